This is an optimization exercise on Yosys and OpenROAD, whose aim is small area, not a production implementation.
RTL that was checked went through simulation tests only; none was proved equivalent to the original.
The runs stand in the order in which they began. Some may have run side by side, so a run need not build on the results above it, and the first need not be the original design.
Not every run is shown, and edits may drop behaviour that the tests do not exercise.
The RTL of runs 4, 5 and 29 was laid out without a check of its function.
No driver is modelled on the clock port, so clocking that relies on it looks cheaper here than on a real chip.
Power and IR drop assume default switching activity.

--- flow/run.sh ---
#!/bin/bash
# synth_recipe.tcl (not shown) runs the flow's synth.tcl, then flattens the netlist and writes it again
# the make line also repeats each setting of config.mk as NAME=value (left out here)
make -C /OpenROAD-flow-scripts/flow DESIGN_CONFIG=/design/flow/config.mk WORK_HOME=/design/flow/orfs CLKGATE_MAP_FILE= SYNTH_SCRIPT=/design/flow/synth_recipe.tcl finish
--- flow/config.mk ---
export PLATFORM = sky130hd
export DESIGN_NAME = SDRAM_arbit
export DESIGN_NICKNAME = SDRAM_arbit
export VERILOG_FILES = /design/flow/design.v
export SDC_FILE = /design/flow/constraint.sdc
export NUM_CORES = 4
export LEC_CHECK = 0
export CAP_MARGIN = 20
export CORE_MARGIN = 2
export CORE_UTILIZATION = 40
export SLEW_MARGIN = 20
--- flow/constraint.sdc ---
create_clock -name core_clock -period 10.0 [get_ports {sysclk_100M}]
set_input_delay 2.0000 -clock core_clock [delete_from_list [all_inputs] [get_ports {sysclk_100M}]]
set_output_delay 2.0000 -clock core_clock [all_outputs]
set_load 0.01 [all_outputs]
--- flow/design.v ---
module SDRAM_init(
    input                   sysclk_100M     ,        
    input                   rst_n           ,
    output  reg     [ 3:0]  cmd_reg         ,
    output          [1:0]   sdram_ba        ,
    output  reg     [12:0]  sdram_addr      ,
    output                  init_end_flag
);
localparam              POWERUP_200us    =   20000  ;
localparam              CMD_CNT          =   11     ;
localparam              NOP         =   4'b0111 ;
localparam              PRECHARGE   =   4'b0010 ;
localparam              REFRESH     =   4'b0001 ;
localparam              MODEREG_SET =   4'b0000 ;
reg     [14:0]      powerup_cnt     ;
reg     [ 3:0]       cmd_cnt         ;
wire                powerup_done    ;
always @(posedge sysclk_100M or negedge rst_n) begin
    if (rst_n == 1'b0)
        powerup_cnt     <=  11'd0   ;
    else if (powerup_cnt == POWERUP_200us)
        powerup_cnt     <=  POWERUP_200us   ;
    else
        powerup_cnt     <= powerup_cnt + 15'd1;
end
assign  powerup_done = (powerup_cnt == POWERUP_200us) ? 1'b1 : 1'b0;
always @(posedge sysclk_100M or negedge rst_n) begin
    if (rst_n == 1'b0)
        cmd_cnt     <= 4'd0     ;
    else if (cmd_cnt == CMD_CNT)
        cmd_cnt     <= CMD_CNT  ;
    else if (powerup_done == 1'b1)
        cmd_cnt     <=  cmd_cnt + 4'd1;
    else
        cmd_cnt     <=  4'd0    ;
end
always @(posedge sysclk_100M or negedge rst_n) begin
    if (rst_n == 1'b0)
        cmd_reg    <=   NOP ;
    else
        case (cmd_cnt)
            0:  begin
                cmd_reg     <=  NOP                     ;
                sdram_addr  <=  13'b0_0100_0000_0000    ;
                end
            1:  begin
                cmd_reg     <=  PRECHARGE               ;
                sdram_addr  <=  13'b0_0100_0000_0000    ;
                end
            3:  begin
                cmd_reg     <=  REFRESH                 ;
                sdram_addr  <=  13'b0_0100_0000_0000    ;
                end
           10:  begin
                cmd_reg     <=  MODEREG_SET             ;
                sdram_addr  <=  13'b0_0000_0011_0011    ;
                end
            default:    begin
                        cmd_reg     <=  NOP                     ;
                        sdram_addr  <=  13'b0_0100_0000_0000    ;
                        end
        endcase
end
assign sdram_ba = 2'b00;
assign init_end_flag = (cmd_cnt == CMD_CNT) ? 1'b1 : 1'b0;
endmodule
module SDRAM_refresh (
    input                       sysclk_100M         ,         
    input                       rst_n               ,
    output          [ 3:0]      cmd_reg             ,
    input                       arbit_refresh_ack   ,
    output                      arbit_refresh_req   ,
    output                      refresh_end      
);
localparam          CNT_7800ns  =   780         ;
localparam          CNT_70ns    =   7           ;
localparam              NOP         =   4'b0111 ;
localparam              REFRESH     =   4'b0001 ;
reg     [12:0]      cnt_refresh                 ;
reg     [ 3:0]      cnt_cmd                     ;
wire                time2refresh                ;
always @(posedge sysclk_100M or negedge rst_n) begin
    if (rst_n == 1'b0)
        cnt_refresh <= 13'd0;
    else if (arbit_refresh_ack == 1'b1)
        cnt_refresh <= 13'd0;
    else if (cnt_refresh == CNT_7800ns)
        cnt_refresh <= cnt_refresh;
    else
        cnt_refresh <= cnt_refresh + 13'd1;
end
assign time2refresh         = (cnt_refresh == CNT_7800ns) ? 1'b1 : 1'b0;
assign arbit_refresh_req    = time2refresh & (~arbit_refresh_ack);
always @(posedge sysclk_100M or negedge rst_n) begin
    if (rst_n == 1'b0)
        cnt_cmd <= 4'd0;
    else if (arbit_refresh_req == 1'b1)
        cnt_cmd <= 4'd0;
    else if (cnt_cmd == CNT_70ns)
        cnt_cmd <= cnt_cmd;
    else
        cnt_cmd <= cnt_cmd + 4'd1;
end
assign cmd_reg = (cnt_cmd == 4'd1) ? REFRESH : NOP;
assign refresh_end = (cnt_cmd == 4'd7) ? 1'b1 : 1'b0;
endmodule
module SDRAM_write(
    input                       sysclk_100M     ,
    input                       rst_n           ,
    output  reg                 arbit_write_req ,
    input                       arbit_write_ack ,
    output  reg                 arbit_prech_end ,
    output  reg                 write_end       ,
    input                       refresh_req     ,
    output  reg     [ 3:0]      cmd_reg         ,
    output  reg     [12:0]      sdram_addr      ,
    output  reg     [ 1:0]      sdram_bank_addr ,
    input                       write_trig      ,
    output  reg                 data_vld        
);
localparam          S_IDLE      =   5'b0_0001   ;
localparam          S_REQ       =   5'b0_0010   ;
localparam          S_ACT       =   5'b0_0100   ;
localparam          S_WRITE     =   5'b0_1000   ;
localparam          S_PRECHG    =   5'b1_0000   ;
localparam          ACTIVE_CMD  =   4'b0011     ;
localparam          WRITE_CMD   =   4'b0100     ;
localparam          NOP         =   4'b0111     ;
localparam          PRECHARGE   =   4'b0010     ;
localparam          ACT_END     =   1           ;
localparam          BURST_END   =   7           ;
localparam          PRECH_END   =   1           ;
localparam          WRITE_TIMEs =   32          ;
reg     [ 4:0]      state       ;
reg                 act_cnt     ;
reg     [ 2:0]      burst_cnt   ;
reg     [19:0]      write_cnt   ;
reg                 prech_cnt   ;
wire                row_end     ;
reg     [12:0]      row_addr    ;
reg     [ 5:0]      col_addr_p  ;
always @(posedge sysclk_100M or negedge rst_n) begin
    if (rst_n == 1'b0)
        state   <=  S_IDLE  ;
    else case (state)
        S_IDLE:
                if (write_trig == 1'b1)
                    state   <=  S_REQ   ;
                else
                    state   <=  S_IDLE  ;
        S_REQ:
                if (arbit_write_ack == 1'b1)
                    state   <=  S_ACT   ;
                else
                    state   <=  S_REQ   ;
        S_ACT:
                if (act_cnt == ACT_END)
                    state   <=  S_WRITE ;
                else
                    state   <=  S_ACT   ;
        S_WRITE:
                if (burst_cnt == BURST_END && (refresh_req == 1'b1 || write_end == 1'b1 || row_end == 1'b1)     )
                    state   <=  S_PRECHG;
                else
                    state   <=  S_WRITE ;
        S_PRECHG:
                if (prech_cnt == PRECH_END && write_end == 1'b1)
                    state   <=  S_IDLE  ;
                else if (prech_cnt == PRECH_END && refresh_req == 1'b1)
                    state   <=  S_REQ   ;
                else if (prech_cnt == PRECH_END)
                    state   <=  S_ACT   ;
        default:    state   <=  S_IDLE  ;
    endcase
end
assign row_end = ({col_addr_p, burst_cnt} == 9'b1_1111_1111) ? 1'b1 : 1'b0;
always @(posedge sysclk_100M or negedge rst_n) begin
    if (rst_n == 1'b0)
        arbit_write_req <= 1'b0 ;
    else if (state == S_REQ)
        arbit_write_req <= 1'b1 ;
    else
        arbit_write_req <= 1'b0 ;
end
always @(posedge sysclk_100M or negedge rst_n) begin
    if (rst_n == 1'b0)
        write_cnt   <=  8'd0    ;
    else if (burst_cnt == BURST_END && write_cnt == WRITE_TIMEs-1)
        write_cnt   <=  8'd0    ;
    else if (burst_cnt == BURST_END)
        write_cnt   <= write_cnt + 8'd1 ;
end
always @(posedge sysclk_100M or negedge rst_n) begin
    if (rst_n == 1'b0)
        write_end   <=  1'b0    ;
    else if (burst_cnt == BURST_END-1 && write_cnt == WRITE_TIMEs-1)
        write_end   <=  1'b1    ;
    else if (state == S_ACT)
        write_end   <=  1'b0    ;
end
always @(posedge sysclk_100M or negedge rst_n) begin
    if (rst_n == 1'b0)
        act_cnt <=  1'd0;
    else if (state == S_ACT)
        act_cnt <=  1'b1;
    else
        act_cnt <=  1'b0;
end
always @(posedge sysclk_100M or negedge rst_n) begin
    if (rst_n == 1'b0)
        prech_cnt <=    1'b0;
    else if (state == S_PRECHG)
        prech_cnt <=    1'b1;
    else
        prech_cnt <=    1'b0;
end
always @(posedge sysclk_100M or negedge rst_n) begin
    if (rst_n == 1'b0)
        arbit_prech_end <=  1'b0 ;
    else if (prech_cnt == PRECH_END)
        arbit_prech_end <=  1'b1 ;
    else
        arbit_prech_end <=  1'b0 ;
end
always @(posedge sysclk_100M or negedge rst_n) begin
    if (rst_n == 1'b0)
        data_vld    <=  1'b0    ;
    else if (state == S_WRITE)
        data_vld    <=  1'b1    ;
    else
        data_vld    <=  1'b0    ;
end
always @(posedge sysclk_100M or negedge rst_n) begin
    if (rst_n == 1'b0)
        burst_cnt   <=  'd0    ;
    else if (state == S_WRITE && burst_cnt == BURST_END)
        burst_cnt   <=  'd0    ;
    else if (state == S_WRITE)
        burst_cnt   <=  burst_cnt + 1'd1    ;
    else
        burst_cnt   <=  'd0    ;
end
always @(posedge sysclk_100M) begin
    case (state)
        S_ACT: 
                if (act_cnt == 1'd0) begin
                    cmd_reg         <=     ACTIVE_CMD        ;
                    sdram_addr      <=     row_addr          ;
                    end
                else begin
                    cmd_reg         <=     NOP               ;
                    sdram_addr      <=     row_addr          ;
                    end
        S_WRITE:
                if (burst_cnt == 2'd0) begin
                    cmd_reg         <=     WRITE_CMD         ;
                    sdram_addr      <=     {4'b0000,col_addr_p, burst_cnt}    ;
                    end
                else begin
                    cmd_reg         <=     NOP               ;
                    sdram_addr      <=     {4'b0000,col_addr_p, burst_cnt}    ;
                    end
        S_PRECHG:
                if (prech_cnt == 1'd0) begin
                    cmd_reg         <=     PRECHARGE         ;
                    sdram_addr      <=     {4'b0010,col_addr_p, burst_cnt}    ;
                    end
                else begin
                    cmd_reg         <=     NOP               ;
                    sdram_addr      <=     {4'b0000,col_addr_p, burst_cnt}    ;
                    end
        default: 
                    begin
                    cmd_reg         <=     NOP               ;
                    sdram_addr      <=     {4'b0000,col_addr_p, burst_cnt}    ;
                    end
    endcase
end
always @(posedge sysclk_100M or negedge rst_n) begin
    if (rst_n == 1'b0)
        col_addr_p <= 'd0;
    else if (row_addr == (1440-1) && {col_addr_p, burst_cnt} == 512-1)
        col_addr_p <= 'd0;
    else if (state == S_WRITE && burst_cnt == BURST_END) 
        col_addr_p <= col_addr_p + 1'd1;
    else
        col_addr_p  <=  col_addr_p  ;
end
always @(posedge sysclk_100M or negedge rst_n) begin
    if (rst_n == 1'b0)
        row_addr    <=  13'd0;
    else if (row_addr == (1440-1) && {col_addr_p, burst_cnt} == 512-1)
        row_addr    <=  13'd0   ;
    else if (state == S_WRITE && {col_addr_p, burst_cnt} == 9'b1_1111_1111)
        row_addr    <=  row_addr + 13'd1;
    else
        row_addr    <=  row_addr    ;
end
always @(posedge sysclk_100M or negedge rst_n) begin
    if (rst_n == 1'b0)
        sdram_bank_addr   <=  2'd0    ;
    else if (row_addr == (1440-1) && {col_addr_p, burst_cnt} == 512-1)
            sdram_bank_addr   <=  sdram_bank_addr + 2'b10   ;
    else
        sdram_bank_addr   <=  sdram_bank_addr   ;
end
endmodule
module SDRAM_read(
    input                       sysclk_100M     ,
    input                       rst_n           ,
    output  reg     [ 3:0]      cmd_reg         ,
    output  reg     [12:0]      sdram_addr      ,
    output  reg     [ 1:0]      sdram_bank_addr ,
    input                       refresh_req     ,
    output  reg                 arbit_read_req  ,
    input                       arbit_read_ack  ,
    output  reg                 arbit_read_end  ,
    output  reg                 arbit_prech_end ,
        input       [ 1:0]      write_bank_addr ,
    input                       read_trig       ,
    output  reg                 data_vld        
);
localparam                      BURST_TIMES =   32  ;   
localparam                      ACT_END     =   1   ;
localparam                      READ_END    =   11   ;   
localparam                      PRECH_END   =   1   ;
localparam                      READ_CMD    =   4'b0101 ;
localparam                      ACTIVE_CMD  =   4'b0011     ;
localparam                      NOP         =   4'b0111     ;
localparam                      PRECH_CMD   =   4'b0010     ;
localparam                      S_IDLE      =   5'b0_0001   ;
localparam                      S_REQ       =   5'b0_0010   ;
localparam                      S_ACT       =   5'b0_0100   ;
localparam                      S_READ      =   5'b0_1000   ;
localparam                      S_PRECH     =   5'b1_0000   ;
reg                             act_cnt     ;
reg                             prech_cnt   ;
reg                 [ 3:0]      read_cnt    ;
reg                 [19:0]      burst_cnt   ;
reg                 [ 4:0]      state       ;
reg                             row_end     ;
reg                 [12:0]      row_addr    ;
reg                 [ 8:0]      col_addr    ;
always @(posedge sysclk_100M or negedge rst_n) begin
    if (rst_n == 1'b0)
        state   <= S_IDLE   ;
    else 
    case (state)
        S_IDLE: begin
                if (read_trig == 1'b1)
                    state   <=  S_REQ   ;
                else 
                    state   <=  S_IDLE  ;
                end
        S_REQ:  begin
                if (arbit_read_ack == 1'b1)
                    state   <=  S_ACT   ;
                else
                    state   <=  S_REQ   ;
                end
        S_ACT:  begin
                if (act_cnt == ACT_END)
                    state   <=  S_READ  ;
                else 
                    state   <=  S_ACT   ;
                end
        S_READ: begin
                if (read_cnt == READ_END && (arbit_read_end == 1'b1 || refresh_req == 1'b1 || row_end == 1'b1) )
                    state   <=  S_PRECH ;
                else
                    state   <=  S_READ  ;
                end
        S_PRECH:begin
                if (prech_cnt == PRECH_END && arbit_read_end == 1'b1)
                    state   <=  S_IDLE  ;
                else if (prech_cnt == PRECH_END && refresh_req == 1'b1)
                    state   <=  S_REQ   ;
                else if (prech_cnt == PRECH_END)
                    state   <=  S_ACT   ;
                else 
                    state   <=  S_PRECH ;
                end
        default:    state   <=  S_IDLE  ;
    endcase
end
always @(posedge sysclk_100M) begin
    case (state)
        S_ACT:  begin
                if (act_cnt == 1'b0)
                    cmd_reg <=  ACTIVE_CMD  ;
                else
                    cmd_reg <=  NOP         ;
                end
        S_READ: begin
                if (read_cnt == 3'd0)
                    cmd_reg <=  READ_CMD    ;
                else
                    cmd_reg <=  NOP         ;
                end
        S_PRECH:begin
                if (prech_cnt == 1'b0)
                    cmd_reg <=  PRECH_CMD   ;
                else
                    cmd_reg <=  NOP         ;
                end
        default: cmd_reg    <=  NOP         ;
    endcase
end
always @(posedge sysclk_100M) begin
    case (state)
        S_REQ:      arbit_read_req  <=  1'b1    ;
        default:    arbit_read_req  <=  1'b0    ;
    endcase
end
always @(posedge sysclk_100M) begin
    case (state)
        S_ACT:      sdram_addr   <=  row_addr   ;
        S_READ:     sdram_addr   <=  {4'b0000, col_addr}    ;
        default:    sdram_addr   <=  13'b0_0100_0000_0000   ;
    endcase
end
always @(posedge sysclk_100M or negedge rst_n) begin
    if (rst_n == 1'b0)
        col_addr    <=  9'd0    ;
    else if (row_addr == (1440-1) && col_addr == (512-1-3'b111) && read_cnt == READ_END)
        col_addr    <=  9'd0    ;
    else if (read_cnt == 4'd11)
        col_addr    <=  col_addr + 9'd8 ;
end
always @(posedge sysclk_100M or negedge rst_n) begin
    if (rst_n == 1'b0)
        sdram_bank_addr <=  2'd0    ;
    else if (row_addr == (1440-1) && col_addr == (512-1-3'b111) && read_cnt == READ_END) begin
            sdram_bank_addr <=  write_bank_addr + 2'b10     ;
    end
end
always @(posedge sysclk_100M or negedge rst_n) begin
    if (rst_n == 1'b0)
        row_addr <=  13'd0   ;
    else if (row_addr == (1440-1) && col_addr == (512-1-3'b111) && read_cnt == READ_END)
        row_addr <=  13'd0   ;
    else if (state == S_READ && col_addr == 9'b1_1111_1000 && read_cnt == READ_END)
        row_addr <= row_addr + 13'd1;
end
always @(posedge sysclk_100M or negedge rst_n) begin
    if (rst_n == 1'b0)
        row_end     <=  1'b0   ;
    else if (col_addr == 9'b1_1111_1001)
        row_end     <=  1'b1   ;
    else if (state == S_ACT)
        row_end     <=  1'b0   ;
end
always @(posedge sysclk_100M or negedge rst_n) begin
    if (rst_n == 1'b0)
        act_cnt     <=  1'b0;
    else if (state == S_ACT && act_cnt == ACT_END)
        act_cnt     <=  act_cnt ;
    else if (state == S_ACT)
        act_cnt     <=  act_cnt + 1'b1;
    else
        act_cnt     <=  1'b0;
end
always @(posedge sysclk_100M or negedge rst_n) begin
    if (rst_n == 1'b0)
        read_cnt    <=  3'd0    ;
    else if (state == S_READ && read_cnt == READ_END)
        read_cnt    <=  3'd0;
    else if (state == S_READ)
        read_cnt    <=  read_cnt + 3'd1 ;
    else
        read_cnt    <=  3'd0    ;
end
always @(posedge sysclk_100M or negedge rst_n) begin
    if (rst_n == 1'b0)
        prech_cnt     <=  1'b0;
    else if (state == S_PRECH && prech_cnt == PRECH_END)
        prech_cnt     <=  prech_cnt ;
    else if (state == S_PRECH)
        prech_cnt     <=  prech_cnt + 1'b1;
    else
        prech_cnt     <=  1'b0;
end
always @(posedge sysclk_100M or negedge rst_n) begin
    if (rst_n == 1'b0)
        arbit_prech_end <=  1'b0 ;
    else if (prech_cnt == PRECH_END)
        arbit_prech_end <=  1'b1 ;
    else
        arbit_prech_end <=  1'b0 ;
end
always @(posedge sysclk_100M) begin
    if (read_cnt >= 4'd4 && read_cnt <= 4'd11)
        data_vld    <=  1'b1    ;
    else
        data_vld    <=  1'b0    ;
end
always @(posedge sysclk_100M or negedge rst_n) begin
    if (rst_n == 1'b0)
        burst_cnt   <=  4'd0    ;
    else if (burst_cnt == BURST_TIMES-1 && read_cnt == 4'd9)
        burst_cnt   <=  4'd0    ;
    else if (state == S_READ && read_cnt == 4'd9)
        burst_cnt   <=  burst_cnt + 4'd1    ;
end
always @(posedge sysclk_100M or negedge rst_n) begin
    if (rst_n == 1'b0)
        arbit_read_end    <=  1'b1    ;
    else if (read_cnt == 4'd9 && burst_cnt == BURST_TIMES-1)
        arbit_read_end    <=  1'b1    ;
    else if (state == S_ACT)
        arbit_read_end    <=  1'b0    ;
end
endmodule
module SDRAM_arbit(
    input                   sysclk_100M         ,
    input                   rst_n               ,
    output                  CKE                 ,
    output  reg             cs_n                ,
    output  reg             ras_n               ,
    output  reg             cas_n               ,
    output  reg             we_n                ,
    output  reg     [12:0]  addr                ,
    output  reg     [ 1:0]  ba                  ,
    output          [ 1:0]  dqm                 ,
    output          [15:0]  dq_o                ,
    output                  dq_oe               ,
    input           [15:0]  dq_i                ,
    input                   write_trig          ,   
    output                  write_data_vld      ,   
    input           [15:0]  w_dq                ,
    input                   read_trig           ,
    output                  read_data_vld       ,   
    output          [15:0]  r_dq                ,
    output                  write_end           
);
localparam              NOP     =   4'b0111     ;
localparam              S_INIT  =   5'b0_0001   ;
localparam              S_ARBIT =   5'b0_0010   ;
localparam              S_REF   =   5'b0_0100   ;
localparam              S_WRITE =   5'b0_1000   ;
localparam              S_READ  =   5'b1_0000   ;
reg         [ 4:0]      state                   ;
wire                    init_end_flag           ;
wire        [ 3:0]      cmd_init                ;
wire        [12:0]      sdram_addr_init         ;
wire        [ 1:0]      bank_addr_init          ;
wire                    arbit_refresh_req       ;
wire                    arbit_refresh_end       ;
reg                     arbit_refresh_ack       ;
wire        [ 3:0]      cmd_refresh             ;
wire        [12:0]      sdram_addr_refresh      ;
wire        [ 1:0]      bank_addr_refresh       ;
wire                    arbit_write_req         ;
wire                    write_prech_end         ;
reg                     arbit_write_ack         ;
wire        [ 3:0]      cmd_write               ;
wire        [12:0]      sdram_addr_write        ;
wire        [ 1:0]      bank_addr_write         ;
wire                    arbit_read_req          ;
wire                    read_prech_end          ;
reg                     arbit_read_ack          ;
wire                    read_end                ;
wire        [ 3:0]      cmd_read                ;
wire        [12:0]      sdram_addr_read         ;
wire        [ 1:0]      bank_addr_read          ;
reg                     write_read_flag         ;
assign dqm  = 2'b00         ;
assign CKE  = 1'b1          ;
assign dq_o  = w_dq                          ;
assign dq_oe = (state == S_WRITE) ? 1'b1 : 1'b0 ;
assign r_dq  = dq_i                          ;
always @(posedge sysclk_100M or negedge rst_n) begin
    if (rst_n == 1'b0)
        state <=    S_INIT  ;
    else
    case (state)
        S_INIT: 
                begin
                    if (init_end_flag == 1'b1)
                        state   <=  S_ARBIT ;
                    else
                        state   <=  S_INIT  ;
                end
        S_ARBIT:
                begin
                    if (arbit_refresh_req == 1'b1)
                        state   <=  S_REF    ;
						  else if (arbit_write_req == 1'b1 && arbit_read_req == 1'b1 && 
                            write_end == 1'b1 && read_end == 1'b1 && write_read_flag == 1'b1)
                        state   <=  S_READ  ;
                    else if (arbit_write_req == 1'b1 && arbit_read_req == 1'b1 && 
                            write_end == 1'b1 && read_end == 1'b1 && write_read_flag == 1'b0)
                        state   <=  S_WRITE ;
                    else if (arbit_write_req == 1'b1 && read_end == 1'b1)
                        state   <= S_WRITE  ;
                    else if (arbit_read_req == 1'b1 && write_end == 1'b1)
                        state   <=  S_READ  ;
                    else 
                        state   <=  S_ARBIT  ;
                end
        S_REF:
                begin
                    if (arbit_refresh_end == 1'b1)
                        state   <=  S_ARBIT ;
                    else
                        state   <=  S_REF   ;
                end
        S_WRITE:
                begin
                    if (write_prech_end == 1'b1 && (arbit_refresh_req == 1'b1 || write_end == 1'b1)) 
                        state   <=  S_ARBIT ;
                    else
                        state   <=  S_WRITE ;
                end
        S_READ:
                begin
                    if (read_prech_end == 1'b1 && (arbit_refresh_req == 1'b1 || read_end == 1'b1))
                        state   <=  S_ARBIT ;
                    else
                        state   <=  S_READ  ;
                end
        default:        state   <=  S_INIT  ;
    endcase
end
always @(posedge sysclk_100M) begin
    case (state)
        S_INIT: 
                begin
                    {cs_n, ras_n, cas_n, we_n}  <=  cmd_init            ;
                    addr                        <=  sdram_addr_init     ;
                    ba                          <=  bank_addr_init      ;
                    write_read_flag             <=  1'b0                ;
                    arbit_refresh_ack           <=  1'b0                ;
                    arbit_write_ack             <=  1'b0                ;
                    arbit_read_ack              <=  1'b0                ;
                end
        S_ARBIT: 
                begin
                    {cs_n, ras_n, cas_n, we_n}  <=  NOP                 ;
                    addr                        <=  addr                ;
                    ba                          <=  ba                  ;
                    write_read_flag             <=  write_read_flag     ;
                    if (arbit_refresh_req == 1'b1) begin
                        arbit_refresh_ack           <=  1'b1                ;
                        arbit_write_ack             <=  1'b0                ;
                        arbit_read_ack              <=  1'b0                ;
                    end
                    else if (arbit_write_req == 1'b1 && arbit_read_req == 1'b1 && 
                            write_end == 1'b1 && read_end == 1'b1 && write_read_flag == 1'b0) begin 
                        arbit_refresh_ack           <=  1'b0                ;
                        arbit_write_ack             <=  1'b1                ;
                        arbit_read_ack              <=  1'b0                ;
                    end
                    else if (arbit_write_req == 1'b1 && arbit_read_req == 1'b1 && 
                            write_end == 1'b1 && read_end == 1'b1 && write_read_flag == 1'b1) begin 
                        arbit_refresh_ack           <=  1'b0                ;
                        arbit_write_ack             <=  1'b0                ;
                        arbit_read_ack              <=  1'b1                ;
                    end
                    else if (arbit_write_req == 1'b1 && read_end == 1'b1) begin 
                        arbit_refresh_ack           <=  1'b0                ;
                        arbit_write_ack             <=  1'b1                ;
                        arbit_read_ack              <=  1'b0                ;
                    end
                    else if (arbit_read_req == 1'b1 && write_end == 1'b1) begin 
                        arbit_refresh_ack           <=  1'b0                ;
                        arbit_write_ack             <=  1'b0                ;
                        arbit_read_ack              <=  1'b1                ;
                    end
                    else begin
                        arbit_refresh_ack           <=  1'b0                ;
                        arbit_write_ack             <=  1'b0                ;
                        arbit_read_ack              <=  1'b0                ;
                    end
                end
        S_REF: 
                begin
                    {cs_n, ras_n, cas_n, we_n}  <=  cmd_refresh         ;
                    addr                        <=  sdram_addr_refresh  ;
                    ba                          <=  bank_addr_refresh   ;
                    write_read_flag             <=  write_read_flag     ;
                    arbit_refresh_ack           <=  1'b0                ;
                    arbit_write_ack             <=  1'b0                ;
                    arbit_read_ack              <=  1'b0                ;
                end
        S_WRITE: 
                begin
                    {cs_n, ras_n, cas_n, we_n}  <=  cmd_write           ;
                    addr                        <=  sdram_addr_write    ;
                    ba                          <=  bank_addr_write     ;
                    write_read_flag             <=  1'b1                ;
                    arbit_refresh_ack           <=  1'b0                ;
                    arbit_write_ack             <=  1'b0                ;
                    arbit_read_ack              <=  1'b0                ;
                end
        S_READ: 
                begin
                    {cs_n, ras_n, cas_n, we_n}  <=  cmd_read            ;
                    addr                        <=  sdram_addr_read     ;
                    ba                          <=  bank_addr_read      ;
                    write_read_flag             <=  1'b0                ;
                    arbit_refresh_ack           <=  1'b0                ;
                    arbit_write_ack             <=  1'b0                ;
                    arbit_read_ack              <=  1'b0                ;
                end
        default: 
                begin
                    {cs_n, ras_n, cas_n, we_n}  <=  NOP                 ;
                    addr                        <=  addr                ;
                    ba                          <=  ba                  ;
                    write_read_flag             <=  write_read_flag     ;
                    arbit_refresh_ack           <=  1'b0                ;
                    arbit_write_ack             <=  1'b0                ;
                    arbit_read_ack              <=  1'b0                ;
                end
    endcase
end
SDRAM_init SDRAM_init_inst(
    .sysclk_100M                (   sysclk_100M                 )   ,        
    .rst_n                      (   rst_n                       )   ,
    .cmd_reg                    (   cmd_init                    )   ,
    .sdram_ba                   (   bank_addr_init              )   ,
    .sdram_addr                 (   sdram_addr_init             )   ,
    .init_end_flag              (   init_end_flag               )
);
SDRAM_refresh SDRAM_refresh_inst(
    .sysclk_100M                (   sysclk_100M                 )   ,         
    .rst_n                      (   rst_n                       )   ,
    .cmd_reg                    (   cmd_refresh                 )   ,
    .arbit_refresh_ack          (   arbit_refresh_ack           )   ,
    .arbit_refresh_req          (   arbit_refresh_req           )   ,
    .refresh_end                (   arbit_refresh_end           )
);
assign  sdram_addr_refresh = 13'd0  ;
assign  bank_addr_refresh  = 2'd0   ;
SDRAM_write SDRAM_write_inst(
    .sysclk_100M                (   sysclk_100M                 )   ,
    .rst_n                      (   rst_n                       )   ,
    .arbit_write_req            (   arbit_write_req             )   ,
    .arbit_write_ack            (   arbit_write_ack             )   ,
    .arbit_prech_end            (   write_prech_end             )   ,
    .write_end                  (   write_end                   )   ,
    .refresh_req                (   arbit_refresh_req           )   ,
    .cmd_reg                    (   cmd_write                   )   ,
    .sdram_addr                 (   sdram_addr_write            )   ,
    .sdram_bank_addr            (   bank_addr_write             )   ,
    .write_trig                 (   write_trig                  )   ,
    .data_vld                   (   write_data_vld              )   
);
SDRAM_read SDRAM_read_inst(
    .sysclk_100M                (   sysclk_100M                 )   ,
    .rst_n                      (   rst_n                       )   ,
    .cmd_reg                    (   cmd_read                    )   ,
    .sdram_addr                 (   sdram_addr_read             )   ,
    .sdram_bank_addr            (   bank_addr_read              )   ,
    .refresh_req                (   arbit_refresh_req           )   ,
    .arbit_read_req             (   arbit_read_req              )   ,
    .arbit_read_ack             (   arbit_read_ack              )   ,
    .arbit_read_end             (   read_end                    )   ,
    .arbit_prech_end            (   read_prech_end              )   ,
        .write_bank_addr        (   bank_addr_write             )   ,
    .read_trig                  (   read_trig                   )   ,
    .data_vld                   (   read_data_vld               )   
);
endmodule
==> out/metrics.cfg, run 1 <==
[routing]
avgRoutedWirePerCell_um=15.14
ant_nets=0
drcViolationCount=0
dr.pass1.iters=5
viasPerCell=5.116
wirelength_um=19140
drtIter0Drc=483
vias=6467

[clock_tree]
clock_latency_ns=0.52
root_buffer=clkbuf_16
cts_buffer_depth=3
numCtsBuffers=24
post_cts_buffers=0
path_clk_slew_ns=0.05
cts.sinks=208
cts_tree=built
htreeDepth=1
cts_resized=0
ctsHoldBuffers=0

[sta]
finalSetupViolations=0
fin_crit_ns=4.633
post-route-period-util_pct=46.33
hold_viol_final=0
tightest_slew_ns=0.9366
finalMaxSlewViolations=0
setup_tns_ns=0
slew_headroom_pct=37.22
skew_ns=0.01692
worst_slack_ns=5.367
timing.fmax_mhz=215.8
rsz0062_at_grt=no

[place]
place_area_um2=9852
place.gp.congestion=0.8198
io_buffer_count=24
dpl.cell_count=1220
pre_cts_ws_ns=5.906
hpwl_um=13070

[setup_path]
critPathMaxFanout=21
endpoint_kind=primary output
crit_type=reg -> out
path_cells=nor3b_1 -> nand2_1 -> inv_1 -> clkdlybuf4s50_1
critPathTopFamily=buffers and inverters
worstSetupStartpointType=register
path_buf_inv=2
crit_cells=4
cp.required_ns=8.00
worstRegToRegCells=5
max_stage_delay_ns=0.67
arrival_ns=2.63
critPathSlowestCell=clkdlybuf4s50_1

[synth]
synth_ff_type=dfrtp_1
synth_most_common_cell=dfrtp_1
yosysTopAreaCellShare_pct=37.86
synth_top_area_cell=dfrtp_1
synth_cell_types=71
yosys_warnings=5
netlist_instances=924
seq_area_frac_synth_pct=53.57
postSynth.asyncResetShare_pct=72.60
yosys-top-cells-area=dfrtp_1, dfxtp_1, edfxtp_1
netlist_area_um2=9518
netlist_top_cells_count=dfrtp_1, nand2_1, nor2_1
synth_edf_count=17
syn_avg_cell_area_um2=10.30
synth-seq-cells=208

[finish]
layout-drive-gt1-share_pct=7.725
final_area_um2=10660
top_regs=SDRAM_read_inst.burst_cnt (20), SDRAM_write_inst.write_cnt (20), SDRAM_init_inst.powerup_cnt (15)
synthToLayoutAreaGrowth_pct=11.99
final_cell_count_no_fill=1264
antenna_cells=0
post-route-util_pct=45.55
nets=988

[run_status]
outcome=timing/DRC/antenna clean

[floorplan]
die_x_um=158.3
coreArea_um2=23400
row_count=56
start_util_pct=40.67
die_y_um=158.3
ios=94
die-area_um2=25040

[grt]
antenna_found_initial=0
grt_overflow=0
grt_usage_pct=15.78
first_global_vias=6203
grt_max_degree=95
grt_pass1_wl_um=31910

[pwr]
ir_drop_mv=0.1322
power.leakage_uw=0.004598
p_per_area_nw_per_um2=165.8

[job]
cap_violations=0

[hold_path]
hold_path_depth=0
hold_class=reg -> reg

routing by layer:
metal / routed length [um] / up-vias / part of all wire [%] / track usage [%]
li1: - / 3216 / - / -
met1: 9564 / 3101 / 50 / 23.59
met4: 393 / 0 / 2.1 / 5.019
met5: 0 / - / 0 / 0
met2: 8293 / 114 / 43 / 23.52
met3: 892 / 36 / 4.7 / 2.422
cell families (layout without fill, tap and decap cells):
family / count (synthesis) / after routing / share of synthesized area, %
compound gates: 125 / 125 / 9.137
buf+inv: 92 / 110 / 5.206
xor+xnor: 84 / 84 / 7.730
simple gates: 385 / 385 / 20.67
flops: 208 / 208 / 53.57
fa+ha+maj: 25 / 25 / 3.286
mux: 3 / 3 / 0.3286
other cells: 2 / 5 / 0.07890
path summary, 6_finish.rpt:
| check | from | to | slack (ns) |
|---|---|---|---|
| hold / removal | SDRAM_read_inst.prech_cnt | SDRAM_read_inst.arbit_prech_end | 0.44 |
| setup / recovery | state[2] | dq_oe | 5.37 |
| min in group asynchronous | rst_n | SDRAM_read_inst.burst_cnt[6] | 1.57 |
| max in group asynchronous | rst_n | SDRAM_read_inst.burst_cnt[4] | 7.15 |
| setup reg to reg | SDRAM_read_inst.row_addr[5] | SDRAM_read_inst.row_addr[8] | 7.39 |
| hold reg to reg | SDRAM_read_inst.prech_cnt | SDRAM_read_inst.arbit_prech_end | 0.44 |
final cells by class:
type	instances	area, um^2
multi-input cells	627	3940
well taps	319	399.1
clock buffers	37	742.0
fillers	2222	12740
inverters	38	142.6
clock inverters	7	65.06
flip-flops and latches	208	5099
repair buffers	28	271.5
report_power, final:
part | leakage (uW) | internal [uW] | switching (uW)
Combinational | 0.00165 | 9.13 | 21.6
Clock | 0.000394 | 535 | 340
Sequential | 0.00255 | 855 | 5.86
cell usage in the layout, fill, tap and decap left out, types with 19 or more instances in the layout:
cell type	instances
dfrtp_1	144
nand2_1	87
nor2_1	83
xnor2_1	54
nand3_1	48
dfxtp_1	40
inv_1	37
o21ai_0	31
xor2_1	30
nand4_1	27
clkbuf_16	26
nor3_1	25
ha_1	25
clkdlybuf4s50_1	23
and2_1	19
a21oi_1	19
through the flow:
stage | hold WS, ns | total power (uW)
after floorplan | 0.3807 | 904.2
after global placement | 0.4107 | 908.5
after detailed placement | 0.4216 | 908.8
after CTS | 0.4516 | 1788
after global routing | 0.4745 | 1829
final | 0.4438 | 1767
==> run 2: changes to the inputs <==
==> flow/design.v (replaced) <==
module SDRAM_arbit(
    input                   sysclk_100M         ,
    input                   rst_n               ,
    output                  CKE                 ,
    output                  cs_n                ,
    output  reg             ras_n               ,
    output  reg             cas_n               ,
    output  reg             we_n                ,
    output          [12:0]  addr                ,
    output          [ 1:0]  ba                  ,
    output          [ 1:0]  dqm                 ,
    output          [15:0]  dq_o                ,
    output                  dq_oe               ,
    input           [15:0]  dq_i                ,
    input                   write_trig          ,
    output                  write_data_vld      ,
    input           [15:0]  w_dq                ,
    input                   read_trig           ,
    output                  read_data_vld       ,
    output          [15:0]  r_dq                ,
    output                  write_end
);
localparam  A_INIT  = 3'b000,
            A_ARB   = 3'b001,
            A_REF0  = 3'b010,    
            A_REF   = 3'b011,
            A_WR0   = 3'b100,    
            A_WR    = 3'b101,
            A_RD0   = 3'b110,    
            A_RD    = 3'b111;
localparam  E_IDLE  = 3'b000,
            E_REQ   = 3'b001,
            E_ACT0  = 3'b010,
            E_ACT1  = 3'b011,
            E_XFER  = 3'b100,
            E_PRE0  = 3'b110,
            E_PRE1  = 3'b111;
localparam  ROW_LAST = 1440 - 1;
reg  [2:0]  sa;
reg         flag;            
reg         ack_d;           
reg  [14:0] dcnt;            
reg         rr_d;            
reg  [10:0] addr_q;
reg         ba_q;
reg  [2:0]  ws;
reg  [8:0]  wcb;             
reg  [10:0] wrow;
reg         wbank;
reg         wend_q;
reg         wpe;             
reg         wtrig_d;
reg  [2:0]  rs;
reg  [3:0]  rc;
reg  [5:0]  rcol;
reg  [10:0] rrow;
reg         rbank;
reg         rend_q;
reg         rpe;
reg         rtrig_d;
assign CKE   = 1'b1;
assign cs_n  = 1'b0;
assign dqm   = 2'b00;
assign addr  = {2'b00, addr_q};
assign ba    = {ba_q, 1'b0};
assign dq_o  = w_dq;
assign r_dq  = dq_i;
assign dq_oe = sa[2] & ~sa[1];
wire d_hi0   = (dcnt[14:1] == 14'd0);
wire d_zero  = d_hi0 & ~dcnt[0];
wire ref0    = (sa == A_REF0);
wire ref_req = d_zero & ~ref0;
wire w_idle  = (ws == E_IDLE);
wire w_req   = (ws == E_REQ);
wire w_act   = ~ws[2] & ws[1];
wire w_act0  = (ws == E_ACT0);
wire w_act1  = (ws == E_ACT1);
wire w_xfer  = ws[2] & ~ws[1];
wire w_pre   = ws[2] & ws[1];
wire w_pre0  = w_pre & ~ws[0];
wire w_pre1  = w_pre & ws[0];
wire w_b7    = (wcb[2:0] == 3'd7);
wire w_rowend = (wcb == 9'h1ff);
wire w_lastrow = (wrow == ROW_LAST);
wire w_frame = w_rowend & w_lastrow;
wire w_end_set = (wcb[7:0] == 8'b1111_1110);
assign write_end      = w_end_set | (~w_act & wend_q);
assign write_data_vld = w_xfer;
wire w_bank_now = wbank ^ w_frame;
wire r_idle  = (rs == E_IDLE);
wire r_req   = (rs == E_REQ);
wire r_act   = ~rs[2] & rs[1];
wire r_act0  = (rs == E_ACT0);
wire r_act1  = (rs == E_ACT1);
wire r_xfer  = rs[2] & ~rs[1];
wire r_pre   = rs[2] & rs[1];
wire r_pre0  = r_pre & ~rs[0];
wire r_pre1  = r_pre & rs[0];
wire rc11    = rc[3] & rc[1] & rc[0];
wire rc9     = rc[3] & ~rc[1] & rc[0];
wire rc0     = (rc == 4'd0);
wire r_rowend = rc11 & (rcol == 6'd63);
wire r_lastrow = (rrow == ROW_LAST);
wire r_frame = r_rowend & r_lastrow;
wire r_end_set = rc9 & (rcol[4:0] == 5'd31);
wire read_end = r_end_set | (~r_act & rend_q);
assign read_data_vld = rc[3] | rc[2];
wire r_bank_now = r_frame ? ~wbank : rbank;
wire both    = w_req & r_req & write_end & read_end;
wire g_ref   = ref_req;
wire g_rd    = both ? flag : (~(w_req & read_end) & r_req & write_end);
wire g_wr    = both ? ~flag : (w_req & read_end);
reg [2:0] sa_nx;
always @(*) begin
    case (sa)
        A_INIT: sa_nx = d_hi0 ? A_ARB : A_INIT;
        A_ARB:  sa_nx = g_ref ? A_REF0 : g_rd ? A_RD0 : g_wr ? A_WR0 : A_ARB;
        A_REF0: sa_nx = A_REF;
        A_REF:  sa_nx = (dcnt[2:0] == 3'b110) ? A_ARB : A_REF;
        A_WR0:  sa_nx = A_WR;
        A_WR:   sa_nx = (wpe & (d_zero | write_end)) ? A_ARB : A_WR;
        A_RD0:  sa_nx = A_RD;
        default: sa_nx = (rpe & (d_zero | read_end)) ? A_ARB : A_RD;
    endcase
end
always @(posedge sysclk_100M or negedge rst_n) begin
    if (!rst_n) begin
        sa    <= A_INIT;
        flag  <= 1'b0;
        ack_d <= 1'b0;
        rr_d  <= 1'b0;
        dcnt  <= 15'd20012;
    end else begin
        sa    <= sa_nx;
        if (sa[2])
            flag <= ~sa[1];
        ack_d <= sa[2] & ~sa[0];
        rr_d  <= ref_req;
        if (ref0)
            dcnt <= 15'd780;
        else if (!d_zero)
            dcnt <= dcnt - 15'd1;
    end
end
reg  [2:0]  cmd_w, cmd_r;
reg  [10:0] adr_w, adr_r;
always @(*) begin
    cmd_w = w_act0 ? 3'b011 : (w_xfer & (wcb[2:0] == 3'd0)) ? 3'b100 : w_pre0 ? 3'b010 : 3'b111;
    adr_w = w_act ? wrow : {w_pre0, 1'b0, wcb};
    cmd_r = r_act0 ? 3'b011 : (r_xfer & rc0) ? 3'b101 : r_pre0 ? 3'b010 : 3'b111;
    adr_r = r_act ? rrow : r_xfer ? {2'b00, rcol, 3'b000} : 11'h400;
end
always @(posedge sysclk_100M) begin
    case (sa)
        A_INIT: begin
            {ras_n, cas_n, we_n} <= (dcnt == 15'd10) ? 3'b010 :
                                    (dcnt == 15'd8)  ? 3'b001 :
                                    (dcnt == 15'd1)  ? 3'b000 : 3'b111;
            addr_q <= (dcnt == 15'd1) ? 11'h033 : 11'h400;
            ba_q   <= 1'b0;
        end
        A_ARB: begin
            {ras_n, cas_n, we_n} <= 3'b111;
        end
        A_REF0, A_REF: begin
            {ras_n, cas_n, we_n} <= (dcnt[2:0] == 3'b100) ? 3'b001 : 3'b111;
            addr_q <= 11'd0;
            ba_q   <= 1'b0;
        end
        A_WR0, A_WR: begin
            {ras_n, cas_n, we_n} <= cmd_w;
            addr_q <= adr_w;
            ba_q   <= w_bank_now;
        end
        default: begin
            {ras_n, cas_n, we_n} <= cmd_r;
            addr_q <= adr_r;
            ba_q   <= r_bank_now;
        end
    endcase
end
wire ack_w_d = ack_d & ~sa[1];
wire ack_r_d = ack_d & sa[1];
reg [2:0] ws_nx;
always @(*) begin
    case (ws)
        E_IDLE: ws_nx = wtrig_d ? E_REQ : E_IDLE;
        E_REQ:  ws_nx = ack_w_d ? E_ACT0 : E_REQ;
        E_ACT0: ws_nx = E_ACT1;
        E_ACT1: ws_nx = E_XFER;
        E_PRE0: ws_nx = E_PRE1;
        E_PRE1: ws_nx = wend_q ? E_IDLE : rr_d ? E_REQ : E_ACT0;
        default: ws_nx = (w_b7 & (rr_d | wend_q | w_rowend)) ? E_PRE0 : E_XFER;
    endcase
end
always @(posedge sysclk_100M or negedge rst_n) begin
    if (!rst_n) begin
        ws      <= E_IDLE;
        wcb     <= 9'd0;
        wrow    <= 11'd0;
        wbank   <= 1'b0;
        wend_q  <= 1'b0;
        wpe     <= 1'b0;
        wtrig_d <= 1'b0;
    end else begin
        ws      <= ws_nx;
        wtrig_d <= write_trig;
        wpe     <= w_pre;
        wend_q  <= write_end;
        if (w_xfer)
            wcb <= wcb + 9'd1;
        if (w_rowend)
            wrow <= w_lastrow ? 11'd0 : wrow + 11'd1;
        wbank <= w_bank_now;
    end
end
reg [2:0] rs_nx;
always @(*) begin
    case (rs)
        E_IDLE: rs_nx = rtrig_d ? E_REQ : E_IDLE;
        E_REQ:  rs_nx = ack_r_d ? E_ACT0 : E_REQ;
        E_ACT0: rs_nx = E_ACT1;
        E_ACT1: rs_nx = E_XFER;
        E_PRE0: rs_nx = E_PRE1;
        E_PRE1: rs_nx = rend_q ? E_IDLE : rr_d ? E_REQ : E_ACT0;
        default: rs_nx = (rc11 & (rend_q | rr_d)) ? E_PRE0 : E_XFER;
    endcase
end
always @(posedge sysclk_100M or negedge rst_n) begin
    if (!rst_n) begin
        rs      <= E_IDLE;
        rc      <= 4'd0;
        rcol    <= 6'd0;
        rrow    <= 11'd0;
        rbank   <= 1'b0;
        rend_q  <= 1'b1;
        rpe     <= 1'b0;
        rtrig_d <= 1'b0;
    end else begin
        rs      <= rs_nx;
        rtrig_d <= read_trig;
        rpe     <= r_pre;
        rend_q  <= read_end;
        if (rc11)
            rc <= 4'd0;
        else if (r_xfer)
            rc <= rc + 4'd1;
        if (rc11)
            rcol <= rcol + 6'd1;
        if (r_rowend)
            rrow <= r_lastrow ? 11'd0 : rrow + 11'd1;
        rbank <= r_bank_now;
    end
end
endmodule
==> out/metrics.cfg, run 2 <==
[finish]
regMostFlops=dcnt
n_fill_cell=1197  ; was 2,222
post-route-util_pct=44.94  ; was 45.55%
final_area_um2=5443  ; was 10,660 um^2
antenna_cells=0  ; unchanged
synthToLayoutAreaGrowth_pct=8.804  ; was 11.99%
nets=555  ; was 988
final_cell_mix=nand2_1, dfrtp_1, nor2_1  ; was dfrtp_1, nand2_1, nor2_1
final_common_cell=nand2_1  ; was dfrtp_1
largest_reg_flops=15
layout-drive-gt1-share_pct=7.466  ; was 7.725%

[clock_tree]
ctsHoldBuffers=0  ; unchanged
htreeDepth=3  ; was 1
clock_latency_ns=0.35  ; was 0.52 ns
path_clk_slew_ns=0.07  ; was 0.05 ns
numCtsBuffers=9  ; was 24
cts.sinks=91  ; was 208
cts_resized=0  ; unchanged
root_buffer=clkbuf_16  ; unchanged
cts_buffer_depth=2  ; was 3
cts_tree=built  ; unchanged
post_cts_buffers=0  ; unchanged

[synth]
synth_ff_type=dfrtp_1  ; unchanged
netlist_instances=529  ; was 924
yosys-top-cells-area=dfrtp_1, edfxtp_1, buf_4  ; was dfrtp_1, dfxtp_1, edfxtp_1
synth_cell_types=67  ; was 71
syn_avg_cell_area_um2=9.456  ; was 10.30 um^2
postSynth.asyncResetShare_pct=83.52  ; was 72.60%
synth_top_area_cell=dfrtp_1  ; unchanged
seq_area_frac_synth_pct=46.62  ; was 53.57%
synthXorXnorAreaFrac_pct=6.303  ; was 7.730%
yosys.area_share.simple_pct=20.06  ; was 20.67%
yosys_warnings=1  ; was 5
synth_top_family_by_area=simple AND/OR/NAND/NOR gates  ; unchanged
synth-seq-cells=91  ; was 208
netlist_area_um2=5002  ; was 9518 um^2
synth_most_common_cell=nand2_1  ; was dfrtp_1
netlist_top_cells_count=nand2_1, dfrtp_1, buf_4  ; was dfrtp_1, nand2_1, nor2_1
yosysTopAreaCellShare_pct=34.02  ; was 37.86%
synth_compound_area_share_pct=11.38  ; was 9.136%
synth_adder_area_share_pct=3.752  ; was 3.286%
synth_edf_count=12  ; was 17
synth.area.mux_share_pct=2.251  ; was 0.3286%

[sta]
skew_ns=0.01297  ; was 0.01692 ns
tightest_slew_ns=0.8307  ; was 0.9366 ns
setup_tns_ns=0  ; unchanged
slew_headroom_pct=43.86  ; was 37.22%
finalSetupViolations=0  ; unchanged
timing.fmax_mhz=235.0  ; was 215.8 MHz
post-route-period-util_pct=42.55  ; was 46.33%
rsz0062_at_grt=no  ; unchanged
finalMaxSlewViolations=0  ; unchanged
hold_viol_final=0  ; unchanged
fin_crit_ns=4.255  ; was 4.633 ns

[place]
place.gp.congestion=0.8916  ; was 0.8198
io_buffer_count=22  ; was 24
place_area_um2=5054  ; was 9852 um^2
hpwl_um=7508  ; was 13,070 um

[routing]
drcViolationCount=0  ; unchanged
drtIter0Drc=253  ; was 483
vias=3575  ; was 6,467
ant_nets=0  ; unchanged
viasPerCell=5.281  ; was 5.116
avgRoutedWirePerCell_um=15.57  ; was 15.14 um
wirelength_um=10540  ; was 19,140 um
dr.pass1.iters=5  ; unchanged

[setup_path]
crit_type=reg -> out  ; unchanged
critPathMaxFanout=18  ; was 21
cp.required_ns=8.00  ; about the same
endpoint_kind=primary output  ; unchanged
worstSetupStartpointType=register  ; unchanged
arrival_ns=2.25  ; was 2.63 ns

[grt]
use_met3_pct=5.178  ; was 2.422%
grt_overflow=0  ; unchanged
met1_usage_pct=23.02  ; was 23.59%
first_global_vias=3532  ; was 6,203
grt_util_met2_pct=27.91  ; was 23.52%
top_usage_layer=met2  ; was met1
grt_pass1_wl_um=18000  ; was 31,910 um
grt_max_degree=77  ; was 95
antenna_found_initial=0  ; unchanged
grt_usage_pct=17.15  ; was 15.78%

[floorplan]
die_y_um=115.8  ; was 158.3 um
row_count=40  ; was 56
die-area_um2=13420  ; was 25,040 um^2
start_util_pct=41.30  ; was 40.67%
ios=94  ; unchanged
coreArea_um2=12110  ; was 23,400 um^2
die_x_um=115.8  ; was 158.3 um

[job]
cap_violations=0  ; unchanged

[run_status]
outcome=timing/DRC/antenna clean  ; unchanged

[hold_path]
hold_class=reg -> reg  ; unchanged

run 2: cells by family (layout without fill, tap and decap cells):
| logic type | after synthesis | count (layout) |
|---|---|---|
| muxes | 11 | 11 |
| and+or+nand+nor | 204 | 204 |
| xor gates and xnor gates | 36 | 36 |
| other | 2 | 7 |
| DFF | 91 | 91 |
| buffers and inverters | 84 | 59 |
| AOI/OAI and AO/OA | 86 | 86 |
| adders and majority gates | 15 | 15 |
run 2: cell type report:
cell class                      instances  area, um^2  area share, %
Timing Repair Buffer                   24       252.7          4.644
Sequential cell                        91        2332          42.85
Multi-Input combinational cell        359        2215          40.69
Tap cell                              168       210.2          3.862
Clock buffer                           11       254.0          4.667
Inverter                               19       71.32          1.310
Clock inverter                          5       107.6          1.977
run 2: routing by layer:
layer / share of wire [%] / routed length (um) / vias to the layer above
met4: 0.73 / 77 / 0
met1: 48 / 5017 / 1725
li1: - / - / 1742
met3: 4.3 / 458 / 14
met5: 0 / 0 / -
met2: 47 / 4989 / 94
run 2: final timing paths:
| path | start | end | slack [ns] | cells past startpoint |
|---|---|---|---|---|
| min in group asynchronous | rst_n | wrow[3] | 1.58 | 1 |
| max in group asynchronous | rst_n | rend_q | 7.78 | 2 |
| min reg2reg | rbank | rbank | 0.50 | 2 |
| max reg2reg | wcb[1] | ba_q | 7.32 | 9 |
| min | rbank | rbank | 0.50 | 2 |
| max | sa[1] | dq_oe | 5.75 | 3 |
run 2: critical path, cell delays in order (launching register included):
cell and delay, ns:
dfrtp_1 0.59, nand2b_1 0.40, inv_1 0.31, clkdlybuf4s50_1 0.60
run 2: metrics by stage:
| stage | cells | hold WS (ns) | setup WS, ns |
|---|---|---|---|
| detailed placement | 660 | 0.4788 | 6.000 |
| floorplan | 534 | 0.4491 | 5.881 |
| CTS | 676 | 0.4947 | 5.732 |
| global placement | 660 | 0.4652 | 6.000 |
| finish | 677 | 0.4977 | 5.745 |
| global route | 677 | 0.5275 | 5.654 |
Power of run 2 is not shown: the default activity estimate is doubtful for this run.
==> run 3: changes to the inputs <==
--- a/flow/config.mk
+++ b/flow/config.mk
@@ -6,4 +6,5 @@
 export NUM_CORES = 4
 export LEC_CHECK = 0
+export ABC_AREA = 1
 export CAP_MARGIN = 20
 export CORE_MARGIN = 2
==> out/metrics.cfg, run 3 <==
[sta]
tightest_slew_ns=0.7806  ; was 0.8307 ns
worst_slack_ns=6.000  ; was 5.745 ns
skew_ns=0.007125  ; was 0.01297 ns
rsz0062_at_grt=no  ; unchanged
timing.fmax_mhz=250.0  ; was 235.0 MHz
slew_headroom_pct=47.77  ; was 43.86%
fin_crit_ns=4.000  ; was 4.255 ns
hold_viol_final=0  ; unchanged
finalSetupViolations=0  ; unchanged
finalMaxSlewViolations=0  ; unchanged
post-route-period-util_pct=40.00  ; was 42.55%
setup_tns_ns=0  ; unchanged

[grt]
grt_overflow=0  ; unchanged
antenna_found_initial=0  ; unchanged
grt_max_degree=77  ; unchanged
first_global_vias=3958  ; was 3,532
grt_usage_pct=17.62  ; was 17.15%
grt_pass1_wl_um=19580  ; was 18,000 um

[run_status]
outcome=timing/DRC/antenna clean  ; unchanged

[setup_path]
endpoint_kind=primary output  ; unchanged
critPathMaxFanout=1  ; was 18
rr_endpoint=dcnt[12]  ; was ba_q
rr_startpoint=sa[2]  ; was wcb[1]
crit_type=in -> out  ; was reg -> out
cp.required_ns=8.00  ; about the same
worstRegToRegCells=7  ; was 9
arrival_ns=2.00  ; was 2.25 ns
r2r_slack_ns=7.72  ; was 7.32 ns
worstSetupStartpointType=primary input  ; was register

[clock_tree]
post_cts_buffers=0  ; unchanged
cts_resized=0  ; unchanged
cts_buffer_depth=2  ; unchanged
htreeDepth=3  ; unchanged
clock_latency_ns=0.35  ; about the same
numCtsBuffers=9  ; unchanged
root_buffer=clkbuf_16  ; unchanged
ctsHoldBuffers=0  ; unchanged
cts.sinks=91  ; unchanged
path_clk_slew_ns=0.06  ; was 0.07 ns
cts_tree=built  ; unchanged

[finish]
final_common_cell=nand2_1  ; unchanged
nets=677  ; was 555
layout-drive-gt1-share_pct=5.388  ; was 7.466%
largest_reg_flops=15  ; unchanged
final_cell_mix=nand2_1, inv_1, nor2_1  ; was nand2_1, dfrtp_1, nor2_1
regMostFlops=dcnt  ; unchanged
synthToLayoutAreaGrowth_pct=8.352  ; was 8.804%
antenna_cells=0  ; unchanged

[synth]
synth_top_area_cell=dfrtp_1  ; unchanged
postSynth.asyncResetShare_pct=83.52  ; unchanged
yosys-top-cells-area=dfrtp_1, nand2_1, edfxtp_1  ; was dfrtp_1, edfxtp_1, buf_4
seq_area_frac_synth_pct=45.39  ; was 46.62%
yosys_warnings=1  ; unchanged
yosysTopAreaCellShare_pct=33.11  ; was 34.02%
synth_ff_type=dfrtp_1  ; unchanged
netlist_top_cells_count=nand2_1, inv_1, nor2_1  ; was nand2_1, dfrtp_1, buf_4
synth_cell_types=43  ; was 67
syn_avg_cell_area_um2=8.131  ; was 9.456 um^2
synth_edf_count=12  ; unchanged
synth_most_common_cell=nand2_1  ; unchanged
netlist_area_um2=5139  ; was 5002 um^2
synth-seq-cells=91  ; unchanged
netlist_instances=632  ; was 529

[hold_path]
hold_end=rc[2]  ; was rbank
min-delay-start=rc[2]  ; was rbank
hold_class=reg -> reg  ; unchanged
hold_path_depth=1  ; was 2

[job]
cap_violations=0  ; unchanged

[routing]
drcViolationCount=0  ; unchanged
viasPerCell=5.072  ; was 5.281
drtIter0Drc=295  ; was 253
wirelength_um=11650  ; was 10,540 um
ant_nets=0  ; unchanged
vias=4073  ; was 3,575
avgRoutedWirePerCell_um=14.50  ; was 15.57 um
dr.pass1.iters=5  ; unchanged

[floorplan]
die_x_um=117.3  ; was 115.8 um
ios=94  ; unchanged
die-area_um2=13770  ; was 13,420 um^2
coreArea_um2=12570  ; was 12,110 um^2
row_count=41  ; was 40
start_util_pct=40.89  ; was 41.30%
die_y_um=117.3  ; was 115.8 um

[place]
io_buffer_count=22  ; unchanged
pre_cts_ws_ns=6.000  ; about the same
hpwl_um=8612  ; was 7508 um
place.gp.congestion=0.8735  ; was 0.8916

## run 3: metrics by stage
stage	instance area, um^2	utilization [%]	hold WS, ns	cells
detailed placement	5270	41.93	0.4578	787
global route	5568	44.30	0.4868	803
floorplan	5157	-	0.4347	637
finish	5568	44.30	0.4658	803
global placement	5270	41.93	0.4503	787
CTS	5564	44.27	0.4666	803
## run 3: final cells by class
class,count,area (um^2)
Multi-Input combinational cell,417,2186
Timing Repair Buffer,22,221.5
Sequential cell,91,2332
Clock buffer,9,225.2
Inverter,85,319.1
Tap cell,172,215.2
Fill cell,1227,7000
Clock inverter,7,68.82
## run 3: how the worst max path moves through the flow
stage                         from         to  cells after the start
after floorplan            w_dq[0]    dq_o[0]                      1
after global placement    w_dq[15]   dq_o[15]                      0
after detailed placement  w_dq[15]   dq_o[15]                      0
after CTS                    ws[2]  write_end                      5
after global routing         sa[1]      dq_oe                      4
final                      w_dq[0]    dq_o[0]                      0
## run 3: metal layers
layer / global-route usage, % / vias to the layer above / share of wire [%]
met1: 22.07 / 1934 / 45
met2: 29.09 / 95 / 47
li1: - / 2008 / -
met4: 6.250 / 0 / 2.6
met5: 0 / - / 0
met3: 5.058 / 36 / 4.8
## run 3: logic make-up (layout without fill, tap and decap cells)
kind of cell / Yosys count / count (layout) / synth area share, %
AND/OR/NAND/NOR: 303 / 303 / 26.32
buffers and inverters: 129 / 123 / 12.44
flip-flops: 91 / 91 / 45.39
AO/OA/AOI/OAI: 67 / 67 / 7.791
XOR/XNOR: 25 / 25 / 4.261
adder cells (fa/ha/maj): 15 / 15 / 3.652
other: 2 / 7 / 0.1461
Power of run 3 is not shown: the default activity estimate is doubtful for this run.
==> run 4: changes to the inputs <==
--- a/flow/design.v
+++ b/flow/design.v
@@ -37,8 +37,11 @@
             E_PRE1  = 3'b111;
 localparam  ROW_LAST = 1440 - 1;
+localparam  INIT_FIRST  = 10'd41;
+localparam  INIT_RELOAD = 10'd316;
+localparam  REF_RELOAD  = 10'd780;
 reg  [2:0]  sa;
 reg         flag;            
 reg         ack_d;           
-reg  [14:0] dcnt;            
+reg  [9:0]  dcnt;            
 reg         rr_d;            
 reg  [10:0] addr_q;
@@ -51,11 +54,9 @@
 reg         wpe;             
 reg         wtrig_d;
-reg  [2:0]  rs;
-reg  [3:0]  rc;
+reg  [4:0]  rs;
 reg  [5:0]  rcol;
 reg  [10:0] rrow;
 reg         rbank;
 reg         rend_q;
-reg         rpe;
 reg         rtrig_d;
 assign CKE   = 1'b1;
@@ -67,17 +68,17 @@
 assign r_dq  = dq_i;
 assign dq_oe = sa[2] & ~sa[1];
-wire d_hi0   = (dcnt[14:1] == 14'd0);
+wire init    = (sa == A_INIT);
+wire d_hi0   = (dcnt[9:1] == 9'd0);
 wire d_zero  = d_hi0 & ~dcnt[0];
+wire d_one   = d_hi0 & dcnt[0];
 wire ref0    = (sa == A_REF0);
 wire ref_req = d_zero & ~ref0;
-wire w_idle  = (ws == E_IDLE);
-wire w_req   = (ws == E_REQ);
+wire rcol63  = (rcol == 6'd63);
+wire init_last = init & rcol63;      
 wire w_act   = ~ws[2] & ws[1];
-wire w_act0  = (ws == E_ACT0);
-wire w_act1  = (ws == E_ACT1);
+wire w_act0  = w_act & ~ws[0];
 wire w_xfer  = ws[2] & ~ws[1];
 wire w_pre   = ws[2] & ws[1];
 wire w_pre0  = w_pre & ~ws[0];
-wire w_pre1  = w_pre & ws[0];
 wire w_b7    = (wcb[2:0] == 3'd7);
 wire w_rowend = (wcb == 9'h1ff);
@@ -88,25 +89,23 @@
 assign write_data_vld = w_xfer;
 wire w_bank_now = wbank ^ w_frame;
-wire r_idle  = (rs == E_IDLE);
-wire r_req   = (rs == E_REQ);
-wire r_act   = ~rs[2] & rs[1];
-wire r_act0  = (rs == E_ACT0);
-wire r_act1  = (rs == E_ACT1);
-wire r_xfer  = rs[2] & ~rs[1];
-wire r_pre   = rs[2] & rs[1];
+wire w_req   = (ws == E_REQ);
+wire r_xfer  = rs[4];
+wire r_act   = ~rs[4] & ~rs[2] & rs[1];
+wire r_act0  = r_act & ~rs[0];
+wire r_pre   = ~rs[4] & rs[2];
 wire r_pre0  = r_pre & ~rs[0];
-wire r_pre1  = r_pre & rs[0];
-wire rc11    = rc[3] & rc[1] & rc[0];
-wire rc9     = rc[3] & ~rc[1] & rc[0];
-wire rc0     = (rc == 4'd0);
-wire r_rowend = rc11 & (rcol == 6'd63);
+wire r_req   = ~rs[4] & ~rs[2] & ~rs[1] & rs[0];
+wire rpe     = ~rs[4] & (rs[3] | (rs[2] & rs[0]));
+wire rc11    = rs[4] & rs[3] & rs[1] & rs[0];
+wire rc9     = rs[4] & rs[3] & ~rs[1] & rs[0];
+wire rc0     = rs[4] & (rs[3:0] == 4'd0);
+wire r_rowend = rc11 & rcol63;
 wire r_lastrow = (rrow == ROW_LAST);
 wire r_frame = r_rowend & r_lastrow;
 wire r_end_set = rc9 & (rcol[4:0] == 5'd31);
 wire read_end = r_end_set | (~r_act & rend_q);
-assign read_data_vld = rc[3] | rc[2];
+assign read_data_vld = rs[4] & (rs[3] | rs[2]);
 wire r_bank_now = r_frame ? ~wbank : rbank;
 wire both    = w_req & r_req & write_end & read_end;
-wire g_ref   = ref_req;
 wire g_rd    = both ? flag : (~(w_req & read_end) & r_req & write_end);
 wire g_wr    = both ? ~flag : (w_req & read_end);
@@ -114,6 +113,6 @@
 always @(*) begin
     case (sa)
-        A_INIT: sa_nx = d_hi0 ? A_ARB : A_INIT;
-        A_ARB:  sa_nx = g_ref ? A_REF0 : g_rd ? A_RD0 : g_wr ? A_WR0 : A_ARB;
+        A_INIT: sa_nx = (d_one & rcol63) ? A_ARB : A_INIT;
+        A_ARB:  sa_nx = ref_req ? A_REF0 : g_rd ? A_RD0 : g_wr ? A_WR0 : A_ARB;
         A_REF0: sa_nx = A_REF;
         A_REF:  sa_nx = (dcnt[2:0] == 3'b110) ? A_ARB : A_REF;
@@ -130,5 +129,5 @@
         ack_d <= 1'b0;
         rr_d  <= 1'b0;
-        dcnt  <= 15'd20012;
+        dcnt  <= INIT_FIRST;
     end else begin
         sa    <= sa_nx;
@@ -137,8 +136,8 @@
         ack_d <= sa[2] & ~sa[0];
         rr_d  <= ref_req;
-        if (ref0)
-            dcnt <= 15'd780;
+        if (ref0 | (init & d_zero))
+            dcnt <= init ? INIT_RELOAD : REF_RELOAD;
         else if (!d_zero)
-            dcnt <= dcnt - 15'd1;
+            dcnt <= dcnt - 10'd1;
     end
 end
@@ -148,5 +147,5 @@
     cmd_w = w_act0 ? 3'b011 : (w_xfer & (wcb[2:0] == 3'd0)) ? 3'b100 : w_pre0 ? 3'b010 : 3'b111;
     adr_w = w_act ? wrow : {w_pre0, 1'b0, wcb};
-    cmd_r = r_act0 ? 3'b011 : (r_xfer & rc0) ? 3'b101 : r_pre0 ? 3'b010 : 3'b111;
+    cmd_r = r_act0 ? 3'b011 : rc0 ? 3'b101 : r_pre0 ? 3'b010 : 3'b111;
     adr_r = r_act ? rrow : r_xfer ? {2'b00, rcol, 3'b000} : 11'h400;
 end
@@ -154,8 +153,8 @@
     case (sa)
         A_INIT: begin
-            {ras_n, cas_n, we_n} <= (dcnt == 15'd10) ? 3'b010 :
-                                    (dcnt == 15'd8)  ? 3'b001 :
-                                    (dcnt == 15'd1)  ? 3'b000 : 3'b111;
-            addr_q <= (dcnt == 15'd1) ? 11'h033 : 11'h400;
+            {ras_n, cas_n, we_n} <= (init_last & (dcnt == 10'd10)) ? 3'b010 :
+                                    (init_last & (dcnt == 10'd8))  ? 3'b001 :
+                                    (init_last & d_one)            ? 3'b000 : 3'b111;
+            addr_q <= (init_last & d_one) ? 11'h033 : 11'h400;
             ba_q   <= 1'b0;
         end
@@ -215,36 +214,30 @@
     end
 end
-reg [2:0] rs_nx;
-always @(*) begin
-    case (rs)
-        E_IDLE: rs_nx = rtrig_d ? E_REQ : E_IDLE;
-        E_REQ:  rs_nx = ack_r_d ? E_ACT0 : E_REQ;
-        E_ACT0: rs_nx = E_ACT1;
-        E_ACT1: rs_nx = E_XFER;
-        E_PRE0: rs_nx = E_PRE1;
-        E_PRE1: rs_nx = rend_q ? E_IDLE : rr_d ? E_REQ : E_ACT0;
-        default: rs_nx = (rc11 & (rend_q | rr_d)) ? E_PRE0 : E_XFER;
-    endcase
+reg [4:0] rs_nx;
+always @(*) begin
+    if (rs[4])
+        rs_nx = rc11 ? ((rend_q | rr_d) ? 5'b00110 : 5'b10000) : rs + 5'd1;
+    else if (rs[2])
+        rs_nx = rs[0] ? (rend_q ? 5'b01000 : rr_d ? 5'b01001 : 5'b01010) : 5'b00111;
+    else if (rs[1])
+        rs_nx = rs[0] ? 5'b10000 : 5'b00011;
+    else if (rs[0])
+        rs_nx = ack_r_d ? 5'b00010 : 5'b00001;
+    else
+        rs_nx = rtrig_d ? 5'b00001 : 5'b00000;
 end
 always @(posedge sysclk_100M or negedge rst_n) begin
     if (!rst_n) begin
-        rs      <= E_IDLE;
-        rc      <= 4'd0;
+        rs      <= 5'd0;
         rcol    <= 6'd0;
         rrow    <= 11'd0;
         rbank   <= 1'b0;
         rend_q  <= 1'b1;
-        rpe     <= 1'b0;
         rtrig_d <= 1'b0;
     end else begin
         rs      <= rs_nx;
         rtrig_d <= read_trig;
-        rpe     <= r_pre;
         rend_q  <= read_end;
-        if (rc11)
-            rc <= 4'd0;
-        else if (r_xfer)
-            rc <= rc + 4'd1;
-        if (rc11)
+        if (rc11 | (init & (d_zero | (d_one & rcol63))))
             rcol <= rcol + 6'd1;
         if (r_rowend)
--- a/flow/config.mk
+++ b/flow/config.mk
@@ -6,7 +6,9 @@
 export NUM_CORES = 4
 export LEC_CHECK = 0
-export ABC_AREA = 1
 export CAP_MARGIN = 20
 export CORE_MARGIN = 2
 export CORE_UTILIZATION = 40
+export CTS_BUF_LIST = sky130_fd_sc_hd__clkbuf_4 sky130_fd_sc_hd__clkbuf_8
+export CTS_CLUSTER_DIAMETER = 60
+export CTS_CLUSTER_SIZE = 20
 export SLEW_MARGIN = 20
==> out/metrics.cfg, run 4 <==
[grt]
grt_usage_pct=17.04  ; was 17.62%
first_global_vias=3338  ; was 3,958
grt_max_degree=69  ; was 77
antenna_found_initial=0  ; unchanged
grt_pass1_wl_um=17040  ; was 19,580 um
grt_overflow=0  ; unchanged

[sta]
skew_ns=0.01808  ; was 0.007125 ns
rsz0062_at_grt=no  ; unchanged
finalMaxSlewViolations=0  ; unchanged
post-route-period-util_pct=43.60  ; was 40.00%
worst_slack_ns=5.640  ; was 6.000 ns
tightest_slew_ns=1.072  ; was 0.7806 ns
setup_tns_ns=0  ; unchanged
fin_crit_ns=4.360  ; was 4.000 ns
slew_headroom_pct=28.40  ; was 47.77%
timing.fmax_mhz=229.4  ; was 250.0 MHz
finalSetupViolations=0  ; unchanged
hold_viol_final=0  ; unchanged

[floorplan]
die_x_um=111.8  ; was 117.3 um
ios=94  ; unchanged
row_count=39  ; was 41
die_y_um=111.8  ; was 117.3 um
start_util_pct=40.87  ; was 40.89%
die-area_um2=12500  ; was 13,770 um^2
coreArea_um2=11370  ; was 12,570 um^2

[clock_tree]
htreeDepth=3  ; unchanged
cts_tree=built  ; unchanged
ctsHoldBuffers=0  ; unchanged
root_buffer=clkbuf_8  ; was clkbuf_16
post_cts_buffers=0  ; unchanged
cts_buffer_depth=2  ; unchanged
cts.sinks=83  ; was 91
cts_resized=0  ; unchanged
clock_latency_ns=0.37  ; was 0.35 ns
numCtsBuffers=9  ; unchanged
path_clk_slew_ns=0.10  ; was 0.06 ns

[finish]
layout-drive-gt1-share_pct=7.595  ; was 5.388%
post-route-util_pct=43.42  ; was 44.30%
antenna_cells=0  ; unchanged
final_common_cell=dfrtp_1  ; was nand2_1
final_cell_count_no_fill=617  ; was 803
final_cell_mix=dfrtp_1, nand2_1, nor2_1  ; was nand2_1, inv_1, nor2_1
nets=520  ; was 677
synthToLayoutAreaGrowth_pct=6.247  ; was 8.352%
top_regs=addr_q (11), rrow (11), wrow (11)

[routing]
drcViolationCount=0  ; unchanged
vias=3426  ; was 4,073
drtIter0Drc=250  ; was 295
ant_nets=0  ; unchanged
dr.pass1.iters=5  ; unchanged
wirelength_um=10010  ; was 11,650 um
avgRoutedWirePerCell_um=16.22  ; was 14.50 um
viasPerCell=5.553  ; was 5.072

[synth]
yosys-top-cells-area=dfrtp_1, edfxtp_1, buf_4  ; was dfrtp_1, nand2_1, edfxtp_1
seq_area_frac_synth_pct=45.77  ; was 45.39%
netlist_top_cells_count=dfrtp_1, nand2_1, buf_4  ; was nand2_1, inv_1, nor2_1
syn_avg_cell_area_um2=9.621  ; was 8.131 um^2
netlist_instances=483  ; was 632
yosys_warnings=1  ; unchanged
synth_edf_count=12  ; unchanged
synth_ff_type=dfrtp_1  ; unchanged
netlist_area_um2=4647  ; was 5139 um^2
postSynth.asyncResetShare_pct=81.93  ; was 83.52%
synth-seq-cells=83  ; was 91
synth_cell_types=59  ; was 43
synth_top_area_cell=dfrtp_1  ; unchanged
synth_most_common_cell=dfrtp_1  ; was nand2_1
yosysTopAreaCellShare_pct=34.46  ; was 33.11%

[pwr]
ir_drop_mv=0.07745
p_per_area_nw_per_um2=125.6
finalPower_uw=620.3
power.leakage_uw=0.002010

[run_status]
outcome=timing/DRC/antenna clean  ; unchanged

[setup_path]
cp.required_ns=8.00  ; about the same
endpoint_kind=primary output  ; unchanged
crit_type=reg -> out  ; was in -> out
arrival_ns=2.36  ; was 2.00 ns
worstSetupStartpointType=register  ; was primary input
critPathMaxFanout=20  ; was 1
worstRegToRegCells=9  ; was 7

[place]
io_buffer_count=22  ; unchanged
dpl.cell_count=601  ; was 787
place.gp.congestion=0.8525  ; was 0.8735
pre_cts_ws_ns=6.000  ; about the same
hpwl_um=7175  ; was 8612 um

[hold_path]
hold_path_depth=1  ; unchanged
hold_class=reg -> reg  ; unchanged

[job]
cap_violations=0  ; unchanged

## run 4: cell count changes after synthesis, moves of 11 or more
cell	change
clkbuf_1	+11
inv_1	-65
nand2_1	-77
nand3_1	-22
nor2_1	-34
nor3_1	-29
xnor2_1	+14
## run 4: cell families (layout without fill, tap and decap cells)
family / after synthesis / in the layout / synth area share (%)
buffers and inverters: 72 / 58 / 9.074
adders and majority gates: 15 / 15 / 4.039
xor gates and xnor gates: 29 / 29 / 5.466
muxes: 13 / 13 / 2.935
and+or+nand+nor: 182 / 182 / 20.73
AOI/OAI and AO/OA: 87 / 87 / 11.82
other: 2 / 7 / 0.1616
DFF: 83 / 83 / 45.77
## run 4: worst paths after layout
path | from | end | slack, ns
min | wcb[7] | wcb[7] | 0.50
min in group asynchronous | rst_n | sa[0] | 1.83
max | rs[4] | read_data_vld | 5.64
min reg2reg | wcb[7] | wcb[7] | 0.50
max in group asynchronous | rst_n | dcnt[4] | 7.60
max reg2reg | wcb[2] | ba_q | 7.25
## run 4: layout make-up
cell class | count | area, um^2
sequential | 83 | 2127
timing repair buffer | 24 | 230.2
clock inverter | 7 | 92.59
clock buffer | 9 | 123.9
multi-input combinational | 333 | 2117
tap | 143 | 178.9
inverter | 18 | 67.56
fill | 1111 | 6432
## run 4: per-layer routing
| layer | vias to the layer above | wire, um | GRT usage, % |
|---|---|---|---|
| met2 | 97 | 4657 | 26.26 |
| met3 | 15 | 545 | 3.756 |
| li1 | 1639 | - | - |
| met1 | 1675 | 4669 | 23.84 |
| met5 | - | 0 | 0 |
| met4 | 0 | 133 | 5.844 |
## run 4: where the power goes
group / internal (uW) / total, uW / switching [uW]
clock: 140 / 268 / 128
combinational: 1.84 / 9.55 / 7.71
sequential: 342 / 343 / 1.29
total: 483 / 620 / 137
## run 4: critical path, stage by stage (launching register included)
cell and delay [ns]:
dfrtp_1 0.74, clkinv_1 0.41, nor2_1 0.27, clkdlybuf4s50_1 0.57
## run 4: metrics by stage
| step | hold slack (ns) | instance area, um^2 |
|---|---|---|
| floorplan | 0.4537 | 4666 |
| global placement | 0.4717 | 4721 |
| detailed placement | 0.4939 | 4721 |
| CTS | 0.5063 | 4937 |
| global route | 0.5306 | 4937 |
| finish | 0.5027 | 4937 |
==> run 5: changes to the inputs <==
--- a/flow/config.mk
+++ b/flow/config.mk
@@ -9,6 +9,4 @@
 export CORE_MARGIN = 2
 export CORE_UTILIZATION = 40
-export CTS_BUF_LIST = sky130_fd_sc_hd__clkbuf_4 sky130_fd_sc_hd__clkbuf_8
-export CTS_CLUSTER_DIAMETER = 60
-export CTS_CLUSTER_SIZE = 20
+export CTS_BUF_LIST = sky130_fd_sc_hd__clkbuf_8
 export SLEW_MARGIN = 20
==> out/metrics.cfg, run 5 <==
[run_status]
outcome=timing/DRC/antenna clean  ; unchanged

[hold_path]
hold_path_depth=1  ; unchanged
hold_class=reg -> reg  ; unchanged

[finish]
top_regs=addr_q (11), rrow (11), wrow (11)  ; unchanged
final_area_um2=4937  ; unchanged
final_cell_count_no_fill=617  ; unchanged
regArea_um2=2127  ; unchanged
layout-drive-gt1-share_pct=7.595  ; unchanged
n_fill_cell=1111  ; unchanged
synthToLayoutAreaGrowth_pct=6.247  ; unchanged
final_common_cell=dfrtp_1  ; unchanged
antenna_cells=0  ; unchanged
multi_input_area_um2=2117  ; unchanged
nets=520  ; unchanged
final_cell_mix=dfrtp_1, nand2_1, nor2_1  ; unchanged

[place]
hpwl_um=7175  ; unchanged
io_buffer_count=22  ; unchanged
place_area_um2=4721  ; unchanged
place.gp.congestion=0.8525  ; unchanged
dpl.cell_count=601  ; unchanged

[setup_path]
path_buf_inv=2  ; unchanged
crit_type=reg -> out  ; unchanged
crit_cells=3  ; unchanged
path_cells=clkinv_1 -> nor2_1 -> clkdlybuf4s50_1  ; unchanged
critPathSlowestCell=dfrtp_1  ; unchanged
max_stage_delay_ns=0.74  ; about the same
critPathTopFamily=buffers and inverters  ; unchanged
endpoint=read_data_vld  ; unchanged
critPathMaxFanout=20  ; unchanged
crit_start=rs[4]  ; unchanged
worstRegToRegCells=9  ; unchanged
endpoint_kind=primary output  ; unchanged
worstSetupStartpointType=register  ; unchanged
arrival_ns=2.36  ; about the same
rr_endpoint=ba_q  ; unchanged
r2r_slack_ns=7.25  ; about the same
cp.required_ns=8.00  ; about the same
rr_startpoint=wcb[2]  ; unchanged

[job]
cap_violations=0  ; unchanged

[sta]
timing.fmax_mhz=229.4  ; unchanged
rsz0062_at_grt=no  ; unchanged
finalSetupViolations=0  ; unchanged
slew_headroom_pct=28.40  ; unchanged
hold_viol_final=0  ; unchanged
fin_crit_ns=4.360  ; unchanged
finalMaxSlewViolations=0  ; unchanged
setup_tns_ns=0  ; unchanged
post-route-period-util_pct=43.60  ; unchanged
tightest_slew_ns=1.072  ; unchanged
skew_ns=0.01808  ; unchanged

[synth]
netlist_instances=483  ; unchanged
synth_cell_types=59  ; unchanged
synth_top_area_cell=dfrtp_1  ; unchanged
synth_edf_count=12  ; unchanged
syn_avg_cell_area_um2=9.621  ; unchanged
yosysTopAreaCellShare_pct=34.46  ; unchanged
seq_area_frac_synth_pct=45.77  ; unchanged
postSynth.asyncResetShare_pct=81.93  ; unchanged
netlist_top_cells_count=dfrtp_1, nand2_1, buf_4  ; unchanged
synth_most_common_cell=dfrtp_1  ; unchanged
yosys-top-cells-area=dfrtp_1, edfxtp_1, buf_4  ; unchanged
yosys_warnings=1  ; unchanged
synth_ff_type=dfrtp_1  ; unchanged
netlist_area_um2=4647  ; unchanged
synth-seq-cells=83  ; unchanged

[pwr]
finalPower_uw=620.3  ; unchanged
power.leakage_uw=0.002010  ; unchanged
p_per_area_nw_per_um2=125.6  ; unchanged
ir_drop_mv=0.07745  ; unchanged

[routing]
wirelength_um=10010  ; unchanged
viasPerCell=5.553  ; unchanged
drtIter0Drc=250  ; unchanged
ant_nets=0  ; unchanged
vias=3426  ; unchanged
dr.pass1.iters=5  ; unchanged
drcViolationCount=0  ; unchanged
avgRoutedWirePerCell_um=16.22  ; unchanged

[clock_tree]
htreeDepth=3  ; unchanged
cts_resized=0  ; unchanged
cts_tree=built  ; unchanged
cts.sinks=83  ; unchanged
post_cts_buffers=0  ; unchanged
clock_latency_ns=0.37  ; about the same
root_buffer=clkbuf_8  ; unchanged
numCtsBuffers=9  ; unchanged
cts_buffer_depth=2  ; unchanged
path_clk_slew_ns=0.10  ; about the same
ctsHoldBuffers=0  ; unchanged

[floorplan]
start_util_pct=40.87  ; unchanged
ios=94  ; unchanged
coreArea_um2=11370  ; unchanged
die_x_um=111.8  ; unchanged
die_y_um=111.8  ; unchanged
die-area_um2=12500  ; unchanged
row_count=39  ; unchanged

[grt]
grt_overflow=0  ; unchanged
grt_max_degree=69  ; unchanged
antenna_found_initial=0  ; unchanged
grt_pass1_wl_um=17040  ; unchanged
grt_usage_pct=17.04  ; unchanged
first_global_vias=3338  ; unchanged

## run 5: per-layer routing
layer	GRT usage [%]	part of all wire, %
met1	23.84	47
met2	26.26	47
met3	3.756	5.4
met4	5.844	1.3
met5	0	0
## run 5: power by group
group | switching [uW] | internal, uW | total [uW]
logic | 7.71 | 1.84 | 9.55
registers | 1.29 | 342 | 343
clock network | 128 | 140 | 268
total | 137 | 483 | 620
## run 5: worst register-to-register path: stages (launching register included)
cell and delay, ns:
dfrtp_1 0.45, and2_1 0.21, nand2_1 0.06, nor2_1 0.10, ha_1 0.35, nand3_1 0.17
nor4_2 0.75, nor2_1 0.13, a31oi_1 0.19, o21ai_1 0.10
## run 5: kinds of logic (layout without fill, tap and decap cells)
logic type / after synthesis / count (layout) / share of synthesized area [%]
fa+ha+maj: 15 / 15 / 4.039
xor+xnor: 29 / 29 / 5.466
buf+inv: 72 / 58 / 9.074
compound gates: 87 / 87 / 11.82
simple gates: 182 / 182 / 20.73
other cells: 2 / 7 / 0.1616
flops: 83 / 83 / 45.77
mux: 13 / 13 / 2.935
## run 5: area by class of cell
class	count	share of cell area [%]
Clock inverter	7	1.875
Clock buffer	9	2.509
Timing Repair Buffer	24	4.663
Tap cell	143	3.624
Sequential cell	83	43.08
Multi-Input combinational cell	333	42.88
Inverter	18	1.368
## run 5: worst min-delay path by stage
| stage | startpoint | to | slack (ns) |
|---|---|---|---|
| 3_3_place_gp | rbank | rbank | 0.47 |
| 3_5_place_dp | wcb[7] | wcb[7] | 0.49 |
| 5_1_grt | wcb[7] | wcb[7] | 0.53 |
| 4_1_cts | wcb[7] | wcb[7] | 0.51 |
| 2_1_floorplan | rbank | rbank | 0.45 |
| 6_report | wcb[7] | wcb[7] | 0.50 |
## run 5: metrics by stage
step / worst slack (ns) / util (%) / hold WS [ns]
detailed placement: 6.000 / 41.52 / 0.4939
global placement: 6.000 / 41.52 / 0.4717
floorplan: 5.881 / - / 0.4537
CTS: 5.669 / 43.42 / 0.5063
finish: 5.640 / 43.42 / 0.5027
global route: 5.507 / 43.42 / 0.5306
==> run 6: changes to the inputs <==
==> flow/design.v (replaced) <==
module SDRAM_arbit(
    input                   sysclk_100M         ,
    input                   rst_n               ,
    output                  CKE                 ,
    output                  cs_n                ,
    output  reg             ras_n               ,
    output  reg             cas_n               ,
    output  reg             we_n                ,
    output          [12:0]  addr                ,
    output          [ 1:0]  ba                  ,
    output          [ 1:0]  dqm                 ,
    output          [15:0]  dq_o                ,
    output                  dq_oe               ,
    input           [15:0]  dq_i                ,
    input                   write_trig          ,
    output                  write_data_vld      ,
    input           [15:0]  w_dq                ,
    input                   read_trig           ,
    output                  read_data_vld       ,
    output          [15:0]  r_dq                ,
    output                  write_end
);
localparam  P_INIT  = 5'b00000,
            P_ARBF  = 5'b00001,      
            P_REF0  = 5'b00010,      
            P_REF   = 5'b00011,
            P_RS0   = 5'b00100,      
            P_RS1   = 5'b00101,
            P_RP0   = 5'b00110,      
            P_RP1   = 5'b00111,
            P_WS0   = 5'b01000,      
            P_WS1   = 5'b01001,
            P_WA0   = 5'b01010,      
            P_WA1   = 5'b01011,
            P_WX    = 5'b01100,      
            P_ARBI  = 5'b01101,      
            P_WP0   = 5'b01110,      
            P_WP1   = 5'b01111,
            P_RX0   = 5'b10000,
            P_RA0   = 5'b11100,      
            P_RA1   = 5'b11101,
            P_ARBS  = 5'b11110;      
localparam  ROW_LAST = 1440 - 1;
localparam  INIT_FIRST  = 10'd41;
localparam  INIT_RELOAD = 10'd316;
localparam  REF_RELOAD  = 10'd780;
reg  [4:0]  ph;
reg         flag;            
reg  [9:0]  dcnt;            
reg         rr_d;            
reg         wstat, rstat;    
reg         wtd, rtd;        
reg         wt1, rt1;        
reg         wend_q, rend_q;  
reg  [8:0]  wcb;             
reg  [10:0] wrow;
reg         wbank;
reg  [5:0]  rcol;            
reg  [10:0] rrow;
reg         rbank;
assign CKE   = 1'b1;
assign cs_n  = 1'b0;
assign dqm   = 2'b00;
assign dq_o  = w_dq;
assign r_dq  = dq_i;
wire init    = (ph == P_INIT);
wire ref0    = (ph == P_REF0);
wire in_ref  = (ph[4:1] == 4'b0001);
wire arb     = (ph == P_ARBF) | (ph == P_ARBS);
wire wsess   = ~ph[4] & ph[3] & (ph != P_ARBI);
wire rsess   = (ph[4:2] == 3'b001) | (ph[4] & (ph[3:1] != 3'b111));
wire w_act   = (ph[4:1] == 4'b0101);
wire w_xfer  = (ph == P_WX);
wire w_pre0  = (ph == P_WP0);
wire w_pre1  = (ph == P_WP1);
wire r_act   = (ph[4:1] == 4'b1110);
wire r_xfer  = ph[4] & ~(ph[3] & ph[2]);
wire r_pre0  = (ph == P_RP0);
wire r_pre1  = (ph == P_RP1);
wire rc11    = (ph == 5'b11011);
wire rc9     = (ph == 5'b11001);
wire d_hi0   = (dcnt[9:1] == 9'd0);
wire d_zero  = d_hi0 & ~dcnt[0];
wire d_one   = d_hi0 & dcnt[0];
wire ref_req = d_zero & ~ref0;
wire rcol63  = (rcol == 6'd63);
wire w_b7    = (wcb[2:0] == 3'd7);
wire w_rowend = (wcb == 9'h1ff);
wire w_lastrow = (wrow == ROW_LAST);
wire w_frame = w_rowend & w_lastrow;
wire wend_c  = (wcb[7:0] == 8'b1111_1110) | (~w_act & wend_q);
wire w_bank_c = wbank ^ w_frame;
wire r_rowend = rc11 & rcol63;
wire r_lastrow = (rrow == ROW_LAST);
wire r_frame = r_rowend & r_lastrow;
wire rend_c  = (rc9 & (rcol[4:0] == 5'd31)) | (~r_act & rend_q);
wire r_bank_c = r_frame ? ~wbank : rbank;
wire both    = wstat & rstat & wend_q & rend_q;
wire g_rd    = both ? flag : (~(wstat & rend_q) & rstat & wend_q);
wire g_wr    = both ? ~flag : (wstat & rend_q);
reg  [4:0]  ph_nx;
always @(*) begin
    if (init)
        ph_nx = (d_one & rcol63) ? P_ARBI : P_INIT;
    else if (ph == P_ARBI)
        ph_nx = P_REF0;
    else if (arb)
        ph_nx = ref_req ? P_REF0 : g_rd ? P_RS0 : g_wr ? P_WS0 : ph;
    else if (ref0)
        ph_nx = P_REF;
    else if (ph == P_REF)
        ph_nx = (dcnt[2:0] == 3'b110) ? P_ARBF : P_REF;
    else if (w_xfer)
        ph_nx = (w_b7 & (rr_d | wend_q | w_rowend)) ? P_WP0 : P_WX;
    else if (w_pre1 | r_pre1)
        ph_nx = P_ARBS;
    else if (r_xfer)
        ph_nx = rc11 ? ((rend_q | rr_d) ? P_RP0 : P_RX0) : ph + 5'd1;
    else if (ph == P_RS1)
        ph_nx = P_RA0;
    else if (ph == P_RA1)
        ph_nx = P_RX0;
    else
        ph_nx = ph + 5'd1;      
end
wire [9:0]  dcnt_nx = (ref0 | (init & d_zero)) ? (init ? INIT_RELOAD : REF_RELOAD) :
                      d_zero ? dcnt : dcnt - 10'd1;
wire [8:0]  wcb_nx  = w_xfer ? wcb + 9'd1 : wcb;
wire        wend_nx = wend_c;
always @(posedge sysclk_100M or negedge rst_n) begin
    if (!rst_n) begin
        ph     <= P_INIT;
        flag   <= 1'b0;
        dcnt   <= INIT_FIRST + 10'd1;
        rr_d   <= 1'b0;
        wstat  <= 1'b0;
        rstat  <= 1'b0;
        wtd    <= 1'b0;
        rtd    <= 1'b0;
        wt1    <= 1'b0;
        rt1    <= 1'b0;
        wend_q <= 1'b0;
        rend_q <= 1'b1;
        wcb    <= 9'd0;
        wrow   <= 11'd0;
        wbank  <= 1'b0;
        rcol   <= 6'd0;
        rrow   <= 11'd0;
        rbank  <= 1'b0;
    end else begin
        ph     <= ph_nx;
        if (ph == P_WS0)
            flag <= 1'b1;
        else if (ph == P_RS0)
            flag <= 1'b0;
        dcnt   <= dcnt_nx;
        rr_d   <= ref_req;
        wstat  <= w_pre1 ? ~wend_q : (wstat | wtd);
        rstat  <= r_pre1 ? ~rend_q : (rstat | rtd);
        wt1    <= write_trig;
        rt1    <= read_trig;
        wtd    <= wt1;
        rtd    <= rt1;
        wend_q <= wend_nx;
        rend_q <= rend_c;
        wcb    <= wcb_nx;
        if (w_rowend)
            wrow <= w_lastrow ? 11'd0 : wrow + 11'd1;
        wbank  <= w_bank_c;
        if (rc11 | (init & (d_zero | (d_one & rcol63))))
            rcol <= rcol + 6'd1;
        if (r_rowend)
            rrow <= r_lastrow ? 11'd0 : rrow + 11'd1;
        rbank  <= r_bank_c;
    end
end
wire nx_w_act = (ph_nx[4:1] == 4'b0101);
assign dq_oe          = ~ph_nx[4] & ph_nx[3] & (ph_nx != P_ARBI);
assign write_data_vld = (ph_nx == P_WX);
assign read_data_vld  = ph_nx[4] & (ph_nx[3] ^ ph_nx[2]);
assign write_end      = (wcb_nx[7:0] == 8'b1111_1110) | (~nx_w_act & wend_nx);
reg  [10:0] addr_c;
reg         ba_c;
always @(*) begin
    {ras_n, cas_n, we_n} = 3'b111;
    addr_c = 11'h400;
    ba_c   = 1'b0;
    if (init) begin
        if (rcol63 & (dcnt == 10'd10)) {ras_n, cas_n, we_n} = 3'b010;
        if (rcol63 & (dcnt == 10'd8))  {ras_n, cas_n, we_n} = 3'b001;
        if (rcol63 & d_one) begin
            {ras_n, cas_n, we_n} = 3'b000;
            addr_c = 11'h033;
        end
    end else if (ph == P_ARBI) begin
        addr_c = 11'h033;
    end else if (in_ref | (ph == P_ARBF)) begin
        if (in_ref & (dcnt[2:0] == 3'b100)) {ras_n, cas_n, we_n} = 3'b001;
        addr_c = 11'd0;
    end else if (wsess | ((ph == P_ARBS) & flag)) begin
        if (ph == P_WA0) {ras_n, cas_n, we_n} = 3'b011;
        if (w_xfer & (wcb[2:0] == 3'd0)) {ras_n, cas_n, we_n} = 3'b100;
        if (w_pre0) {ras_n, cas_n, we_n} = 3'b010;
        addr_c = w_act ? wrow : {w_pre0, 1'b0, wcb};
        ba_c   = w_bank_c;
    end else begin
        if (ph == P_RA0) {ras_n, cas_n, we_n} = 3'b011;
        if (ph == P_RX0) {ras_n, cas_n, we_n} = 3'b101;
        if (r_pre0) {ras_n, cas_n, we_n} = 3'b010;
        if (r_act)  addr_c = rrow;
        if (r_xfer) addr_c = {2'b00, rcol, 3'b000};
        ba_c   = r_bank_c;
    end
end
assign addr = {2'b00, addr_c};
assign ba   = {ba_c, 1'b0};
endmodule
--- a/flow/config.mk
+++ b/flow/config.mk
@@ -9,4 +9,3 @@
 export CORE_MARGIN = 2
 export CORE_UTILIZATION = 40
-export CTS_BUF_LIST = sky130_fd_sc_hd__clkbuf_8
 export SLEW_MARGIN = 20
==> out/metrics.cfg, run 6 <==
[grt]
top_usage_layer=met2  ; unchanged
met1_usage_pct=26.83  ; was 23.84%
grt_overflow=0  ; unchanged
first_global_vias=3796  ; was 3,338
grt_pass1_wl_um=19240  ; was 17,040 um
grt_max_degree=65  ; was 69
grt_usage_pct=19.19  ; was 17.04%
antenna_found_initial=0  ; unchanged
grt_util_met2_pct=28.74  ; was 26.26%
use_met3_pct=4.300  ; was 3.756%

[sta]
finalSetupViolations=0  ; unchanged
timing.fmax_mhz=170.6  ; was 229.4 MHz
fin_crit_ns=5.861  ; was 4.360 ns
rsz0062_at_grt=no  ; unchanged
setup_tns_ns=0  ; unchanged
finalMaxSlewViolations=0  ; unchanged
post-route-period-util_pct=58.61  ; was 43.60%
slew_headroom_pct=31.14  ; was 28.40%
tightest_slew_ns=1.033  ; was 1.072 ns
hold_viol_final=0  ; unchanged
skew_ns=0.004617  ; was 0.01808 ns

[synth]
seq_area_frac_synth_pct=34.80  ; was 45.77%
netlist_instances=534  ; was 483
yosys-top-cells-area=dfrtp_1, buf_4, ha_1  ; was dfrtp_1, edfxtp_1, buf_4
synth-seq-cells=64  ; was 83
synth_ff_type=dfrtp_1  ; unchanged
postSynth.asyncResetShare_pct=100.0  ; was 81.93%
netlist_area_um2=4617  ; was 4647 um^2
netlist_top_cells_count=dfrtp_1, nand2_1, nor2_1  ; was dfrtp_1, nand2_1, buf_4
yosysTopAreaCellShare_pct=32.52  ; was 34.46%
synth_top_area_cell=dfrtp_1  ; unchanged
syn_avg_cell_area_um2=8.646  ; was 9.621 um^2
synth_edf_count=0  ; was 12
synth_cell_types=72  ; was 59
synth_most_common_cell=dfrtp_1  ; unchanged
yosys_warnings=1  ; unchanged

[finish]
layout-drive-gt1-share_pct=8.704  ; was 7.595%
antenna_cells=0  ; unchanged
final_common_cell=dfrtp_1  ; unchanged
final_cell_mix=dfrtp_1, nand2_1, nor2_1  ; unchanged
synthToLayoutAreaGrowth_pct=8.076  ; was 6.247%
top_regs=rrow (11), wrow (11), dcnt (10)  ; was addr_q (11), rrow (11), wrow (11)
nets=566  ; was 520
post-route-util_pct=44.08  ; was 43.42%
final_cell_count_no_fill=660  ; was 617

[routing]
ant_nets=0  ; unchanged
avgRoutedWirePerCell_um=17.36  ; was 16.22 um
dr.pass1.iters=4  ; was 5
drtIter0Drc=261  ; was 250
wirelength_um=11460  ; was 10,010 um
drcViolationCount=0  ; unchanged
vias=3846  ; was 3,426
viasPerCell=5.827  ; was 5.553

[place]
dpl.cell_count=644  ; was 601
hpwl_um=8098  ; was 7175 um
place.gp.congestion=0.9229  ; was 0.8525
io_buffer_count=22  ; unchanged

[setup_path]
arrival_ns=3.86  ; was 2.36 ns
crit_type=reg -> out  ; unchanged
worstSetupStartpointType=register  ; unchanged
endpoint_kind=primary output  ; unchanged
cp.required_ns=8.00  ; about the same
rr_startpoint=ph[1]  ; was wcb[2]
crit_start=ph[1]  ; was rs[4]
critPathMaxFanout=15  ; was 20

[clock_tree]
cts_resized=0  ; unchanged
cts.sinks=64  ; was 83
cts_tree=built  ; unchanged
root_buffer=clkbuf_16  ; was clkbuf_8
path_clk_slew_ns=0.06  ; was 0.10 ns
post_cts_buffers=0  ; unchanged
clock_latency_ns=0.34  ; was 0.37 ns
ctsHoldBuffers=0  ; unchanged
htreeDepth=3  ; unchanged
numCtsBuffers=9  ; unchanged
cts_buffer_depth=2  ; unchanged

[floorplan]
die_y_um=111.4  ; was 111.8 um
coreArea_um2=11320  ; was 11,370 um^2
row_count=39  ; unchanged
die_x_um=111.4  ; was 111.8 um
start_util_pct=40.78  ; was 40.87%
die-area_um2=12420  ; was 12,500 um^2
ios=94  ; unchanged

[run_status]
outcome=timing/DRC/antenna clean  ; unchanged

[hold_path]
hold_class=reg -> reg  ; unchanged
min-delay-start=rt1  ; was wcb[7]

[job]
cap_violations=0  ; unchanged

==> run 6: cell count changes after synthesis, sizes merged, moves of 6 or more <==
cell / delta
and2: -6
nand2: +11
edfxtp: -12
buf: +14
nor2: +13
inv: -7
==> run 6: stage by stage <==
stage	cell area, um^2	hold WS, ns	worst slack (ns)
finish	4990	0.3471	4.139
global route	4990	0.3648	3.896
CTS	4990	0.3478	4.154
floorplan	4636	0.3312	5.489
global placement	4644	0.3334	4.591
detailed placement	4644	0.3347	4.518
==> run 6: worst max-delay path: stages (launching register included) <==
cell and delay (ns):
dfrtp_1 0.55, inv_1 0.20, ha_1 0.49, nor4bb_1 0.43, a311oi_1 0.08, or4b_1 0.53, a32oi_2 0.30, nand4bb_1 0.24
a22o_1 0.16, clkdlybuf4s50_1 0.52
==> run 6: area by class of cell <==
type	instances	area, um^2
timing repair buffer	26	245.2
sequential	64	1607
inverter	11	41.29
clock buffer	9	225.2
multi-input combinational	400	2572
fill	1120	6331
clock inverter	7	120.1
tap	143	178.9
==> run 6: per-layer routing <==
layer | vias up | routed length (um)
met1 | 1862 | 5370
met4 | 0 | 337
met2 | 118 | 5157
met3 | 25 | 589
li1 | 1841 | -
met5 | - | 0
==> run 6: worst paths after layout <==
check | end | slack, ns | depth (start not counted)
worst max-delay path | write_end | 4.14 | 9
min in group asynchronous | wrow[4] | 1.84 | 2
worst min-delay path | rtd | 0.35 | 0
worst max register to register | ph[1] | 7.19 | 7
worst min register to register | rtd | 0.35 | 0
max in group asynchronous | dcnt[0] | 7.62 | 2
==> run 6: cells by family after synthesis <==
logic type	share of synthesized area [%]
AOI/OAI and AO/OA	16.48
xor gates and xnor gates	5.122
adders and majority gates	4.878
buffers and inverters	9.892
DFF	34.80
muxes	3.388
other	0.1627
and+or+nand+nor	25.28
Power of run 6 is not shown: the default activity estimate is doubtful for this run.
==> run 7: changes to the inputs <==
--- a/flow/config.mk
+++ b/flow/config.mk
@@ -9,3 +9,4 @@
 export CORE_MARGIN = 2
 export CORE_UTILIZATION = 40
+export CTS_BUF_LIST = sky130_fd_sc_hd__clkbuf_8
 export SLEW_MARGIN = 20
==> out/metrics.cfg, run 7 <==
[routing]
viasPerCell=5.821  ; was 5.827
avgRoutedWirePerCell_um=17.19  ; was 17.36 um
dr.pass1.iters=4  ; unchanged
drtIter0Drc=215  ; was 261
ant_nets=0  ; unchanged
drcViolationCount=0  ; unchanged
vias=3842  ; was 3,846
wirelength_um=11350  ; was 11,460 um

[place]
hpwl_um=8098  ; unchanged
io_buffer_count=22  ; unchanged
place.gp.congestion=0.9229  ; unchanged
place_area_um2=4644  ; unchanged

[synth]
synth-seq-cells=64  ; unchanged
synth_edf_count=0  ; unchanged
seq_area_frac_synth_pct=34.80  ; unchanged
synth_top_area_cell=dfrtp_1  ; unchanged
synth_ff_type=dfrtp_1  ; unchanged
netlist_instances=534  ; unchanged
syn_avg_cell_area_um2=8.646  ; unchanged
postSynth.asyncResetShare_pct=100.0  ; unchanged
yosys-top-cells-area=dfrtp_1, buf_4, ha_1  ; unchanged
netlist_top_cells_count=dfrtp_1, nand2_1, nor2_1  ; unchanged
synth_cell_types=72  ; unchanged
netlist_area_um2=4617  ; unchanged
synth_most_common_cell=dfrtp_1  ; unchanged
yosysTopAreaCellShare_pct=32.52  ; unchanged
yosys_warnings=1  ; unchanged

[clock_tree]
root_buffer=clkbuf_8  ; was clkbuf_16
numCtsBuffers=9  ; unchanged
ctsHoldBuffers=0  ; unchanged
clock_latency_ns=0.36  ; was 0.34 ns
post_cts_buffers=0  ; unchanged
htreeDepth=3  ; unchanged
cts_tree=built  ; unchanged
cts.sinks=64  ; unchanged
path_clk_slew_ns=0.07  ; was 0.06 ns
cts_resized=0  ; unchanged
cts_buffer_depth=2  ; unchanged

[setup_path]
max_stage_delay_ns=0.56  ; was 0.55 ns
critPathMaxFanout=15  ; unchanged
worstRegToRegCells=7  ; unchanged
worstSetupStartpointType=register  ; unchanged
cp.required_ns=8.00  ; about the same
arrival_ns=3.89  ; was 3.86 ns
endpoint_kind=primary output  ; unchanged
path_cells=inv_1 -> ha_1 -> nor4bb_1 -> a311oi_1 -> or4b_1 -> a32oi_2 -> nand4bb_1 -> a22o_1 -> clkdlybuf4s50_1  ; unchanged
critPathSlowestCell=dfrtp_1  ; unchanged
crit_type=reg -> out  ; unchanged

[sta]
rsz0062_at_grt=no  ; unchanged
slew_headroom_pct=32.04  ; was 31.14%
finalMaxSlewViolations=0  ; unchanged
hold_viol_final=0  ; unchanged
post-route-period-util_pct=58.92  ; was 58.61%
timing.fmax_mhz=169.7  ; was 170.6 MHz
fin_crit_ns=5.892  ; was 5.861 ns
finalSetupViolations=0  ; unchanged
skew_ns=0.005963  ; was 0.004617 ns
setup_tns_ns=0  ; unchanged
tightest_slew_ns=1.019  ; was 1.033 ns

[grt]
first_global_vias=3801  ; was 3,796
grt_usage_pct=19.20  ; was 19.19%
antenna_found_initial=0  ; unchanged
grt_max_degree=65  ; unchanged
grt_overflow=0  ; unchanged
grt_pass1_wl_um=19270  ; was 19,240 um

[finish]
final_area_um2=4888  ; was 4990 um^2
top_regs=rrow (11), wrow (11), dcnt (10)  ; unchanged
final_common_cell=dfrtp_1  ; unchanged
antenna_cells=0  ; unchanged
n_fill_cell=1126  ; was 1,120
layout-drive-gt1-share_pct=8.704  ; unchanged
final_cell_mix=dfrtp_1, nand2_1, nor2_1  ; unchanged
nets=566  ; unchanged
synthToLayoutAreaGrowth_pct=5.881  ; was 8.076%

[floorplan]
die_x_um=111.4  ; unchanged
die_y_um=111.4  ; unchanged
start_util_pct=40.78  ; unchanged
coreArea_um2=11320  ; unchanged
die-area_um2=12420  ; unchanged
ios=94  ; unchanged
row_count=39  ; unchanged

[hold_path]
hold_class=reg -> reg  ; unchanged
hold_path_depth=0  ; unchanged

[job]
cap_violations=0  ; unchanged

[run_status]
outcome=timing/DRC/antenna clean  ; unchanged

run 7: cell counts after synthesis:
No cell type changed its count.
run 7: cells by family after synthesis:
logic type,after synthesis,synth area share [%]
xor gates and xnor gates,27,5.122
buffers and inverters,75,9.892
AOI/OAI and AO/OA,110,16.48
and+or+nand+nor,223,25.28
other,2,0.1627
DFF,64,34.80
adders and majority gates,18,4.878
muxes,15,3.388
run 7: path summary, 6_finish.rpt:
path / startpoint / endpoint / slack, ns
max reg2reg: ph[1] / ph[1] / 7.19
min: rt1 / rtd / 0.35
min in group asynchronous: rst_n / wrow[4] / 1.81
max in group asynchronous: rst_n / dcnt[0] / 7.65
max: ph[1] / write_end / 4.11
min reg2reg: rt1 / rtd / 0.35
run 7: routing by layer:
layer	routed length, um	track usage, %
met4	355	8.477
met3	608	5.008
met2	5089	28.09
met5	0	0
met1	5295	26.83
run 7: stage by stage:
stage | utilization (%) | hold WS, ns | instances | setup WS [ns]
finish | 43.18 | 0.3512 | 660 | 4.108
global route | 43.18 | 0.3707 | 660 | 3.860
CTS | 43.18 | 0.3525 | 660 | 4.120
detailed placement | 41.03 | 0.3347 | 644 | 4.518
global placement | 41.03 | 0.3334 | 644 | 4.591
floorplan | - | 0.3312 | 539 | 5.489
run 7: critical path: cells and delay by family, from the launching register on:
kind            cells  cell delay [ns]
compound gates      3             0.54
fa+ha+maj           1             0.49
buf+inv             2             0.72
flops               1             0.56
simple gates        3             1.20
run 7: cell type report:
| cell class | count | area (um^2) | area share [%] |
|---|---|---|---|
| Tap cell | 143 | 178.9 | 3.660 |
| Sequential cell | 64 | 1607 | 32.86 |
| Multi-Input combinational cell | 400 | 2572 | 52.62 |
| Clock buffer | 9 | 123.9 | 2.534 |
| Clock inverter | 7 | 120.1 | 2.457 |
| Timing Repair Buffer | 26 | 245.2 | 5.017 |
| Inverter | 11 | 41.29 | 0.8446 |
Power of run 7 is not shown: the default activity estimate is doubtful for this run.
==> run 8: changes to the inputs <==
==> flow/design.v (replaced) <==
module SDRAM_arbit(
    input                   sysclk_100M         ,
    input                   rst_n               ,
    output                  CKE                 ,
    output                  cs_n                ,
    output  reg             ras_n               ,
    output  reg             cas_n               ,
    output  reg             we_n                ,
    output          [12:0]  addr                ,
    output          [ 1:0]  ba                  ,
    output          [ 1:0]  dqm                 ,
    output          [15:0]  dq_o                ,
    output                  dq_oe               ,
    input           [15:0]  dq_i                ,
    input                   write_trig          ,
    output                  write_data_vld      ,
    input           [15:0]  w_dq                ,
    input                   read_trig           ,
    output                  read_data_vld       ,
    output          [15:0]  r_dq                ,
    output                  write_end
);
localparam  P_INIT  = 4'b0000,
            P_ARBI  = 4'b0001,       
            P_ARBF  = 4'b0010,       
            P_ARBS  = 4'b0011,       
            P_REF0  = 4'b0100,       
            P_REF   = 4'b0101,
            P_S0    = 4'b1000,       
            P_S1    = 4'b1001,
            P_A0    = 4'b1010,       
            P_A1    = 4'b1011,
            P_X     = 4'b1100,       
            P_P0    = 4'b1110,       
            P_P1    = 4'b1111;
localparam  ROW_LAST = 1440 - 1;
localparam  INIT_FIRST  = 10'd41;
localparam  INIT_RELOAD = 10'd316;
localparam  REF_RELOAD  = 10'd780;
reg  [3:0]  ph;
reg         flag;            
reg  [3:0]  wc;              
reg  [9:0]  dcnt;            
reg         rr_d;            
reg         wstat, rstat;    
reg         wtd, rtd;        
reg         wt1, rt1;        
reg         wend_q, rend_q;  
reg  [5:0]  wcol;            
reg  [10:0] wrow;
reg         wbank;
reg  [5:0]  rcol;            
reg  [10:0] rrow;
reg         rbank;
assign CKE   = 1'b1;
assign cs_n  = 1'b0;
assign dqm   = 2'b00;
assign dq_o  = w_dq;
assign r_dq  = dq_i;
wire init    = (ph == P_INIT);
wire arbi    = (ph == P_ARBI);
wire arb     = ~ph[3] & ~ph[2] & ph[1];             
wire ref0    = (ph == P_REF0);
wire in_ref  = ~ph[3] & ph[2];
wire sess    = ph[3];
wire s_act   = ph[3] & ~ph[2] & ph[1];
wire s_xfer  = ph[3] & ph[2] & ~ph[1];
wire s_pre0  = (ph == P_P0);
wire s_pre1  = (ph == P_P1);
wire wr      = flag;
wire d_hi0   = (dcnt[9:1] == 9'd0);
wire d_zero  = d_hi0 & ~dcnt[0];
wire d_one   = d_hi0 & dcnt[0];
wire ref_req = d_zero & ~ref0;
wire rcol63  = (rcol == 6'd63);
wire wc0     = (wc == 4'd0);
wire w_b7    = s_xfer & wr & (wc[2:0] == 3'd7);     
wire w_rowend = w_b7 & (wcol == 6'd63);
wire w_lastrow = (wrow == ROW_LAST);
wire w_frame = w_rowend & w_lastrow;
wire wend_c  = (s_xfer & wr & (wc[2:0] == 3'd6) & (wcol[4:0] == 5'd31)) | (~(s_act & wr) & wend_q);
wire w_bank_c = wbank ^ w_frame;
wire rc11    = (wc == 4'd11);                       
wire rc9     = (wc == 4'd9);
wire r_rowend = rc11 & rcol63;
wire r_lastrow = (rrow == ROW_LAST);
wire r_frame = r_rowend & r_lastrow;
wire rend_c  = (rc9 & (rcol[4:0] == 5'd31)) | (~(s_act & ~wr) & rend_q);
wire r_bank_c = r_frame ? ~wbank : rbank;
wire both    = wstat & rstat & wend_q & rend_q;
wire g_rd    = both ? flag : (~(wstat & rend_q) & rstat & wend_q);
wire g_wr    = both ? ~flag : (wstat & rend_q);
wire x_last  = w_b7 | rc11;                         
wire x_stop  = x_last & (rr_d | (wr ? (wend_q | w_rowend) : rend_q));
reg  [3:0]  ph_nx;
always @(*) begin
    if (init)
        ph_nx = (d_one & rcol63) ? P_ARBI : P_INIT;
    else if (arbi)
        ph_nx = P_REF0;
    else if (arb)
        ph_nx = ref_req ? P_REF0 : (g_rd | g_wr) ? P_S0 : ph;
    else if (ref0)
        ph_nx = P_REF;
    else if (in_ref)
        ph_nx = (dcnt[2:0] == 3'b110) ? P_ARBF : P_REF;
    else if (s_xfer)
        ph_nx = x_stop ? P_P0 : P_X;
    else if (s_pre1)
        ph_nx = P_ARBS;
    else if (ph == P_A1)
        ph_nx = P_X;
    else
        ph_nx = ph + 4'd1;      
end
wire        flag_nx = (arb & ~ref_req & (g_rd | g_wr)) ? g_wr : flag;
wire [3:0]  wc_nx   = (s_xfer & ~x_last) ? wc + 4'd1 : 4'd0;
wire [5:0]  wcol_nx = w_b7 ? wcol + 6'd1 : wcol;
wire [9:0]  dcnt_nx = (ref0 | (init & d_zero)) ? (init ? INIT_RELOAD : REF_RELOAD) :
                      d_zero ? dcnt : dcnt - 10'd1;
always @(posedge sysclk_100M or negedge rst_n) begin
    if (!rst_n) begin
        ph     <= P_INIT;
        flag   <= 1'b0;
        wc     <= 4'd0;
        dcnt   <= INIT_FIRST + 10'd1;
        rr_d   <= 1'b0;
        wstat  <= 1'b0;
        rstat  <= 1'b0;
        wtd    <= 1'b0;
        rtd    <= 1'b0;
        wt1    <= 1'b0;
        rt1    <= 1'b0;
        wend_q <= 1'b0;
        rend_q <= 1'b1;
        wcol   <= 6'd0;
        wrow   <= 11'd0;
        wbank  <= 1'b0;
        rcol   <= 6'd0;
        rrow   <= 11'd0;
        rbank  <= 1'b0;
    end else begin
        ph     <= ph_nx;
        flag   <= flag_nx;
        wc     <= wc_nx;
        dcnt   <= dcnt_nx;
        rr_d   <= ref_req;
        wstat  <= (s_pre1 & wr)  ? ~wend_q : (wstat | wtd);
        rstat  <= (s_pre1 & ~wr) ? ~rend_q : (rstat | rtd);
        wt1    <= write_trig;
        rt1    <= read_trig;
        wtd    <= wt1;
        rtd    <= rt1;
        wend_q <= wend_c;
        rend_q <= rend_c;
        wcol   <= wcol_nx;
        if (w_rowend)
            wrow <= w_lastrow ? 11'd0 : wrow + 11'd1;
        wbank  <= w_bank_c;
        if (rc11 | (init & (d_zero | (d_one & rcol63))))
            rcol <= rcol + 6'd1;
        if (r_rowend)
            rrow <= r_lastrow ? 11'd0 : rrow + 11'd1;
        rbank  <= r_bank_c;
    end
end
wire nx_xfer = ph_nx[3] & ph_nx[2] & ~ph_nx[1];
wire nx_act  = ph_nx[3] & ~ph_nx[2] & ph_nx[1];
assign dq_oe          = ph_nx[3] & flag_nx;
assign write_data_vld = nx_xfer & flag_nx;
assign read_data_vld  = nx_xfer & ~flag_nx & (wc_nx[3] | wc_nx[2]);
assign write_end      = (nx_xfer & flag_nx & (wc_nx[2:0] == 3'd6) & (wcol_nx[4:0] == 5'd31)) |
                        (~(nx_act & flag_nx) & wend_c);
reg  [10:0] addr_c;
reg         ba_c;
always @(*) begin
    {ras_n, cas_n, we_n} = 3'b111;
    addr_c = 11'h400;
    ba_c   = 1'b0;
    if (init) begin
        if (rcol63 & (dcnt == 10'd10)) {ras_n, cas_n, we_n} = 3'b010;
        if (rcol63 & (dcnt == 10'd8))  {ras_n, cas_n, we_n} = 3'b001;
        if (rcol63 & d_one) begin
            {ras_n, cas_n, we_n} = 3'b000;
            addr_c = 11'h033;
        end
    end else if (arbi) begin
        addr_c = 11'h033;
    end else if (in_ref | (ph == P_ARBF)) begin
        if (in_ref & (dcnt[2:0] == 3'b100)) {ras_n, cas_n, we_n} = 3'b001;
        addr_c = 11'd0;
    end else begin
        if (ph == P_A0) {ras_n, cas_n, we_n} = 3'b011;
        if (s_xfer & wc0) {ras_n, cas_n, we_n} = {2'b10, ~wr};
        if (s_pre0) {ras_n, cas_n, we_n} = 3'b010;
        if (s_act)
            addr_c = wr ? wrow : rrow;
        else if (wr)
            addr_c = {s_pre0, 1'b0, wcol, wc[2:0]};
        else if (s_xfer)
            addr_c = {2'b00, rcol, 3'b000};
        ba_c = wr ? w_bank_c : r_bank_c;
    end
end
assign addr = {2'b00, addr_c};
assign ba   = {ba_c, 1'b0};
endmodule
==> out/metrics.cfg, run 8 <==
[synth]
synth_top_area_cell=dfrtp_1  ; unchanged
synth-seq-cells=64  ; unchanged
synth_cell_types=66  ; was 72
yosys-top-cells-area=dfrtp_1, buf_4, ha_1  ; unchanged
yosys_warnings=1  ; unchanged
netlist_top_cells_count=dfrtp_1, nand2_1, buf_4  ; was dfrtp_1, nand2_1, nor2_1
seq_area_frac_synth_pct=37.12  ; was 34.80%
synth_edf_count=0  ; unchanged
synth_most_common_cell=dfrtp_1  ; unchanged
synth_ff_type=dfrtp_1  ; unchanged
postSynth.asyncResetShare_pct=100.0  ; unchanged
netlist_area_um2=4328  ; was 4617 um^2
netlist_instances=485  ; was 534
syn_avg_cell_area_um2=8.924  ; was 8.646 um^2
yosysTopAreaCellShare_pct=34.69  ; was 32.52%

[finish]
nets=514  ; was 566
antenna_cells=0  ; unchanged
top_regs=rrow (11), wrow (11), dcnt (10)  ; unchanged
final_cell_mix=dfrtp_1, nand2_1, nor2_1  ; unchanged
layout-drive-gt1-share_pct=8.817  ; was 8.704%
synthToLayoutAreaGrowth_pct=4.684  ; was 5.881%
final_common_cell=dfrtp_1  ; unchanged
final_area_um2=4531  ; was 4888 um^2
n_fill_cell=1016  ; was 1,126

[sta]
rsz0062_at_grt=no  ; unchanged
tightest_slew_ns=0.8308  ; was 1.019 ns
finalMaxSlewViolations=0  ; unchanged
slew_headroom_pct=44.61  ; was 32.04%
skew_ns=0.007740  ; was 0.005963 ns
setup_tns_ns=0  ; unchanged
fin_crit_ns=5.447  ; was 5.892 ns
post-route-period-util_pct=54.47  ; was 58.92%
hold_viol_final=0  ; unchanged
timing.fmax_mhz=183.6  ; was 169.7 MHz
worst_hold_slack_ns=0.3498  ; was 0.3512 ns
finalSetupViolations=0  ; unchanged

[hold_path]
hold_class=reg -> reg  ; unchanged

[routing]
dr.pass1.iters=4  ; unchanged
drtIter0Drc=210  ; was 215
vias=3345  ; was 3,842
drcViolationCount=0  ; unchanged
avgRoutedWirePerCell_um=16.13  ; was 17.19 um
viasPerCell=5.566  ; was 5.821
wirelength_um=9694  ; was 11,350 um
ant_nets=0  ; unchanged

[clock_tree]
numCtsBuffers=9  ; unchanged
htreeDepth=3  ; unchanged
path_clk_slew_ns=0.07  ; about the same
clock_latency_ns=0.35  ; was 0.36 ns
cts_tree=built  ; unchanged
root_buffer=clkbuf_8  ; unchanged
post_cts_buffers=0  ; unchanged
cts_buffer_depth=2  ; unchanged
ctsHoldBuffers=0  ; unchanged
cts_resized=0  ; unchanged
cts.sinks=64  ; unchanged

[setup_path]
worstSetupStartpointType=register  ; unchanged
crit_type=reg -> out  ; unchanged
cp.required_ns=8.00  ; about the same
endpoint_kind=primary output  ; unchanged
critPathMaxFanout=28  ; was 15
arrival_ns=3.45  ; was 3.89 ns

[run_status]
outcome=timing/DRC/antenna clean  ; unchanged

[place]
io_buffer_count=22  ; unchanged
hpwl_um=6989  ; was 8098 um
place.gp.congestion=0.8983  ; was 0.9229
place_area_um2=4334  ; was 4644 um^2

[grt]
grt_usage_pct=17.94  ; was 19.20%
grt_pass1_wl_um=16200  ; was 19,270 um
antenna_found_initial=0  ; unchanged
grt_max_degree=65  ; unchanged
grt_overflow=0  ; unchanged
first_global_vias=3158  ; was 3,801

[floorplan]
ios=94  ; unchanged
die-area_um2=11670  ; was 12,420 um^2
coreArea_um2=10420  ; was 11,320 um^2
die_y_um=108.0  ; was 111.4 um
start_util_pct=41.55  ; was 40.78%
die_x_um=108.0  ; was 111.4 um
row_count=37  ; was 39

[job]
cap_violations=0  ; unchanged

## run 8: cell families after synthesis
kind of cell    Yosys count  share of synthesized area [%]
flops                    64                          37.12
simple gates            182                          21.65
other cells               2                         0.1735
buf+inv                  83                          11.10
mux                      17                          4.134
compound gates           92                          15.15
fa+ha+maj                18                          5.204
xor+xnor                 27                          5.464
## run 8: final timing paths
check / startpoint / endpoint / slack, ns / depth (start not counted)
max in group asynchronous: rst_n / wrow[7] / 7.62 / 2
min reg2reg: wt1 / wtd / 0.35 / 0
max: ph[3] / ba[1] / 4.55 / 6
min: wt1 / wtd / 0.35 / 0
min in group asynchronous: rst_n / ph[2] / 1.83 / 2
max reg2reg: ph[1] / rcol[5] / 7.20 / 7
## run 8: area by class of cell
type | instances | area, um^2 | area share, %
clock buffer | 10 | 137.6 | 3.038
clock inverter | 6 | 58.81 | 1.298
inverter | 18 | 67.56 | 1.491
multi-input combinational | 343 | 2260 | 49.88
sequential | 64 | 1607 | 35.46
tap | 136 | 170.2 | 3.756
timing repair buffer | 24 | 230.2 | 5.081
## run 8: per-stage QoR
step                utilization, %  setup slack, ns  std cells
finish                       43.50            4.553        601
global route                 43.50            4.259        601
CTS                          43.50            4.551        601
detailed placement           41.61            4.955        585
global placement             41.61            5.010        585
floorplan                        -            5.824        490
## run 8: routing by layer
layer,vias up,GRT usage [%],part of all wire (%)
li1,1628,-,-
met1,1582,25.29,49
met2,106,25.74,43
met3,29,3.978,4.8
met4,0,9.066,2.8
met5,-,0,0
## run 8: worst max-delay path, cell delays in order, from the launching register on
cell and delay (ns):
dfrtp_1 0.86, nand3b_2 0.24, or4_1 0.74, nor2_2 0.30, xnor2_1 0.13, a211oi_1 0.25
clkdlybuf4s50_1 0.58
Power of run 8 is not shown: the default activity estimate is doubtful for this run.
==> run 9: changes to the inputs <==
==> flow/flow/run.sh (new file) <==
#!/bin/bash
# Layout: the standard ORFS flow (standard.sh, standard synthesis unchanged) with two
# changes: the clock tree is built from clkbuf_8 without dummy loads, and the port buffers
# use the smallest buffer cell. Each tool's output stays in orfs/logs; standard.sh's own
# output goes to standard.log.
set -euo pipefail
cd "$(dirname "$0")/.."
export CTS_ARGS="-sink_clustering_enable -repair_clock_nets -buf_list sky130_fd_sc_hd__clkbuf_8 -dont_use_dummy_load"
export BUFFER_PORTS_ARGS="-buffer_cell sky130_fd_sc_hd__buf_1"
bash standard.sh > standard.log 2>&1
==> flow/standard.sh (new file) <==
#!/bin/bash
# synth_recipe.tcl (not shown) runs the flow's synth.tcl, then flattens the netlist and writes it again
# the make line also repeats each setting of config.mk as NAME=value (left out here)
make -C /OpenROAD-flow-scripts/flow DESIGN_CONFIG=/design/flow/config.mk WORK_HOME=/design/flow/orfs CLKGATE_MAP_FILE= SYNTH_SCRIPT=/design/flow/synth_recipe.tcl "${@:-finish}"
--- a/flow/config.mk
+++ b/flow/config.mk
@@ -9,4 +9,3 @@
 export CORE_MARGIN = 2
 export CORE_UTILIZATION = 40
-export CTS_BUF_LIST = sky130_fd_sc_hd__clkbuf_8
 export SLEW_MARGIN = 20
removed: flow/run.sh
==> out/metrics.cfg, run 9 <==
[sta]
skew_ns=0.01923  ; was 0.007740 ns
hold_viol_final=0  ; unchanged
setup_tns_ns=0  ; unchanged
tightest_slew_ns=0.8407  ; was 0.8308 ns
worst_hold_slack_ns=0.3552  ; was 0.3498 ns
fin_crit_ns=5.044  ; was 5.447 ns
rsz0062_at_grt=no  ; unchanged
finalSetupViolations=0  ; unchanged
timing.fmax_mhz=198.3  ; was 183.6 MHz
post-route-period-util_pct=50.44  ; was 54.47%
slew_headroom_pct=43.95  ; was 44.61%
finalMaxSlewViolations=0  ; unchanged

[place]
place.gp.congestion=0.8481  ; was 0.8983
hpwl_um=7080  ; was 6989 um
io_buffer_count=22  ; unchanged
dpl.cell_count=585  ; unchanged

[finish]
antenna_cells=0  ; unchanged
final_cell_mix=dfrtp_1, nand2_1, nor2_1  ; unchanged
top_regs=rrow (11), wrow (11), dcnt (10)  ; unchanged
post-route-util_pct=41.54  ; was 43.50%
final_common_cell=dfrtp_1  ; unchanged
final_cell_count_no_fill=594  ; was 601
synthToLayoutAreaGrowth_pct=-0.02891  ; was 4.684%
nets=514  ; unchanged
layout-drive-gt1-share_pct=7.424  ; was 8.817%

[clock_tree]
ctsHoldBuffers=0  ; unchanged
cts.sinks=64  ; unchanged
path_clk_slew_ns=0.06  ; was 0.07 ns
clock_latency_ns=0.34  ; was 0.35 ns
htreeDepth=3  ; unchanged
cts_buffer_depth=2  ; unchanged
numCtsBuffers=9  ; unchanged
root_buffer=clkbuf_8  ; unchanged
cts_tree=built  ; unchanged
post_cts_buffers=0  ; unchanged
cts_resized=0  ; unchanged

[routing]
drcViolationCount=0  ; unchanged
avgRoutedWirePerCell_um=16.44  ; was 16.13 um
wirelength_um=9766  ; was 9694 um
viasPerCell=5.715  ; was 5.566
ant_nets=0  ; unchanged
vias=3395  ; was 3,345
drtIter0Drc=274  ; was 210
dr.pass1.iters=5  ; was 4

[grt]
grt_pass1_wl_um=16460  ; was 16,200 um
grt_usage_pct=18.11  ; was 17.94%
grt_max_degree=65  ; unchanged
grt_overflow=0  ; unchanged
antenna_found_initial=0  ; unchanged
first_global_vias=3235  ; was 3,158

[synth]
synth_cell_types=66  ; unchanged
netlist_area_um2=4328  ; unchanged
syn_avg_cell_area_um2=8.924  ; unchanged
yosys_warnings=1  ; unchanged
synth_most_common_cell=dfrtp_1  ; unchanged
postSynth.asyncResetShare_pct=100.0  ; unchanged
seq_area_frac_synth_pct=37.12  ; unchanged
synth_ff_type=dfrtp_1  ; unchanged
netlist_instances=485  ; unchanged
synth_top_area_cell=dfrtp_1  ; unchanged
netlist_top_cells_count=dfrtp_1, nand2_1, buf_4  ; unchanged
yosys-top-cells-area=dfrtp_1, buf_4, ha_1  ; unchanged
synth_edf_count=0  ; unchanged
synth-seq-cells=64  ; unchanged
yosysTopAreaCellShare_pct=34.69  ; unchanged

[floorplan]
die_y_um=108.0  ; unchanged
die-area_um2=11670  ; unchanged
ios=94  ; unchanged
start_util_pct=41.55  ; unchanged
die_x_um=108.0  ; unchanged
row_count=37  ; unchanged
coreArea_um2=10420  ; unchanged

[job]
cap_violations=0  ; unchanged

[setup_path]
max_stage_delay_ns=0.87  ; was 0.86 ns
critPathSlowestCell=dfrtp_1  ; unchanged
path_buf_inv=1  ; unchanged
path_cells=nand3b_2 -> or4_1 -> nor2_2 -> xnor2_1 -> a211oi_1 -> buf_1  ; was nand3b_2 -> or4_1 -> nor2_2 -> xnor2_1 -> a211oi_1 -> clkdlybuf4s50_1
arrival_ns=3.04  ; was 3.45 ns
crit_type=reg -> out  ; unchanged
cp.required_ns=8.00  ; about the same
worstSetupStartpointType=register  ; unchanged
critPathMaxFanout=28  ; unchanged
critPathTopFamily=simple AND/OR/NAND/NOR gates  ; unchanged
endpoint_kind=primary output  ; unchanged

[run_status]
outcome=timing/DRC/antenna clean  ; unchanged

[hold_path]
hold_class=reg -> reg  ; unchanged

==> run 9: changes by cell type in the layout (fill, tap and decap cells not counted) <==
cell,change
clkbuf_8,-1
bufinv_16,-1
buf_1,+21
clkinv_2,-4
clkinv_4,-1
clkdlybuf4s50_1,-21
==> run 9: layout make-up <==
cell class	instances	area, um^2
timing repair buffer	24	98.84
clock buffer	9	123.9
inverter	18	67.56
fill	1057	6090
tap	136	170.2
sequential	64	1607
multi-input combinational	343	2260
==> run 9: cells by family (layout without fill, tap and decap cells) <==
family                     after synthesis  after routing  share of synthesized area, %
muxes                                   17             17                         4.134
xor gates and xnor gates                27             27                         5.464
and+or+nand+nor                        182            182                         21.65
AOI/OAI and AO/OA                       92             92                         15.15
DFF                                     64             64                         37.12
buffers and inverters                   83             51                         11.10
adders and majority gates               18             18                         5.204
other                                    2              7                        0.1735
==> run 9: per-layer routing <==
layer / GRT usage, % / up-vias / wire length, um
met5: 0 / - / 0
met4: 8.150 / 0 / 227
met3: 3.195 / 23 / 444
met2: 27.58 / 104 / 4411
met1: 25.15 / 1642 / 4683
li1: - / 1626 / -
==> run 9: final timing paths <==
check / from / to / slack [ns] / cells past startpoint
setup / recovery: ph[3] / ba[1] / 4.96 / 6
hold / removal: wt1 / wtd / 0.36 / 0
setup reg to reg: ph[1] / rcol[5] / 7.33 / 7
hold reg to reg: wt1 / wtd / 0.36 / 0
max in group asynchronous: rst_n / wend_q / 7.58 / 2
min in group asynchronous: rst_n / dcnt[7] / 1.83 / 2
==> run 9: through the flow <==
step / cell area [um^2] / setup slack, ns
floorplan: 4347 / 5.824
finish: 4327 / 4.956
detailed placement: 4203 / 5.348
CTS: 4327 / 4.979
global placement: 4203 / 5.421
global route: 4327 / 4.711
Power of run 9 is not shown: the default activity estimate is doubtful for this run.
==> run 10: changes to the inputs <==
--- a/flow/flow/run.sh
+++ b/flow/flow/run.sh
@@ -6,5 +6,5 @@
 set -euo pipefail
 cd "$(dirname "$0")/.."
-export CTS_ARGS="-sink_clustering_enable -repair_clock_nets -buf_list sky130_fd_sc_hd__clkbuf_8 -dont_use_dummy_load"
+export CTS_ARGS="-sink_clustering_enable -repair_clock_nets -buf_list sky130_fd_sc_hd__clkbuf_8 -dont_use_dummy_load -sink_clustering_size 64 -sink_clustering_max_diameter 400"
 export BUFFER_PORTS_ARGS="-buffer_cell sky130_fd_sc_hd__buf_1"
 bash standard.sh > standard.log 2>&1
==> out/metrics.cfg, run 10 <==
[clock_tree]
clock_latency_ns=0.34  ; about the same
numCtsBuffers=9  ; unchanged
root_buffer=clkbuf_8  ; unchanged
htreeDepth=3  ; unchanged
path_clk_slew_ns=0.06  ; about the same
ctsHoldBuffers=0  ; unchanged
cts.sinks=64  ; unchanged
cts_resized=0  ; unchanged
post_cts_buffers=0  ; unchanged
cts_buffer_depth=2  ; unchanged
cts_tree=built  ; unchanged

[sta]
skew_ns=0.01923  ; unchanged
timing.fmax_mhz=198.3  ; unchanged
finalMaxSlewViolations=0  ; unchanged
finalSetupViolations=0  ; unchanged
rsz0062_at_grt=no  ; unchanged
worst_slack_ns=4.956  ; unchanged
fin_crit_ns=5.044  ; unchanged
tightest_slew_ns=0.8407  ; unchanged
post-route-period-util_pct=50.44  ; unchanged
hold_viol_final=0  ; unchanged
slew_headroom_pct=43.95  ; unchanged
setup_tns_ns=0  ; unchanged

[synth]
netlist_top_cells_count=dfrtp_1, nand2_1, buf_4  ; unchanged
netlist_instances=485  ; unchanged
synth_ff_type=dfrtp_1  ; unchanged
yosys-top-cells-area=dfrtp_1, buf_4, ha_1  ; unchanged
synth-seq-cells=64  ; unchanged
yosys_warnings=1  ; unchanged
synth_top_area_cell=dfrtp_1  ; unchanged
synth_cell_types=66  ; unchanged
postSynth.asyncResetShare_pct=100.0  ; unchanged
yosysTopAreaCellShare_pct=34.69  ; unchanged
syn_avg_cell_area_um2=8.924  ; unchanged
synth_edf_count=0  ; unchanged
synth_most_common_cell=dfrtp_1  ; unchanged
seq_area_frac_synth_pct=37.12  ; unchanged
netlist_area_um2=4328  ; unchanged

[finish]
post-route-util_pct=41.54  ; unchanged
synthToLayoutAreaGrowth_pct=-0.02891  ; unchanged
final_common_cell=dfrtp_1  ; unchanged
antenna_cells=0  ; unchanged
regArea_um2=1607  ; unchanged
multi_input_area_um2=2260  ; unchanged
final_cell_mix=dfrtp_1, nand2_1, nor2_1  ; unchanged
nets=514  ; unchanged
top_regs=rrow (11), wrow (11), dcnt (10)  ; unchanged
layout-drive-gt1-share_pct=7.424  ; unchanged
n_fill_cell=1057  ; unchanged

[run_status]
outcome=timing/DRC/antenna clean  ; unchanged

[routing]
drcViolationCount=0  ; unchanged
viasPerCell=5.715  ; unchanged
avgRoutedWirePerCell_um=16.44  ; unchanged
vias=3395  ; unchanged
drtIter0Drc=274  ; unchanged
dr.pass1.iters=5  ; unchanged
wirelength_um=9766  ; unchanged
ant_nets=0  ; unchanged

[place]
pre_cts_ws_ns=5.348  ; unchanged
io_buffer_count=22  ; unchanged
place.gp.congestion=0.8481  ; unchanged
hpwl_um=7080  ; unchanged

[setup_path]
critPathMaxFanout=28  ; unchanged
endpoint_kind=primary output  ; unchanged
cp.required_ns=8.00  ; about the same
rr_startpoint=ph[1]  ; unchanged
rr_endpoint=rcol[5]  ; unchanged
arrival_ns=3.04  ; about the same
r2r_slack_ns=7.33  ; about the same
worstRegToRegCells=7  ; unchanged
worstSetupStartpointType=register  ; unchanged
crit_type=reg -> out  ; unchanged

[grt]
grt_overflow=0  ; unchanged
grt_usage_pct=18.11  ; unchanged
grt_pass1_wl_um=16460  ; unchanged
first_global_vias=3235  ; unchanged
grt_max_degree=65  ; unchanged
antenna_found_initial=0  ; unchanged

[floorplan]
die_x_um=108.0  ; unchanged
row_count=37  ; unchanged
die_y_um=108.0  ; unchanged
coreArea_um2=10420  ; unchanged
die-area_um2=11670  ; unchanged
start_util_pct=41.55  ; unchanged
ios=94  ; unchanged

[hold_path]
min-delay-start=wt1  ; unchanged
hold_class=reg -> reg  ; unchanged
hold_path_depth=0  ; unchanged
hold_end=wtd  ; unchanged

[job]
cap_violations=0  ; unchanged

-- run 10: layout make-up --
type / count / area share [%]
inverters: 18 / 1.562
well taps: 136 / 3.933
clock buffers: 9 / 2.863
repair buffers: 24 / 2.285
flip-flops and latches: 64 / 37.13
multi-input cells: 343 / 52.23
-- run 10: how the worst max path moves through the flow --
| stage | to | cells after the start | from | slack, ns |
|---|---|---|---|---|
| 2_1_floorplan | ba[1] | 9 | wc[0] | 5.82 |
| 6_report | ba[1] | 6 | ph[3] | 4.96 |
| 3_3_place_gp | ba[1] | 6 | ph[3] | 5.42 |
| 4_1_cts | ba[1] | 6 | ph[3] | 4.98 |
| 3_5_place_dp | ba[1] | 6 | ph[3] | 5.35 |
| 5_1_grt | ba[1] | 6 | ph[3] | 4.71 |
-- run 10: metrics by stage --
step	cells	instance area (um^2)	hold WS [ns]
finish	594	4327	0.3552
detailed placement	585	4203	0.3434
global route	594	4327	0.3699
floorplan	490	4347	0.3312
global placement	585	4203	0.3349
CTS	594	4327	0.3580
-- run 10: cells by family (layout without fill, tap and decap cells) --
family | after synthesis | in the layout | synth area share [%]
adders and majority gates | 18 | 18 | 5.204
DFF | 64 | 64 | 37.12
other | 2 | 7 | 0.1735
xor gates and xnor gates | 27 | 27 | 5.464
muxes | 17 | 17 | 4.134
AOI/OAI and AO/OA | 92 | 92 | 15.15
and+or+nand+nor | 182 | 182 | 21.65
buffers and inverters | 83 | 51 | 11.10
-- run 10: critical path: stages (launching register included) --
cell and delay [ns]:
dfrtp_1 0.87, nand3b_2 0.25, or4_1 0.73, nor2_2 0.29, xnor2_1 0.13, a211oi_1 0.24
buf_1 0.19
-- run 10: per-layer routing --
metal / GRT usage [%] / part of all wire, % / vias up
met1: 25.15 / 48 / 1642
met4: 8.150 / 2.3 / 0
met5: 0 / 0 / -
li1: - / - / 1626
met2: 27.58 / 45 / 104
met3: 3.195 / 4.5 / 23
Power of run 10 is not shown: the default activity estimate is doubtful for this run.
==> run 11: changes to the inputs <==
--- a/flow/design.v
+++ b/flow/design.v
@@ -42,5 +42,4 @@
 reg  [3:0]  wc;              
 reg  [9:0]  dcnt;            
-reg         rr_d;            
 reg         wstat, rstat;    
 reg         wtd, rtd;        
@@ -72,10 +71,11 @@
 wire d_zero  = d_hi0 & ~dcnt[0];
 wire d_one   = d_hi0 & dcnt[0];
-wire ref_req = d_zero & ~ref0;
+wire d_ones  = &dcnt;                
+wire ref_req = (d_zero | d_ones) & ~ref0;
 wire rcol63  = (rcol == 6'd63);
 wire wc0     = (wc == 4'd0);
 wire w_b7    = s_xfer & wr & (wc[2:0] == 3'd7);     
 wire w_rowend = w_b7 & (wcol == 6'd63);
-wire w_lastrow = (wrow == ROW_LAST);
+wire w_lastrow = ((wrow & ROW_LAST) == ROW_LAST);    
 wire w_frame = w_rowend & w_lastrow;
 wire wend_c  = (s_xfer & wr & (wc[2:0] == 3'd6) & (wcol[4:0] == 5'd31)) | (~(s_act & wr) & wend_q);
@@ -84,5 +84,5 @@
 wire rc9     = (wc == 4'd9);
 wire r_rowend = rc11 & rcol63;
-wire r_lastrow = (rrow == ROW_LAST);
+wire r_lastrow = ((rrow & ROW_LAST) == ROW_LAST);
 wire r_frame = r_rowend & r_lastrow;
 wire rend_c  = (rc9 & (rcol[4:0] == 5'd31)) | (~(s_act & ~wr) & rend_q);
@@ -92,5 +92,5 @@
 wire g_wr    = both ? ~flag : (wstat & rend_q);
 wire x_last  = w_b7 | rc11;                         
-wire x_stop  = x_last & (rr_d | (wr ? (wend_q | w_rowend) : rend_q));
+wire x_stop  = x_last & (d_ones | (wr ? (wend_q | w_rowend) : rend_q));
 reg  [3:0]  ph_nx;
 always @(*) begin
@@ -109,6 +109,4 @@
     else if (s_pre1)
         ph_nx = P_ARBS;
-    else if (ph == P_A1)
-        ph_nx = P_X;
     else
         ph_nx = ph + 4'd1;      
@@ -118,5 +116,5 @@
 wire [5:0]  wcol_nx = w_b7 ? wcol + 6'd1 : wcol;
 wire [9:0]  dcnt_nx = (ref0 | (init & d_zero)) ? (init ? INIT_RELOAD : REF_RELOAD) :
-                      d_zero ? dcnt : dcnt - 10'd1;
+                      d_ones ? dcnt : dcnt - 10'd1;
 always @(posedge sysclk_100M or negedge rst_n) begin
     if (!rst_n) begin
@@ -125,5 +123,4 @@
         wc     <= 4'd0;
         dcnt   <= INIT_FIRST + 10'd1;
-        rr_d   <= 1'b0;
         wstat  <= 1'b0;
         rstat  <= 1'b0;
@@ -145,5 +142,4 @@
         wc     <= wc_nx;
         dcnt   <= dcnt_nx;
-        rr_d   <= ref_req;
         wstat  <= (s_pre1 & wr)  ? ~wend_q : (wstat | wtd);
         rstat  <= (s_pre1 & ~wr) ? ~rend_q : (rstat | rtd);
--- a/flow/flow/run.sh
+++ b/flow/flow/run.sh
@@ -6,5 +6,5 @@
 set -euo pipefail
 cd "$(dirname "$0")/.."
-export CTS_ARGS="-sink_clustering_enable -repair_clock_nets -buf_list sky130_fd_sc_hd__clkbuf_8 -dont_use_dummy_load -sink_clustering_size 64 -sink_clustering_max_diameter 400"
+export CTS_ARGS="-sink_clustering_enable -repair_clock_nets -buf_list sky130_fd_sc_hd__clkbuf_8 -dont_use_dummy_load"
 export BUFFER_PORTS_ARGS="-buffer_cell sky130_fd_sc_hd__buf_1"
 bash standard.sh > standard.log 2>&1
==> out/metrics.cfg, run 11 <==
[grt]
grt_overflow=0  ; unchanged
grt_max_degree=64  ; was 65
antenna_found_initial=0  ; unchanged
grt_usage_pct=17.46  ; was 18.11%
grt_pass1_wl_um=15750  ; was 16,460 um
first_global_vias=3150  ; was 3,235

[floorplan]
row_count=37  ; unchanged
die-area_um2=11430  ; was 11,670 um^2
ios=94  ; unchanged
start_util_pct=41.04  ; was 41.55%
die_x_um=106.9  ; was 108.0 um
coreArea_um2=10320  ; was 10,420 um^2
die_y_um=106.9  ; was 108.0 um

[synth]
synth-seq-cells=63  ; was 64
netlist_area_um2=4237  ; was 4328 um^2
yosysTopAreaCellShare_pct=34.85  ; was 34.69%
yosys_warnings=1  ; unchanged
postSynth.asyncResetShare_pct=100.0  ; unchanged
synth_ff_type=dfrtp_1  ; unchanged
yosys-top-cells-area=dfrtp_1, buf_4, ha_1  ; unchanged
synth_edf_count=0  ; unchanged
syn_avg_cell_area_um2=8.790  ; was 8.924 um^2
netlist_instances=482  ; was 485
synth_most_common_cell=nand2_1  ; was dfrtp_1
synth_cell_types=66  ; unchanged
synth_top_area_cell=dfrtp_1  ; unchanged
netlist_top_cells_count=nand2_1, dfrtp_1, nor2_1  ; was dfrtp_1, nand2_1, buf_4
seq_area_frac_synth_pct=37.33  ; was 37.12%

[sta]
setup_tns_ns=0  ; unchanged
skew_ns=0.02962  ; was 0.01923 ns
timing.fmax_mhz=199.0  ; was 198.3 MHz
finalSetupViolations=0  ; unchanged
rsz0062_at_grt=no  ; unchanged
slew_headroom_pct=40.77  ; was 43.95%
finalMaxSlewViolations=0  ; unchanged
tightest_slew_ns=0.8885  ; was 0.8407 ns
hold_viol_final=0  ; unchanged
post-route-period-util_pct=50.24  ; was 50.44%
worst_slack_ns=4.976  ; was 4.956 ns
fin_crit_ns=5.024  ; was 5.044 ns
worst_hold_slack_ns=0.3562  ; was 0.3552 ns

[finish]
final_cell_count_no_fill=597  ; was 594
antenna_cells=0  ; unchanged
layout-drive-gt1-share_pct=7.809  ; was 7.424%
top_regs=rrow (11), wrow (11), dcnt (10)  ; unchanged
final_cell_mix=nand2_1, dfrtp_1, nor2_1  ; was dfrtp_1, nand2_1, nor2_1
n_fill_cell=1030  ; was 1,057
final_common_cell=nand2_1  ; was dfrtp_1
nets=518  ; was 514
synthToLayoutAreaGrowth_pct=0.8860  ; was -0.02891%

[clock_tree]
cts_buffer_depth=2  ; unchanged
cts.sinks=63  ; was 64
htreeDepth=3  ; unchanged
cts_tree=built  ; unchanged
ctsHoldBuffers=0  ; unchanged
numCtsBuffers=9  ; unchanged
cts_resized=0  ; unchanged
post_cts_buffers=0  ; unchanged
clock_latency_ns=0.35  ; was 0.34 ns
root_buffer=clkbuf_8  ; unchanged
path_clk_slew_ns=0.08  ; was 0.06 ns

[routing]
dr.pass1.iters=5  ; unchanged
wirelength_um=9568  ; was 9766 um
avgRoutedWirePerCell_um=16.03  ; was 16.44 um
ant_nets=0  ; unchanged
drcViolationCount=0  ; unchanged
viasPerCell=5.616  ; was 5.715
drtIter0Drc=219  ; was 274
vias=3353  ; was 3,395

[place]
hpwl_um=6978  ; was 7080 um
place.gp.congestion=0.8556  ; was 0.8481
io_buffer_count=22  ; unchanged
pre_cts_ws_ns=5.415  ; was 5.348 ns
dpl.cell_count=588  ; was 585

[hold_path]
hold_path_depth=0  ; unchanged
hold_class=reg -> reg  ; unchanged

[setup_path]
crit_type=reg -> out  ; unchanged
cp.required_ns=8.00  ; about the same
worstRegToRegCells=6  ; was 7
max_stage_delay_ns=0.93  ; was 0.87 ns
arrival_ns=3.02  ; was 3.04 ns
critPathSlowestCell=dfrtp_1  ; unchanged
path_cells=and4b_1 -> nand4_2 -> nor3_2 -> xor2_1 -> mux2i_1 -> nor2_1 -> buf_1  ; was nand3b_2 -> or4_1 -> nor2_2 -> xnor2_1 -> a211oi_1 -> buf_1
endpoint_kind=primary output  ; unchanged
critPathMaxFanout=29  ; was 28
worstSetupStartpointType=register  ; unchanged

[run_status]
outcome=timing/DRC/antenna clean  ; unchanged

[job]
cap_violations=0  ; unchanged

## run 11: cell count changes after synthesis, sizes merged, moves of 5 or more
cell   change
nand2     +18
nor2b      -5
nor3       -9
inv        -8
## run 11: final timing paths
path	slack (ns)	start	endpoint
min in group asynchronous	1.84	rst_n	ph[0]
max	4.98	ph[2]	ba[1]
max in group asynchronous	7.62	rst_n	wcol[5]
min	0.36	wt1	wtd
min reg2reg	0.36	wt1	wtd
max reg2reg	7.35	ph[2]	wrow[9]
## run 11: routing by layer
layer	vias up	GRT usage [%]	share of wire, %
li1	1615	-	-
met1	1605	24.41	47
met2	115	26.71	45
met3	18	4.802	6.9
met4	0	4.545	1.4
met5	-	0	0
## run 11: cell type report
type | count | area (um^2) | share of cell area (%)
repair buffers | 24 | 98.84 | 2.313
inverters | 10 | 37.54 | 0.8782
multi-input cells | 355 | 2262 | 52.93
flip-flops and latches | 63 | 1582 | 37.00
well taps | 136 | 170.2 | 3.981
clock buffers | 9 | 123.9 | 2.898
## run 11: stage by stage
stage	area (um^2)	util (%)
after floorplan	4255	-
after global routing	4274	41.40
after global placement	4150	40.20
final	4274	41.40
after detailed placement	4150	40.20
after CTS	4274	41.40
## run 11: critical path: cells and delay by family, from the launching register on
kind          cells  cell delay, ns
simple gates      4            1.26
flops             1            0.93
xor+xnor          1            0.23
buf+inv           1            0.16
mux               1            0.10
## run 11: cells by family after synthesis
kind of cell,Yosys count,synth area share (%)
AND/OR/NAND/NOR,196,24.07
AO/OA/AOI/OAI,91,13.82
buffers and inverters,69,9.717
flip-flops,63,37.33
XOR/XNOR,27,5.582
adder cells (fa/ha/maj),19,5.611
multiplexers,15,3.692
other,2,0.1773
Power of run 11 is not shown: the default activity estimate is doubtful for this run.
==> run 12: changes to the inputs <==
==> flow/flow/run.sh (replaced) <==
#!/bin/bash
# Layout: the standard ORFS flow (standard.sh, standard synthesis unchanged) with two
# changes: the clock tree is built by flow/clock_tree.tcl (the clock port drives four
# clkbuf_16, one per quadrant of the flip-flops) in place of TritonCTS's H-tree, and the
# port buffers use the smallest buffer cell. Each tool's output stays in orfs/logs;
# standard.sh's own output goes to standard.log.
set -euo pipefail
cd "$(dirname "$0")/.."
export PRE_CTS_TCL="$PWD/flow/clock_tree.tcl"
export CTS_ARGS="-sink_clustering_enable -repair_clock_nets -buf_list sky130_fd_sc_hd__clkbuf_8 -dont_use_dummy_load"
export BUFFER_PORTS_ARGS="-buffer_cell sky130_fd_sc_hd__buf_1"
bash standard.sh > standard.log 2>&1
==> flow/flow/clock_tree.tcl (new file) <==
# Clock tree built by hand: the clock port drives four clock buffers directly, each
# placed at the centre of one group of flip-flops (the flip-flops split at the median
# x, then each half at the median y) and driving that group's clock pins. TritonCTS
# then skips these nets; detailed placement legalizes the buffers.
set db [ord::get_db]
set block [ord::get_db_block]
set clk_net [$block findNet sysclk_100M]
set master [$db findMaster sky130_fd_sc_hd__clkbuf_16]
set items {}
foreach it [$clk_net getITerms] {
  if {![$it isInputSignal]} { continue }
  set loc [[$it getInst] getLocation]
  lappend items [list [lindex $loc 0] [lindex $loc 1] $it]
}
proc split_half {lst idx} {
  set s [lsort -integer -index $idx $lst]
  set h [expr {[llength $s] / 2}]
  return [list [lrange $s 0 [expr {$h - 1}]] [lrange $s $h end]]
}
set groups {}
foreach half [split_half $items 0] {
  foreach q [split_half $half 1] { lappend groups $q }
}
set skip [list sysclk_100M]
set i 0
foreach g $groups {
  set sx 0; set sy 0
  foreach it $g { set sx [expr {$sx + [lindex $it 0]}]; set sy [expr {$sy + [lindex $it 1]}] }
  set n [llength $g]
  set buf [odb::dbInst_create $block $master "clkq_buf_$i"]
  set net [odb::dbNet_create $block "clkq_net_$i"]
  $net setSigType CLOCK
  [$buf findITerm A] connect $clk_net
  [$buf findITerm X] connect $net
  foreach it $g {
    set iterm [lindex $it 2]
    $iterm disconnect
    $iterm connect $net
  }
  $buf setLocation [expr {$sx / $n}] [expr {$sy / $n}]
  $buf setPlacementStatus PLACED
  lappend skip "clkq_net_$i"
  incr i
}
global_connect
puts "hand-built clock tree: $i buffers of sky130_fd_sc_hd__clkbuf_16, nets $skip"
set_cts_config -skip_nets $skip
set_propagated_clock [all_clocks]
==> out/metrics.cfg, run 12 <==
[sta]
slew_headroom_pct=41.86  ; was 40.77%
setup_tns_ns=0  ; unchanged
timing.fmax_mhz=208.8  ; was 199.0 MHz
finalSetupViolations=0  ; unchanged
tightest_slew_ns=0.8721  ; was 0.8885 ns
rsz0062_at_grt=no  ; unchanged
hold_viol_final=0  ; unchanged
fin_crit_ns=4.790  ; was 5.024 ns
finalMaxSlewViolations=0  ; unchanged
post-route-period-util_pct=47.90  ; was 50.24%
skew_ns=0.009497  ; was 0.02962 ns

[clock_tree]
post_cts_buffers=0  ; unchanged
path_clk_slew_ns=0.07  ; was 0.08 ns
clock_latency_ns=0.14  ; was 0.35 ns
ctsHoldBuffers=0  ; unchanged
cts_resized=0  ; unchanged

[grt]
grt_usage_pct=16.41  ; was 17.46%
grt_pass1_wl_um=15550  ; was 15,750 um
antenna_found_initial=0  ; unchanged
grt_overflow=0  ; unchanged
grt_max_degree=64  ; unchanged
first_global_vias=3084  ; was 3,150

[finish]
synthToLayoutAreaGrowth_pct=0.3250  ; was 0.8860%
top_regs=rrow (11), wrow (11), dcnt (10)  ; unchanged
final_cell_mix=nand2_1, dfrtp_1, nor2_1  ; unchanged
antenna_cells=0  ; unchanged
final_common_cell=nand2_1  ; unchanged
layout-drive-gt1-share_pct=6.798  ; was 7.809%
nets=513  ; was 518

[routing]
drcViolationCount=0  ; unchanged
viasPerCell=5.535  ; was 5.616
dr.pass1.iters=5  ; unchanged
vias=3277  ; was 3,353
avgRoutedWirePerCell_um=16.04  ; was 16.03 um
ant_nets=0  ; unchanged
wirelength_um=9498  ; was 9568 um
drtIter0Drc=202  ; was 219

[setup_path]
worstRegToRegCells=6  ; unchanged
max_stage_delay_ns=0.91  ; was 0.93 ns
worstSetupStartpointType=register  ; unchanged
critPathMaxFanout=29  ; unchanged
rr_startpoint=ph[2]  ; unchanged
rr_endpoint=wrow[9]  ; unchanged
crit_type=reg -> out  ; unchanged
endpoint_kind=primary output  ; unchanged
critPathSlowestCell=dfrtp_1  ; unchanged
arrival_ns=2.79  ; was 3.02 ns
r2r_slack_ns=7.39  ; was 7.35 ns
path_cells=and4b_1 -> nand4_2 -> nor3_2 -> xor2_1 -> mux2i_1 -> nor2_1 -> buf_1  ; unchanged
cp.required_ns=8.00  ; about the same

[synth]
postSynth.asyncResetShare_pct=100.0  ; unchanged
yosys_warnings=1  ; unchanged
synth_top_area_cell=dfrtp_1  ; unchanged
netlist_top_cells_count=nand2_1, dfrtp_1, nor2_1  ; unchanged
netlist_area_um2=4237  ; unchanged
synth-seq-cells=63  ; unchanged
yosys.area_share.simple_pct=24.07  ; unchanged
synth_adder_area_share_pct=5.611  ; unchanged
synth_most_common_cell=nand2_1  ; unchanged
synth_compound_area_share_pct=13.82  ; unchanged
synthXorXnorAreaFrac_pct=5.582  ; unchanged
seq_area_frac_synth_pct=37.33  ; unchanged
synth_ff_type=dfrtp_1  ; unchanged
yosys-top-cells-area=dfrtp_1, buf_4, ha_1  ; unchanged
netlist_instances=482  ; unchanged
syn_avg_cell_area_um2=8.790  ; unchanged
synth_top_family_by_area=simple AND/OR/NAND/NOR gates  ; unchanged
synth.area.mux_share_pct=3.692  ; unchanged
yosysTopAreaCellShare_pct=34.85  ; unchanged
synth_edf_count=0  ; unchanged
synth_cell_types=66  ; unchanged

[place]
hpwl_um=6978  ; unchanged
place.gp.congestion=0.8556  ; unchanged
io_buffer_count=22  ; unchanged

[floorplan]
die_y_um=106.9  ; unchanged
die_x_um=106.9  ; unchanged
start_util_pct=41.04  ; unchanged
die-area_um2=11430  ; unchanged
ios=94  ; unchanged
coreArea_um2=10320  ; unchanged
row_count=37  ; unchanged

[job]
cap_violations=0  ; unchanged

[run_status]
outcome=timing/DRC/antenna clean  ; unchanged

[hold_path]
hold_class=reg -> reg  ; unchanged
hold_path_depth=0  ; unchanged
hold_end=wtd  ; unchanged
min-delay-start=wt1  ; unchanged

==> run 12: per-layer routing <==
metal  track usage, %  vias to the layer above  part of all wire (%)
met5                0                        -                     0
met4            1.855                        0                   1.0
met3            2.006                       12                   5.7
met2            26.71                       88                    45
met1            24.18                     1581                    48
li1                 -                     1596                     -
==> run 12: critical path, delay by kind of cell (launching register included) <==
family	cells	cell delay, ns
XOR/XNOR	1	0.22
buffers and inverters	1	0.16
multiplexers	1	0.10
AND/OR/NAND/NOR	4	1.26
flip-flops	1	0.91
==> run 12: cells by family after synthesis <==
logic type,Yosys count
AND/OR/NAND/NOR,196
AO/OA/AOI/OAI,91
buffers and inverters,69
flip-flops,63
XOR/XNOR,27
adder cells (fa/ha/maj),19
multiplexers,15
other,2
==> run 12: layout make-up <==
class | instances | area [um^2]
plain buffers | 4 | 100.1
repair buffers | 24 | 98.84
multi-input cells | 355 | 2262
fillers | 1027 | 6073
well taps | 136 | 170.2
inverters | 10 | 37.54
flip-flops and latches | 63 | 1582
==> run 12: worst max-delay path by stage <==
stage                     startpoint             end  slack, ns
after floorplan                wc[0]  write_data_vld       5.85
after global placement         ph[2]           ba[1]       5.46
after detailed placement       ph[2]           ba[1]       5.41
after CTS                      ph[2]           ba[1]       5.24
after global routing           ph[2]           ba[1]       4.95
final                          ph[2]           ba[1]       5.21
==> run 12: through the flow <==
stage	hold WS (ns)	instance area, um^2	instances	utilization (%)	worst slack (ns)
6_report	0.3517	4250	592	41.17	5.210
5_1_grt	0.3625	4250	592	41.17	4.952
4_1_cts	0.3566	4250	592	41.17	5.239
3_5_place_dp	0.3412	4150	588	40.20	5.415
3_3_place_gp	0.3335	4150	588	40.20	5.459
2_1_floorplan	0.3312	4255	487	-	5.854
Power of run 12 is not shown: the default activity estimate is doubtful for this run.
==> run 13: changes to the inputs <==
--- a/flow/design.v
+++ b/flow/design.v
@@ -114,5 +114,5 @@
 wire        flag_nx = (arb & ~ref_req & (g_rd | g_wr)) ? g_wr : flag;
 wire [3:0]  wc_nx   = (s_xfer & ~x_last) ? wc + 4'd1 : 4'd0;
-wire [5:0]  wcol_nx = w_b7 ? wcol + 6'd1 : wcol;
+wire [5:0]  wcol_nx = wcol + {5'd0, w_b7};
 wire [9:0]  dcnt_nx = (ref0 | (init & d_zero)) ? (init ? INIT_RELOAD : REF_RELOAD) :
                       d_ones ? dcnt : dcnt - 10'd1;
@@ -154,6 +154,5 @@
             wrow <= w_lastrow ? 11'd0 : wrow + 11'd1;
         wbank  <= w_bank_c;
-        if (rc11 | (init & (d_zero | (d_one & rcol63))))
-            rcol <= rcol + 6'd1;
+        rcol   <= rcol + {5'd0, rc11 | (init & (d_zero | (d_one & rcol63)))};
         if (r_rowend)
             rrow <= r_lastrow ? 11'd0 : rrow + 11'd1;
==> out/metrics.cfg, run 13 <==
[place]
place_area_um2=4054  ; was 4150 um^2
dpl.cell_count=584  ; was 588
hpwl_um=7238  ; was 6978 um
place.gp.congestion=0.8886  ; was 0.8556
io_buffer_count=22  ; unchanged

[grt]
grt_pass1_wl_um=16400  ; was 15,550 um
grt_usage_pct=17.51  ; was 16.41%
first_global_vias=3233  ; was 3,084
grt_overflow=0  ; unchanged
grt_max_degree=64  ; unchanged
antenna_found_initial=0  ; unchanged

[run_status]
outcome=timing/DRC/antenna clean  ; unchanged

[clock_tree]
post_cts_buffers=0  ; unchanged
clock_latency_ns=0.14  ; about the same
path_clk_slew_ns=0.07  ; about the same
ctsHoldBuffers=0  ; unchanged
cts_resized=0  ; unchanged

[finish]
layout-drive-gt1-share_pct=4.646  ; was 6.798%
top_regs=rrow (11), wrow (11), dcnt (10)  ; unchanged
antenna_cells=0  ; unchanged
final_cell_count_no_fill=588  ; was 592
final_cell_mix=nand2_1, dfrtp_1, nor2_1  ; unchanged
final_area_um2=4154  ; was 4250 um^2
regArea_um2=1582  ; unchanged
n_fill_cell=1049  ; was 1,027
multi_input_area_um2=2155  ; was 2262 um^2
synthToLayoutAreaGrowth_pct=0.1205  ; was 0.3250%
nets=509  ; was 513

[routing]
avgRoutedWirePerCell_um=16.68  ; was 16.04 um
dr.pass1.iters=5  ; unchanged
ant_nets=0  ; unchanged
drcViolationCount=0  ; unchanged
vias=3354  ; was 3,277
viasPerCell=5.704  ; was 5.535
wirelength_um=9805  ; was 9498 um
drtIter0Drc=180  ; was 202

[synth]
yosys_warnings=1  ; unchanged
synthXorXnorAreaFrac_pct=4.433  ; was 5.582%
synth_cell_types=57  ; was 66
synth_top_area_cell=dfrtp_1  ; unchanged
synth_top_family_by_area=simple AND/OR/NAND/NOR gates  ; unchanged
synth_compound_area_share_pct=16.22  ; was 13.82%
yosys-top-cells-area=dfrtp_1, buf_4, ha_1  ; unchanged
yosysTopAreaCellShare_pct=35.59  ; was 34.85%
netlist_instances=479  ; was 482
synth.area.mux_share_pct=1.689  ; was 3.692%
seq_area_frac_synth_pct=38.12  ; was 37.33%
yosys.area_share.simple_pct=23.22  ; was 24.07%
synth_edf_count=0  ; unchanged
synth_adder_area_share_pct=5.730  ; was 5.611%
synth_ff_type=dfrtp_1  ; unchanged
postSynth.asyncResetShare_pct=100.0  ; unchanged
netlist_top_cells_count=dfrtp_1, nand2_1, buf_4  ; was nand2_1, dfrtp_1, nor2_1
syn_avg_cell_area_um2=8.662  ; was 8.790 um^2
synth-seq-cells=63  ; unchanged
netlist_area_um2=4149  ; was 4237 um^2

[setup_path]
critPathMaxFanout=19  ; was 29
arrival_ns=2.65  ; was 2.79 ns
worstSetupStartpointType=register  ; unchanged
cp.required_ns=8.00  ; about the same
crit_type=reg -> out  ; unchanged
endpoint_kind=primary output  ; unchanged

[sta]
tightest_slew_ns=0.8348  ; was 0.8721 ns
setup_tns_ns=0  ; unchanged
timing.fmax_mhz=215.1  ; was 208.8 MHz
skew_ns=0.005441  ; was 0.009497 ns
hold_viol_final=0  ; unchanged
slew_headroom_pct=44.35  ; was 41.86%
rsz0062_at_grt=no  ; unchanged
post-route-period-util_pct=46.50  ; was 47.90%
fin_crit_ns=4.650  ; was 4.790 ns
finalSetupViolations=0  ; unchanged
worst_hold_slack_ns=0.3505  ; was 0.3517 ns
finalMaxSlewViolations=0  ; unchanged

[floorplan]
die_y_um=105.8  ; was 106.9 um
start_util_pct=40.74  ; was 41.04%
coreArea_um2=10180  ; was 10,320 um^2
die-area_um2=11200  ; was 11,430 um^2
row_count=37  ; unchanged
ios=94  ; unchanged
die_x_um=105.8  ; was 106.9 um

[job]
cap_violations=0  ; unchanged

[hold_path]
hold_class=reg -> reg  ; unchanged

run 13: cell count changes after synthesis, sizes merged, moves of 5 or more:
cell,delta
mux2,-5
nand2b,-7
nand3,+8
nand4,-5
nor2,-6
o21ai,+6
xor2,-5
run 13: cell type report:
cell class,instances,share of cell area (%)
tap,136,4.096
multi-input combinational,348,51.87
timing repair buffer,24,2.380
buffer,4,2.410
inverter,13,1.175
sequential,63,38.07
run 13: final timing paths:
path,slack [ns],start,endpoint,cells past startpoint
max in group asynchronous,7.40,rst_n,ph[0],2
hold / removal,0.35,rt1,rtd,0
min in group asynchronous,2.03,rst_n,dcnt[2],2
hold reg to reg,0.35,rt1,rtd,0
setup / recovery,5.35,ph[2],write_end,10
setup reg to reg,7.31,dcnt[6],rcol[4],8
run 13: worst max-delay path: stages (launching register included):
cell and delay [ns]:
dfrtp_1 0.73, nand2_1 0.23, nor3_1 0.22, ha_1 0.23, ha_1 0.19, xor2_1 0.19, nand2_1 0.08, nand4b_1 0.19
o21ai_0 0.17, o2bb2ai_1 0.12, buf_1 0.16
run 13: per-stage QoR:
step           util [%]  setup WS (ns)
2_1_floorplan         -          5.767
3_3_place_gp      39.80          5.605
3_5_place_dp      39.80          5.521
4_1_cts           40.79          5.361
5_1_grt           40.79          4.968
6_report          40.79          5.350
run 13: routing by layer:
layer | wire (um) | GRT usage, % | up-vias
met1 | 4747 | 26.72 | 1636
met5 | 0 | 0 | -
met2 | 4482 | 27.70 | 94
met4 | 135 | 2.726 | 0
met3 | 439 | 1.175 | 9
li1 | - | - | 1615
run 13: cell families after synthesis:
group / after synthesis
AND/OR/NAND/NOR: 191
AO/OA/AOI/OAI: 103
buffers and inverters: 73
flip-flops: 63
XOR/XNOR: 21
adder cells (fa/ha/maj): 19
multiplexers: 7
other: 2
Power of run 13 is not shown: the default activity estimate is doubtful for this run.
==> run 14: changes to the inputs <==
--- a/flow/config.mk
+++ b/flow/config.mk
@@ -8,4 +8,4 @@
 export CAP_MARGIN = 20
 export CORE_MARGIN = 2
-export CORE_UTILIZATION = 40
+export CORE_UTILIZATION = 65
 export SLEW_MARGIN = 20
==> out/metrics.cfg, run 14 <==
[sta]
finalMaxSlewViolations=0  ; unchanged
setup_tns_ns=0  ; unchanged
tightest_slew_ns=0.8080  ; was 0.8348 ns
worst_hold_slack_ns=0.3536  ; was 0.3505 ns
fin_crit_ns=4.649  ; was 4.650 ns
rsz0062_at_grt=no  ; unchanged
slew_headroom_pct=46.13  ; was 44.35%
finalSetupViolations=0  ; unchanged
post-route-period-util_pct=46.49  ; was 46.50%
timing.fmax_mhz=215.1  ; about the same
skew_ns=0.008644  ; was 0.005441 ns
hold_viol_final=0  ; unchanged

[grt]
grt_usage_pct=26.30  ; was 17.51%
grt_pass1_wl_um=15460  ; was 16,400 um
first_global_vias=3130  ; was 3,233
antenna_found_initial=0  ; unchanged
grt_max_degree=64  ; unchanged
grt_overflow=0  ; unchanged

[routing]
drtIter0Drc=212  ; was 180
avgRoutedWirePerCell_um=17.66  ; was 16.68 um
dr.pass1.iters=5  ; unchanged
viasPerCell=6.342  ; was 5.704
vias=3355  ; was 3,354
ant_nets=0  ; unchanged
wirelength_um=9340  ; was 9805 um
drcViolationCount=0  ; unchanged

[finish]
antenna_cells=0  ; unchanged
nets=509  ; unchanged
top_regs=rrow (11), wrow (11), dcnt (10)  ; unchanged
final_cell_mix=nand2_1, dfrtp_1, nor2_1  ; unchanged
synthToLayoutAreaGrowth_pct=-1.659  ; was 0.1205%
layout-drive-gt1-share_pct=4.646  ; unchanged

[clock_tree]
post_cts_buffers=0  ; unchanged
clock_latency_ns=0.14  ; about the same
path_clk_slew_ns=0.07  ; about the same
ctsHoldBuffers=0  ; unchanged
cts_resized=0  ; unchanged

[synth]
synth_ff_type=dfrtp_1  ; unchanged
synth_compound_area_share_pct=16.22  ; unchanged
yosys.area_share.simple_pct=23.22  ; unchanged
synth_adder_area_share_pct=5.730  ; unchanged
synth_top_area_cell=dfrtp_1  ; unchanged
synth_top_family_by_area=simple AND/OR/NAND/NOR gates  ; unchanged
syn_avg_cell_area_um2=8.662  ; unchanged
seq_area_frac_synth_pct=38.12  ; unchanged
synth.area.mux_share_pct=1.689  ; unchanged
synth_cell_types=57  ; unchanged
yosys_warnings=1  ; unchanged
postSynth.asyncResetShare_pct=100.0  ; unchanged
yosys-top-cells-area=dfrtp_1, buf_4, ha_1  ; unchanged
yosysTopAreaCellShare_pct=35.59  ; unchanged
synth-seq-cells=63  ; unchanged
netlist_top_cells_count=dfrtp_1, nand2_1, buf_4  ; unchanged
netlist_instances=479  ; unchanged
synth_edf_count=0  ; unchanged
netlist_area_um2=4149  ; unchanged
synthXorXnorAreaFrac_pct=4.433  ; unchanged

[setup_path]
cp.required_ns=8.00  ; about the same
endpoint_kind=primary output  ; unchanged
worstSetupStartpointType=register  ; unchanged
worstRegToRegCells=8  ; unchanged
crit_type=reg -> out  ; unchanged
arrival_ns=2.65  ; about the same
critPathMaxFanout=16  ; was 19

[floorplan]
die-area_um2=7038  ; was 11,200 um^2
coreArea_um2=6277  ; was 10,180 um^2
die_y_um=83.90  ; was 105.8 um
die_x_um=83.90  ; was 105.8 um
row_count=29  ; was 37
start_util_pct=66.10  ; was 40.74%
ios=94  ; unchanged

[hold_path]
hold_class=reg -> reg  ; unchanged
hold_path_depth=0  ; unchanged

[place]
hpwl_um=6862  ; was 7238 um
io_buffer_count=22  ; unchanged
place.gp.congestion=0.9001  ; was 0.8886

[job]
cap_violations=0  ; unchanged

[run_status]
outcome=timing/DRC/antenna clean  ; unchanged

run 14: area by class of cell:
type,instances,area [um^2]
Timing Repair Buffer,24,98.84
Multi-Input combinational cell,348,2155
Inverter,13,48.80
Fill cell,557,2197
Tap cell,77,96.34
Buffer,4,100.1
Sequential cell,63,1582
run 14: worst max-delay path, stage by stage (launching register included):
cell and delay, ns:
dfrtp_1 0.60, inv_1 0.19, ha_1 0.30, o21ai_1 0.63
a21oi_1 0.13, a21o_1 0.21, o21ai_0 0.16, o2bb2ai_1 0.12
buf_1 0.16
run 14: logic make-up after synthesis:
family | count (synthesis)
and+or+nand+nor | 191
AOI/OAI and AO/OA | 103
muxes | 7
DFF | 63
other | 2
adders and majority gates | 19
xor gates and xnor gates | 21
buffers and inverters | 73
run 14: layer usage:
layer	part of all wire, %	track usage, %	wire, um
met1	45	38.12	4245
met2	46	43.05	4343
met3	6.3	3.561	588
met4	1.7	4.399	162
met5	0	0	0
run 14: metrics by stage:
step	setup WS (ns)	utilization, %	cells	area (um^2)
final	5.351	65.00	529	4080
after global routing	5.102	65.00	529	4080
after CTS	5.388	65.00	529	4080
after detailed placement	5.538	63.40	525	3980
after global placement	5.631	63.40	525	3980
after floorplan	5.767	-	484	4168
run 14: worst paths after layout:
check	startpoint	endpoint	slack [ns]
worst max register to register	dcnt[6]	rcol[4]	7.29
worst max-delay path	ph[1]	write_end	5.35
min in group asynchronous	rst_n	dcnt[2]	2.03
worst min register to register	wt1	wtd	0.35
worst min-delay path	wt1	wtd	0.35
max in group asynchronous	rst_n	wcol[5]	7.44
Power of run 14 is not shown: the default activity estimate is doubtful for this run.
==> run 15: changes to the inputs <==
--- a/flow/design.v
+++ b/flow/design.v
@@ -35,7 +35,18 @@
             P_P1    = 4'b1111;
 localparam  ROW_LAST = 1440 - 1;
-localparam  INIT_FIRST  = 10'd41;
-localparam  INIT_RELOAD = 10'd316;
-localparam  REF_RELOAD  = 10'd780;
+localparam  L_ZERO        = 10'b1110101100;    
+localparam  L_INIT_FIRST  = 10'b0000011100;    
+localparam  L_INIT_RELOAD = 10'b1110110111;    
+localparam  L_REF_RELOAD  = 10'b0011011011;    
+localparam  M_ONE         = 10'b0100111111;    
+localparam  V_ONE         = 10'b0100010110;
+localparam  M_INIT_PRE    = 10'b0101011100;    
+localparam  V_INIT_PRE    = 10'b0000010000;
+localparam  M_INIT_REF    = 10'b0111101001;    
+localparam  V_INIT_REF    = 10'b0011001001;
+localparam  M_REF_CMD     = 10'b0000000101;    
+localparam  V_REF_CMD     = 10'b0000000001;
+localparam  M_REF_END     = 10'b0100100000;    
+localparam  V_REF_END     = 10'b0000100000;
 reg  [3:0]  ph;
 reg         flag;            
@@ -68,9 +79,8 @@
 wire s_pre1  = (ph == P_P1);
 wire wr      = flag;
-wire d_hi0   = (dcnt[9:1] == 9'd0);
-wire d_zero  = d_hi0 & ~dcnt[0];
-wire d_one   = d_hi0 & dcnt[0];
-wire d_ones  = &dcnt;                
-wire ref_req = (d_zero | d_ones) & ~ref0;
+wire d_zero  = (dcnt == L_ZERO);
+wire d_lock  = (dcnt == 10'd0);      
+wire d_one   = ((dcnt & M_ONE) == V_ONE);                    
+wire ref_req = (d_zero | d_lock) & ~ref0;
 wire rcol63  = (rcol == 6'd63);
 wire wc0     = (wc == 4'd0);
@@ -92,5 +102,5 @@
 wire g_wr    = both ? ~flag : (wstat & rend_q);
 wire x_last  = w_b7 | rc11;                         
-wire x_stop  = x_last & (d_ones | (wr ? (wend_q | w_rowend) : rend_q));
+wire x_stop  = x_last & (d_lock | (wr ? (wend_q | w_rowend) : rend_q));
 reg  [3:0]  ph_nx;
 always @(*) begin
@@ -104,5 +114,5 @@
         ph_nx = P_REF;
     else if (in_ref)
-        ph_nx = (dcnt[2:0] == 3'b110) ? P_ARBF : P_REF;
+        ph_nx = ((dcnt & M_REF_END) == V_REF_END) ? P_ARBF : P_REF;
     else if (s_xfer)
         ph_nx = x_stop ? P_P0 : P_X;
@@ -115,6 +125,6 @@
 wire [3:0]  wc_nx   = (s_xfer & ~x_last) ? wc + 4'd1 : 4'd0;
 wire [5:0]  wcol_nx = wcol + {5'd0, w_b7};
-wire [9:0]  dcnt_nx = (ref0 | (init & d_zero)) ? (init ? INIT_RELOAD : REF_RELOAD) :
-                      d_ones ? dcnt : dcnt - 10'd1;
+wire [9:0]  dcnt_nx = (ref0 | (init & d_zero)) ? (init ? L_INIT_RELOAD : L_REF_RELOAD) :
+                      d_zero ? 10'd0 : {dcnt[8:0], dcnt[9] ^ dcnt[6]};
 always @(posedge sysclk_100M or negedge rst_n) begin
     if (!rst_n) begin
@@ -122,5 +132,5 @@
         flag   <= 1'b0;
         wc     <= 4'd0;
-        dcnt   <= INIT_FIRST + 10'd1;
+        dcnt   <= L_INIT_FIRST;
         wstat  <= 1'b0;
         rstat  <= 1'b0;
@@ -174,6 +184,6 @@
     ba_c   = 1'b0;
     if (init) begin
-        if (rcol63 & (dcnt == 10'd10)) {ras_n, cas_n, we_n} = 3'b010;
-        if (rcol63 & (dcnt == 10'd8))  {ras_n, cas_n, we_n} = 3'b001;
+        if (rcol63 & ((dcnt & M_INIT_PRE) == V_INIT_PRE)) {ras_n, cas_n, we_n} = 3'b010;
+        if (rcol63 & ((dcnt & M_INIT_REF) == V_INIT_REF)) {ras_n, cas_n, we_n} = 3'b001;
         if (rcol63 & d_one) begin
             {ras_n, cas_n, we_n} = 3'b000;
@@ -183,5 +193,5 @@
         addr_c = 11'h033;
     end else if (in_ref | (ph == P_ARBF)) begin
-        if (in_ref & (dcnt[2:0] == 3'b100)) {ras_n, cas_n, we_n} = 3'b001;
+        if (in_ref & ((dcnt & M_REF_CMD) == V_REF_CMD)) {ras_n, cas_n, we_n} = 3'b001;
         addr_c = 11'd0;
     end else begin
--- a/flow/config.mk
+++ b/flow/config.mk
@@ -8,4 +8,4 @@
 export CAP_MARGIN = 20
 export CORE_MARGIN = 2
-export CORE_UTILIZATION = 65
+export CORE_UTILIZATION = 40
 export SLEW_MARGIN = 20
==> out/metrics.cfg, run 15 <==
[clock_tree]
path_clk_slew_ns=0.06  ; was 0.07 ns
post_cts_buffers=0  ; unchanged
ctsHoldBuffers=0  ; unchanged
cts_resized=0  ; unchanged
clock_latency_ns=0.14  ; about the same

[sta]
timing.fmax_mhz=208.8  ; was 215.1 MHz
finalMaxSlewViolations=0  ; unchanged
setup_tns_ns=0  ; unchanged
hold_viol_final=0  ; unchanged
post-route-period-util_pct=47.89  ; was 46.49%
tightest_slew_ns=0.8291  ; was 0.8080 ns
skew_ns=0.01049  ; was 0.008644 ns
rsz0062_at_grt=no  ; unchanged
finalSetupViolations=0  ; unchanged
fin_crit_ns=4.789  ; was 4.649 ns
slew_headroom_pct=44.53  ; was 46.13%

[synth]
yosys_warnings=1  ; unchanged
postSynth.asyncResetShare_pct=100.0  ; unchanged
yosys-top-cells-area=dfrtp_1, buf_4, nand2_1  ; was dfrtp_1, buf_4, ha_1
yosysTopAreaCellShare_pct=36.62  ; was 35.59%
netlist_area_um2=4031  ; was 4149 um^2
synth_ff_type=dfrtp_1  ; unchanged
synth_top_area_cell=dfrtp_1  ; unchanged
syn_avg_cell_area_um2=8.802  ; was 8.662 um^2
netlist_top_cells_count=dfrtp_1, nand2_1, buf_4  ; unchanged
synth_cell_types=59  ; was 57
synth_edf_count=0  ; unchanged
seq_area_frac_synth_pct=39.23  ; was 38.12%
synth-seq-cells=63  ; unchanged
netlist_instances=458  ; was 479

[job]
cap_violations=0  ; unchanged

[grt]
grt_overflow=0  ; unchanged
antenna_found_initial=0  ; unchanged
grt_max_degree=64  ; unchanged
grt_usage_pct=16.66  ; was 26.30%
first_global_vias=3111  ; was 3,130
grt_pass1_wl_um=15440  ; was 15,460 um

[finish]
final_cell_count_no_fill=568  ; was 529
synthToLayoutAreaGrowth_pct=0.3104  ; was -1.659%
n_fill_cell=997  ; was 557
multi_input_area_um2=2059  ; was 2155 um^2
regArea_um2=1582  ; unchanged
antenna_cells=0  ; unchanged
layout-drive-gt1-share_pct=5.287  ; was 4.646%
top_regs=rrow (11), wrow (11), dcnt (10)  ; unchanged
final_cell_mix=nand2_1, dfrtp_1, nor2_1  ; unchanged
nets=488  ; was 509
post-route-util_pct=41.37  ; was 65.00%

[setup_path]
arrival_ns=2.79  ; was 2.65 ns
crit_type=reg -> out  ; unchanged
cp.required_ns=8.00  ; about the same
endpoint_kind=primary output  ; unchanged
critPathMaxFanout=25  ; was 16
worstSetupStartpointType=register  ; unchanged

[routing]
drtIter0Drc=159  ; was 212
ant_nets=0  ; unchanged
wirelength_um=9194  ; was 9340 um
drcViolationCount=0  ; unchanged
viasPerCell=5.585  ; was 6.342
vias=3172  ; was 3,355
avgRoutedWirePerCell_um=16.19  ; was 17.66 um
dr.pass1.iters=4  ; was 5

[floorplan]
row_count=36  ; was 29
start_util_pct=41.24  ; was 66.10%
die_x_um=104.4  ; was 83.90 um
ios=94  ; unchanged
die_y_um=104.4  ; was 83.90 um
coreArea_um2=9774  ; was 6277 um^2
die-area_um2=10900  ; was 7038 um^2

[place]
place.gp.congestion=0.8774  ; was 0.9001
io_buffer_count=22  ; unchanged
dpl.cell_count=564  ; was 525
hpwl_um=6929  ; was 6862 um

[hold_path]
hold_class=reg -> reg  ; unchanged

[run_status]
outcome=timing/DRC/antenna clean  ; unchanged

## run 15: cell type report
| cell class | instances | area share (%) |
|---|---|---|
| plain buffers | 4 | 2.475 |
| well taps | 133 | 4.115 |
| multi-input cells | 334 | 50.93 |
| flip-flops and latches | 63 | 39.11 |
| inverters | 10 | 0.9282 |
| repair buffers | 24 | 2.444 |
## run 15: per-stage QoR
stage	cell area, um^2	worst slack [ns]	hold WS [ns]
after global placement	3944	5.541	0.3349
after detailed placement	3944	5.417	0.3403
after global routing	4044	5.002	0.3590
final	4044	5.211	0.3507
after floorplan	4050	5.881	0.3312
after CTS	4044	5.253	0.3561
## run 15: final timing paths
kind	start	end	slack, ns	cells past startpoint
worst max-delay path	ph[3]	ba[1]	5.21	7
worst min-delay path	rt1	rtd	0.35	0
worst max register to register	wc[0]	rrow[5]	7.49	5
worst min register to register	rt1	rtd	0.35	0
max in group asynchronous	rst_n	wend_q	7.45	2
min in group asynchronous	rst_n	rrow[7]	2.03	2
## run 15: kinds of logic (layout without fill, tap and decap cells)
kind of cell,Yosys count,in the layout,share of synthesized area (%)
AOI/OAI and AO/OA,105,105,17.54
DFF,63,63,39.23
and+or+nand+nor,182,182,22.47
other,2,7,0.1863
buffers and inverters,66,38,10.15
xor gates and xnor gates,15,15,3.259
adders and majority gates,15,15,4.655
muxes,10,10,2.514
## run 15: worst max-delay path, stage by stage (launching register included)
cell and delay [ns]:
dfrtp_1 0.78, and3b_1 0.47, and3_1 0.25, and2_1 0.35
nand2_1 0.11, xor2_1 0.17, a221oi_1 0.32, buf_1 0.19
## run 15: metal layers
metal,wire [um],share of wire [%],GRT usage [%],up-vias
met4,171,1.9,3.089,0
met1,4319,47,23.44,1535
met2,4326,47,27.92,74
met5,0,0,0,-
met3,376,4.1,1.754,14
li1,-,-,-,1549
Power of run 15 is not shown: the default activity estimate is doubtful for this run.
==> run 16: changes to the inputs <==
--- a/flow/flow/run.sh
+++ b/flow/flow/run.sh
@@ -10,3 +10,4 @@
 export CTS_ARGS="-sink_clustering_enable -repair_clock_nets -buf_list sky130_fd_sc_hd__clkbuf_8 -dont_use_dummy_load"
 export BUFFER_PORTS_ARGS="-buffer_cell sky130_fd_sc_hd__buf_1"
+export SKIP_REPAIR_TIE_FANOUT=1
 bash standard.sh > standard.log 2>&1
==> out/metrics.cfg, run 16 <==
[finish]
n_fill_cell=1010  ; was 997
layout-drive-gt1-share_pct=5.349  ; was 5.287%
nets=483  ; was 488
antenna_cells=0  ; unchanged
synthToLayoutAreaGrowth_pct=-0.1552  ; was 0.3104%
final_cell_mix=nand2_1, dfrtp_1, nor2_1  ; unchanged
top_regs=rrow (11), wrow (11), dcnt (10)  ; unchanged

[run_status]
outcome=timing/DRC/antenna clean  ; unchanged

[sta]
post-route-period-util_pct=47.93  ; was 47.89%
rsz0062_at_grt=no  ; unchanged
fin_crit_ns=4.793  ; was 4.789 ns
slew_headroom_pct=41.04  ; was 44.53%
hold_viol_final=0  ; unchanged
tightest_slew_ns=0.8811  ; was 0.8291 ns
finalMaxSlewViolations=0  ; unchanged
setup_tns_ns=0  ; unchanged
skew_ns=0.006974  ; was 0.01049 ns
finalSetupViolations=0  ; unchanged
timing.fmax_mhz=208.6  ; was 208.8 MHz

[clock_tree]
cts_resized=0  ; unchanged
path_clk_slew_ns=0.07  ; was 0.06 ns
ctsHoldBuffers=0  ; unchanged
clock_latency_ns=0.14  ; about the same
post_cts_buffers=0  ; unchanged

[setup_path]
critPathMaxFanout=25  ; unchanged
worstRegToRegCells=5  ; unchanged
critPathTopFamily=simple AND/OR/NAND/NOR gates  ; unchanged
endpoint_kind=primary output  ; unchanged
critPathSlowestCell=dfrtp_1  ; unchanged
cp.required_ns=8.00  ; about the same
path_buf_inv=1  ; unchanged
path_cells=and3b_1 -> and3_1 -> and2_1 -> nand2_1 -> xor2_1 -> a221oi_1 -> buf_1  ; unchanged
crit_type=reg -> out  ; unchanged
arrival_ns=2.79  ; about the same
max_stage_delay_ns=0.79  ; was 0.78 ns
crit_cells=7  ; unchanged
r2r_slack_ns=7.39  ; was 7.49 ns
worstSetupStartpointType=register  ; unchanged

[synth]
synthXorXnorAreaFrac_pct=3.259  ; unchanged
synth.area.mux_share_pct=2.514  ; unchanged
netlist_area_um2=4031  ; unchanged
yosys-top-cells-area=dfrtp_1, buf_4, nand2_1  ; unchanged
netlist_top_cells_count=dfrtp_1, nand2_1, buf_4  ; unchanged
postSynth.asyncResetShare_pct=100.0  ; unchanged
synth_top_area_cell=dfrtp_1  ; unchanged
syn_avg_cell_area_um2=8.802  ; unchanged
yosys.area_share.simple_pct=22.47  ; unchanged
synth_edf_count=0  ; unchanged
synth-seq-cells=63  ; unchanged
synth_top_family_by_area=simple AND/OR/NAND/NOR gates  ; unchanged
seq_area_frac_synth_pct=39.23  ; unchanged
netlist_instances=458  ; unchanged
yosys_warnings=1  ; unchanged
synth_ff_type=dfrtp_1  ; unchanged
synth_cell_types=59  ; unchanged
yosysTopAreaCellShare_pct=36.62  ; unchanged
synth_adder_area_share_pct=4.655  ; unchanged
synth_compound_area_share_pct=17.54  ; unchanged

[hold_path]
hold_path_depth=0  ; unchanged
hold_class=reg -> reg  ; unchanged

[routing]
ant_nets=0  ; unchanged
drcViolationCount=0  ; unchanged
dr.pass1.iters=4  ; unchanged
drtIter0Drc=262  ; was 159
avgRoutedWirePerCell_um=16.65  ; was 16.19 um
wirelength_um=9374  ; was 9194 um
viasPerCell=5.741  ; was 5.585
vias=3232  ; was 3,172

[floorplan]
die_x_um=104.4  ; unchanged
coreArea_um2=9774  ; unchanged
start_util_pct=41.24  ; unchanged
die-area_um2=10900  ; unchanged
die_y_um=104.4  ; unchanged
row_count=36  ; unchanged
ios=94  ; unchanged

[grt]
grt_overflow=0  ; unchanged
grt_usage_pct=16.97  ; was 16.66%
first_global_vias=3108  ; was 3,111
antenna_found_initial=0  ; unchanged
grt_max_degree=64  ; unchanged
grt_pass1_wl_um=15710  ; was 15,440 um

[place]
place.gp.congestion=0.8630  ; was 0.8774
hpwl_um=6968  ; was 6929 um
io_buffer_count=22  ; unchanged

[job]
cap_violations=0  ; unchanged

-- run 16: changes by cell type in the layout (fill, tap and decap cells not counted), sizes merged --
cell	change
conb	-5
-- run 16: layout make-up --
class	count	area (um^2)	area share, %
flip-flops and latches	63	1582	39.29
plain buffers	4	100.1	2.487
inverters	10	37.54	0.9325
well taps	133	166.4	4.134
repair buffers	24	98.84	2.456
multi-input cells	329	2041	50.70
-- run 16: logic make-up (layout without fill, tap and decap cells) --
family	count (synthesis)	count (layout)
buffers and inverters	66	38
and+or+nand+nor	182	182
AOI/OAI and AO/OA	105	105
adders and majority gates	15	15
other	2	2
xor gates and xnor gates	15	15
DFF	63	63
muxes	10	10
-- run 16: path summary, 6_finish.rpt --
kind	to	start
worst max-delay path	ba[1]	ph[3]
worst min-delay path	rtd	rt1
worst max register to register	rrow[6]	wc[0]
worst min register to register	rtd	rt1
max in group asynchronous	wend_q	rst_n
min in group asynchronous	rrow[7]	rst_n
-- run 16: per-stage QoR --
step           hold WS [ns]  std cells  cell area [um^2]  utilization [%]  setup slack, ns
3_3_place_gp         0.3320        559              3925            40.16            5.545
4_1_cts              0.3527        563              4025            41.18            5.258
3_5_place_dp         0.3362        559              3925            40.16            5.426
5_1_grt              0.3573        563              4025            41.18            5.012
2_1_floorplan        0.3312        458              4031                -            5.881
6_report             0.3487        563              4025            41.18            5.207
-- run 16: metal layers --
layer / GRT usage [%] / vias to the layer above / share of wire (%) / wire length, um
met5: 0 / - / 0 / 0
met4: 3.282 / 0 / 2.2 / 206
met3: 1.817 / 28 / 5.1 / 474
met2: 27.68 / 89 / 45 / 4258
met1: 24.46 / 1572 / 47 / 4436
li1: - / 1543 / - / -
Power of run 16 is not shown: the default activity estimate is doubtful for this run.
==> run 17: changes to the inputs <==
--- a/flow/flow/clock_tree.tcl
+++ b/flow/flow/clock_tree.tcl
@@ -6,5 +6,5 @@
 set block [ord::get_db_block]
 set clk_net [$block findNet sysclk_100M]
-set master [$db findMaster sky130_fd_sc_hd__clkbuf_16]
+set master [$db findMaster sky130_fd_sc_hd__clkbuf_8]
 set items {}
 foreach it [$clk_net getITerms] {
@@ -44,5 +44,5 @@
 }
 global_connect
-puts "hand-built clock tree: $i buffers of sky130_fd_sc_hd__clkbuf_16, nets $skip"
+puts "hand-built clock tree: $i buffers of sky130_fd_sc_hd__clkbuf_8, nets $skip"
 set_cts_config -skip_nets $skip
 set_propagated_clock [all_clocks]
==> out/metrics.cfg, run 17 <==
[routing]
ant_nets=0  ; unchanged
drtIter0Drc=230  ; was 262
avgRoutedWirePerCell_um=16.59  ; was 16.65 um
vias=3277  ; was 3,232
drcViolationCount=0  ; unchanged
viasPerCell=5.821  ; was 5.741
dr.pass1.iters=5  ; was 4
wirelength_um=9341  ; was 9374 um

[synth]
netlist_top_cells_count=dfrtp_1, nand2_1, buf_4  ; unchanged
syn_avg_cell_area_um2=8.802  ; unchanged
synth_top_area_cell=dfrtp_1  ; unchanged
netlist_area_um2=4031  ; unchanged
synth-seq-cells=63  ; unchanged
yosys_warnings=1  ; unchanged
synth_ff_type=dfrtp_1  ; unchanged
synth_edf_count=0  ; unchanged
yosys-top-cells-area=dfrtp_1, buf_4, nand2_1  ; unchanged
yosysTopAreaCellShare_pct=36.62  ; unchanged
netlist_instances=458  ; unchanged
postSynth.asyncResetShare_pct=100.0  ; unchanged
seq_area_frac_synth_pct=39.23  ; unchanged
synth_cell_types=59  ; unchanged

[sta]
tightest_slew_ns=0.8538  ; was 0.8811 ns
finalMaxSlewViolations=0  ; unchanged
finalSetupViolations=0  ; unchanged
hold_viol_final=0  ; unchanged
setup_tns_ns=0  ; unchanged
fin_crit_ns=4.801  ; was 4.793 ns
slew_headroom_pct=42.87  ; was 41.04%
timing.fmax_mhz=208.3  ; was 208.6 MHz
post-route-period-util_pct=48.01  ; was 47.93%
rsz0062_at_grt=no  ; unchanged
skew_ns=0.01240  ; was 0.006974 ns

[place]
io_buffer_count=22  ; unchanged
place.gp.congestion=0.8630  ; unchanged
hpwl_um=6968  ; unchanged

[floorplan]
row_count=36  ; unchanged
ios=94  ; unchanged
die_y_um=104.4  ; unchanged
die-area_um2=10900  ; unchanged
die_x_um=104.4  ; unchanged
coreArea_um2=9774  ; unchanged
start_util_pct=41.24  ; unchanged

[hold_path]
min-delay-start=rt1  ; unchanged
hold_path_depth=0  ; unchanged
hold_class=reg -> reg  ; unchanged
hold_end=rtd  ; unchanged

[finish]
n_fill_cell=1020  ; was 1,010
synthToLayoutAreaGrowth_pct=-1.272  ; was -0.1552%
nets=483  ; unchanged
multi_input_area_um2=2041  ; unchanged
regArea_um2=1582  ; unchanged
antenna_cells=0  ; unchanged
final_cell_mix=nand2_1, dfrtp_1, nor2_1  ; unchanged
top_regs=rrow (11), wrow (11), dcnt (10)  ; unchanged
layout-drive-gt1-share_pct=5.349  ; unchanged

[setup_path]
crit_type=reg -> out  ; unchanged
rr_endpoint=rrow[6]  ; unchanged
r2r_slack_ns=7.43  ; was 7.39 ns
cp.required_ns=8.00  ; about the same
arrival_ns=2.80  ; was 2.79 ns
path_cells=and3b_1 -> and3_1 -> and2_1 -> nand2_1 -> xor2_1 -> a221oi_1 -> buf_1  ; unchanged
rr_startpoint=wc[0]  ; unchanged
endpoint_kind=primary output  ; unchanged
critPathTopFamily=simple AND/OR/NAND/NOR gates  ; unchanged
critPathMaxFanout=25  ; unchanged
worstSetupStartpointType=register  ; unchanged
path_buf_inv=1  ; unchanged
worstRegToRegCells=5  ; unchanged
max_stage_delay_ns=0.79  ; about the same
critPathSlowestCell=dfrtp_1  ; unchanged

[job]
cap_violations=0  ; unchanged

[clock_tree]
cts_resized=0  ; unchanged
post_cts_buffers=0  ; unchanged
ctsHoldBuffers=0  ; unchanged
clock_latency_ns=0.16  ; was 0.14 ns
path_clk_slew_ns=0.09  ; was 0.07 ns

[grt]
grt_max_degree=64  ; unchanged
grt_pass1_wl_um=15720  ; was 15,710 um
grt_usage_pct=17.00  ; was 16.97%
antenna_found_initial=0  ; unchanged
first_global_vias=3114  ; was 3,108
grt_overflow=0  ; unchanged

[run_status]
outcome=timing/DRC/antenna clean  ; unchanged

## run 17: final cells by class
class | count | share of cell area (%)
timing repair buffer | 24 | 2.483
multi-input combinational | 329 | 51.27
inverter | 10 | 0.9431
sequential | 63 | 39.74
tap | 133 | 4.181
buffer | 4 | 1.383
## run 17: metrics by stage
stage          worst slack, ns  hold slack [ns]  instance area, um^2  instances  utilization, %
2_1_floorplan            5.881           0.3312                 4031        458               -
6_report                 5.199           0.3552                 3980        563           40.72
3_3_place_gp             5.545           0.3320                 3925        559           40.16
4_1_cts                  5.226           0.3602                 3980        563           40.72
3_5_place_dp             5.426           0.3362                 3925        559           40.16
5_1_grt                  4.977           0.3655                 3980        563           40.72
## run 17: routing by layer
metal	track usage, %	part of all wire (%)	up-vias
li1	-	-	1543
met3	1.817	5.4	30
met1	24.50	47	1597
met2	27.73	46	107
met4	3.282	2.4	0
met5	0	0	-
## run 17: cell families (layout without fill, tap and decap cells)
group                      count (synthesis)  count (layout)  synth area share (%)
DFF                                       63              63                 39.23
buffers and inverters                     66              38                 10.15
adders and majority gates                 15              15                 4.655
xor gates and xnor gates                  15              15                 3.259
muxes                                     10              10                 2.514
and+or+nand+nor                          182             182                 22.47
other                                      2               2                0.1863
AOI/OAI and AO/OA                        105             105                 17.54
## run 17: worst max path at each step
stage | from | to | slack, ns | depth (start not counted)
6_report | ph[3] | ba[1] | 5.20 | 7
5_1_grt | ph[3] | ba[1] | 4.98 | 7
3_3_place_gp | ph[3] | ba[1] | 5.55 | 7
3_5_place_dp | ph[3] | ba[1] | 5.43 | 7
2_1_floorplan | w_dq[0] | dq_o[0] | 5.88 | 1
4_1_cts | ph[3] | ba[1] | 5.23 | 7
Power of run 17 is not shown: the default activity estimate is doubtful for this run.
==> run 18: changes to the inputs <==
==> flow/flow/run.sh (replaced) <==
#!/bin/bash
# Layout: the standard ORFS flow (standard.sh, standard synthesis unchanged) with three
# changes: the clock tree is built by flow/clock_tree.tcl (the clock port drives four
# clkbuf_8, one per quadrant of the flip-flops) in place of TritonCTS's H-tree; the port
# buffers use the smallest buffer cell; and the constant outputs keep the synthesis's two
# tie cells instead of one tie cell each. Each tool's output stays in orfs/logs;
# standard.sh's own output goes to standard.log.
set -euo pipefail
cd "$(dirname "$0")/.."
export PRE_CTS_TCL="$PWD/flow/clock_tree.tcl"
export CTS_ARGS="-sink_clustering_enable -repair_clock_nets -buf_list sky130_fd_sc_hd__clkbuf_8 -dont_use_dummy_load"
export BUFFER_PORTS_ARGS="-buffer_cell sky130_fd_sc_hd__buf_1"
export SKIP_REPAIR_TIE_FANOUT=1
bash standard.sh > standard.log 2>&1
--- a/flow/flow/clock_tree.tcl
+++ b/flow/flow/clock_tree.tcl
@@ -1,3 +1,3 @@
-# Clock tree built by hand: the clock port drives four clock buffers directly, each
+# Clock tree built by hand: the clock port drives four clkbuf_8 directly, each
 # placed at the centre of one group of flip-flops (the flip-flops split at the median
 # x, then each half at the median y) and driving that group's clock pins. TritonCTS
==> out/metrics.cfg, run 18 <==
[sta]
tightest_slew_ns=0.8538  ; unchanged
finalMaxSlewViolations=0  ; unchanged
post-route-period-util_pct=48.01  ; unchanged
rsz0062_at_grt=no  ; unchanged
timing.fmax_mhz=208.3  ; unchanged
setup_tns_ns=0  ; unchanged
skew_ns=0.01240  ; unchanged
hold_viol_final=0  ; unchanged
slew_headroom_pct=42.87  ; unchanged
worst_slack_ns=5.199  ; unchanged
finalSetupViolations=0  ; unchanged
fin_crit_ns=4.801  ; unchanged

[floorplan]
coreArea_um2=9774  ; unchanged
die-area_um2=10900  ; unchanged
start_util_pct=41.24  ; unchanged
die_x_um=104.4  ; unchanged
row_count=36  ; unchanged
die_y_um=104.4  ; unchanged
ios=94  ; unchanged

[grt]
antenna_found_initial=0  ; unchanged
first_global_vias=3114  ; unchanged
grt_max_degree=64  ; unchanged
grt_overflow=0  ; unchanged
grt_usage_pct=17.00  ; unchanged
grt_pass1_wl_um=15720  ; unchanged

[synth]
synth_top_family_by_area=simple AND/OR/NAND/NOR gates  ; unchanged
netlist_area_um2=4031  ; unchanged
synth_adder_area_share_pct=4.655  ; unchanged
synth_edf_count=0  ; unchanged
synthXorXnorAreaFrac_pct=3.259  ; unchanged
syn_avg_cell_area_um2=8.802  ; unchanged
synth_compound_area_share_pct=17.54  ; unchanged
yosys_warnings=1  ; unchanged
yosys-top-cells-area=dfrtp_1, buf_4, nand2_1  ; unchanged
netlist_top_cells_count=dfrtp_1, nand2_1, buf_4  ; unchanged
yosys.area_share.simple_pct=22.47  ; unchanged
synth_top_area_cell=dfrtp_1  ; unchanged
synth_cell_types=59  ; unchanged
postSynth.asyncResetShare_pct=100.0  ; unchanged
seq_area_frac_synth_pct=39.23  ; unchanged
synth-seq-cells=63  ; unchanged
yosysTopAreaCellShare_pct=36.62  ; unchanged
netlist_instances=458  ; unchanged
synth.area.mux_share_pct=2.514  ; unchanged
synth_ff_type=dfrtp_1  ; unchanged

[setup_path]
cp.required_ns=8.00  ; about the same
worstSetupStartpointType=register  ; unchanged
crit_type=reg -> out  ; unchanged
arrival_ns=2.80  ; about the same
critPathMaxFanout=25  ; unchanged
endpoint_kind=primary output  ; unchanged

[hold_path]
hold_class=reg -> reg  ; unchanged

[routing]
vias=3277  ; unchanged
wirelength_um=9341  ; unchanged
viasPerCell=5.821  ; unchanged
drcViolationCount=0  ; unchanged
avgRoutedWirePerCell_um=16.59  ; unchanged
drtIter0Drc=230  ; unchanged
dr.pass1.iters=5  ; unchanged
ant_nets=0  ; unchanged

[finish]
synthToLayoutAreaGrowth_pct=-1.272  ; unchanged
final_cell_count_no_fill=563  ; unchanged
antenna_cells=0  ; unchanged
nets=483  ; unchanged
top_regs=rrow (11), wrow (11), dcnt (10)  ; unchanged
layout-drive-gt1-share_pct=5.349  ; unchanged
final_cell_mix=nand2_1, dfrtp_1, nor2_1  ; unchanged

[clock_tree]
post_cts_buffers=0  ; unchanged
path_clk_slew_ns=0.09  ; about the same
clock_latency_ns=0.16  ; about the same
cts_resized=0  ; unchanged
ctsHoldBuffers=0  ; unchanged

[place]
place.gp.congestion=0.8630  ; unchanged
dpl.cell_count=559  ; unchanged
pre_cts_ws_ns=5.426  ; unchanged
io_buffer_count=22  ; unchanged
hpwl_um=6968  ; unchanged

[job]
cap_violations=0  ; unchanged

[run_status]
outcome=timing/DRC/antenna clean  ; unchanged

## run 18: logic make-up after synthesis
| family | after synthesis |
|---|---|
| other | 2 |
| muxes | 10 |
| AOI/OAI and AO/OA | 105 |
| DFF | 63 |
| xor gates and xnor gates | 15 |
| buffers and inverters | 66 |
| adders and majority gates | 15 |
| and+or+nand+nor | 182 |
## run 18: through the flow
step	utilization (%)	hold WS [ns]	cell area (um^2)
final	40.72	0.3552	3980
after global routing	40.72	0.3655	3980
after CTS	40.72	0.3602	3980
after detailed placement	40.16	0.3362	3925
after global placement	40.16	0.3320	3925
after floorplan	-	0.3312	4031
## run 18: path summary, 6_finish.rpt
kind	cells past startpoint	from	slack (ns)	end
min reg2reg	0	rt1	0.36	rtd
max	7	ph[3]	5.20	ba[1]
max reg2reg	5	wc[0]	7.43	rrow[6]
min in group asynchronous	2	rst_n	2.00	rrow[7]
max in group asynchronous	2	rst_n	7.48	rstat
min	0	rt1	0.36	rtd
## run 18: layer usage
metal  up-vias  track usage [%]  share of wire (%)
li1       1543                -                  -
met1      1597            24.50                 47
met2       107            27.73                 46
met3        30            1.817                5.4
met4         0            3.282                2.4
met5         -                0                  0
## run 18: area by class of cell
cell class,count,area (um^2)
repair buffers,24,98.84
plain buffers,4,55.05
flip-flops and latches,63,1582
well taps,133,166.4
multi-input cells,329,2041
fillers,1020,5794
inverters,10,37.54
## run 18: critical path: stages (launching register included)
cell,delay [ns]
dfrtp_1,0.79
and3b_1,0.46
and3_1,0.24
and2_1,0.35
nand2_1,0.12
xor2_1,0.17
a221oi_1,0.33
buf_1,0.19
Power of run 18 is not shown: the default activity estimate is doubtful for this run.
==> run 19: changes to the inputs <==
--- a/flow/design.v
+++ b/flow/design.v
@@ -127,9 +127,14 @@
 wire [9:0]  dcnt_nx = (ref0 | (init & d_zero)) ? (init ? L_INIT_RELOAD : L_REF_RELOAD) :
                       d_zero ? 10'd0 : {dcnt[8:0], dcnt[9] ^ dcnt[6]};
+always @(posedge sysclk_100M)
+    wc <= wc_nx;
+always @(posedge sysclk_100M) begin
+    wrow <= ((w_frame | init) ? 11'd0 : wrow) + {10'd0, w_rowend & ~w_lastrow};
+    rrow <= ((r_frame | init) ? 11'd0 : rrow) + {10'd0, r_rowend & ~r_lastrow};
+end
 always @(posedge sysclk_100M or negedge rst_n) begin
     if (!rst_n) begin
         ph     <= P_INIT;
         flag   <= 1'b0;
-        wc     <= 4'd0;
         dcnt   <= L_INIT_FIRST;
         wstat  <= 1'b0;
@@ -142,13 +147,10 @@
         rend_q <= 1'b1;
         wcol   <= 6'd0;
-        wrow   <= 11'd0;
         wbank  <= 1'b0;
         rcol   <= 6'd0;
-        rrow   <= 11'd0;
         rbank  <= 1'b0;
     end else begin
         ph     <= ph_nx;
         flag   <= flag_nx;
-        wc     <= wc_nx;
         dcnt   <= dcnt_nx;
         wstat  <= (s_pre1 & wr)  ? ~wend_q : (wstat | wtd);
@@ -161,10 +163,6 @@
         rend_q <= rend_c;
         wcol   <= wcol_nx;
-        if (w_rowend)
-            wrow <= w_lastrow ? 11'd0 : wrow + 11'd1;
         wbank  <= w_bank_c;
         rcol   <= rcol + {5'd0, rc11 | (init & (d_zero | (d_one & rcol63)))};
-        if (r_rowend)
-            rrow <= r_lastrow ? 11'd0 : rrow + 11'd1;
         rbank  <= r_bank_c;
     end
==> out/metrics.cfg, run 19 <==
[setup_path]
rr_endpoint=wrow[10]  ; was rrow[6]
worstRegToRegCells=11  ; was 5
cp.required_ns=8.00  ; about the same
critPathMaxFanout=11  ; was 25
endpoint_kind=primary output  ; unchanged
arrival_ns=3.04  ; was 2.80 ns
worstSetupStartpointType=register  ; unchanged
r2r_slack_ns=6.86  ; was 7.43 ns
rr_startpoint=ph[2]  ; was wc[0]
crit_type=reg -> out  ; unchanged

[synth]
yosysTopAreaCellShare_pct=21.24  ; was 36.62%
netlist_top_cells_count=nor2_1, nand2_1, buf_4  ; was dfrtp_1, nand2_1, buf_4
yosys_warnings=1  ; unchanged
syn_avg_cell_area_um2=8.719  ; was 8.802 um^2
synth_top_area_cell=dfrtp_1  ; unchanged
synth_edf_count=0  ; unchanged
seq_area_frac_synth_pct=37.32  ; was 39.23%
synth_most_common_cell=nor2_1
yosys-top-cells-area=dfrtp_1, dfxtp_1, buf_4  ; was dfrtp_1, buf_4, nand2_1
postSynth.asyncResetShare_pct=58.73  ; was 100.0%
synth_cell_types=66  ; was 59
synth_ff_type=dfrtp_1  ; unchanged
netlist_area_um2=3889  ; was 4031 um^2
synth-seq-cells=63  ; unchanged
netlist_instances=446  ; was 458

[finish]
final_common_cell=nor2_1
antenna_cells=0  ; unchanged
layout-drive-gt1-share_pct=5.714  ; was 5.349%
synthToLayoutAreaGrowth_pct=-1.448  ; was -1.272%
post-route-util_pct=41.09  ; was 40.72%
final_area_um2=3832  ; was 3980 um^2
top_regs=rrow (11), wrow (11), dcnt (10)  ; unchanged
final_cell_mix=nor2_1, nand2_1, dfrtp_1  ; was nand2_1, dfrtp_1, nor2_1
nets=475  ; was 483

[grt]
grt_max_degree=40  ; was 64
grt_overflow=0  ; unchanged
first_global_vias=2835  ; was 3,114
use_met3_pct=0.8814  ; was 1.817%
grt_util_met2_pct=27.70  ; was 27.73%
grt_usage_pct=17.48  ; was 17.00%
top_usage_layer=met2  ; unchanged
antenna_found_initial=0  ; unchanged
grt_pass1_wl_um=14950  ; was 15,720 um
met1_usage_pct=26.33  ; was 24.50%

[sta]
post-route-period-util_pct=50.39  ; was 48.01%
tightest_slew_ns=0.9931  ; was 0.8538 ns
rsz0062_at_grt=no  ; unchanged
fin_crit_ns=5.039  ; was 4.801 ns
worst_hold_slack_ns=0.3554  ; was 0.3552 ns
timing.fmax_mhz=198.5  ; was 208.3 MHz
finalMaxSlewViolations=0  ; unchanged
hold_viol_final=0  ; unchanged
slew_headroom_pct=33.43  ; was 42.87%
finalSetupViolations=0  ; unchanged
skew_ns=0.02329  ; was 0.01240 ns
setup_tns_ns=0  ; unchanged

[floorplan]
ios=94  ; unchanged
row_count=35  ; was 36
die_y_um=102.6  ; was 104.4 um
coreArea_um2=9328  ; was 9774 um^2
die-area_um2=10530  ; was 10,900 um^2
start_util_pct=41.69  ; was 41.24%
die_x_um=102.6  ; was 104.4 um

[clock_tree]
path_clk_slew_ns=0.12  ; was 0.09 ns
post_cts_buffers=0  ; unchanged
cts_resized=0  ; unchanged
clock_latency_ns=0.17  ; was 0.16 ns
ctsHoldBuffers=0  ; unchanged

[hold_path]
hold_path_depth=0  ; unchanged
hold_class=reg -> reg  ; unchanged
min-delay-start=wt1  ; was rt1
hold_end=wtd  ; was rtd

[routing]
drtIter0Drc=222  ; was 230
ant_nets=0  ; unchanged
dr.pass1.iters=4  ; was 5
vias=2984  ; was 3,277
avgRoutedWirePerCell_um=16.62  ; was 16.59 um
drcViolationCount=0  ; unchanged
viasPerCell=5.435  ; was 5.821
wirelength_um=9126  ; was 9341 um

[place]
io_buffer_count=22  ; unchanged
hpwl_um=6827  ; was 6968 um
place_area_um2=3777  ; was 3925 um^2
place.gp.congestion=0.9034  ; was 0.8630

[job]
cap_violations=0  ; unchanged

[run_status]
outcome=timing/DRC/antenna clean  ; unchanged

==> run 19: cell types whose count changed after synthesis, sizes merged, moves of 11 or more <==
cell,previous run,this run
o21ai,30,18
nand2,59,47
nor2,37,52
xor2,6,17
dfrtp,59,33
dfxtp,0,26
==> run 19: final cells by class <==
cell class | count | area [um^2]
multi-input combinational | 316 | 2021
tap | 129 | 161.4
sequential | 63 | 1451
inverter | 14 | 52.55
buffer | 4 | 55.05
timing repair buffer | 23 | 91.34
fill | 935 | 5495
==> run 19: worst max path at each step <==
| stage | from | end | slack, ns | cells past startpoint |
|---|---|---|---|---|
| after CTS | ph[1] | write_end | 4.97 | 9 |
| after floorplan | ph[1] | write_end | 5.74 | 11 |
| after detailed placement | ph[1] | write_end | 5.22 | 9 |
| after global routing | ph[1] | write_end | 4.72 | 9 |
| final | ph[1] | write_end | 4.96 | 9 |
| after global placement | ph[1] | write_end | 5.17 | 9 |
==> run 19: metrics by stage <==
| stage | setup slack (ns) | cells |
|---|---|---|
| after floorplan | 5.738 | 446 |
| after detailed placement | 5.223 | 545 |
| after CTS | 4.973 | 549 |
| after global routing | 4.724 | 549 |
| final | 4.961 | 549 |
| after global placement | 5.168 | 545 |
==> run 19: routing by layer <==
| metal | wire length (um) | up-vias |
|---|---|---|
| met2 | 4061 | 81 |
| met5 | 0 | - |
| met4 | 201 | 0 |
| met3 | 406 | 18 |
| li1 | - | 1469 |
| met1 | 4456 | 1416 |
==> run 19: worst max-delay path, stage by stage, from the launching register on <==
cell	delay, ns
dfrtp_1	0.52
inv_1	0.22
ha_1	0.36
nor2_1	0.10
nor3_1	0.59
nor3b_1	0.13
a21oi_1	0.46
a311oi_1	0.13
o21bai_1	0.17
buf_1	0.17
==> run 19: cells by family after synthesis <==
| family | share of synthesized area [%] |
|---|---|
| AND/OR/NAND/NOR | 23.94 |
| AO/OA/AOI/OAI | 12.77 |
| buffers and inverters | 10.71 |
| flip-flops | 37.32 |
| XOR/XNOR | 6.499 |
| adder cells (fa/ha/maj) | 5.470 |
| multiplexers | 3.089 |
| other | 0.1931 |
Power of run 19 is not shown: the default activity estimate is doubtful for this run.
==> run 20: changes to the inputs <==
--- a/flow/config.mk
+++ b/flow/config.mk
@@ -6,6 +6,7 @@
 export NUM_CORES = 4
 export LEC_CHECK = 0
-export CAP_MARGIN = 20
+export CAP_MARGIN = 0
 export CORE_MARGIN = 2
 export CORE_UTILIZATION = 40
-export SLEW_MARGIN = 20
+export GPL_TIMING_DRIVEN = 0
+export SLEW_MARGIN = 0
==> out/metrics.cfg, run 20 <==
[grt]
grt_pass1_wl_um=15390  ; was 14,950 um
grt_overflow=0  ; unchanged
antenna_found_initial=0  ; unchanged
first_global_vias=2940  ; was 2,835
grt_max_degree=38  ; was 40
grt_usage_pct=18.23  ; was 17.48%

[routing]
ant_nets=0  ; unchanged
drtIter0Drc=331  ; was 222
wirelength_um=9845  ; was 9126 um
viasPerCell=5.431  ; was 5.435
drcViolationCount=0  ; unchanged
vias=3438  ; was 2,984
avgRoutedWirePerCell_um=15.55  ; was 16.62 um
dr.pass1.iters=5  ; was 4

[setup_path]
cp.required_ns=8.00  ; about the same
arrival_ns=2.99  ; was 3.04 ns
path_buf_inv=3  ; was 2
endpoint_kind=primary output  ; unchanged
critPathSlowestCell=nor3_1  ; unchanged
critPathMaxFanout=9  ; was 11
worstSetupStartpointType=register  ; unchanged
max_stage_delay_ns=0.60  ; was 0.59 ns
path_cells=buf_6 -> inv_1 -> ha_1 -> nor2_1 -> nor3_1 -> nor3b_1 -> a21oi_1 -> a311oi_1 -> o21bai_1 -> buf_1  ; was inv_1 -> ha_1 -> nor2_1 -> nor3_1 -> nor3b_1 -> a21oi_1 -> a311oi_1 -> o21bai_1 -> buf_1
crit_type=reg -> out  ; unchanged
r2r_slack_ns=7.18  ; was 6.86 ns
critPathTopFamily=simple AND/OR/NAND/NOR gates  ; unchanged

[synth]
netlist_instances=446  ; unchanged
netlist_top_cells_count=nor2_1, nand2_1, buf_4  ; unchanged
syn_avg_cell_area_um2=8.719  ; unchanged
yosys_warnings=1  ; unchanged
yosysTopAreaCellShare_pct=21.24  ; unchanged
synth_cell_types=66  ; unchanged
yosys-top-cells-area=dfrtp_1, dfxtp_1, buf_4  ; unchanged
netlist_area_um2=3889  ; unchanged
synth_most_common_cell=nor2_1  ; unchanged
synth_edf_count=0  ; unchanged
seq_area_frac_synth_pct=37.32  ; unchanged
synth_ff_type=dfrtp_1  ; unchanged
synth-seq-cells=63  ; unchanged
postSynth.asyncResetShare_pct=58.73  ; unchanged
synth_top_area_cell=dfrtp_1  ; unchanged

[finish]
n_fill_cell=941  ; was 935
post-route-util_pct=46.20  ; was 41.09%
antenna_cells=0  ; unchanged
nets=559  ; was 475
top_regs=rrow (11), wrow (11), dcnt (10)  ; unchanged
final_area_um2=4309  ; was 3832 um^2
layout-drive-gt1-share_pct=13.89  ; was 5.714%
final_common_cell=buf_1  ; was nor2_1
final_cell_mix=buf_1, nor2_1, nand2_1  ; was nor2_1, nand2_1, dfrtp_1
synthToLayoutAreaGrowth_pct=10.81  ; was -1.448%

[sta]
finalMaxSlewViolations=0  ; unchanged
skew_ns=0.01387  ; was 0.02329 ns
rsz0062_at_grt=no  ; unchanged
tightest_slew_ns=0.8339  ; was 0.9931 ns
fin_crit_ns=4.990  ; was 5.039 ns
post-route-period-util_pct=49.90  ; was 50.39%
finalSetupViolations=0  ; unchanged
slew_headroom_pct=44.40  ; was 33.43%
worst_hold_slack_ns=0.3572  ; was 0.3554 ns
timing.fmax_mhz=200.4  ; was 198.5 MHz
setup_tns_ns=0  ; unchanged
hold_viol_final=0  ; unchanged

[place]
place_area_um2=4254  ; was 3777 um^2
place.gp.congestion=0.8922  ; was 0.9034
io_buffer_count=54  ; was 22
hpwl_um=7580  ; was 6827 um

[pwr]
p_seq_share_pct=66.4
pwr-share-clk_pct=27.3
p_int_uw=303.5
combPwrFrac_pct=6.2
p_sw_share_pct=20.64
power.leakage_uw=0.001757
p_per_area_nw_per_um2=88.75
power.switching_uw=78.95
ir_drop_mv=0.08960

[run_status]
outcome=timing/DRC/antenna clean  ; unchanged

[floorplan]
row_count=35  ; unchanged
start_util_pct=41.69  ; unchanged
die_x_um=102.6  ; unchanged
die-area_um2=10530  ; unchanged
ios=94  ; unchanged
coreArea_um2=9328  ; unchanged
die_y_um=102.6  ; unchanged

[clock_tree]
post_cts_buffers=0  ; unchanged
ctsHoldBuffers=0  ; unchanged
path_clk_slew_ns=0.11  ; was 0.12 ns
clock_latency_ns=0.17  ; about the same
cts_resized=0  ; unchanged

[hold_path]
hold_class=reg -> reg  ; unchanged

[job]
cap_violations=0  ; unchanged

## run 20: cell counts after synthesis
Identical to the previous run, type by type.
## run 20: worst paths after layout
kind	cells after the start	start	end
setup / recovery	10	ph[1]	write_end
hold reg to reg	0	rt1	rtd
min in group asynchronous	1	rst_n	flag
max in group asynchronous	1	rst_n	rcol[1]
setup reg to reg	12	ph[1]	rrow[4]
hold / removal	0	rt1	rtd
## run 20: layout make-up
type                       instances  area [um^2]  area share (%)
timing repair buffer              54        203.9           4.733
multi-input combinational        316         2021           46.89
buffer                            57        419.2           9.727
tap                              129        161.4           3.746
sequential                        63         1451           33.68
inverter                          14        52.55           1.220
## run 20: metal layers
layer,routed length (um),track usage (%),part of all wire (%)
met5,0,0,0
met4,155,2.769,1.6
met3,658,1.153,6.7
met2,4429,29.16,45
met1,4603,27.70,47
## run 20: kinds of logic (layout without fill, tap and decap cells)
logic type               after synthesis  count (layout)  share of synthesized area, %
buffers and inverters                 67             125                         10.71
XOR/XNOR                              28              28                         6.499
AO/OA/AOI/OAI                         73              73                         12.77
AND/OR/NAND/NOR                      184             184                         23.94
adder cells (fa/ha/maj)               17              17                         5.470
flip-flops                            63              63                         37.32
other                                  2               2                        0.1931
multiplexers                          12              12                         3.089
## run 20: per-stage QoR
step	total power, uW	cells	worst slack (ns)
after global routing	397.6	633	4.715
final	382.4	633	5.010
after global placement	283.3	629	5.206
after detailed placement	283.6	629	5.236
after floorplan	275.7	446	5.738
after CTS	384.9	633	5.013
## run 20: power by group through the flow
stage / combinational (uW) / sequential (uW) / clock, uW
after floorplan: 16.4 / 259 / 0
after global placement: 24.0 / 259 / 0
after detailed placement: 24.2 / 259 / 0
after CTS: 24.3 / 254 / 107
after global routing: 26.9 / 254 / 117
final: 23.8 / 254 / 105
==> run 21: changes to the inputs <==
--- a/flow/design.v
+++ b/flow/design.v
@@ -130,4 +130,8 @@
     wc <= wc_nx;
 always @(posedge sysclk_100M) begin
+    wtd <= wt1;
+    rtd <= rt1;
+end
+always @(posedge sysclk_100M) begin
     wrow <= ((w_frame | init) ? 11'd0 : wrow) + {10'd0, w_rowend & ~w_lastrow};
     rrow <= ((r_frame | init) ? 11'd0 : rrow) + {10'd0, r_rowend & ~r_lastrow};
@@ -140,6 +144,4 @@
         wstat  <= 1'b0;
         rstat  <= 1'b0;
-        wtd    <= 1'b0;
-        rtd    <= 1'b0;
         wt1    <= 1'b0;
         rt1    <= 1'b0;
@@ -158,6 +160,4 @@
         wt1    <= write_trig;
         rt1    <= read_trig;
-        wtd    <= wt1;
-        rtd    <= rt1;
         wend_q <= wend_c;
         rend_q <= rend_c;
--- a/flow/config.mk
+++ b/flow/config.mk
@@ -6,7 +6,6 @@
 export NUM_CORES = 4
 export LEC_CHECK = 0
-export CAP_MARGIN = 0
+export CAP_MARGIN = 20
 export CORE_MARGIN = 2
 export CORE_UTILIZATION = 40
-export GPL_TIMING_DRIVEN = 0
-export SLEW_MARGIN = 0
+export SLEW_MARGIN = 20
==> out/metrics.cfg, run 21 <==
[run_status]
outcome=timing/DRC/antenna clean  ; unchanged

[routing]
wirelength_um=8951  ; was 9845 um
vias=3005  ; was 3,438
viasPerCell=5.464  ; was 5.431
drtIter0Drc=190  ; was 331
drcViolationCount=0  ; unchanged
dr.pass1.iters=4  ; was 5
ant_nets=0  ; unchanged
avgRoutedWirePerCell_um=16.27  ; was 15.55 um

[finish]
top_regs=rrow (11), wrow (11), dcnt (10)  ; unchanged
final_cell_mix=nor2_1, nand2_1, dfrtp_1  ; was buf_1, nor2_1, nand2_1
nets=476  ; was 559
n_fill_cell=987  ; was 941
final_area_um2=3830  ; was 4309 um^2
synthToLayoutAreaGrowth_pct=-1.258  ; was 10.81%
final_common_cell=nor2_1  ; was buf_1
layout-drive-gt1-share_pct=5.938  ; was 13.89%
antenna_cells=0  ; unchanged

[clock_tree]
post_cts_buffers=0  ; unchanged
clock_latency_ns=0.15  ; was 0.17 ns
ctsHoldBuffers=0  ; unchanged
path_clk_slew_ns=0.10  ; was 0.11 ns
cts_resized=0  ; unchanged

[floorplan]
die_x_um=102.5  ; was 102.6 um
start_util_pct=41.58  ; was 41.69%
ios=94  ; unchanged
die_y_um=102.5  ; was 102.6 um
die-area_um2=10500  ; was 10,530 um^2
row_count=35  ; unchanged
coreArea_um2=9328  ; unchanged

[job]
cap_violations=0  ; unchanged

[setup_path]
rr_endpoint=wrow[10]  ; was rrow[4]
r2r_slack_ns=6.86  ; was 7.18 ns
worstRegToRegCells=11  ; was 12
endpoint_kind=primary output  ; unchanged
arrival_ns=2.90  ; was 2.99 ns
cp.required_ns=8.00  ; about the same
rr_startpoint=ph[2]  ; was ph[1]
critPathMaxFanout=21  ; was 9
worstSetupStartpointType=register  ; unchanged
crit_type=reg -> out  ; unchanged

[grt]
first_global_vias=2818  ; was 2,940
grt_pass1_wl_um=14290  ; was 15,390 um
grt_overflow=0  ; unchanged
grt_usage_pct=16.87  ; was 18.23%
grt_max_degree=40  ; was 38
antenna_found_initial=0  ; unchanged

[sta]
fin_crit_ns=4.896  ; was 4.990 ns
timing.fmax_mhz=204.2  ; was 200.4 MHz
rsz0062_at_grt=no  ; unchanged
skew_ns=0.003613  ; was 0.01387 ns
post-route-period-util_pct=48.96  ; was 49.90%
finalMaxSlewViolations=0  ; unchanged
finalSetupViolations=0  ; unchanged
tightest_slew_ns=0.8658  ; was 0.8339 ns
slew_headroom_pct=42.28  ; was 44.40%
hold_viol_final=0  ; unchanged
setup_tns_ns=0  ; unchanged
worst_hold_slack_ns=0.3606  ; was 0.3572 ns

[synth]
netlist_instances=446  ; unchanged
synth_ff_type=dfrtp_1  ; unchanged
synth_cell_types=66  ; unchanged
netlist_top_cells_count=nor2_1, nand2_1, buf_4  ; unchanged
synth-seq-cells=63  ; unchanged
yosysTopAreaCellShare_pct=20.00  ; was 21.24%
netlist_area_um2=3879  ; was 3889 um^2
yosys-top-cells-area=dfrtp_1, dfxtp_1, buf_4  ; unchanged
synth_edf_count=0  ; unchanged
seq_area_frac_synth_pct=37.16  ; was 37.32%
postSynth.asyncResetShare_pct=55.56  ; was 58.73%
yosys_warnings=1  ; unchanged
synth_most_common_cell=nor2_1  ; unchanged
synth_top_area_cell=dfrtp_1  ; unchanged
syn_avg_cell_area_um2=8.697  ; was 8.719 um^2

[hold_path]
hold_path_depth=0  ; unchanged
min-delay-start=rt1  ; unchanged
hold_class=reg -> reg  ; unchanged
hold_end=rtd  ; unchanged

[place]
place.gp.congestion=0.8704  ; was 0.8922
place_area_um2=3767  ; was 4254 um^2
hpwl_um=6789  ; was 7580 um
io_buffer_count=22  ; was 54

-- run 21: how the worst max path moves through the flow --
stage               startpoint         to  depth (start not counted)
floorplan                ph[1]  write_end                         11
global placement         ph[2]  write_end                         10
detailed placement       ph[2]  write_end                         10
CTS                      ph[2]  write_end                         10
global route             ph[2]  write_end                         10
finish                   ph[2]  write_end                         10
-- run 21: cell type report --
cell class              instances  area [um^2]  area share (%)
plain buffers                   4        55.05           1.437
well taps                     129        161.4           4.214
repair buffers                 24        98.84           2.581
flip-flops and latches         63         1441           37.63
multi-input cells             316         2021           52.76
inverters                      14        52.55           1.372
-- run 21: per-stage QoR --
step | utilization [%] | instances | setup slack (ns)
6_report | 41.06 | 550 | 5.104
2_1_floorplan | - | 446 | 5.738
5_1_grt | 41.06 | 550 | 4.855
3_3_place_gp | 40.39 | 545 | 5.400
4_1_cts | 40.98 | 549 | 5.098
3_5_place_dp | 40.39 | 545 | 5.279
-- run 21: worst max-delay path, cell delays in order (launching register included) --
cell and delay [ns]:
dfrtp_1 0.77, and3b_2 0.46, and3_1 0.19, ha_1 0.18, ha_1 0.19, nand3_1 0.10, xnor2_1 0.21, nand4_1 0.12
nor3b_1 0.21, o21bai_1 0.14, buf_1 0.17
-- run 21: logic make-up after synthesis --
kind of cell	share of synthesized area, %
muxes	3.097
AOI/OAI and AO/OA	12.81
other	0.1936
DFF	37.16
xor gates and xnor gates	6.516
buffers and inverters	10.74
adders and majority gates	5.484
and+or+nand+nor	24.00
-- run 21: per-layer routing --
layer / GRT usage (%) / wire length, um / vias to the layer above
met5: 0 / 0 / -
met4: 3.179 / 136 / 0
met3: 1.573 / 447 / 20
met2: 26.90 / 4017 / 63
met1: 25.05 / 4350 / 1438
li1: - / - / 1484
Power of run 21 is not shown: the default activity estimate is doubtful for this run.
==> run 22: changes to the inputs <==
--- a/flow/design.v
+++ b/flow/design.v
@@ -56,5 +56,5 @@
 reg         wtd, rtd;        
 reg         wt1, rt1;        
-reg         wend_q, rend_q;  
+reg         wend_q;          
 reg  [5:0]  wcol;            
 reg  [10:0] wrow;
@@ -92,15 +92,15 @@
 wire w_bank_c = wbank ^ w_frame;
 wire rc11    = (wc == 4'd11);                       
-wire rc9     = (wc == 4'd9);
 wire r_rowend = rc11 & rcol63;
 wire r_lastrow = ((rrow & ROW_LAST) == ROW_LAST);
 wire r_frame = r_rowend & r_lastrow;
-wire rend_c  = (rc9 & (rcol[4:0] == 5'd31)) | (~(s_act & ~wr) & rend_q);
+wire rend_idle = (rcol[4:0] == 5'd0);
+wire rend_last = (rcol[4:0] == 5'd31);
 wire r_bank_c = r_frame ? ~wbank : rbank;
-wire both    = wstat & rstat & wend_q & rend_q;
-wire g_rd    = both ? flag : (~(wstat & rend_q) & rstat & wend_q);
-wire g_wr    = both ? ~flag : (wstat & rend_q);
+wire both    = wstat & rstat & wend_q & rend_idle;
+wire g_rd    = both ? flag : (~(wstat & rend_idle) & rstat & wend_q);
+wire g_wr    = both ? ~flag : (wstat & rend_idle);
 wire x_last  = w_b7 | rc11;                         
-wire x_stop  = x_last & (d_lock | (wr ? (wend_q | w_rowend) : rend_q));
+wire x_stop  = x_last & (d_lock | (wr ? (wend_q | w_rowend) : rend_last));
 reg  [3:0]  ph_nx;
 always @(*) begin
@@ -147,5 +147,4 @@
         rt1    <= 1'b0;
         wend_q <= 1'b0;
-        rend_q <= 1'b1;
         wcol   <= 6'd0;
         wbank  <= 1'b0;
@@ -157,9 +156,8 @@
         dcnt   <= dcnt_nx;
         wstat  <= (s_pre1 & wr)  ? ~wend_q : (wstat | wtd);
-        rstat  <= (s_pre1 & ~wr) ? ~rend_q : (rstat | rtd);
+        rstat  <= (s_pre1 & ~wr) ? ~rend_idle : (rstat | rtd);
         wt1    <= write_trig;
         rt1    <= read_trig;
         wend_q <= wend_c;
-        rend_q <= rend_c;
         wcol   <= wcol_nx;
         wbank  <= w_bank_c;
--- a/flow/flow/run.sh
+++ b/flow/flow/run.sh
@@ -2,5 +2,6 @@
 # Layout: the standard ORFS flow (standard.sh, standard synthesis unchanged) with three
 # changes: the clock tree is built by flow/clock_tree.tcl (the clock port drives four
-# clkbuf_8, one per quadrant of the flip-flops) in place of TritonCTS's H-tree; the port
+# clock buffers, one per quadrant of the flip-flops, each a clkbuf_8 unless its
+# quadrant needs a clkbuf_16) in place of TritonCTS's H-tree; the port
 # buffers use the smallest buffer cell; and the constant outputs keep the synthesis's two
 # tie cells instead of one tie cell each. Each tool's output stays in orfs/logs;
--- a/flow/flow/clock_tree.tcl
+++ b/flow/flow/clock_tree.tcl
@@ -1,6 +1,2 @@
-# Clock tree built by hand: the clock port drives four clkbuf_8 directly, each
-# placed at the centre of one group of flip-flops (the flip-flops split at the median
-# x, then each half at the median y) and driving that group's clock pins. TritonCTS
-# then skips these nets; detailed placement legalizes the buffers.
 set db [ord::get_db]
 set block [ord::get_db_block]
@@ -44,4 +40,25 @@
 }
 global_connect
+
+# upsize the buffer of any group whose clock pins would see too slow a clock edge
+set_propagated_clock [all_clocks]
+estimate_parasitics -placement
+set big [$db findMaster sky130_fd_sc_hd__clkbuf_16]
+for {set k 0} {$k < $i} {incr k} {
+  set buf [$block findInst "clkq_buf_$k"]
+  set worst 0.0
+  foreach it [[$block findNet "clkq_net_$k"] getITerms] {
+    if {![$it isInputSignal]} { continue }
+    set pin [get_pins "[[$it getInst] getName]/[[$it getMTerm] getName]"]
+    set sl [get_property $pin slew_max]
+    if {$sl > $worst} { set worst $sl }
+  }
+  if {$worst > 0.110} {
+    $buf swapMaster $big
+    puts "clock buffer clkq_buf_$k: estimated slew [format %.1f [expr {$worst * 1000}]] ps, now clkbuf_16"
+  } else {
+    puts "clock buffer clkq_buf_$k: estimated slew [format %.1f [expr {$worst * 1000}]] ps"
+  }
+}
 puts "hand-built clock tree: $i buffers of sky130_fd_sc_hd__clkbuf_8, nets $skip"
 set_cts_config -skip_nets $skip
==> out/metrics.cfg, run 22 <==
[run_status]
outcome=timing/DRC/antenna clean  ; unchanged

[floorplan]
die_y_um=102.0  ; was 102.5 um
start_util_pct=41.39  ; was 41.58%
ios=94  ; unchanged
row_count=35  ; unchanged
die-area_um2=10410  ; was 10,500 um^2
die_x_um=102.0  ; was 102.5 um
coreArea_um2=9284  ; was 9328 um^2

[setup_path]
critPathSlowestCell=dfrtp_1  ; unchanged
worstSetupStartpointType=register  ; unchanged
critPathTopFamily=flip-flops  ; was simple AND/OR/NAND/NOR gates
arrival_ns=2.92  ; was 2.90 ns
crit_top_cell=ha_1  ; unchanged
crit_type=reg -> out  ; unchanged
path_cells=nand3b_1 -> nor2_1 -> ha_1 -> ha_1 -> nand3_1 -> xnor2_1 -> nand2_1 -> nor4b_1 -> a31oi_1 -> o21ai_1 -> buf_1  ; was and3b_2 -> and3_1 -> ha_1 -> ha_1 -> nand3_1 -> xnor2_1 -> nand4_1 -> nor3b_1 -> o21bai_1 -> buf_1
endpoint_kind=primary output  ; unchanged
path_buf_inv=1  ; unchanged
max_stage_delay_ns=0.88  ; was 0.77 ns
critPathMaxFanout=27  ; was 21
cp.required_ns=8.00  ; about the same

[synth]
netlist_top_cells_count=nor2_1, nand2_1, buf_4  ; unchanged
netlist_instances=440  ; was 446
yosys_warnings=1  ; unchanged
synth-seq-cells=62  ; was 63
postSynth.asyncResetShare_pct=54.84  ; was 55.56%
seq_area_frac_synth_pct=36.83  ; was 37.16%
synth_cell_types=67  ; was 66
yosysTopAreaCellShare_pct=20.19  ; was 20.00%
synth_top_area_cell=dfrtp_1  ; unchanged
yosys-top-cells-area=dfrtp_1, dfxtp_1, buf_4  ; unchanged
syn_avg_cell_area_um2=8.733  ; was 8.697 um^2
netlist_area_um2=3842  ; was 3879 um^2
synth_most_common_cell=nor2_1  ; unchanged
synth_edf_count=0  ; unchanged
synth_ff_type=dfrtp_1  ; unchanged

[routing]
viasPerCell=5.428  ; was 5.464
avgRoutedWirePerCell_um=16.31  ; was 16.27 um
wirelength_um=8842  ; was 8951 um
drtIter0Drc=178  ; was 190
ant_nets=0  ; unchanged
drcViolationCount=0  ; unchanged
vias=2942  ; was 3,005
dr.pass1.iters=4  ; unchanged

[finish]
final_common_cell=nor2_1  ; unchanged
synthToLayoutAreaGrowth_pct=-1.302  ; was -1.258%
post-route-util_pct=40.85  ; was 41.06%
n_fill_cell=986  ; was 987
antenna_cells=0  ; unchanged
layout-drive-gt1-share_pct=6.538  ; was 5.938%
final_cell_mix=nor2_1, nand2_1, dfrtp_1  ; unchanged
top_regs=rrow (11), wrow (11), dcnt (10)  ; unchanged
nets=467  ; was 476

[grt]
grt_overflow=0  ; unchanged
first_global_vias=2801  ; was 2,818
antenna_found_initial=0  ; unchanged
grt_usage_pct=16.75  ; was 16.87%
grt_pass1_wl_um=14210  ; was 14,290 um
grt_max_degree=38  ; was 40

[place]
hpwl_um=6663  ; was 6789 um
io_buffer_count=22  ; unchanged
place.gp.congestion=0.8941  ; was 0.8704

[hold_path]
hold_class=reg -> reg  ; unchanged

[clock_tree]
cts_resized=0  ; unchanged
ctsHoldBuffers=0  ; unchanged
post_cts_buffers=0  ; unchanged
path_clk_slew_ns=0.10  ; about the same
clock_latency_ns=0.16  ; was 0.15 ns

[sta]
setup_tns_ns=0  ; unchanged
skew_ns=0.007780  ; was 0.003613 ns
timing.fmax_mhz=203.1  ; was 204.2 MHz
tightest_slew_ns=0.8567  ; was 0.8658 ns
finalMaxSlewViolations=0  ; unchanged
hold_viol_final=0  ; unchanged
fin_crit_ns=4.924  ; was 4.896 ns
finalSetupViolations=0  ; unchanged
rsz0062_at_grt=no  ; unchanged
post-route-period-util_pct=49.24  ; was 48.96%
slew_headroom_pct=42.89  ; was 42.28%

[job]
cap_violations=0  ; unchanged

-- run 22: cell count changes in the layout (fill, tap and decap cells not counted), sizes merged, moves of 3 or more --
cell and change:
nand4 -8, nand3 +7, nand2 -5, nor2 -5, xnor2 +4, xor2 -4
a21o +3, and2 -3, nand3b +3, nor3b -3
-- run 22: worst paths after layout --
kind / startpoint / endpoint / slack, ns / depth (start not counted)
setup / recovery: ph[2] / write_end / 5.08 / 11
hold / removal: rt1 / rtd / 0.35 / 0
setup reg to reg: ph[2] / wrow[8] / 6.81 / 11
hold reg to reg: rt1 / rtd / 0.35 / 0
max in group asynchronous: rst_n / wcol[2] / 7.53 / 1
min in group asynchronous: rst_n / wbank / 1.94 / 1
-- run 22: metrics by stage --
step / setup slack (ns) / instances / hold slack (ns) / instance area [um^2]
6_report: 5.076 / 542 / 0.3491 / 3792
5_1_grt: 4.756 / 542 / 0.3589 / 3792
4_1_cts: 5.071 / 542 / 0.3528 / 3792
3_5_place_dp: 5.268 / 538 / 0.3294 / 3737
3_3_place_gp: 5.346 / 538 / 0.3274 / 3737
2_1_floorplan: 5.881 / 440 / 0.3242 / 3842
-- run 22: logic make-up after synthesis --
kind of cell             synth area share (%)
adder cells (fa/ha/maj)                 5.210
AND/OR/NAND/NOR                         24.39
XOR/XNOR                                6.382
flip-flops                              36.83
other                                  0.1954
AO/OA/AOI/OAI                           12.34
buffers and inverters                   10.71
multiplexers                            3.940
-- run 22: layout make-up --
| type | instances | area, um^2 | area share, % |
|---|---|---|---|
| inverters | 14 | 53.80 | 1.419 |
| plain buffers | 4 | 55.05 | 1.452 |
| repair buffers | 23 | 91.34 | 2.408 |
| well taps | 129 | 161.4 | 4.256 |
| flip-flops and latches | 62 | 1415 | 37.31 |
| multi-input cells | 310 | 2016 | 53.15 |
-- run 22: layer usage --
metal	GRT usage (%)	routed length [um]	up-vias
met5	0	0	-
met4	3.077	156	0
met3	1.505	576	21
met2	27.18	4011	84
met1	24.60	4098	1391
li1	-	-	1446
Power of run 22 is not shown: the default activity estimate is doubtful for this run.
==> run 23: changes to the inputs <==
--- a/flow/design.v
+++ b/flow/design.v
@@ -36,13 +36,11 @@
 localparam  ROW_LAST = 1440 - 1;
 localparam  L_ZERO        = 10'b1110101100;    
-localparam  L_INIT_FIRST  = 10'b0000011100;    
+localparam  L_INIT_FIRST  = 10'b0000111000;    
 localparam  L_INIT_RELOAD = 10'b1110110111;    
 localparam  L_REF_RELOAD  = 10'b0011011011;    
-localparam  M_ONE         = 10'b0100111111;    
-localparam  V_ONE         = 10'b0100010110;
-localparam  M_INIT_PRE    = 10'b0101011100;    
-localparam  V_INIT_PRE    = 10'b0000010000;
-localparam  M_INIT_REF    = 10'b0111101001;    
-localparam  V_INIT_REF    = 10'b0011001001;
+localparam  M_INIT_PRE    = 10'b1010111000;    
+localparam  V_INIT_PRE    = 10'b0000100000;
+localparam  M_INIT_REF    = 10'b1111010010;    
+localparam  V_INIT_REF    = 10'b0110010010;
 localparam  M_REF_CMD     = 10'b0000000101;    
 localparam  V_REF_CMD     = 10'b0000000001;
@@ -81,5 +79,4 @@
 wire d_zero  = (dcnt == L_ZERO);
 wire d_lock  = (dcnt == 10'd0);      
-wire d_one   = ((dcnt & M_ONE) == V_ONE);                    
 wire ref_req = (d_zero | d_lock) & ~ref0;
 wire rcol63  = (rcol == 6'd63);
@@ -106,5 +103,5 @@
 always @(*) begin
     if (init)
-        ph_nx = (d_one & rcol63) ? P_ARBI : P_INIT;
+        ph_nx = (d_zero & rcol63) ? P_ARBI : P_INIT;
     else if (arbi)
         ph_nx = P_REF0;
@@ -125,5 +122,5 @@
 wire [3:0]  wc_nx   = (s_xfer & ~x_last) ? wc + 4'd1 : 4'd0;
 wire [5:0]  wcol_nx = wcol + {5'd0, w_b7};
-wire [9:0]  dcnt_nx = (ref0 | (init & d_zero)) ? (init ? L_INIT_RELOAD : L_REF_RELOAD) :
+wire [9:0]  dcnt_nx = (ref0 | (init & d_zero & ~rcol63)) ? (init ? L_INIT_RELOAD : L_REF_RELOAD) :
                       d_zero ? 10'd0 : {dcnt[8:0], dcnt[9] ^ dcnt[6]};
 always @(posedge sysclk_100M)
@@ -162,5 +159,5 @@
         wcol   <= wcol_nx;
         wbank  <= w_bank_c;
-        rcol   <= rcol + {5'd0, rc11 | (init & (d_zero | (d_one & rcol63)))};
+        rcol   <= rcol + {5'd0, rc11 | (init & d_zero)};
         rbank  <= r_bank_c;
     end
@@ -182,5 +179,5 @@
         if (rcol63 & ((dcnt & M_INIT_PRE) == V_INIT_PRE)) {ras_n, cas_n, we_n} = 3'b010;
         if (rcol63 & ((dcnt & M_INIT_REF) == V_INIT_REF)) {ras_n, cas_n, we_n} = 3'b001;
-        if (rcol63 & d_one) begin
+        if (rcol63 & d_zero) begin
             {ras_n, cas_n, we_n} = 3'b000;
             addr_c = 11'h033;
==> out/metrics.cfg, run 23 <==
[sta]
skew_ns=0.01407  ; was 0.007780 ns
finalSetupViolations=0  ; unchanged
timing.fmax_mhz=205.5  ; was 203.1 MHz
fin_crit_ns=4.866  ; was 4.924 ns
slew_headroom_pct=33.79  ; was 42.89%
tightest_slew_ns=0.9931  ; was 0.8567 ns
hold_viol_final=0  ; unchanged
rsz0062_at_grt=no  ; unchanged
setup_tns_ns=0  ; unchanged
finalMaxSlewViolations=0  ; unchanged
worst_hold_slack_ns=0.3507  ; was 0.3491 ns
post-route-period-util_pct=48.66  ; was 49.24%

[setup_path]
crit_type=reg -> out  ; unchanged
r2r_slack_ns=6.78  ; was 6.81 ns
worstRegToRegCells=9  ; was 11
worstSetupStartpointType=register  ; unchanged
critPathMaxFanout=13  ; was 27
endpoint=write_end  ; unchanged
crit_start=ph[1]  ; was ph[2]
rr_endpoint=wrow[10]  ; was wrow[8]
arrival_ns=2.87  ; was 2.92 ns
cp.required_ns=8.00  ; about the same
rr_startpoint=flag  ; was ph[2]
endpoint_kind=primary output  ; unchanged

[finish]
n_fill_cell=963  ; was 986
layout-drive-gt1-share_pct=4.726  ; was 6.538%
nets=456  ; was 467
post-route-util_pct=40.08  ; was 40.85%
final_cell_count_no_fill=513  ; was 542
synthToLayoutAreaGrowth_pct=-2.547  ; was -1.302%
final_cell_mix=nor2_1, nand2_1, dfrtp_1  ; unchanged
top_regs=rrow (11), wrow (11), dcnt (10)  ; unchanged
final_common_cell=nor2_1  ; unchanged
antenna_cells=0  ; unchanged

[grt]
first_global_vias=2797  ; was 2,801
grt_max_degree=35  ; was 38
grt_usage_pct=17.29  ; was 16.75%
antenna_found_initial=0  ; unchanged
grt_overflow=0  ; unchanged
grt_pass1_wl_um=14610  ; was 14,210 um

[synth]
syn_avg_cell_area_um2=8.776  ; was 8.733 um^2
seq_area_frac_synth_pct=37.41  ; was 36.83%
postSynth.asyncResetShare_pct=54.84  ; unchanged
yosys-top-cells-area=dfrtp_1, dfxtp_1, buf_4  ; unchanged
synth_cell_types=59  ; was 67
synth_ff_type=dfrtp_1  ; unchanged
synth_edf_count=0  ; unchanged
netlist_instances=431  ; was 440
netlist_area_um2=3782  ; was 3842 um^2
synth_top_area_cell=dfrtp_1  ; unchanged
netlist_top_cells_count=buf_4, nor2_1, nand2_1  ; was nor2_1, nand2_1, buf_4
synth-seq-cells=62  ; unchanged
yosys_warnings=1  ; unchanged
yosysTopAreaCellShare_pct=20.51  ; was 20.19%

[routing]
dr.pass1.iters=5  ; was 4
ant_nets=0  ; unchanged
drtIter0Drc=207  ; was 178
viasPerCell=5.823  ; was 5.428
vias=2987  ; was 2,942
avgRoutedWirePerCell_um=17.17  ; was 16.31 um
wirelength_um=8808  ; was 8842 um
drcViolationCount=0  ; unchanged

[clock_tree]
path_clk_slew_ns=0.10  ; about the same
ctsHoldBuffers=0  ; unchanged
cts_resized=0  ; unchanged
clock_latency_ns=0.16  ; about the same
post_cts_buffers=0  ; unchanged

[place]
hpwl_um=6625  ; was 6663 um
place.gp.congestion=0.8786  ; was 0.8941
dpl.cell_count=509  ; was 538
io_buffer_count=22  ; unchanged

[floorplan]
die_y_um=101.2  ; was 102.0 um
ios=94  ; unchanged
coreArea_um2=9196  ; was 9284 um^2
die_x_um=101.2  ; was 102.0 um
row_count=35  ; unchanged
start_util_pct=41.13  ; was 41.39%
die-area_um2=10250  ; was 10,410 um^2

[run_status]
outcome=timing/DRC/antenna clean  ; unchanged

[job]
cap_violations=0  ; unchanged

[hold_path]
hold_class=reg -> reg  ; unchanged

run 23: worst min path at each step:
stage | to | cells past startpoint | startpoint | slack [ns]
final | wtd | 0 | wt1 | 0.35
after detailed placement | wtd | 0 | wt1 | 0.33
after CTS | wtd | 0 | wt1 | 0.35
after global routing | rtd | 0 | rt1 | 0.36
after global placement | wtd | 0 | wt1 | 0.33
after floorplan | rtd | 0 | rt1 | 0.32
run 23: routing by layer:
layer	track usage [%]	wire (um)
met5	0	0
met3	1.794	411
met2	26.18	3816
met4	3.534	176
met1	26.66	4403
run 23: cells by family after synthesis:
logic type / share of synthesized area [%]
AND/OR/NAND/NOR: 22.89
AO/OA/AOI/OAI: 14.52
buffers and inverters: 11.08
flip-flops: 37.41
XOR/XNOR: 6.484
adder cells (fa/ha/maj): 5.293
multiplexers: 2.117
other: 0.1986
run 23: cell type report:
| type | instances | area, um^2 | share of cell area (%) |
|---|---|---|---|
| flip-flops and latches | 62 | 1415 | 38.39 |
| repair buffers | 22 | 83.83 | 2.274 |
| multi-input cells | 302 | 1948 | 52.85 |
| plain buffers | 4 | 55.05 | 1.494 |
| well taps | 111 | 138.9 | 3.768 |
| inverters | 12 | 45.04 | 1.222 |
run 23: per-stage QoR:
| stage | setup WS (ns) | instance area, um^2 |
|---|---|---|
| after floorplan | 5.525 | 3782 |
| after global placement | 5.405 | 3631 |
| after detailed placement | 5.314 | 3631 |
| after CTS | 5.129 | 3686 |
| after global routing | 4.794 | 3686 |
| final | 5.135 | 3686 |
run 23: critical path: stages (launching register included):
cell and delay (ns):
dfrtp_1 0.59, inv_1 0.14, ha_1 0.29, nor2_1 0.18, nor3_1 0.16, or4_4 0.61
o32ai_4 0.25, a41oi_1 0.14, a31oi_1 0.17, buf_1 0.17
Power of run 23 is not shown: the default activity estimate is doubtful for this run.
==> run 24: changes to the inputs <==
==> flow/flow/run.sh (replaced) <==
#!/bin/bash
# Layout: the standard ORFS flow (standard.sh) with these changes:
# - synthesis: the standard flow's own synthesis script with flow/synth_overrides.tcl inserted, which
#   maps adders ripple-carry and runs ABC with an area script (flow/area.abc); the
#   flip-flops and their names are the standard synthesis's;
# - clock tree: flow/clock_tree.tcl, in place of TritonCTS's H-tree: the clock port drives
#   four clock buffers, one per quadrant of the flip-flops, each a clkbuf_8 unless its
#   quadrant needs a clkbuf_16;
# - port buffers: the smallest buffer cell;
# - constant outputs: the synthesis's two tie cells, not one tie cell per output.
# Each tool's output stays in orfs/logs; the make run's own output goes to standard.log.
set -euo pipefail
cd "$(dirname "$0")/.."
{ head -n 1 synth_recipe.tcl; cat flow/synth_overrides.tcl; tail -n +2 synth_recipe.tcl; } > flow_synth.tcl
sed "s#SYNTH_SCRIPT=[^ ]*#SYNTH_SCRIPT=$PWD/flow_synth.tcl#" standard.sh > flow_standard.sh
grep -q "SYNTH_SCRIPT=$PWD/flow_synth.tcl" flow_standard.sh
export FLOW_AREA_ABC="$PWD/flow/area.abc"
export PRE_CTS_TCL="$PWD/flow/clock_tree.tcl"
export CTS_ARGS="-sink_clustering_enable -repair_clock_nets -buf_list sky130_fd_sc_hd__clkbuf_8 -dont_use_dummy_load"
export BUFFER_PORTS_ARGS="-buffer_cell sky130_fd_sc_hd__buf_1"
export SKIP_REPAIR_TIE_FANOUT=1
bash flow_standard.sh > standard.log 2>&1
==> flow/flow/area.abc (new file) <==
strash
dc2
strash
&get -n
&dch -f
&nf -p -F 8 -A 4 -R 1000
&put
==> flow/flow/synth_overrides.tcl (new file) <==
# Inserted by flow/run.sh into the standard flow's synthesis script (synth_recipe.tcl) right after
# its first line, before ORFS's synth.tcl runs. Only the combinational mapping changes;
# the flip-flop mapping, names and everything else stay the standard synthesis's.
#
# Adders: Yosys's default ripple-carry map instead of ORFS's Kogge-Stone extra map
# (synth.tcl adds that map only while SYNTH_OPERATIONS_ARGS is empty).
set ::env(SYNTH_OPERATIONS_ARGS) " "
# ABC: an area-oriented script (flow/area.abc) without ORFS's delay target, which
# reaches ABC as 10 ps because the clock period is given in ns.
proc abc {args} {
  set keep {}
  set skip 0
  foreach a $args {
    if {$skip} { set skip 0; continue }
    if {$a eq "-script" || $a eq "-D"} { set skip 1; continue }
    lappend keep $a
  }
  yosys abc -script $::env(FLOW_AREA_ABC) {*}$keep
}
==> out/metrics.cfg, run 24 <==
[run_status]
outcome=timing/DRC/antenna clean  ; unchanged

[synth]
synth_ff_type=dfrtp_1  ; unchanged
synth_cell_types=44  ; was 59
postSynth.asyncResetShare_pct=54.84  ; unchanged
netlist_top_cells_count=nand2_1, buf_4, dfrtp_1  ; was buf_4, nor2_1, nand2_1
synth_top_area_cell=dfrtp_1  ; unchanged
synth_most_common_cell=nand2_1
yosys_warnings=1  ; unchanged
netlist_instances=387  ; was 431
synth_edf_count=0  ; unchanged
yosysTopAreaCellShare_pct=21.95  ; was 20.51%
seq_area_frac_synth_pct=40.04  ; was 37.41%
yosys-top-cells-area=dfrtp_1, dfxtp_1, ha_1  ; was dfrtp_1, dfxtp_1, buf_4
netlist_area_um2=3535  ; was 3782 um^2
synth-seq-cells=62  ; unchanged
syn_avg_cell_area_um2=9.133  ; was 8.776 um^2

[routing]
ant_nets=0  ; unchanged
dr.pass1.iters=5  ; unchanged
viasPerCell=5.638  ; was 5.823
drcViolationCount=0  ; unchanged
drtIter0Drc=164  ; was 207
wirelength_um=8112  ; was 8808 um
vias=2723  ; was 2,987
avgRoutedWirePerCell_um=16.80  ; was 17.17 um

[place]
hpwl_um=6147  ; was 6625 um
io_buffer_count=22  ; unchanged
place.gp.congestion=0.8937  ; was 0.8786

[sta]
fin_crit_ns=5.196  ; was 4.866 ns
finalMaxSlewViolations=0  ; unchanged
slew_headroom_pct=35.52  ; was 33.79%
tightest_slew_ns=0.9571  ; was 0.9931 ns
setup_tns_ns=0  ; unchanged
rsz0062_at_grt=no  ; unchanged
post-route-period-util_pct=51.96  ; was 48.66%
timing.fmax_mhz=192.5  ; was 205.5 MHz
finalSetupViolations=0  ; unchanged
hold_viol_final=0  ; unchanged
skew_ns=0.007184  ; was 0.01407 ns

[job]
cap_violations=0  ; unchanged

[grt]
grt_max_degree=35  ; unchanged
grt_usage_pct=16.61  ; was 17.29%
grt_pass1_wl_um=13550  ; was 14,610 um
grt_overflow=0  ; unchanged
first_global_vias=2735  ; was 2,797
antenna_found_initial=0  ; unchanged

[finish]
layout-drive-gt1-share_pct=2.667  ; was 4.726%
nets=442  ; was 456
antenna_cells=0  ; unchanged
post-route-util_pct=40.80  ; was 40.08%
final_cell_mix=nand2_1, dfrtp_1, ha_1  ; was nor2_1, nand2_1, dfrtp_1
final_common_cell=nand2_1  ; was nor2_1
synthToLayoutAreaGrowth_pct=-0.3186  ; was -2.547%
top_regs=rrow (11), wrow (11), dcnt (10)  ; unchanged

[clock_tree]
path_clk_slew_ns=0.10  ; about the same
ctsHoldBuffers=0  ; unchanged
clock_latency_ns=0.16  ; about the same
cts_resized=0  ; unchanged
post_cts_buffers=0  ; unchanged

[setup_path]
worstSetupStartpointType=register  ; unchanged
worstRegToRegCells=12  ; was 9
crit_type=reg -> out  ; unchanged
critPathMaxFanout=15  ; was 13
crit_start=ph[2]  ; was ph[1]
arrival_ns=3.20  ; was 2.87 ns
cp.required_ns=8.00  ; about the same
endpoint_kind=primary output  ; unchanged
rr_startpoint=ph[2]  ; was flag
rr_endpoint=wrow[9]  ; was wrow[10]
r2r_slack_ns=6.20  ; was 6.78 ns

[floorplan]
die-area_um2=9605  ; was 10,250 um^2
die_y_um=98.01  ; was 101.2 um
ios=94  ; unchanged
coreArea_um2=8636  ; was 9196 um^2
row_count=34  ; was 35
die_x_um=98.01  ; was 101.2 um
start_util_pct=40.93  ; was 41.13%

[hold_path]
hold_path_depth=0  ; unchanged
min-delay-start=rt1  ; was wt1
hold_end=rtd  ; was wtd
hold_class=reg -> reg  ; unchanged

==> run 24: cell count changes in the layout (fill, tap and decap cells not counted), moves of 8 or more <==
cell,before,now
and2_0,0,10
nor2_1,42,18
ha_1,16,29
xor2_1,20,6
a211oi_1,9,1
inv_1,12,0
nand3_1,29,17
clkinv_1,0,8
nand2_1,34,51
a21oi_1,16,24
==> run 24: worst max path at each step <==
stage,endpoint,slack [ns]
after floorplan,write_end,5.52
after CTS,write_end,4.84
after global placement,write_end,5.16
after global routing,write_end,4.48
final,write_end,4.80
after detailed placement,write_end,5.06
==> run 24: stage by stage <==
step | setup WS (ns) | hold slack, ns | cells | cell area (um^2)
2_1_floorplan | 5.520 | 0.3242 | 387 | 3535
3_3_place_gp | 5.156 | 0.3256 | 478 | 3461
3_5_place_dp | 5.058 | 0.3302 | 479 | 3468
4_1_cts | 4.841 | 0.3544 | 483 | 3523
5_1_grt | 4.485 | 0.3664 | 483 | 3523
6_report | 4.804 | 0.3501 | 483 | 3523
==> run 24: worst max-delay path, stage by stage (launching register included) <==
cell	delay, ns
dfrtp_1	0.57
nand2_1	0.12
nor2_1	0.71
and3_1	0.33
ha_1	0.17
ha_1	0.17
and3_1	0.16
ha_1	0.23
and3_1	0.18
nand4_1	0.09
nand4b_1	0.11
nand2_1	0.05
buf_1	0.12
==> run 24: layout make-up <==
cell class	instances	area, um^2
Buffer	4	55.05
Fill cell	876	5112
Inverter	8	30.03
Multi-Input combinational cell	277	1789
Sequential cell	62	1415
Tap cell	108	135.1
Timing Repair Buffer	24	98.84
==> run 24: layer usage <==
layer / up-vias / GRT usage [%] / share of wire, %
li1: 1306 / - / -
met5: - / 0 / 0
met3: 22 / 1.575 / 5.3
met1: 1298 / 23.19 / 46
met2: 97 / 27.71 / 46
met4: 0 / 4.380 / 2.7
==> run 24: kinds of logic (layout without fill, tap and decap cells) <==
family                   Yosys count  after routing  share of synthesized area (%)
AO/OA/AOI/OAI                     66             66                          11.33
flip-flops                        62             62                          40.04
multiplexers                       9              9                          2.584
other                              2              2                         0.2125
AND/OR/NAND/NOR                  153            153                          21.77
XOR/XNOR                          18             18                          4.460
buffers and inverters             48             36                          9.345
adder cells (fa/ha/maj)           29             29                          10.27
Power of run 24 is not shown: the default activity estimate is doubtful for this run.
==> run 25: changes to the inputs <==
--- a/flow/flow/run.sh
+++ b/flow/flow/run.sh
@@ -2,6 +2,7 @@
 # Layout: the standard ORFS flow (standard.sh) with these changes:
 # - synthesis: the standard flow's own synthesis script with flow/synth_overrides.tcl inserted, which
-#   maps adders ripple-carry and runs ABC with an area script (flow/area.abc); the
-#   flip-flops and their names are the standard synthesis's;
+#   maps adders ripple-carry, leaves them to ABC instead of adder cells, and runs ABC
+#   with an area script (flow/area.abc); the flip-flops and their names are the
+#   standard synthesis's;
 # - clock tree: flow/clock_tree.tcl, in place of TritonCTS's H-tree: the clock port drives
 #   four clock buffers, one per quadrant of the flip-flops, each a clkbuf_8 unless its
==> flow/flow/area.abc (replaced) <==
strash
dc2
strash
&get -n
&dch -f
&nf -p -F 8 -A 4 -R 1000
&put
strash
dc2
strash
&get -n
&dch -f
&nf -p -F 8 -A 4 -R 1000
&put
strash
dc2
strash
&get -n
&dch -f
&nf -p -F 8 -A 4 -R 1000
&put
--- a/flow/flow/synth_overrides.tcl
+++ b/flow/flow/synth_overrides.tcl
@@ -4,7 +4,11 @@
 #
 # Adders: Yosys's default ripple-carry map instead of ORFS's Kogge-Stone extra map
-# (synth.tcl adds that map only while SYNTH_OPERATIONS_ARGS is empty).
+# (synth.tcl adds that map only while SYNTH_OPERATIONS_ARGS is empty), and no
+# extraction of half and full adders into adder cells ahead of ABC, so that ABC maps
+# them together with the logic around them.
 set ::env(SYNTH_OPERATIONS_ARGS) " "
-# ABC: an area-oriented script (flow/area.abc) without ORFS's delay target, which
+set ::env(ADDER_MAP_FILE) ""
+# ABC: an area-oriented script (flow/area.abc: three rounds of rewriting, choice
+# computation and area-recovering mapping) without ORFS's delay target, which
 # reaches ABC as 10 ps because the clock period is given in ns.
 proc abc {args} {
==> out/metrics.cfg, run 25 <==
[floorplan]
die_y_um=94.11  ; was 98.01 um
ios=94  ; unchanged
die-area_um2=8857  ; was 9605 um^2
start_util_pct=41.60  ; was 40.93%
row_count=32  ; was 34
die_x_um=94.11  ; was 98.01 um
coreArea_um2=7807  ; was 8636 um^2

[synth]
netlist_top_cells_count=nor2_1, nand2_1, buf_4  ; was nand2_1, buf_4, dfrtp_1
synth_ff_type=dfrtp_1  ; unchanged
netlist_area_um2=3248  ; was 3535 um^2
synth-seq-cells=62  ; unchanged
syn_avg_cell_area_um2=8.350  ; was 9.133 um^2
synth_edf_count=0  ; unchanged
synth_cell_types=42  ; was 44
yosysTopAreaCellShare_pct=23.88  ; was 21.95%
synth_most_common_cell=nor2_1  ; was nand2_1
yosys-top-cells-area=dfrtp_1, dfxtp_1, buf_4  ; was dfrtp_1, dfxtp_1, ha_1
seq_area_frac_synth_pct=43.57  ; was 40.04%
synth_top_area_cell=dfrtp_1  ; unchanged
netlist_instances=389  ; was 387
yosys_warnings=1  ; unchanged
postSynth.asyncResetShare_pct=54.84  ; unchanged

[place]
io_buffer_count=22  ; unchanged
hpwl_um=5671  ; was 6147 um
place.gp.congestion=0.8344  ; was 0.8937

[finish]
final_common_cell=nor2_1  ; was nand2_1
n_fill_cell=802  ; was 876
nets=415  ; was 442
final_cell_mix=nor2_1, nand2_1, a21oi_1  ; was nand2_1, dfrtp_1, ha_1
antenna_cells=0  ; unchanged
synthToLayoutAreaGrowth_pct=-0.5777  ; was -0.3186%
top_regs=rrow (11), wrow (11), dcnt (10)  ; unchanged
layout-drive-gt1-share_pct=2.653  ; was 2.667%

[sta]
finalMaxSlewViolations=0  ; unchanged
post-route-period-util_pct=53.04  ; was 51.96%
hold_viol_final=0  ; unchanged
rsz0062_at_grt=no  ; unchanged
slew_headroom_pct=41.91  ; was 35.52%
skew_ns=0.01166  ; was 0.007184 ns
finalSetupViolations=0  ; unchanged
tightest_slew_ns=0.8713  ; was 0.9571 ns
setup_tns_ns=0  ; unchanged
timing.fmax_mhz=188.5  ; was 192.5 MHz
fin_crit_ns=5.304  ; was 5.196 ns

[routing]
vias=2680  ; was 2,723
ant_nets=0  ; unchanged
drcViolationCount=0  ; unchanged
viasPerCell=5.595  ; was 5.638
wirelength_um=7558  ; was 8112 um
dr.pass1.iters=4  ; was 5
drtIter0Drc=170  ; was 164
avgRoutedWirePerCell_um=15.78  ; was 16.80 um

[grt]
grt_usage_pct=16.75  ; was 16.61%
grt_max_degree=35  ; unchanged
antenna_found_initial=0  ; unchanged
first_global_vias=2376  ; was 2,735
grt_pass1_wl_um=12100  ; was 13,550 um
grt_overflow=0  ; unchanged

[clock_tree]
ctsHoldBuffers=0  ; unchanged
clock_latency_ns=0.16  ; about the same
post_cts_buffers=0  ; unchanged
cts_resized=0  ; unchanged
path_clk_slew_ns=0.10  ; about the same

[job]
cap_violations=0  ; unchanged

[setup_path]
endpoint_kind=primary output  ; unchanged
worstSetupStartpointType=register  ; unchanged
crit_type=reg -> out  ; unchanged
cp.required_ns=8.00  ; about the same
arrival_ns=3.30  ; was 3.20 ns
crit_start=ph[2]  ; unchanged
rr_startpoint=ph[2]  ; unchanged
critPathMaxFanout=14  ; was 15

[hold_path]
min-delay-start=rt1  ; unchanged
hold_class=reg -> reg  ; unchanged

[run_status]
outcome=timing/DRC/antenna clean  ; unchanged

## run 25: worst max-delay path: stages (launching register included)
cell and delay [ns]:
dfrtp_1 0.58, nand2_1 0.17, nor2_1 0.31, nand4_1 0.17, nor2b_1 0.37, nand2_1 0.16, nor2_1 0.27, and4_1 0.31
o21ai_0 0.09, o2111ai_1 0.16, a21oi_1 0.13, and3_1 0.17, nand3_1 0.08, nand2_1 0.05, buf_1 0.12
## run 25: metrics by stage
stage | cell area, um^2 | setup WS [ns] | hold WS (ns) | util (%) | cells
2_1_floorplan | 3248 | 5.402 | 0.3242 | - | 389
3_3_place_gp | 3174 | 5.027 | 0.3241 | 40.66 | 475
3_5_place_dp | 3174 | 4.894 | 0.3286 | 40.66 | 475
4_1_cts | 3229 | 4.684 | 0.3500 | 41.36 | 479
5_1_grt | 3229 | 4.231 | 0.3689 | 41.36 | 479
6_report | 3229 | 4.696 | 0.3509 | 41.36 | 479
## run 25: layout make-up
type | count | area, um^2 | area share (%)
plain buffers | 4 | 55.05 | 1.705
inverters | 6 | 22.52 | 0.6974
multi-input cells | 281 | 1510 | 46.76
flip-flops and latches | 62 | 1415 | 43.82
well taps | 102 | 127.6 | 3.952
repair buffers | 24 | 98.84 | 3.061
## run 25: metal layers
layer  vias to the layer above  share of wire, %  GRT usage, %
li1                       1327                 -             -
met1                      1267                47         24.49
met2                        68                46         27.14
met3                        18               4.8         1.124
met4                         0               2.3         3.744
met5                         -                 0             0
## run 25: path summary, 6_finish.rpt
path | end | slack [ns] | cells past startpoint
max | write_end | 4.70 | 14
min | rtd | 0.35 | 0
max reg2reg | wrow[9] | 5.58 | 19
min reg2reg | rtd | 0.35 | 0
max in group asynchronous | wend_q | 7.51 | 1
min in group asynchronous | wcol[5] | 1.95 | 1
## run 25: logic make-up (layout without fill, tap and decap cells)
group	Yosys count	after routing	share of synthesized area, %
xor gates and xnor gates	11	11	2.966
buffers and inverters	46	34	9.938
DFF	62	62	43.57
AOI/OAI and AO/OA	89	89	16.33
and+or+nand+nor	179	179	26.96
other	2	2	0.2312
Power of run 25 is not shown: the default activity estimate is doubtful for this run.
==> run 26: changes to the inputs <==
--- a/flow/design.v
+++ b/flow/design.v
@@ -35,16 +35,16 @@
             P_P1    = 4'b1111;
 localparam  ROW_LAST = 1440 - 1;
-localparam  L_ZERO        = 10'b1110101100;    
-localparam  L_INIT_FIRST  = 10'b0000111000;    
-localparam  L_INIT_RELOAD = 10'b1110110111;    
-localparam  L_REF_RELOAD  = 10'b0011011011;    
-localparam  M_INIT_PRE    = 10'b1010111000;    
-localparam  V_INIT_PRE    = 10'b0000100000;
-localparam  M_INIT_REF    = 10'b1111010010;    
-localparam  V_INIT_REF    = 10'b0110010010;
-localparam  M_REF_CMD     = 10'b0000000101;    
-localparam  V_REF_CMD     = 10'b0000000001;
-localparam  M_REF_END     = 10'b0100100000;    
-localparam  V_REF_END     = 10'b0000100000;
+localparam  L_ZERO        = 10'b0000000001;    
+localparam  L_INIT_FIRST  = 10'b0100111110;    
+localparam  L_INIT_RELOAD = 10'b1010111001;    
+localparam  L_REF_RELOAD  = 10'b0111011111;    
+localparam  M_INIT_PRE    = 10'b0100110111;    
+localparam  V_INIT_PRE    = 10'b0000010010;
+localparam  M_INIT_REF    = 10'b0100011111;    
+localparam  V_INIT_REF    = 10'b0000001000;
+localparam  M_REF_CMD     = 10'b0000100010;    
+localparam  V_REF_CMD     = 10'b0000000010;
+localparam  M_REF_END     = 10'b0000000110;    
+localparam  V_REF_END     = 10'b0000000010;
 reg  [3:0]  ph;
 reg         flag;            
@@ -77,7 +77,8 @@
 wire s_pre1  = (ph == P_P1);
 wire wr      = flag;
-wire d_zero  = (dcnt == L_ZERO);
-wire d_lock  = (dcnt == 10'd0);      
-wire ref_req = (d_zero | d_lock) & ~ref0;
+wire d_low   = (dcnt[9:1] == 9'd0);   
+wire d_zero  = d_low & dcnt[0];
+wire d_lock  = d_low & ~dcnt[0];      
+wire ref_req = d_low & ~ref0;
 wire rcol63  = (rcol == 6'd63);
 wire wc0     = (wc == 4'd0);
==> out/metrics.cfg, run 26 <==
[setup_path]
path_buf_inv=1  ; unchanged
crit_type=reg -> out  ; unchanged
cp.required_ns=8.00  ; about the same
critPathTopFamily=simple AND/OR/NAND/NOR gates  ; unchanged
critPathMaxFanout=16  ; was 14
critPathSlowestCell=dfrtp_1  ; unchanged
arrival_ns=3.30  ; about the same
max_stage_delay_ns=0.61  ; was 0.58 ns
worstSetupStartpointType=register  ; unchanged
endpoint_kind=primary output  ; unchanged
path_cells=nand2_1 -> or2_0 -> nor2_1 -> and4_1 -> nor2b_1 -> nand2_1 -> nand3b_1 -> o21ai_0 -> o311ai_0 -> a21oi_1 -> nor2_1 -> nor3_1 -> nand4_1 -> nand2_1 -> buf_1  ; was nand2_1 -> nor2_1 -> nand4_1 -> nor2b_1 -> nand2_1 -> nor2_1 -> and4_1 -> o21ai_0 -> o2111ai_1 -> a21oi_1 -> and3_1 -> nand3_1 -> nand2_1 -> buf_1
crit_top_cell=nand2_1  ; unchanged

[synth]
synth-seq-cells=62  ; unchanged
netlist_top_cells_count=nor2_1, buf_4, a21oi_1  ; was nor2_1, nand2_1, buf_4
synth_edf_count=0  ; unchanged
yosys-top-cells-area=dfrtp_1, dfxtp_1, buf_4  ; unchanged
yosysTopAreaCellShare_pct=21.78  ; was 23.88%
synth_cell_types=42  ; unchanged
synth_top_area_cell=dfrtp_1  ; unchanged
netlist_area_um2=3217  ; was 3248 um^2
yosys_warnings=1  ; unchanged
postSynth.asyncResetShare_pct=54.84  ; unchanged
seq_area_frac_synth_pct=44.11  ; was 43.57%
synth_most_common_cell=nor2_1  ; unchanged
syn_avg_cell_area_um2=8.694  ; was 8.350 um^2
synth_ff_type=dfxtp_1  ; was dfrtp_1
netlist_instances=370  ; was 389

[finish]
final_cell_mix=nor2_1, a21oi_1, dfrtp_1, dfxtp_1, nand2_1  ; was nor2_1, nand2_1, a21oi_1
synthToLayoutAreaGrowth_pct=-0.3502  ; was -0.5777%
nets=397  ; was 415
n_fill_cell=817  ; was 802
antenna_cells=0  ; unchanged
layout-drive-gt1-share_pct=3.900  ; was 2.653%
final_cell_count_no_fill=461  ; was 479
final_common_cell=nor2_1  ; unchanged
top_regs=rrow (11), wrow (11), dcnt (10)  ; unchanged

[floorplan]
die_x_um=93.68  ; was 94.11 um
row_count=32  ; unchanged
die-area_um2=8775  ; was 8857 um^2
die_y_um=93.68  ; was 94.11 um
start_util_pct=41.41  ; was 41.60%
ios=94  ; unchanged
coreArea_um2=7767  ; was 7807 um^2

[clock_tree]
clock_latency_ns=0.16  ; about the same
ctsHoldBuffers=0  ; unchanged
post_cts_buffers=0  ; unchanged
path_clk_slew_ns=0.10  ; about the same
cts_resized=0  ; unchanged

[grt]
first_global_vias=2354  ; was 2,376
top_usage_layer=met2  ; unchanged
grt_pass1_wl_um=12200  ; was 12,100 um
antenna_found_initial=0  ; unchanged
use_met3_pct=1.766  ; was 1.124%
met1_usage_pct=25.20  ; was 24.49%
grt_usage_pct=17.02  ; was 16.75%
grt_util_met2_pct=27.82  ; was 27.14%
grt_max_degree=35  ; unchanged
grt_overflow=0  ; unchanged

[sta]
timing.fmax_mhz=188.8  ; was 188.5 MHz
finalMaxSlewViolations=0  ; unchanged
slew_headroom_pct=38.49  ; was 41.91%
tightest_slew_ns=0.9156  ; was 0.8713 ns
rsz0062_at_grt=no  ; unchanged
skew_ns=0.01060  ; was 0.01166 ns
finalSetupViolations=0  ; unchanged
fin_crit_ns=5.296  ; was 5.304 ns
post-route-period-util_pct=52.96  ; was 53.04%
setup_tns_ns=0  ; unchanged
hold_viol_final=0  ; unchanged

[job]
cap_violations=0  ; unchanged

[routing]
drtIter0Drc=185  ; was 170
dr.pass1.iters=5  ; was 4
avgRoutedWirePerCell_um=15.77  ; was 15.78 um
vias=2576  ; was 2,680
wirelength_um=7269  ; was 7558 um
viasPerCell=5.588  ; was 5.595
ant_nets=0  ; unchanged
drcViolationCount=0  ; unchanged

[place]
dpl.cell_count=457  ; was 475
hpwl_um=5477  ; was 5671 um
place.gp.congestion=0.8769  ; was 0.8344
io_buffer_count=22  ; unchanged

[run_status]
outcome=timing/DRC/antenna clean  ; unchanged

[hold_path]
hold_class=reg -> reg  ; unchanged

run 26: cell types whose count changed in the layout (fill, tap and decap cells not counted), moves of 5 or more:
| cell | change |
|---|---|
| nand2_1 | -16 |
| nor2_1 | -5 |
| nor4_1 | -5 |
| o21a_1 | +6 |
| o221ai_1 | +5 |
run 26: final cells by class:
type,count,area (um^2),share of cell area [%]
Tap cell,102,127.6,3.981
Buffer,4,55.05,1.717
Inverter,8,30.03,0.9368
Sequential cell,62,1419,44.26
Timing Repair Buffer,25,106.4,3.318
Multi-Input combinational cell,260,1468,45.78
run 26: logic make-up (layout without fill, tap and decap cells):
| kind of cell | after synthesis | in the layout | share of synthesized area [%] |
|---|---|---|---|
| AOI/OAI and AO/OA | 101 | 101 | 19.88 |
| DFF | 62 | 62 | 44.11 |
| and+or+nand+nor | 148 | 148 | 23.07 |
| xor gates and xnor gates | 9 | 9 | 2.451 |
| buffers and inverters | 48 | 37 | 10.27 |
| other | 2 | 2 | 0.2335 |
run 26: per-layer routing:
metal | up-vias | share of wire, %
met3 | 10 | 5.7
met2 | 58 | 46
met1 | 1228 | 48
met4 | 0 | 1.0
met5 | - | 0
li1 | 1280 | -
run 26: final timing paths:
| kind | from | to | slack [ns] | cells past startpoint |
|---|---|---|---|---|
| setup / recovery | ph[2] | write_end | 4.70 | 15 |
| hold / removal | rt1 | rtd | 0.35 | 0 |
| setup reg to reg | ph[2] | wrow[10] | 5.85 | 16 |
| hold reg to reg | rt1 | rtd | 0.35 | 0 |
| max in group asynchronous | rst_n | rcol[0] | 7.54 | 1 |
| min in group asynchronous | rst_n | ph[3] | 1.93 | 1 |
run 26: through the flow:
step	cell area [um^2]	worst slack (ns)	util (%)	hold WS (ns)
floorplan	3217	5.394	-	0.3242
global placement	3151	5.070	40.56	0.3263
detailed placement	3151	4.969	40.56	0.3277
CTS	3206	4.735	41.27	0.3494
global route	3206	4.313	41.27	0.3728
finish	3206	4.704	41.27	0.3480
Power of run 26 is not shown: the default activity estimate is doubtful for this run.
==> run 27: changes to the inputs <==
--- a/flow/flow/clock_tree.tcl
+++ b/flow/flow/clock_tree.tcl
@@ -2,5 +2,5 @@
 set block [ord::get_db_block]
 set clk_net [$block findNet sysclk_100M]
-set master [$db findMaster sky130_fd_sc_hd__clkbuf_8]
+set master [$db findMaster sky130_fd_sc_hd__clkbuf_4]
 set items {}
 foreach it [$clk_net getITerms] {
@@ -43,8 +43,6 @@
 # upsize the buffer of any group whose clock pins would see too slow a clock edge
 set_propagated_clock [all_clocks]
-estimate_parasitics -placement
-set big [$db findMaster sky130_fd_sc_hd__clkbuf_16]
-for {set k 0} {$k < $i} {incr k} {
-  set buf [$block findInst "clkq_buf_$k"]
+proc group_slew {block k} {
+  estimate_parasitics -placement
   set worst 0.0
   foreach it [[$block findNet "clkq_net_$k"] getITerms] {
@@ -54,10 +52,14 @@
     if {$sl > $worst} { set worst $sl }
   }
-  if {$worst > 0.110} {
-    $buf swapMaster $big
-    puts "clock buffer clkq_buf_$k: estimated slew [format %.1f [expr {$worst * 1000}]] ps, now clkbuf_16"
-  } else {
-    puts "clock buffer clkq_buf_$k: estimated slew [format %.1f [expr {$worst * 1000}]] ps"
+  return $worst
+}
+for {set k 0} {$k < $i} {incr k} {
+  set buf [$block findInst "clkq_buf_$k"]
+  foreach size {8 16} {
+    set worst [group_slew $block $k]
+    if {$worst <= 0.110} { break }
+    $buf swapMaster [$db findMaster sky130_fd_sc_hd__clkbuf_$size]
   }
+  puts "clock buffer clkq_buf_$k: [[$buf getMaster] getName], estimated slew [format %.1f [expr {[group_slew $block $k] * 1000}]] ps"
 }
 puts "hand-built clock tree: $i buffers of sky130_fd_sc_hd__clkbuf_8, nets $skip"
--- a/flow/config.mk
+++ b/flow/config.mk
@@ -8,4 +8,4 @@
 export CAP_MARGIN = 20
 export CORE_MARGIN = 2
-export CORE_UTILIZATION = 40
+export CORE_UTILIZATION = 70
 export SLEW_MARGIN = 20
==> out/metrics.cfg, run 27 <==
[run_status]
outcome=timing/DRC/antenna clean  ; unchanged

[synth]
yosys-top-cells-area=dfrtp_1, dfxtp_1, buf_4  ; unchanged
seq_area_frac_synth_pct=44.11  ; unchanged
yosysTopAreaCellShare_pct=21.78  ; unchanged
synth_edf_count=0  ; unchanged
syn_avg_cell_area_um2=8.694  ; unchanged
synthXorXnorAreaFrac_pct=2.450  ; unchanged
synth_top_area_cell=dfrtp_1  ; unchanged
yosys_warnings=1  ; unchanged
synth_ff_type=dfxtp_1  ; unchanged
synth_top_family_by_area=simple AND/OR/NAND/NOR gates  ; unchanged
netlist_instances=370  ; unchanged
netlist_area_um2=3217  ; unchanged
synth_compound_area_share_pct=19.88  ; unchanged
netlist_top_cells_count=nor2_1, buf_4, a21oi_1  ; unchanged
synth-seq-cells=62  ; unchanged
synth_adder_area_share_pct=0  ; unchanged
postSynth.asyncResetShare_pct=54.84  ; unchanged
synth.area.mux_share_pct=0  ; unchanged
synth_cell_types=42  ; unchanged
yosys.area_share.simple_pct=23.06  ; unchanged
synth_most_common_cell=nor2_1  ; unchanged

[routing]
wirelength_um=6969  ; was 7269 um
viasPerCell=6.401  ; was 5.588
vias=2631  ; was 2,576
avgRoutedWirePerCell_um=16.96  ; was 15.77 um
drcViolationCount=0  ; unchanged
ant_nets=0  ; unchanged
dr.pass1.iters=5  ; unchanged
drtIter0Drc=185  ; unchanged

[setup_path]
cp.required_ns=8.00  ; about the same
endpoint_kind=primary output  ; unchanged
worstSetupStartpointType=register  ; unchanged
critPathMaxFanout=16  ; unchanged
crit_type=reg -> out  ; unchanged
r2r_slack_ns=5.81  ; was 5.85 ns
crit_start=ph[2]  ; unchanged
worstRegToRegCells=16  ; unchanged
arrival_ns=3.31  ; was 3.30 ns
rr_startpoint=ph[2]  ; unchanged

[sta]
finalMaxSlewViolations=0  ; unchanged
finalSetupViolations=0  ; unchanged
worst_slack_ns=4.692  ; was 4.704 ns
fin_crit_ns=5.308  ; was 5.296 ns
timing.fmax_mhz=188.4  ; was 188.8 MHz
hold_viol_final=0  ; unchanged
skew_ns=0.01222  ; was 0.01060 ns
tightest_slew_ns=0.8102  ; was 0.9156 ns
post-route-period-util_pct=53.08  ; was 52.96%
rsz0062_at_grt=no  ; unchanged
slew_headroom_pct=45.99  ; was 38.49%
setup_tns_ns=0  ; unchanged

[grt]
grt_max_degree=35  ; unchanged
grt_pass1_wl_um=11450  ; was 12,200 um
use_met3_pct=1.266  ; was 1.766%
met1_usage_pct=41.81  ; was 25.20%
grt_util_met2_pct=43.31  ; was 27.82%
grt_overflow=0  ; unchanged
top_usage_layer=met2  ; unchanged
first_global_vias=2384  ; was 2,354
grt_usage_pct=27.24  ; was 17.02%
antenna_found_initial=0  ; unchanged

[hold_path]
hold_path_depth=0  ; unchanged
min-delay-start=wt1  ; was rt1
hold_class=reg -> reg  ; unchanged

[finish]
final_common_cell=nor2_1  ; unchanged
synthToLayoutAreaGrowth_pct=-2.295  ; was -0.3502%
antenna_cells=0  ; unchanged
layout-drive-gt1-share_pct=3.900  ; unchanged
top_regs=rrow (11), wrow (11), dcnt (10)  ; unchanged
nets=397  ; unchanged
final_cell_mix=nor2_1, a21oi_1, dfrtp_1, dfxtp_1, nand2_1  ; unchanged

[floorplan]
ios=94  ; unchanged
die_x_um=71.79  ; was 93.68 um
row_count=24  ; was 32
start_util_pct=73.37  ; was 41.41%
die-area_um2=5154  ; was 8775 um^2
die_y_um=71.79  ; was 93.68 um
coreArea_um2=4384  ; was 7767 um^2

[job]
cap_violations=0  ; unchanged

[place]
hpwl_um=5295  ; was 5477 um
pre_cts_ws_ns=4.935  ; was 4.969 ns
io_buffer_count=22  ; unchanged
place.gp.congestion=0.9596  ; was 0.8769

[clock_tree]
post_cts_buffers=0  ; unchanged
cts_resized=0  ; unchanged
ctsHoldBuffers=0  ; unchanged
path_clk_slew_ns=0.09  ; was 0.10 ns
clock_latency_ns=0.15  ; was 0.16 ns

[run 27: metrics by stage]
step | cells | cell area (um^2) | util, % | hold WS (ns)
5_1_grt | 411 | 3143 | 71.69 | 0.3559
3_5_place_dp | 407 | 3088 | 70.43 | 0.3325
4_1_cts | 411 | 3143 | 71.69 | 0.3529
6_report | 411 | 3143 | 71.69 | 0.3475
3_3_place_gp | 407 | 3088 | 70.43 | 0.3250
2_1_floorplan | 370 | 3217 | - | 0.3242
[run 27: final timing paths]
| kind | endpoint |
|---|---|
| max | write_end |
| min reg2reg | wtd |
| max reg2reg | wrow[10] |
| max in group asynchronous | wcol[1] |
| min | wtd |
| min in group asynchronous | rbank |
[run 27: worst max-delay path: stages, from the launching register on]
cell and delay [ns]:
dfrtp_1 0.60, nand2_1 0.17, or2_0 0.33, nor2_1 0.27, and4_1 0.30, nor2b_1 0.32
nand2_1 0.15, nand3b_1 0.10, o21ai_0 0.12, o311ai_0 0.15, a21oi_1 0.15, nor2_1 0.14
nor3_1 0.08, nand4_1 0.09, nand2_1 0.05, buf_1 0.13
[run 27: metal layers]
layer	wire, um	share of wire, %
met1	3286	47
met2	3157	45
met3	405	5.8
met4	119	1.7
met5	0	0
[run 27: cells by family after synthesis]
kind of cell    Yosys count
simple gates            148
compound gates          101
flops                    62
buf+inv                  48
xor+xnor                  9
other cells               2
[run 27: layout make-up]
class,count,area (um^2)
timing repair buffer,25,106.4
multi-input combinational,260,1468
tap,52,65.06
sequential,62,1419
buffer,4,55.05
inverter,8,30.03
fill,356,1241
Power of run 27 is not shown: the default activity estimate is doubtful for this run.
==> run 28: changes to the inputs <==
--- a/flow/flow/clock_tree.tcl
+++ b/flow/flow/clock_tree.tcl
@@ -2,5 +2,5 @@
 set block [ord::get_db_block]
 set clk_net [$block findNet sysclk_100M]
-set master [$db findMaster sky130_fd_sc_hd__clkbuf_4]
+set master [$db findMaster sky130_fd_sc_hd__clkbuf_8]
 set items {}
 foreach it [$clk_net getITerms] {
@@ -43,6 +43,8 @@
 # upsize the buffer of any group whose clock pins would see too slow a clock edge
 set_propagated_clock [all_clocks]
-proc group_slew {block k} {
-  estimate_parasitics -placement
+estimate_parasitics -placement
+set big [$db findMaster sky130_fd_sc_hd__clkbuf_16]
+for {set k 0} {$k < $i} {incr k} {
+  set buf [$block findInst "clkq_buf_$k"]
   set worst 0.0
   foreach it [[$block findNet "clkq_net_$k"] getITerms] {
@@ -52,14 +54,10 @@
     if {$sl > $worst} { set worst $sl }
   }
-  return $worst
-}
-for {set k 0} {$k < $i} {incr k} {
-  set buf [$block findInst "clkq_buf_$k"]
-  foreach size {8 16} {
-    set worst [group_slew $block $k]
-    if {$worst <= 0.110} { break }
-    $buf swapMaster [$db findMaster sky130_fd_sc_hd__clkbuf_$size]
+  if {$worst > 0.110} {
+    $buf swapMaster $big
+    puts "clock buffer clkq_buf_$k: estimated slew [format %.1f [expr {$worst * 1000}]] ps, now clkbuf_16"
+  } else {
+    puts "clock buffer clkq_buf_$k: estimated slew [format %.1f [expr {$worst * 1000}]] ps"
   }
-  puts "clock buffer clkq_buf_$k: [[$buf getMaster] getName], estimated slew [format %.1f [expr {[group_slew $block $k] * 1000}]] ps"
 }
 puts "hand-built clock tree: $i buffers of sky130_fd_sc_hd__clkbuf_8, nets $skip"
--- a/flow/config.mk
+++ b/flow/config.mk
@@ -6,6 +6,6 @@
 export NUM_CORES = 4
 export LEC_CHECK = 0
-export CAP_MARGIN = 20
+export CAP_MARGIN = 0
 export CORE_MARGIN = 2
-export CORE_UTILIZATION = 70
-export SLEW_MARGIN = 20
+export CORE_UTILIZATION = 40
+export SLEW_MARGIN = 0
==> out/metrics.cfg, run 28 <==
[place]
io_buffer_count=22  ; unchanged
hpwl_um=5477  ; was 5295 um
place.gp.congestion=0.8769  ; was 0.9596
place_area_um2=3151  ; was 3088 um^2

[setup_path]
path_cells=nand2_1 -> or2_0 -> nor2_1 -> and4_1 -> nor2b_1 -> nand2_1 -> nand3b_1 -> o21ai_0 -> o311ai_0 -> a21oi_1 -> nor2_1 -> nor3_1 -> nand4_1 -> nand2_1 -> buf_1  ; unchanged
rr_startpoint=ph[2]  ; unchanged
arrival_ns=3.30  ; was 3.31 ns
critPathSlowestCell=dfrtp_1  ; unchanged
crit_type=reg -> out  ; unchanged
cp.required_ns=8.00  ; about the same
critPathTopFamily=simple AND/OR/NAND/NOR gates  ; unchanged
r2r_slack_ns=5.85  ; was 5.81 ns
path_buf_inv=1  ; unchanged
critPathMaxFanout=16  ; unchanged
worstSetupStartpointType=register  ; unchanged
endpoint_kind=primary output  ; unchanged
crit_top_cell=nand2_1  ; unchanged
max_stage_delay_ns=0.61  ; was 0.60 ns
worstRegToRegCells=16  ; unchanged
rr_endpoint=wrow[10]  ; unchanged

[routing]
wirelength_um=7269  ; was 6969 um
drcViolationCount=0  ; unchanged
ant_nets=0  ; unchanged
avgRoutedWirePerCell_um=15.77  ; was 16.96 um
dr.pass1.iters=5  ; unchanged
drtIter0Drc=185  ; unchanged
vias=2576  ; was 2,631
viasPerCell=5.588  ; was 6.401

[finish]
top_regs=rrow (11), wrow (11), dcnt (10)  ; unchanged
final_common_cell=nor2_1  ; unchanged
n_fill_cell=817  ; was 356
layout-drive-gt1-share_pct=3.900  ; unchanged
final_area_um2=3206  ; was 3143 um^2
nets=397  ; unchanged
final_cell_mix=nor2_1, a21oi_1, dfrtp_1, dfxtp_1, nand2_1  ; unchanged
synthToLayoutAreaGrowth_pct=-0.3502  ; was -2.295%
antenna_cells=0  ; unchanged

[sta]
fin_crit_ns=5.296  ; was 5.308 ns
skew_ns=0.01060  ; was 0.01222 ns
hold_viol_final=0  ; unchanged
finalSetupViolations=0  ; unchanged
finalMaxSlewViolations=0  ; unchanged
setup_tns_ns=0  ; unchanged
rsz0062_at_grt=no  ; unchanged
tightest_slew_ns=0.9156  ; was 0.8102 ns
timing.fmax_mhz=188.8  ; was 188.4 MHz
slew_headroom_pct=38.49  ; was 45.99%
post-route-period-util_pct=52.96  ; was 53.08%

[synth]
netlist_area_um2=3217  ; unchanged
syn_avg_cell_area_um2=8.694  ; unchanged
synth_most_common_cell=nor2_1  ; unchanged
synth-seq-cells=62  ; unchanged
synth_edf_count=0  ; unchanged
netlist_instances=370  ; unchanged
yosys-top-cells-area=dfrtp_1, dfxtp_1, buf_4  ; unchanged
yosysTopAreaCellShare_pct=21.78  ; unchanged
postSynth.asyncResetShare_pct=54.84  ; unchanged
seq_area_frac_synth_pct=44.11  ; unchanged
synth_ff_type=dfxtp_1  ; unchanged
synth_cell_types=42  ; unchanged
netlist_top_cells_count=nor2_1, buf_4, a21oi_1  ; unchanged
synth_top_area_cell=dfrtp_1  ; unchanged
yosys_warnings=1  ; unchanged

[job]
cap_violations=0  ; unchanged

[grt]
first_global_vias=2354  ; was 2,384
grt_max_degree=35  ; unchanged
grt_pass1_wl_um=12200  ; was 11,450 um
grt_overflow=0  ; unchanged
antenna_found_initial=0  ; unchanged
grt_usage_pct=17.02  ; was 27.24%

[floorplan]
start_util_pct=41.41  ; was 73.37%
die-area_um2=8775  ; was 5154 um^2
row_count=32  ; was 24
die_y_um=93.68  ; was 71.79 um
die_x_um=93.68  ; was 71.79 um
ios=94  ; unchanged
coreArea_um2=7767  ; was 4384 um^2

[clock_tree]
path_clk_slew_ns=0.10  ; was 0.09 ns
post_cts_buffers=0  ; unchanged
ctsHoldBuffers=0  ; unchanged
cts_resized=0  ; unchanged
clock_latency_ns=0.16  ; was 0.15 ns

[run_status]
outcome=timing/DRC/antenna clean  ; unchanged

[hold_path]
hold_class=reg -> reg  ; unchanged
hold_end=rtd  ; was wtd
min-delay-start=rt1  ; was wt1
hold_path_depth=0  ; unchanged

-- run 28: routing by layer --
layer  wire (um)  global-route usage (%)
met5           0                       0
met1        3453                   25.20
met2        3328                   27.82
met4          74                   2.053
met3         413                   1.766
-- run 28: kinds of logic after synthesis --
kind of cell	Yosys count	synth area share, %
simple gates	148	23.07
compound gates	101	19.88
flops	62	44.11
buf+inv	48	10.27
xor+xnor	9	2.451
other cells	2	0.2335
-- run 28: how the worst max path moves through the flow --
stage	start	to	slack [ns]	depth (start not counted)
2_1_floorplan	ph[2]	write_end	5.39	14
3_3_place_gp	ph[2]	write_end	5.07	15
3_5_place_dp	ph[2]	write_end	4.97	15
4_1_cts	ph[2]	write_end	4.73	15
5_1_grt	ph[2]	write_end	4.31	15
6_report	ph[2]	write_end	4.70	15
-- run 28: area by class of cell --
| class | count | area [um^2] | share of cell area [%] |
|---|---|---|---|
| plain buffers | 4 | 55.05 | 1.717 |
| flip-flops and latches | 62 | 1419 | 44.26 |
| well taps | 102 | 127.6 | 3.981 |
| repair buffers | 25 | 106.4 | 3.318 |
| inverters | 8 | 30.03 | 0.9368 |
| multi-input cells | 260 | 1468 | 45.78 |
-- run 28: metrics by stage --
stage | setup WS [ns] | utilization, % | std cells | hold WS, ns
after floorplan | 5.394 | - | 370 | 0.3242
after global placement | 5.070 | 40.56 | 457 | 0.3263
after detailed placement | 4.969 | 40.56 | 457 | 0.3277
after CTS | 4.735 | 41.27 | 461 | 0.3494
after global routing | 4.313 | 41.27 | 461 | 0.3728
final | 4.704 | 41.27 | 461 | 0.3480
Power of run 28 is not shown: the default activity estimate is doubtful for this run.
==> run 29: changes to the inputs <==
--- a/flow/design.v
+++ b/flow/design.v
@@ -21,6 +21,6 @@
     output                  write_end
 );
-localparam  P_INIT  = 4'b0000,
-            P_ARBI  = 4'b0001,       
+localparam  P_INIT0 = 4'b0000,       
+            P_INIT  = 4'b0001,       
             P_ARBF  = 4'b0010,       
             P_ARBS  = 4'b0011,       
@@ -36,5 +36,5 @@
 localparam  ROW_LAST = 1440 - 1;
 localparam  L_ZERO        = 10'b0000000001;    
-localparam  L_INIT_FIRST  = 10'b0100111110;    
+localparam  L_INIT_START  = 10'b1001111100;    
 localparam  L_INIT_RELOAD = 10'b1010111001;    
 localparam  L_REF_RELOAD  = 10'b0111011111;    
@@ -66,6 +66,6 @@
 assign dq_o  = w_dq;
 assign r_dq  = dq_i;
+wire init0   = (ph == P_INIT0);
 wire init    = (ph == P_INIT);
-wire arbi    = (ph == P_ARBI);
 wire arb     = ~ph[3] & ~ph[2] & ph[1];             
 wire ref0    = (ph == P_REF0);
@@ -103,8 +103,8 @@
 reg  [3:0]  ph_nx;
 always @(*) begin
-    if (init)
-        ph_nx = (d_zero & rcol63) ? P_ARBI : P_INIT;
-    else if (arbi)
-        ph_nx = P_REF0;
+    if (init0)
+        ph_nx = P_INIT;
+    else if (init)
+        ph_nx = d_lock ? P_REF0 : P_INIT;    
     else if (arb)
         ph_nx = ref_req ? P_REF0 : (g_rd | g_wr) ? P_S0 : ph;
@@ -123,8 +123,11 @@
 wire [3:0]  wc_nx   = (s_xfer & ~x_last) ? wc + 4'd1 : 4'd0;
 wire [5:0]  wcol_nx = wcol + {5'd0, w_b7};
-wire [9:0]  dcnt_nx = (ref0 | (init & d_zero & ~rcol63)) ? (init ? L_INIT_RELOAD : L_REF_RELOAD) :
+wire [9:0]  dcnt_nx = init0 ? L_INIT_START :
+                      (ref0 | (init & d_zero & ~rcol63)) ? (init ? L_INIT_RELOAD : L_REF_RELOAD) :
                       d_zero ? 10'd0 : {dcnt[8:0], dcnt[9] ^ dcnt[6]};
 always @(posedge sysclk_100M)
     wc <= wc_nx;
+always @(posedge sysclk_100M)
+    dcnt <= dcnt_nx;
 always @(posedge sysclk_100M) begin
     wtd <= wt1;
@@ -137,7 +140,6 @@
 always @(posedge sysclk_100M or negedge rst_n) begin
     if (!rst_n) begin
-        ph     <= P_INIT;
+        ph     <= P_INIT0;
         flag   <= 1'b0;
-        dcnt   <= L_INIT_FIRST;
         wstat  <= 1'b0;
         rstat  <= 1'b0;
@@ -152,5 +154,4 @@
         ph     <= ph_nx;
         flag   <= flag_nx;
-        dcnt   <= dcnt_nx;
         wstat  <= (s_pre1 & wr)  ? ~wend_q : (wstat | wtd);
         rstat  <= (s_pre1 & ~wr) ? ~rend_idle : (rstat | rtd);
@@ -180,10 +181,6 @@
         if (rcol63 & ((dcnt & M_INIT_PRE) == V_INIT_PRE)) {ras_n, cas_n, we_n} = 3'b010;
         if (rcol63 & ((dcnt & M_INIT_REF) == V_INIT_REF)) {ras_n, cas_n, we_n} = 3'b001;
-        if (rcol63 & d_zero) begin
-            {ras_n, cas_n, we_n} = 3'b000;
-            addr_c = 11'h033;
-        end
-    end else if (arbi) begin
-        addr_c = 11'h033;
+        if (rcol63 & d_zero) {ras_n, cas_n, we_n} = 3'b000;
+        if ((rcol63 & d_zero) | d_lock) addr_c = 11'h033;
     end else if (in_ref | (ph == P_ARBF)) begin
         if (in_ref & ((dcnt & M_REF_CMD) == V_REF_CMD)) {ras_n, cas_n, we_n} = 3'b001;
--- a/flow/config.mk
+++ b/flow/config.mk
@@ -6,6 +6,6 @@
 export NUM_CORES = 4
 export LEC_CHECK = 0
-export CAP_MARGIN = 0
+export CAP_MARGIN = 20
 export CORE_MARGIN = 2
 export CORE_UTILIZATION = 40
-export SLEW_MARGIN = 0
+export SLEW_MARGIN = 20
==> out/metrics.cfg, run 29 <==
[run_status]
outcome=timing/DRC/antenna clean  ; unchanged

[sta]
post-route-period-util_pct=52.57  ; was 52.96%
timing.fmax_mhz=190.2  ; was 188.8 MHz
worst_hold_slack_ns=0.3549  ; was 0.3480 ns
rsz0062_at_grt=no  ; unchanged
setup_tns_ns=0  ; unchanged
slew_headroom_pct=39.43  ; was 38.49%
skew_ns=0.01274  ; was 0.01060 ns
worst_slack_ns=4.743  ; was 4.704 ns
tightest_slew_ns=0.9052  ; was 0.9156 ns
finalMaxSlewViolations=0  ; unchanged
hold_viol_final=0  ; unchanged
finalSetupViolations=0  ; unchanged
fin_crit_ns=5.257  ; was 5.296 ns

[clock_tree]
cts_resized=0  ; unchanged
clock_latency_ns=0.16  ; about the same
path_clk_slew_ns=0.10  ; about the same
post_cts_buffers=0  ; unchanged
ctsHoldBuffers=0  ; unchanged

[routing]
ant_nets=0  ; unchanged
dr.pass1.iters=4  ; was 5
avgRoutedWirePerCell_um=15.47  ; was 15.77 um
viasPerCell=5.588  ; about the same
vias=2688  ; was 2,576
wirelength_um=7442  ; was 7269 um
drtIter0Drc=148  ; was 185
drcViolationCount=0  ; unchanged

[synth]
yosys_warnings=1  ; unchanged
netlist_instances=390  ; was 370
synth_edf_count=0  ; unchanged
synth_top_area_cell=dfxtp_1  ; was dfrtp_1
seq_area_frac_synth_pct=42.29  ; was 44.11%
netlist_area_um2=3219  ; was 3217 um^2
yosys-top-cells-area=dfxtp_1, dfrtp_1, buf_4  ; was dfrtp_1, dfxtp_1, buf_4
synth-seq-cells=62  ; unchanged
synth_ff_type=dfxtp_1  ; unchanged
synth_cell_types=38  ; was 42
yosysTopAreaCellShare_pct=23.63  ; was 21.78%
postSynth.asyncResetShare_pct=38.71  ; was 54.84%
synth_most_common_cell=nor2_1  ; unchanged
netlist_top_cells_count=nor2_1, a21oi_1, buf_4  ; was nor2_1, buf_4, a21oi_1
syn_avg_cell_area_um2=8.255  ; was 8.694 um^2

[finish]
synthToLayoutAreaGrowth_pct=-0.3109  ; was -0.3502%
antenna_cells=0  ; unchanged
n_fill_cell=847  ; was 817
top_regs=rrow (11), wrow (11), dcnt (10)  ; unchanged
nets=417  ; was 397
post-route-util_pct=41.32  ; was 41.27%
layout-drive-gt1-share_pct=2.111  ; was 3.900%
multi_input_area_um2=1538  ; was 1468 um^2
regArea_um2=1361  ; was 1419 um^2
final_cell_mix=nor2_1, a21oi_1, nand2_1, dfxtp_1, dfrtp_1  ; was nor2_1, a21oi_1, dfrtp_1, dfxtp_1, nand2_1
final_common_cell=nor2_1  ; unchanged

[setup_path]
crit_type=reg -> out  ; unchanged
path_buf_inv=1  ; unchanged
worstRegToRegCells=21  ; was 16
r2r_slack_ns=5.56  ; was 5.85 ns
worstSetupStartpointType=register  ; unchanged
max_stage_delay_ns=0.57  ; was 0.61 ns
arrival_ns=3.26  ; was 3.30 ns
cp.required_ns=8.00  ; about the same
path_cells=nand2_1 -> nor2_1 -> nand2_1 -> nor2_1 -> nand2_1 -> nor2_1 -> nand4_1 -> a21oi_1 -> nor2_1 -> nor4_1 -> o21ai_0 -> and3_1 -> nand4_1 -> nand2_1 -> buf_1  ; was nand2_1 -> or2_0 -> nor2_1 -> and4_1 -> nor2b_1 -> nand2_1 -> nand3b_1 -> o21ai_0 -> o311ai_0 -> a21oi_1 -> nor2_1 -> nor3_1 -> nand4_1 -> nand2_1 -> buf_1
critPathMaxFanout=13  ; was 16
rr_endpoint=wrow[9]  ; was wrow[10]
rr_startpoint=ph[2]  ; unchanged
critPathSlowestCell=dfrtp_1  ; unchanged
endpoint_kind=primary output  ; unchanged
critPathTopFamily=simple AND/OR/NAND/NOR gates  ; unchanged

[floorplan]
coreArea_um2=7767  ; unchanged
ios=94  ; unchanged
die-area_um2=8782  ; was 8775 um^2
die_x_um=93.71  ; was 93.68 um
start_util_pct=41.45  ; was 41.41%
row_count=32  ; unchanged
die_y_um=93.71  ; was 93.68 um

[place]
io_buffer_count=22  ; unchanged
place.gp.congestion=0.8556  ; was 0.8769
pre_cts_ws_ns=5.001  ; was 4.969 ns
hpwl_um=5573  ; was 5477 um

[grt]
grt_max_degree=35  ; unchanged
first_global_vias=2544  ; was 2,354
grt_usage_pct=16.97  ; was 17.02%
antenna_found_initial=0  ; unchanged
grt_pass1_wl_um=12390  ; was 12,200 um
grt_overflow=0  ; unchanged

[hold_path]
min-delay-start=rt1  ; unchanged
hold_end=rtd  ; unchanged
hold_path_depth=0  ; unchanged
hold_class=reg -> reg  ; unchanged

[job]
cap_violations=0  ; unchanged

-- run 29: metrics by stage --
step / instance area, um^2 / cells
floorplan: 3219 / 390
global placement: 3152 / 477
detailed placement: 3152 / 477
finish: 3209 / 481
global route: 3209 / 481
CTS: 3207 / 481
-- run 29: layout make-up --
class                      count  area share (%)
multi-input combinational    282           47.91
sequential                    62           42.42
tap                          102           3.977
timing repair buffer          25           3.275
buffer                         4           1.715
inverter                       6          0.7018
-- run 29: layer usage --
layer	share of wire [%]	global-route usage [%]	vias to the layer above
met2	44	27.44	70
met4	1.1	1.691	0
li1	-	-	1321
met1	49	25.38	1287
met3	5.8	1.846	10
met5	0	0	-
-- run 29: kinds of logic (layout without fill, tap and decap cells) --
kind of cell	after synthesis	count (layout)	synth area share, %
compound gates	92	92	16.98
flops	62	62	42.29
buf+inv	46	35	10.03
other cells	2	2	0.2333
xor+xnor	13	13	3.537
mux	6	6	1.866
simple gates	169	169	25.07
-- run 29: how the worst max path moves through the flow --
stage	from	end	slack [ns]	cells past startpoint
floorplan	flag	write_end	5.30	12
global placement	ph[2]	write_end	5.12	15
detailed placement	ph[2]	write_end	5.00	15
CTS	ph[2]	write_end	4.79	15
global route	ph[2]	write_end	4.36	15
finish	ph[2]	write_end	4.74	15
Power of run 29 is not shown: the default activity estimate is doubtful for this run.
==> run 30: changes to the inputs <==
==> flow/design.v: back to that of run 26 <==
--- a/flow/flow/synth_overrides.tcl
+++ b/flow/flow/synth_overrides.tcl
@@ -22,2 +22,4 @@
   yosys abc -script $::env(FLOW_AREA_ABC) {*}$keep
 }
+# No buffers on pass-through wires (the standard flow removes them again in placement).
+set ::env(SYNTH_INSBUF) 0
--- a/flow/config.mk
+++ b/flow/config.mk
@@ -9,3 +9,4 @@
 export CORE_MARGIN = 2
 export CORE_UTILIZATION = 40
+export GPL_TIMING_DRIVEN = 0
 export SLEW_MARGIN = 20
==> out/metrics.cfg, run 30 <==
[floorplan]
die-area_um2=7991  ; was 8782 um^2
die_x_um=89.39  ; was 93.71 um
row_count=31  ; was 32
coreArea_um2=7137  ; was 7767 um^2
ios=94  ; unchanged
die_y_um=89.39  ; was 93.71 um
start_util_pct=40.87  ; was 41.45%

[clock_tree]
path_clk_slew_ns=0.09  ; was 0.10 ns
ctsHoldBuffers=0  ; unchanged
clock_latency_ns=0.16  ; about the same
cts_resized=0  ; unchanged
post_cts_buffers=0  ; unchanged

[place]
io_buffer_count=22  ; unchanged
place.gp.congestion=0.8263  ; was 0.8556
hpwl_um=5474  ; was 5573 um
dpl.cell_count=452  ; was 477

[synth]
yosys-top-cells-area=dfrtp_1, dfxtp_1, a21oi_1  ; was dfxtp_1, dfrtp_1, buf_4
netlist_top_cells_count=nor2_1, a21oi_1, dfrtp_1, dfxtp_1, nand2_1  ; was nor2_1, a21oi_1, buf_4
seq_area_frac_synth_pct=48.65  ; was 42.29%
synth_most_common_cell=nor2_1  ; unchanged
yosys_warnings=1  ; unchanged
synth-seq-cells=62  ; unchanged
synth_top_area_cell=dfrtp_1  ; was dfxtp_1
synth_edf_count=0  ; unchanged
netlist_instances=330  ; was 390
netlist_area_um2=2917  ; was 3219 um^2
syn_avg_cell_area_um2=8.838  ; was 8.255 um^2
yosysTopAreaCellShare_pct=24.02  ; was 23.63%
synth_ff_type=dfxtp_1  ; unchanged
synth_cell_types=41  ; was 38
postSynth.asyncResetShare_pct=54.84  ; was 38.71%

[setup_path]
critPathSlowestCell=dfrtp_1  ; unchanged
arrival_ns=3.39  ; was 3.26 ns
rr_startpoint=ph[2]  ; unchanged
worstSetupStartpointType=register  ; unchanged
path_cells=nand2_1 -> or2_0 -> nor2_1 -> and4_1 -> nor2b_1 -> nand2_1 -> nand3b_1 -> o21ai_0 -> o311ai_0 -> a21oi_1 -> nor2_1 -> nor3_1 -> nand4_1 -> nand2_1 -> buf_1  ; was nand2_1 -> nor2_1 -> nand2_1 -> nor2_1 -> nand2_1 -> nor2_1 -> nand4_1 -> a21oi_1 -> nor2_1 -> nor4_1 -> o21ai_0 -> and3_1 -> nand4_1 -> nand2_1 -> buf_1
critPathMaxFanout=16  ; was 13
max_stage_delay_ns=0.61  ; was 0.57 ns
cp.required_ns=8.00  ; about the same
rr_endpoint=wrow[9]  ; unchanged
r2r_slack_ns=5.32  ; was 5.56 ns
crit_type=reg -> out  ; unchanged
endpoint_kind=primary output  ; unchanged
worstRegToRegCells=16  ; was 21
crit_top_cell=nand2_1

[sta]
fin_crit_ns=5.394  ; was 5.257 ns
slew_headroom_pct=33.26  ; was 39.43%
setup_tns_ns=0  ; unchanged
finalMaxSlewViolations=0  ; unchanged
worst_hold_slack_ns=0.3479  ; was 0.3549 ns
skew_ns=0.01014  ; was 0.01274 ns
tightest_slew_ns=0.9934  ; was 0.9052 ns
timing.fmax_mhz=185.4  ; was 190.2 MHz
finalSetupViolations=0  ; unchanged
post-route-period-util_pct=53.94  ; was 52.57%
rsz0062_at_grt=no  ; unchanged
hold_viol_final=0  ; unchanged

[grt]
first_global_vias=2323  ; was 2,544
antenna_found_initial=0  ; unchanged
grt_pass1_wl_um=11500  ; was 12,390 um
grt_overflow=0  ; unchanged
grt_max_degree=28  ; was 35
grt_usage_pct=17.89  ; was 16.97%

[routing]
wirelength_um=7292  ; was 7442 um
viasPerCell=5.618  ; was 5.588
avgRoutedWirePerCell_um=15.99  ; was 15.47 um
vias=2562  ; was 2,688
drtIter0Drc=147  ; was 148
ant_nets=0  ; unchanged
dr.pass1.iters=4  ; unchanged
drcViolationCount=0  ; unchanged

[hold_path]
hold_class=reg -> reg  ; unchanged
min-delay-start=wt1  ; was rt1
hold_end=wtd  ; was rtd
hold_path_depth=0  ; unchanged

[finish]
top_regs=rrow (11), wrow (11), dcnt (10)  ; unchanged
antenna_cells=0  ; unchanged
post-route-util_pct=44.93  ; was 41.32%
final_cell_count_no_fill=456  ; was 481
n_fill_cell=759  ; was 847
layout-drive-gt1-share_pct=3.361  ; was 2.111%
final_cell_mix=nor2_1, a21oi_1, dfrtp_1, dfxtp_1, nand2_1  ; was nor2_1, a21oi_1, nand2_1, dfxtp_1, dfrtp_1
nets=395  ; was 417
synthToLayoutAreaGrowth_pct=9.953  ; was -0.3109%
final_common_cell=nor2_1  ; unchanged

[job]
cap_violations=0  ; unchanged

[run_status]
outcome=timing/DRC/antenna clean  ; unchanged

==> run 30: cell types whose count changed in the layout (fill, tap and decap cells not counted), sizes merged, moves of 7 or more <==
cell,before,now
and4,0,8
a21oi,44,37
dfxtp,38,28
nand2,38,26
nor2,54,47
a22oi,0,7
==> run 30: per-stage QoR <==
stage	cell area, um^2	worst slack, ns
after floorplan	2917	5.394
after global placement	3123	4.755
after detailed placement	3152	4.754
after CTS	3207	4.537
after global routing	3207	4.153
final	3207	4.606
==> run 30: cells by family after synthesis <==
logic type             count (synthesis)  synth area share (%)
AND/OR/NAND/NOR                      148                 25.44
flip-flops                            62                 48.65
buffers and inverters                  8                 1.030
other                                  2                0.2575
XOR/XNOR                               9                 2.703
AO/OA/AOI/OAI                        101                 21.92
==> run 30: layer usage <==
metal | track usage [%] | part of all wire, % | wire, um
met5 | 0 | 0 | 0
met4 | 2.714 | 1.5 | 111
met3 | 4.340 | 6.0 | 441
met2 | 27.88 | 45 | 3299
met1 | 25.79 | 47 | 3439
==> run 30: worst max-delay path by stage <==
stage                endpoint  slack (ns)  start
floorplan           write_end        5.39  ph[2]
global placement    write_end        4.75  ph[2]
detailed placement  write_end        4.75  ph[2]
CTS                 write_end        4.54  ph[2]
global route        write_end        4.15  ph[2]
finish              write_end        4.61  ph[2]
==> run 30: worst max-delay path: cells and delay by family (launching register included) <==
kind                   cells  cell delay [ns]
AOI/OAI and AO/OA          3             0.41
buffers and inverters      1             0.13
DFF                        1             0.61
and+or+nand+nor           11             2.08
==> run 30: final cells by class <==
class | count | area, um^2 | area share (%)
buffer | 4 | 55.05 | 1.717
tap | 99 | 123.9 | 3.863
multi-input combinational | 260 | 1468 | 45.77
timing repair buffer | 23 | 111.4 | 3.472
inverter | 8 | 30.03 | 0.9364
sequential | 62 | 1419 | 44.24
Power of run 30 is not shown: the default activity estimate is doubtful for this run.

-- separate check: timing with driven ports --
The flow's constraints put no driver on any port. The routed layouts listed below were extracted and timed again, unchanged, in two steps.
Step 1 (the two cells are an assumption about what drives the block):
set clk [get_ports {sysclk_100M}]
set_driving_cell -lib_cell sky130_fd_sc_hd__clkbuf_16 $clk
set_driving_cell -lib_cell sky130_fd_sc_hd__buf_2 [delete_from_list [all_inputs] $clk]
Step 2 adds t to the input delays and takes it off the output delays; t is the mean of the earliest and latest rising clock arrival at the registers after step 1. Input paths then give back, and output paths get back, about the clock's delay inside the block.
a / b / c = ideal / step 1 / step 2; a / b = the first two.
run	t (ns)	setup WS [ns]	worst setup path at the end	slew at the worst register clock pin (ns)	worst data-port slew with drivers (ns)
run 1	0.555	5.367 / 5.324 / 5.879	register to output	0.06 / 0.06	0.07
run 2	0.379	5.745 / 5.709 / 5.953	input to output	0.07 / 0.07	0.07
run 3	0.382	6.000 / 5.949 / 5.949	input to output	0.07 / 0.07	0.07
run 4	0.397	5.640 / 5.604 / 5.953	input to output	0.10 / 0.10	0.07
run 5	0.397	5.640 / 5.604 / 5.953	input to output	0.10 / 0.10	0.07
run 6	0.370	4.139 / 4.103 / 4.473	register to output	0.06 / 0.06	0.07
run 7	0.388	4.108 / 4.076 / 4.464	register to output	0.08 / 0.08	0.07
run 8	0.379	4.553 / 4.520 / 4.899	register to output	0.08 / 0.08	0.07
run 9	0.366	4.956 / 4.921 / 5.288	register to output	0.07 / 0.07	0.07
run 10	0.366	4.956 / 4.921 / 5.288	register to output	0.07 / 0.07	0.07
run 11	0.363	4.976 / 4.945 / 5.308	register to output	0.08 / 0.08	0.07
run 12	0.220	5.210 / 5.127 / 5.347	register to output	0.08 / 0.08	0.07
run 13	0.217	5.350 / 5.271 / 5.488	register to output	0.07 / 0.07	0.07
run 14	0.214	5.351 / 5.274 / 5.488	register to output	0.08 / 0.08	0.08
run 15	0.217	5.211 / 5.130 / 5.347	register to output	0.07 / 0.07	0.07
run 16	0.220	5.207 / 5.123 / 5.342	register to output	0.07 / 0.07	0.07
run 17	0.222	5.199 / 5.130 / 5.352	register to output	0.10 / 0.10	0.07
run 18	0.222	5.199 / 5.130 / 5.352	register to output	0.10 / 0.10	0.07
run 19	0.224	4.961 / 4.895 / 5.120	register to output	0.12 / 0.12	0.07
run 20	0.226	5.010 / 4.944 / 5.170	register to output	0.11 / 0.11	0.04
run 21	0.216	5.104 / 5.040 / 5.256	register to output	0.10 / 0.10	0.07
run 22	0.216	5.076 / 5.014 / 5.230	register to output	0.10 / 0.10	0.07
run 23	0.215	5.134 / 5.070 / 5.285	register to output	0.10 / 0.10	0.07
run 24	0.218	4.804 / 4.739 / 4.957	register to output	0.10 / 0.10	0.07
run 25	0.211	4.696 / 4.638 / 4.849	register to output	0.10 / 0.10	0.07
run 26	0.213	4.704 / 4.643 / 4.856	register to output	0.10 / 0.10	0.07
run 27	0.203	4.692 / 4.637 / 4.840	register to output	0.10 / 0.10	0.07
run 28	0.213	4.704 / 4.643 / 4.856	register to output	0.10 / 0.10	0.07
run 29	0.215	4.743 / 4.681 / 4.896	register to output	0.10 / 0.10	0.07
run 30	0.214	4.606 / 4.544 / 4.758	register to output	0.10 / 0.10	0.08
After both steps every run listed still meets setup and hold. For run 3, which loses most, drivers alone change the setup slack by -0.051 ns; drivers and shift together by -0.051 ns.
